Context: an optimization exercise on an open-source flow, tuned for small area, a short achievable clock period and few clock cycles. The choices shown serve that exercise and are no tape-out recipe.
Where RTL was checked, it was by simulation tests only, not by an equivalence proof against the original.
Runs are listed by start time; runs that overlapped did not see each other's results, and the first one shown may already differ from the original design.
Not every run is shown, and edits may drop behaviour that the tests do not exercise.
For runs 4 to 7, 12, 14, 16, 18 to 23, 38 and 39, only the layout was checked, not whether the RTL still works.
Power is estimated from default activity; no workload was simulated.

===== design.v =====
module ALU (
    input [19:0] input1,        
    input [19:0] input2,        
    input [2:0] aluop,          
    output reg [19:0] aluOutput, 
    output reg ZeroFlag,         
    output reg NegativeFlag,    
    output reg PF                
);
always @(*) begin
    aluOutput = 20'b0;
    ZeroFlag = 1'b0;
    NegativeFlag = 1'b0;
    PF = 1'b0;
    case (aluop)
        3'b000: aluOutput = input1 + input2;          
        3'b001: aluOutput = input1 - input2;          
        3'b010: aluOutput = input1 | input2;          
        3'b011: aluOutput = ~(input1 & input2);       
        3'b100: aluOutput = input1 << input2[4:0];   
        default: aluOutput = 20'b0;                   
    endcase
    ZeroFlag = (aluOutput == 20'b0) ? 1'b1 : 1'b0;
    NegativeFlag = aluOutput[19];
    PF = ~(^aluOutput); 
end
endmodule
module RegisterFile (
    input clock,                
    input enable,             
    input writeEnable,        
    input [3:0] writeRegister, 
    input [19:0] WriteData,   
    input [3:0] ReadRegister1, 
    input [3:0] ReadRegister2, 
    output reg [19:0] ReadData1, 
    output reg [19:0] ReadData2  
);
    reg [19:0] registers [0:15];
    integer i;
    always @(posedge clock) begin
        if (writeEnable) begin
            registers[writeRegister] <= WriteData; 
        end
    end
    always @(*) begin
        ReadData1 = registers[ReadRegister1]; 
        ReadData2 = registers[ReadRegister2]; 
    end
endmodule
module ProgramCounter (
    input clock,                   
    input reset,                
    input pcWrite,               
    input branch,
    input enableJump,         
    input [19:0] pcIn,          
    input [19:0] branchAddress,
    input [19:0] JumpAddress, 
    output reg [19:0] pcOut      
);
    always @(posedge clock or posedge reset) begin
        if (reset) begin
            pcOut <= 20'b0; 
        end else if (branch | enableJump) begin
		if(branch)begin
		pcOut <= branchAddress;
		end else if(enableJump)begin
		pcOut <= JumpAddress; end 
        end else if (pcWrite) begin
            pcOut <= pcIn + 1; 
        end
    end
endmodule
module cpu20 (
    input             clk,
    input             reset,
    output     [11:0] imem_addr,
    input      [19:0] imem_data,
    output     [10:0] dmem_addr,
    output     [19:0] dmem_wdata,
    output            dmem_we,
    input      [19:0] dmem_rdata,
    output reg        halted
);
    localparam OP_ADD   = 5'b00000, OP_SUB   = 5'b00001, OP_OR    = 5'b00010,
               OP_NAND  = 5'b00011, OP_SLL   = 5'b00100, OP_ADDI  = 5'b00101,
               OP_ORI   = 5'b00110, OP_NANDI = 5'b00111, OP_SUBI  = 5'b01000,
               OP_SLLI  = 5'b01001, OP_LD    = 5'b01010, OP_ST    = 5'b01011,
               OP_JUMP  = 5'b01100, OP_BEQ   = 5'b01101, OP_BLT   = 5'b01110,
               OP_BGT   = 5'b01111, OP_BLE   = 5'b10000, OP_BGE   = 5'b10001;
    wire [19:0] instr  = imem_data;
    wire [4:0]  opcode = instr[19:15];
    wire [19:0] pc;
    localparam S_EXEC = 1'b0, S_NEXT = 1'b1;
    reg state;
    always @(posedge clk or posedge reset) begin
        if (reset)
            state <= S_EXEC;
        else
            state <= ~state;
    end
    wire in_exec = (state == S_EXEC);
    wire in_next = (state == S_NEXT);
    reg        is_rtype, is_itype, is_ld, is_st, is_jump, is_branch;
    reg [2:0]  aluop;
    always @(*) begin
        is_rtype  = 1'b0;
        is_itype  = 1'b0;
        is_ld     = 1'b0;
        is_st     = 1'b0;
        is_jump   = 1'b0;
        is_branch = 1'b0;
        aluop     = 3'b000;
        case (opcode)
            OP_ADD:   begin is_rtype = 1'b1; aluop = 3'b000; end
            OP_SUB:   begin is_rtype = 1'b1; aluop = 3'b001; end
            OP_OR:    begin is_rtype = 1'b1; aluop = 3'b010; end
            OP_NAND:  begin is_rtype = 1'b1; aluop = 3'b011; end
            OP_SLL:   begin is_rtype = 1'b1; aluop = 3'b100; end
            OP_ADDI:  begin is_itype = 1'b1; aluop = 3'b000; end
            OP_ORI:   begin is_itype = 1'b1; aluop = 3'b010; end
            OP_NANDI: begin is_itype = 1'b1; aluop = 3'b011; end
            OP_SUBI:  begin is_itype = 1'b1; aluop = 3'b001; end
            OP_SLLI:  begin is_itype = 1'b1; aluop = 3'b100; end
            OP_LD:    is_ld = 1'b1;
            OP_ST:    is_st = 1'b1;
            OP_JUMP:  is_jump = 1'b1;
            OP_BEQ, OP_BLT, OP_BGT, OP_BLE, OP_BGE: is_branch = 1'b1;
            default: ;
        endcase
    end
    wire [19:0] imm7   = {{13{instr[6]}}, instr[6:0]};
    wire [10:0] addr11 = instr[10:0];
    wire [3:0]  rs1 = (is_st | is_branch) ? instr[14:11] : instr[10:7];
    wire [3:0]  rs2 = is_branch ? instr[10:7] : instr[6:3];
    wire [3:0]  rd  = instr[14:11];
    wire [19:0] rdata1, rdata2;
    wire        reg_write = (is_rtype | is_itype | is_ld) & in_exec;
    wire [19:0] alu_out;
    wire [19:0] wb_data = is_ld ? dmem_rdata : alu_out;
    RegisterFile rf (
        .clock(clk),
        .enable(1'b1),
        .writeEnable(reg_write),
        .writeRegister(rd),
        .WriteData(wb_data),
        .ReadRegister1(rs1),
        .ReadRegister2(rs2),
        .ReadData1(rdata1),
        .ReadData2(rdata2)
    );
    wire [19:0] alu_in2 = is_itype ? imm7 : rdata2;
    wire        alu_zero, alu_neg, alu_parity;
    ALU alu (
        .input1(rdata1),
        .input2(alu_in2),
        .aluop(aluop),
        .aluOutput(alu_out),
        .ZeroFlag(alu_zero),
        .NegativeFlag(alu_neg),
        .PF(alu_parity)
    );
    wire equal   = (rdata1 == rdata2);
    wire lower   = ($signed(rdata1) < $signed(rdata2));
    wire greater = ($signed(rdata1) > $signed(rdata2));
    reg  take_branch;
    always @(*) begin
        case (opcode)
            OP_BEQ:  take_branch = equal;
            OP_BLT:  take_branch = lower;
            OP_BGT:  take_branch = greater;
            OP_BLE:  take_branch = lower | equal;
            OP_BGE:  take_branch = greater | equal;
            default: take_branch = 1'b0;
        endcase
    end
    reg comparison;
    always @(posedge clk) begin
        if (in_exec)
            comparison <= take_branch;
    end
    wire [19:0] branch_address = pc + imm7;
    wire [19:0] jump_address   = {9'b0, addr11};
    ProgramCounter pcu (
        .clock(clk),
        .reset(reset),
        .pcWrite(in_next),
        .branch(comparison & is_branch & in_next),
        .enableJump(is_jump & in_next),
        .pcIn(pc),
        .branchAddress(branch_address),
        .JumpAddress(jump_address),
        .pcOut(pc)
    );
    assign imem_addr = pc[11:0];
    assign dmem_addr  = addr11;
    assign dmem_wdata = rdata1;
    assign dmem_we    = is_st & in_exec;
    always @(posedge clk or posedge reset) begin
        if (reset)
            halted <= 1'b0;
        else if (in_next && is_jump && ({1'b0, addr11} == pc[11:0]))
            halted <= 1'b1;
    end
endmodule

===== run.sh =====
#!/bin/bash
# synth_recipe.tcl (not shown) runs the flow's synth.tcl, then flattens the netlist and writes it again
# the make line also repeats each setting of config.mk as NAME=value (left out here)
make -C /OpenROAD-flow-scripts/flow DESIGN_CONFIG=/design/flow/config.mk WORK_HOME=/design/flow/orfs CLKGATE_MAP_FILE= SYNTH_SCRIPT=/design/flow/synth_recipe.tcl finish

===== constraint.sdc =====
create_clock -name core_clock -period 10.0 [get_ports {clk}]
set_input_delay 2.0000 -clock core_clock [delete_from_list [all_inputs] [get_ports {clk}]]
set_output_delay 2.0000 -clock core_clock [all_outputs]
set_load 0.01 [all_outputs]

===== config.mk =====
export PLATFORM = sky130hd
export DESIGN_NAME = cpu20
export DESIGN_NICKNAME = cpu20
export VERILOG_FILES = /design/flow/design.v
export SDC_FILE = /design/flow/constraint.sdc
export NUM_CORES = 4
export LEC_CHECK = 0
export CAP_MARGIN = 20
export CORE_MARGIN = 2
export CORE_UTILIZATION = 40
export PLACE_DENSITY = 0.6
export SLEW_MARGIN = 20

==> impl_results.md, run 1 <==
- Status: finished clean
- Drt wl/cell: 28.5 um
- Max incr delay on CP: 0.75 ns
- PwrDens: around 210 nW/um^2
- P_int: 3.39 mW
- Switching pwr: 1.87 mW
- Longest Clk Path Bufs: 3
- Via Count: roughly 19,000
- Clock power share: a little over a quarter
- Hold buffer count at cts: 0
- Setup tns final: 0 ns
- Area of the multi-input gates: about 10,000 sq um
- Post-CTS Setup Inserts: 0
- Clock Root Buffer: clkbuf_16
- Fraction of registers with async set/reset: 4.18%
- Fmax: 104 MHz
- Hold_ws: 0.497 ns
- Post-synth EDFFs: 321
- Syn. warnings: 4
- Worst Path Required: 10.28 ns
- Vias/cell: 6.45
- DRT iter0 DRCs: 2,623
- Synth Flop Type: edfxtp_1
- Clock latency on the worst-skew pair: 0.58 ns
- Sequential fraction of the synthesis area: 47.3%
- Worst vdd ir: around 120 uV
- Setup violators final: 0
- Commonest non-fill, non-tap cell in the layout: nand2_1
- RSZ-0062 raised after global routing: no
- Final WL: 82,300 um
- Clk sink count: 335
- Buf/Inv on CP: 3
- Core Region: 52,400 sq um
- FF+latch area: 9990 sq um
- Nets: 2,267
- Switching share of power: 35.5%
- Cell Rows: 84
- Cell Area, Synth: roughly 21,000 sq um
- Crit path top cell by count: mux2i_1
- Worst Reg2Reg Path Length in Cells: 22
- DRC: 0
- Crit path capture type: flip-flop
- Gr usage total: about 30%
- Gate Count Post-Synth: 2,042
- Slew HR: 38.7%
- First-pass GRT wire length: 118,000 um
- Clock transition at path regs: 0.06 ns
- Post-cts resize count: 0
- IO Pins: 87
- Die X: 234 um
- Starting density of the core: 40.3%
- # fillers: 4,797
- Synth Register Bits: about 340
- Post-route insts no fill: 2,883
- Inst Count DP: 2,815
- Critical path class: in -> reg
- Most frequent cells in the layout: 367 x nand2_1, 321 x edfxtp_1, 149 x mux2i_1
- Aggregate global routing overflow: 0
- Setup ws final: around 0.40 ns
- Crit Path Max Fanout: 32
- Largest net degree at the start of global routing: 42
- Crit start category: input port
- Final ANT Viol Nets: 0
- Final slew viol count: 0
- Max_cap viols: 0
- Worst hold-check path type: reg -> reg
- Syn Area/Cell: 10.4 sq um
- Leak: 9.22 nW
- Final period utilization: 96.0%
- Final HPWL DP: 57,400 um
- GP Congestion: around 1
- Critical path depth: 25
- Cell variety after synth: 95
- TritonCTS clock tree: built
- Tmin final: 9.60 ns
- Die H: 234 um
- IO Port Bufs: 86
- Area Growth Syn to Fin: 16.5%
- Vias in the first global route: 17,756
- Fin. Hold Viols: 0
- Cts bufs inserted: 37
- Top delay family on crit path: compound AO/OA/AOI/OAI gates
- 1st-pass router iterations: 6
- Post-Syn Nets: 2,143
- Worst Path Arrival: 9.88 ns
- Slowest cell on the critical path: clkdlybuf4s50_1
- Sequential Power Share: a little under two fifths
- H-tree levels: 2
- Comb pwr share: 36.5%
- # diodes: 0
- Worst Clk Skew: 0.0457 ns
- Share of layout cells above drive strength 1: between 10 and 15%
- Worst slew pin tran: 0.907 ns
- Die area: between 50,000 and 60,000 sq um
- Hold depth: 1
- Dpl ws: 0.118 ns
- Antenna violations before repair: 1
cells in the mapped netlist (30+ instances only):
master,instances,area share (%)
nor2_1,131,2.3
o21ai_0,44,1.0
clkbuf_1,65,1.2
buf_2,38,0.90
mux2_2,36,1.9
nand3_1,70,1.7
nand2_1,368,6.5
inv_1,38,0.67
mux2i_1,155,7.3
a211oi_1,30,1.1
a21oi_1,71,1.7
a31oi_1,55,1.6
and3_1,40,1.2
xnor2_1,31,1.3
ha_1,57,3.4
nor3_1,30,0.71
edfxtp_1,321,46
sequential cells by signal (all words and copies together), names as in the netlist:
name          count
comparison        1
rf.registers    320
state             1
pcu.pcOut        12
halted            1
metrics by stage:
step	util, %	power, mW	cell area (sq um)
2_1_floorplan	-	3.08	21100
3_3_place_gp	44.6	3.81	23400
3_5_place_dp	44.6	3.83	23400
4_1_cts	46.9	5.23	24600
5_1_grt	46.9	5.47	24600
6_report	46.9	5.27	24600
power groups by stage:
stage	sequential [mW]	combinational (mW)	clock [mW]
3_3_place_gp	1.96	1.84	0
4_1_cts	1.93	1.88	1.42
5_1_grt	1.94	2.05	1.47
3_5_place_dp	1.96	1.87	0
2_1_floorplan	1.95	1.13	0
6_report	1.93	1.92	1.41
per-layer routing:
layer  track usage, %  part of all wire (%)  up-vias
met5                0                     0        -
met3             5.20                    11      284
li1                 -                     -     7995
met4             16.7                   6.3        0
met2             46.5                    44     1269
met1             38.6                    38     9047
layout make-up:
type                            count  share of cell area [%]
Clock inverter                     27                    1.17
Multi-Input combinational cell   1525                    42.4
Tap cell                          688                    3.50
Timing Repair Buffer              228                    7.98
Inverter                           39                   0.595
Clock buffer                       41                    3.82
Sequential cell                   335                    40.6
final timing paths:
check	startpoint	to	slack (ns)
max in group asynchronous	reset	pcu.pcOut[11]	7.76
max	imem_data[16]	rf.registers[0][19]	0.40
min reg2reg	halted	halted	0.50
max reg2reg	rf.registers[3][5]	rf.registers[0][19]	3.74
min	halted	halted	0.50
min in group asynchronous	reset	pcu.pcOut[1]	1.81
kinds of logic (layout without fill, tap and decap cells):
family          after synthesis  after routing  synth area share [%]
buf+inv                     182            335                  4.08
compound gates              448            448                  15.3
simple gates                754            754                  16.3
xor+xnor                     51             51                  2.11
flops                       335            335                  47.3
fa+ha+maj                    60             60                  3.61
mux                         212            212                  11.3
worst reg2reg max path, delay by kind of cell (launching register included):
| kind | cells | cell delay, ns |
|---|---|---|
| DFF | 1 | 0.42 |
| buffers and inverters | 2 | 0.31 |
| adders and majority gates | 1 | 0.24 |
| and+or+nand+nor | 5 | 1.39 |
| AOI/OAI and AO/OA | 12 | 3.29 |
| muxes | 1 | 0.16 |
| xor gates and xnor gates | 1 | 0.15 |
Testbench counts, summed over its fixed seeds: cycles 138,770.
==> run 2: changes to the inputs <==
==> design.v (replaced) <==
module ALU (
    input      [19:0] input1,
    input      [19:0] input2,
    input      [4:0]  op,
    output reg [19:0] aluOutput
);
    wire [19:0] sum  = input1 + (op[1] ? ~input2 : input2) + {19'b0, op[1]};
    wire [19:0] shl  = input1 << input2[4:0];
    always @(*) begin
        aluOutput = ({20{op[0] | op[1]}} & sum)
                  | ({20{op[2]}} & (input1 | input2))
                  | ({20{op[3]}} & ~(input1 & input2))
                  | ({20{op[4]}} & shl);
    end
endmodule
module RegisterFile (
    input             clock,
    input             writeEnable,
    input      [3:0]  writeRegister,
    input      [19:0] WriteData,
    input      [3:0]  ReadRegister1,
    input      [3:0]  ReadRegister2,
    output     [19:0] ReadData1,
    output     [19:0] ReadData2
);
    reg [19:0] registers [0:15];
    always @(posedge clock) begin
        if (writeEnable)
            registers[writeRegister] <= WriteData;
    end
    assign ReadData1 = registers[ReadRegister1];
    assign ReadData2 = registers[ReadRegister2];
endmodule
module ProgramCounter (
    input             clock,
    input             reset,
    input             branch,
    input             enableJump,
    input      [11:0] branchAddress,
    input      [11:0] JumpAddress,
    output reg [11:0] pcOut
);
    always @(posedge clock or posedge reset) begin
        if (reset)
            pcOut <= 12'b0;
        else if (branch)
            pcOut <= branchAddress;
        else if (enableJump)
            pcOut <= JumpAddress;
        else
            pcOut <= pcOut + 12'd1;
    end
endmodule
module cpu20 (
    input             clk,
    input             reset,
    output     [11:0] imem_addr,
    input      [19:0] imem_data,
    output reg [10:0] dmem_addr,
    output     [19:0] dmem_wdata,
    output reg        dmem_we,
    input      [19:0] dmem_rdata,
    output reg        halted
);
    wire [19:0] instr  = imem_data;
    wire [4:0]  opcode = instr[19:15];
    wire [11:0] pc_f;
    wire f_rtype  = (opcode <= 5'd4);
    wire f_itype  = (opcode >= 5'd5) && (opcode <= 5'd9);
    wire f_ld     = (opcode == 5'd10);
    wire f_st     = (opcode == 5'd11);
    wire f_jump   = (opcode == 5'd12);
    wire f_br     = (opcode >= 5'd13) && (opcode <= 5'd17);
    reg [4:0] f_aluop;
    always @(*) begin
        case (opcode)
            5'd0, 5'd5: f_aluop = 5'b00001;
            5'd1, 5'd8: f_aluop = 5'b00010;
            5'd2, 5'd6: f_aluop = 5'b00100;
            5'd3, 5'd7: f_aluop = 5'b01000;
            5'd4, 5'd9: f_aluop = 5'b10000;
            default:    f_aluop = 5'b00000;
        endcase
    end
    reg [2:0] f_cond;    
    always @(*) begin
        case (opcode)
            5'd13:   f_cond = 3'b001;    
            5'd14:   f_cond = 3'b010;    
            5'd15:   f_cond = 3'b100;    
            5'd16:   f_cond = 3'b011;    
            5'd17:   f_cond = 3'b101;    
            default: f_cond = 3'b000;
        endcase
    end
    wire [3:0] f_rs1 = (f_st | f_br) ? instr[14:11] : instr[10:7];
    wire [3:0] f_rs2 = f_br ? instr[10:7] : instr[6:3];
    wire       f_halt = f_jump && (instr[10:0] == pc_f[10:0]) && !pc_f[11];
    reg [3:0]  x_rs1, x_rs2, x_rd;
    reg [6:0]  x_imm;
    reg        x_useimm, x_ld;
    reg [4:0]  x_aluop;
    reg        x_wen;        
    reg [2:0]  x_cond;       
    wire taken;
    always @(posedge clk or posedge reset) begin
        if (reset) begin
            x_wen   <= 1'b0;
            x_cond  <= 3'b000;
            dmem_we <= 1'b0;
            halted  <= 1'b0;
        end else begin
            x_wen   <= (f_rtype | f_itype | f_ld) & ~taken;
            x_cond  <= f_cond & {3{~taken}};
            dmem_we <= f_st & ~taken;
            if (f_halt & ~taken)
                halted <= 1'b1;
        end
    end
    always @(posedge clk) begin
        x_rs1     <= f_rs1;
        x_rs2     <= f_rs2;
        x_rd      <= instr[14:11];
        x_imm     <= instr[6:0];
        x_useimm  <= f_itype;
        x_ld      <= f_ld;
        x_aluop   <= f_aluop;
        dmem_addr <= instr[10:0];
    end
    wire [19:0] rdata1, rdata2, alu_out;
    wire [19:0] imm20   = {{13{x_imm[6]}}, x_imm};
    wire [19:0] wb_data = x_ld ? dmem_rdata : alu_out;
    RegisterFile rf (
        .clock(clk),
        .writeEnable(x_wen),
        .writeRegister(x_rd),
        .WriteData(wb_data),
        .ReadRegister1(x_rs1),
        .ReadRegister2(x_rs2),
        .ReadData1(rdata1),
        .ReadData2(rdata2)
    );
    ALU alu (
        .input1(rdata1),
        .input2(x_useimm ? imm20 : rdata2),
        .op(x_aluop),
        .aluOutput(alu_out)
    );
    wire equal = (rdata1 == rdata2);
    wire lower = ($signed(rdata1) < $signed(rdata2));
    wire greater = ~equal & ~lower;
    assign taken = (x_cond[0] & equal) | (x_cond[1] & lower) | (x_cond[2] & greater);
    wire [11:0] branch_target = pc_f + {{5{x_imm[6]}}, x_imm} - 12'd1;
    ProgramCounter pcu (
        .clock(clk),
        .reset(reset),
        .branch(taken),
        .enableJump(f_jump),
        .branchAddress(branch_target),
        .JumpAddress({1'b0, instr[10:0]}),
        .pcOut(pc_f)
    );
    assign imem_addr  = pc_f;
    assign dmem_wdata = rdata1;
endmodule
==> impl_results.md, run 2 <==
- Clock Root Buffer: clkbuf_16
- Top cells by area in the synthesized netlist: edfxtp_1 47%, mux4_2 21%, mux2i_1 3.8%
- Crit path top cell by count: mux4_2
- Syn Area/Cell: 14.7 sq um
- Dpl ws: 3.33 ns
- Clk sink count: 368
- Worst hold-check path type: reg -> reg
- Worst vdd ir: 92.8 uV
- DP Area: 22,300 sq um
- Yosys top cell area share: 46.6%
- Post-cts resize count: 0
- DRT iter0 DRCs: 1,722
- Worst Path Required: 10.17 ns
- Slowest cell on the critical path: dfxtp_4
- Clock latency on the worst-skew pair: 0.56 ns
- Sequential fraction of the synthesis area: 51.7%
- Setup tns final: 0 ns
- RSZ-0062 raised after global routing: no
- Synth Register Bits: about 370
- Worst Clk Skew: 0.0259 ns
- Finished Core Util: a little under half
- Syn. warnings: 4
- Crit-path cells: buf_4, mux4_2, mux4_2, mux2i_4, xnor2_1, ha_1, a21oi_1, nor2b_1, o21ai_0, nand2b_1, o41a_2, a21oi_2, o21a_1, mux2_1, a211o_1
- Antenna violations before repair: 1
- Largest net degree at the start of global routing: 59
- # diodes: 0
- Post-CTS Setup Inserts: 0
- Final ANT Viol Nets: 0
- Post-Syn Nets: 1,507
- Final HPWL DP: 38,300 um
- Hold buffer count at cts: 0
- Worst slew pin tran: 1.08 ns
- TritonCTS clock tree: built
- Cell variety after synth: just under 70
- Slew HR: 28.0%
- Cts bufs inserted: 38
- Drt wl/cell: between 20 and 30 um
- Synth area leader: edfxtp_1
- Status: finished clean
- Final WL: 58,700 um
- DRC: 0
- Max reg flops: 320
- Die H: 231 um
- Crit start category: flip-flop
- Nets: 1,589
- Crit Path Max Fanout: 34
- Max incr delay on CP: roughly 0.80 ns
- Area Growth Syn to Fin: 14.2%
- Max_cap viols: 0
- Aggregate global routing overflow: 0
- Fraction of registers with async set/reset: 4.89%
- Post-route insts no fill: 2,188
- Vias in the first global route: 13,431
- Worst Path Arrival: 6.54 ns
- Setup violators final: 0
- Longest Clk Path Bufs: 3
- 1st-pass router iterations: 5
- Tmin final: about 6.4 ns
- Most common cell in the synthesized netlist: edfxtp_1
- Final Cell Area: ~24,000 sq um
- H-tree levels: 2
- Inst Count DP: around 2,100
- Crit path capture type: flip-flop
- IO Port Bufs: between 80 and 90
- Leak: roughly 8.3 nW
- Share of layout cells above drive strength 1: 23.2%
- Cell Area, Synth: 20,600 sq um
- Commonest non-fill, non-tap cell in the layout: edfxtp_1
- Most frequent cells after synthesis: 320 x edfxtp_1, 191 x mux4_2, 79 x mux2i_1, 72 x a21oi_1, 71 x inv_1
- # fillers: roughly 4,500
- Fin. Hold Viols: 0
- Via Count: 13,199
- GP Congestion: 0.928
- Critical path class: reg -> reg
- Clock transition at path regs: 0.06 ns
- Final period utilization: 63.7%
- Core Region: between 50,000 and 60,000 sq um
- PwrDens: slightly above 200 nW/um^2
- Top flop regs: rf.registers: 320 flops, pcu.pcOut: 12 flops, x_imm: 6 flops
- Synth Flop Type: edfxtp_1
- First-pass GRT wire length: 87,500 um
- Top delay family on crit path: multiplexers
- Most frequent cells in the layout: 320 x edfxtp_1, 191 x mux4_2, 86 x clkdlybuf4s50_1
- Gr usage total: between 20% and 30%
- Buf/Inv on CP: 1
- Setup ws final: 3.63 ns
- Cell Rows: 83
- Die area: 53,400 sq um
- Starting density of the core: 40.4%
- Gate Count Post-Synth: between 1,000 and 1,500
- Final slew viol count: 0
- Post-synth EDFFs: between 300 and 400
- Top reg by flops: rf.registers
- Vias/cell: 6.03
- Die X: 231 um
- Fmax: 157 MHz
- IO Pins: 87
## run 2: layout make-up
type,count,area (sq um),area share (%)
clock buffers,47,1010,4.27
well taps,680,851,3.61
repair buffers,124,1150,4.86
flip-flops and latches,368,10700,45.3
inverters,72,270,1.15
clock inverters,18,215,0.913
multi-input cells,879,9390,39.9
## run 2: worst paths after layout
check	end	from	cells after the start	slack, ns
max	rf.registers[12][19]	flip-flop	15	3.63
min	halted	halted	1	0.48
max reg2reg	rf.registers[12][19]	flip-flop	15	3.63
min reg2reg	halted	halted	1	0.48
max in group asynchronous	x_cond[2]	reset	2	7.61
min in group asynchronous	halted	reset	2	1.89
## run 2: kinds of logic after synthesis
| family | after synthesis | synth area share, % |
|---|---|---|
| fa+ha+maj | 65 | 4.00 |
| simple gates | 238 | 5.55 |
| flops | 368 | 51.7 |
| buf+inv | 154 | 3.11 |
| xor+xnor | 66 | 2.80 |
| compound gates | 206 | 6.18 |
| mux | 304 | 26.7 |
## run 2: layer usage
layer	GRT usage [%]	wire, um	vias up
met4	7.36	1870	0
met2	37.8	29000	507
met3	2.95	3530	122
li1	-	-	5731
met5	0	0	-
met1	29.9	24200	6839
## run 2: power breakdown
| part | internal (mW) | leakage [nW] | switching (mW) |
|---|---|---|---|
| logic | 0.646 | 4.25 | 0.814 |
| registers | 1.78 | 3.44 | 0.0847 |
| clock network | 0.841 | 0.597 | 0.584 |
| total | 3.27 | 8.29 | 1.48 |
## run 2: stage by stage
stage                     hold WS (ns)  power, mW
final                            0.481       4.75
after global routing             0.528       4.98
after CTS                        0.478       4.77
after detailed placement         0.464       3.34
after global placement           0.470       3.32
after floorplan                  0.513       2.89
Testbench counts for the RTL of run 2, summed over its fixed seeds: cycles 76,491.
==> run 3: changes to the inputs <==
==> flow/run.sh (new file) <==
#!/bin/bash
# Standard synthesis, then the standard layout with repair_timing aiming for
# extra setup slack (a tighter internal target than the 10 ns clock).
set -euo pipefail
MARGIN=$(cat flow/margin.txt)
bash standard.sh synth > synth.log 2>&1
bash standard.sh SETUP_SLACK_MARGIN=$MARGIN finish > layout.log 2>&1
==> flow/margin.txt (new file) <==
6
==> standard.sh (new file) <==
#!/bin/bash
# synth_recipe.tcl (not shown) runs the flow's synth.tcl, then flattens the netlist and writes it again
# the make line also repeats each setting of config.mk as NAME=value (left out here)
make -C /OpenROAD-flow-scripts/flow DESIGN_CONFIG=/design/flow/config.mk WORK_HOME=/design/flow/orfs CLKGATE_MAP_FILE= SYNTH_SCRIPT=/design/flow/synth_recipe.tcl "${@:-finish}"
removed: run.sh
==> impl_results.md, run 3 <==
- Final HPWL DP: 39,200 um
- Status: finished clean
- Gate Count Post-Synth: 1,401
- Slew HR: 34.0%
- Worst reg-to-reg setup slack: 5.30 ns
- Hold depth: 1
- Cts bufs inserted: 40
- Worst hold-check path type: reg -> reg
- Syn Area/Cell: approximately 15 sq um
- Finished Core Util: 53.8%
- Fin. Hold Viols: 0
- Via Count: between 10,000 and 15,000
- Crit start category: flip-flop
- Post-Synth Adder-Cell Area: around 4.0%
- Vias in the first global route: 14,299
- Top reg by flops: rf.registers
- Die area: between 50,000 and 60,000 sq um
- Vias/cell: around 6.2
- Longest Clk Path Bufs: 3
- Setup violators final: 0
- Share of layout cells above drive strength 1: between 40% and 50%
- TritonCTS clock tree: built
- Largest net degree at the start of global routing: between 50 and 60
- Sequential fraction of the synthesis area: 51.7%
- Clock latency on the worst-skew pair: 0.57 ns
- Post-Syn Nets: 1,507
- Worst Path Arrival: 2.72 ns
- Cell Area, Synth: 20,600 sq um
- Origin of the worst min-delay path: halted
- Worst hold endpoint: halted
- Worst vdd ir: 134 uV
- Fmax: 212 MHz
- Final slew viol count: 0
- Final period utilization: 47.2%
- RSZ-0062 raised after global routing: yes
- Final Cell Area: 27,500 sq um
- Crit Path Max Fanout: 5
- Combinational family with the most area after synthesis: multiplexers
- Top flop regs: rf.registers: 320 flops, pcu.pcOut: 12 flops, x_imm: 6 flops
- Max_cap viols: 0
- Clock Root Buffer: clkbuf_16
- Worst Clk Skew: 0.0229 ns
- GP Congestion: just over 0.9
- Fraction of registers with async set/reset: 4.89%
- Dpl ws: 3.77 ns
- Post-route insts no fill: 2,397
- Synth area leader: edfxtp_1
- Antenna violations before repair: 2
- Cell Rows: 83
- Starting density of the core: roughly 40%
- R2r endpoint: pcu.pcOut[4]
- Setup ws final: 5.28 ns
- Most common cell in the synthesized netlist: edfxtp_1
- Crit path capture type: primary output
- Worst Path Required: 8.00 ns
- Synth Area in Simple Gates: 5.55%
- Clk sink count: roughly 370
- Post-Synth XOR/XNOR Area: around 2.8%
- Drt wl/cell: 29.6 um
- Compound-Gate Fraction of Synth Area: 6.18%
- Mux share of post-synthesis cell area: a little over a quarter
- Final WL: 70,900 um
- DRC: 0
- Worst Reg2Reg Path Length in Cells: 18
- Worst slew pin tran: 0.989 ns
- IO Port Bufs: between 80 and 90
- Hold_ws: around 0.51 ns
- Max reg flops: 320
- Core Region: 51,100 sq um
- Hold buffer count at cts: 0
- Most frequent cells after synthesis: 320 x edfxtp_1, 191 x mux4_2, 79 x mux2i_1, 72 x a21oi_1, 71 x inv_1
- Synth Flop Type: edfxtp_1
- Nets: 1,794
- Leak: 9.97 nW
- PwrDens: about 200 nW/um^2
- Design Power: 5.46 mW
- # diodes: 0
- Post-synth EDFFs: 320
- Die H: between 200 and 250 um
- Clock transition at path regs: around 0.06 ns
- Setup tns final: 0 ns
- Inst Count DP: 2,119
- Cell variety after synth: between 60 and 70
- Critical path class: reg -> out
- Tmin final: 4.72 ns
- Die X: 231 um
- 1st-pass router iterations: 6
- Top cells by area in the synthesized netlist: edfxtp_1 47%, mux4_2 21%, mux2i_1 3.8%
- DP Area: between 20,000 and 25,000 sq um
- Commonest non-fill, non-tap cell in the layout: edfxtp_1
- Yosys top cell area share: between 40 and 50%
- IO Pins: 87
- Syn. warnings: 4
- Area Growth Syn to Fin: 33.3%
- Final ANT Viol Nets: 0
- Most frequent cells in the layout: 320 x edfxtp_1, 191 x mux4_2, 116 x buf_4
- Aggregate global routing overflow: 0
- Gr usage total: 25.7%
- DRT iter0 DRCs: around 1,900
- First-pass GRT wire length: 99,100 um
- H-tree levels: 2
- Synth Register Bits: 368
[run 3: cell types whose count changed in the layout (fill, tap and decap cells not counted), moves of 10 or more]
cell,delta
ha_4,+13
buf_6,+75
clkdlybuf4s50_1,-20
buf_16,+15
ha_1,-17
xnor2_2,+11
xnor2_1,-11
o21ai_0,-21
a21oi_1,-15
a21oi_4,+16
mux2_4,+10
buf_4,+79
buf_12,+27
[run 3: layer usage]
| layer | vias up | track usage, % | part of all wire, % |
|---|---|---|---|
| li1 | 6203 | - | - |
| met1 | 7705 | 34.9 | 40 |
| met2 | 832 | 41.7 | 47 |
| met3 | 149 | 5.49 | 9.5 |
| met4 | 0 | 7.82 | 3.3 |
| met5 | - | 0 | 0 |
[run 3: how the worst max path moves through the flow]
stage / start / end / slack, ns / cells past startpoint
2_1_floorplan: flip-flop / pcu.pcOut[6] / 5.54 / 18
3_3_place_gp: flip-flop / rf.registers[13][11] / 3.86 / 14
3_5_place_dp: flip-flop / rf.registers[15][11] / 3.77 / 14
4_1_cts: flip-flop / dmem_wdata[12] / 5.29 / 6
5_1_grt: flip-flop / pcu.pcOut[11] / 5.16 / 19
6_report: flip-flop / dmem_wdata[6] / 5.28 / 8
[run 3: area by class of cell]
class                   count  area [sq um]
fillers                  4051         23600
well taps                 680           851
clock inverters            19           231
flip-flops and latches    368         10700
repair buffers            313          3610
inverters                  72           270
clock buffers              52          1070
multi-input cells         893         10800
[run 3: logic make-up (layout without fill, tap and decap cells)]
group,count (synthesis),count (layout)
XOR/XNOR,66,66
buffers and inverters,154,456
multiplexers,304,307
adder cells (fa/ha/maj),65,65
AND/OR/NAND/NOR,238,239
flip-flops,368,368
AO/OA/AOI/OAI,206,216
[run 3: worst max-delay path, cell delays in order, from the launching register on]
cell	delay [ns]
dfxtp_4	0.38
buf_6	0.12
buf_12	0.11
buf_16	0.12
mux4_2	0.48
mux4_2	0.56
buf_6	0.16
buf_6	0.12
buf_6	0.11
[run 3: timing repair]
action | 4_1_cts | 5_1_grt
resized for setup | 277 | 121
setup buffers | 117 | 58
pin swaps | 37 | 49
cloned | 26 | 6
setup endpoints to repair | 358 | 310
[run 3: where the power goes]
group          internal, mW  leakage (nW)  total [mW]  switching, mW
clock network         0.884         0.625        1.50          0.611
logic                  1.03          5.90        2.11           1.08
registers              1.78          3.44        1.85         0.0729
total                  3.70          9.97        5.46           1.77
==> run 4: changes to the inputs <==
==> design.v (replaced) <==
module ALU (
    input      [19:0] input1,
    input      [19:0] input2,
    input      [4:0]  op,
    output reg [19:0] aluOutput
);
    wire [19:0] sum  = input1 + (op[1] ? ~input2 : input2) + {19'b0, op[1]};
    wire [19:0] shl  = input1 << input2[4:0];
    always @(*) begin
        aluOutput = ({20{op[0] | op[1]}} & sum)
                  | ({20{op[2]}} & (input1 | input2))
                  | ({20{op[3]}} & ~(input1 & input2))
                  | ({20{op[4]}} & shl);
    end
endmodule
module RegisterFile (
    input             clock,
    input             writeEnable,
    input      [3:0]  writeRegister,
    input      [19:0] WriteData,
    input      [3:0]  ReadRegister1,
    input      [3:0]  ReadRegister2,
    output     [19:0] ReadData1,
    output     [19:0] ReadData2
);
    reg [19:0] registers [0:15];
    always @(posedge clock) begin
        if (writeEnable)
            registers[writeRegister] <= WriteData;
    end
    assign ReadData1 = registers[ReadRegister1];
    assign ReadData2 = registers[ReadRegister2];
endmodule
module ProgramCounter (
    input             clock,
    input             reset,
    input             mispredict,
    input      [11:0] recoverAddress,
    input             redirect,
    input      [11:0] redirectAddress,
    output reg [11:0] pcOut
);
    always @(posedge clock or posedge reset) begin
        if (reset)
            pcOut <= 12'b0;
        else if (mispredict)
            pcOut <= recoverAddress;
        else if (redirect)
            pcOut <= redirectAddress;
        else
            pcOut <= pcOut + 12'd1;
    end
endmodule
module cpu20 (
    input             clk,
    input             reset,
    output     [11:0] imem_addr,
    input      [19:0] imem_data,
    output reg [10:0] dmem_addr,
    output     [19:0] dmem_wdata,
    output reg        dmem_we,
    input      [19:0] dmem_rdata,
    output reg        halted
);
    wire        misp;         
    wire [11:0] pc_f;
    wire [19:0] instr  = imem_data;
    wire [4:0]  opcode = instr[19:15];
    wire f_rtype = (opcode <= 5'd4);
    wire f_itype = (opcode >= 5'd5) && (opcode <= 5'd9);
    wire f_ld    = (opcode == 5'd10);
    wire f_st    = (opcode == 5'd11);
    wire f_jump  = (opcode == 5'd12);
    wire f_br    = (opcode >= 5'd13) && (opcode <= 5'd17);
    wire f_pred  = f_br & instr[6];             
    reg [4:0] f_aluop;
    always @(*) begin
        case (opcode)
            5'd0, 5'd5: f_aluop = 5'b00001;
            5'd1, 5'd8: f_aluop = 5'b00010;
            5'd2, 5'd6: f_aluop = 5'b00100;
            5'd3, 5'd7: f_aluop = 5'b01000;
            5'd4, 5'd9: f_aluop = 5'b10000;
            default:    f_aluop = 5'b00000;
        endcase
    end
    reg [2:0] f_cond;
    always @(*) begin
        case (opcode)
            5'd13:   f_cond = 3'b001;    
            5'd14:   f_cond = 3'b010;    
            5'd15:   f_cond = 3'b100;    
            5'd16:   f_cond = 3'b011;    
            5'd17:   f_cond = 3'b101;    
            default: f_cond = 3'b000;
        endcase
    end
    wire [2:0] f_mcond = f_pred ? ~f_cond : f_cond;
    wire [3:0] f_rs1 = (f_st | f_br) ? instr[14:11] : instr[10:7];
    wire [3:0] f_rs2 = (f_st | f_br) ? instr[10:7]  : instr[6:3];
    wire       f_halt = f_jump && (instr[10:0] == pc_f[10:0]) && !pc_f[11];
    wire [11:0] f_imm12 = {{5{instr[6]}}, instr[6:0]};
    wire [11:0] redirect_address = f_jump ? {1'b0, instr[10:0]} : pc_f + f_imm12;
    reg [3:0]  r_rs1, r_rs2, r_rd;
    reg [6:0]  r_imm;
    reg        r_useimm, r_ld, r_pred;
    reg [4:0]  r_aluop;
    reg        r_wen, r_st, r_halt;      
    reg [2:0]  r_mcond;
    always @(posedge clk or posedge reset) begin
        if (reset) begin
            r_wen   <= 1'b0;
            r_st    <= 1'b0;
            r_halt  <= 1'b0;
            r_mcond <= 3'b000;
        end else begin
            r_wen   <= (f_rtype | f_itype | f_ld) & ~misp;
            r_st    <= f_st & ~misp;
            r_halt  <= f_halt & ~misp;
            r_mcond <= f_mcond & {3{~misp}};
        end
    end
    always @(posedge clk) begin
        r_rs1    <= f_rs1;
        r_rs2    <= f_rs2;
        r_rd     <= instr[14:11];
        r_imm    <= instr[6:0];
        r_useimm <= f_itype;
        r_ld     <= f_ld;
        r_pred   <= f_pred;
        r_aluop  <= f_aluop;
    end
    wire [19:0] rdata1, rdata2;
    reg  [19:0] x_a, x_b;
    reg  [3:0]  x_rd;
    reg  [4:0]  x_aluop;
    reg         x_ld;
    reg         x_wen;
    reg  [2:0]  x_mcond;
    reg  [11:0] x_alt;
    wire [19:0] x_res;
    wire        fwd1 = x_wen && (x_rd == r_rs1);
    wire        fwd2 = x_wen && (x_rd == r_rs2);
    wire [19:0] r_imm20 = {{13{r_imm[6]}}, r_imm};
    wire [11:0] r_alt = r_pred ? pc_f - r_imm20[11:0] + 12'd1
                               : pc_f + r_imm20[11:0] - 12'd1;
    always @(posedge clk or posedge reset) begin
        if (reset) begin
            x_wen   <= 1'b0;
            x_mcond <= 3'b000;
            dmem_we <= 1'b0;
            halted  <= 1'b0;
        end else begin
            x_wen   <= r_wen & ~misp;
            x_mcond <= r_mcond & {3{~misp}};
            dmem_we <= r_st & ~misp;
            if (r_halt & ~misp)
                halted <= 1'b1;
        end
    end
    always @(posedge clk) begin
        x_a       <= fwd1 ? x_res : rdata1;
        x_b       <= r_useimm ? r_imm20 : (fwd2 ? x_res : rdata2);
        x_rd      <= r_rd;
        x_aluop   <= r_aluop;
        x_ld      <= r_ld;
        x_alt     <= r_alt;
        dmem_addr <= {(r_st ? r_rs2 : r_rs1), r_imm};
    end
    wire [19:0] alu_out;
    ALU alu (
        .input1(x_a),
        .input2(x_b),
        .op(x_aluop),
        .aluOutput(alu_out)
    );
    assign x_res = x_ld ? dmem_rdata : alu_out;
    RegisterFile rf (
        .clock(clk),
        .writeEnable(x_wen),
        .writeRegister(x_rd),
        .WriteData(x_res),
        .ReadRegister1(r_rs1),
        .ReadRegister2(r_rs2),
        .ReadData1(rdata1),
        .ReadData2(rdata2)
    );
    wire equal   = (x_a == x_b);
    wire lower   = ($signed(x_a) < $signed(x_b));
    wire greater = ~equal & ~lower;
    assign misp  = (x_mcond[0] & equal) | (x_mcond[1] & lower) | (x_mcond[2] & greater);
    ProgramCounter pcu (
        .clock(clk),
        .reset(reset),
        .mispredict(misp),
        .recoverAddress(x_alt),
        .redirect(f_jump | f_pred),
        .redirectAddress(redirect_address),
        .pcOut(pc_f)
    );
    assign imem_addr  = pc_f;
    assign dmem_wdata = x_a;
endmodule
==> impl_results.md, run 4 <==
- Commonest non-fill, non-tap cell in the layout: edfxtp_1
- RSZ-0062 raised after global routing: yes
- GRT met1 Usage: 33.4%
- Top delay family on crit path: multiplexers
- Nets: approximately 2,200
- DRT iter0 DRCs: roughly 1,800
- Combinational family with the most area after synthesis: multiplexers
- Cell variety after synth: 79
- R2r endpoint: pcu.pcOut[9]
- Area Growth Syn to Fin: 28.3%
- Compound-Gate Fraction of Synth Area: slightly above 8%
- Fmax: 216 MHz
- Synth area leader: edfxtp_1
- Critical path class: reg -> reg
- Core Region: 58,800 sq um
- Most frequent cells in the layout: 320 x edfxtp_1, 185 x mux4_2, 154 x buf_4
- Most frequent cells after synthesis: 320 x edfxtp_1, 185 x mux4_2, 133 x ha_1, 124 x inv_1, 103 x nor2_1
- Via Count: 16,862
- Final Cell Area: about 30,000 sq um
- Gr usage total: 24.4%
- Worst vdd ir: 127 uV
- Worst hold-check path type: reg -> reg
- Inst Count DP: 2,516
- Antenna violations before repair: 0
- Cts bufs inserted: 44
- Max reg flops: 320
- Die H: 247 um
- Vias/cell: 6.04
- Top cells by area in the synthesized netlist: edfxtp_1 41%, mux4_2 18%, dfxtp_1 7.1%
- Synth Area in Simple Gates: 5.50%
- Synth Flop Type: edfxtp_1
- Final ANT Viol Nets: 0
- Met3 usage: 4.31%
- Final WL: 76,200 um
- Crit start category: flip-flop
- Mux share of post-synthesis cell area: 21.8%
- Top reg by flops: rf.registers
- Slew HR: 35.0%
- Clock latency on the worst-skew pair: between 0.5 and 0.6 ns
- Synth Register Bits: 428
- GP Congestion: 0.959
- DP Area: 25,600 sq um
- Syn Area/Cell: approximately 14 sq um
- Clk sink count: 428
- Drt wl/cell: 27.3 um
- Post-Synth XOR/XNOR Area: approximately 3.1%
- First-pass GRT wire length: 109,000 um
- Worst hold endpoint: x_aluop[1]
- Share of layout cells above drive strength 1: 36.3%
- Longest Clk Path Bufs: 3
- Worst Path Arrival: 5.09 ns
- Worst reg-to-reg setup slack: 5.36 ns
- Clock transition at path regs: 0.06 ns
- Crit-path cells: buf_12, buf_12, mux4_2, mux4_2, buf_4, inv_1, ha_1, or4_4, nor2_4, and3_4, o21a_1, a211oi_2, mux2i_2, buf_4, mux2i_4, clkbuf_16, mux2_4
- Crit Path Max Fanout: 7
- Buf/Inv on CP: 6
- Cell Area, Synth: ~24,000 sq um
- Hold_ws: ~0.33 ns
- Final period utilization: 46.4%
- Worst Clk Skew: 0.0199 ns
- H-tree levels: 2
- GR Util met2: between 30% and 40%
- PwrDens: 211 nW/um^2
- Aggregate global routing overflow: 0
- # diodes: 0
- Cell Rows: 89
- Syn. warnings: 4
- Vias in the first global route: 16,681
- Final slew viol count: 0
- Max_cap viols: 0
- Post-Syn Nets: between 1,500 and 2,000
- Post-route insts no fill: between 2,000 and 3,000
- Setup violators final: 0
- Starting density of the core: 40.3%
- Gate Count Post-Synth: 1,707
- Worst Path Required: roughly 10 ns
- IO Port Bufs: 86
- Critical path depth: 17
- Die X: 247 um
- Hold buffer count at cts: 0
- Fin. Hold Viols: 0
- Post-synth EDFFs: 320
- Die area: 61,200 sq um
- Clock Root Buffer: clkbuf_16
- IO Pins: between 80 and 90
- Crit path capture type: flip-flop
- Tmin final: between 4 and 5 ns
- TritonCTS clock tree: built
- Worst Reg2Reg Path Length in Cells: 17
- Origin of the worst min-delay path: r_aluop[1]
- 1st-pass router iterations: 6
- Slowest cell on the critical path: mux4_2
- Largest net degree at the start of global routing: 57
- Fraction of registers with async set/reset: 5.61%
- Leak: 11.4 nW
- Finished Core Util: 51.7%
- Post-Synth Adder-Cell Area: about 7.4%
- Max incr delay on CP: 0.57 ns
- Yosys top cell area share: between 40 and 50%
- Sequential fraction of the synthesis area: 50.2%
- Worst slew pin tran: about 0.97 ns
- Top flop regs: rf.registers: 320 flops, x_b: 20 flops
- GRT Max-Usage Layer: met2
- Setup tns final: 0 ns
- Status: finished clean
- Final HPWL DP: 45,600 um
- DRC: 0
- Most common cell in the synthesized netlist: edfxtp_1
- Hold depth: 0
==> run 4: cell count changes in the layout (fill, tap and decap cells not counted), sizes merged, moves of 18 or more <==
cell / previous run / this run
inv: 75 / 128
mux2i: 83 / 47
nor2: 68 / 103
dfxtp: 30 / 84
nor2b: 6 / 24
ha: 62 / 133
o22ai: 5 / 23
==> run 4: repair_timing <==
action / 4_1_cts / 5_1_grt
pin swaps: 43 / 50
gates resized for setup: 282 / 90
endpoints found under the setup margin: 384 / 303
gates cloned: 14 / 4
setup buffers: 134 / 47
==> run 4: worst reg2reg max path, delay by kind of cell, from the launching register on <==
| kind | cells | cell delay [ns] |
|---|---|---|
| muxes | 5 | 1.89 |
| buffers and inverters | 6 | 0.92 |
| and+or+nand+nor | 3 | 0.85 |
| DFF | 1 | 0.43 |
| adders and majority gates | 1 | 0.25 |
| AOI/OAI and AO/OA | 2 | 0.20 |
==> run 4: final cells by class <==
type | instances | area, sq um
Sequential cell | 428 | 11900
Timing Repair Buffer | 325 | 3580
Tap cell | 773 | 967
Clock inverter | 19 | 198
Clock buffer | 59 | 1200
Multi-Input combinational cell | 1058 | 12100
Fill cell | 4851 | 28400
Inverter | 131 | 507
==> run 4: how the worst max path moves through the flow <==
stage | slack, ns | endpoint | from
after floorplan | 5.72 | pcu.pcOut[10] | flip-flop
after global placement | 3.83 | pcu.pcOut[11] | flip-flop
after detailed placement | 3.77 | pcu.pcOut[1] | flip-flop
after CTS | 5.43 | dmem_wdata[10] | flip-flop
after global routing | 5.32 | pcu.pcOut[6] | flip-flop
final | 5.36 | pcu.pcOut[9] | flip-flop
==> run 4: logic make-up (layout without fill, tap and decap cells) <==
group	Yosys count	after routing
xor gates and xnor gates	83	83
DFF	428	428
buffers and inverters	225	534
adders and majority gates	138	138
and+or+nand+nor	279	279
AOI/OAI and AO/OA	277	280
muxes	277	278
==> run 4: metrics by stage <==
step,setup slack (ns),power (mW)
2_1_floorplan,5.72,3.60
3_3_place_gp,3.83,4.17
3_5_place_dp,3.77,4.19
4_1_cts,5.43,6.22
5_1_grt,5.32,6.72
6_report,5.36,6.43
==> run 4: metal layers <==
metal | wire, um | vias to the layer above
li1 | - | 7161
met2 | 36100 | 889
met1 | 31000 | 8663
met3 | 6770 | 149
met4 | 2330 | 0
met5 | 0 | -
==> run 4: where the power goes <==
| group | switching, mW | internal (mW) |
|---|---|---|
| sequential | 0.133 | 2.08 |
| clock | 0.690 | 0.948 |
| combinational | 1.32 | 1.25 |
==> run 5: changes to the inputs <==
--- a/design.v
+++ b/design.v
@@ -25,9 +25,51 @@
 );
-    reg [19:0] registers [0:15];
+    reg [19:0] r0, r1, r2, r3, r4, r5, r6, r7,
+               r8, r9, r10, r11, r12, r13, r14, r15;
     always @(posedge clock) begin
-        if (writeEnable)
-            registers[writeRegister] <= WriteData;
-    end
-    assign ReadData1 = registers[ReadRegister1];
-    assign ReadData2 = registers[ReadRegister2];
+        if (writeEnable) begin
+            case (writeRegister)
+                4'd0:  r0  <= WriteData;
+                4'd1:  r1  <= WriteData;
+                4'd2:  r2  <= WriteData;
+                4'd3:  r3  <= WriteData;
+                4'd4:  r4  <= WriteData;
+                4'd5:  r5  <= WriteData;
+                4'd6:  r6  <= WriteData;
+                4'd7:  r7  <= WriteData;
+                4'd8:  r8  <= WriteData;
+                4'd9:  r9  <= WriteData;
+                4'd10: r10 <= WriteData;
+                4'd11: r11 <= WriteData;
+                4'd12: r12 <= WriteData;
+                4'd13: r13 <= WriteData;
+                4'd14: r14 <= WriteData;
+                default: r15 <= WriteData;
+            endcase
+        end
+    end
+    function [19:0] sel;
+        input [3:0] a;
+        begin
+            case (a)
+                4'd0:  sel = r0;
+                4'd1:  sel = r1;
+                4'd2:  sel = r2;
+                4'd3:  sel = r3;
+                4'd4:  sel = r4;
+                4'd5:  sel = r5;
+                4'd6:  sel = r6;
+                4'd7:  sel = r7;
+                4'd8:  sel = r8;
+                4'd9:  sel = r9;
+                4'd10: sel = r10;
+                4'd11: sel = r11;
+                4'd12: sel = r12;
+                4'd13: sel = r13;
+                4'd14: sel = r14;
+                default: sel = r15;
+            endcase
+        end
+    endfunction
+    assign ReadData1 = sel(ReadRegister1);
+    assign ReadData2 = sel(ReadRegister2);
 endmodule
==> impl_results.md, run 5 <==
- Status: finished clean
- Aggregate global routing overflow: 0
- Nets: approximately 2,300
- Finished Core Util: 47.1%
- Clock transition at path regs: 0.06 ns
- Vias in the first global route: 18,592
- Commonest non-fill, non-tap cell in the layout: edfxtp_1
- Syn Area/Cell: 11.4 sq um
- Worst slew pin tran: 1.24 ns
- Slew HR: 16.7%
- Drt wl/cell: 29.8 um
- Final ANT Viol Nets: 0
- Fraction of registers with async set/reset: 5.41%
- Share of layout cells above drive strength 1: 11.5%
- Setup tns final: 0 ns
- Die area: just under 60,000 sq um
- Crit Path Max Fanout: 16
- Final HPWL DP: between 50,000 and 60,000 um
- DP Area: around 25,000 sq um
- Most frequent cells in the layout: 320 x edfxtp_1, 172 x a22oi_1, 134 x ha_1
- Fin. Hold Viols: 0
- Yosys top cell area share: approximately two fifths
- Final period utilization: 40.5%
- Synth Flop Type: edfxtp_1
- Die X: 244 um
- DRC: 0
- Crit path capture type: flip-flop
- Final slew viol count: 0
- Area Growth Syn to Fin: 16.2%
- Final Cell Area: 26,700 sq um
- IO Pins: 87
- Clk sink count: 444
- Leak: 9.90 nW
- Cell Rows: 87
- GRT met1 Usage: a little under two fifths
- Worst Path Required: 10.48 ns
- # diodes: 0
- Sequential fraction of the synthesis area: 53.2%
- Syn. warnings: 4
- Cell variety after synth: 73
- TritonCTS clock tree: built
- Critical path class: in -> reg
- Max_cap viols: 0
- IO Port Bufs: 86
- Worst Path Arrival: 4.53 ns
- Final WL: 86,100 um
- Post-Syn Nets: 2,191
- Fmax: 247 MHz
- Gate Count Post-Synth: about 2,000
- 1st-pass router iterations: 9
- Starting density of the core: 40.5%
- Via Count: 18,875
- Most frequent cells after synthesis: 320 x edfxtp_1, 172 x a22oi_1, 135 x ha_1, 121 x inv_1, 112 x a21oi_1
- Clock latency on the worst-skew pair: 0.61 ns
- Synth area leader: edfxtp_1
- RSZ-0062 raised after global routing: yes
- Cell Area, Synth: 22,900 sq um
- # fillers: 5,123
- Setup ws final: 5.95 ns
- GP Congestion: 0.950
- Crit start category: input port
- Longest Clk Path Bufs: 3
- Met3 usage: 7.88%
- Cts bufs inserted: 46
- Antenna violations before repair: 0
- Vias/cell: between 6 and 7
- DRT iter0 DRCs: 2,892
- GRT Max-Usage Layer: met2
- Setup violators final: 0
- Post-synth EDFFs: 320
- Most common cell in the synthesized netlist: edfxtp_1
- PwrDens: roughly 230 nW/um^2
- Largest net degree at the start of global routing: 40
- Gr usage total: roughly 28%
- Top cells by area in the synthesized netlist: edfxtp_1 42%, dfxtp_1 8.7%, ha_1 7.4%
- GR Util met2: 42.4%
- Synth Register Bits: 444
- Clock Root Buffer: clkbuf_16
- Worst Clk Skew: 0.0235 ns
- Worst vdd ir: approximately 160 uV
- Die H: 244 um
- Core Region: 56,600 sq um
- H-tree levels: 2
- Worst hold-check path type: reg -> reg
- First-pass GRT wire length: between 100,000 and 150,000 um
- Tmin final: 4.05 ns
- Dpl ws: 4.89 ns
## run 5: cell types whose count changed after synthesis, sizes merged, moves of 29 or more
cell	before	now
a22oi	4	172
a21oi	61	112
nand4	5	44
buf	46	17
a22o	5	53
nand2	55	87
mux4	185	9
clkbuf	48	93
nand3	19	60
a221oi	4	60
## run 5: critical path, stage by stage
cell	delay [ns]
clkdlybuf4s50_1	0.68
nor4b_4	0.48
o21ai_1	0.12
buf_4	0.22
nand2_1	0.34
o22ai_1	0.15
a311o_1	0.27
mux2_2	0.26
## run 5: worst paths after layout
| path | slack [ns] | cells past startpoint | to | startpoint |
|---|---|---|---|---|
| hold reg to reg | 0.33 | 0 | x_rd[0] | r_rd[0] |
| max in group asynchronous | 7.77 | 2 | pcu.pcOut[0] | reset |
| setup / recovery | 5.95 | 8 | pcu.pcOut[11] | imem_data[16] |
| setup reg to reg | 6.13 | 12 | pcu.pcOut[2] | x_a[12] |
| hold / removal | 0.33 | 0 | x_rd[0] | r_rd[0] |
| min in group asynchronous | 1.80 | 2 | r_mcond[0] | reset |
## run 5: kinds of logic (layout without fill, tap and decap cells)
group / after synthesis / in the layout / synth area share, %
XOR/XNOR: 86 / 86 / 3.28
AND/OR/NAND/NOR: 419 / 419 / 8.91
multiplexers: 61 / 61 / 3.46
buffers and inverters: 233 / 353 / 3.92
AO/OA/AOI/OAI: 627 / 628 / 19.5
adder cells (fa/ha/maj): 140 / 140 / 7.75
flip-flops: 444 / 444 / 53.2
## run 5: timing repair
item	4_1_cts	5_1_grt
gates resized for setup	6	19
gates cloned	1	0
hold buffers	0	0
endpoints found under the setup margin	44	133
pin swaps	0	3
buffers inserted	0	4
## run 5: area by class of cell
cell class              count  area [sq um]  share of cell area, %
inverters                 123           462                   1.73
multi-input cells        1334         10200                   38.2
flip-flops and latches    444         12200                   45.8
clock buffers              53          1180                   4.41
clock inverters            33           367                   1.37
repair buffers            144          1320                   4.93
well taps                 756           946                   3.55
## run 5: through the flow
step / instances / hold slack [ns] / power (mW)
2_1_floorplan: 2010 / 0.310 / 3.69
3_3_place_gp: 2796 / 0.311 / 4.35
3_5_place_dp: 2796 / 0.312 / 4.38
4_1_cts: 2883 / 0.325 / 6.14
5_1_grt: 2887 / 0.336 / 6.49
6_report: 2887 / 0.326 / 6.19
## run 5: power breakdown
group	total [mW]	switching, mW	internal (mW)
sequential	2.40	0.220	2.18
clock	1.76	0.772	0.990
combinational	2.03	1.17	0.859
total	6.19	2.17	4.03
## run 5: per-layer routing
layer	part of all wire, %	vias to the layer above
li1	-	7956
met1	39	9257
met2	44	1401
met3	13	261
met4	4.3	0
met5	0	-
==> run 6: changes to the inputs <==
==> flow/margin.txt (replaced) <==
7
==> impl_results.md, run 6 <==
- Worst Path Required: around 10 ns
- Longest Clk Path Bufs: 3
- Die X: 244 um
- Crit Path Max Fanout: 9
- Setup violators final: 0
- Vias in the first global route: 19,410
- Worst Clk Skew: 0.0366 ns
- Clock transition at path regs: 0.07 ns
- Worst Path Arrival: ~3.8 ns
- RSZ-0062 raised after global routing: yes
- Drt wl/cell: 30.2 um
- Syn. warnings: 4
- Die area: about 59,000 sq um
- Slew HR: between 20% and 30%
- GP Congestion: about 0.95
- Max_cap viols: 0
- Post-route insts no fill: just over 3,000
- Final period utilization: 34.8%
- Final WL: 91,400 um
- Most common cell in the synthesized netlist: edfxtp_1
- DRT iter0 DRCs: 3,154
- Gate Count Post-Synth: 2,010
- Cell Rows: 87
- Share of layout cells above drive strength 1: between 20 and 30%
- Synth Register Bits: roughly 440
- Tmin final: 3.48 ns
- Clock latency on the worst-skew pair: 0.61 ns
- Yosys top cell area share: 41.9%
- IO Port Bufs: 86
- Vias/cell: ~6.5
- Crit path capture type: flip-flop
- Starting density of the core: 40.5%
- TritonCTS clock tree: built
- # diodes: 0
- Synth Flop Type: edfxtp_1
- Syn Area/Cell: ~11 sq um
- Top cells by area in the synthesized netlist: edfxtp_1 42%, dfxtp_1 8.7%, ha_1 7.4%
- Antenna violations before repair: 0
- Cell variety after synth: 73
- Sequential fraction of the synthesis area: 53.2%
- Clk sink count: 444
- DP Area: roughly 25,000 sq um
- Cell Area, Synth: 22,900 sq um
- Setup tns final: 0 ns
- Via Count: between 15,000 and 20,000
- Worst hold-check path type: reg -> reg
- Gr usage total: approximately 30%
- Cts bufs inserted: 47
- Area Growth Syn to Fin: 27.5%
- First-pass GRT wire length: 130,000 um
- 1st-pass router iterations: 9
- Worst slew pin tran: approximately 1.1 ns
- Final slew viol count: 0
- Final ANT Viol Nets: 0
- Final Cell Area: 29,300 sq um
- Status: finished clean
- Aggregate global routing overflow: 0
- Commonest non-fill, non-tap cell in the layout: edfxtp_1
- Inst Count DP: approximately 2,800
- Design Power: 6.92 mW
- Largest net degree at the start of global routing: 40
- H-tree levels: 2
- IO Pins: 87
- Post-synth EDFFs: 320
- PwrDens: roughly 240 nW/um^2
- Hold buffer count at cts: 0
- Clock Root Buffer: clkbuf_16
- Fin. Hold Viols: 0
- Worst vdd ir: 155 uV
- Synth area leader: edfxtp_1
- Fraction of registers with async set/reset: roughly 5.4%
- Die H: 244 um
- Nets: about 2,400
- Fmax: 288 MHz
- Most frequent cells after synthesis: 320 x edfxtp_1, 172 x a22oi_1, 135 x ha_1, 121 x inv_1, 112 x a21oi_1
- DRC: 0
- Post-Syn Nets: approximately 2,200
- Final HPWL DP: 51,700 um
- Core Region: 56,600 sq um
- Most frequent cells in the layout: 320 x edfxtp_1, 172 x a22oi_1, 151 x buf_4
- Leak: about 11 nW
- Crit start category: flip-flop
- Critical path class: reg -> reg
-- run 6: cell counts after synthesis --
No cell type changed its count.
-- run 6: final timing paths --
check	startpoint	to	depth (start not counted)	slack (ns)
worst max register to register	x_aluop[1]	rf.r11[19]	12	6.52
worst min-delay path	r_aluop[0]	x_aluop[0]	0	0.32
min in group asynchronous	reset	x_mcond[0]	2	1.95
worst min register to register	r_aluop[0]	x_aluop[0]	0	0.32
worst max-delay path	x_aluop[1]	rf.r11[19]	12	6.52
max in group asynchronous	reset	pcu.pcOut[8]	2	7.36
-- run 6: kinds of logic after synthesis --
logic type / share of synthesized area (%)
flops: 53.2
buf+inv: 3.92
fa+ha+maj: 7.75
mux: 3.46
compound gates: 19.5
simple gates: 8.91
xor+xnor: 3.28
-- run 6: metal layers --
metal  routed length (um)  share of wire (%)  global-route usage [%]
met2                40300                 44                    45.5
met1                34100                 37                    39.2
met3                11700                 13                    7.91
met5                    0                  0                       0
met4                 5390                5.9                    14.9
-- run 6: worst max-delay path, cell delays in order (launching register included) --
cell and delay (ns):
dfxtp_4 0.40, xor2_2 0.15, ha_1 0.36, a21o_1 0.18
a21o_1 0.19, a221o_1 0.39, a211o_4 0.37, a211oi_4 0.38
xnor2_2 0.14, a221oi_4 0.27, buf_12 0.17, a21oi_4 0.04
buf_12 0.17
-- run 6: timing repair --
item	in CTS	in global routing
buffers inserted	106	27
setup endpoints to repair	389	298
resized for setup	475	104
pin swaps	63	43
cloned	11	1
-- run 6: area by class of cell --
cell class	instances	area (sq um)
Inverter	123	482
Tap cell	756	946
Timing Repair Buffer	282	2720
Multi-Input combinational cell	1341	11300
Clock inverter	21	153
Sequential cell	444	12300
Clock buffer	65	1350
Fill cell	4884	27300
-- run 6: report_power, final --
part / total (mW) / leakage, nW / internal, mW / switching (mW)
combinational: 2.87 / 6.16 / 1.32 / 1.55
clock: 1.71 / 0.738 / 0.974 / 0.737
sequential: 2.34 / 4.09 / 2.20 / 0.142
total: 6.92 / 11.0 / 4.49 / 2.43
-- run 6: stage by stage --
step	hold WS [ns]	utilization, %	setup slack, ns
2_1_floorplan	0.310	-	6.15
3_3_place_gp	0.312	44.6	5.30
3_5_place_dp	0.313	44.6	5.22
4_1_cts	0.327	50.6	6.65
5_1_grt	0.330	51.7	6.45
6_report	0.321	51.7	6.52
==> run 7: changes to the inputs <==
==> flow/margin.txt (replaced) <==
6.5
==> impl_results.md, run 7 <==
- Synth Register Bits: 444
- GP Congestion: just under 1
- Vias in the first global route: approximately 19,000
- Worst hold-check path type: reg -> reg
- Dpl ws: 5.27 ns
- Nets: 2,310
- Clk sink count: roughly 440
- TritonCTS clock tree: built
- Final WL: 87,900 um
- Syn. warnings: 4
- Status: finished clean
- Crit path capture type: flip-flop
- Fmax: between 200 and 300 MHz
- Final period utilization: ~36%
- Cell variety after synth: 73
- Commonest non-fill, non-tap cell in the layout: edfxtp_1
- Syn Area/Cell: ~11 sq um
- Drt wl/cell: around 30 um
- Slew HR: 20.2%
- Antenna violations before repair: 0
- Worst Path Required: 10.48 ns
- Cell Rows: 87
- Final ANT Viol Nets: 0
- Aggregate global routing overflow: 0
- Top cells by area in the synthesized netlist: edfxtp_1 42%, dfxtp_1 8.7%, ha_1 7.4%
- PwrDens: roughly 230 nW/um^2
- Worst Path Arrival: 4.03 ns
- Final HPWL DP: 51,300 um
- Switching share of power: 35.3%
- Hold buffer count at cts: 0
- Die H: about 240 um
- Die area: between 50,000 and 60,000 sq um
- Design Power: 6.29 mW
- Gr usage total: 28.5%
- Crit start category: input port
- Fraction of registers with async set/reset: 5.41%
- H-tree levels: 2
- Max_cap viols: 0
- Setup tns final: 0 ns
- First-pass GRT wire length: between 100,000 and 150,000 um
- Leak: 10.1 nW
- Setup ws final: ~6.4 ns
- Setup violators final: 0
- Fin. Hold Viols: 0
- Largest net degree at the start of global routing: 40
- Die X: 244 um
- Clock transition at path regs: 0.06 ns
- Yosys top cell area share: between 40% and 50%
- Comb pwr share: 35.5%
- IO Pins: between 80 and 90
- DRT iter0 DRCs: 3,179
- Clock latency on the worst-skew pair: approximately 0.61 ns
- Tmin final: 3.56 ns
- Post-Syn Nets: 2,191
- Sequential fraction of the synthesis area: 53.2%
- Vias/cell: 6.56
- Cell Area, Synth: 22,900 sq um
- Core Region: ~57,000 sq um
- # diodes: 0
- Starting density of the core: 40.5%
- Gate Count Post-Synth: between 2,000 and 2,500
- Switching pwr: 2.22 mW
- Post-synth EDFFs: between 300 and 400
- DRC: 0
- Worst slew pin tran: 1.18 ns
- Via Count: 19,151
- IO Port Bufs: between 80 and 90
- Share of layout cells above drive strength 1: 16.4%
- Worst vdd ir: 187 uV
- Critical path class: in -> reg
- RSZ-0062 raised after global routing: yes
- Final slew viol count: 0
- Sequential Power Share: 37.8%
- Synth area leader: edfxtp_1
- Longest Clk Path Bufs: 3
- Cts bufs inserted: 46
- Clock power share: 26.7%
- Most frequent cells in the layout: 320 x edfxtp_1, 172 x a22oi_1, 125 x ha_1
- 1st-pass router iterations: 6
- Most frequent cells after synthesis: 320 x edfxtp_1, 172 x a22oi_1, 135 x ha_1, 121 x inv_1, 112 x a21oi_1
- Worst Clk Skew: around 0.031 ns
- Area Growth Syn to Fin: 18.9%
- Synth Flop Type: edfxtp_1
- Crit Path Max Fanout: 16
- Clock Root Buffer: clkbuf_16
- Most common cell in the synthesized netlist: edfxtp_1
- P_int: 4.07 mW
run 7: per-stage QoR:
step / instances / hold slack (ns) / utilization, % / area, sq um
final: 2921 / 0.322 / 48.2 / 27300
after global routing: 2921 / 0.329 / 48.2 / 27300
after CTS: 2904 / 0.326 / 47.6 / 26900
after detailed placement: 2799 / 0.315 / 44.3 / 25100
after global placement: 2799 / 0.312 / 44.3 / 25100
after floorplan: 2010 / 0.310 / - / 23000
run 7: final cells by class:
| cell class | instances | area, sq um |
|---|---|---|
| clock inverters | 24 | 233 |
| flip-flops and latches | 444 | 12300 |
| well taps | 756 | 946 |
| clock buffers | 60 | 1210 |
| fillers | 5081 | 29300 |
| inverters | 123 | 470 |
| multi-input cells | 1337 | 10500 |
| repair buffers | 177 | 1620 |
run 7: metal layers:
| layer | up-vias | track usage (%) | part of all wire, % |
|---|---|---|---|
| met1 | 9338 | 37.9 | 39 |
| met3 | 310 | 7.20 | 12 |
| met5 | - | 0 | 0 |
| li1 | 8035 | - | - |
| met2 | 1468 | 43.1 | 44 |
| met4 | 0 | 14.8 | 5.6 |
run 7: final timing paths:
path	from	endpoint	slack (ns)	cells after the start
max reg2reg	x_b[0]	rf.r0[8]	6.55	10
max	imem_data[16]	pcu.pcOut[11]	6.44	8
min in group asynchronous	reset	x_wen	1.82	2
min	r_aluop[4]	x_aluop[4]	0.32	0
min reg2reg	r_aluop[4]	x_aluop[4]	0.32	0
max in group asynchronous	reset	pcu.pcOut[0]	7.69	2
run 7: logic make-up (layout without fill, tap and decap cells):
group	after synthesis	in the layout	synth area share [%]
fa+ha+maj	140	140	7.75
xor+xnor	86	86	3.28
buf+inv	233	384	3.92
simple gates	419	421	8.91
compound gates	627	629	19.5
flops	444	444	53.2
mux	61	61	3.46
run 7: repair_timing:
| action | 4_1_cts | 5_1_grt |
|---|---|---|
| cloned | 3 | 4 |
| resized for setup | 142 | 54 |
| pin swaps | 13 | 19 |
| setup endpoints to repair | 273 | 173 |
| setup buffers | 18 | 13 |
run 7: power by group through the flow:
stage	Sequential (mW)	Clock (mW)	Combinational (mW)
6_report	2.38	1.68	2.23
5_1_grt	2.38	1.76	2.41
4_1_cts	2.37	1.69	2.10
3_5_place_dp	2.43	0	1.96
3_3_place_gp	2.43	0	1.93
2_1_floorplan	2.35	0	1.36
run 7: worst max-delay path: stages:
cell and delay (ns):
dlygate4sd2_1 0.39, nor4b_4 0.43, o21ai_1 0.12, buf_4 0.22, nand2_2 0.22, o22ai_1 0.13
a311o_1 0.26, mux2_2 0.26
==> run 8: changes to the inputs <==
--- a/design.v
+++ b/design.v
@@ -116,3 +116,3 @@
     wire f_br    = (opcode >= 5'd13) && (opcode <= 5'd17);
-    wire f_pred  = f_br & instr[6];             
+    wire f_same  = (instr[14:11] == instr[10:7]);
     reg [4:0] f_aluop;
@@ -139,2 +139,3 @@
     end
+    wire f_pred  = f_br & (f_same ? f_cond[0] : instr[6]);
     wire [2:0] f_mcond = f_pred ? ~f_cond : f_cond;
==> impl_results.md, run 8 <==
- Crit-path cells: buf_4, nand2b_1, nor2_1, a2111oi_0, a21oi_1, a211o_1
- Vias in the first global route: roughly 20,000
- Fraction of registers with async set/reset: under 10%
- Syn Area/Cell: 10.9 sq um
- Die H: 251 um
- Crit path capture type: flip-flop
- Synth area leader: edfxtp_1
- Via Count: 21,304
- Hold buffer count at cts: 0
- Leak: ~11 nW
- Core Region: 60,500 sq um
- Die area: 63,200 sq um
- Cell Area, Synth: approximately 24,000 sq um
- Starting density of the core: 40.5%
- Commonest non-fill, non-tap cell in the layout: edfxtp_1
- Final slew viol count: 0
- Worst Clk Skew: 0.0386 ns
- Worst Path Required: ~11 ns
- Antenna violations before repair: 3
- IO Port Bufs: 86
- Status: finished clean
- Most frequent cells in the layout: 320 x edfxtp_1, 140 x nand2_1, 130 x ha_1
- Max incr delay on CP: 0.77 ns
- Setup violators final: 0
- Dpl ws: 4.74 ns
- Final WL: just over 100,000 um
- Synth Register Bits: between 400 and 500
- Crit Path Max Fanout: 34
- Finished Core Util: roughly 47%
- Clock Root Buffer: clkbuf_16
- PwrDens: 230 nW/um^2
- Clock latency on the worst-skew pair: approximately 0.61 ns
- Most common cell in the synthesized netlist: edfxtp_1
- Final period utilization: 36.3%
- Setup tns final: 0 ns
- Hold depth: 0
- Fmax: 275 MHz
- Top cells by area in the synthesized netlist: edfxtp_1 39%, dfxtp_1 8.2%, ha_1 6.9%
- H-tree levels: 2
- Final HPWL DP: 67,400 um
- DRT iter0 DRCs: about 3,400
- GP Congestion: 0.990
- Crit start category: flip-flop
- Gr usage total: between 30% and 40%
- Setup ws final: about 6.4 ns
- Syn. warnings: 4
- DRC: 0
- Largest net degree at the start of global routing: 48
- Area Growth Syn to Fin: 17.0%
- Nets: 2,535
- Cell Rows: 90
- Fin. Hold Viols: 0
- Yosys top cell area share: 39.2%
- Clk sink count: 444
- Final ANT Viol Nets: 0
- Tmin final: 3.63 ns
- Slew HR: approximately 21%
- Post-synth EDFFs: 320
- IO Pins: 87
- Drt wl/cell: ~32 um
- Aggregate global routing overflow: 0
- Share of layout cells above drive strength 1: 16.6%
- Longest Clk Path Bufs: 3
- Clock transition at path regs: 0.07 ns
- Critical path class: reg -> reg
- Worst vdd ir: 144 uV
- Gate Count Post-Synth: 2,245
- RSZ-0062 raised after global routing: yes
- Worst slew pin tran: 1.18 ns
- Slowest cell on the critical path: nor2_1
- Cell variety after synth: 82
- Most frequent cells after synthesis: 320 x edfxtp_1, 150 x nor2_1, 141 x nand2_1, 135 x ha_1, 125 x inv_1
- 1st-pass router iterations: 8
- First-pass GRT wire length: between 100,000 and 150,000 um
- Die X: 251 um
- Vias/cell: 6.71
- Worst hold-check path type: reg -> reg
- TritonCTS clock tree: built
- Worst Reg2Reg Path Length in Cells: 6
- Synth Flop Type: edfxtp_1
- Sequential fraction of the synthesis area: around half
- Max_cap viols: 0
- Worst Path Arrival: 4.15 ns
- # diodes: 0
- Cts bufs inserted: between 40 and 50
- Post-Syn Nets: roughly 2,400
[run 8: layout make-up]
class                      instances  area [sq um]
timing repair buffer             186          1570
fill                            5509         31800
sequential                       444         12300
tap                              782           978
inverter                         127           495
clock buffer                      67          1360
clock inverter                    21           249
multi-input combinational       1546         11700
timing repair inverter             1          7.51
[run 8: critical path: cells and delay by family (launching register included)]
kind                   cells  cell delay [ns]
DFF                        1             0.76
buffers and inverters      1             0.60
AOI/OAI and AO/OA          3             0.97
and+or+nand+nor            2             1.19
[run 8: final timing paths]
kind,slack [ns],endpoint,start
worst max register to register,6.37,x_b[17],r_rs2[1]
max in group asynchronous,7.80,pcu.pcOut[11],reset
worst min register to register,0.33,x_aluop[0],r_aluop[0]
worst min-delay path,0.33,x_aluop[0],r_aluop[0]
min in group asynchronous,1.79,pcu.pcOut[10],reset
worst max-delay path,6.37,x_b[17],r_rs2[1]
[run 8: metal layers]
layer	global-route usage, %	share of wire, %
met5	0.541	0.079
met1	42.2	39
met4	14.5	5.9
met2	47.5	43
met3	7.74	12
[run 8: where the power goes]
part,internal [mW],switching (mW)
Combinational,0.954,1.43
Clock,1.08,0.768
Sequential,2.19,0.170
[run 8: repair_timing]
item	in CTS	in global routing
pin swaps	2	8
gates cloned	2	1
setup buffers	22	9
resized for setup	149	55
setup endpoints to repair	237	129
[run 8: cell families after synthesis]
kind of cell	synth area share [%]
multiplexers	5.37
AND/OR/NAND/NOR	10.3
AO/OA/AOI/OAI	19.8
adder cells (fa/ha/maj)	7.26
buffers and inverters	4.13
flip-flops	49.9
XOR/XNOR	3.25
[run 8: metrics by stage]
step | power [mW] | hold WS, ns | instances | area (sq um)
after global placement | 4.57 | 0.312 | 3052 | 26500
final | 6.59 | 0.326 | 3174 | 28700
after detailed placement | 4.58 | 0.313 | 3052 | 26500
after CTS | 6.49 | 0.327 | 3164 | 28500
after floorplan | 3.82 | 0.310 | 2245 | 24600
after global routing | 6.87 | 0.332 | 3174 | 28700
Testbench counts for the RTL of run 8, summed over its fixed seeds: cycles 76,573.
==> run 9: changes to the inputs <==
==> flow/run.sh (replaced) <==
#!/bin/bash
# Standard synthesis, then the standard layout with repair_timing aiming for
# extra setup slack (a tighter internal target than the 10 ns clock), sizing
# not limited to same-footprint cells, and port buffers of a fixed type.
set -euo pipefail
MARGIN=$(cat flow/margin.txt)
bash standard.sh synth > synth.log 2>&1
bash standard.sh SETUP_SLACK_MARGIN=$MARGIN MATCH_CELL_FOOTPRINT=0 \
  "BUFFER_PORTS_ARGS=-buffer_cell sky130_fd_sc_hd__buf_4" finish > layout.log 2>&1
==> impl_results.md, run 9 <==
- Starting density of the core: 40.5%
- Critical path class: reg -> reg
- Largest net degree at the start of global routing: 50
- Setup tns final: 0 ns
- Synth Area in Simple Gates: 10.3%
- Worst vdd ir: around 140 uV
- Worst Clk Skew: 0.0287 ns
- Sequential fraction of the synthesis area: 49.9%
- Die area: 63,200 sq um
- Tmin final: about 3.6 ns
- Drt wl/cell: 31.7 um
- Clock power share: between 20% and 30%
- Most frequent cells in the layout: 320 x edfxtp_1, 162 x buf_4, 140 x nand2_1
- Worst Path Required: 10.46 ns
- Vias in the first global route: 20,495
- Combinational family with the most area after synthesis: compound AO/OA/AOI/OAI gates
- Final ANT Viol Nets: 0
- Via Count: ~21,000
- Most common cell in the synthesized netlist: edfxtp_1
- Fraction of registers with async set/reset: under 10%
- Dpl ws: 5.35 ns
- Comb pwr share: 34.4%
- Post-Synth XOR/XNOR Area: 3.25%
- Area of the multi-input gates: 11,600 sq um
- Final WL: between 100,000 and 150,000 um
- Area Growth Syn to Fin: 15.6%
- Clock Root Buffer: clkbuf_16
- Synth Flop Type: edfxtp_1
- Aggregate global routing overflow: 0
- Max_cap viols: 0
- 1st-pass router iterations: 7
- Worst Path Arrival: 4.06 ns
- Fmax: around 280 MHz
- DRC: 0
- First-pass GRT wire length: approximately 140,000 um
- Switching share of power: 35.6%
- Yosys top cell area share: 39.2%
- Nets: 2,518
- Gate Count Post-Synth: 2,245
- Die H: 251 um
- Die X: roughly 250 um
- Most frequent cells after synthesis: 320 x edfxtp_1, 150 x nor2_1, 141 x nand2_1, 135 x ha_1, 125 x inv_1
- # diodes: 0
- Compound-Gate Fraction of Synth Area: 19.8%
- Fin. Hold Viols: 0
- Switching pwr: 2.33 mW
- GP Congestion: 1.00
- Final period utilization: a little over a third
- FF+latch area: about 12,000 sq um
- Final HPWL DP: around 67,000 um
- Sequential Power Share: 36.5%
- Syn Area/Cell: 10.9 sq um
- Setup violators final: 0
- Crit path top cell by count: buf_4
- Cts bufs inserted: 48
- Post-synth EDFFs: 320
- Slowest cell on the critical path: nand2b_2
- Core Region: 60,500 sq um
- RSZ-0062 raised after global routing: no
- Vias/cell: between 6 and 7
- Cell variety after synth: 82
- Commonest non-fill, non-tap cell in the layout: edfxtp_1
- Slew HR: 11.0%
- Hold_ws: 0.315 ns
- # fillers: ~5,500
- Cell Area, Synth: about 24,000 sq um
- Synth area leader: edfxtp_1
- Setup ws final: 6.40 ns
- Leak: 10.6 nW
- Syn. warnings: 4
- Max incr delay on CP: 0.51 ns
- Longest Clk Path Bufs: 3
- Crit path capture type: flip-flop
- Share of layout cells above drive strength 1: 17.5%
- Post-Syn Nets: 2,426
- Clk sink count: 444
- IO Port Bufs: 86
- Post-Synth Adder-Cell Area: 7.26%
- Worst slew pin tran: approximately 1.3 ns
- Top delay family on crit path: compound AO/OA/AOI/OAI gates
- Design Power: 6.56 mW
- P_int: 4.22 mW
- H-tree levels: 2
- Worst hold-check path type: reg -> reg
- Mux share of post-synthesis cell area: 5.37%
- Crit start category: flip-flop
- DRT iter0 DRCs: 3,768
- Clock latency on the worst-skew pair: 0.61 ns
- Cell Rows: 90
- Status: finished clean
- IO Pins: 87
- Hold buffer count at cts: 0
- Top cells by area in the synthesized netlist: edfxtp_1 39%, dfxtp_1 8.2%, ha_1 6.9%
- PwrDens: 231 nW/um^2
- Synth Register Bits: ~440
- Crit-path cells: buf_4, buf_6, nand2b_2, nor2_1, buf_4, a32o_1, a221oi_1, o2111ai_1, o22ai_1, o21a_1, mux2i_1
- Gr usage total: 30.8%
- Antenna violations before repair: 0
- Clock transition at path regs: about 0.06 ns
- Crit Path Max Fanout: 46
- Final slew viol count: 0
- TritonCTS clock tree: built
- Buf/Inv on CP: 3
## run 9: power groups by stage
| stage | clock (mW) | combinational (mW) | sequential, mW |
|---|---|---|---|
| 2_1_floorplan | 0 | 1.48 | 2.34 |
| 3_3_place_gp | 0 | 2.11 | 2.42 |
| 3_5_place_dp | 0 | 2.14 | 2.42 |
| 4_1_cts | 1.93 | 2.18 | 2.39 |
| 5_1_grt | 1.99 | 2.43 | 2.41 |
| 6_report | 1.91 | 2.25 | 2.40 |
## run 9: logic make-up after synthesis
kind of cell / after synthesis
AO/OA/AOI/OAI: 684
buffers and inverters: 256
multiplexers: 100
XOR/XNOR: 91
AND/OR/NAND/NOR: 530
adder cells (fa/ha/maj): 140
flip-flops: 444
## run 9: path summary, 6_finish.rpt
kind | start | end | slack (ns) | cells after the start
setup / recovery | r_rs2[3] | x_b[3] | 6.40 | 11
hold / removal | r_rd[3] | x_rd[3] | 0.31 | 0
setup reg to reg | r_rs2[3] | x_b[3] | 6.40 | 11
hold reg to reg | r_rd[3] | x_rd[3] | 0.31 | 0
max in group asynchronous | reset | pcu.pcOut[2] | 7.97 | 2
min in group asynchronous | reset | x_mcond[0] | 1.53 | 2
## run 9: metal layers
metal	track usage, %	wire length, um
met1	41.1	38000
met2	45.7	42300
met3	8.12	13200
met4	16.5	6520
met5	0	0
## run 9: cell type report
class	count	area share [%]
clock buffer	66	4.77
clock inverter	22	1.14
inverter	127	1.74
multi-input combinational	1545	40.9
sequential	444	43.2
tap	782	3.45
timing repair buffer	171	4.77
## run 9: metrics by stage
step	cells	instance area, sq um	utilization [%]
floorplan	2245	24600	-
global placement	3053	26300	43.5
detailed placement	3053	26300	43.5
CTS	3150	28200	46.6
global route	3157	28300	46.8
finish	3157	28300	46.8
## run 9: worst register-to-register path, stage by stage, from the launching register on
cell and delay, ns:
dfxtp_2 0.31, buf_4 0.37, buf_6 0.51, nand2b_2 0.54
nor2_1 0.08, buf_4 0.23, a32o_1 0.23, a221oi_1 0.35
o2111ai_1 0.20, o22ai_1 0.37, o21a_1 0.21, mux2i_1 0.08
## run 9: repair_timing
action,4_1_cts,5_1_grt
setup buffers,9,7
resized for setup,33,28
pin swaps,2,1
setup endpoints to repair,210,168
==> run 10: changes to the inputs <==
--- a/design.v
+++ b/design.v
@@ -49,27 +49,18 @@
     end
-    function [19:0] sel;
-        input [3:0] a;
-        begin
-            case (a)
-                4'd0:  sel = r0;
-                4'd1:  sel = r1;
-                4'd2:  sel = r2;
-                4'd3:  sel = r3;
-                4'd4:  sel = r4;
-                4'd5:  sel = r5;
-                4'd6:  sel = r6;
-                4'd7:  sel = r7;
-                4'd8:  sel = r8;
-                4'd9:  sel = r9;
-                4'd10: sel = r10;
-                4'd11: sel = r11;
-                4'd12: sel = r12;
-                4'd13: sel = r13;
-                4'd14: sel = r14;
-                default: sel = r15;
-            endcase
-        end
-    endfunction
-    assign ReadData1 = sel(ReadRegister1);
-    assign ReadData2 = sel(ReadRegister2);
+    wire [319:0] all = {r15, r14, r13, r12, r11, r10, r9, r8,
+                        r7, r6, r5, r4, r3, r2, r1, r0};
+    RegisterRead port1 (.sel(16'b1 << ReadRegister1), .regs(all), .data(ReadData1));
+    RegisterRead port2 (.sel(16'b1 << ReadRegister2), .regs(all), .data(ReadData2));
+endmodule
+module RegisterRead (
+    input      [15:0]  sel,
+    input      [319:0] regs,
+    output reg [19:0]  data
+);
+    integer i;
+    always @(*) begin
+        data = 20'b0;
+        for (i = 0; i < 16; i = i + 1)
+            data = data | (regs[20*i +: 20] & {20{sel[i]}});
+    end
 endmodule
==> impl_results.md, run 10 <==
- Tmin final: 3.54 ns
- Yosys top cell area share: 41.6%
- Final HPWL DP: around 50,000 um
- Final WL: 83,700 um
- Post-Syn Nets: 2,168
- Commonest non-fill, non-tap cell in the layout: edfxtp_1
- Worst Clk Skew: 0.0288 ns
- Sequential fraction of the synthesis area: 52.8%
- Status: finished clean
- Core Region: between 50,000 and 60,000 sq um
- Hold buffer count at cts: 0
- Via Count: about 19,000
- Syn Area/Cell: 11.6 sq um
- Nets: roughly 2,300
- RSZ-0062 raised after global routing: yes
- # diodes: 0
- Top cells by area in the synthesized netlist: edfxtp_1 42%, dfxtp_1 8.7%, ha_1 7.2%
- DRT iter0 DRCs: 2,570
- Die area: 59,800 sq um
- Share of layout cells above drive strength 1: 19.0%
- First-pass GRT wire length: 121,000 um
- Clock power share: between 20% and 30%
- Worst Path Arrival: ~4 ns
- Worst vdd ir: 162 uV
- Cell variety after synth: 73
- Worst slew pin tran: 1.09 ns
- Sequential Power Share: a little under two fifths
- Setup tns final: 0 ns
- Hold_ws: 0.326 ns
- Clk sink count: 444
- Inst Count DP: between 2,000 and 3,000
- Final ANT Viol Nets: 0
- Antenna violations before repair: 0
- Post-synth EDFFs: 320
- Aggregate global routing overflow: 0
- Post-route insts no fill: a little under 3,000
- Die X: 244 um
- Cell Rows: a little under 90
- Fmax: 282 MHz
- Vias in the first global route: approximately 18,000
- Clock Root Buffer: clkbuf_16
- Fraction of registers with async set/reset: 5.41%
- 1st-pass router iterations: 8
- H-tree levels: 2
- Longest Clk Path Bufs: 3
- Crit path capture type: flip-flop
- Crit Path Max Fanout: 3
- DRC: 0
- Synth Register Bits: between 400 and 500
- Worst Path Required: around 10 ns
- Most common cell in the synthesized netlist: edfxtp_1
- Cts bufs inserted: 46
- Fin. Hold Viols: 0
- Final period utilization: 35.4%
- Slew HR: 26.8%
- TritonCTS clock tree: built
- Syn. warnings: 5
- Crit start category: input port
- Clock transition at path regs: 0.06 ns
- Vias/cell: 6.50
- Final slew viol count: 0
- Design Power: 6.39 mW
- Worst hold-check path type: reg -> reg
- Largest net degree at the start of global routing: 30
- Switching pwr: 2.18 mW
- Max_cap viols: 0
- Synth Flop Type: edfxtp_1
- DP Area: about 25,000 sq um
- IO Port Bufs: 86
- GP Congestion: 0.916
- Gr usage total: 27.3%
- IO Pins: 87
- Leak: between 10 and 15 nW
- Clock latency on the worst-skew pair: 0.61 ns
- Cell Area, Synth: 23,100 sq um
- Synth area leader: edfxtp_1
- Starting density of the core: 40.2%
- PwrDens: 235 nW/um^2
- Most frequent cells in the layout: 320 x edfxtp_1, 155 x buf_4, 126 x ha_1
- # fillers: 5,157
- Comb pwr share: between 30% and 40%
- Most frequent cells after synthesis: 320 x edfxtp_1, 133 x ha_1, 124 x inv_1, 115 x a22oi_1, 108 x a221oi_1
- Setup violators final: 0
- P_int: 4.22 mW
- Area of the multi-input gates: 10,500 sq um
- Critical path class: in -> reg
- Area Growth Syn to Fin: 17.8%
- Final Cell Area: roughly 27,000 sq um
- Gate Count Post-Synth: between 1,500 and 2,000
- FF+latch area: ~12,000 sq um
- Die H: 244 um
- Drt wl/cell: a little under 30 um
- Switching share of power: around a third
==> run 10: cells by family after synthesis <==
family	count (synthesis)	share of synthesized area, %
AO/OA/AOI/OAI	597	19.6
XOR/XNOR	88	3.33
adder cells (fa/ha/maj)	138	7.59
buffers and inverters	242	4.02
flip-flops	444	52.8
multiplexers	73	3.90
AND/OR/NAND/NOR	407	8.79
==> run 10: final cells by class <==
class | count | area share (%)
tap | 765 | 3.51
clock inverter | 26 | 1.37
timing repair inverter | 1 | 0.0276
clock buffer | 60 | 4.84
sequential | 444 | 44.9
timing repair buffer | 166 | 4.91
inverter | 124 | 1.76
multi-input combinational | 1303 | 38.7
==> run 10: layer usage <==
metal / track usage, % / part of all wire, % / vias up
li1: - / - / 7961
met5: 0 / 0 / -
met2: 41.5 / 44 / 1378
met1: 37.2 / 39 / 9175
met3: 5.96 / 12 / 275
met4: 12.8 / 4.6 / 0
==> run 10: path summary, 6_finish.rpt <==
kind,to,slack (ns),cells after the start,from
setup / recovery,pcu.pcOut[10],6.46,12,imem_data[0]
hold / removal,x_ld,0.33,0,r_ld
setup reg to reg,rf.r14[10],6.60,11,x_b[0]
hold reg to reg,x_ld,0.33,0,r_ld
max in group asynchronous,x_wen,8.05,3,reset
min in group asynchronous,pcu.pcOut[0],1.46,2,reset
==> run 10: per-stage QoR <==
step / worst slack, ns / util, %
floorplan: 6.07 / -
global placement: 5.53 / 43.5
detailed placement: 5.54 / 43.5
CTS: 6.50 / 46.8
global route: 6.39 / 47.4
finish: 6.46 / 47.4
==> run 10: power groups by stage <==
stage / clock [mW] / combinational [mW] / sequential (mW)
final: 1.89 / 2.11 / 2.40
after global routing: 1.99 / 2.32 / 2.42
after global placement: 0 / 1.93 / 2.43
after CTS: 1.91 / 2.02 / 2.39
after detailed placement: 0 / 1.97 / 2.43
after floorplan: 0 / 1.40 / 2.35
==> run 10: timing repair <==
| action | 4_1_cts | 5_1_grt |
|---|---|---|
| pin swaps | 5 | 16 |
| cloned | 1 | 3 |
| endpoints found under the setup margin | 194 | 174 |
| gates resized for setup | 25 | 45 |
| buffers inserted | 4 | 16 |
==> run 10: worst max-delay path: stages <==
cell     delay (ns)
buf_4          0.11
ha_4           0.13
inv_2          0.04
fa_2           0.33
inv_1          0.07
a21o_1         0.13
nand4_1        0.15
a31oi_2        0.21
a31oi_1        0.13
xnor2_1        0.14
a221o_1        0.32
mux2_4         0.26
Testbench counts for the RTL of run 10, summed over its fixed seeds: cycles 76,573.
==> run 11: changes to the inputs <==
--- a/config.mk
+++ b/config.mk
@@ -12 +12,2 @@
 export SLEW_MARGIN = 20
+export SYNTH_HIERARCHICAL = 1
==> impl_results.md, run 11 <==
- Dpl ws: 5.64 ns
- Gr usage total: 25.0%
- Max_cap viols: 0
- Worst vdd ir: 153 uV
- Post-Syn Nets: 2,086
- 1st-pass router iterations: 6
- Final period utilization: 34.5%
- Synth Register Bits: 444
- DRC: 0
- Fin. Hold Viols: 0
- Crit start category: flip-flop
- H-tree levels: 2
- Compound-Gate Fraction of Synth Area: 20.0%
- Leak: 9.63 nW
- IO Pins: 87
- Origin of the worst min-delay path: r_aluop[3]
- Synth Area in Simple Gates: 8.89%
- R2r endpoint: x_b[16]
- Worst Path Arrival: approximately 1.5 ns
- Final slew viol count: 0
- Post-synth EDFFs: 320
- Setup crit start: x_a[11]
- Syn. warnings: 11
- Drt wl/cell: 27.1 um
- Clock Root Buffer: clkbuf_16
- Vias/cell: between 6 and 7
- Largest net degree at the start of global routing: 39
- PwrDens: 241 nW/um^2
- Critical path class: reg -> out
- Fraction of registers with async set/reset: 5.41%
- # diodes: 0
- Final Cell Area: 26,500 sq um
- Syn Area/Cell: about 12 sq um
- Setup violators final: 0
- Worst Clk Skew: between 0.015 and 0.02 ns
- Die X: 245 um
- Post-Synth Adder-Cell Area: 5.40%
- Area Growth Syn to Fin: 13.9%
- Vias in the first global route: 17,495
- Cts bufs inserted: 48
- Hold buffer count at cts: 0
- Reg-to-reg startpoint: x_b[0]
- DRT iter0 DRCs: 2,032
- Slew HR: 26.9%
- Crit path capture type: primary output
- Share of layout cells above drive strength 1: 18.2%
- Inst Count DP: 2,731
- Cell variety after synth: a little under 90
- RSZ-0062 raised after global routing: yes
- Starting density of the core: 40.4%
- Max incr delay on CP: 0.63 ns
- Cell Area, Synth: 23,300 sq um
- Slowest cell on the critical path: dfxtp_1
- Synth area leader: edfxtp_1
- Combinational family with the most area after synthesis: compound AO/OA/AOI/OAI gates
- Top cells by area in the synthesized netlist: edfxtp_1 41%, dfxtp_1 8.6%, a221oi_1 6.0%
- Worst Path Required: 8.00 ns
- Nets: around 2,200
- Hold depth: 0
- Clock latency on the worst-skew pair: 0.60 ns
- Top delay family on crit path: flip-flops
- Most frequent cells in the layout: 320 x edfxtp_1, 160 x a221oi_1, 160 x a22o_1
- Worst Reg2Reg Path Length in Cells: 13
- Final WL: 76,500 um
- GP Congestion: between 0.9 and 1
- Aggregate global routing overflow: 0
- Crit Path Max Fanout: 7
- Crit-path cells: buf_4
- Worst hold endpoint: x_aluop[3]
- Status: finished clean
- Setup tns final: 0 ns
- Fmax: 290 MHz
- Longest Clk Path Bufs: 3
- TritonCTS clock tree: built
- Final ANT Viol Nets: 0
- Worst hold-check path type: reg -> reg
- Most frequent cells after synthesis: 320 x edfxtp_1, 160 x a221oi_1, 160 x a22o_1, 100 x dfxtp_1, 97 x nand2_1
- Buf/Inv on CP: 1
- Critical path depth: 1
- Clock transition at path regs: 0.06 ns
- Die H: 245 um
- Setup ws final: 6.55 ns
- Post-route insts no fill: 2,827
- Worst reg-to-reg setup slack: 6.67 ns
- Antenna violations before repair: 0
- Cell Rows: 88
- Finished Core Util: 46.0%
- Die area: 60,100 sq um
- # fillers: 5,187
- Hold_ws: 0.326 ns
- Final HPWL DP: 49,400 um
- First-pass GRT wire length: 111,000 um
- Clk sink count: ~440
- Via Count: 17,915
- Yosys top cell area share: 41.3%
- Gate Count Post-Synth: 1,946
- Design Power: 6.38 mW
- Mux share of post-synthesis cell area: 5.46%
- Core Region: 57,600 sq um
- Tmin final: 3.45 ns
- Commonest non-fill, non-tap cell in the layout: edfxtp_1
- DP Area: about 25,000 sq um
- Post-Synth XOR/XNOR Area: 3.16%
- Worst slew pin tran: about 1.1 ns
- IO Port Bufs: between 80 and 90
- Synth Flop Type: edfxtp_1
- Most common cell in the synthesized netlist: edfxtp_1
- Sequential fraction of the synthesis area: a little over half
[run 11: modules after synthesis, one instance, submodules excluded]
module	times used	area, sq um	cells inside	flops+latches
ALU	1	2610	388	0
ProgramCounter	1	738	77	12
RegisterFile	1	9930	387	320
RegisterRead	2	1800	212	0
cpu20	1	6390	670	112
[run 11: kinds of logic (layout without fill, tap and decap cells)]
logic type,count (synthesis),in the layout
AO/OA/AOI/OAI,604,604
multiplexers,117,117
flip-flops,444,444
buffers and inverters,203,318
AND/OR/NAND/NOR,396,397
XOR/XNOR,84,84
adder cells (fa/ha/maj),98,98
[run 11: how the worst max path moves through the flow]
stage / endpoint / slack [ns]
2_1_floorplan: pcu.pcOut[8] / 6.30
3_3_place_gp: pcu.pcOut[8] / 5.69
3_5_place_dp: pcu.pcOut[8] / 5.64
4_1_cts: pcu.pcOut[8] / 6.52
5_1_grt: x_b[15] / 6.49
6_report: dmem_wdata[11] / 6.55
[run 11: cell type report]
type                            instances  area [sq um]  area share (%)
Timing Repair Buffer                  135          1030            3.89
Inverter                               93           349            1.32
Clock inverter                         34           409            1.54
Clock buffer                           56          1240            4.69
Sequential cell                       444         12200            46.1
Multi-Input combinational cell       1300         10300            38.8
Tap cell                              765           957            3.61
[run 11: what timing repair did]
item / CTS / global route
endpoints found under the setup margin: 197 / 52
pin swaps: 0 / 6
cloned: 0 / 1
gates resized for setup: 6 / 14
buffers inserted: 0 / 4
[run 11: report_power, final]
group          internal [mW]  leakage (nW)  switching [mW]
clock network           1.10         0.805           0.758
logic                  0.867          4.74            1.23
registers               2.19          4.09           0.232
[run 11: per-layer routing]
metal	part of all wire [%]	track usage, %	vias to the layer above
met1	42	34.2	8855
met4	4.3	10.5	0
li1	-	-	7863
met2	44	38.1	1020
met5	0	0	-
met3	10	5.70	177
==> run 12: changes to the inputs <==
--- a/design.v
+++ b/design.v
@@ -135,4 +135,8 @@
     wire       f_halt = f_jump && (instr[10:0] == pc_f[10:0]) && !pc_f[11];
-    wire [11:0] f_imm12 = {{5{instr[6]}}, instr[6:0]};
-    wire [11:0] redirect_address = f_jump ? {1'b0, instr[10:0]} : pc_f + f_imm12;
+    wire [7:0]  f_lo     = {1'b0, pc_f[6:0]} + {1'b0, instr[6:0]};
+    wire [4:0]  f_hi     = pc_f[11:7];
+    wire [4:0]  f_hi_inc = f_hi + 5'd1;
+    wire [4:0]  f_hi_dec = f_hi - 5'd1;
+    wire [4:0]  f_tgt_hi = (instr[6] == f_lo[7]) ? f_hi : (f_lo[7] ? f_hi_inc : f_hi_dec);
+    wire [11:0] redirect_address = f_jump ? {1'b0, instr[10:0]} : {f_tgt_hi, f_lo[6:0]};
     reg [3:0]  r_rs1, r_rs2, r_rd;
==> impl_results.md, run 12 <==
- Status: finished clean
- Via Count: around 18,000
- Reg-to-reg startpoint: x_a[11]
- Worst hold-check path type: reg -> reg
- Gr usage total: about a quarter
- Fmax: 256 MHz
- Most frequent cells in the layout: 320 x edfxtp_1, 160 x a22o_1, 159 x a221oi_1
- Most frequent cells after synthesis: 320 x edfxtp_1, 160 x a221oi_1, 160 x a22o_1, 102 x nand2_1, 100 x dfxtp_1
- Final period utilization: 39.1%
- Starting density of the core: roughly 40%
- Clk sink count: 444
- Fin. Hold Viols: 0
- Worst vdd ir: 162 uV
- H-tree levels: 2
- RSZ-0062 raised after global routing: yes
- Commonest non-fill, non-tap cell in the layout: edfxtp_1
- Setup violators final: 0
- Synth Register Bits: 444
- Yosys top cell area share: 41.4%
- Crit path capture type: flip-flop
- Antenna violations before repair: 1
- DRT iter0 DRCs: roughly 2,000
- Die H: around 250 um
- DRC: 0
- Setup ws final: roughly 6.1 ns
- Design Power: 6.47 mW
- # fillers: 5,182
- DP Area: 24,700 sq um
- Worst slew pin tran: 1.22 ns
- Worst Path Required: 10.48 ns
- Tmin final: about 4 ns
- Origin of the worst min-delay path: r_aluop[3]
- GP Congestion: 0.912
- Vias/cell: between 6 and 7
- Clock transition at path regs: 0.06 ns
- Final slew viol count: 0
- Syn. warnings: 11
- IO Pins: 87
- Drt wl/cell: 26.9 um
- Worst Clk Skew: 0.0262 ns
- Crit-path cells: buf_8, ha_4, a21o_1, a41oi_2, o21a_1, a21oi_4, inv_4, ha_4, a21o_1, a21oi_2, or2_2, mux2i_1, xnor2_1, nor2_1, a22oi_1, o21ai_2
- Largest net degree at the start of global routing: 39
- Crit Path Max Fanout: 4
- Gate Count Post-Synth: 1,941
- Core Region: roughly 58,000 sq um
- Cell variety after synth: 79
- Top cells by area in the synthesized netlist: edfxtp_1 41%, dfxtp_1 8.6%, a221oi_1 6.0%
- Area of the multi-input gates: 10,300 sq um
- Vias in the first global route: 17,343
- Final ANT Viol Nets: 0
- Cell Rows: 88
- IO Port Bufs: 86
- Post-Syn Nets: 2,081
- Synth Flop Type: edfxtp_1
- PwrDens: 244 nW/um^2
- Slew HR: 18.9%
- Longest Clk Path Bufs: 3
- Wire length on met2: between 30,000 and 40,000 um
- Area Growth Syn to Fin: 14.3%
- Synth area leader: edfxtp_1
- Inst Count DP: 2,726
- DR WL met3: 6870 um
- Sequential fraction of the synthesis area: 52.6%
- Post-route insts no fill: about 2,800
- Leak: 9.68 nW
- Max_cap viols: 0
- Die X: between 200 and 250 um
- Worst Path Arrival: 4.39 ns
- Final Cell Area: 26,600 sq um
- Post-synth EDFFs: 320
- Wl on met1: around 32,000 um
- Cts bufs inserted: between 40 and 50
- Crit start category: input port
- Share of layout cells above drive strength 1: 18.2%
- Syn Area/Cell: 12.0 sq um
- Aggregate global routing overflow: 0
- Die area: 60,000 sq um
- Setup crit start: imem_data[1]
- Dpl ws: around 5.4 ns
- Setup tns final: 0 ns
- 1st-pass router iterations: 8
- Final WL: approximately 76,000 um
- Most common cell in the synthesized netlist: edfxtp_1
- DR top layer: met4
- First-pass GRT wire length: 110,000 um
- Critical path class: in -> reg
- TritonCTS clock tree: built
- Nets: ~2,200
- Max incr delay on CP: between 0.2 and 0.3 ns
- Cell Area, Synth: 23,200 sq um
- Fraction of registers with async set/reset: 5.41%
- Clock latency on the worst-skew pair: 0.60 ns
- Clock Root Buffer: clkbuf_16
- Slowest cell on the critical path: ha_4
- # diodes: 0
- FF+latch area: about 12,000 sq um
- Final HPWL DP: 49,500 um
## run 12: worst max-delay path, delay by kind of cell
kind | cells | cell delay (ns)
AOI/OAI and AO/OA | 8 | 1.03
and+or+nand+nor | 2 | 0.33
xor gates and xnor gates | 1 | 0.14
buffers and inverters | 2 | 0.17
adders and majority gates | 2 | 0.53
muxes | 1 | 0.17
## run 12: final cells by class
class / instances / share of cell area, %
Inverter: 88 / 1.25
Multi-Input combinational cell: 1296 / 39.0
Tap cell: 765 / 3.60
Clock inverter: 28 / 1.12
Timing Repair Buffer: 144 / 4.22
Sequential cell: 444 / 46.0
Clock buffer: 61 / 4.82
## run 12: where the power goes
group | leakage [nW] | internal (mW) | switching, mW | total (mW)
Combinational | 4.82 | 0.949 | 1.29 | 2.24
Sequential | 4.09 | 2.21 | 0.247 | 2.45
Clock | 0.768 | 1.04 | 0.738 | 1.78
Total | 9.68 | 4.19 | 2.27 | 6.47
## run 12: cells by family (layout without fill, tap and decap cells)
| group | after synthesis | in the layout | share of synthesized area (%) |
|---|---|---|---|
| AOI/OAI and AO/OA | 604 | 604 | 19.9 |
| muxes | 124 | 124 | 5.77 |
| adders and majority gates | 99 | 99 | 5.48 |
| and+or+nand+nor | 381 | 381 | 8.35 |
| DFF | 444 | 444 | 52.6 |
| buffers and inverters | 201 | 321 | 4.60 |
| xor gates and xnor gates | 88 | 88 | 3.32 |
## run 12: final timing paths
path,endpoint,depth (start not counted),slack [ns]
min reg2reg,x_aluop[3],0,0.33
min,x_aluop[3],0,0.33
max,pcu.pcOut[11],16,6.09
min in group asynchronous,r_wen,2,1.44
max in group asynchronous,pcu.pcOut[7],2,8.14
max reg2reg,pcu.pcOut[10],10,6.66
## run 12: what timing repair did
item	4_1_cts	5_1_grt
endpoints found under the setup margin	54	106
setup buffers	6	5
hold buffers	0	0
pin swaps	14	8
resized for setup	15	24
## run 12: stage by stage
stage          hold WS (ns)  util (%)
4_1_cts               0.328      45.9
3_5_place_dp          0.312      43.0
3_3_place_gp          0.311      43.0
2_1_floorplan         0.310         -
5_1_grt               0.334      46.1
6_report              0.330      46.1
## run 12: metal layers
metal  vias to the layer above  GRT usage (%)
met2                       820           39.0
met1                      8802           33.8
met5                         -              0
met4                         0           9.04
li1                       7842              -
met3                       140           5.02
## run 12: modules after synthesis, one instance, submodules excluded
module,cells inside,flops+latches,copies in the design
RegisterFile,387,320,1
cpu20,665,112,1
ALU,388,0,1
RegisterRead,212,0,2
ProgramCounter,77,12,1
==> run 13: changes to the inputs <==
--- a/design.v
+++ b/design.v
@@ -135,8 +135,4 @@
     wire       f_halt = f_jump && (instr[10:0] == pc_f[10:0]) && !pc_f[11];
-    wire [7:0]  f_lo     = {1'b0, pc_f[6:0]} + {1'b0, instr[6:0]};
-    wire [4:0]  f_hi     = pc_f[11:7];
-    wire [4:0]  f_hi_inc = f_hi + 5'd1;
-    wire [4:0]  f_hi_dec = f_hi - 5'd1;
-    wire [4:0]  f_tgt_hi = (instr[6] == f_lo[7]) ? f_hi : (f_lo[7] ? f_hi_inc : f_hi_dec);
-    wire [11:0] redirect_address = f_jump ? {1'b0, instr[10:0]} : {f_tgt_hi, f_lo[6:0]};
+    wire [11:0] f_imm12 = {{5{instr[6]}}, instr[6:0]};
+    wire [11:0] redirect_address = f_jump ? {1'b0, instr[10:0]} : pc_f + f_imm12;
     reg [3:0]  r_rs1, r_rs2, r_rd;
==> flow/margin.txt (replaced) <==
6.7
--- a/config.mk
+++ b/config.mk
@@ -9,4 +9,4 @@
 export CORE_MARGIN = 2
-export CORE_UTILIZATION = 40
-export PLACE_DENSITY = 0.6
+export CORE_UTILIZATION = 60
+export PLACE_DENSITY = 0.75
 export SLEW_MARGIN = 20
==> impl_results.md, run 13 <==
- Status: finished clean
- Hold buffer count at cts: 0
- Cell Rows: 72
- Top cells by area in the synthesized netlist: edfxtp_1 41%, dfxtp_1 8.6%, a221oi_1 6.0%
- Crit path capture type: flip-flop
- Leak: about 9.8 nW
- Final HPWL DP: between 40,000 and 50,000 um
- FF+latch area: 12,300 sq um
- Fraction of registers with async set/reset: under 10%
- Cell variety after synth: 88
- Final ANT Viol Nets: 0
- H-tree levels: 2
- Gate Count Post-Synth: 1,946
- IO Port Bufs: 86
- Synth Flop Type: edfxtp_1
- Finished Core Util: 69.1%
- Max incr delay on CP: 0.34 ns
- Vias in the first global route: 18,014
- Worst hold-check path type: reg -> reg
- DR WL met3: 8130 um
- Wire length on met2: 34,500 um
- Most common cell in the synthesized netlist: edfxtp_1
- Worst slew pin tran: 1.14 ns
- Synth area leader: edfxtp_1
- Aggregate global routing overflow: 0
- Slew HR: a little under a quarter
- Top delay family on crit path: compound AO/OA/AOI/OAI gates
- IO Pins: 87
- Syn. warnings: 11
- Hold_ws: between 0.3 and 0.4 ns
- Clock transition at path regs: 0.06 ns
- Core Region: 38,500 sq um
- Area Growth Syn to Fin: 14.2%
- Wl on met1: between 20,000 and 30,000 um
- Nets: about 2,200
- Die X: 201 um
- Inst Count DP: around 2,500
- RSZ-0062 raised after global routing: yes
- Final period utilization: roughly a third
- Worst Path Arrival: about 3.8 ns
- Syn Area/Cell: 12.0 sq um
- Tmin final: 3.32 ns
- Post-route insts no fill: about 2,600
- Clock latency on the worst-skew pair: 0.61 ns
- First-pass GRT wire length: 109,000 um
- Starting density of the core: a little over 60%
- Die H: 201 um
- # fillers: 2,744
- Buf/Inv on CP: 2
- Fin. Hold Viols: 0
- Fmax: 301 MHz
- DP Area: 24,500 sq um
- GP Congestion: 0.919
- TritonCTS clock tree: built
- DRT iter0 DRCs: around 2,100
- PwrDens: 240 nW/um^2
- Longest Clk Path Bufs: 3
- 1st-pass router iterations: 5
- Setup ws final: 6.68 ns
- Worst Clk Skew: 0.0411 ns
- Worst vdd ir: roughly 180 uV
- Commonest non-fill, non-tap cell in the layout: edfxtp_1
- Vias/cell: 7.02
- Clk sink count: 444
- Design Power: 6.37 mW
- Drt wl/cell: 28.5 um
- Gr usage total: 36.2%
- Max_cap viols: 0
- Largest net degree at the start of global routing: 39
- Most frequent cells in the layout: 320 x edfxtp_1, 160 x a22o_1, 159 x a221oi_1
- Dpl ws: 5.81 ns
- Most frequent cells after synthesis: 320 x edfxtp_1, 160 x a221oi_1, 160 x a22o_1, 100 x dfxtp_1, 97 x nand2_1
- Die area: 40,400 sq um
- Crit-path cells: buf_8, ha_4, inv_2, fa_2, nor2b_2, o21ai_2, a21boi_2, o41ai_4, o21ba_2, xor2_1, a21oi_1, a22oi_1, o21ai_1
- Sequential fraction of the synthesis area: 52.5%
- Slowest cell on the critical path: fa_2
- Antenna violations before repair: 0
- Share of layout cells above drive strength 1: a little over a fifth
- Clock Root Buffer: clkbuf_16
- Critical path class: in -> reg
- Synth Register Bits: between 400 and 500
- Final Cell Area: 26,600 sq um
- Cell Area, Synth: 23,300 sq um
- Post-Syn Nets: approximately 2,100
- Setup violators final: 0
- DRC: 0
- Yosys top cell area share: between 40% and 50%
- Area of the multi-input gates: 10,500 sq um
- Post-synth EDFFs: 320
- Crit start category: input port
- # diodes: 0
- Final WL: 74,200 um
- Setup tns final: 0 ns
- Via Count: between 15,000 and 20,000
- Final slew viol count: 0
- Crit Path Max Fanout: 3
- DR top layer: met4
- Worst Path Required: 10.48 ns
- Cts bufs inserted: 44
-- run 13: changes by cell type after synthesis, moves of 5 or more --
cell      change
nor2_2        +8
mux2i_1       -7
nand2b_1      +6
a21boi_0      -5
a21boi_1      -5
clkbuf_1      -5
nand2_1       -5
nor2_1        +5
xor2_1        -5
-- run 13: power breakdown --
part	switching, mW	internal [mW]	total (mW)
logic	1.30	0.940	2.24
registers	0.226	2.20	2.43
clock network	0.734	0.965	1.70
-- run 13: layer usage --
| metal | vias to the layer above | GRT usage (%) |
|---|---|---|
| li1 | 7901 | - |
| met1 | 8833 | 44.8 |
| met2 | 1200 | 58.7 |
| met3 | 316 | 8.38 |
| met4 | 0 | 20.4 |
| met5 | - | 0.714 |
-- run 13: area by class of cell --
| type | instances | share of cell area [%] |
|---|---|---|
| timing repair buffer | 165 | 5.10 |
| clock inverter | 29 | 1.11 |
| clock buffer | 52 | 4.49 |
| multi-input combinational | 1300 | 39.4 |
| inverter | 93 | 1.31 |
| tap | 518 | 2.44 |
| sequential | 444 | 46.1 |
-- run 13: worst paths after layout --
check | start | endpoint | slack (ns) | depth (start not counted)
worst max-delay path | imem_data[0] | pcu.pcOut[8] | 6.68 | 13
worst min-delay path | r_aluop[3] | x_aluop[3] | 0.33 | 0
worst max register to register | x_aluop[1] | rf.r15[16] | 6.77 | 11
worst min register to register | r_aluop[3] | x_aluop[3] | 0.33 | 0
max in group asynchronous | reset | pcu.pcOut[9] | 8.16 | 2
min in group asynchronous | reset | halted | 1.45 | 2
-- run 13: Yosys stat by module, one instance, submodules excluded --
module / area, sq um / times used / flops+latches / cells inside
cpu20: 6390 / 1 / 112 / 670
ProgramCounter: 738 / 1 / 12 / 77
RegisterRead: 1800 / 2 / 0 / 212
ALU: 2610 / 1 / 0 / 388
RegisterFile: 9930 / 1 / 320 / 387
-- run 13: what timing repair did --
item / 4_1_cts / 5_1_grt
buffers inserted: 12 / 16
pin swaps: 10 / 7
gates resized for setup: 48 / 38
gates cloned: 2 / 1
endpoints found under the setup margin: 154 / 109
-- run 13: logic make-up (layout without fill, tap and decap cells) --
kind of cell	after synthesis	after routing	share of synthesized area [%]
muxes	117	117	5.46
DFF	444	444	52.5
AOI/OAI and AO/OA	604	604	20.0
buffers and inverters	203	339	4.63
xor gates and xnor gates	84	84	3.16
and+or+nand+nor	396	397	8.89
adders and majority gates	98	98	5.40
-- run 13: worst register-to-register path, cell delays in order, from the launching register on --
cell,delay [ns]
dfxtp_4,0.37
buf_12,0.17
xor2_4,0.20
ha_1,0.32
a21oi_1,0.23
a21oi_2,0.11
o211a_1,0.30
o211ai_1,0.37
a211oi_2,0.13
a211o_1,0.29
mux2_4,0.33
buf_4,0.18
Testbench counts for the RTL of run 13, summed over its fixed seeds: cycles 76,573.
==> run 14: changes to the inputs <==
--- a/design.v
+++ b/design.v
@@ -6,4 +6,4 @@
 );
-    wire [19:0] sum  = input1 + (op[1] ? ~input2 : input2) + {19'b0, op[1]};
-    wire [19:0] shl  = input1 << input2[4:0];
+    wire [19:0] sum = input1 + input2 + {19'b0, op[1]};
+    wire [19:0] shl = input1 << input2[4:0];
     always @(*) begin
@@ -135,4 +135,13 @@
     wire       f_halt = f_jump && (instr[10:0] == pc_f[10:0]) && !pc_f[11];
-    wire [11:0] f_imm12 = {{5{instr[6]}}, instr[6:0]};
-    wire [11:0] redirect_address = f_jump ? {1'b0, instr[10:0]} : pc_f + f_imm12;
+    wire [6:0]  f_lo;
+    wire        f_c7;
+    wire [4:0]  f_hi_inc = pc_f[11:7] + 5'd1;
+    wire [4:0]  f_hi_dec = pc_f[11:7] - 5'd1;
+    Add7 tlo (.a(pc_f[6:0]), .b(instr[6:0]), .sum(f_lo), .cout(f_c7));
+    wire [11:0] redirect_address;
+    TargetSelect tsel (
+        .jump(f_jump), .addr11(instr[10:0]), .neg(instr[6]), .carry(f_c7),
+        .lo(f_lo), .hi(pc_f[11:7]), .hi_inc(f_hi_inc), .hi_dec(f_hi_dec),
+        .target(redirect_address)
+    );
     reg [3:0]  r_rs1, r_rs2, r_rd;
@@ -196,3 +205,3 @@
         x_a       <= fwd1 ? x_res : rdata1;
-        x_b       <= r_useimm ? r_imm20 : (fwd2 ? x_res : rdata2);
+        x_b       <= {20{r_aluop[1]}} ^ (r_useimm ? r_imm20 : (fwd2 ? x_res : rdata2));
         x_rd      <= r_rd;
@@ -237 +246,23 @@
 endmodule
+module Add7 (
+    input  [6:0] a,
+    input  [6:0] b,
+    output [6:0] sum,
+    output       cout
+);
+    assign {cout, sum} = {1'b0, a} + {1'b0, b};
+endmodule
+module TargetSelect (
+    input         jump,
+    input  [10:0] addr11,
+    input         neg,
+    input         carry,
+    input  [6:0]  lo,
+    input  [4:0]  hi,
+    input  [4:0]  hi_inc,
+    input  [4:0]  hi_dec,
+    output [11:0] target
+);
+    wire [4:0] t_hi = (neg == carry) ? hi : (carry ? hi_inc : hi_dec);
+    assign target = jump ? {1'b0, addr11} : {t_hi, lo};
+endmodule
--- a/config.mk
+++ b/config.mk
@@ -9,4 +9,4 @@
 export CORE_MARGIN = 2
-export CORE_UTILIZATION = 60
-export PLACE_DENSITY = 0.75
+export CORE_UTILIZATION = 40
+export PLACE_DENSITY = 0.6
 export SLEW_MARGIN = 20
==> impl_results.md, run 14 <==
- Post-route insts no fill: 2,946
- Final HPWL DP: 51,300 um
- Clk sink count: 444
- Synth Flop Type: edfxtp_1
- Max incr delay on CP: 0.35 ns
- Die H: 248 um
- Crit start category: input port
- Worst hold-check path type: reg -> reg
- Slew HR: 17.6%
- Fin. Hold Viols: 0
- Top cells by area in the synthesized netlist: edfxtp_1 40%, dfxtp_1 8.4%, ha_1 5.9%
- H-tree levels: 2
- Post-synth EDFFs: 320
- Max_cap viols: 0
- Crit-path cells: buf_8, ha_4, a21oi_4, nor2b_4, a311oi_4, o21ai_4, buf_12, mux2_4, o22ai_4, a21oi_2, a22oi_2, o21ai_1
- Most frequent cells in the layout: 320 x edfxtp_1, 190 x buf_4, 160 x a22o_1
- Cell variety after synth: 85
- Top delay family on crit path: compound AO/OA/AOI/OAI gates
- Setup violators final: 0
- Setup tns final: 0 ns
- Worst Path Required: 10.46 ns
- IO Port Bufs: 86
- Inst Count DP: 2,788
- Final period utilization: 34.2%
- Final WL: 79,300 um
- Sequential fraction of the synthesis area: 51.3%
- # diodes: 0
- Clock Root Buffer: clkbuf_16
- Gr usage total: about a quarter
- Via Count: around 19,000
- Worst Clk Skew: 0.0349 ns
- Clock transition at path regs: approximately 0.060 ns
- FF+latch area: 12,300 sq um
- TritonCTS clock tree: built
- Fmax: ~300 MHz
- Post-Syn Nets: 2,153
- Finished Core Util: between 40% and 50%
- Status: finished clean
- Aggregate global routing overflow: 0
- Area Growth Syn to Fin: 18.1%
- Gate Count Post-Synth: 1,993
- Drt wl/cell: 26.9 um
- Area of the multi-input gates: about 11,000 sq um
- Crit path capture type: flip-flop
- Core Region: 58,900 sq um
- Share of layout cells above drive strength 1: roughly 25%
- Syn Area/Cell: 11.9 sq um
- Worst slew pin tran: 1.23 ns
- Slowest cell on the critical path: a311oi_4
- Largest net degree at the start of global routing: 28
- Worst Path Arrival: 3.88 ns
- Buf/Inv on CP: 2
- IO Pins: 87
- Crit Path Max Fanout: 5
- Final slew viol count: 0
- Synth area leader: edfxtp_1
- Worst vdd ir: 162 uV
- Vias in the first global route: between 15,000 and 20,000
- Most frequent cells after synthesis: 320 x edfxtp_1, 160 x a22o_1, 159 x a221oi_1, 126 x inv_1, 113 x ha_1
- DP Area: 25,400 sq um
- Hold_ws: between 0.3 and 0.4 ns
- Cell Rows: 89
- Critical path class: in -> reg
- Dpl ws: between 5 and 6 ns
- Leak: 10.4 nW
- Vias/cell: 6.29
- 1st-pass router iterations: 5
- Nets: approximately 2,300
- Longest Clk Path Bufs: 3
- First-pass GRT wire length: 116,000 um
- Cts bufs inserted: 48
- GP Congestion: 0.911
- Synth Register Bits: 444
- Die X: ~250 um
- PwrDens: between 200 and 250 nW/um^2
- Starting density of the core: a little over 40%
- DRC: 0
- DRT iter0 DRCs: about 1,900
- Final Cell Area: 28,100 sq um
- Die area: 61,500 sq um
- Setup ws final: 6.58 ns
- Commonest non-fill, non-tap cell in the layout: edfxtp_1
- Antenna violations before repair: 0
- RSZ-0062 raised after global routing: yes
- Cell Area, Synth: about 24,000 sq um
- Fraction of registers with async set/reset: between 5 and 6%
- # fillers: 5,294
- Syn. warnings: 11
- Final ANT Viol Nets: 0
- Most common cell in the synthesized netlist: edfxtp_1
- Clock latency on the worst-skew pair: 0.61 ns
- Tmin final: approximately 3.4 ns
- Yosys top cell area share: 40.4%
- Design Power: 6.90 mW
## run 14: cell count changes in the layout (fill, tap and decap cells not counted), sizes merged, moves of 8 or more
cell    previous run  this run
a211oi             7        15
a21boi             2        11
buf              163       207
clkbuf            54        63
ha                94       113
inv               92       136
mux2              70        60
nand2             97        76
nand3             14        31
nor3              55        34
o21ai             81        61
o22ai             11        25
## run 14: logic make-up after synthesis
group                    Yosys count  synth area share, %
flip-flops                       444                 51.3
buffers and inverters            250                 5.33
adder cells (fa/ha/maj)          118                 6.36
XOR/XNOR                          95                 3.49
multiplexers                     116                 5.71
AO/OA/AOI/OAI                    600                 19.6
AND/OR/NAND/NOR                  370                 8.18
## run 14: cell type report
class                      count  share of cell area [%]
clock buffer                  60                    4.73
clock inverter                28                   0.859
inverter                     132                    1.78
multi-input combinational   1299                    39.4
sequential                   444                    43.6
tap                          773                    3.44
timing repair buffer         210                    6.19
## run 14: worst paths after layout
kind	startpoint	end	slack (ns)	cells past startpoint
max reg2reg	x_b[4]	x_b[12]	6.73	12
max in group asynchronous	reset	pcu.pcOut[10]	8.18	2
min	r_aluop[4]	x_aluop[4]	0.32	0
max	imem_data[3]	pcu.pcOut[9]	6.58	12
min reg2reg	r_aluop[4]	x_aluop[4]	0.32	0
min in group asynchronous	reset	r_st	1.45	2
## run 14: worst register-to-register path, cell delays in order, from the launching register on
cell and delay [ns]:
dfxtp_1 0.49, inv_1 0.13, ha_1 0.40, o211ai_1 0.14, a21o_4 0.24, a211oi_4 0.24, o211ai_1 0.15, mux2i_1 0.15
a221o_1 0.42, mux2_4 0.31, mux2i_1 0.17, o21ai_1 0.09, xor2_1 0.19
## run 14: routing by layer
layer  share of wire (%)  vias to the layer above  GRT usage [%]
met3                 8.0                      161           3.34
met1                  43                     9415           35.6
met5                   0                        -              0
met4                 4.0                        0           11.4
li1                    -                     8081              -
met2                  45                      870           39.5
## run 14: repair_timing
item,4_1_cts,5_1_grt
pin swaps,25,30
cloned,3,0
setup buffers,32,35
setup endpoints to repair,273,115
hold buffers,0,0
gates resized for setup,91,64
## run 14: power by group
| group | switching [mW] | internal, mW |
|---|---|---|
| Sequential | 0.181 | 2.21 |
| Clock | 0.763 | 1.01 |
| Combinational | 1.54 | 1.21 |
| Total | 2.48 | 4.42 |
## run 14: Yosys stat by module (local to each module, per instance)
module / cells inside / flops+latches / cell area, sq um
RegisterFile: 387 / 320 / 9930
cpu20: 643 / 112 / 6210
ALU: 393 / 0 / 2750
RegisterRead: 212 / 0 / 1800
ProgramCounter: 77 / 12 / 738
TargetSelect: 32 / 0 / 297
Add7: 37 / 0 / 287
==> run 15: changes to the inputs <==
--- a/design.v
+++ b/design.v
@@ -6,4 +6,4 @@
 );
-    wire [19:0] sum = input1 + input2 + {19'b0, op[1]};
-    wire [19:0] shl = input1 << input2[4:0];
+    wire [19:0] sum  = input1 + (op[1] ? ~input2 : input2) + {19'b0, op[1]};
+    wire [19:0] shl  = input1 << input2[4:0];
     always @(*) begin
@@ -135,13 +135,4 @@
     wire       f_halt = f_jump && (instr[10:0] == pc_f[10:0]) && !pc_f[11];
-    wire [6:0]  f_lo;
-    wire        f_c7;
-    wire [4:0]  f_hi_inc = pc_f[11:7] + 5'd1;
-    wire [4:0]  f_hi_dec = pc_f[11:7] - 5'd1;
-    Add7 tlo (.a(pc_f[6:0]), .b(instr[6:0]), .sum(f_lo), .cout(f_c7));
-    wire [11:0] redirect_address;
-    TargetSelect tsel (
-        .jump(f_jump), .addr11(instr[10:0]), .neg(instr[6]), .carry(f_c7),
-        .lo(f_lo), .hi(pc_f[11:7]), .hi_inc(f_hi_inc), .hi_dec(f_hi_dec),
-        .target(redirect_address)
-    );
+    wire [11:0] f_imm12 = {{5{instr[6]}}, instr[6:0]};
+    wire [11:0] redirect_address = f_jump ? {1'b0, instr[10:0]} : pc_f + f_imm12;
     reg [3:0]  r_rs1, r_rs2, r_rd;
@@ -205,3 +196,3 @@
         x_a       <= fwd1 ? x_res : rdata1;
-        x_b       <= {20{r_aluop[1]}} ^ (r_useimm ? r_imm20 : (fwd2 ? x_res : rdata2));
+        x_b       <= r_useimm ? r_imm20 : (fwd2 ? x_res : rdata2);
         x_rd      <= r_rd;
@@ -246,23 +237 @@
 endmodule
-module Add7 (
-    input  [6:0] a,
-    input  [6:0] b,
-    output [6:0] sum,
-    output       cout
-);
-    assign {cout, sum} = {1'b0, a} + {1'b0, b};
-endmodule
-module TargetSelect (
-    input         jump,
-    input  [10:0] addr11,
-    input         neg,
-    input         carry,
-    input  [6:0]  lo,
-    input  [4:0]  hi,
-    input  [4:0]  hi_inc,
-    input  [4:0]  hi_dec,
-    output [11:0] target
-);
-    wire [4:0] t_hi = (neg == carry) ? hi : (carry ? hi_inc : hi_dec);
-    assign target = jump ? {1'b0, addr11} : {t_hi, lo};
-endmodule
==> flow/margin.txt (replaced) <==
6.9
==> impl_results.md, run 15 <==
- Status: finished clean
- Hold buffer count at cts: 0
- Syn. warnings: 11
- Setup crit start: imem_data[0]
- IO Port Bufs: 86
- Most frequent cells after synthesis: 320 x edfxtp_1, 160 x a221oi_1, 160 x a22o_1, 100 x dfxtp_1, 97 x nand2_1
- Most common cell in the synthesized netlist: edfxtp_1
- Synth area leader: edfxtp_1
- TritonCTS clock tree: built
- Final ANT Viol Nets: 0
- IO Pins: 87
- Comb pwr share: about two fifths
- Tmin final: 3.25 ns
- PwrDens: 241 nW/um^2
- Share of layout cells above drive strength 1: 25.5%
- First-pass GRT wire length: 117,000 um
- Die area: ~60,000 sq um
- Cell variety after synth: just under 90
- Worst hold-check path type: reg -> reg
- Crit Path Max Fanout: 3
- Clock Root Buffer: clkbuf_16
- Largest net degree at the start of global routing: 39
- Longest Clk Path Bufs: 3
- Most frequent cells in the layout: 320 x edfxtp_1, 160 x a22o_1, 160 x buf_4
- H-tree levels: 2
- Antenna violations before repair: 1
- Final WL: 81,900 um
- Area Growth Syn to Fin: 20.2%
- Worst Path Required: ~10 ns
- Slew HR: between 20% and 30%
- # diodes: 0
- Switching pwr: roughly 2.4 mW
- Crit start category: input port
- Design Power: 6.73 mW
- Post-Syn Nets: between 2,000 and 2,500
- Post-synth EDFFs: 320
- Sequential Power Share: 35.2%
- Clock transition at path regs: 0.06 ns
- Nets: 2,247
- Synth Flop Type: edfxtp_1
- Worst slew pin tran: 1.07 ns
- Top cells by area in the synthesized netlist: edfxtp_1 41%, dfxtp_1 8.6%, a221oi_1 6.0%
- Vias/cell: roughly 6.3
- Vias in the first global route: 17,820
- DRC: 0
- Final slew viol count: 0
- Worst Path Arrival: around 3.7 ns
- Cts bufs inserted: 47
- Starting density of the core: 40.4%
- Drt wl/cell: 28.2 um
- Cell Area, Synth: between 20,000 and 25,000 sq um
- Sequential fraction of the synthesis area: 52.5%
- Via Count: 18,361
- Commonest non-fill, non-tap cell in the layout: edfxtp_1
- Reg-to-reg startpoint: x_aluop[1]
- Fraction of registers with async set/reset: about 5.4%
- GP Congestion: 0.884
- Crit path capture type: flip-flop
- Clock latency on the worst-skew pair: 0.62 ns
- Fin. Hold Viols: 0
- Setup tns final: 0 ns
- Die X: around 250 um
- Post-route insts no fill: 2,909
- Yosys top cell area share: roughly two fifths
- DP Area: approximately 25,000 sq um
- Clock power share: 25.4%
- Worst reg-to-reg setup slack: 6.89 ns
- Final HPWL DP: 49,700 um
- Leak: ~10 nW
- Inst Count DP: ~2,700
- Worst Clk Skew: 0.0327 ns
- RSZ-0062 raised after global routing: yes
- Max_cap viols: 0
- Fmax: 308 MHz
- Origin of the worst min-delay path: r_aluop[2]
- 1st-pass router iterations: 6
- Setup violators final: 0
- Switching share of power: between 30% and 40%
- Final period utilization: around 32%
- Aggregate global routing overflow: 0
- Cell Rows: 88
- Core Region: 57,600 sq um
- Synth Register Bits: 444
- DRT iter0 DRCs: 2,006
- Hold_ws: 0.325 ns
- Critical path class: in -> reg
- Final Cell Area: 28,000 sq um
- Gate Count Post-Synth: 1,946
- Gr usage total: 26.5%
- Syn Area/Cell: roughly 12 sq um
- Worst vdd ir: 164 uV
- Die H: about 250 um
- Clk sink count: 444
- P_int: 4.33 mW
## run 15: changes by cell type after synthesis, sizes merged, moves of 7 or more
cell    previous run  this run
mux2              60        70
inv              129        91
o22ai             25        11
a21boi            11         2
o21ai             61        81
ha               113        94
a211oi            15         7
nand2             76        97
nand3             31        14
nor3              34        55
mux4               8         1
## run 15: per-stage QoR
step | worst slack [ns] | util, %
floorplan | 6.30 | -
finish | 6.75 | 48.6
CTS | 6.77 | 47.3
detailed placement | 5.68 | 43.1
global placement | 5.66 | 43.1
global route | 6.66 | 48.6
## run 15: path summary, 6_finish.rpt
check | endpoint | depth (start not counted)
worst max-delay path | pcu.pcOut[8] | 13
worst min-delay path | x_aluop[2] | 0
worst max register to register | x_b[9] | 12
worst min register to register | x_aluop[2] | 0
max in group asynchronous | pcu.pcOut[9] | 2
min in group asynchronous | pcu.pcOut[5] | 2
## run 15: per-layer routing
layer / up-vias / part of all wire [%] / GRT usage, %
met5: - / 0.021 / 0
met4: 2 / 4.7 / 11.9
met3: 202 / 9.6 / 5.35
met2: 1042 / 45 / 41.5
met1: 9102 / 41 / 35.4
li1: 8013 / - / -
## run 15: cell families after synthesis
family	count (synthesis)	share of synthesized area, %
compound gates	604	20.0
xor+xnor	84	3.16
fa+ha+maj	98	5.40
buf+inv	203	4.63
flops	444	52.5
mux	117	5.46
simple gates	396	8.89
## run 15: power by group through the flow
stage | clock [mW] | combinational [mW] | sequential (mW)
2_1_floorplan | 0 | 1.50 | 2.37
4_1_cts | 1.72 | 2.39 | 2.37
3_5_place_dp | 0 | 2.06 | 2.47
3_3_place_gp | 0 | 2.01 | 2.47
5_1_grt | 1.80 | 2.86 | 2.38
6_report | 1.71 | 2.66 | 2.37
## run 15: repair_timing
| action | in CTS | in global routing |
|---|---|---|
| buffers inserted | 56 | 34 |
| gates resized for setup | 133 | 87 |
| hold endpoints to repair | 0 | 0 |
| pin swaps | 21 | 30 |
| setup endpoints to repair | 360 | 227 |
| cloned | 2 | 2 |
## run 15: worst max-delay path, cell delays in order
cell and delay, ns:
buf_8 0.08, ha_4 0.12, inv_2 0.03, fa_2 0.35, nor2b_2 0.14, o21ai_2 0.08
a21boi_2 0.17, o41ai_2 0.09, o21ba_2 0.23, xor2_2 0.14, a21oi_1 0.08, a22oi_1 0.13
o21ai_1 0.08
## run 15: area by class of cell
| cell class | count | area [sq um] |
|---|---|---|
| clock inverter | 18 | 189 |
| clock buffer | 68 | 1300 |
| multi-input combinational | 1300 | 10800 |
| timing repair buffer | 221 | 2050 |
| tap | 765 | 957 |
| fill | 5082 | 29600 |
| inverter | 93 | 352 |
| sequential | 444 | 12300 |
## run 15: modules after synthesis (local to each module, per instance)
module	flops+latches	copies in the design
ProgramCounter	12	1
RegisterRead	0	2
RegisterFile	320	1
ALU	0	1
cpu20	112	1
Testbench counts for the RTL of run 15, summed over its fixed seeds: cycles 76,573.
==> run 16: changes to the inputs <==
--- a/design.v
+++ b/design.v
@@ -91,3 +91,3 @@
     input      [19:0] imem_data,
-    output reg [10:0] dmem_addr,
+    output     [10:0] dmem_addr,
     output     [19:0] dmem_wdata,
@@ -139,3 +139,3 @@
     reg [6:0]  r_imm;
-    reg        r_useimm, r_ld, r_pred;
+    reg        r_useimm, r_ld, r_ldst, r_pred;
     reg [4:0]  r_aluop;
@@ -161,3 +161,4 @@
         r_imm    <= instr[6:0];
-        r_useimm <= f_itype;
+        r_useimm <= f_itype | f_ld | f_st;
+        r_ldst   <= f_ld | f_st;
         r_ld     <= f_ld;
@@ -178,2 +179,3 @@
     wire [19:0] r_imm20 = {{13{r_imm[6]}}, r_imm};
+    wire [19:0] r_immval = r_ldst ? {9'b0, (r_st ? r_rs2 : r_rs1), r_imm} : r_imm20;
     wire [11:0] r_alt = r_pred ? pc_f - r_imm20[11:0] + 12'd1
@@ -196,3 +198,3 @@
         x_a       <= fwd1 ? x_res : rdata1;
-        x_b       <= r_useimm ? r_imm20 : (fwd2 ? x_res : rdata2);
+        x_b       <= r_useimm ? r_immval : (fwd2 ? x_res : rdata2);
         x_rd      <= r_rd;
@@ -201,3 +203,2 @@
         x_alt     <= r_alt;
-        dmem_addr <= {(r_st ? r_rs2 : r_rs1), r_imm};
     end
@@ -221,4 +222,4 @@
     );
-    wire equal   = (x_a == x_b);
-    wire lower   = ($signed(x_a) < $signed(x_b));
+    wire equal, lower;
+    Compare20 cmp (.a(x_a), .b(x_b), .eq(equal), .lt(lower));
     wire greater = ~equal & ~lower;
@@ -236,2 +237,50 @@
     assign dmem_wdata = x_a;
-endmodule
+    assign dmem_addr  = x_b[10:0];
+endmodule
+module Compare20 (
+    input  [19:0] a,
+    input  [19:0] b,
+    output        eq,
+    output        lt
+);
+    wire [31:0] l0, e0;
+    genvar i;
+    generate
+        for (i = 0; i < 32; i = i + 1) begin : bits
+            if (i < 19) begin : mag
+                assign l0[i] = ~a[i] & b[i];
+                assign e0[i] = ~(a[i] ^ b[i]);
+            end else if (i == 19) begin : sign
+                assign l0[i] = a[i] & ~b[i];
+                assign e0[i] = ~(a[i] ^ b[i]);
+            end else begin : pad
+                assign l0[i] = 1'b0;
+                assign e0[i] = 1'b1;
+            end
+        end
+    endgenerate
+    wire [15:0] l1, e1;
+    wire [7:0]  l2, e2;
+    wire [3:0]  l3, e3;
+    wire [1:0]  l4, e4;
+    generate
+        for (i = 0; i < 16; i = i + 1) begin : m1
+            assign l1[i] = l0[2*i+1] | (e0[2*i+1] & l0[2*i]);
+            assign e1[i] = e0[2*i+1] & e0[2*i];
+        end
+        for (i = 0; i < 8; i = i + 1) begin : m2
+            assign l2[i] = l1[2*i+1] | (e1[2*i+1] & l1[2*i]);
+            assign e2[i] = e1[2*i+1] & e1[2*i];
+        end
+        for (i = 0; i < 4; i = i + 1) begin : m3
+            assign l3[i] = l2[2*i+1] | (e2[2*i+1] & l2[2*i]);
+            assign e3[i] = e2[2*i+1] & e2[2*i];
+        end
+        for (i = 0; i < 2; i = i + 1) begin : m4
+            assign l4[i] = l3[2*i+1] | (e3[2*i+1] & l3[2*i]);
+            assign e4[i] = e3[2*i+1] & e3[2*i];
+        end
+    endgenerate
+    assign lt = l4[1] | (e4[1] & l4[0]);
+    assign eq = e4[1] & e4[0];
+endmodule
==> flow/margin.txt (replaced) <==
6.7
==> impl_results.md, run 16 <==
- H-tree levels: 2
- Clock transition at path regs: 0.06 ns
- Synth area leader: edfxtp_1
- Fmax: 294 MHz
- Switching pwr: 2.17 mW
- Worst vdd ir: 166 uV
- Gr usage total: 25.6%
- Synth Register Bits: ~430
- Critical path class: in -> reg
- Hold depth: 0
- Leak: 9.84 nW
- Final period utilization: 34.0%
- Worst slew pin tran: around 1.1 ns
- Syn. warnings: 11
- Final HPWL DP: 50,400 um
- Top cells by area in the synthesized netlist: edfxtp_1 41%, dfxtp_1 7.7%, a221oi_1 6.1%
- Dpl ws: 5.68 ns
- Core Region: roughly 58,000 sq um
- Syn Area/Cell: 11.8 sq um
- Via Count: 18,205
- Share of layout cells above drive strength 1: 20.7%
- Switching share of power: between 30% and 40%
- PwrDens: 232 nW/um^2
- Area Growth Syn to Fin: 14.8%
- Longest Clk Path Bufs: 3
- Cts bufs inserted: 47
- Crit path capture type: flip-flop
- Max_cap viols: 0
- IO Port Bufs: 86
- Worst reg-to-reg setup slack: 6.80 ns
- Reg-to-reg startpoint: x_aluop[1]
- 1st-pass router iterations: 6
- Post-Syn Nets: 2,105
- Yosys top cell area share: 41.3%
- Status: finished clean
- Post-synth EDFFs: 320
- Setup violators final: 0
- Nets: 2,188
- Clk sink count: 434
- Antenna violations before repair: 1
- Fraction of registers with async set/reset: ~5.5%
- Synth Flop Type: edfxtp_1
- Final ANT Viol Nets: 0
- Crit Path Max Fanout: 3
- Gate Count Post-Synth: ~2,000
- Final slew viol count: 0
- Final WL: 78,900 um
- Origin of the worst min-delay path: r_rd[3]
- Vias/cell: approximately 6.4
- Worst Clk Skew: 0.0293 ns
- Clock power share: a little over a quarter
- Vias in the first global route: 17,502
- Worst hold endpoint: x_rd[3]
- Cell Rows: 88
- TritonCTS clock tree: built
- First-pass GRT wire length: 114,000 um
- Worst hold-check path type: reg -> reg
- Largest net degree at the start of global routing: 39
- Die X: 245 um
- Fin. Hold Viols: 0
- # fillers: 5,275
- Sequential Power Share: 38.2%
- Most common cell in the synthesized netlist: edfxtp_1
- Die H: around 250 um
- Comb pwr share: 34.7%
- Most frequent cells in the layout: 320 x edfxtp_1, 160 x a221oi_1, 160 x a22o_1
- RSZ-0062 raised after global routing: yes
- IO Pins: between 80 and 90
- DRC: 0
- Starting density of the core: around two fifths
- Tmin final: 3.40 ns
- DRT iter0 DRCs: about 2,200
- Drt wl/cell: 27.6 um
- Most frequent cells after synthesis: 320 x edfxtp_1, 161 x a221oi_1, 160 x a22o_1, 103 x nand2_1
- R2r endpoint: rf.r14[15]
- GP Congestion: 0.881
- Worst Path Required: about 11 ns
- Finished Core Util: 46.4%
- Clock Root Buffer: clkbuf_16
- Slew HR: 23.7%
- Clock latency on the worst-skew pair: 0.59 ns
- Worst Path Arrival: 3.90 ns
- Cell variety after synth: 86
- Aggregate global routing overflow: 0
- Setup tns final: 0 ns
- Commonest non-fill, non-tap cell in the layout: edfxtp_1
- Setup ws final: 6.60 ns
- P_int: slightly above 4 mW
- Die area: between 60,000 and 70,000 sq um
- Cell Area, Synth: 23,300 sq um
- Worst Reg2Reg Path Length in Cells: 11
- Sequential fraction of the synthesis area: 51.6%
- Crit start category: input port
-- run 16: metrics by stage --
| step | instance area [sq um] | instances | power (mW) | hold slack [ns] |
|---|---|---|---|---|
| CTS | 26500 | 2840 | 6.14 | 0.332 |
| floorplan | 23400 | 1969 | 3.77 | 0.310 |
| detailed placement | 24700 | 2741 | 4.39 | 0.318 |
| global placement | 24700 | 2741 | 4.36 | 0.315 |
| global route | 26700 | 2853 | 6.50 | 0.337 |
| finish | 26700 | 2855 | 6.21 | 0.331 |
-- run 16: worst max path at each step --
stage                       start       endpoint  cells after the start
global placement    imem_data[13]   pcu.pcOut[8]                      9
CTS                  imem_data[0]  pcu.pcOut[10]                     13
floorplan            imem_data[0]  pcu.pcOut[10]                     12
global route         imem_data[0]  pcu.pcOut[10]                     13
detailed placement   imem_data[9]   pcu.pcOut[8]                      9
finish               imem_data[0]  pcu.pcOut[10]                     13
-- run 16: cell type report --
| type | count | area (sq um) | area share (%) |
|---|---|---|---|
| well taps | 765 | 957 | 3.58 |
| repair buffers | 158 | 1300 | 4.88 |
| multi-input cells | 1320 | 10500 | 39.5 |
| clock buffers | 61 | 1260 | 4.73 |
| clock inverters | 24 | 205 | 0.768 |
| inverters | 91 | 345 | 1.29 |
| diodes | 2 | 5.00 | 0.0187 |
| flip-flops and latches | 434 | 12100 | 45.2 |
-- run 16: timing repair --
action / CTS / global route
setup endpoints to repair: 253 / 82
gates resized for setup: 62 / 33
endpoints found under the hold margin: 0 / 0
cloned: 1 / 1
buffers inserted: 13 / 12
pin swaps: 7 / 15
hold buffers: 0 / 0
-- run 16: power by group through the flow --
stage	registers (mW)	logic, mW	clock network (mW)
6_report	2.37	2.15	1.68
5_1_grt	2.38	2.35	1.77
4_1_cts	2.37	2.07	1.70
3_5_place_dp	2.41	1.99	0
3_3_place_gp	2.41	1.96	0
2_1_floorplan	2.31	1.46	0
-- run 16: cells by family (layout without fill, tap and decap cells) --
| logic type | Yosys count | count (layout) | share of synthesized area [%] |
|---|---|---|---|
| mux | 120 | 120 | 5.57 |
| compound gates | 614 | 614 | 20.3 |
| xor+xnor | 87 | 87 | 3.28 |
| simple gates | 402 | 402 | 8.83 |
| flops | 434 | 434 | 51.6 |
| fa+ha+maj | 97 | 97 | 5.33 |
| buf+inv | 215 | 334 | 5.04 |
| other cells | 0 | 2 | 0 |
-- run 16: per-module statistics from Yosys, one instance, submodules excluded --
module / cells inside / flip-flops and latches
RegisterFile: 387 / 320
ProgramCounter: 77 / 12
RegisterRead: 212 / 0
ALU: 388 / 0
cpu20: 623 / 102
Compare20: 70 / 0
-- run 16: layer usage --
| layer | track usage [%] | wire length (um) |
|---|---|---|
| met1 | 35.7 | 33300 |
| met2 | 39.3 | 35100 |
| met3 | 5.51 | 7910 |
| met4 | 8.43 | 2540 |
| met5 | 0 | 0 |
-- run 16: worst max-delay path, cell delays in order --
cell and delay [ns]:
buf_8 0.08, ha_4 0.12, inv_2 0.03, fa_2 0.35
nor2b_2 0.15, o21ai_2 0.08, a21boi_2 0.16, o21ai_2 0.10
a211oi_2 0.25, nor3_1 0.07, o31ai_1 0.25, nand2_1 0.08
o221ai_1 0.17
==> run 17: changes to the inputs <==
==> design.v: back to that of run 10 <==
==> impl_results.md, run 17 <==
- Status: finished clean
- Post-route insts no fill: between 2,000 and 3,000
- Worst hold-check path type: reg -> reg
- DRC: 0
- # fillers: 5,195
- Critical path class: in -> reg
- IO Port Bufs: 86
- Cts bufs inserted: 48
- Vias in the first global route: 17,651
- Worst reg-to-reg setup slack: 6.77 ns
- Share of layout cells above drive strength 1: 21.5%
- Worst vdd ir: ~170 uV
- PwrDens: between 200 and 250 nW/um^2
- Die H: 245 um
- Final HPWL DP: between 40,000 and 50,000 um
- Nets: between 2,000 and 2,500
- Die X: 245 um
- Crit-path cells: buf_8, ha_4, inv_2, fa_2, nor2b_2, o21ai_2, a21boi_2, o41ai_2, o21ba_2, xor2_1, a21oi_1, a22oi_1, o21ai_1
- Yosys top cell area share: 41.3%
- Synth Flop Type: edfxtp_1
- DRT iter0 DRCs: 1,846
- Final period utilization: 33.3%
- Design Power: 6.38 mW
- RSZ-0062 raised after global routing: yes
- Origin of the worst min-delay path: r_ld
- Setup tns final: 0 ns
- Clock transition at path regs: 0.06 ns
- Final ANT Viol Nets: 0
- GP Congestion: ~0.9
- Final WL: 77,500 um
- Gate Count Post-Synth: roughly 1,900
- Crit start category: input port
- Area Growth Syn to Fin: 15.3%
- Final slew viol count: 0
- Fmax: around 300 MHz
- # diodes: 0
- Max incr delay on CP: around 0.34 ns
- Fin. Hold Viols: 0
- Drt wl/cell: ~27 um
- Aggregate global routing overflow: 0
- Antenna violations before repair: 0
- Most frequent cells in the layout: 320 x edfxtp_1, 160 x a221oi_1, 160 x a22o_1
- Cell Area, Synth: 23,300 sq um
- TritonCTS clock tree: built
- Vias/cell: 6.29
- Tmin final: approximately 3.3 ns
- Syn Area/Cell: 12.0 sq um
- IO Pins: between 80 and 90
- Clk sink count: 444
- Commonest non-fill, non-tap cell in the layout: edfxtp_1
- Inst Count DP: 2,734
- Most common cell in the synthesized netlist: edfxtp_1
- Worst Path Arrival: 3.81 ns
- Core Region: 57,600 sq um
- Slowest cell on the critical path: fa_2
- Setup violators final: 0
- Synth area leader: edfxtp_1
- Syn. warnings: 11
- 1st-pass router iterations: 5
- Fraction of registers with async set/reset: under 10%
- Clock Root Buffer: clkbuf_16
- Clock latency on the worst-skew pair: around 0.60 ns
- H-tree levels: 2
- Worst Path Required: 10.48 ns
- Most frequent cells after synthesis: 320 x edfxtp_1, 160 x a221oi_1, 160 x a22o_1, 100 x dfxtp_1, 97 x nand2_1
- Cell variety after synth: 88
- Worst Reg2Reg Path Length in Cells: 12
- Reg-to-reg startpoint: x_aluop[1]
- Crit Path Max Fanout: 3
- Slew HR: 26.0%
- Crit path capture type: flip-flop
- First-pass GRT wire length: 113,000 um
- Via Count: roughly 18,000
- Top cells by area in the synthesized netlist: edfxtp_1 41%, dfxtp_1 8.6%, a221oi_1 6.0%
- Gr usage total: 25.2%
- Max_cap viols: 0
- Synth Register Bits: 444
- Worst slew pin tran: 1.11 ns
- Worst Clk Skew: 0.0268 ns
- Sequential fraction of the synthesis area: a little over half
- Worst hold endpoint: x_ld
- Die area: 60,100 sq um
- Post-Syn Nets: 2,086
- Cell Rows: 88
- Starting density of the core: 40.4%
- Longest Clk Path Bufs: 3
- Leak: 9.79 nW
- Largest net degree at the start of global routing: 39
- Hold_ws: 0.328 ns
- R2r endpoint: x_b[19]
- Hold depth: 0
- Post-synth EDFFs: 320
## run 17: changes by cell type after synthesis, sizes merged, moves of 6 or more
cell    change
dfxtp      +10
nand2       -6
and2        -6
a21o        -6
mux2i       -7
buf        -14
nand2b      +7
nor2        +9
## run 17: kinds of logic after synthesis
family / share of synthesized area [%]
AND/OR/NAND/NOR: 8.89
multiplexers: 5.46
buffers and inverters: 4.63
adder cells (fa/ha/maj): 5.40
flip-flops: 52.5
XOR/XNOR: 3.16
AO/OA/AOI/OAI: 20.0
## run 17: metal layers
layer	global-route usage [%]	part of all wire (%)	vias to the layer above	routed length, um
met4	9.49	3.9	0	3030
met3	4.40	9.3	154	7170
met1	35.7	43	8979	33300
li1	-	-	7896	-
met2	38.5	44	901	34000
met5	0	0	-	0
## run 17: metrics by stage
step	instance area, sq um	setup WS, ns	utilization, %
final	26800	6.67	46.6
after global routing	26800	6.60	46.6
after CTS	26600	6.70	46.1
after detailed placement	24800	5.80	43.0
after global placement	24800	5.80	43.0
after floorplan	23400	6.30	-
## run 17: layout make-up
cell class,instances,area [sq um],share of cell area [%]
inverters,93,349,1.30
flip-flops and latches,444,12300,45.7
well taps,765,957,3.57
repair buffers,162,1310,4.87
clock buffers,66,1390,5.18
clock inverters,22,201,0.751
multi-input cells,1300,10400,38.6
## run 17: worst max-delay path by stage
| stage | startpoint | endpoint |
|---|---|---|
| after floorplan | imem_data[0] | pcu.pcOut[8] |
| after global placement | imem_data[13] | pcu.pcOut[8] |
| after detailed placement | imem_data[9] | pcu.pcOut[5] |
| after CTS | imem_data[0] | pcu.pcOut[8] |
| after global routing | imem_data[0] | pcu.pcOut[8] |
| final | imem_data[0] | pcu.pcOut[8] |
## run 17: repair_timing
item	in CTS	in global routing
pin swaps	9	5
setup buffers	9	18
endpoints found under the hold margin	0	0
gates resized for setup	47	22
gates cloned	1	1
endpoints found under the setup margin	316	66
hold buffers	0	0
## run 17: modules after synthesis (local to each module, per instance)
module          flops+latches  copies in the design  cell area (sq um)  cells inside
RegisterFile              320                     1               9930           387
cpu20                     112                     1               6390           670
ALU                         0                     1               2610           388
RegisterRead                0                     2               1800           212
ProgramCounter             12                     1                738            77
## run 17: power by group
part | total, mW | switching (mW) | internal, mW
Clock | 1.78 | 0.749 | 1.03
Combinational | 2.19 | 1.27 | 0.919
Sequential | 2.41 | 0.209 | 2.20
Total | 6.38 | 2.23 | 4.15
## run 17: worst max-delay path: cells and delay by family
kind	cells	cell delay [ns]
buffers and inverters	2	0.12
AO/OA/AOI/OAI	7	0.93
AND/OR/NAND/NOR	1	0.13
XOR/XNOR	1	0.15
adder cells (fa/ha/maj)	2	0.46
Testbench counts for the RTL of run 17, summed over its fixed seeds: cycles 76,573.
==> run 18: changes to the inputs <==
--- a/design.v
+++ b/design.v
@@ -69,6 +69,3 @@
     input             reset,
-    input             mispredict,
-    input      [11:0] recoverAddress,
-    input             redirect,
-    input      [11:0] redirectAddress,
+    input      [11:0] pcNext,
     output reg [11:0] pcOut
@@ -78,9 +75,21 @@
             pcOut <= 12'b0;
-        else if (mispredict)
-            pcOut <= recoverAddress;
-        else if (redirect)
-            pcOut <= redirectAddress;
         else
-            pcOut <= pcOut + 12'd1;
-    end
+            pcOut <= pcNext;
+    end
+endmodule
+module LateSelect7 (
+    input        s,
+    input  [6:0] a1,
+    input  [6:0] a0,
+    output [6:0] y
+);
+    assign y = s ? a1 : a0;
+endmodule
+module LateSelect5 (
+    input        s,
+    input  [4:0] a1,
+    input  [4:0] a0,
+    output [4:0] y
+);
+    assign y = s ? a1 : a0;
 endmodule
@@ -91,3 +100,3 @@
     input      [19:0] imem_data,
-    output reg [10:0] dmem_addr,
+    output     [10:0] dmem_addr,
     output     [19:0] dmem_wdata,
@@ -135,7 +144,21 @@
     wire       f_halt = f_jump && (instr[10:0] == pc_f[10:0]) && !pc_f[11];
-    wire [11:0] f_imm12 = {{5{instr[6]}}, instr[6:0]};
-    wire [11:0] redirect_address = f_jump ? {1'b0, instr[10:0]} : pc_f + f_imm12;
+    wire [6:0]  f_lo;
+    wire        f_c7;
+    Add7 tlo (.a(pc_f[6:0]), .b(instr[6:0]), .sum(f_lo), .cout(f_c7));
+    wire [11:0] pc_inc   = pc_f + 12'd1;
+    wire [4:0]  f_hi     = pc_f[11:7];
+    wire [4:0]  f_hi_inc = f_hi + 5'd1;
+    wire [4:0]  f_hi_dec = f_hi - 5'd1;
+    wire        f_neg    = instr[6];
+    wire [11:0] pc_other = misp   ? x_alt :
+                           f_jump ? {1'b0, instr[10:0]} : pc_inc;
+    wire        use_tgt  = ~misp & ~f_jump & f_pred;
+    wire [4:0]  hi_c1    = use_tgt ? (f_neg ? f_hi : f_hi_inc) : pc_other[11:7];
+    wire [4:0]  hi_c0    = use_tgt ? (f_neg ? f_hi_dec : f_hi) : pc_other[11:7];
+    wire [11:0] pc_next;
+    LateSelect7 sel_lo (.s(use_tgt), .a1(f_lo), .a0(pc_other[6:0]), .y(pc_next[6:0]));
+    LateSelect5 sel_hi (.s(f_c7), .a1(hi_c1), .a0(hi_c0), .y(pc_next[11:7]));
     reg [3:0]  r_rs1, r_rs2, r_rd;
     reg [6:0]  r_imm;
-    reg        r_useimm, r_ld, r_pred;
+    reg        r_useimm, r_ld, r_ldst, r_pred;
     reg [4:0]  r_aluop;
@@ -161,3 +184,4 @@
         r_imm    <= instr[6:0];
-        r_useimm <= f_itype;
+        r_useimm <= f_itype | f_ld | f_st;
+        r_ldst   <= f_ld | f_st;
         r_ld     <= f_ld;
@@ -178,2 +202,3 @@
     wire [19:0] r_imm20 = {{13{r_imm[6]}}, r_imm};
+    wire [19:0] r_immval = r_ldst ? {9'b0, (r_st ? r_rs2 : r_rs1), r_imm} : r_imm20;
     wire [11:0] r_alt = r_pred ? pc_f - r_imm20[11:0] + 12'd1
@@ -196,3 +221,3 @@
         x_a       <= fwd1 ? x_res : rdata1;
-        x_b       <= r_useimm ? r_imm20 : (fwd2 ? x_res : rdata2);
+        x_b       <= r_useimm ? r_immval : (fwd2 ? x_res : rdata2);
         x_rd      <= r_rd;
@@ -201,3 +226,2 @@
         x_alt     <= r_alt;
-        dmem_addr <= {(r_st ? r_rs2 : r_rs1), r_imm};
     end
@@ -221,4 +245,4 @@
     );
-    wire equal   = (x_a == x_b);
-    wire lower   = ($signed(x_a) < $signed(x_b));
+    wire equal, lower;
+    Compare20 cmp (.a(x_a), .b(x_b), .eq(equal), .lt(lower));
     wire greater = ~equal & ~lower;
@@ -228,6 +252,3 @@
         .reset(reset),
-        .mispredict(misp),
-        .recoverAddress(x_alt),
-        .redirect(f_jump | f_pred),
-        .redirectAddress(redirect_address),
+        .pcNext(pc_next),
         .pcOut(pc_f)
@@ -236,2 +257,58 @@
     assign dmem_wdata = x_a;
-endmodule
+    assign dmem_addr  = x_b[10:0];
+endmodule
+module Compare20 (
+    input  [19:0] a,
+    input  [19:0] b,
+    output        eq,
+    output        lt
+);
+    wire [31:0] l0, e0;
+    genvar i;
+    generate
+        for (i = 0; i < 32; i = i + 1) begin : bits
+            if (i < 19) begin : mag
+                assign l0[i] = ~a[i] & b[i];
+                assign e0[i] = ~(a[i] ^ b[i]);
+            end else if (i == 19) begin : sign
+                assign l0[i] = a[i] & ~b[i];
+                assign e0[i] = ~(a[i] ^ b[i]);
+            end else begin : pad
+                assign l0[i] = 1'b0;
+                assign e0[i] = 1'b1;
+            end
+        end
+    endgenerate
+    wire [15:0] l1, e1;
+    wire [7:0]  l2, e2;
+    wire [3:0]  l3, e3;
+    wire [1:0]  l4, e4;
+    generate
+        for (i = 0; i < 16; i = i + 1) begin : m1
+            assign l1[i] = l0[2*i+1] | (e0[2*i+1] & l0[2*i]);
+            assign e1[i] = e0[2*i+1] & e0[2*i];
+        end
+        for (i = 0; i < 8; i = i + 1) begin : m2
+            assign l2[i] = l1[2*i+1] | (e1[2*i+1] & l1[2*i]);
+            assign e2[i] = e1[2*i+1] & e1[2*i];
+        end
+        for (i = 0; i < 4; i = i + 1) begin : m3
+            assign l3[i] = l2[2*i+1] | (e2[2*i+1] & l2[2*i]);
+            assign e3[i] = e2[2*i+1] & e2[2*i];
+        end
+        for (i = 0; i < 2; i = i + 1) begin : m4
+            assign l4[i] = l3[2*i+1] | (e3[2*i+1] & l3[2*i]);
+            assign e4[i] = e3[2*i+1] & e3[2*i];
+        end
+    endgenerate
+    assign lt = l4[1] | (e4[1] & l4[0]);
+    assign eq = e4[1] & e4[0];
+endmodule
+module Add7 (
+    input  [6:0] a,
+    input  [6:0] b,
+    output [6:0] sum,
+    output       cout
+);
+    assign {cout, sum} = {1'b0, a} + {1'b0, b};
+endmodule
==> impl_results.md, run 18 <==
- Status: finished clean
- Worst hold-check path type: reg -> reg
- Worst Reg2Reg Path Length in Cells: 13
- Syn Area/Cell: 11.9 sq um
- Most frequent cells after synthesis: 320 x edfxtp_1, 161 x a221oi_1, 160 x a22o_1, 103 x nand2_1, 90 x dfxtp_1
- Setup violators final: 0
- Die area: 60,100 sq um
- Hold buffer count at cts: 0
- Worst vdd ir: 153 uV
- Critical path class: reg -> out
- Largest net degree at the start of global routing: 39
- Gate Count Post-Synth: 1,955
- Slew HR: 30.5%
- DRC: 0
- Clk sink count: ~430
- Buf/Inv on CP: 1
- Worst Path Arrival: ~1.3 ns
- Vias in the first global route: 17,299
- Leak: about 10 nW
- Max_cap viols: 0
- Core Region: 57,600 sq um
- Synth area leader: edfxtp_1
- Cell variety after synth: 84
- Starting density of the core: 40.4%
- Clock Root Buffer: clkbuf_16
- Worst Path Required: roughly 8.0 ns
- Yosys top cell area share: roughly two fifths
- # fillers: just over 5,000
- Setup tns final: 0 ns
- Design Power: 6.26 mW
- Crit start category: flip-flop
- Gr usage total: 25.6%
- Crit Path Max Fanout: 6
- TritonCTS clock tree: built
- Most frequent cells in the layout: 320 x edfxtp_1, 160 x a22o_1, 159 x a221oi_1
- Clock transition at path regs: 0.06 ns
- Cell Rows: 88
- Top cells by area in the synthesized netlist: edfxtp_1 41%, dfxtp_1 7.7%, a221oi_1 6.1%
- DRT iter0 DRCs: roughly 2,000
- Syn. warnings: 11
- Final WL: approximately 80,000 um
- H-tree levels: 2
- Sequential fraction of the synthesis area: 51.6%
- Final slew viol count: 0
- Final ANT Viol Nets: 0
- IO Pins: a little under 90
- Max incr delay on CP: 0.52 ns
- Cell Area, Synth: 23,300 sq um
- Nets: 2,170
- Critical path depth: 1
- Via Count: 17,920
- Hold depth: 0
- Antenna violations before repair: 2
- Synth Flop Type: edfxtp_1
- Fmax: 304 MHz
- Crit-path cells: buf_4
- Fin. Hold Viols: 0
- Cts bufs inserted: 46
- RSZ-0062 raised after global routing: yes
- Share of layout cells above drive strength 1: a little over a fifth
- Most common cell in the synthesized netlist: edfxtp_1
- Synth Register Bits: approximately 430
- Worst Clk Skew: around 0.032 ns
- 1st-pass router iterations: 5
- Post-synth EDFFs: 320
- Clock latency on the worst-skew pair: between 0.5 and 0.6 ns
- Final HPWL DP: 49,700 um
- Final Cell Area: 26,900 sq um
- DP Area: 24,600 sq um
- Longest Clk Path Bufs: 3
- Post-Syn Nets: 2,089
- Worst slew pin tran: 1.04 ns
- Die X: 245 um
- # diodes: 0
- Setup ws final: 6.71 ns
- Die H: 245 um
- Tmin final: 3.29 ns
- Final period utilization: ~33%
- Fraction of registers with async set/reset: 5.53%
- Slowest cell on the critical path: dfrtp_1
- Top delay family on crit path: flip-flops
- Vias/cell: 6.32
- PwrDens: 233 nW/um^2
- Drt wl/cell: 28.1 um
- First-pass GRT wire length: 113,000 um
- Dpl ws: 5.78 ns
- Area Growth Syn to Fin: 15.6%
- Aggregate global routing overflow: 0
- IO Port Bufs: 86
- Commonest non-fill, non-tap cell in the layout: edfxtp_1
- GP Congestion: between 0.8 and 0.9
- Crit path capture type: primary output
[run 18: changes by cell type in the layout (fill, tap and decap cells not counted), moves of 9 or more]
cell,change
dfxtp_1,-12
nand2b_1,-9
nor2b_1,+9
mux2_4,+19
nand3_1,+9
mux2_2,-11
nor2_2,-19
xnor2_1,+13
buf_4,-13
[run 18: repair_timing]
action / in CTS / in global routing
resized for setup: 76 / 48
gates cloned: 4 / 2
setup buffers: 16 / 10
endpoints found under the hold margin: 0 / 0
pin swaps: 8 / 9
setup endpoints to repair: 192 / 117
[run 18: area by class of cell]
cell class	instances	area [sq um]	area share [%]
Inverter	81	304	1.13
Clock buffer	68	1360	5.06
Multi-Input combinational cell	1310	10600	39.4
Clock inverter	15	150	0.558
Tap cell	765	957	3.56
Sequential cell	434	12100	44.9
Timing Repair Buffer	163	1450	5.38
[run 18: per-stage QoR]
step	hold WS (ns)	cells	util, %
floorplan	0.310	1955	-
global placement	0.314	2721	42.7
detailed placement	0.312	2721	42.7
CTS	0.326	2824	46.1
global route	0.336	2836	46.7
finish	0.326	2836	46.7
[run 18: cells by family after synthesis]
| kind of cell | Yosys count | synth area share [%] |
|---|---|---|
| compound gates | 587 | 19.4 |
| flops | 434 | 51.6 |
| simple gates | 392 | 8.46 |
| buf+inv | 212 | 5.12 |
| mux | 135 | 6.39 |
| xor+xnor | 101 | 3.80 |
| fa+ha+maj | 94 | 5.16 |
[run 18: report_power, final]
part           switching (mW)  leakage (nW)  internal [mW]
sequential              0.216          4.00           2.15
clock                   0.726         0.740          0.979
combinational            1.25          5.23          0.944
total                    2.19          9.97           4.07
[run 18: path summary, 6_finish.rpt]
path                                from       endpoint  slack, ns
setup / recovery           pcu.pcOut[11]  imem_addr[11]       6.71
hold / removal                   r_rd[2]        x_rd[2]       0.33
setup reg to reg              x_aluop[1]        x_b[16]       6.81
hold reg to reg                  r_rd[2]        x_rd[2]       0.33
max in group asynchronous          reset  pcu.pcOut[10]       8.17
min in group asynchronous          reset         r_halt       1.44
[run 18: worst reg2reg max path: stages, from the launching register on]
cell and delay (ns):
dfxtp_4 0.37, buf_12 0.16, mux2i_4 0.18, inv_1 0.08, fa_1 0.40, nand3_1 0.13
a21oi_2 0.09, o211a_4 0.30, o211ai_1 0.27, a211oi_1 0.12, a211o_1 0.32, mux2_4 0.31
mux2i_2 0.21, o21ai_0 0.10
[run 18: routing by layer]
layer / global-route usage, % / part of all wire (%) / vias up
met5: 0 / 0.083 / -
met3: 5.08 / 9.8 / 195
met2: 41.7 / 46 / 1005
met1: 33.5 / 40 / 8839
li1: - / - / 7875
met4: 10.3 / 4.1 / 6
[run 18: Yosys stat by module (local to each module, per instance), excerpt]
module	area (sq um)	copies in the design	flip-flops and latches	cells
LateSelect7	116	1	0	8
Add7	287	1	0	37
ALU	2610	1	0	388
RegisterRead	1800	2	0	212
ProgramCounter	304	1	12	13
Compare20	495	1	0	70
cpu20	5870	1	102	623
==> run 19: changes to the inputs <==
--- a/design.v
+++ b/design.v
@@ -100,3 +100,3 @@
     input      [19:0] imem_data,
-    output     [10:0] dmem_addr,
+    output reg [10:0] dmem_addr,
     output     [19:0] dmem_wdata,
@@ -162,3 +162,3 @@
     reg [6:0]  r_imm;
-    reg        r_useimm, r_ld, r_ldst, r_pred;
+    reg        r_useimm, r_ld, r_pred;
     reg [4:0]  r_aluop;
@@ -184,4 +184,3 @@
         r_imm    <= instr[6:0];
-        r_useimm <= f_itype | f_ld | f_st;
-        r_ldst   <= f_ld | f_st;
+        r_useimm <= f_itype;
         r_ld     <= f_ld;
@@ -202,3 +201,2 @@
     wire [19:0] r_imm20 = {{13{r_imm[6]}}, r_imm};
-    wire [19:0] r_immval = r_ldst ? {9'b0, (r_st ? r_rs2 : r_rs1), r_imm} : r_imm20;
     wire [11:0] r_alt = r_pred ? pc_f - r_imm20[11:0] + 12'd1
@@ -221,3 +219,3 @@
         x_a       <= fwd1 ? x_res : rdata1;
-        x_b       <= r_useimm ? r_immval : (fwd2 ? x_res : rdata2);
+        x_b       <= r_useimm ? r_imm20 : (fwd2 ? x_res : rdata2);
         x_rd      <= r_rd;
@@ -226,2 +224,3 @@
         x_alt     <= r_alt;
+        dmem_addr <= {(r_st ? r_rs2 : r_rs1), r_imm};
     end
@@ -245,4 +244,4 @@
     );
-    wire equal, lower;
-    Compare20 cmp (.a(x_a), .b(x_b), .eq(equal), .lt(lower));
+    wire equal   = (x_a == x_b);
+    wire lower   = ($signed(x_a) < $signed(x_b));
     wire greater = ~equal & ~lower;
@@ -257,50 +256,2 @@
     assign dmem_wdata = x_a;
-    assign dmem_addr  = x_b[10:0];
-endmodule
-module Compare20 (
-    input  [19:0] a,
-    input  [19:0] b,
-    output        eq,
-    output        lt
-);
-    wire [31:0] l0, e0;
-    genvar i;
-    generate
-        for (i = 0; i < 32; i = i + 1) begin : bits
-            if (i < 19) begin : mag
-                assign l0[i] = ~a[i] & b[i];
-                assign e0[i] = ~(a[i] ^ b[i]);
-            end else if (i == 19) begin : sign
-                assign l0[i] = a[i] & ~b[i];
-                assign e0[i] = ~(a[i] ^ b[i]);
-            end else begin : pad
-                assign l0[i] = 1'b0;
-                assign e0[i] = 1'b1;
-            end
-        end
-    endgenerate
-    wire [15:0] l1, e1;
-    wire [7:0]  l2, e2;
-    wire [3:0]  l3, e3;
-    wire [1:0]  l4, e4;
-    generate
-        for (i = 0; i < 16; i = i + 1) begin : m1
-            assign l1[i] = l0[2*i+1] | (e0[2*i+1] & l0[2*i]);
-            assign e1[i] = e0[2*i+1] & e0[2*i];
-        end
-        for (i = 0; i < 8; i = i + 1) begin : m2
-            assign l2[i] = l1[2*i+1] | (e1[2*i+1] & l1[2*i]);
-            assign e2[i] = e1[2*i+1] & e1[2*i];
-        end
-        for (i = 0; i < 4; i = i + 1) begin : m3
-            assign l3[i] = l2[2*i+1] | (e2[2*i+1] & l2[2*i]);
-            assign e3[i] = e2[2*i+1] & e2[2*i];
-        end
-        for (i = 0; i < 2; i = i + 1) begin : m4
-            assign l4[i] = l3[2*i+1] | (e3[2*i+1] & l3[2*i]);
-            assign e4[i] = e3[2*i+1] & e3[2*i];
-        end
-    endgenerate
-    assign lt = l4[1] | (e4[1] & l4[0]);
-    assign eq = e4[1] & e4[0];
 endmodule
==> impl_results.md, run 19 <==
- Aggregate global routing overflow: 0
- Final WL: 77,200 um
- RSZ-0062 raised after global routing: yes
- Die area: 60,300 sq um
- Most common cell in the synthesized netlist: edfxtp_1
- Cell variety after synth: between 70 and 80
- IO Pins: 87
- Post-synth EDFFs: 320
- Die H: 246 um
- Worst slew pin tran: 1.08 ns
- Crit Path Max Fanout: 16
- Most frequent cells in the layout: 320 x edfxtp_1, 160 x a22o_1, 159 x a221oi_1
- Fraction of registers with async set/reset: under 10%
- Crit path capture type: flip-flop
- Tmin final: 3.28 ns
- Longest Clk Path Bufs: 3
- Cell Rows: 88
- # diodes: 0
- Die X: around 250 um
- DRC: 0
- Worst hold-check path type: reg -> reg
- Worst Clk Skew: 0.0220 ns
- Share of layout cells above drive strength 1: 21.9%
- Fin. Hold Viols: 0
- IO Port Bufs: 86
- Fmax: 305 MHz
- Gr usage total: between 20 and 30%
- Syn. warnings: 11
- First-pass GRT wire length: 113,000 um
- Most frequent cells after synthesis: 320 x edfxtp_1, 161 x a221oi_1, 160 x a22o_1, 100 x dfxtp_1, 97 x nand2_1
- DRT iter0 DRCs: 1,989
- Final HPWL DP: 48,400 um
- Crit-path cells: inv_1, ha_2, and4_1, and4_4, a21bo_1, o2111ai_4, mux2_4, nand2_8, mux2_2, mux2_4
- Cts bufs inserted: 47
- Switching share of power: 34.4%
- Worst Path Required: around 10 ns
- Worst vdd ir: about 170 uV
- Crit path top cell by count: mux2_4
- Slowest cell on the critical path: ha_2
- Vias/cell: 6.28
- Clock transition at path regs: 0.06 ns
- Hold depth: 0
- Switching pwr: between 2 and 2.5 mW
- Starting density of the core: 40.5%
- TritonCTS clock tree: built
- Clock latency on the worst-skew pair: 0.60 ns
- Via Count: 17,831
- Clock power share: 27.1%
- Largest net degree at the start of global routing: 39
- Drt wl/cell: 27.2 um
- Post-Syn Nets: 2,081
- Hold buffer count at cts: 0
- Setup violators final: 0
- Synth area leader: edfxtp_1
- Final ANT Viol Nets: 0
- Comb pwr share: 35.6%
- Final slew viol count: 0
- Sequential fraction of the synthesis area: approximately 52%
- Commonest non-fill, non-tap cell in the layout: edfxtp_1
- Worst Path Arrival: 3.74 ns
- Top cells by area in the synthesized netlist: edfxtp_1 41%, dfxtp_1 8.6%, a221oi_1 6.0%
- Cell Area, Synth: ~23,000 sq um
- Leak: 9.89 nW
- Vias in the first global route: 17,425
- Synth Register Bits: 444
- PwrDens: 243 nW/um^2
- Core Region: 57,700 sq um
- Antenna violations before repair: 0
- GP Congestion: 0.911
- Worst Reg2Reg Path Length in Cells: 10
- Crit start category: flip-flop
- Syn Area/Cell: between 10 and 15 sq um
- Synth Flop Type: edfxtp_1
- Yosys top cell area share: 41.1%
- Area Growth Syn to Fin: 15.8%
- Sequential Power Share: 37.3%
- H-tree levels: 2
- Slew HR: 27.9%
- Setup tns final: 0 ns
- Status: finished clean
- Critical path class: reg -> reg
- Post-route insts no fill: 2,839
- 1st-pass router iterations: 6
- Gate Count Post-Synth: just under 2,000
- Max_cap viols: 0
- P_int: 4.31 mW
- Clock Root Buffer: clkbuf_16
- Design Power: 6.56 mW
- Max incr delay on CP: 0.43 ns
- Nets: between 2,000 and 2,500
- Inst Count DP: between 2,000 and 3,000
- Final period utilization: ~33%
- Clk sink count: 444
run 19: worst max-delay path: cells and delay by family, from the launching register on:
kind                       cells  cell delay (ns)
DFF                            1             0.39
and+or+nand+nor                3             0.72
adders and majority gates      1             0.43
AOI/OAI and AO/OA              2             0.51
muxes                          3             1.02
buffers and inverters          1             0.07
run 19: per-layer routing:
metal / part of all wire [%] / GRT usage (%) / vias up / routed length (um)
li1: - / - / 7848 / -
met1: 40 / 33.5 / 8848 / 31100
met2: 46 / 40.0 / 944 / 35300
met3: 9.8 / 4.91 / 191 / 7550
met4: 4.2 / 10.9 / 0 / 3250
met5: 0 / 0 / - / 0
run 19: per-module statistics from Yosys, one instance, submodules excluded, a selection:
| module | times used | cells |
|---|---|---|
| cpu20 | 1 | 681 |
| RegisterRead | 2 | 212 |
| LateSelect7 | 1 | 8 |
| LateSelect5 | 1 | 5 |
| Add7 | 1 | 37 |
| ALU | 1 | 388 |
run 19: layout make-up:
type                    instances  area (sq um)
multi-input cells            1301         10600
inverters                      82           308
fillers                      5214         30600
repair buffers                160          1360
well taps                     765           957
clock buffers                  66          1350
clock inverters                21           213
flip-flops and latches        444         12300
run 19: worst paths after layout:
path | start | to | slack [ns]
min in group asynchronous | reset | r_halt | 1.46
max in group asynchronous | reset | pcu.pcOut[3] | 8.14
max reg2reg | x_b[19] | pcu.pcOut[2] | 6.72
min | r_rd[0] | x_rd[0] | 0.32
max | x_b[19] | pcu.pcOut[2] | 6.72
min reg2reg | r_rd[0] | x_rd[0] | 0.32
run 19: power by group through the flow:
stage | Sequential (mW) | Combinational, mW | Clock, mW
finish | 2.45 | 2.34 | 1.78
global route | 2.46 | 2.56 | 1.87
CTS | 2.44 | 2.21 | 1.80
detailed placement | 2.47 | 2.12 | 0
global placement | 2.47 | 2.06 | 0
floorplan | 2.37 | 1.58 | 0
run 19: kinds of logic (layout without fill, tap and decap cells):
group / Yosys count / in the layout / share of synthesized area (%)
mux: 143 / 143 / 6.90
flops: 444 / 444 / 52.3
xor+xnor: 97 / 97 / 3.64
fa+ha+maj: 97 / 97 / 5.31
buf+inv: 200 / 329 / 4.62
simple gates: 389 / 391 / 8.28
compound gates: 573 / 573 / 19.0
run 19: through the flow:
step	utilization [%]	worst slack, ns	hold WS (ns)	cell area (sq um)
floorplan	-	6.32	0.310	23400
global placement	42.9	5.92	0.312	24800
detailed placement	42.9	5.90	0.312	24800
CTS	46.2	6.55	0.326	26600
global route	46.9	6.67	0.333	27100
finish	46.9	6.72	0.321	27100
run 19: repair_timing:
action	CTS	global route
resized for setup	63	53
pin swaps	5	15
cloned	3	1
setup buffers	7	21
endpoints found under the setup margin	223	148
==> run 20: changes to the inputs <==
--- a/design.v
+++ b/design.v
@@ -218,4 +218,4 @@
     always @(posedge clk) begin
-        x_a       <= fwd1 ? x_res : rdata1;
-        x_b       <= r_useimm ? r_imm20 : (fwd2 ? x_res : rdata2);
+        x_a       <= a_next;
+        x_b       <= b_next;
         x_rd      <= r_rd;
@@ -234,2 +234,14 @@
     assign x_res = x_ld ? dmem_rdata : alu_out;
+    wire        a_alu = fwd1 & ~x_ld;
+    wire        a_ldd = fwd1 &  x_ld;
+    wire        a_rf  = ~fwd1;
+    wire        b_imm = r_useimm;
+    wire        b_alu = ~r_useimm & fwd2 & ~x_ld;
+    wire        b_ldd = ~r_useimm & fwd2 &  x_ld;
+    wire        b_rf  = ~r_useimm & ~fwd2;
+    wire [19:0] a_next, b_next;
+    OperandSelect3 osa (.s_alu(a_alu), .s_ld(a_ldd), .s_rf(a_rf),
+                        .alu(alu_out), .ld(dmem_rdata), .rf(rdata1), .y(a_next));
+    OperandSelect osb (.s_alu(b_alu), .s_ld(b_ldd), .s_rf(b_rf), .s_imm(b_imm),
+                       .alu(alu_out), .ld(dmem_rdata), .rf(rdata2), .imm(r_imm20), .y(b_next));
     RegisterFile rf (
@@ -265 +277,25 @@
 endmodule
+module OperandSelect (
+    input         s_alu,
+    input         s_ld,
+    input         s_rf,
+    input         s_imm,
+    input  [19:0] alu,
+    input  [19:0] ld,
+    input  [19:0] rf,
+    input  [19:0] imm,
+    output [19:0] y
+);
+    assign y = ({20{s_alu}} & alu) | ({20{s_ld}} & ld) | ({20{s_rf}} & rf) | ({20{s_imm}} & imm);
+endmodule
+module OperandSelect3 (
+    input         s_alu,
+    input         s_ld,
+    input         s_rf,
+    input  [19:0] alu,
+    input  [19:0] ld,
+    input  [19:0] rf,
+    output [19:0] y
+);
+    assign y = ({20{s_alu}} & alu) | ({20{s_ld}} & ld) | ({20{s_rf}} & rf);
+endmodule
==> impl_results.md, run 20 <==
- Worst Reg2Reg Path Length in Cells: 10
- Sequential Power Share: 37.4%
- Top cells by area in the synthesized netlist: edfxtp_1 41%, dfxtp_1 8.5%, a221oi_1 6.0%
- Clock latency on the worst-skew pair: a little over 0.6 ns
- Final Cell Area: 26,900 sq um
- Most common cell in the synthesized netlist: edfxtp_1
- Status: finished clean
- Cell variety after synth: 81
- Sequential fraction of the synthesis area: 51.8%
- Cell Rows: 88
- TritonCTS clock tree: built
- Synth area leader: edfxtp_1
- Synth Flop Type: edfxtp_1
- H-tree levels: 2
- Largest net degree at the start of global routing: 39
- Final HPWL DP: about 49,000 um
- Final ANT Viol Nets: 0
- Critical path class: reg -> out
- Reg-to-reg startpoint: x_b[19]
- IO Port Bufs: 86
- Switching pwr: 2.25 mW
- Commonest non-fill, non-tap cell in the layout: edfxtp_1
- Post-Syn Nets: 2,126
- Die X: 247 um
- Post-synth EDFFs: 320
- Starting density of the core: 40.7%
- GP Congestion: 0.994
- Slew HR: 25.3%
- Hold buffer count at cts: 0
- Area Growth Syn to Fin: 14.3%
- Crit Path Max Fanout: 7
- Syn. warnings: 11
- RSZ-0062 raised after global routing: no
- Antenna violations before repair: 2
- Dpl ws: 5.89 ns
- Worst Clk Skew: 0.0301 ns
- Max_cap viols: 0
- Die H: about 250 um
- Critical Path End: dmem_wdata[9]
- Vias in the first global route: 17,904
- Cts bufs inserted: 48
- Nets: 2,210
- Fin. Hold Viols: 0
- Synth Register Bits: around 440
- DRT iter0 DRCs: 2,126
- Cell Area, Synth: 23,600 sq um
- Die area: between 60,000 and 70,000 sq um
- Design Power: 6.48 mW
- Gate Count Post-Synth: 1,988
- Setup crit start: x_a[9]
- Clock power share: 27.6%
- Worst Path Required: 8.00 ns
- Buf/Inv on CP: 1
- Most frequent cells in the layout: 320 x edfxtp_1, 161 x a221oi_1, 160 x a22o_1
- 1st-pass router iterations: 7
- Final period utilization: roughly 33%
- Crit start category: flip-flop
- Max incr delay on CP: 0.49 ns
- P_int: 4.23 mW
- Final slew viol count: 0
- DP Area: 25,000 sq um
- Setup tns final: 0 ns
- Longest Clk Path Bufs: 3
- Worst vdd ir: just under 200 uV
- DRC: 0
- Tmin final: around 3.3 ns
- Most frequent cells after synthesis: 320 x edfxtp_1, 161 x a221oi_1, 160 x a22o_1, 108 x nand2_1, 102 x inv_1
- Core Region: 57,900 sq um
- PwrDens: 241 nW/um^2
- Clock Root Buffer: clkbuf_16
- Fmax: approximately 300 MHz
- Slowest cell on the critical path: dfxtp_1
- Critical path depth: 1
- Switching share of power: between 30% and 40%
- Syn Area/Cell: 11.9 sq um
- Via Count: 18,354
- Share of layout cells above drive strength 1: 20.4%
- Worst reg-to-reg setup slack: just under 7 ns
- Fraction of registers with async set/reset: 5.41%
- Vias/cell: 6.38
- Top delay family on crit path: flip-flops
- Worst Path Arrival: ~1.3 ns
- Drt wl/cell: roughly 27 um
- IO Pins: between 80 and 90
- Crit-path cells: buf_4
- Worst hold-check path type: reg -> reg
- Comb pwr share: roughly a third
- Yosys top cell area share: 40.8%
- Gr usage total: 25.1%
- Final WL: 77,800 um
- Crit path capture type: primary output
- Setup violators final: 0
- Clock transition at path regs: 0.06 ns
- Leak: 10.0 nW
- Setup ws final: 6.73 ns
- Worst slew pin tran: ~1.1 ns
- Clk sink count: between 400 and 500
- First-pass GRT wire length: 113,000 um
- R2r endpoint: pcu.pcOut[11]
- Aggregate global routing overflow: 0
[run 20: cell types whose count changed after synthesis, moves of 4 or more]
cell,delta
buf_2,+6
nor3_1,+4
nand2_1,+11
a22oi_1,+38
mux2i_1,-20
inv_1,+21
clkbuf_1,-6
buf_6,+5
o21ai_0,-20
mux2_2,-20
a222oi_1,+20
[run 20: cell families after synthesis]
kind of cell	Yosys count	synth area share (%)
compound gates	614	20.6
flops	444	51.8
simple gates	406	8.49
buf+inv	227	5.21
mux	103	5.03
xor+xnor	97	3.61
fa+ha+maj	97	5.27
[run 20: final cells by class]
type                            count  area [sq um]
Timing Repair Buffer              156          1200
Multi-Input combinational cell   1319         10500
Tap cell                          765           957
Fill cell                        5283         31000
Sequential cell                   444         12300
Antenna cell                        2          5.00
Inverter                          103           387
Clock inverter                     26           273
Clock buffer                       63          1310
[run 20: stage by stage]
step	hold slack (ns)	instances	util, %
final	0.326	2878	46.5
after global routing	0.323	2876	46.5
after CTS	0.325	2866	46.1
after detailed placement	0.313	2766	43.1
after global placement	0.314	2766	43.1
after floorplan	0.310	1988	-
[run 20: repair_timing]
| action | in CTS | in global routing |
|---|---|---|
| cloned | 1 | 2 |
| setup buffers | 10 | 8 |
| resized for setup | 36 | 35 |
| pin swaps | 3 | 4 |
| endpoints found under the setup margin | 299 | 186 |
[run 20: power groups by stage]
stage | clock (mW) | sequential [mW] | combinational (mW)
detailed placement | 0 | 2.46 | 2.11
global route | 1.88 | 2.44 | 2.48
CTS | 1.81 | 2.42 | 2.19
global placement | 0 | 2.46 | 2.06
floorplan | 0 | 2.37 | 1.59
finish | 1.79 | 2.42 | 2.26
[run 20: per-module statistics from Yosys (local to each module, per instance)]
module / flip-flops and latches / cells inside / times used
OperandSelect3: 0 / 46 / 1
LateSelect7: 0 / 8 / 1
LateSelect5: 0 / 5 / 1
ALU: 0 / 388 / 1
RegisterRead: 0 / 212 / 2
RegisterFile: 320 / 387 / 1
Add7: 0 / 37 / 1
cpu20: 112 / 612 / 1
ProgramCounter: 12 / 13 / 1
OperandSelect: 0 / 68 / 1
[run 20: worst min-delay path by stage]
stage          slack (ns)    endpoint  cells after the start        from
6_report             0.33        x_ld                      0        r_ld
5_1_grt              0.32        x_ld                      0        r_ld
4_1_cts              0.32        x_ld                      0        r_ld
3_5_place_dp         0.31        x_ld                      0        r_ld
3_3_place_gp         0.31     x_rd[1]                      0     r_rd[1]
2_1_floorplan        0.31  x_aluop[0]                      0  r_aluop[0]
[run 20: per-layer routing]
| metal | routed length (um) | global-route usage, % |
|---|---|---|
| met5 | 16 | 0 |
| met4 | 3810 | 11.2 |
| met3 | 7240 | 4.98 |
| met2 | 35200 | 40.0 |
| met1 | 31500 | 33.0 |
[run 20: worst reg2reg max path: stages, from the launching register on]
cell and delay [ns]:
dfxtp_1 0.41, inv_1 0.07, ha_2 0.44, and4_2 0.31, and4_4 0.27, a21bo_1 0.26
o2111ai_2 0.19, mux2_4 0.40, nand2_8 0.18, mux2_2 0.36, mux2_2 0.27
==> run 21: changes to the inputs <==
--- a/design.v
+++ b/design.v
@@ -87,10 +87,2 @@
 endmodule
-module LateSelect5 (
-    input        s,
-    input  [4:0] a1,
-    input  [4:0] a0,
-    output [4:0] y
-);
-    assign y = s ? a1 : a0;
-endmodule
 module cpu20 (
@@ -100,3 +92,3 @@
     input      [19:0] imem_data,
-    output reg [10:0] dmem_addr,
+    output     [10:0] dmem_addr,
     output     [19:0] dmem_wdata,
@@ -154,11 +146,14 @@
                            f_jump ? {1'b0, instr[10:0]} : pc_inc;
-    wire        use_tgt  = ~misp & ~f_jump & f_pred;
-    wire [4:0]  hi_c1    = use_tgt ? (f_neg ? f_hi : f_hi_inc) : pc_other[11:7];
-    wire [4:0]  hi_c0    = use_tgt ? (f_neg ? f_hi_dec : f_hi) : pc_other[11:7];
+    wire        use_tgt;
+    PredictSelect psel (.misp(misp), .same(f_same), .pred_same(f_br & f_cond[0]),
+                        .pred_diff(f_br & instr[6]), .sel(use_tgt));
+    wire [4:0]  hi_c1    = f_neg ? f_hi : f_hi_inc;
+    wire [4:0]  hi_c0    = f_neg ? f_hi_dec : f_hi;
     wire [11:0] pc_next;
     LateSelect7 sel_lo (.s(use_tgt), .a1(f_lo), .a0(pc_other[6:0]), .y(pc_next[6:0]));
-    LateSelect5 sel_hi (.s(f_c7), .a1(hi_c1), .a0(hi_c0), .y(pc_next[11:7]));
+    FinalSelectHi sel_hi (.sel(use_tgt), .c(f_c7), .t1(hi_c1), .t0(hi_c0),
+                          .o(pc_other[11:7]), .y(pc_next[11:7]));
     reg [3:0]  r_rs1, r_rs2, r_rd;
     reg [6:0]  r_imm;
-    reg        r_useimm, r_ld, r_pred;
+    reg        r_useimm, r_ld, r_ldst, r_pred;
     reg [4:0]  r_aluop;
@@ -184,3 +179,4 @@
         r_imm    <= instr[6:0];
-        r_useimm <= f_itype;
+        r_useimm <= f_itype | f_ld | f_st;
+        r_ldst   <= f_ld | f_st;
         r_ld     <= f_ld;
@@ -201,2 +197,3 @@
     wire [19:0] r_imm20 = {{13{r_imm[6]}}, r_imm};
+    wire [19:0] r_immval = r_ldst ? {9'b0, (r_st ? r_rs2 : r_rs1), r_imm} : r_imm20;
     wire [11:0] r_alt = r_pred ? pc_f - r_imm20[11:0] + 12'd1
@@ -218,4 +215,4 @@
     always @(posedge clk) begin
-        x_a       <= a_next;
-        x_b       <= b_next;
+        x_a       <= fwd1 ? x_res : rdata1;
+        x_b       <= r_useimm ? r_immval : (fwd2 ? x_res : rdata2);
         x_rd      <= r_rd;
@@ -224,3 +221,2 @@
         x_alt     <= r_alt;
-        dmem_addr <= {(r_st ? r_rs2 : r_rs1), r_imm};
     end
@@ -234,14 +230,2 @@
     assign x_res = x_ld ? dmem_rdata : alu_out;
-    wire        a_alu = fwd1 & ~x_ld;
-    wire        a_ldd = fwd1 &  x_ld;
-    wire        a_rf  = ~fwd1;
-    wire        b_imm = r_useimm;
-    wire        b_alu = ~r_useimm & fwd2 & ~x_ld;
-    wire        b_ldd = ~r_useimm & fwd2 &  x_ld;
-    wire        b_rf  = ~r_useimm & ~fwd2;
-    wire [19:0] a_next, b_next;
-    OperandSelect3 osa (.s_alu(a_alu), .s_ld(a_ldd), .s_rf(a_rf),
-                        .alu(alu_out), .ld(dmem_rdata), .rf(rdata1), .y(a_next));
-    OperandSelect osb (.s_alu(b_alu), .s_ld(b_ldd), .s_rf(b_rf), .s_imm(b_imm),
-                       .alu(alu_out), .ld(dmem_rdata), .rf(rdata2), .imm(r_imm20), .y(b_next));
     RegisterFile rf (
@@ -256,4 +240,4 @@
     );
-    wire equal   = (x_a == x_b);
-    wire lower   = ($signed(x_a) < $signed(x_b));
+    wire equal, lower;
+    Compare20 cmp (.a(x_a), .b(x_b), .eq(equal), .lt(lower));
     wire greater = ~equal & ~lower;
@@ -268,2 +252,50 @@
     assign dmem_wdata = x_a;
+    assign dmem_addr  = x_b[10:0];
+endmodule
+module Compare20 (
+    input  [19:0] a,
+    input  [19:0] b,
+    output        eq,
+    output        lt
+);
+    wire [31:0] l0, e0;
+    genvar i;
+    generate
+        for (i = 0; i < 32; i = i + 1) begin : bits
+            if (i < 19) begin : mag
+                assign l0[i] = ~a[i] & b[i];
+                assign e0[i] = ~(a[i] ^ b[i]);
+            end else if (i == 19) begin : sign
+                assign l0[i] = a[i] & ~b[i];
+                assign e0[i] = ~(a[i] ^ b[i]);
+            end else begin : pad
+                assign l0[i] = 1'b0;
+                assign e0[i] = 1'b1;
+            end
+        end
+    endgenerate
+    wire [15:0] l1, e1;
+    wire [7:0]  l2, e2;
+    wire [3:0]  l3, e3;
+    wire [1:0]  l4, e4;
+    generate
+        for (i = 0; i < 16; i = i + 1) begin : m1
+            assign l1[i] = l0[2*i+1] | (e0[2*i+1] & l0[2*i]);
+            assign e1[i] = e0[2*i+1] & e0[2*i];
+        end
+        for (i = 0; i < 8; i = i + 1) begin : m2
+            assign l2[i] = l1[2*i+1] | (e1[2*i+1] & l1[2*i]);
+            assign e2[i] = e1[2*i+1] & e1[2*i];
+        end
+        for (i = 0; i < 4; i = i + 1) begin : m3
+            assign l3[i] = l2[2*i+1] | (e2[2*i+1] & l2[2*i]);
+            assign e3[i] = e2[2*i+1] & e2[2*i];
+        end
+        for (i = 0; i < 2; i = i + 1) begin : m4
+            assign l4[i] = l3[2*i+1] | (e3[2*i+1] & l3[2*i]);
+            assign e4[i] = e3[2*i+1] & e3[2*i];
+        end
+    endgenerate
+    assign lt = l4[1] | (e4[1] & l4[0]);
+    assign eq = e4[1] & e4[0];
 endmodule
@@ -277,25 +309,20 @@
 endmodule
-module OperandSelect (
-    input         s_alu,
-    input         s_ld,
-    input         s_rf,
-    input         s_imm,
-    input  [19:0] alu,
-    input  [19:0] ld,
-    input  [19:0] rf,
-    input  [19:0] imm,
-    output [19:0] y
+module PredictSelect (
+    input  misp,
+    input  same,
+    input  pred_same,
+    input  pred_diff,
+    output sel
 );
-    assign y = ({20{s_alu}} & alu) | ({20{s_ld}} & ld) | ({20{s_rf}} & rf) | ({20{s_imm}} & imm);
+    assign sel = ~misp & (same ? pred_same : pred_diff);
 endmodule
-module OperandSelect3 (
-    input         s_alu,
-    input         s_ld,
-    input         s_rf,
-    input  [19:0] alu,
-    input  [19:0] ld,
-    input  [19:0] rf,
-    output [19:0] y
+module FinalSelectHi (
+    input        sel,
+    input        c,
+    input  [4:0] t1,
+    input  [4:0] t0,
+    input  [4:0] o,
+    output [4:0] y
 );
-    assign y = ({20{s_alu}} & alu) | ({20{s_ld}} & ld) | ({20{s_rf}} & rf);
+    assign y = sel ? (c ? t1 : t0) : o;
 endmodule
==> impl_results.md, run 21 <==
- Fraction of registers with async set/reset: roughly 5.5%
- Hold depth: 0
- Via Count: 17,893
- Reg-to-reg startpoint: x_a[2]
- Worst hold endpoint: x_ld
- Final ANT Viol Nets: 0
- Vias/cell: between 6 and 7
- Syn Area/Cell: 11.9 sq um
- Design Power: 6.23 mW
- Fin. Hold Viols: 0
- Gate Count Post-Synth: 1,963
- GR Util met2: around 40%
- GRT Max-Usage Layer: met2
- Most frequent cells in the layout: 320 x edfxtp_1, 160 x a22o_1, 159 x a221oi_1
- Fmax: 306 MHz
- Tmin final: roughly 3.3 ns
- GP Congestion: slightly above 0.9
- DRC: 0
- Yosys top cell area share: around 41%
- Worst Reg2Reg Path Length in Cells: 13
- Met3 usage: ~4.7%
- Synth Flop Type: edfxtp_1
- Final HPWL DP: 49,300 um
- Critical path class: reg -> out
- Final WL: 77,700 um
- Top delay family on crit path: flip-flops
- Synth Register Bits: 434
- Worst vdd ir: 144 uV
- Antenna violations before repair: 5
- Top cells by area in the synthesized netlist: edfxtp_1 41%, dfxtp_1 7.7%, a221oi_1 6.0%
- Final period utilization: 32.7%
- Cell Rows: 88
- Syn. warnings: 11
- IO Pins: a little under 90
- Clock transition at path regs: 0.06 ns
- Vias in the first global route: 17,834
- Core Region: between 50,000 and 60,000 sq um
- Worst Path Arrival: 1.27 ns
- Worst Path Required: 8.00 ns
- Origin of the worst min-delay path: r_ld
- H-tree levels: 2
- GRT met1 Usage: 34.7%
- Crit Path Max Fanout: 6
- Aggregate global routing overflow: 0
- IO Port Bufs: 86
- Worst hold-check path type: reg -> reg
- Gr usage total: 25.4%
- Clock latency on the worst-skew pair: 0.60 ns
- DP Area: 24,600 sq um
- Cts bufs inserted: 46
- Commonest non-fill, non-tap cell in the layout: edfxtp_1
- Most common cell in the synthesized netlist: edfxtp_1
- Slowest cell on the critical path: dfrtp_2
- Area Growth Syn to Fin: 15.1%
- Clock Root Buffer: clkbuf_16
- DRT iter0 DRCs: 1,849
- R2r endpoint: pcu.pcOut[0]
- Worst reg-to-reg setup slack: 6.78 ns
- Sequential fraction of the synthesis area: 51.6%
- Worst Clk Skew: between 0.015 and 0.02 ns
- Cell Area, Synth: 23,300 sq um
- Hold_ws: 0.323 ns
- First-pass GRT wire length: roughly 110,000 um
- Clk sink count: 434
- Crit path capture type: primary output
- Largest net degree at the start of global routing: 39
- Synth area leader: edfxtp_1
- Slew HR: slightly below 30%
- Nets: 2,179
- Post-synth EDFFs: 320
- Die X: 245 um
- Longest Clk Path Bufs: 3
- Starting density of the core: 40.4%
- TritonCTS clock tree: built
- Cell variety after synth: 84
- Drt wl/cell: between 20 and 30 um
- Most frequent cells after synthesis: 320 x edfxtp_1, 160 x a221oi_1, 160 x a22o_1, 111 x nand2_1, 90 x dfxtp_1
- Setup violators final: 0
- Dpl ws: 5.81 ns
- Crit start category: flip-flop
- Setup ws final: 6.73 ns
- Post-Syn Nets: between 2,000 and 2,500
- Crit-path cells: buf_4
- Max incr delay on CP: 0.50 ns
- Max_cap viols: 0
- Status: finished clean
- Buf/Inv on CP: 1
- Final Cell Area: between 20,000 and 30,000 sq um
- Final slew viol count: 0
- 1st-pass router iterations: 5
- Die area: about 60,000 sq um
- Share of layout cells above drive strength 1: 19.7%
- # fillers: 5,208
- PwrDens: 232 nW/um^2
- Leak: 9.98 nW
- Die H: 245 um
- RSZ-0062 raised after global routing: yes
- Worst slew pin tran: 1.06 ns
- Setup tns final: 0 ns
[run 21: cell types whose count changed after synthesis, moves of 10 or more]
cell / before / now
a22oi_1: 40 / 2
mux2i_1: 29 / 61
inv_1: 102 / 81
mux2_1: 1 / 22
a222oi_1: 20 / 1
o21ai_0: 47 / 66
o21ai_1: 3 / 17
a21oi_1: 85 / 72
mux2_2: 58 / 46
buf_4: 3 / 13
dfxtp_1: 100 / 90
[run 21: kinds of logic after synthesis]
family | count (synthesis) | share of synthesized area, %
AO/OA/AOI/OAI | 585 | 19.5
adder cells (fa/ha/maj) | 95 | 5.22
XOR/XNOR | 101 | 3.80
flip-flops | 434 | 51.6
AND/OR/NAND/NOR | 394 | 8.31
buffers and inverters | 217 | 5.09
multiplexers | 137 | 6.46
[run 21: repair_timing]
| item | 4_1_cts | 5_1_grt |
|---|---|---|
| hold buffers | 0 | 0 |
| resized for setup | 73 | 33 |
| cloned | 2 | 3 |
| pin swaps | 0 | 5 |
| setup buffers | 6 | 19 |
| endpoints found under the setup margin | 233 | 180 |
[run 21: worst max path at each step]
| stage | startpoint | end | slack (ns) | depth (start not counted) |
|---|---|---|---|---|
| 4_1_cts | x_b[0] | x_a[16] | 6.66 | 12 |
| 3_3_place_gp | x_a[13] | pcu.pcOut[2] | 5.84 | 13 |
| 2_1_floorplan | imem_data[18] | pcu.pcOut[0] | 6.55 | 10 |
| 5_1_grt | x_aluop[1] | x_b[12] | 6.54 | 11 |
| 3_5_place_dp | x_a[13] | pcu.pcOut[0] | 5.81 | 13 |
| 6_report | pcu.pcOut[6] | imem_addr[6] | 6.73 | 1 |
[run 21: report_power, final]
part / switching [mW] / internal (mW)
clock: 0.720 / 0.953
sequential: 0.211 / 2.15
combinational: 1.24 / 0.955
[run 21: metrics by stage]
stage	instances	util, %
after global routing	2847	46.5
final	2850	46.5
after CTS	2825	45.9
after detailed placement	2732	42.8
after global placement	2732	42.8
after floorplan	1963	-
[run 21: cell type report]
type / instances / area (sq um) / share of cell area, %
multi-input combinational: 1312 / 10500 / 39.1
clock inverter: 20 / 146 / 0.546
timing repair inverter: 1 / 5.00 / 0.0187
sequential: 434 / 12100 / 45.2
antenna: 3 / 7.51 / 0.0280
timing repair buffer: 165 / 1430 / 5.34
inverter: 85 / 333 / 1.24
tap: 765 / 957 / 3.57
clock buffer: 65 / 1330 / 4.95
[run 21: Yosys stat by module, one instance, submodules excluded, a selection]
| module | flops+latches | cell area, sq um | cells inside |
|---|---|---|---|
| Add7 | 0 | 287 | 37 |
| Compare20 | 0 | 495 | 70 |
| FinalSelectHi | 0 | 110 | 17 |
| LateSelect7 | 0 | 116 | 8 |
| PredictSelect | 0 | 13.8 | 2 |
| ProgramCounter | 12 | 304 | 13 |
| RegisterFile | 320 | 9930 | 387 |
| RegisterRead | 0 | 1800 | 212 |
| cpu20 | 102 | 5800 | 617 |
[run 21: metal layers]
metal	part of all wire, %	vias to the layer above
met5	0.039	-
met4	4.9	4
met3	8.6	209
met2	44	898
met1	42	8920
li1	-	7862
==> run 22: changes to the inputs <==
==> flow/margin.txt (replaced) <==
6.9
==> impl_results.md, run 22 <==
- Tmin final: 3.17 ns
- Synth Register Bits: 434
- Leak: 10.4 nW
- Drt wl/cell: 27.6 um
- Die H: 245 um
- Area of the multi-input gates: approximately 11,000 sq um
- Clock Root Buffer: clkbuf_16
- Setup tns final: 0 ns
- Nets: 2,250
- Synth Flop Type: edfxtp_1
- Status: finished clean
- 1st-pass router iterations: 6
- Clock transition at path regs: 0.06 ns
- Final period utilization: between 30% and 40%
- Slowest cell on the critical path: dfxtp_4
- Post-route insts no fill: roughly 2,900
- RSZ-0062 raised after global routing: yes
- Syn Area/Cell: 11.9 sq um
- Critical path class: reg -> out
- First-pass GRT wire length: 117,000 um
- Origin of the worst min-delay path: r_aluop[2]
- Gate Count Post-Synth: 1,963
- Crit Path Max Fanout: 3
- Antenna violations before repair: 0
- Longest Clk Path Bufs: 3
- TritonCTS clock tree: built
- Worst vdd ir: between 100 and 150 uV
- FF+latch area: 12,200 sq um
- Fmax: about 320 MHz
- Final ANT Viol Nets: 0
- R2r endpoint: rf.r2[15]
- Final slew viol count: 0
- Via Count: 18,404
- Worst Clk Skew: 0.0435 ns
- PwrDens: 235 nW/um^2
- DRT iter0 DRCs: 2,265
- Final WL: 80,700 um
- # fillers: around 5,000
- Setup violators final: 0
- Slew HR: 20.7%
- DRC: 0
- Inst Count DP: ~2,700
- Starting density of the core: between 40% and 50%
- Most frequent cells after synthesis: 320 x edfxtp_1, 160 x a221oi_1, 160 x a22o_1, 111 x nand2_1, 90 x dfxtp_1
- Vias/cell: 6.30
- Commonest non-fill, non-tap cell in the layout: edfxtp_1
- Crit path capture type: primary output
- Post-Syn Nets: 2,097
- Crit-path cells: buf_12, buf_6
- Max incr delay on CP: 0.35 ns
- Fin. Hold Viols: 0
- Worst hold-check path type: reg -> reg
- Die area: 60,100 sq um
- Die X: 245 um
- Clk sink count: ~430
- Sequential fraction of the synthesis area: between 50% and 60%
- Cell Area, Synth: around 23,000 sq um
- Cell Rows: 88
- Top cells by area in the synthesized netlist: edfxtp_1 41%, dfxtp_1 7.7%, a221oi_1 6.0%
- IO Pins: 87
- Worst Path Required: approximately 8.0 ns
- Gr usage total: 26.3%
- Yosys top cell area share: 41.3%
- Worst reg-to-reg setup slack: 6.86 ns
- Largest net degree at the start of global routing: 39
- Cell variety after synth: 84
- Aggregate global routing overflow: 0
- Post-synth EDFFs: 320
- Share of layout cells above drive strength 1: between 20% and 30%
- Syn. warnings: 11
- Hold depth: 0
- Worst slew pin tran: ~1.2 ns
- Clock latency on the worst-skew pair: just under 0.6 ns
- Worst Reg2Reg Path Length in Cells: 12
- Reg-to-reg startpoint: x_aluop[1]
- Area Growth Syn to Fin: 20.7%
- Worst hold endpoint: x_aluop[2]
- IO Port Bufs: 86
- Final HPWL DP: 50,200 um
- Most frequent cells in the layout: 320 x edfxtp_1, 170 x buf_4, 160 x a22o_1
- H-tree levels: 2
- Worst Path Arrival: ~1.2 ns
- Vias in the first global route: 18,141
- Fraction of registers with async set/reset: approximately 5.5%
- Max_cap viols: 0
- Synth area leader: edfxtp_1
- GP Congestion: approximately 0.9
- Most common cell in the synthesized netlist: edfxtp_1
- Core Region: 57,600 sq um
- Crit start category: flip-flop
- Hold_ws: 0.327 ns
- Cts bufs inserted: 47
-- run 22: cell counts after synthesis --
No cell type changed its count.
-- run 22: area by class of cell --
class,count,share of cell area (%)
Sequential cell,434,43.3
Multi-Input combinational cell,1312,39.0
Timing Repair Buffer,235,7.75
Clock buffer,69,4.82
Tap cell,765,3.41
Inverter,85,1.18
Clock inverter,18,0.592
Timing Repair inverter,1,0.0223
Antenna cell,2,0.0178
-- run 22: where the power goes --
| part | internal [mW] | switching, mW | total, mW | leakage (nW) |
|---|---|---|---|---|
| Clock | 0.972 | 0.727 | 1.70 | 0.741 |
| Sequential | 2.16 | 0.133 | 2.29 | 4.01 |
| Combinational | 1.15 | 1.46 | 2.62 | 5.69 |
| Total | 4.28 | 2.32 | 6.60 | 10.4 |
-- run 22: critical path, delay by kind of cell (launching register included) --
family                 cells  cell delay (ns)
DFF                        1             0.35
buffers and inverters      2             0.24
-- run 22: how the worst max path moves through the flow --
stage | from | endpoint | slack, ns | cells past startpoint
2_1_floorplan | imem_data[18] | pcu.pcOut[0] | 6.55 | 10
3_3_place_gp | x_a[13] | pcu.pcOut[0] | 5.79 | 13
3_5_place_dp | x_a[13] | pcu.pcOut[0] | 5.79 | 13
4_1_cts | x_b[0] | dmem_addr[0] | 6.79 | 2
5_1_grt | x_aluop[1] | rf.r0[15] | 6.78 | 12
6_report | x_b[0] | dmem_addr[0] | 6.83 | 2
-- run 22: cell families (layout without fill, tap and decap cells) --
kind of cell,count (synthesis),count (layout),synth area share [%]
adders and majority gates,95,95,5.22
muxes,137,137,6.46
and+or+nand+nor,394,394,8.31
xor gates and xnor gates,101,101,3.80
other,0,2,0
AOI/OAI and AO/OA,585,585,19.5
buffers and inverters,217,408,5.09
DFF,434,434,51.6
-- run 22: per-module statistics from Yosys (local to each module, per instance), a selection --
| module | cells inside | copies in the design | cell area, sq um |
|---|---|---|---|
| PredictSelect | 2 | 1 | 13.8 |
| ProgramCounter | 13 | 1 | 304 |
| RegisterFile | 387 | 1 | 9930 |
| cpu20 | 617 | 1 | 5800 |
| LateSelect7 | 8 | 1 | 116 |
| Add7 | 37 | 1 | 287 |
| RegisterRead | 212 | 2 | 1800 |
| ALU | 388 | 1 | 2610 |
| FinalSelectHi | 17 | 1 | 110 |
-- run 22: metrics by stage --
| stage | power, mW | setup slack, ns | area, sq um | util [%] |
|---|---|---|---|---|
| floorplan | 3.79 | 6.55 | 23400 | - |
| global placement | 4.40 | 5.79 | 24600 | 42.8 |
| detailed placement | 4.42 | 5.79 | 24600 | 42.8 |
| CTS | 6.41 | 6.79 | 27400 | 47.6 |
| global route | 6.92 | 6.78 | 28100 | 48.8 |
| finish | 6.60 | 6.83 | 28100 | 48.8 |
-- run 22: per-layer routing --
layer	part of all wire, %	vias to the layer above	wire length [um]	GRT usage [%]
met5	0	-	0	0
met4	4.1	0	3270	10.2
met3	8.3	165	6730	4.32
met2	46	993	37100	42.1
met1	42	9238	33500	35.8
li1	-	8008	-	-
-- run 22: what timing repair did --
action	4_1_cts	5_1_grt
endpoints found under the setup margin	312	159
hold buffers	0	0
cloned	5	1
pin swaps	19	42
resized for setup	165	107
buffers inserted	72	19
==> run 23: changes to the inputs <==
--- a/design.v
+++ b/design.v
@@ -215,4 +215,4 @@
     always @(posedge clk) begin
-        x_a       <= fwd1 ? x_res : rdata1;
-        x_b       <= r_useimm ? r_immval : (fwd2 ? x_res : rdata2);
+        x_a       <= a_next;
+        x_b       <= b_next;
         x_rd      <= r_rd;
@@ -230,2 +230,14 @@
     assign x_res = x_ld ? dmem_rdata : alu_out;
+    wire        a_alu = fwd1 & ~x_ld;
+    wire        a_ldd = fwd1 &  x_ld;
+    wire        a_rf  = ~fwd1;
+    wire        b_imm = r_useimm;
+    wire        b_alu = ~r_useimm & fwd2 & ~x_ld;
+    wire        b_ldd = ~r_useimm & fwd2 &  x_ld;
+    wire        b_rf  = ~r_useimm & ~fwd2;
+    wire [19:0] a_next, b_next;
+    OperandSelect3 osa (.s_alu(a_alu), .s_ld(a_ldd), .s_rf(a_rf),
+                        .alu(alu_out), .ld(dmem_rdata), .rf(rdata1), .y(a_next));
+    OperandSelect osb (.s_alu(b_alu), .s_ld(b_ldd), .s_rf(b_rf), .s_imm(b_imm),
+                       .alu(alu_out), .ld(dmem_rdata), .rf(rdata2), .imm(r_immval), .y(b_next));
     RegisterFile rf (
@@ -328 +340,25 @@
 endmodule
+module OperandSelect (
+    input         s_alu,
+    input         s_ld,
+    input         s_rf,
+    input         s_imm,
+    input  [19:0] alu,
+    input  [19:0] ld,
+    input  [19:0] rf,
+    input  [19:0] imm,
+    output [19:0] y
+);
+    assign y = ({20{s_alu}} & alu) | ({20{s_ld}} & ld) | ({20{s_rf}} & rf) | ({20{s_imm}} & imm);
+endmodule
+module OperandSelect3 (
+    input         s_alu,
+    input         s_ld,
+    input         s_rf,
+    input  [19:0] alu,
+    input  [19:0] ld,
+    input  [19:0] rf,
+    output [19:0] y
+);
+    assign y = ({20{s_alu}} & alu) | ({20{s_ld}} & ld) | ({20{s_rf}} & rf);
+endmodule
==> flow/margin.txt (replaced) <==
6.7
==> impl_results.md, run 23 <==
- Status: finished clean
- Fraction of registers with async set/reset: 5.53%
- Area Growth Syn to Fin: 14.9%
- Clk sink count: around 430
- Setup tns final: 0 ns
- Dpl ws: around 5.9 ns
- Fin. Hold Viols: 0
- 1st-pass router iterations: 7
- H-tree levels: 2
- Most frequent cells in the layout: 320 x edfxtp_1, 160 x a22o_1, 159 x a221oi_1
- Worst Clk Skew: roughly 0.026 ns
- Syn Area/Cell: between 10 and 15 sq um
- Fmax: 306 MHz
- Longest Clk Path Bufs: 3
- Post-route insts no fill: 2,875
- Cell variety after synth: between 80 and 90
- # diodes: 0
- Tmin final: 3.27 ns
- Post-synth EDFFs: 320
- First-pass GRT wire length: 115,000 um
- Worst Path Arrival: around 1.3 ns
- Worst vdd ir: 145 uV
- Clock transition at path regs: 0.06 ns
- Via Count: 18,332
- Core Region: 57,800 sq um
- Critical path class: reg -> out
- Worst Path Required: 8.00 ns
- DRT iter0 DRCs: 2,225
- Commonest non-fill, non-tap cell in the layout: edfxtp_1
- Most common cell in the synthesized netlist: edfxtp_1
- Crit start category: flip-flop
- Die X: 246 um
- IO Pins: 87
- Final slew viol count: 0
- # fillers: 5,229
- Slew HR: 21.4%
- DP Area: 24,700 sq um
- Die H: 246 um
- Slowest cell on the critical path: dfxtp_1
- Top cells by area in the synthesized netlist: edfxtp_1 41%, dfxtp_1 7.7%, a221oi_1 6.0%
- IO Port Bufs: 86
- Final period utilization: 32.7%
- Cts bufs inserted: 46
- RSZ-0062 raised after global routing: yes
- Final Cell Area: 26,900 sq um
- Nets: 2,207
- Setup violators final: 0
- Vias/cell: between 6 and 7
- Aggregate global routing overflow: 0
- Syn. warnings: 11
- Cell Rows: 88
- Final HPWL DP: roughly 53,000 um
- Crit-path cells: buf_4
- Hold buffer count at cts: 0
- PwrDens: 238 nW/um^2
- Die area: 60,500 sq um
- Starting density of the core: about 41%
- Gr usage total: 25.8%
- Final WL: 80,200 um
- Inst Count DP: 2,766
- Cell Area, Synth: about 23,000 sq um
- Crit Path Max Fanout: 7
- Worst hold-check path type: reg -> reg
- Synth Flop Type: edfxtp_1
- Antenna violations before repair: 1
- Most frequent cells after synthesis: 320 x edfxtp_1, 160 x a221oi_1, 160 x a22o_1, 117 x nand2_1, 99 x inv_1
- FF+latch area: about 12,000 sq um
- Max incr delay on CP: 0.51 ns
- Clock latency on the worst-skew pair: 0.59 ns
- Hold_ws: 0.325 ns
- Crit path capture type: primary output
- Share of layout cells above drive strength 1: between 10% and 20%
- Max_cap viols: 0
- Sequential fraction of the synthesis area: 51.3%
- Synth Register Bits: 434
- Finished Core Util: 46.6%
- Leak: 9.98 nW
- Top delay family on crit path: flip-flops
- Buf/Inv on CP: 1
- Yosys top cell area share: 41.0%
- GP Congestion: 0.930
- Gate Count Post-Synth: 2,002
- Worst slew pin tran: 1.17 ns
- Post-Syn Nets: 2,136
- Design Power: 6.40 mW
- Area of the multi-input gates: 10,600 sq um
- Vias in the first global route: 17,756
- DRC: 0
- Setup ws final: 6.73 ns
- Synth area leader: edfxtp_1
- Largest net degree at the start of global routing: 39
- Clock Root Buffer: clkbuf_16
- Final ANT Viol Nets: 0
- Drt wl/cell: 27.9 um
- TritonCTS clock tree: built
[run 23: changes by cell type after synthesis, moves of 6 or more]
cell	change
a22oi_1	+38
o21ai_0	-21
mux2_1	-20
mux2i_1	-20
a222oi_1	+19
inv_1	+18
buf_2	+6
clkbuf_1	-6
nand2_1	+6
nor3_1	+6
[run 23: repair_timing]
action                                  CTS  global route
setup buffers                             9             6
gates resized for setup                  61            37
cloned                                    6             2
endpoints found under the setup margin  223           197
pin swaps                                 4             6
[run 23: worst paths after layout]
check                      startpoint              to  slack (ns)  cells after the start
max reg2reg                x_aluop[1]       rf.r4[16]        6.77                     10
min reg2reg                   r_rd[3]         x_rd[3]        0.33                      0
min                           r_rd[3]         x_rd[3]        0.33                      0
max                           x_a[18]  dmem_wdata[18]        6.73                      1
min in group asynchronous       reset          r_halt        1.43                      2
max in group asynchronous       reset   pcu.pcOut[10]        8.19                      2
[run 23: layout make-up]
type | instances | share of cell area [%]
clock buffers | 59 | 4.68
multi-input cells | 1330 | 39.4
flip-flops and latches | 434 | 44.8
clock inverters | 26 | 1.33
inverters | 105 | 1.49
well taps | 765 | 3.56
repair buffers | 156 | 4.76
[run 23: power by group]
part	internal [mW]	switching, mW
Sequential	2.15	0.179
Combinational	0.930	1.29
Clock	1.12	0.724
[run 23: metal layers]
| metal | track usage [%] | up-vias | share of wire, % |
|---|---|---|---|
| met1 | 33.0 | 9009 | 39 |
| met4 | 11.1 | 0 | 4.7 |
| li1 | - | 8048 | - |
| met2 | 42.4 | 1032 | 46 |
| met3 | 5.33 | 243 | 9.5 |
| met5 | 0 | - | 0 |
[run 23: Yosys stat by module (local to each module, per instance)]
module,flip-flops and latches,cells,copies in the design
ALU,0,388,1
Add7,0,37,1
Compare20,0,70,1
FinalSelectHi,0,17,1
LateSelect7,0,8,1
OperandSelect,0,68,1
OperandSelect3,0,46,1
PredictSelect,0,2,1
ProgramCounter,12,13,1
RegisterFile,320,387,1
RegisterRead,0,212,2
cpu20,102,542,1
[run 23: cells by family (layout without fill, tap and decap cells)]
family          count (synthesis)  in the layout  synth area share [%]
compound gates                624            624                  21.0
xor+xnor                      103            103                  3.85
fa+ha+maj                      95             95                  5.18
buf+inv                       243            346                  5.67
flops                         434            434                  51.3
mux                            96            101                  4.56
simple gates                  407            407                  8.45
==> run 24: changes to the inputs <==
--- a/design.v
+++ b/design.v
@@ -210,3 +210,3 @@
             dmem_we <= r_st & ~misp;
-            if (r_halt & ~misp)
+            if ((r_halt | (f_halt & ~r_st & (r_mcond == 3'b000))) & ~misp)
                 halted <= 1'b1;
@@ -215,4 +215,4 @@
     always @(posedge clk) begin
-        x_a       <= a_next;
-        x_b       <= b_next;
+        x_a       <= fwd1 ? x_res : rdata1;
+        x_b       <= r_useimm ? r_immval : (fwd2 ? x_res : rdata2);
         x_rd      <= r_rd;
@@ -230,14 +230,2 @@
     assign x_res = x_ld ? dmem_rdata : alu_out;
-    wire        a_alu = fwd1 & ~x_ld;
-    wire        a_ldd = fwd1 &  x_ld;
-    wire        a_rf  = ~fwd1;
-    wire        b_imm = r_useimm;
-    wire        b_alu = ~r_useimm & fwd2 & ~x_ld;
-    wire        b_ldd = ~r_useimm & fwd2 &  x_ld;
-    wire        b_rf  = ~r_useimm & ~fwd2;
-    wire [19:0] a_next, b_next;
-    OperandSelect3 osa (.s_alu(a_alu), .s_ld(a_ldd), .s_rf(a_rf),
-                        .alu(alu_out), .ld(dmem_rdata), .rf(rdata1), .y(a_next));
-    OperandSelect osb (.s_alu(b_alu), .s_ld(b_ldd), .s_rf(b_rf), .s_imm(b_imm),
-                       .alu(alu_out), .ld(dmem_rdata), .rf(rdata2), .imm(r_immval), .y(b_next));
     RegisterFile rf (
@@ -340,25 +328 @@
 endmodule
-module OperandSelect (
-    input         s_alu,
-    input         s_ld,
-    input         s_rf,
-    input         s_imm,
-    input  [19:0] alu,
-    input  [19:0] ld,
-    input  [19:0] rf,
-    input  [19:0] imm,
-    output [19:0] y
-);
-    assign y = ({20{s_alu}} & alu) | ({20{s_ld}} & ld) | ({20{s_rf}} & rf) | ({20{s_imm}} & imm);
-endmodule
-module OperandSelect3 (
-    input         s_alu,
-    input         s_ld,
-    input         s_rf,
-    input  [19:0] alu,
-    input  [19:0] ld,
-    input  [19:0] rf,
-    output [19:0] y
-);
-    assign y = ({20{s_alu}} & alu) | ({20{s_ld}} & ld) | ({20{s_rf}} & rf);
-endmodule
==> impl_results.md, run 24 <==
- Vias in the first global route: 17,789
- Die area: 60,100 sq um
- Combinational family with the most area after synthesis: compound AO/OA/AOI/OAI gates
- Synth area leader: edfxtp_1
- Reg-to-reg startpoint: x_a[7]
- Gate Count Post-Synth: ~2,000
- Worst Clk Skew: about 0.025 ns
- Cell variety after synth: 82
- Post-synth EDFFs: 320
- Wl on met1: 30,400 um
- Crit path capture type: primary output
- Syn Area/Cell: 11.8 sq um
- IO Port Bufs: 86
- Sequential fraction of the synthesis area: ~52%
- Core Region: ~58,000 sq um
- Commonest non-fill, non-tap cell in the layout: edfxtp_1
- Final HPWL DP: 50,500 um
- 1st-pass router iterations: 7
- Tmin final: 3.27 ns
- DR WL met3: 7160 um
- Share of layout cells above drive strength 1: 20.1%
- Synth Flop Type: edfxtp_1
- Final ANT Viol Nets: 0
- Crit-path cells: buf_4
- TritonCTS clock tree: built
- Crit start category: flip-flop
- Post-Synth Adder-Cell Area: 5.22%
- Hold_ws: 0.324 ns
- Largest net degree at the start of global routing: 39
- IO Pins: 87
- Max incr delay on CP: 0.53 ns
- Synth Area in Simple Gates: 8.36%
- Post-Syn Nets: 2,101
- DR top layer: met4
- Vias/cell: 6.36
- Cell Rows: 88
- Synth Register Bits: 434
- Antenna violations before repair: 2
- First-pass GRT wire length: 116,000 um
- Leak: slightly below 10 nW
- Status: finished clean
- Gr usage total: 26.1%
- Fin. Hold Viols: 0
- Worst slew pin tran: between 1 and 1.5 ns
- Fmax: 306 MHz
- Setup crit start: pcu.pcOut[2]
- DRT iter0 DRCs: 1,801
- Via Count: approximately 18,000
- Final WL: 81,000 um
- RSZ-0062 raised after global routing: yes
- DRC: 0
- Clock Root Buffer: clkbuf_16
- Worst hold-check path type: reg -> reg
- Aggregate global routing overflow: 0
- Syn. warnings: 11
- Critical path class: reg -> out
- PwrDens: 234 nW/um^2
- Yosys top cell area share: 41.3%
- Most frequent cells after synthesis: 320 x edfxtp_1, 160 x a221oi_1, 160 x a22o_1, 108 x nand2_1, 90 x dfxtp_1
- Nets: 2,170
- Wire length on met2: 38,400 um
- Clk sink count: 434
- Setup tns final: 0 ns
- Crit Path Max Fanout: 10
- Longest Clk Path Bufs: 3
- Slew HR: between 30% and 40%
- Clock latency on the worst-skew pair: 0.57 ns
- Inst Count DP: 2,733
- Slowest cell on the critical path: dfrtp_2
- Most common cell in the synthesized netlist: edfxtp_1
- Max_cap viols: 0
- Worst vdd ir: 129 uV
- Post-route insts no fill: ~2,800
- Setup violators final: 0
- Fraction of registers with async set/reset: 5.53%
- Starting density of the core: approximately two fifths
- Final period utilization: 32.7%
- Clock transition at path regs: 0.07 ns
- Cell Area, Synth: 23,300 sq um
- Worst Path Required: roughly 8.0 ns
- # diodes: 0
- Worst Path Arrival: between 1 and 1.5 ns
- GP Congestion: about 0.95
- Top delay family on crit path: flip-flops
- Area Growth Syn to Fin: 14.3%
- Die H: 245 um
- Design Power: 6.21 mW
- Die X: ~250 um
- Compound-Gate Fraction of Synth Area: 19.4%
- Mux share of post-synthesis cell area: 6.41%
- Top cells by area in the synthesized netlist: edfxtp_1 41%, dfxtp_1 7.7%, a221oi_1 6.0%
- Post-Synth XOR/XNOR Area: 3.88%
- Origin of the worst min-delay path: r_aluop[1]
- Finished Core Util: 46.2%
- Drt wl/cell: between 20 and 30 um
- H-tree levels: 2
- Most frequent cells in the layout: 320 x edfxtp_1, 160 x a22o_1, 158 x a221oi_1
- Final slew viol count: 0
- Buf/Inv on CP: 1
- Cts bufs inserted: 42
[run 24: final timing paths]
check,slack (ns),endpoint,cells past startpoint
max in group asynchronous,8.13,pcu.pcOut[0],2
hold / removal,0.32,x_aluop[1],0
setup / recovery,6.73,imem_addr[2],1
setup reg to reg,6.80,pcu.pcOut[0],12
hold reg to reg,0.32,x_aluop[1],0
min in group asynchronous,1.48,pcu.pcOut[4],2
[run 24: kinds of logic (layout without fill, tap and decap cells)]
group / count (synthesis) / count (layout)
AO/OA/AOI/OAI: 584 / 584
XOR/XNOR: 103 / 103
adder cells (fa/ha/maj): 95 / 95
buffers and inverters: 218 / 321
flip-flops: 434 / 434
multiplexers: 136 / 136
AND/OR/NAND/NOR: 397 / 397
[run 24: cell type report]
class,instances,area [sq um]
inverters,87,327
clock buffers,55,1160
repair buffers,156,1340
fillers,5215,31000
multi-input cells,1315,10500
well taps,765,957
clock inverters,23,234
flip-flops and latches,434,12100
[run 24: report_power, final]
part	internal (mW)	total [mW]	switching, mW
combinational	0.941	2.20	1.26
sequential	2.15	2.38	0.233
clock	0.928	1.63	0.698
total	4.02	6.21	2.19
[run 24: metrics by stage]
step | setup WS [ns] | instance area, sq um
after global routing | 6.66 | 26600
after CTS | 6.70 | 26200
after detailed placement | 6.13 | 24600
final | 6.73 | 26600
after floorplan | 6.58 | 23300
after global placement | 6.17 | 24600
[run 24: repair_timing]
item	in CTS	in global routing
pin swaps	2	3
setup buffers	7	13
endpoints found under the setup margin	218	122
resized for setup	55	47
gates cloned	1	3
hold buffers	0	0
[run 24: modules after synthesis (local to each module, per instance)]
module,area (sq um),flip-flops and latches,copies in the design,cells inside
ProgramCounter,304,12,1,13
Add7,287,0,1,37
RegisterFile,9930,320,1,387
LateSelect7,116,0,1,8
PredictSelect,13.8,0,1,2
Compare20,495,0,1,70
ALU,2610,0,1,388
RegisterRead,1800,0,2,212
FinalSelectHi,110,0,1,17
cpu20,5790,102,1,621
[run 24: layer usage]
layer,vias to the layer above,global-route usage [%]
met5,-,0
met4,0,15.0
met3,254,3.84
met2,1015,43.3
met1,8914,32.6
li1,7849,-
Testbench counts for the RTL of run 24, summed over its fixed seeds: cycles 76,271.
==> run 25: changes to the inputs <==
==> flow/margin.txt (replaced) <==
6.8
==> impl_results.md, run 25 <==
- Syn Area/Cell: 11.8 sq um
- First-pass GRT wire length: 119,000 um
- Starting density of the core: 40.4%
- Synth area leader: edfxtp_1
- IO Pins: 87
- Fin. Hold Viols: 0
- Setup tns final: 0 ns
- Crit Path Max Fanout: 16
- Leak: slightly below 10 nW
- Antenna violations before repair: 0
- Switching pwr: 2.18 mW
- Critical path class: reg -> reg
- Design Power: 6.30 mW
- Vias/cell: 6.36
- GP Congestion: 0.911
- Worst hold-check path type: reg -> reg
- Max_cap viols: 0
- Final WL: between 80,000 and 90,000 um
- Yosys top cell area share: 41.3%
- Top cells by area in the synthesized netlist: edfxtp_1 41%, dfxtp_1 7.7%, a221oi_1 6.0%
- Core Region: 57,600 sq um
- Cell Area, Synth: 23,300 sq um
- Worst Path Required: 10.30 ns
- DRT iter0 DRCs: approximately 1,900
- Cell variety after synth: 82
- RSZ-0062 raised after global routing: yes
- Synth Register Bits: 434
- Most common cell in the synthesized netlist: edfxtp_1
- Drt wl/cell: between 20 and 30 um
- TritonCTS clock tree: built
- 1st-pass router iterations: 5
- DRC: 0
- Post-Syn Nets: 2,101
- Switching share of power: 34.6%
- Nets: 2,195
- Fmax: 315 MHz
- Vias in the first global route: around 18,000
- Slew HR: 27.3%
- P_int: 4.12 mW
- Clock transition at path regs: 0.06 ns
- Final HPWL DP: between 50,000 and 60,000 um
- Tmin final: 3.18 ns
- Worst vdd ir: 108 uV
- Via Count: 18,180
- Clk sink count: 434
- Inst Count DP: 2,731
- Fraction of registers with async set/reset: 5.53%
- Die X: between 200 and 250 um
- Die H: 245 um
- Cts bufs inserted: 43
- Crit start category: flip-flop
- Aggregate global routing overflow: 0
- Area Growth Syn to Fin: 16.0%
- Final Cell Area: 27,000 sq um
- Post-synth EDFFs: 320
- Gate Count Post-Synth: 1,967
- Share of layout cells above drive strength 1: 22.1%
- Die area: 60,100 sq um
- Most frequent cells after synthesis: 320 x edfxtp_1, 160 x a221oi_1, 160 x a22o_1, 108 x nand2_1, 90 x dfxtp_1
- H-tree levels: 2
- Longest Clk Path Bufs: 3
- Post-route insts no fill: 2,858
- Setup violators final: 0
- Largest net degree at the start of global routing: 39
- PwrDens: 233 nW/um^2
- Crit path capture type: flip-flop
- IO Port Bufs: 86
- Gr usage total: 26.7%
- Worst Clk Skew: 0.0144 ns
- Clock power share: 25.7%
- Clock latency on the worst-skew pair: 0.55 ns
- Comb pwr share: 37.4%
- Status: finished clean
- Sequential Power Share: a little under two fifths
- Clock Root Buffer: clkbuf_16
- Setup ws final: 6.82 ns
- Synth Flop Type: edfxtp_1
- Syn. warnings: 11
- Final period utilization: between 30% and 40%
- Most frequent cells in the layout: 320 x edfxtp_1, 160 x a22o_1, 160 x buf_4
- Commonest non-fill, non-tap cell in the layout: edfxtp_1
- Sequential fraction of the synthesis area: about half
- Final ANT Viol Nets: 0
- Cell Rows: 88
- Dpl ws: about 6 ns
- # diodes: 0
- Worst Path Arrival: between 3 and 4 ns
- Final slew viol count: 0
- Worst slew pin tran: 1.09 ns
- DP Area: 24,600 sq um
==> run 25: cell counts after synthesis <==
Identical to the previous run, type by type.
==> run 25: final cells by class <==
type                       instances  area (sq um)
fill                            5183         30600
tap                              765           957
timing repair buffer             180          1580
clock buffer                      58          1190
inverter                          87           327
sequential                       434         12100
clock inverter                    19           188
multi-input combinational       1315         10600
==> run 25: worst paths after layout <==
| path | start | end | slack, ns | cells past startpoint |
|---|---|---|---|---|
| max | x_b[0] | rf.r5[15] | 6.82 | 10 |
| min | r_aluop[1] | x_aluop[1] | 0.32 | 0 |
| max reg2reg | x_b[0] | rf.r5[15] | 6.82 | 10 |
| min reg2reg | r_aluop[1] | x_aluop[1] | 0.32 | 0 |
| max in group asynchronous | reset | pcu.pcOut[1] | 8.11 | 2 |
| min in group asynchronous | reset | r_halt | 1.47 | 2 |
==> run 25: power by group through the flow <==
stage               sequential [mW]  clock, mW  combinational [mW]
floorplan                      2.31          0                1.49
global placement               2.39          0                2.00
detailed placement             2.40          0                2.03
CTS                            2.32       1.63                2.25
global route                   2.33       1.70                2.56
finish                         2.32       1.62                2.36
==> run 25: layer usage <==
metal | track usage [%] | wire length (um) | vias to the layer above
li1 | - | - | 7915
met1 | 32.7 | 30900 | 8985
met2 | 44.8 | 39100 | 1028
met3 | 4.92 | 7100 | 252
met4 | 14.3 | 4880 | 0
met5 | 0 | 0 | -
==> run 25: cells by family (layout without fill, tap and decap cells) <==
kind of cell | after synthesis | after routing | share of synthesized area (%)
AOI/OAI and AO/OA | 584 | 584 | 19.4
DFF | 434 | 434 | 51.6
and+or+nand+nor | 397 | 397 | 8.36
buffers and inverters | 218 | 344 | 5.09
muxes | 136 | 136 | 6.41
xor gates and xnor gates | 103 | 103 | 3.88
adders and majority gates | 95 | 95 | 5.22
==> run 25: worst max-delay path, stage by stage (launching register included) <==
cell and delay, ns:
dfxtp_4 0.36, buf_12 0.14, buf_4 0.13, buf_4 0.17
mux2_2 0.36, o21ai_0 0.14, o21ai_0 0.16, a221oi_1 0.72
o21ai_0 0.21, mux2_4 0.36, buf_12 0.16
==> run 25: Yosys stat by module (local to each module, per instance) <==
module          flops+latches  cell area, sq um  cells inside
ProgramCounter             12               304            13
ALU                         0              2610           388
LateSelect7                 0               116             8
cpu20                     102              5790           621
RegisterFile              320              9930           387
PredictSelect               0              13.8             2
RegisterRead                0              1800           212
Compare20                   0               495            70
Add7                        0               287            37
FinalSelectHi               0               110            17
==> run 25: stage by stage <==
stage / util [%] / hold WS [ns]
2_1_floorplan: - / 0.310
3_3_place_gp: 42.7 / 0.313
3_5_place_dp: 42.7 / 0.312
4_1_cts: 46.3 / 0.324
5_1_grt: 46.9 / 0.337
6_report: 46.9 / 0.323
==> run 25: timing repair <==
item	in CTS	in global routing
setup endpoints to repair	235	121
cloned	5	0
hold buffers	0	0
setup buffers	31	14
resized for setup	93	50
pin swaps	2	14
==> run 26: changes to the inputs <==
--- a/flow/run.sh
+++ b/flow/run.sh
@@ -6,4 +6,5 @@
 MARGIN=$(cat flow/margin.txt)
+PORTBUF=$(cat flow/portbuf.txt)
 bash standard.sh synth > synth.log 2>&1
 bash standard.sh SETUP_SLACK_MARGIN=$MARGIN MATCH_CELL_FOOTPRINT=0 \
-  "BUFFER_PORTS_ARGS=-buffer_cell sky130_fd_sc_hd__buf_4" finish > layout.log 2>&1
+  "BUFFER_PORTS_ARGS=-buffer_cell $PORTBUF" finish > layout.log 2>&1
==> flow/margin.txt (replaced) <==
6.7
==> flow/portbuf.txt (new file) <==
sky130_fd_sc_hd__buf_2
--- a/config.mk
+++ b/config.mk
@@ -10,2 +10,3 @@
 export CORE_UTILIZATION = 40
+export CTS_BUF_LIST = sky130_fd_sc_hd__clkbuf_4 sky130_fd_sc_hd__clkbuf_8
 export PLACE_DENSITY = 0.6
==> impl_results.md, run 26 <==
- Worst Reg2Reg Path Length in Cells: 13
- Worst slew pin tran: 1.08 ns
- Post-Synth Adder-Cell Area: 5.22%
- Worst vdd ir: 82.6 uV
- Critical path class: reg -> out
- Drt wl/cell: 28.4 um
- Tmin final: 3.28 ns
- Cell Rows: 88
- Crit Path Max Fanout: 5
- Vias in the first global route: 17,861
- Core Region: roughly 58,000 sq um
- Max_cap viols: 0
- Top cells by area in the synthesized netlist: edfxtp_1 41%, dfxtp_1 7.7%, a221oi_1 6.0%
- FF+latch area: 12,100 sq um
- R2r endpoint: rf.r9[17]
- Dpl ws: 6.07 ns
- Origin of the worst min-delay path: r_ld
- Max incr delay on CP: around 0.47 ns
- Post-synth EDFFs: between 300 and 400
- Most frequent cells after synthesis: 320 x edfxtp_1, 160 x a221oi_1, 160 x a22o_1, 108 x nand2_1, 90 x dfxtp_1
- Wl on met1: 30,100 um
- Area Growth Syn to Fin: 14.2%
- Cts bufs inserted: a little under 70
- Share of layout cells above drive strength 1: 23.3%
- Top delay family on crit path: flip-flops
- Longest Clk Path Bufs: 3
- Nets: 2,214
- Antenna violations before repair: 3
- Final slew viol count: 0
- Final HPWL DP: 49,700 um
- IO Pins: between 80 and 90
- Post-Synth XOR/XNOR Area: just under 4%
- 1st-pass router iterations: 6
- Compound-Gate Fraction of Synth Area: 19.4%
- Post-Syn Nets: about 2,100
- Yosys top cell area share: 41.3%
- # fillers: 5,210
- Cell Area, Synth: 23,300 sq um
- Crit start category: flip-flop
- Syn. warnings: 11
- Hold depth: 0
- Worst Clk Skew: about 0.025 ns
- Mux share of post-synthesis cell area: approximately 6.4%
- Synth Flop Type: edfxtp_1
- DR WL met3: around 7600 um
- Commonest non-fill, non-tap cell in the layout: edfxtp_1
- IO Port Bufs: 86
- Hold buffer count at cts: 0
- TritonCTS clock tree: built
- Worst Path Arrival: 1.28 ns
- Fmax: 305 MHz
- Vias/cell: 6.29
- Clock Root Buffer: clkbuf_8
- Clk sink count: 434
- Wire length on met2: 38,800 um
- Setup ws final: between 6 and 7 ns
- Die area: 60,100 sq um
- Reg-to-reg startpoint: x_aluop[1]
- Leak: 9.76 nW
- PwrDens: between 200 and 250 nW/um^2
- Gr usage total: 26.6%
- Setup violators final: 0
- Aggregate global routing overflow: 0
- Fin. Hold Viols: 0
- Synth Area in Simple Gates: 8.36%
- Worst Path Required: 8.00 ns
- Clock latency on the worst-skew pair: about 0.62 ns
- Slew HR: 27.6%
- Via Count: 18,226
- Worst reg-to-reg setup slack: 6.78 ns
- Syn Area/Cell: 11.8 sq um
- Buf/Inv on CP: 1
- RSZ-0062 raised after global routing: yes
- Die X: about 250 um
- Sequential fraction of the synthesis area: 51.6%
- Clock transition at path regs: 0.06 ns
- Slowest cell on the critical path: dfxtp_2
- Hold_ws: between 0.3 and 0.4 ns
- Most common cell in the synthesized netlist: edfxtp_1
- Final WL: 82,200 um
- DRT iter0 DRCs: 1,770
- Crit-path cells: buf_2
- Worst hold endpoint: x_ld
- Area of the multi-input gates: 10,500 sq um
- Most frequent cells in the layout: 320 x edfxtp_1, 160 x a22o_1, 159 x a221oi_1
- Fraction of registers with async set/reset: 5.53%
- Worst hold-check path type: reg -> reg
- Synth area leader: edfxtp_1
- Die H: 245 um
- DR top layer: met5
- Status: finished clean
- GP Congestion: around 0.91
- Crit path capture type: primary output
- Combinational family with the most area after synthesis: compound AO/OA/AOI/OAI gates
- Final period utilization: around a third
- Gate Count Post-Synth: 1,967
- Final ANT Viol Nets: 0
- Design Power: 6.15 mW
- Setup tns final: 0 ns
- Largest net degree at the start of global routing: 39
- First-pass GRT wire length: 116,000 um
- Starting density of the core: 40.4%
- DRC: 0
- Cell variety after synth: a little over 80
- H-tree levels: 3
- Synth Register Bits: approximately 430
-- run 26: cell counts after synthesis --
No cell type changed its count.
-- run 26: layout make-up --
| type | count | area share [%] |
|---|---|---|
| clock buffer | 109 | 5.08 |
| timing repair buffer | 174 | 4.89 |
| tap | 765 | 3.60 |
| multi-input combinational | 1315 | 39.4 |
| inverter | 87 | 1.24 |
| clock inverter | 12 | 0.212 |
| antenna | 1 | 0.00942 |
| sequential | 434 | 45.5 |
-- run 26: routing by layer --
layer | up-vias | global-route usage (%)
li1 | 7946 | -
met1 | 8947 | 31.3
met2 | 1042 | 44.2
met3 | 289 | 5.26
met4 | 2 | 17.5
met5 | - | 0
-- run 26: Yosys stat by module, one instance, submodules excluded --
| module | cell area (sq um) | times used | cells | flip-flops and latches |
|---|---|---|---|---|
| PredictSelect | 13.8 | 1 | 2 | 0 |
| cpu20 | 5790 | 1 | 621 | 102 |
| LateSelect7 | 116 | 1 | 8 | 0 |
| ProgramCounter | 304 | 1 | 13 | 12 |
| Add7 | 287 | 1 | 37 | 0 |
| ALU | 2610 | 1 | 388 | 0 |
| Compare20 | 495 | 1 | 70 | 0 |
| FinalSelectHi | 110 | 1 | 17 | 0 |
| RegisterRead | 1800 | 2 | 212 | 0 |
| RegisterFile | 9930 | 1 | 387 | 320 |
-- run 26: where the power goes --
group / switching [mW] / leakage (nW) / internal, mW
clock: 0.693 / 0.753 / 0.853
sequential: 0.183 / 4.00 / 2.15
combinational: 1.31 / 5.01 / 0.955
-- run 26: per-stage QoR --
stage                     std cells  util (%)  area [sq um]
after detailed placement       2732      42.3         24400
after global routing           2897      46.1         26600
final                          2897      46.1         26600
after floorplan                1967         -         23300
after global placement         2732      42.3         24400
after CTS                      2878      45.6         26200
-- run 26: kinds of logic (layout without fill, tap and decap cells) --
logic type / after synthesis / after routing
compound gates: 584 / 584
xor+xnor: 103 / 103
fa+ha+maj: 95 / 95
buf+inv: 218 / 382
flops: 434 / 434
mux: 136 / 136
other cells: 0 / 1
simple gates: 397 / 397
-- run 26: how the worst max path moves through the flow --
| stage | from | end | slack (ns) | depth (start not counted) |
|---|---|---|---|---|
| floorplan | imem_data[19] | pcu.pcOut[0] | 6.58 | 10 |
| global placement | imem_data[2] | pcu.pcOut[11] | 6.17 | 7 |
| detailed placement | imem_data[18] | halted | 6.07 | 7 |
| CTS | x_b[2] | dmem_addr[2] | 6.70 | 2 |
| global route | x_b[0] | x_b[19] | 6.66 | 12 |
| finish | x_b[8] | dmem_addr[8] | 6.72 | 1 |
-- run 26: what timing repair did --
item                       CTS  global route
resized for setup           80            35
cloned                       4             2
pin swaps                    2             8
buffers inserted            21            16
setup endpoints to repair  185            81
==> run 27: changes to the inputs <==
==> flow/margin.txt (replaced) <==
6.8
==> impl_results.md, run 27 <==
- IO Port Bufs: 86
- Clock Root Buffer: clkbuf_8
- Syn Area/Cell: 11.8 sq um
- Nets: 2,248
- Crit start category: flip-flop
- Crit Path Max Fanout: 3
- Clock latency on the worst-skew pair: approximately 0.65 ns
- Gate Count Post-Synth: between 1,500 and 2,000
- Setup tns final: 0 ns
- PwrDens: 234 nW/um^2
- Core Region: 57,600 sq um
- Cell variety after synth: 82
- Wire length on met2: 38,900 um
- Synth Flop Type: edfxtp_1
- Final ANT Viol Nets: 0
- Wl on met1: 31,400 um
- Post-Syn Nets: 2,101
- Fraction of registers with async set/reset: 5.53%
- Slowest cell on the critical path: dfxtp_4
- Max incr delay on CP: 0.35 ns
- Starting density of the core: 40.4%
- Die X: ~250 um
- Post-synth EDFFs: 320
- Most frequent cells in the layout: 320 x edfxtp_1, 160 x a22o_1, 158 x a221oi_1
- Die H: 245 um
- # fillers: 5,126
- R2r endpoint: x_b[19]
- Worst reg-to-reg setup slack: 6.84 ns
- Worst Clk Skew: 0.0304 ns
- DR top layer: met4
- Design Power: ~6.4 mW
- Tmin final: 3.26 ns
- Final WL: 82,800 um
- Longest Clk Path Bufs: 3
- Synth Register Bits: 434
- Status: finished clean
- Reg-to-reg startpoint: x_b[0]
- DRC: 0
- Largest net degree at the start of global routing: 39
- Commonest non-fill, non-tap cell in the layout: edfxtp_1
- Fin. Hold Viols: 0
- Cell Rows: 88
- Clock transition at path regs: 0.07 ns
- Final HPWL DP: 50,300 um
- Final period utilization: 32.6%
- DR WL met3: ~8000 um
- Syn. warnings: 11
- Max_cap viols: 0
- Hold depth: 0
- IO Pins: 87
- Leak: 10.0 nW
- RSZ-0062 raised after global routing: yes
- Worst slew pin tran: 1.08 ns
- Worst Path Required: 8.00 ns
- Vias/cell: 6.35
- Share of layout cells above drive strength 1: 25.3%
- Crit path capture type: primary output
- Vias in the first global route: 18,381
- Setup violators final: 0
- First-pass GRT wire length: around 120,000 um
- Cts bufs inserted: 72
- Via Count: 18,630
- Slew HR: about 28%
- Worst Path Arrival: around 1.3 ns
- 1st-pass router iterations: 6
- Die area: 60,100 sq um
- Top cells by area in the synthesized netlist: edfxtp_1 41%, dfxtp_1 7.7%, a221oi_1 6.0%
- Sequential fraction of the synthesis area: 51.6%
- Crit-path cells: buf_12, buf_6
- TritonCTS clock tree: built
- Fmax: between 300 and 400 MHz
- Yosys top cell area share: roughly two fifths
- H-tree levels: 3
- GP Congestion: 0.907
- Worst vdd ir: 83.2 uV
- Worst hold-check path type: reg -> reg
- Worst Reg2Reg Path Length in Cells: 12
- Drt wl/cell: 28.2 um
- Final slew viol count: 0
- Antenna violations before repair: 1
- Hold_ws: 0.322 ns
- Finished Core Util: 47.2%
- Inst Count DP: 2,737
- Worst hold endpoint: x_aluop[4]
- Cell Area, Synth: ~23,000 sq um
- Most frequent cells after synthesis: 320 x edfxtp_1, 160 x a221oi_1, 160 x a22o_1, 108 x nand2_1, 90 x dfxtp_1
- DRT iter0 DRCs: 2,300
- Critical path class: reg -> out
- Most common cell in the synthesized netlist: edfxtp_1
- Clk sink count: about 430
- Post-route insts no fill: 2,935
- Gr usage total: roughly 27%
- Synth area leader: edfxtp_1
- Aggregate global routing overflow: 0
- Origin of the worst min-delay path: r_aluop[4]
- Area Growth Syn to Fin: 16.8%
run 27: area by class of cell:
type	instances	area (sq um)	share of cell area, %
Inverter	87	330	1.22
Sequential cell	434	12100	44.7
Antenna cell	1	2.50	0.00921
Clock buffer	105	1320	4.86
Clock inverter	24	185	0.682
Timing Repair Buffer	204	1660	6.13
Multi-Input combinational cell	1315	10600	38.9
Tap cell	765	957	3.52
run 27: logic make-up after synthesis:
group,share of synthesized area (%)
buffers and inverters,5.09
multiplexers,6.41
AO/OA/AOI/OAI,19.4
XOR/XNOR,3.88
flip-flops,51.6
AND/OR/NAND/NOR,8.36
adder cells (fa/ha/maj),5.22
run 27: worst max-delay path by stage:
stage,start,to,slack [ns],cells past startpoint
5_1_grt,x_b[0],dmem_addr[0],6.73,2
3_3_place_gp,imem_data[18],pcu.pcOut[6],6.19,7
6_report,x_b[0],dmem_addr[0],6.74,2
4_1_cts,x_aluop[1],x_b[13],6.72,12
2_1_floorplan,imem_data[19],pcu.pcOut[0],6.59,10
3_5_place_dp,imem_data[18],halted,6.00,7
run 27: what timing repair did:
action,CTS,global route
buffers inserted,46,15
hold buffers,0,0
setup endpoints to repair,245,109
cloned,3,4
resized for setup,133,43
pin swaps,2,19
run 27: modules after synthesis (local to each module, per instance), a selection:
| module | cells inside | cell area (sq um) | copies in the design |
|---|---|---|---|
| RegisterFile | 387 | 9930 | 1 |
| Compare20 | 70 | 495 | 1 |
| PredictSelect | 2 | 13.8 | 1 |
| ProgramCounter | 13 | 304 | 1 |
| RegisterRead | 212 | 1800 | 2 |
| cpu20 | 621 | 5790 | 1 |
| LateSelect7 | 8 | 116 | 1 |
run 27: critical path: cells and delay by family, from the launching register on:
kind | cells | cell delay (ns)
buffers and inverters | 2 | 0.26
DFF | 1 | 0.35
run 27: metal layers:
layer | global-route usage, % | vias to the layer above
met3 | 5.22 | 270
li1 | - | 8013
met1 | 33.4 | 9223
met5 | 0 | -
met2 | 43.9 | 1124
met4 | 14.2 | 0
run 27: where the power goes:
| group | total (mW) | switching (mW) | internal, mW |
|---|---|---|---|
| clock | 1.64 | 0.735 | 0.904 |
| combinational | 2.40 | 1.35 | 1.05 |
| sequential | 2.32 | 0.157 | 2.16 |
| total | 6.35 | 2.24 | 4.11 |
run 27: stage by stage:
step / worst slack, ns / area [sq um]
global placement: 6.19 / 24400
detailed placement: 6.00 / 24400
floorplan: 6.59 / 23300
CTS: 6.72 / 26700
finish: 6.74 / 27200
global route: 6.73 / 27200
==> run 28: changes to the inputs <==
==> flow/margin.txt (replaced) <==
6.9
==> impl_results.md, run 28 <==
- Fraction of registers with async set/reset: under 10%
- Leak: 10.3 nW
- Top cells by area in the synthesized netlist: edfxtp_1 41%, dfxtp_1 7.7%, a221oi_1 6.0%
- Cell Rows: 88
- IO Port Bufs: between 80 and 90
- Most common cell in the synthesized netlist: edfxtp_1
- Worst hold-check path type: reg -> reg
- Cell Area, Synth: 23,300 sq um
- Dpl ws: 6.10 ns
- Status: finished clean
- Most frequent cells after synthesis: 320 x edfxtp_1, 160 x a221oi_1, 160 x a22o_1, 108 x nand2_1, 90 x dfxtp_1
- Final WL: approximately 84,000 um
- Gr usage total: a little over a quarter
- Die area: roughly 60,000 sq um
- Setup ws final: 6.76 ns
- Final period utilization: 32.4%
- Worst Path Required: roughly 8.0 ns
- Clock latency on the worst-skew pair: 0.65 ns
- Gate Count Post-Synth: 1,967
- Post-synth EDFFs: 320
- Crit Path Max Fanout: 1
- Worst slew pin tran: 1.13 ns
- Buf/Inv on CP: 1
- Final Cell Area: 28,100 sq um
- Starting density of the core: ~40%
- GP Congestion: 0.969
- Via Count: 19,034
- RSZ-0062 raised after global routing: yes
- Area of the multi-input gates: 10,900 sq um
- # fillers: 5,050
- Setup tns final: 0 ns
- Syn Area/Cell: 11.8 sq um
- Largest net degree at the start of global routing: 39
- DRT iter0 DRCs: 2,055
- Final slew viol count: 0
- FF+latch area: 12,200 sq um
- Commonest non-fill, non-tap cell in the layout: edfxtp_1
- Top delay family on crit path: flip-flops
- Antenna violations before repair: 4
- Core Region: 57,600 sq um
- Critical path class: reg -> out
- Final HPWL DP: 50,100 um
- Setup violators final: 0
- Fin. Hold Viols: 0
- Fmax: ~310 MHz
- Slowest cell on the critical path: dfrtp_1
- Max_cap viols: 0
- DP Area: 24,400 sq um
- Synth Flop Type: edfxtp_1
- Tmin final: 3.24 ns
- Aggregate global routing overflow: 0
- Most frequent cells in the layout: 320 x edfxtp_1, 160 x a22o_1, 159 x a221oi_1
- Worst Path Arrival: 1.24 ns
- Share of layout cells above drive strength 1: between 20 and 30%
- Crit start category: flip-flop
- Crit-path cells: buf_2
- Crit path capture type: primary output
- Syn. warnings: 11
- Sequential fraction of the synthesis area: 51.6%
- Area Growth Syn to Fin: 20.8%
- Slew HR: 24.6%
- Die X: approximately 250 um
- Worst vdd ir: 141 uV
- 1st-pass router iterations: 6
- IO Pins: 87
- Drt wl/cell: 28.2 um
- DRC: 0
- Yosys top cell area share: 41.3%
- Clock transition at path regs: 0.06 ns
- Nets: 2,288
- TritonCTS clock tree: built
- Vias in the first global route: 18,407
- Cell variety after synth: 82
- Post-Syn Nets: 2,101
- Final ANT Viol Nets: 0
- Clock Root Buffer: clkbuf_8
- Cts bufs inserted: 72
- PwrDens: 235 nW/um^2
- Longest Clk Path Bufs: 3
- First-pass GRT wire length: 119,000 um
- Die H: 245 um
- Vias/cell: 6.39
- H-tree levels: 3
- Synth area leader: edfxtp_1
- Clk sink count: between 400 and 500
- Max incr delay on CP: around 0.43 ns
- Worst Clk Skew: 0.0316 ns
- Synth Register Bits: between 400 and 500
## run 28: cell count changes in the layout (fill, tap and decap cells not counted), moves of 6 or more
cell	previous run	this run
buf_4	106	124
a21oi_1	73	67
nor2_4	11	17
buf_6	18	59
a21oi_2	5	11
clkbuf_4	20	28
ha_1	80	70
buf_2	64	42
ha_4	6	14
## run 28: final cells by class
class / instances / area share (%)
antenna: 2 / 0.0178
tap: 765 / 3.41
sequential: 434 / 43.3
timing repair buffer: 243 / 7.73
inverter: 87 / 1.17
multi-input combinational: 1316 / 38.9
clock inverter: 20 / 0.628
clock buffer: 112 / 4.86
## run 28: metal layers
metal  vias to the layer above  global-route usage, %  part of all wire (%)
li1                       8109                      -                     -
met2                      1260                   42.9                    45
met4                         4                   13.3                   5.1
met5                         -                      0                 0.032
met3                       295                   7.01                    11
met1                      9366                   34.4                    39
## run 28: where the power goes
| group | total (mW) | switching, mW | internal [mW] |
|---|---|---|---|
| Clock | 1.67 | 0.726 | 0.948 |
| Combinational | 2.63 | 1.46 | 1.18 |
| Sequential | 2.30 | 0.139 | 2.16 |
## run 28: path summary, 6_finish.rpt
kind,slack [ns],cells past startpoint,from,to
worst max register to register,6.86,13,x_aluop[1],x_b[19]
worst min register to register,0.33,0,r_rd[2],x_rd[2]
worst max-delay path,6.76,1,dmem_we,dmem_we
min in group asynchronous,1.41,2,reset,r_halt
max in group asynchronous,8.14,2,reset,pcu.pcOut[1]
worst min-delay path,0.33,0,r_rd[2],x_rd[2]
## run 28: per-module statistics from Yosys, one instance, submodules excluded, a selection
| module | copies in the design | area, sq um | flip-flops and latches | cells |
|---|---|---|---|---|
| ALU | 1 | 2610 | 0 | 388 |
| FinalSelectHi | 1 | 110 | 0 | 17 |
| LateSelect7 | 1 | 116 | 0 | 8 |
| PredictSelect | 1 | 13.8 | 0 | 2 |
| ProgramCounter | 1 | 304 | 12 | 13 |
| RegisterRead | 2 | 1800 | 0 | 212 |
| cpu20 | 1 | 5790 | 102 | 621 |
## run 28: what timing repair did
item,CTS,global route
gates cloned,4,1
pin swaps,9,40
hold buffers,0,0
setup buffers,75,36
setup endpoints to repair,311,211
resized for setup,177,96
## run 28: through the flow
stage / hold slack, ns / instances / util, % / power (mW)
finish: 0.326 / 2979 / 48.8 / 6.61
global placement: 0.314 / 2729 / 42.4 / 4.34
detailed placement: 0.313 / 2729 / 42.4 / 4.38
CTS: 0.325 / 2940 / 47.4 / 6.37
floorplan: 0.310 / 1967 / - / 3.79
global route: 0.324 / 2978 / 48.8 / 6.92
## run 28: logic make-up after synthesis
family,Yosys count,synth area share [%]
AOI/OAI and AO/OA,584,19.4
xor gates and xnor gates,103,3.88
adders and majority gates,95,5.22
buffers and inverters,218,5.09
DFF,434,51.6
muxes,136,6.41
and+or+nand+nor,397,8.36
==> run 29: changes to the inputs <==
--- a/flow/run.sh
+++ b/flow/run.sh
@@ -6,5 +6,4 @@
 MARGIN=$(cat flow/margin.txt)
-PORTBUF=$(cat flow/portbuf.txt)
 bash standard.sh synth > synth.log 2>&1
 bash standard.sh SETUP_SLACK_MARGIN=$MARGIN MATCH_CELL_FOOTPRINT=0 \
-  "BUFFER_PORTS_ARGS=-buffer_cell $PORTBUF" finish > layout.log 2>&1
+  "BUFFER_PORTS_ARGS=-buffer_cell sky130_fd_sc_hd__buf_4" finish > layout.log 2>&1
==> flow/margin.txt (replaced) <==
6.7
--- a/config.mk
+++ b/config.mk
@@ -10,3 +10,4 @@
 export CORE_UTILIZATION = 40
-export CTS_BUF_LIST = sky130_fd_sc_hd__clkbuf_4 sky130_fd_sc_hd__clkbuf_8
+export CTS_CLUSTER_DIAMETER = 100
+export CTS_CLUSTER_SIZE = 25
 export PLACE_DENSITY = 0.6
removed: flow/portbuf.txt
==> impl_results.md, run 29 <==
- Clk sink count: 434
- Sequential fraction of the synthesis area: 51.6%
- Top cells by area in the synthesized netlist: edfxtp_1 41%, dfxtp_1 7.7%, a221oi_1 6.0%
- Max incr delay on CP: 0.54 ns
- Clock latency on the worst-skew pair: 0.57 ns
- Crit-path cells: buf_4
- Final WL: about 80,000 um
- Drt wl/cell: about 29 um
- # fillers: 5,268
- Syn. warnings: 11
- Synth area leader: edfxtp_1
- Slowest cell on the critical path: dfrtp_2
- Setup tns final: 0 ns
- Vias/cell: 6.41
- Final slew viol count: 0
- DRC: 0
- DP Area: 24,600 sq um
- Synth Area in Simple Gates: 8.36%
- Combinational family with the most area after synthesis: compound AO/OA/AOI/OAI gates
- Worst Clk Skew: 0.0339 ns
- First-pass GRT wire length: 115,000 um
- Worst hold-check path type: reg -> reg
- Hold buffer count at cts: 0
- Tmin final: 3.27 ns
- Post-synth EDFFs: 320
- Max_cap viols: 0
- Post-Synth Adder-Cell Area: between 5 and 6%
- Clock Root Buffer: clkbuf_16
- Commonest non-fill, non-tap cell in the layout: edfxtp_1
- Setup ws final: 6.73 ns
- Nets: 2,158
- IO Pins: 87
- Syn Area/Cell: 11.8 sq um
- Final Cell Area: 25,900 sq um
- Longest Clk Path Bufs: 3
- Crit path capture type: primary output
- Antenna violations before repair: 0
- Inst Count DP: 2,733
- Worst Path Required: 8.00 ns
- Worst vdd ir: 119 uV
- Most frequent cells after synthesis: 320 x edfxtp_1, 160 x a221oi_1, 160 x a22o_1, 108 x nand2_1, 90 x dfxtp_1
- Final period utilization: 32.7%
- PwrDens: 216 nW/um^2
- Yosys top cell area share: 41.3%
- Die H: about 250 um
- DRT iter0 DRCs: ~1,900
- Share of layout cells above drive strength 1: 19.1%
- Compound-Gate Fraction of Synth Area: approximately 19%
- Design Power: 5.58 mW
- Starting density of the core: 40.4%
- Top delay family on crit path: flip-flops
- Most common cell in the synthesized netlist: edfxtp_1
- Post-route insts no fill: 2,804
- Clock transition at path regs: 0.10 ns
- Mux share of post-synthesis cell area: under 10%
- Synth Register Bits: 434
- Via Count: 17,985
- Crit Path Max Fanout: 9
- IO Port Bufs: between 80 and 90
- Fraction of registers with async set/reset: 5.53%
- Final HPWL DP: between 50,000 and 60,000 um
- Worst slew pin tran: between 1 and 1.5 ns
- Die X: 245 um
- Vias in the first global route: ~18,000
- Fmax: 306 MHz
- Most frequent cells in the layout: 320 x edfxtp_1, 160 x a22o_1, 158 x a221oi_1
- Finished Core Util: approximately 45%
- Post-Syn Nets: 2,101
- Fin. Hold Viols: 0
- Worst Path Arrival: 1.27 ns
- H-tree levels: 1
- TritonCTS clock tree: built
- Slew HR: 30.8%
- RSZ-0062 raised after global routing: no
- Leak: 9.33 nW
- Gr usage total: 26.0%
- Synth Flop Type: edfxtp_1
- Cell Rows: 88
- Core Region: 57,600 sq um
- Post-Synth XOR/XNOR Area: approximately 3.9%
- 1st-pass router iterations: 6
- Setup violators final: 0
- Final ANT Viol Nets: 0
- Cts bufs inserted: 21
- Aggregate global routing overflow: 0
- Buf/Inv on CP: 1
- GP Congestion: 0.950
- Critical path class: reg -> out
- Dpl ws: around 6.1 ns
- Gate Count Post-Synth: 1,967
- Die area: 60,100 sq um
- Cell Area, Synth: 23,300 sq um
- Crit start category: flip-flop
- # diodes: 0
- Area Growth Syn to Fin: 11.3%
- Largest net degree at the start of global routing: 39
- Cell variety after synth: 82
- Hold_ws: 0.329 ns
- Status: finished clean
-- run 29: cell counts after synthesis --
Identical to the previous run, type by type.
-- run 29: final cells by class --
cell class | instances | area (sq um) | area share (%)
inverters | 87 | 327 | 1.26
clock inverters | 3 | 28.8 | 0.111
flip-flops and latches | 434 | 12100 | 46.7
clock buffers | 35 | 578 | 2.23
well taps | 765 | 957 | 3.70
multi-input cells | 1316 | 10500 | 40.6
repair buffers | 164 | 1420 | 5.47
-- run 29: final timing paths --
kind,from,endpoint,slack [ns],cells after the start
min reg2reg,r_aluop[1],x_aluop[1],0.33,0
min in group asynchronous,reset,pcu.pcOut[8],1.49,2
min,r_aluop[1],x_aluop[1],0.33,0
max,pcu.pcOut[0],imem_addr[0],6.73,1
max in group asynchronous,reset,pcu.pcOut[4],8.14,2
max reg2reg,x_a[6],pcu.pcOut[2],6.75,12
-- run 29: cell families after synthesis --
| kind of cell | after synthesis |
|---|---|
| compound gates | 584 |
| flops | 434 |
| simple gates | 397 |
| buf+inv | 218 |
| mux | 136 |
| xor+xnor | 103 |
| fa+ha+maj | 95 |
-- run 29: report_power, final --
| group | internal [mW] | total [mW] | switching, mW |
|---|---|---|---|
| clock network | 0.407 | 0.980 | 0.573 |
| logic | 0.956 | 2.23 | 1.27 |
| registers | 2.15 | 2.37 | 0.225 |
-- run 29: per-module statistics from Yosys (local to each module, per instance), excerpt --
module          cells inside  copies in the design  flops+latches
RegisterFile             387                     1            320
cpu20                    621                     1            102
ALU                      388                     1              0
RegisterRead             212                     2              0
Compare20                 70                     1              0
ProgramCounter            13                     1             12
LateSelect7                8                     1              0
FinalSelectHi             17                     1              0
PredictSelect              2                     1              0
-- run 29: routing by layer --
layer | track usage, % | up-vias | routed length [um]
met1 | 32.5 | 8946 | 30900
met2 | 43.0 | 998 | 38100
li1 | - | 7804 | -
met3 | 3.60 | 237 | 6790
met5 | 0 | - | 0
met4 | 15.0 | 0 | 5020
-- run 29: what timing repair did --
item | 4_1_cts | 5_1_grt
resized for setup | 58 | 46
hold endpoints to repair | 0 | 0
endpoints found under the setup margin | 223 | 119
pin swaps | 2 | 5
cloned | 2 | 4
buffers inserted | 10 | 17
==> run 30: changes to the inputs <==
--- a/config.mk
+++ b/config.mk
@@ -10,4 +10,4 @@
 export CORE_UTILIZATION = 40
-export CTS_CLUSTER_DIAMETER = 100
-export CTS_CLUSTER_SIZE = 25
+export CTS_CLUSTER_DIAMETER = 70
+export CTS_CLUSTER_SIZE = 30
 export PLACE_DENSITY = 0.6
==> impl_results.md, run 30 <==
- Cell variety after synth: 82
- Yosys top cell area share: 41.3%
- Worst Path Required: 8.00 ns
- DRT iter0 DRCs: roughly 1,900
- Comb pwr share: approximately 39%
- Worst reg-to-reg setup slack: 6.79 ns
- Setup crit start: pcu.pcOut[4]
- Antenna violations before repair: 0
- Status: finished clean
- Vias in the first global route: 17,730
- Most common cell in the synthesized netlist: edfxtp_1
- Reg-to-reg startpoint: x_a[7]
- Crit path capture type: primary output
- Fraction of registers with async set/reset: 5.53%
- Worst Clk Skew: ~0.024 ns
- # diodes: 0
- Switching pwr: about 2.1 mW
- Cts bufs inserted: 22
- Syn. warnings: 11
- Final ANT Viol Nets: 0
- Clock Root Buffer: clkbuf_16
- Gr usage total: 26.0%
- Clock power share: 19.3%
- Tmin final: ~3.3 ns
- Synth Register Bits: 434
- Fin. Hold Viols: 0
- Via Count: 17,894
- Aggregate global routing overflow: 0
- IO Port Bufs: 86
- Max_cap viols: 0
- Clock latency on the worst-skew pair: 0.58 ns
- Setup tns final: 0 ns
- Nets: 2,155
- Cell Area, Synth: ~23,000 sq um
- Cell Rows: 88
- Largest net degree at the start of global routing: 39
- Fmax: 305 MHz
- Worst Path Arrival: 1.28 ns
- Final HPWL DP: 50,500 um
- Synth Flop Type: edfxtp_1
- Syn Area/Cell: 11.8 sq um
- TritonCTS clock tree: built
- Leak: 9.38 nW
- Final WL: 80,600 um
- Final slew viol count: 0
- Finished Core Util: 45.1%
- Commonest non-fill, non-tap cell in the layout: edfxtp_1
- Synth area leader: edfxtp_1
- Post-synth EDFFs: 320
- Switching share of power: 37.4%
- Clock transition at path regs: 0.11 ns
- Crit-path cells: buf_4
- Critical path class: reg -> out
- Crit Path Max Fanout: 8
- RSZ-0062 raised after global routing: yes
- Top cells by area in the synthesized netlist: edfxtp_1 41%, dfxtp_1 7.7%, a221oi_1 6.0%
- Core Region: 57,600 sq um
- Max incr delay on CP: between 0.5 and 0.6 ns
- Worst slew pin tran: ~1.0 ns
- Clk sink count: 434
- Most frequent cells after synthesis: 320 x edfxtp_1, 160 x a221oi_1, 160 x a22o_1, 108 x nand2_1, 90 x dfxtp_1
- Vias/cell: roughly 6.4
- Die area: 60,100 sq um
- Design Power: 5.69 mW
- Slew HR: 30.1%
- Critical Path End: imem_addr[4]
- Top delay family on crit path: flip-flops
- Setup violators final: 0
- Share of layout cells above drive strength 1: 19.4%
- Post-Syn Nets: ~2,100
- Sequential Power Share: 41.6%
- Worst hold-check path type: reg -> reg
- IO Pins: 87
- P_int: 3.56 mW
- First-pass GRT wire length: 116,000 um
- Inst Count DP: 2,733
- Post-route insts no fill: 2,802
- Most frequent cells in the layout: 320 x edfxtp_1, 160 x a22o_1, 158 x a221oi_1
- Crit start category: flip-flop
- H-tree levels: 1
- DP Area: roughly 25,000 sq um
- Area Growth Syn to Fin: 11.8%
- Buf/Inv on CP: 1
- Sequential fraction of the synthesis area: between 50 and 60%
- Die X: 245 um
- Longest Clk Path Bufs: 3
- Critical path depth: 1
- GP Congestion: 0.950
- 1st-pass router iterations: 5
- Starting density of the core: roughly two fifths
- Final period utilization: 32.8%
- Worst Reg2Reg Path Length in Cells: 12
- Gate Count Post-Synth: 1,967
- R2r endpoint: pcu.pcOut[4]
- Final Cell Area: between 20,000 and 30,000 sq um
- Worst vdd ir: 107 uV
- DRC: 0
- PwrDens: 219 nW/um^2
- Drt wl/cell: 28.8 um
- Die H: 245 um
- Slowest cell on the critical path: dfrtp_2
==> run 30: modules after synthesis, one instance, submodules excluded <==
module          times used  flip-flops and latches  cells inside
LateSelect7              1                       0             8
ALU                      1                       0           388
FinalSelectHi            1                       0            17
Compare20                1                       0            70
RegisterRead             2                       0           212
PredictSelect            1                       0             2
Add7                     1                       0            37
cpu20                    1                     102           621
ProgramCounter           1                      12            13
RegisterFile             1                     320           387
==> run 30: final cells by class <==
cell class                      count  area [sq um]
Fill cell                        5261         31600
Sequential cell                   434         12100
Multi-Input combinational cell   1316         10500
Timing Repair Buffer              160          1370
Tap cell                          765           957
Clock buffer                       29           598
Inverter                           87           327
Clock inverter                     11           168
==> run 30: power by group through the flow <==
stage	Combinational (mW)	Clock, mW	Sequential [mW]
finish	2.22	1.10	2.37
global route	2.41	1.17	2.38
CTS	2.11	1.11	2.36
detailed placement	2.03	0	2.41
global placement	2.00	0	2.40
floorplan	1.48	0	2.30
==> run 30: routing by layer <==
metal / track usage, % / vias to the layer above / wire, um
met1: 32.4 / 8853 / 30300
met3: 3.93 / 204 / 7490
li1: - / 7802 / -
met5: 0 / - / 0
met4: 15.2 / 0 / 4630
met2: 43.0 / 1035 / 38300
==> run 30: worst min-delay path by stage <==
stage,startpoint,cells past startpoint,end,slack (ns)
after floorplan,r_aluop[0],0,x_aluop[0],0.31
after global placement,r_rd[3],0,x_rd[3],0.31
after detailed placement,r_rd[3],0,x_rd[3],0.31
after CTS,r_rd[3],0,x_rd[3],0.34
after global routing,r_aluop[1],0,x_aluop[1],0.34
final,r_aluop[1],0,x_aluop[1],0.33
==> run 30: kinds of logic (layout without fill, tap and decap cells) <==
| logic type | after synthesis | after routing | share of synthesized area (%) |
|---|---|---|---|
| mux | 136 | 137 | 6.41 |
| flops | 434 | 434 | 51.6 |
| buf+inv | 218 | 287 | 5.09 |
| fa+ha+maj | 95 | 95 | 5.22 |
| xor+xnor | 103 | 103 | 3.88 |
| simple gates | 397 | 397 | 8.36 |
| compound gates | 584 | 584 | 19.4 |
==> run 30: timing repair <==
item,in CTS,in global routing
gates resized for setup,63,39
hold buffers,0,0
endpoints found under the setup margin,222,122
gates cloned,2,3
pin swaps,2,3
buffers inserted,8,16
==> run 30: stage by stage <==
step                setup WS [ns]  hold WS (ns)
global placement             6.17         0.310
global route                 6.68         0.340
CTS                          6.70         0.341
floorplan                    6.58         0.310
finish                       6.72         0.331
detailed placement           6.13         0.314
==> run 31: changes to the inputs <==
--- a/design.v
+++ b/design.v
@@ -198,4 +198,5 @@
     wire [19:0] r_immval = r_ldst ? {9'b0, (r_st ? r_rs2 : r_rs1), r_imm} : r_imm20;
-    wire [11:0] r_alt = r_pred ? pc_f - r_imm20[11:0] + 12'd1
-                               : pc_f + r_imm20[11:0] - 12'd1;
+    wire [7:0]  r_k   = {r_imm[6], r_imm} - 8'd1;
+    wire [7:0]  r_kx  = r_k ^ {8{r_pred}};
+    wire [11:0] r_alt = pc_f + {{4{r_kx[7]}}, r_kx} + {11'b0, r_pred};
     always @(posedge clk or posedge reset) begin
--- a/config.mk
+++ b/config.mk
@@ -10,4 +10,4 @@
 export CORE_UTILIZATION = 40
-export CTS_CLUSTER_DIAMETER = 70
-export CTS_CLUSTER_SIZE = 30
+export CTS_CLUSTER_DIAMETER = 100
+export CTS_CLUSTER_SIZE = 25
 export PLACE_DENSITY = 0.6
==> impl_results.md, run 31 <==
- Status: finished clean
- Most common cell in the synthesized netlist: edfxtp_1
- Share of layout cells above drive strength 1: 19.7%
- Top cells by area in the synthesized netlist: edfxtp_1 43%, dfxtp_1 8.0%, a221oi_1 6.2%
- Critical path class: reg -> out
- Die X: 242 um
- Post-Syn Nets: 1,977
- Buf/Inv on CP: 1
- IO Port Bufs: 86
- Area Growth Syn to Fin: 11.8%
- Setup tns final: 0 ns
- Crit start category: flip-flop
- Fraction of registers with async set/reset: 5.53%
- Starting density of the core: 40.3%
- Synth area leader: edfxtp_1
- Core Region: 56,100 sq um
- Clock transition at path regs: 0.10 ns
- PwrDens: 206 nW/um^2
- Synth Flop Type: edfxtp_1
- Sequential fraction of the synthesis area: 53.2%
- Crit-path cells: buf_4
- Slew HR: 30.5%
- Die area: around 60,000 sq um
- Commonest non-fill, non-tap cell in the layout: edfxtp_1
- Clock Root Buffer: clkbuf_16
- Worst hold-check path type: reg -> reg
- Switching pwr: roughly 1.8 mW
- Inst Count DP: 2,634
- Die H: 242 um
- Tmin final: approximately 3.3 ns
- Gate Count Post-Synth: roughly 1,900
- Synth Register Bits: 434
- Max incr delay on CP: 0.49 ns
- Slowest cell on the critical path: dfxtp_2
- Syn. warnings: 11
- Worst vdd ir: 159 uV
- DRT iter0 DRCs: approximately 2,100
- Compound-Gate Fraction of Synth Area: 19.5%
- Combinational family with the most area after synthesis: compound AO/OA/AOI/OAI gates
- Post-synth EDFFs: 320
- Crit path capture type: primary output
- Antenna violations before repair: 0
- Final ANT Viol Nets: 0
- TritonCTS clock tree: built
- Largest net degree at the start of global routing: 39
- Cell Area, Synth: 22,600 sq um
- Setup violators final: 0
- Cts bufs inserted: 22
- Nets: 2,044
- Yosys top cell area share: 42.6%
- Aggregate global routing overflow: 0
- Longest Clk Path Bufs: 3
- Syn Area/Cell: 12.1 sq um
- Final slew viol count: 0
- GP Congestion: 0.901
- Drt wl/cell: ~27 um
- Clk sink count: 434
- Final HPWL DP: 47,000 um
- IO Pins: 87
- Worst Path Required: 8.00 ns
- Clock latency on the worst-skew pair: 0.58 ns
- Leak: roughly 9 nW
- First-pass GRT wire length: 107,000 um
- Most frequent cells after synthesis: 320 x edfxtp_1, 161 x a221oi_1, 160 x a22o_1, 101 x nand2_1, 90 x dfxtp_1
- Gr usage total: a little under a quarter
- Final period utilization: 32.6%
- DRC: 0
- Cell Rows: 87
- Cell variety after synth: 79
- Sequential Power Share: between 40% and 50%
- Post-Synth Adder-Cell Area: 3.70%
- Via Count: 17,216
- Final WL: 73,200 um
- Dpl ws: 5.86 ns
- Vias/cell: approximately 6.4
- P_int: 3.37 mW
- Synth Area in Simple Gates: 8.58%
- Worst Clk Skew: 0.0470 ns
- Mux share of post-synthesis cell area: 6.61%
- Post-route insts no fill: 2,708
- Switching share of power: 35.2%
- Finished Core Util: 45.0%
- Fmax: just over 300 MHz
- Crit Path Max Fanout: 5
- Worst Path Arrival: between 1 and 1.5 ns
- Comb pwr share: about a third
- Vias in the first global route: 16,637
- Clock power share: 19.7%
- Top delay family on crit path: flip-flops
- Max_cap viols: 0
- H-tree levels: 1
- Setup ws final: 6.74 ns
- Most frequent cells in the layout: 320 x edfxtp_1, 160 x a22o_1, 159 x a221oi_1, 159 x buf_4, 101 x nand2_1
- Fin. Hold Viols: 0
- 1st-pass router iterations: 5
- Post-Synth XOR/XNOR Area: 3.73%
- Worst slew pin tran: around 1.0 ns
- # diodes: 0
- RSZ-0062 raised after global routing: yes
==> run 31: changes by cell type in the layout (fill, tap and decap cells not counted), sizes merged, moves of 6 or more <==
| cell | change |
|---|---|
| inv | -43 |
| ha | -26 |
| buf | +13 |
| nor2b | -9 |
| o21ai | -8 |
| clkbuf | +7 |
| nand2 | -7 |
| a21o | -6 |
| xnor2 | -6 |
==> run 31: cell type report <==
class,instances,area (sq um)
sequential,434,12100
clock inverter,4,67.6
multi-input combinational,1254,9850
tap,756,946
inverter,50,191
clock buffer,35,599
timing repair buffer,174,1480
fill,5110,30800
timing repair inverter,1,7.51
==> run 31: what timing repair did <==
item                                    4_1_cts  5_1_grt
pin swaps                                     1       12
buffers inserted                             10       20
endpoints found under the setup margin      230      105
hold buffers                                  0        0
resized for setup                            62       43
gates cloned                                  2        3
==> run 31: power by group through the flow <==
stage               Combinational, mW  Sequential, mW  Clock (mW)
floorplan                        1.19            2.30           0
global placement                 1.61            2.39           0
detailed placement               1.63            2.39           0
CTS                              1.72            2.35        1.04
global route                     1.98            2.37        1.10
finish                           1.82            2.35        1.03
==> run 31: logic make-up (layout without fill, tap and decap cells) <==
| logic type | Yosys count | count (layout) |
|---|---|---|
| AOI/OAI and AO/OA | 567 | 567 |
| xor gates and xnor gates | 96 | 96 |
| adders and majority gates | 65 | 65 |
| buffers and inverters | 182 | 264 |
| DFF | 434 | 434 |
| muxes | 136 | 136 |
| and+or+nand+nor | 390 | 390 |
==> run 31: layer usage <==
layer  vias to the layer above  routed length [um]  global-route usage [%]
li1                       7543                   -                       -
met1                      8680               32100                    34.5
met2                       855               32900                    37.6
met3                       138                5730                    3.16
met4                         0                2460                    7.56
met5                         -                   0                       0
==> run 31: modules after synthesis, one instance, submodules excluded <==
module,flip-flops and latches,cells,times used
RegisterFile,320,387,1
cpu20,102,524,1
ALU,0,388,1
RegisterRead,0,212,2
Compare20,0,70,1
ProgramCounter,12,13,1
Add7,0,37,1
LateSelect7,0,8,1
FinalSelectHi,0,17,1
PredictSelect,0,2,1
==> run 31: through the flow <==
stage               total power [mW]  hold WS, ns  cell area (sq um)
global route                    5.45        0.339              25200
global placement                4.00        0.313              23900
CTS                             5.11        0.336              24900
finish                          5.20        0.333              25200
detailed placement              4.03        0.312              23900
floorplan                       3.49        0.310              22600
==> run 31: final timing paths <==
path | from | end | slack (ns) | cells past startpoint
worst max-delay path | x_b[10] | dmem_addr[10] | 6.74 | 1
worst min-delay path | r_aluop[1] | x_aluop[1] | 0.33 | 0
worst max register to register | x_b[0] | x_a[19] | 6.78 | 10
worst min register to register | r_aluop[1] | x_aluop[1] | 0.33 | 0
max in group asynchronous | reset | pcu.pcOut[7] | 8.18 | 2
min in group asynchronous | reset | r_wen | 1.45 | 2
Testbench counts for the RTL of run 31, summed over its fixed seeds: cycles 76,271.
==> run 32: changes to the inputs <==
--- a/config.mk
+++ b/config.mk
@@ -11,3 +11,3 @@
 export CTS_CLUSTER_DIAMETER = 100
-export CTS_CLUSTER_SIZE = 25
+export CTS_CLUSTER_SIZE = 20
 export PLACE_DENSITY = 0.6
==> impl_results.md, run 32 <==
- Status: finished clean
- IO Pins: 87
- Slowest cell on the critical path: dfrtp_2
- Max incr delay on CP: 0.51 ns
- Worst Path Required: 8.00 ns
- Cell variety after synth: 79
- Sequential fraction of the synthesis area: 53.2%
- Slew HR: 28.9%
- Final ANT Viol Nets: 0
- Final WL: 73,300 um
- Synth Register Bits: approximately 430
- Fin. Hold Viols: 0
- Clk sink count: 434
- Die X: around 240 um
- Worst Path Arrival: around 1.3 ns
- Dpl ws: a little under 6 ns
- Drt wl/cell: 27.0 um
- Antenna violations before repair: 0
- Most frequent cells in the layout: 320 x edfxtp_1, 160 x a22o_1, 159 x a221oi_1
- Post-synth EDFFs: 320
- Area Growth Syn to Fin: 12.1%
- Synth Flop Type: edfxtp_1
- Syn. warnings: 11
- Worst hold-check path type: reg -> reg
- Largest net degree at the start of global routing: 39
- Die area: ~60,000 sq um
- Setup violators final: 0
- Yosys top cell area share: 42.6%
- Fmax: 306 MHz
- TritonCTS clock tree: built
- Cts bufs inserted: 26
- Cell Area, Synth: 22,600 sq um
- Setup tns final: 0 ns
- Cell Rows: 87
- RSZ-0062 raised after global routing: yes
- Worst Clk Skew: about 0.016 ns
- Most frequent cells after synthesis: 320 x edfxtp_1, 161 x a221oi_1, 160 x a22o_1, 101 x nand2_1, 90 x dfxtp_1
- Crit-path cells: buf_4
- # diodes: 0
- First-pass GRT wire length: 107,000 um
- Synth area leader: edfxtp_1
- Final period utilization: 32.7%
- Setup ws final: 6.73 ns
- Longest Clk Path Bufs: 3
- Vias/cell: 6.35
- Via Count: 17,220
- Core Region: 56,100 sq um
- Design Power: between 5 and 6 mW
- Final Cell Area: 25,300 sq um
- DRT iter0 DRCs: 1,984
- Leak: between 9 and 10 nW
- Clock latency on the worst-skew pair: between 0.5 and 0.6 ns
- Post-Syn Nets: 1,977
- Max_cap viols: 0
- Syn Area/Cell: 12.1 sq um
- DRC: 0
- Tmin final: between 3 and 4 ns
- Fraction of registers with async set/reset: 5.53%
- Finished Core Util: 45.2%
- Gate Count Post-Synth: ~1,900
- Top cells by area in the synthesized netlist: edfxtp_1 43%, dfxtp_1 8.0%, a221oi_1 6.2%
- PwrDens: 208 nW/um^2
- H-tree levels: 1
- Worst slew pin tran: 1.06 ns
- Vias in the first global route: 16,680
- Inst Count DP: 2,634
- Buf/Inv on CP: 1
- Hold_ws: 0.329 ns
- Crit start category: flip-flop
- IO Port Bufs: 86
- Nets: 2,044
- 1st-pass router iterations: 5
- Aggregate global routing overflow: 0
- Commonest non-fill, non-tap cell in the layout: edfxtp_1
- Critical path class: reg -> out
- Top delay family on crit path: flip-flops
- Starting density of the core: 40.3%
- Final slew viol count: 0
- Clock Root Buffer: clkbuf_16
- Clock transition at path regs: 0.09 ns
- Final HPWL DP: 47,000 um
- Crit Path Max Fanout: 8
- Die H: 242 um
- Post-route insts no fill: 2,713
- Gr usage total: 24.2%
- Crit path capture type: primary output
- GP Congestion: 0.901
- DP Area: 23,900 sq um
- Worst vdd ir: around 140 uV
- Share of layout cells above drive strength 1: 19.7%
- Most common cell in the synthesized netlist: edfxtp_1
==> run 32: power breakdown <==
| group | internal [mW] | total, mW | switching, mW |
|---|---|---|---|
| clock network | 0.506 | 1.11 | 0.606 |
| registers | 2.15 | 2.35 | 0.206 |
| logic | 0.784 | 1.81 | 1.03 |
| total | 3.44 | 5.28 | 1.84 |
==> run 32: layout make-up <==
type,count,area [sq um]
Sequential cell,434,12100
Fill cell,5118,30700
Clock inverter,4,45.0
Inverter,50,191
Timing Repair inverter,1,7.51
Tap cell,756,946
Clock buffer,44,728
Multi-Input combinational cell,1254,9840
Timing Repair Buffer,170,1480
==> run 32: logic make-up (layout without fill, tap and decap cells) <==
family	count (synthesis)	count (layout)	synth area share, %
flops	434	434	53.2
mux	136	136	6.61
buf+inv	182	269	4.72
compound gates	567	567	19.5
xor+xnor	96	96	3.73
simple gates	390	390	8.58
fa+ha+maj	65	65	3.70
==> run 32: routing by layer <==
layer / track usage (%) / share of wire, % / vias to the layer above
li1: - / - / 7543
met1: 34.6 / 43 / 8622
met2: 37.6 / 44 / 907
met3: 3.35 / 8.4 / 148
met4: 8.15 / 3.7 / 0
met5: 0 / 0 / -
==> run 32: modules after synthesis, one instance, submodules excluded, excerpt <==
module	cell area (sq um)	flip-flops and latches
LateSelect7	116	0
RegisterFile	9930	320
ProgramCounter	304	12
cpu20	5100	102
PredictSelect	13.8	0
Add7	287	0
ALU	2610	0
==> run 32: final timing paths <==
check / from / endpoint / slack (ns) / cells past startpoint
max in group asynchronous: reset / pcu.pcOut[0] / 8.19 / 2
max: pcu.pcOut[4] / imem_addr[4] / 6.73 / 1
min in group asynchronous: reset / x_mcond[0] / 1.44 / 2
min: r_ld / x_ld / 0.33 / 0
min reg2reg: r_ld / x_ld / 0.33 / 0
max reg2reg: x_aluop[1] / x_b[10] / 6.80 / 12
==> run 32: what timing repair did <==
item / CTS / global route
hold endpoints to repair: 0 / 0
setup endpoints to repair: 230 / 82
gates cloned: 3 / 3
setup buffers: 12 / 13
gates resized for setup: 64 / 36
hold buffers: 0 / 0
pin swaps: 1 / 7
==> run 33: changes to the inputs <==
--- a/flow/run.sh
+++ b/flow/run.sh
@@ -6,4 +6,5 @@
 MARGIN=$(cat flow/margin.txt)
+PORTBUF=$(cat flow/portbuf.txt)
 bash standard.sh synth > synth.log 2>&1
 bash standard.sh SETUP_SLACK_MARGIN=$MARGIN MATCH_CELL_FOOTPRINT=0 \
-  "BUFFER_PORTS_ARGS=-buffer_cell sky130_fd_sc_hd__buf_4" finish > layout.log 2>&1
+  "BUFFER_PORTS_ARGS=-buffer_cell $PORTBUF" finish > layout.log 2>&1
==> flow/portbuf.txt (new file) <==
sky130_fd_sc_hd__buf_2
==> impl_results.md, run 33 <==
- Vias/cell: 6.31
- Synth Area in Simple Gates: around 8.6%
- Worst hold-check path type: reg -> reg
- Die H: 242 um
- Starting density of the core: 40.3%
- Final ANT Viol Nets: 0
- Cell Area, Synth: 22,600 sq um
- IO Port Bufs: 86
- Worst hold endpoint: x_aluop[2]
- GP Congestion: 0.906
- Die area: 58,300 sq um
- Mux share of post-synthesis cell area: under 10%
- DR WL met3: 6030 um
- Cell variety after synth: between 70 and 80
- Hold buffer count at cts: 0
- Crit path capture type: flip-flop
- Worst Path Required: 10.45 ns
- PwrDens: 207 nW/um^2
- Gate Count Post-Synth: 1,870
- Post-synth EDFFs: 320
- Most frequent cells in the layout: 320 x edfxtp_1, 160 x a22o_1, 159 x a221oi_1
- Commonest non-fill, non-tap cell in the layout: edfxtp_1
- Tmin final: 3.27 ns
- Clock latency on the worst-skew pair: 0.59 ns
- H-tree levels: 1
- Post-Syn Nets: 1,977
- Critical path class: in -> reg
- Hold depth: 0
- IO Pins: 87
- Yosys top cell area share: 42.6%
- Max incr delay on CP: 0.44 ns
- Core Region: 56,100 sq um
- Share of layout cells above drive strength 1: 19.7%
- Via Count: 17,104
- Leak: 9.05 nW
- Final WL: ~73,000 um
- Worst Path Arrival: 3.72 ns
- Setup tns final: 0 ns
- Die X: 242 um
- Finished Core Util: 44.6%
- Inst Count DP: 2,635
- Worst vdd ir: 144 uV
- Most frequent cells after synthesis: 320 x edfxtp_1, 161 x a221oi_1, 160 x a22o_1, 101 x nand2_1, 90 x dfxtp_1
- Status: finished clean
- RSZ-0062 raised after global routing: yes
- Worst Reg2Reg Path Length in Cells: 12
- R2r endpoint: rf.r5[16]
- Worst Clk Skew: 0.0329 ns
- Compound-Gate Fraction of Synth Area: 19.5%
- Antenna violations before repair: 1
- Aggregate global routing overflow: 0
- Nets: 2,042
- Gr usage total: 24.2%
- Vias in the first global route: 16,553
- Crit Path Max Fanout: 15
- Clk sink count: 434
- Slew HR: 18.3%
- Setup violators final: 0
- Sequential fraction of the synthesis area: 53.2%
- Fmax: 306 MHz
- Final HPWL DP: 47,000 um
- Combinational family with the most area after synthesis: compound AO/OA/AOI/OAI gates
- Syn. warnings: 11
- TritonCTS clock tree: built
- Crit start category: input port
- Post-Synth Adder-Cell Area: 3.70%
- Top cells by area in the synthesized netlist: edfxtp_1 43%, dfxtp_1 8.0%, a221oi_1 6.2%
- Clock Root Buffer: clkbuf_16
- DR top layer: met4
- Synth area leader: edfxtp_1
- # diodes: 0
- Final slew viol count: 0
- Post-Synth XOR/XNOR Area: 3.73%
- Wire length on met2: 33,500 um
- 1st-pass router iterations: 5
- Post-route insts no fill: 2,709
- Final period utilization: 32.7%
- Area Growth Syn to Fin: 10.9%
- Cell Rows: a little under 90
- Top delay family on crit path: simple AND/OR/NAND/NOR gates
- Synth Flop Type: edfxtp_1
- Synth Register Bits: 434
- Syn Area/Cell: 12.1 sq um
- DRC: 0
- Worst slew pin tran: 1.22 ns
- Crit-path cells: clkbuf_4, or3b_4, o22ai_4, nand2_1, inv_1, mux2i_1, nor2_2, buf_6, mux2_4
- Buf/Inv on CP: 3
- Fin. Hold Viols: 0
- Fraction of registers with async set/reset: 5.53%
- Cts bufs inserted: 25
- DRT iter0 DRCs: 1,849
- Largest net degree at the start of global routing: 39
- Wl on met1: 31,400 um
- Slowest cell on the critical path: or3b_4
- Drt wl/cell: between 20 and 30 um
- Most common cell in the synthesized netlist: edfxtp_1
- Origin of the worst min-delay path: r_aluop[2]
- Worst reg-to-reg setup slack: 6.81 ns
- Clock transition at path regs: around 0.090 ns
- First-pass GRT wire length: between 100,000 and 150,000 um
- Max_cap viols: 0
- Reg-to-reg startpoint: x_b[0]
- Longest Clk Path Bufs: 3
==> run 33: cell count changes in the layout (fill, tap and decap cells not counted), sizes merged <==
| cell | before | now |
|---|---|---|
| clkbuf | 49 | 51 |
| inv | 51 | 49 |
| buf | 165 | 161 |
==> run 33: per-stage QoR <==
step	hold WS, ns	total power, mW	cell area [sq um]	setup slack, ns
2_1_floorplan	0.310	3.49	22600	6.53
3_3_place_gp	0.312	3.97	23700	6.00
3_5_place_dp	0.312	4.00	23700	5.92
4_1_cts	0.334	5.14	24800	6.70
5_1_grt	0.338	5.43	25000	6.65
6_report	0.332	5.18	25000	6.73
==> run 33: worst max path at each step <==
stage / from / end / slack, ns / cells after the start
4_1_cts: x_a[14] / pcu.pcOut[2] / 6.70 / 13
6_report: imem_data[18] / pcu.pcOut[2] / 6.73 / 9
3_3_place_gp: imem_data[8] / pcu.pcOut[3] / 6.00 / 7
3_5_place_dp: x_a[12] / pcu.pcOut[2] / 5.92 / 13
2_1_floorplan: imem_data[17] / pcu.pcOut[0] / 6.53 / 8
5_1_grt: imem_data[18] / pcu.pcOut[0] / 6.65 / 9
==> run 33: worst reg2reg max path, cell delays in order, from the launching register on <==
cell and delay (ns):
dfxtp_4 0.40, buf_12 0.11, mux2i_2 0.24, inv_1 0.08
fa_1 0.41, nand3_1 0.11, a21oi_1 0.11, o211a_2 0.33
o211ai_1 0.28, a211oi_1 0.11, a211o_1 0.30, mux2_4 0.32
buf_12 0.16
==> run 33: layout make-up <==
| class | instances | area [sq um] |
|---|---|---|
| tap | 756 | 946 |
| fill | 5171 | 31000 |
| clock inverter | 2 | 17.5 |
| inverter | 50 | 191 |
| multi-input combinational | 1254 | 9830 |
| clock buffer | 43 | 693 |
| sequential | 434 | 12100 |
| timing repair inverter | 1 | 7.51 |
| timing repair buffer | 169 | 1250 |
==> run 33: layer usage <==
| layer | global-route usage, % | up-vias |
|---|---|---|
| met2 | 38.8 | 828 |
| li1 | - | 7543 |
| met1 | 34.5 | 8607 |
| met5 | 0 | - |
| met4 | 6.76 | 0 |
| met3 | 3.02 | 126 |
==> run 33: power by group <==
group          internal (mW)  total (mW)  switching, mW
logic                  0.749        1.77           1.02
registers               2.15        2.35          0.203
clock network          0.475        1.06          0.585
total                   3.37        5.18           1.81
==> run 33: kinds of logic (layout without fill, tap and decap cells) <==
kind of cell / count (synthesis) / in the layout
flops: 434 / 434
buf+inv: 182 / 265
fa+ha+maj: 65 / 65
compound gates: 567 / 567
mux: 136 / 136
simple gates: 390 / 390
xor+xnor: 96 / 96
==> run 33: repair_timing <==
| action | CTS | global route |
|---|---|---|
| pin swaps | 2 | 8 |
| resized for setup | 73 | 36 |
| setup buffers | 13 | 10 |
| endpoints found under the setup margin | 215 | 117 |
| cloned | 4 | 2 |
==> run 33: per-module statistics from Yosys (local to each module, per instance) <==
module          flip-flops and latches  area [sq um]  copies in the design  cells
cpu20                              102          5100                     1    524
Compare20                            0           495                     1     70
ProgramCounter                      12           304                     1     13
Add7                                 0           287                     1     37
RegisterRead                         0          1800                     2    212
ALU                                  0          2610                     1    388
RegisterFile                       320          9930                     1    387
LateSelect7                          0           116                     1      8
FinalSelectHi                        0           110                     1     17
PredictSelect                        0          13.8                     1      2
==> run 34: changes to the inputs <==
--- a/design.v
+++ b/design.v
@@ -4,2 +4,4 @@
     input      [4:0]  op,
+    input             ld,
+    input      [19:0] loadData,
     output reg [19:0] aluOutput
@@ -12,3 +14,4 @@
                   | ({20{op[3]}} & ~(input1 & input2))
-                  | ({20{op[4]}} & shl);
+                  | ({20{op[4]}} & shl)
+                  | ({20{ld}} & loadData);
     end
@@ -228,5 +231,7 @@
         .op(x_aluop),
+        .ld(x_ld),
+        .loadData(dmem_rdata),
         .aluOutput(alu_out)
     );
-    assign x_res = x_ld ? dmem_rdata : alu_out;
+    assign x_res = alu_out;      
     RegisterFile rf (
--- a/flow/run.sh
+++ b/flow/run.sh
@@ -6,5 +6,4 @@
 MARGIN=$(cat flow/margin.txt)
-PORTBUF=$(cat flow/portbuf.txt)
 bash standard.sh synth > synth.log 2>&1
 bash standard.sh SETUP_SLACK_MARGIN=$MARGIN MATCH_CELL_FOOTPRINT=0 \
-  "BUFFER_PORTS_ARGS=-buffer_cell $PORTBUF" finish > layout.log 2>&1
+  "BUFFER_PORTS_ARGS=-buffer_cell sky130_fd_sc_hd__buf_4" finish > layout.log 2>&1
removed: flow/portbuf.txt
==> impl_results.md, run 34 <==
- Drt wl/cell: 28.8 um
- Commonest non-fill, non-tap cell in the layout: edfxtp_1
- Most frequent cells in the layout: 320 x edfxtp_1, 164 x a221oi_1, 160 x a22o_1
- Fmax: approximately 300 MHz
- Slew HR: 25.1%
- Clock transition at path regs: 0.09 ns
- Crit-path cells: buf_4
- DRC: 0
- Final ANT Viol Nets: 0
- Status: finished clean
- Aggregate global routing overflow: 0
- Largest net degree at the start of global routing: 39
- Die area: 58,100 sq um
- Top cells by area in the synthesized netlist: edfxtp_1 43%, dfxtp_1 8.0%, a221oi_1 6.4%
- Fin. Hold Viols: 0
- Nets: 2,041
- Vias/cell: 6.40
- Synth Flop Type: edfxtp_1
- Max incr delay on CP: around 0.5 ns
- Cell variety after synth: 86
- Worst vdd ir: 131 uV
- Clk sink count: 434
- Buf/Inv on CP: 1
- Longest Clk Path Bufs: 3
- Worst slew pin tran: 1.12 ns
- Crit path capture type: primary output
- Worst Clk Skew: 0.0225 ns
- DP Area: 23,800 sq um
- Final WL: 77,800 um
- IO Pins: 87
- Most common cell in the synthesized netlist: edfxtp_1
- Slowest cell on the critical path: dfxtp_2
- RSZ-0062 raised after global routing: no
- Crit start category: flip-flop
- Core Region: ~55,000 sq um
- Synth area leader: edfxtp_1
- Top delay family on crit path: flip-flops
- Worst Path Arrival: ~1.3 ns
- Setup tns final: 0 ns
- First-pass GRT wire length: 110,000 um
- Post-Syn Nets: slightly below 2,000
- Setup violators final: 0
- Antenna violations before repair: 1
- Most frequent cells after synthesis: 320 x edfxtp_1, 165 x a221oi_1, 160 x a22o_1, 103 x nand2_1, 93 x nor2_1
- Die H: 241 um
- Die X: 241 um
- Final Cell Area: 25,200 sq um
- Leak: roughly 8.9 nW
- Worst Path Required: 8.00 ns
- Syn. warnings: 11
- PwrDens: 212 nW/um^2
- TritonCTS clock tree: built
- Gate Count Post-Synth: 1,863
- 1st-pass router iterations: 5
- Gr usage total: approximately a quarter
- Final period utilization: 32.7%
- Starting density of the core: 40.6%
- Final slew viol count: 0
- Area Growth Syn to Fin: 12.2%
- Hold_ws: 0.331 ns
- Crit Path Max Fanout: 8
- Syn Area/Cell: 12.1 sq um
- Cts bufs inserted: 26
- Clock Root Buffer: clkbuf_16
- Tmin final: between 3 and 4 ns
- GP Congestion: 0.924
- Worst hold-check path type: reg -> reg
- Via Count: 17,311
- Yosys top cell area share: a little over two fifths
- Synth Register Bits: roughly 430
- Cell Rows: 86
- DRT iter0 DRCs: 2,079
- Vias in the first global route: 16,399
- IO Port Bufs: 86
- Cell Area, Synth: between 20,000 and 25,000 sq um
- Share of layout cells above drive strength 1: 18.5%
- Max_cap viols: 0
- Post-synth EDFFs: 320
- Final HPWL DP: 47,100 um
- Clock latency on the worst-skew pair: 0.59 ns
- Fraction of registers with async set/reset: 5.53%
- Critical path class: reg -> out
- H-tree levels: 1
- Sequential fraction of the synthesis area: 53.5%
- Hold buffer count at cts: 0
## run 34: cells by family (layout without fill, tap and decap cells)
family,after synthesis,count (layout),share of synthesized area (%)
fa+ha+maj,65,65,3.72
mux,112,112,5.65
other cells,0,1,0
xor+xnor,95,95,3.70
buf+inv,179,270,4.68
simple gates,408,408,9.10
flops,434,434,53.5
compound gates,570,570,19.7
## run 34: cell type report
type	instances	area, sq um
clock buffer	46	747
sequential	434	12100
antenna	1	2.50
inverter	50	193
fill	5088	30100
multi-input combinational	1250	9810
clock inverter	2	32.5
tap	748	936
timing repair buffer	172	1410
## run 34: routing by layer
metal | GRT usage [%] | vias up | routed length, um
li1 | - | 7548 | -
met2 | 40.3 | 1028 | 34700
met5 | 0 | - | 12
met3 | 5.94 | 162 | 8580
met1 | 35.8 | 8571 | 31300
met4 | 9.84 | 2 | 3200
## run 34: power by group
group / switching, mW / internal [mW] / total (mW) / leakage (nW)
Combinational: 1.08 / 0.788 / 1.86 / 4.51
Clock: 0.613 / 0.514 / 1.13 / 0.369
Sequential: 0.198 / 2.15 / 2.34 / 3.99
Total: 1.89 / 3.45 / 5.34 / 8.87
## run 34: Yosys stat by module (local to each module, per instance)
module	flops+latches	area, sq um	cells	copies in the design
PredictSelect	0	13.8	2	1
ALU	0	2720	404	1
ProgramCounter	12	304	13	1
Add7	0	287	37	1
LateSelect7	0	116	8	1
Compare20	0	495	70	1
FinalSelectHi	0	110	17	1
RegisterRead	0	1800	212	2
RegisterFile	320	9930	387	1
cpu20	102	4890	501	1
## run 34: what timing repair did
action | in CTS | in global routing
gates cloned | 1 | 1
setup endpoints to repair | 260 | 118
resized for setup | 59 | 23
pin swaps | 4 | 7
setup buffers | 11 | 20
## run 34: final timing paths
path                       startpoint              to  slack [ns]  depth (start not counted)
max                           x_a[17]  dmem_wdata[17]        6.73                          1
min                        r_aluop[0]      x_aluop[0]        0.33                          0
max reg2reg                x_aluop[1]         x_a[16]        6.82                         10
min reg2reg                r_aluop[0]      x_aluop[0]        0.33                          0
max in group asynchronous       reset    pcu.pcOut[0]        8.20                          2
min in group asynchronous       reset          r_halt        1.43                          2
## run 34: through the flow
step           util, %  cells  setup WS, ns  total power, mW
2_1_floorplan        -   1863          6.55             3.49
3_3_place_gp      43.1   2621          5.84             4.05
3_5_place_dp      43.1   2621          5.87             4.06
4_1_cts           45.1   2681          6.70             5.24
5_1_grt           45.6   2702          6.70             5.58
6_report          45.6   2703          6.73             5.34
Testbench counts for the RTL of run 34, summed over its fixed seeds: cycles 76,271.
==> run 35: changes to the inputs <==
==> flow/margin.txt (replaced) <==
6.9
==> impl_results.md, run 35 <==
- Status: finished clean
- Final period utilization: 31.6%
- First-pass GRT wire length: 109,000 um
- Share of layout cells above drive strength 1: a little under a quarter
- Clock transition at path regs: 0.09 ns
- Cts bufs inserted: 25
- Comb pwr share: 38.4%
- Final WL: 76,700 um
- Largest net degree at the start of global routing: 39
- Max_cap viols: 0
- Area Growth Syn to Fin: 16.0%
- Most frequent cells after synthesis: 320 x edfxtp_1, 165 x a221oi_1, 160 x a22o_1, 103 x nand2_1, 93 x nor2_1
- Worst Clk Skew: 0.0201 ns
- Max incr delay on CP: 0.46 ns
- Post-route insts no fill: 2,751
- Sequential fraction of the synthesis area: around 53%
- Worst Path Arrival: 1.16 ns
- Most common cell in the synthesized netlist: edfxtp_1
- Gate Count Post-Synth: 1,863
- Most frequent cells in the layout: 320 x edfxtp_1, 177 x buf_4, 163 x a221oi_1
- Syn. warnings: 11
- Clk sink count: ~430
- Worst slew pin tran: around 1.1 ns
- Sequential Power Share: a little over two fifths
- Setup tns final: 0 ns
- Switching pwr: 1.91 mW
- Finished Core Util: 47.1%
- Antenna violations before repair: 1
- TritonCTS clock tree: built
- Synth Flop Type: edfxtp_1
- Synth Register Bits: 434
- Nets: 2,093
- Cell Rows: 86
- Dpl ws: 6.02 ns
- Crit Path Max Fanout: 2
- Buf/Inv on CP: 1
- Yosys top cell area share: 42.8%
- Hold depth: 0
- Clock latency on the worst-skew pair: 0.57 ns
- Synth area leader: edfxtp_1
- Fraction of registers with async set/reset: under 10%
- Setup ws final: about 6.8 ns
- Worst hold-check path type: reg -> reg
- Worst Reg2Reg Path Length in Cells: 12
- Fin. Hold Viols: 0
- Slew HR: 28.7%
- Reg-to-reg startpoint: x_aluop[1]
- # fillers: 5,019
- H-tree levels: 1
- RSZ-0062 raised after global routing: yes
- Tmin final: 3.16 ns
- IO Port Bufs: 86
- Crit-path cells: buf_6
- Crit start category: flip-flop
- Via Count: 17,637
- Slowest cell on the critical path: dfrtp_2
- Die area: 58,100 sq um
- Clock power share: 19.5%
- Worst vdd ir: 168 uV
- Setup violators final: 0
- Hold_ws: between 0.3 and 0.4 ns
- Final slew viol count: 0
- Crit path capture type: primary output
- Vias in the first global route: 16,572
- Critical path class: reg -> out
- Post-synth EDFFs: 320
- Clock Root Buffer: clkbuf_16
- PwrDens: around 210 nW/um^2
- Top cells by area in the synthesized netlist: edfxtp_1 43%, dfxtp_1 8.0%, a221oi_1 6.4%
- Cell variety after synth: 86
- DRC: 0
- Die H: roughly 240 um
- Longest Clk Path Bufs: 3
- Final HPWL DP: between 40,000 and 50,000 um
- Design Power: around 5.4 mW
- Worst reg-to-reg setup slack: just under 7 ns
- # diodes: 0
- Inst Count DP: between 2,000 and 3,000
- P_int: 3.53 mW
- DRT iter0 DRCs: 2,128
- Gr usage total: 25.6%
- Leak: 9.21 nW
- Post-Syn Nets: 1,970
- Cell Area, Synth: between 20,000 and 25,000 sq um
- 1st-pass router iterations: 5
- DP Area: 23,900 sq um
- IO Pins: between 80 and 90
- Core Region: 55,300 sq um
- R2r endpoint: x_a[12]
- Final ANT Viol Nets: 0
- Vias/cell: 6.41
- Die X: 241 um
- Switching share of power: 35.1%
- Hold buffer count at cts: 0
- Aggregate global routing overflow: 0
- Worst hold endpoint: x_ld
- Final Cell Area: 26,100 sq um
- Syn Area/Cell: approximately 12 sq um
- Commonest non-fill, non-tap cell in the layout: edfxtp_1
- Top delay family on crit path: flip-flops
- GP Congestion: 0.881
- Worst Path Required: 8.00 ns
- Starting density of the core: between 40% and 50%
- Fmax: 316 MHz
- Origin of the worst min-delay path: r_ld
- Drt wl/cell: 27.9 um
run 35: cell counts after synthesis:
No cell type changed its count.
run 35: cell type report:
cell class / instances / area, sq um / share of cell area, %
Clock buffer: 42 / 689 / 2.65
Clock inverter: 2 / 10.0 / 0.0384
Inverter: 50 / 193 / 0.740
Multi-Input combinational cell: 1250 / 10100 / 38.8
Sequential cell: 434 / 12100 / 46.6
Tap cell: 748 / 936 / 3.59
Timing Repair Buffer: 225 / 1970 / 7.56
run 35: cell families (layout without fill, tap and decap cells):
family | Yosys count | count (layout) | synth area share (%)
xor+xnor | 95 | 95 | 3.70
compound gates | 570 | 570 | 19.7
flops | 434 | 434 | 53.5
simple gates | 408 | 408 | 9.10
fa+ha+maj | 65 | 65 | 3.72
buf+inv | 179 | 319 | 4.68
mux | 112 | 112 | 5.65
run 35: power groups by stage:
stage	Sequential [mW]	Clock [mW]	Combinational, mW
6_report	2.29	1.06	2.08
5_1_grt	2.30	1.12	2.24
4_1_cts	2.29	1.07	1.96
3_5_place_dp	2.40	0	1.66
3_3_place_gp	2.40	0	1.63
2_1_floorplan	2.31	0	1.20
run 35: modules after synthesis, one instance, submodules excluded:
module          flip-flops and latches  cell area (sq um)  times used  cells
ALU                                  0               2720           1    404
Add7                                 0                287           1     37
Compare20                            0                495           1     70
FinalSelectHi                        0                110           1     17
LateSelect7                          0                116           1      8
PredictSelect                        0               13.8           1      2
ProgramCounter                      12                304           1     13
RegisterFile                       320               9930           1    387
RegisterRead                         0               1800           2    212
cpu20                              102               4890           1    501
run 35: worst max path at each step:
stage	startpoint	cells past startpoint	to
CTS	pcu.pcOut[8]	1	imem_addr[8]
floorplan	imem_data[17]	8	pcu.pcOut[0]
finish	pcu.pcOut[7]	1	imem_addr[7]
global placement	imem_data[8]	7	pcu.pcOut[5]
detailed placement	imem_data[8]	7	pcu.pcOut[5]
global route	x_aluop[1]	12	x_a[12]
run 35: per-layer routing:
metal,part of all wire (%),global-route usage (%),vias to the layer above
li1,-,-,7644
met1,42,35.9,8927
met2,45,40.5,910
met3,8.8,4.05,154
met4,4.0,8.87,2
met5,0.014,0,-
run 35: timing repair:
action / in CTS / in global routing
pin swaps: 11 / 20
setup buffers: 58 / 18
gates resized for setup: 139 / 56
cloned: 4 / 1
endpoints found under the setup margin: 317 / 150
==> run 36: changes to the inputs <==
==> flow/margin.txt (replaced) <==
7.0
==> impl_results.md, run 36 <==
- Tmin final: between 3 and 4 ns
- Final slew viol count: 0
- Worst Clk Skew: 0.0243 ns
- DRC: 0
- Gr usage total: 26.4%
- Most frequent cells in the layout: 320 x edfxtp_1, 178 x buf_4, 160 x a221oi_1, 160 x a22o_1, 99 x nand2_1
- Crit start category: flip-flop
- Clock Root Buffer: clkbuf_16
- Commonest non-fill, non-tap cell in the layout: edfxtp_1
- Worst reg-to-reg setup slack: 6.91 ns
- Cell Rows: 86
- Cell Area, Synth: 22,500 sq um
- Area of the multi-input gates: 10,500 sq um
- IO Port Bufs: 86
- Clock power share: 18.8%
- Crit Path Max Fanout: 2
- Fmax: ~320 MHz
- Worst Path Required: ~8.0 ns
- GP Congestion: 0.917
- Drt wl/cell: 28.2 um
- Final ANT Viol Nets: 0
- Crit-path cells: buf_6
- Yosys top cell area share: 42.8%
- Synth area leader: edfxtp_1
- Die area: 58,100 sq um
- Clock latency on the worst-skew pair: roughly 0.59 ns
- Leak: 9.61 nW
- Reg-to-reg startpoint: x_a[17]
- Gate Count Post-Synth: 1,863
- Setup violators final: 0
- Worst hold endpoint: x_aluop[4]
- Final period utilization: 31.7%
- Post-synth EDFFs: 320
- Area Growth Syn to Fin: 20.1%
- Sequential fraction of the synthesis area: between 50 and 60%
- DRT iter0 DRCs: 2,005
- R2r endpoint: pcu.pcOut[4]
- Most common cell in the synthesized netlist: edfxtp_1
- P_int: ~3.6 mW
- FF+latch area: 12,100 sq um
- Starting density of the core: 40.6%
- Worst Path Arrival: about 1.2 ns
- Die H: between 200 and 250 um
- Via Count: 18,005
- First-pass GRT wire length: around 110,000 um
- Setup tns final: 0 ns
- Max_cap viols: 0
- # fillers: 4,973
- Final HPWL DP: 47,300 um
- Critical path class: reg -> out
- Synth Register Bits: 434
- IO Pins: 87
- Vias/cell: 6.45
- Worst vdd ir: 171 uV
- Origin of the worst min-delay path: r_aluop[4]
- TritonCTS clock tree: built
- Synth Flop Type: edfxtp_1
- Top delay family on crit path: flip-flops
- Share of layout cells above drive strength 1: 27.1%
- Max incr delay on CP: 0.45 ns
- Comb pwr share: 40.8%
- Buf/Inv on CP: 1
- Largest net degree at the start of global routing: 39
- Clk sink count: 434
- Hold depth: 0
- Syn. warnings: 11
- H-tree levels: 1
- Post-Syn Nets: 1,970
- Nets: 2,132
- 1st-pass router iterations: 6
- Slowest cell on the critical path: dfrtp_2
- Cell variety after synth: between 80 and 90
- # diodes: 0
- Worst slew pin tran: between 1 and 1.5 ns
- Slew HR: 19.9%
- Syn Area/Cell: 12.1 sq um
- Longest Clk Path Bufs: 3
- Worst hold-check path type: reg -> reg
- Fin. Hold Viols: 0
- Dpl ws: 6.07 ns
- Worst Reg2Reg Path Length in Cells: 13
- Crit path capture type: primary output
- Clock transition at path regs: 0.09 ns
- Vias in the first global route: 17,287
- Antenna violations before repair: 0
- Cts bufs inserted: 25
- PwrDens: around 210 nW/um^2
- Switching pwr: 2.00 mW
- RSZ-0062 raised after global routing: yes
- Top cells by area in the synthesized netlist: edfxtp_1 43%, dfxtp_1 8.0%, a221oi_1 6.4%
- Aggregate global routing overflow: 0
- Core Region: 55,300 sq um
- Status: finished clean
- Final WL: 78,800 um
- Sequential Power Share: between 40% and 50%
- Die X: 241 um
- Switching share of power: a little over a third
- Setup ws final: 6.83 ns
- Most frequent cells after synthesis: 320 x edfxtp_1, 165 x a221oi_1, 160 x a22o_1, 103 x nand2_1, 93 x nor2_1
- Fraction of registers with async set/reset: 5.53%
==> run 36: layout make-up <==
cell class | instances | area share, %
inverters | 50 | 0.751
repair buffers | 262 | 9.20
flip-flops and latches | 434 | 45.0
repair inverters | 2 | 0.0649
clock buffers | 43 | 2.57
multi-input cells | 1250 | 38.8
clock inverters | 3 | 0.0696
well taps | 748 | 3.47
==> run 36: per-module statistics from Yosys, one instance, submodules excluded <==
module	cell area (sq um)	copies in the design	cells inside	flops+latches
ALU	2720	1	404	0
Add7	287	1	37	0
Compare20	495	1	70	0
FinalSelectHi	110	1	17	0
LateSelect7	116	1	8	0
PredictSelect	13.8	1	2	0
ProgramCounter	304	1	13	12
RegisterFile	9930	1	387	320
RegisterRead	1800	2	212	0
cpu20	4890	1	501	102
==> run 36: layer usage <==
metal / track usage [%] / up-vias / share of wire [%]
met5: 0 / - / 0
met4: 11.2 / 0 / 4.7
met3: 4.47 / 184 / 8.7
met2: 41.3 / 997 / 46
met1: 36.2 / 9101 / 41
li1: - / 7723 / -
==> run 36: worst max-delay path by stage <==
stage	start	to	cells past startpoint
floorplan	imem_data[17]	pcu.pcOut[0]	8
global placement	imem_data[12]	pcu.pcOut[6]	7
detailed placement	imem_data[12]	pcu.pcOut[6]	7
CTS	pcu.pcOut[7]	imem_addr[7]	1
global route	pcu.pcOut[7]	imem_addr[7]	1
finish	pcu.pcOut[7]	imem_addr[7]	1
==> run 36: what timing repair did <==
action	in CTS	in global routing
setup endpoints to repair	304	219
setup buffers	83	38
cloned	3	4
hold buffers	0	0
resized for setup	172	106
pin swaps	20	46
==> run 36: power groups by stage <==
stage          registers [mW]  logic (mW)  clock network [mW]
5_1_grt                  2.29        2.47                1.13
3_5_place_dp             2.41        1.66                   0
6_report                 2.28        2.30                1.06
3_3_place_gp             2.40        1.63                   0
4_1_cts                  2.28        2.05                1.07
2_1_floorplan            2.31        1.21                   0
==> run 36: per-stage QoR <==
stage	std cells	hold WS, ns	total power [mW]	utilization [%]	instance area (sq um)
floorplan	1863	0.310	3.52	-	22800
global placement	2617	0.313	4.04	43.4	24000
detailed placement	2617	0.312	4.07	43.4	24000
CTS	2749	0.340	5.41	47.0	26000
global route	2792	0.344	5.89	48.8	27000
finish	2792	0.335	5.65	48.8	27000
==> run 36: cells by family (layout without fill, tap and decap cells) <==
logic type	after synthesis	count (layout)	share of synthesized area, %
compound gates	570	570	19.7
flops	434	434	53.5
simple gates	408	408	9.10
buf+inv	179	360	4.68
mux	112	112	5.65
xor+xnor	95	95	3.70
fa+ha+maj	65	65	3.72
==> run 37: changes to the inputs <==
==> flow/margin.txt (replaced) <==
6.8
==> impl_results.md, run 37 <==
- Status: finished clean
- Final ANT Viol Nets: 0
- Most common cell in the synthesized netlist: edfxtp_1
- Mux share of post-synthesis cell area: 5.65%
- Syn Area/Cell: between 10 and 15 sq um
- First-pass GRT wire length: 109,000 um
- Reg-to-reg startpoint: x_aluop[1]
- Share of layout cells above drive strength 1: 19.7%
- Commonest non-fill, non-tap cell in the layout: edfxtp_1
- Clk sink count: approximately 430
- Compound-Gate Fraction of Synth Area: 19.7%
- P_int: 3.47 mW
- Clock transition at path regs: around 0.090 ns
- Worst Path Arrival: roughly 1.2 ns
- Yosys top cell area share: 42.8%
- H-tree levels: 1
- Clock latency on the worst-skew pair: around 0.6 ns
- Final HPWL DP: 46,900 um
- Post-route insts no fill: 2,708
- Final period utilization: 31.8%
- Most frequent cells in the layout: 320 x edfxtp_1, 164 x a221oi_1, 160 x a22o_1
- Crit path capture type: primary output
- RSZ-0062 raised after global routing: yes
- Design Power: 5.36 mW
- Aggregate global routing overflow: 0
- Hold buffer count at cts: 0
- Max_cap viols: 0
- Worst Reg2Reg Path Length in Cells: 11
- PwrDens: around 210 nW/um^2
- Slew HR: 28.0%
- Fmax: around 310 MHz
- Clock Root Buffer: clkbuf_16
- DP Area: 23,900 sq um
- Nets: 2,048
- Finished Core Util: 45.9%
- Switching share of power: between 30% and 40%
- Die H: 241 um
- Via Count: around 17,000
- Sequential Power Share: about 43%
- Drt wl/cell: 28.1 um
- Synth area leader: edfxtp_1
- Worst vdd ir: 146 uV
- Longest Clk Path Bufs: 3
- Leak: 8.92 nW
- Core Region: between 50,000 and 60,000 sq um
- # diodes: 0
- Gr usage total: around 25%
- Switching pwr: roughly 1.9 mW
- Setup ws final: 6.82 ns
- Post-Synth XOR/XNOR Area: approximately 3.7%
- TritonCTS clock tree: built
- Cell Rows: 86
- Clock power share: 20.7%
- Setup tns final: 0 ns
- Worst Path Required: about 8.0 ns
- Crit start category: flip-flop
- Post-Syn Nets: 1,970
- Die area: 58,100 sq um
- Synth Flop Type: edfxtp_1
- Setup violators final: 0
- IO Pins: 87
- Post-Synth Adder-Cell Area: between 3 and 4%
- Worst Clk Skew: 0.0320 ns
- Synth Register Bits: 434
- R2r endpoint: rf.r6[17]
- Setup crit start: x_b[0]
- Hold_ws: around 0.32 ns
- Largest net degree at the start of global routing: 39
- Final WL: approximately 76,000 um
- Area Growth Syn to Fin: 13.1%
- Tmin final: 3.18 ns
- IO Port Bufs: 86
- Final slew viol count: 0
- DRC: 0
- Die X: between 200 and 250 um
- Comb pwr share: 36.2%
- Top cells by area in the synthesized netlist: edfxtp_1 43%, dfxtp_1 8.0%, a221oi_1 6.4%
- Dpl ws: 6.06 ns
- Vias/cell: approximately 6.4
- Worst slew pin tran: 1.08 ns
- Syn. warnings: 11
- Sequential fraction of the synthesis area: 53.5%
- Worst reg-to-reg setup slack: between 6 and 7 ns
- Post-synth EDFFs: between 300 and 400
- DRT iter0 DRCs: 1,977
- Inst Count DP: 2,624
- Cts bufs inserted: 25
- Crit Path Max Fanout: 2
- GP Congestion: about 0.9
- Fin. Hold Viols: 0
- Cell Area, Synth: 22,500 sq um
- Combinational family with the most area after synthesis: compound AO/OA/AOI/OAI gates
- Antenna violations before repair: 1
- Critical Path End: dmem_addr[0]
- 1st-pass router iterations: 8
- Synth Area in Simple Gates: 9.10%
- Starting density of the core: 40.6%
- Vias in the first global route: 16,588
- Worst hold-check path type: reg -> reg
- Critical path class: reg -> out
- Fraction of registers with async set/reset: under 10%
- Gate Count Post-Synth: 1,863
- Cell variety after synth: 86
- Most frequent cells after synthesis: 320 x edfxtp_1, 165 x a221oi_1, 160 x a22o_1, 103 x nand2_1, 93 x nor2_1
- Final Cell Area: around 25,000 sq um
-- run 37: cell counts after synthesis --
Identical to the previous run, type by type.
-- run 37: power groups by stage --
stage	logic (mW)	clock network [mW]	registers, mW
final	1.94	1.11	2.31
after global routing	2.10	1.18	2.32
after detailed placement	1.65	0	2.41
after CTS	1.85	1.12	2.31
after floorplan	1.19	0	2.31
after global placement	1.63	0	2.40
-- run 37: cell families (layout without fill, tap and decap cells) --
family                   Yosys count  count (layout)
AO/OA/AOI/OAI                    570             570
XOR/XNOR                          95              95
adder cells (fa/ha/maj)           65              65
buffers and inverters            179             276
flip-flops                       434             434
multiplexers                     112             112
AND/OR/NAND/NOR                  408             408
-- run 37: metal layers --
metal / part of all wire, % / vias up / track usage (%) / routed length, um
met5: 0 / - / 0 / 0
met4: 4.2 / 0 / 9.48 / 3220
met3: 9.3 / 165 / 4.51 / 7050
met2: 46 / 892 / 40.5 / 34800
met1: 41 / 8715 / 34.8 / 30900
li1: - / 7566 / - / -
-- run 37: Yosys stat by module, one instance, submodules excluded --
module	cell area (sq um)	cells inside	times used
RegisterFile	9930	387	1
cpu20	4890	501	1
ALU	2720	404	1
RegisterRead	1800	212	2
Compare20	495	70	1
ProgramCounter	304	13	1
Add7	287	37	1
LateSelect7	116	8	1
FinalSelectHi	110	17	1
PredictSelect	13.8	2	1
-- run 37: how the worst min path moves through the flow --
stage,start,end,slack [ns],cells after the start
after global placement,r_aluop[1],x_aluop[1],0.31,0
after floorplan,r_aluop[0],x_aluop[0],0.31,0
after detailed placement,r_rd[3],x_rd[3],0.31,0
after CTS,r_rd[3],x_rd[3],0.33,0
final,r_rd[3],x_rd[3],0.32,0
after global routing,r_rd[3],x_rd[3],0.34,0
-- run 37: final cells by class --
cell class | instances | area (sq um)
Fill cell | 5098 | 29900
Inverter | 50 | 193
Clock buffer | 43 | 693
Timing Repair Buffer | 180 | 1540
Clock inverter | 3 | 53.8
Sequential cell | 434 | 12100
Tap cell | 748 | 936
Multi-Input combinational cell | 1250 | 9870
-- run 37: timing repair --
action / CTS / global route
gates resized for setup: 85 / 41
pin swaps: 3 / 17
setup endpoints to repair: 259 / 102
setup buffers: 25 / 11
gates cloned: 1 / 1
-- run 37: worst max-delay path, cell delays in order, from the launching register on --
cell and delay [ns]:
dfxtp_4 0.36, buf_12 0.12, buf_8 0.12
==> run 38: changes to the inputs <==
--- a/design.v
+++ b/design.v
@@ -200,2 +200,3 @@
     wire [19:0] r_imm20 = {{13{r_imm[6]}}, r_imm};
+    wire [19:0] a_next = fwd1 ? x_res : rdata1;
     wire [19:0] r_immval = r_ldst ? {9'b0, (r_st ? r_rs2 : r_rs1), r_imm} : r_imm20;
@@ -219,3 +220,3 @@
     always @(posedge clk) begin
-        x_a       <= fwd1 ? x_res : rdata1;
+        x_a       <= a_next;
         x_b       <= r_useimm ? r_immval : (fwd2 ? x_res : rdata2);
@@ -256,5 +257,7 @@
     );
-    assign imem_addr  = pc_f;
-    assign dmem_wdata = x_a;
-    assign dmem_addr  = x_b[10:0];
+    OutputRegisters outregs (
+        .clock(clk), .reset(reset),
+        .pcNext(pc_next), .storeNext(a_next), .addrNext(r_immval[10:0]),
+        .imemAddr(imem_addr), .dmemWdata(dmem_wdata), .dmemAddr(dmem_addr)
+    );
 endmodule
@@ -334 +337,22 @@
 endmodule
+module OutputRegisters (
+    input             clock,
+    input             reset,
+    input      [11:0] pcNext,
+    input      [19:0] storeNext,
+    input      [10:0] addrNext,
+    output reg [11:0] imemAddr,
+    output reg [19:0] dmemWdata,
+    output reg [10:0] dmemAddr
+);
+    always @(posedge clock or posedge reset) begin
+        if (reset)
+            imemAddr <= 12'b0;
+        else
+            imemAddr <= pcNext;
+    end
+    always @(posedge clock) begin
+        dmemWdata <= storeNext;
+        dmemAddr  <= addrNext;
+    end
+endmodule
==> flow/margin.txt (replaced) <==
7.0
==> impl_results.md, run 38 <==
- Die area: 60,200 sq um
- Dpl ws: 6.02 ns
- Fraction of registers with async set/reset: 7.55%
- Post-route insts no fill: around 2,800
- Fin. Hold Viols: 0
- Crit start category: flip-flop
- Clock latency on the worst-skew pair: 0.59 ns
- 1st-pass router iterations: 5
- H-tree levels: 1
- Finished Core Util: 47.7%
- Synth Flop Type: edfxtp_1
- Most common cell in the synthesized netlist: edfxtp_1
- Clock transition at path regs: 0.08 ns
- Cell variety after synth: 86
- Post-Syn Nets: 1,997
- Cell Rows: 88
- Top cells by area in the synthesized netlist: edfxtp_1 41%, dfxtp_1 10%, a221oi_1 6.2%
- Top delay family on crit path: flip-flops
- # fillers: 5,167
- Cts bufs inserted: 27
- Vias in the first global route: 17,332
- DRC: 0
- Longest Clk Path Bufs: 3
- Setup violators final: 0
- Worst Path Required: 8.00 ns
- Syn. warnings: 12
- Worst vdd ir: 176 uV
- Origin of the worst min-delay path: r_aluop[3]
- Area Growth Syn to Fin: 17.9%
- Worst slew pin tran: a little under 1 ns
- Most frequent cells in the layout: 320 x edfxtp_1, 160 x a221oi_1, 160 x a22o_1
- Crit-path cells: buf_6
- Share of layout cells above drive strength 1: 25.0%
- Clock Root Buffer: clkbuf_16
- Syn Area/Cell: 12.3 sq um
- Starting density of the core: 40.4%
- Final slew viol count: 0
- Setup ws final: approximately 6.9 ns
- TritonCTS clock tree: built
- Design Power: 5.82 mW
- Gr usage total: 24.9%
- Buf/Inv on CP: 1
- Drt wl/cell: 27.5 um
- Final HPWL DP: 50,000 um
- DRT iter0 DRCs: 1,889
- Largest net degree at the start of global routing: 39
- Final WL: between 70,000 and 80,000 um
- Cell Area, Synth: 23,300 sq um
- GP Congestion: 0.961
- Nets: 2,127
- Max incr delay on CP: 0.42 ns
- Post-synth EDFFs: 320
- Tmin final: 3.15 ns
- Max_cap viols: 0
- Sequential fraction of the synthesis area: 55.5%
- Antenna violations before repair: 2
- Inst Count DP: 2,684
- Status: finished clean
- RSZ-0062 raised after global routing: yes
- Slew HR: around a third
- Die H: 245 um
- Reg-to-reg startpoint: x_aluop[1]
- PwrDens: 212 nW/um^2
- Critical path class: reg -> out
- Worst Path Arrival: between 1 and 1.5 ns
- Leak: roughly 9.7 nW
- Die X: 245 um
- Yosys top cell area share: 41.2%
- Commonest non-fill, non-tap cell in the layout: edfxtp_1
- Final ANT Viol Nets: 0
- # diodes: 0
- Fmax: 318 MHz
- Clk sink count: 477
- Aggregate global routing overflow: 0
- Core Region: between 50,000 and 60,000 sq um
- IO Pins: 87
- First-pass GRT wire length: 113,000 um
- Synth Register Bits: around 480
- IO Port Bufs: 86
- Crit path capture type: primary output
- Crit Path Max Fanout: 2
- Slowest cell on the critical path: dfrtp_1
- Setup crit start: halted
- Gate Count Post-Synth: 1,890
- Final period utilization: between 30% and 40%
- Setup tns final: 0 ns
- Vias/cell: 6.37
- Synth area leader: edfxtp_1
- Worst Clk Skew: 0.0169 ns
- Via Count: 17,849
- Most frequent cells after synthesis: 320 x edfxtp_1, 165 x a221oi_1, 160 x a22o_1, 121 x dfxtp_1, 102 x nand2_1
- Worst hold-check path type: reg -> reg
-- run 38: routing by layer --
metal,track usage [%],share of wire [%],vias up
met5,0,0,-
met4,7.68,3.7,0
met3,2.66,7.5,145
met2,40.0,46,891
met1,35.5,43,9055
li1,-,-,7758
-- run 38: path summary, 6_finish.rpt --
| path | slack [ns] | depth (start not counted) | end |
|---|---|---|---|
| max | 6.85 | 1 | halted |
| min | 0.33 | 0 | x_aluop[3] |
| max reg2reg | 7.00 | 13 | outregs.dmemWdata[14] |
| min reg2reg | 0.33 | 0 | x_aluop[3] |
| max in group asynchronous | 8.13 | 2 | pcu.pcOut[11] |
| min in group asynchronous | 1.46 | 2 | r_wen |
-- run 38: logic make-up after synthesis --
group / count (synthesis) / synth area share [%]
fa+ha+maj: 65 / 3.58
buf+inv: 163 / 4.07
compound gates: 570 / 19.0
mux: 111 / 5.40
simple gates: 409 / 8.92
xor+xnor: 95 / 3.57
flops: 477 / 55.5
-- run 38: final cells by class --
cell class / instances / area [sq um] / share of cell area [%]
tap: 765 / 957 / 3.48
timing repair inverter: 2 / 12.5 / 0.0455
inverter: 47 / 180 / 0.655
multi-input combinational: 1250 / 10500 / 38.0
sequential: 477 / 13000 / 47.4
clock inverter: 1 / 5.00 / 0.0182
timing repair buffer: 215 / 2090 / 7.60
clock buffer: 47 / 751 / 2.73
-- run 38: per-module statistics from Yosys (local to each module, per instance) --
module           cells  times used  area [sq um]  flops+latches
ALU                404           1          2720              0
RegisterFile       387           1          9930            320
ProgramCounter      13           1           304             12
LateSelect7          8           1           116              0
Compare20           70           1           495              0
OutputRegisters     44           1           925             43
PredictSelect        2           1          13.8              0
RegisterRead       212           2          1800              0
Add7                37           1           287              0
FinalSelectHi       17           1           110              0
cpu20              484           1          4810            102
-- run 38: stage by stage --
stage               instance area (sq um)  hold WS (ns)
global placement                    25000         0.311
floorplan                           23600         0.310
finish                              27500         0.331
CTS                                 26800         0.332
detailed placement                  25000         0.312
global route                        27500         0.335
-- run 38: power breakdown --
part / leakage (nW) / switching (mW) / internal, mW
sequential: 4.41 / 0.246 / 2.37
combinational: 4.97 / 1.14 / 0.915
clock: 0.360 / 0.640 / 0.511
-- run 38: what timing repair did --
action                     CTS  global route
setup buffers               35            33
pin swaps                   25            29
cloned                       3             1
setup endpoints to repair  364           164
hold endpoints to repair     0             0
gates resized for setup    172            83
hold buffers                 0             0
==> run 39: changes to the inputs <==
==> flow/margin.txt (replaced) <==
6.8
==> impl_results.md, run 39 <==
- Status: finished clean
- Aggregate global routing overflow: 0
- Dpl ws: 5.50 ns
- Clk sink count: 477
- Post-Syn Nets: 1,997
- Leak: 9.32 nW
- Combinational family with the most area after synthesis: compound AO/OA/AOI/OAI gates
- Max incr delay on CP: 0.38 ns
- H-tree levels: 1
- Synth Flop Type: edfxtp_1
- Slowest cell on the critical path: or3b_1
- Buf/Inv on CP: 2
- Design Power: 5.59 mW
- Syn Area/Cell: 12.3 sq um
- Sequential fraction of the synthesis area: 55.5%
- Cell Area, Synth: 23,300 sq um
- Setup tns final: 0 ns
- Top delay family on crit path: simple AND/OR/NAND/NOR gates
- First-pass GRT wire length: about 110,000 um
- Share of layout cells above drive strength 1: 18.0%
- Most frequent cells after synthesis: 320 x edfxtp_1, 165 x a221oi_1, 160 x a22o_1, 121 x dfxtp_1, 102 x nand2_1
- Tmin final: 3.16 ns
- Most common cell in the synthesized netlist: edfxtp_1
- IO Port Bufs: 86
- Worst vdd ir: 185 uV
- Crit start category: input port
- DP Area: 24,900 sq um
- Commonest non-fill, non-tap cell in the layout: edfxtp_1
- Post-Synth XOR/XNOR Area: 3.57%
- Starting density of the core: between 40 and 50%
- TritonCTS clock tree: built
- Cts bufs inserted: 28
- DRT iter0 DRCs: slightly below 2,000
- Via Count: 17,529
- Gr usage total: about 25%
- Synth Area in Simple Gates: 8.92%
- Setup violators final: 0
- Inst Count DP: 2,679
- Antenna violations before repair: 4
- Clock latency on the worst-skew pair: 0.62 ns
- Post-synth EDFFs: between 300 and 400
- GP Congestion: roughly 0.93
- Worst slew pin tran: 1.02 ns
- DRC: 0
- Mux share of post-synthesis cell area: 5.40%
- Crit-path cells: buf_4, or3b_1, a21oi_2, mux2i_2, nor2_4, clkbuf_16, mux2_4
- Fmax: 317 MHz
- Worst Path Arrival: 3.63 ns
- Critical path class: in -> reg
- Final period utilization: 31.6%
- Crit path capture type: flip-flop
- Vias/cell: 6.34
- Hold buffer count at cts: 0
- Worst Path Required: 10.48 ns
- Setup ws final: 6.84 ns
- Largest net degree at the start of global routing: 39
- Gate Count Post-Synth: between 1,500 and 2,000
- Area Growth Syn to Fin: 13.0%
- Fraction of registers with async set/reset: 7.55%
- Cell variety after synth: 86
- Slew HR: 32.1%
- IO Pins: 87
- Die H: 245 um
- Hold_ws: 0.322 ns
- Core Region: between 50,000 and 60,000 sq um
- Top cells by area in the synthesized netlist: edfxtp_1 41%, dfxtp_1 10%, a221oi_1 6.2%
- Yosys top cell area share: 41.2%
- Final Cell Area: ~26,000 sq um
- 1st-pass router iterations: 6
- Die area: about 60,000 sq um
- Vias in the first global route: 17,095
- Worst Clk Skew: 0.0374 ns
- # fillers: 5,290
- Compound-Gate Fraction of Synth Area: between 10% and 20%
- Finished Core Util: 45.7%
- Drt wl/cell: 27.8 um
- Synth Register Bits: ~480
- Post-Synth Adder-Cell Area: between 3 and 4%
- PwrDens: about 210 nW/um^2
- Post-route insts no fill: 2,763
- Max_cap viols: 0
- Final slew viol count: 0
- Clock Root Buffer: clkbuf_16
- Longest Clk Path Bufs: 3
- Final WL: ~77,000 um
- Synth area leader: edfxtp_1
- Nets: 2,081
- RSZ-0062 raised after global routing: no
- Final ANT Viol Nets: 0
- Most frequent cells in the layout: 320 x edfxtp_1, 165 x a221oi_1, 160 x a22o_1
- Final HPWL DP: 48,400 um
- Worst hold-check path type: reg -> reg
- Cell Rows: 88
- Fin. Hold Viols: 0
- Crit Path Max Fanout: 14
- Syn. warnings: 12
- Die X: 245 um
- Clock transition at path regs: 0.09 ns
## run 39: cell counts after synthesis
Identical to the previous run, type by type.
## run 39: layer usage
layer / GRT usage (%) / share of wire, % / wire [um]
met1: 34.5 / 42 / 32000
met2: 39.2 / 45 / 34700
met3: 4.41 / 9.5 / 7330
met4: 8.82 / 3.7 / 2830
met5: 0 / 0.035 / 27
## run 39: power breakdown
group          internal [mW]  switching (mW)
Sequential              2.36           0.215
Clock                  0.537           0.662
Combinational          0.769            1.05
Total                   3.66            1.93
## run 39: cells by family (layout without fill, tap and decap cells)
| logic type | after synthesis | after routing |
|---|---|---|
| mux | 111 | 111 |
| other cells | 0 | 2 |
| xor+xnor | 95 | 95 |
| fa+ha+maj | 65 | 65 |
| buf+inv | 163 | 269 |
| compound gates | 570 | 570 |
| simple gates | 409 | 409 |
| flops | 477 | 477 |
## run 39: worst paths after layout
kind / slack, ns / end / from / cells past startpoint
setup / recovery: 6.84 / outregs.imemAddr[4] / imem_data[19] / 7
hold / removal: 0.32 / x_rd[2] / r_rd[2] / 0
setup reg to reg: 6.90 / x_a[13] / x_aluop[1] / 11
hold reg to reg: 0.32 / x_rd[2] / r_rd[2] / 0
max in group asynchronous: 8.20 / outregs.imemAddr[1] / reset / 2
min in group asynchronous: 1.44 / halted / reset / 2
## run 39: worst reg2reg max path: stages, from the launching register on
cell      delay [ns]
dfxtp_4         0.41
buf_12          0.17
xor2_1          0.16
ha_2            0.34
a2111o_1        0.47
a31oi_4         0.21
o32a_1          0.28
buf_4           0.17
nor2_1          0.05
a31oi_1         0.28
o21ai_4         0.15
mux2_2          0.33
## run 39: area by class of cell
cell class / instances / area [sq um] / share of cell area, %
clock inverters: 4 / 46.3 / 0.176
inverters: 47 / 180 / 0.684
repair inverters: 1 / 7.51 / 0.0285
multi-input cells: 1250 / 9970 / 37.9
flip-flops and latches: 477 / 13000 / 49.2
well taps: 765 / 957 / 3.63
clock buffers: 48 / 776 / 2.94
repair buffers: 169 / 1430 / 5.44
diodes: 2 / 5.00 / 0.0190
## run 39: Yosys stat by module, one instance, submodules excluded
module,flops+latches,times used,cells inside
OutputRegisters,43,1,44
RegisterFile,320,1,387
RegisterRead,0,2,212
cpu20,102,1,484
PredictSelect,0,1,2
LateSelect7,0,1,8
ALU,0,1,404
Compare20,0,1,70
Add7,0,1,37
ProgramCounter,12,1,13
FinalSelectHi,0,1,17
## run 39: timing repair
action / in CTS / in global routing
pin swaps: 8 / 10
setup endpoints to repair: 297 / 157
resized for setup: 34 / 44
gates cloned: 2 / 2
setup buffers: 15 / 11

==> static timing again, ports no longer ideal <==
The results above use ideal ports. As a check the final layouts listed here were re-extracted and re-timed, cells and wires unchanged.
Step 1: set_driving_cell puts a clkbuf_16 on clk and a buf_2 on each other input, an assumption about the parent block.
Step 2, shift: input delay + t, output delay - t, t = (earliest + latest rising clock arrival at the registers) / 2. This alone moves slack from input paths to output paths.
a / b / c = no drivers / after step 1 / after step 2; a / b = the first two.
| run | t (ns) | slack for setup (ns) | worst slew at a driven data input, ns |
|---|---|---|---|
| run 1 | 0.617 | 0.396 / 0.427 / -0.190 | 0.05 |
| run 2 | 0.599 | 3.629 / 3.629 / 3.629 | 0.07 |
| run 3 | 0.617 | 5.277 / 5.215 / 5.302 | 0.07 |
| run 4 | 0.621 | 5.361 / 5.335 / 4.934 | 0.07 |
| run 5 | 0.651 | 5.953 / 5.982 / 5.331 | 0.05 |
| run 6 | 0.655 | 6.524 / 6.524 / 5.958 | 0.08 |
| run 7 | 0.653 | 6.444 / 6.471 / 5.818 | 0.05 |
| run 8 | 0.653 | 6.369 / 6.369 / 5.880 | 0.05 |
| run 9 | 0.654 | 6.398 / 6.398 / 5.987 | 0.05 |
| run 10 | 0.659 | 6.458 / 6.430 / 5.840 | 0.04 |
| run 11 | 0.658 | 6.551 / 6.486 / 5.951 | 0.05 |
| run 12 | 0.653 | 6.091 / 6.112 / 5.460 | 0.06 |
| run 13 | 0.647 | 6.683 / 6.630 / 6.043 | 0.05 |
| run 14 | 0.655 | 6.576 / 6.600 / 5.945 | 0.05 |
| run 15 | 0.667 | 6.754 / 6.742 / 6.103 | 0.10 |
| run 16 | 0.635 | 6.603 / 6.566 / 5.931 | 0.09 |
| run 17 | 0.648 | 6.669 / 6.646 / 6.032 | 0.05 |
| run 18 | 0.642 | 6.714 / 6.649 / 6.072 | 0.11 |
| run 19 | 0.645 | 6.722 / 6.664 / 6.099 | 0.07 |
| run 20 | 0.652 | 6.730 / 6.672 / 6.119 | 0.13 |
| run 21 | 0.647 | 6.734 / 6.672 / 6.199 | 0.14 |
| run 22 | 0.643 | 6.826 / 6.762 / 6.341 | 0.15 |
| run 23 | 0.636 | 6.727 / 6.667 / 6.258 | 0.04 |
| run 24 | 0.615 | 6.729 / 6.668 / 6.174 | 0.05 |
| run 25 | 0.605 | 6.821 / 6.765 / 6.296 | 0.05 |
| run 26 | 0.665 | 6.725 / 6.664 / 6.130 | 0.04 |
| run 27 | 0.686 | 6.741 / 6.685 / 6.268 | 0.05 |
| run 28 | 0.687 | 6.758 / 6.708 / 6.273 | 0.05 |
| run 29 | 0.619 | 6.729 / 6.667 / 6.246 | 0.05 |
| run 30 | 0.623 | 6.718 / 6.659 / 6.224 | 0.05 |
| run 31 | 0.614 | 6.736 / 6.683 / 6.181 | 0.05 |
| run 32 | 0.634 | 6.733 / 6.673 / 6.175 | 0.05 |
| run 33 | 0.627 | 6.732 / 6.677 / 6.138 | 0.04 |
| run 34 | 0.640 | 6.731 / 6.672 / 6.221 | 0.04 |
| run 35 | 0.626 | 6.837 / 6.775 / 6.316 | 0.07 |
| run 36 | 0.628 | 6.835 / 6.778 / 6.288 | 0.07 |
| run 37 | 0.642 | 6.815 / 6.757 / 6.220 | 0.05 |
| run 38 | 0.638 | 6.854 / 6.796 / 6.311 | 0.06 |
| run 39 | 0.655 | 6.843 / 6.788 / 6.208 | 0.05 |
Met with ideal ports but missed after step 2: setup timing in run 1. For run 16, which loses most, drivers alone change the setup slack by -0.037 ns; drivers and shift together by -0.672 ns.
